This design comes from an exercise in tuning for small area on the open sky130 flow, not from production work. RTL that was checked went through simulation tests only; none was proved equivalent to the original. Runs are listed by start time; runs that overlapped did not see each other's results, and the first one shown may already differ from the original design. Not every run is shown, and edits may drop behaviour that the tests do not exercise. No functional check of the RTL was part of runs 2, 3 and 8. Power figures rest on the tool's default switching activity, not on a simulated workload.

===== design/flow/design.v =====
module fa3(input a, input b, input c, output s, output co);
  assign s = a ^ b ^ c;
  assign co = (a & b) | (a & c) | (b & c);
endmodule
module ha2(input a, input b, output s, output co);
  assign s = a ^ b;
  assign co = a & b;
endmodule
module conv1_layer (
  input clk,
  input rst_n,
  input [7:0] data_in,
  output [11:0] conv_out_1, conv_out_2, conv_out_3,
  output valid_out_conv
);
  reg [8*141-1:0] sr;
  always @(posedge clk) sr <= {sr[8*140-1:0], data_in};
  reg [4:0] col, row;
  always @(posedge clk) begin
    if (!rst_n) begin col <= 5'd26; row <= 5'd0; end
    else if (col == 5'd27) begin col <= 5'd0; row <= row + 5'd1; end
    else col <= col + 5'd1;
  end
  wire [7:0] t00 = sr[1127:1120];
  wire [7:0] t01 = sr[1119:1112];
  wire [7:0] t02 = sr[1111:1104];
  wire [7:0] t03 = sr[1103:1096];
  wire [7:0] t04 = sr[1095:1088];
  wire [7:0] t10 = sr[903:896];
  wire [7:0] t11 = sr[895:888];
  wire [7:0] t12 = sr[887:880];
  wire [7:0] t13 = sr[879:872];
  wire [7:0] t14 = sr[871:864];
  wire [7:0] t20 = sr[679:672];
  wire [7:0] t21 = sr[671:664];
  wire [7:0] t22 = sr[663:656];
  wire [7:0] t23 = sr[655:648];
  wire [7:0] t24 = sr[647:640];
  wire [7:0] t30 = sr[455:448];
  wire [7:0] t31 = sr[447:440];
  wire [7:0] t32 = sr[439:432];
  wire [7:0] t33 = sr[431:424];
  wire [7:0] t34 = sr[423:416];
  wire [7:0] t40 = sr[231:224];
  wire [7:0] t41 = sr[223:216];
  wire [7:0] t42 = sr[215:208];
  wire [7:0] t43 = sr[207:200];
  wire [7:0] t44 = sr[199:192];
  wire f1 = (16'haaaa >> t00[3:0]) & 1'b1;
  wire f2 = (16'h6666 >> t00[3:0]) & 1'b1;
  wire f3 = (16'hb4b4 >> t00[3:0]) & 1'b1;
  wire f4 = (16'hc738 >> t00[3:0]) & 1'b1;
  wire f5 = (16'h07c0 >> t00[3:0]) & 1'b1;
  wire f6 = (16'hf800 >> t00[3:0]) & 1'b1;
  wire f7 = (16'h1e1e >> t00[3:0]) & 1'b1;
  wire f8 = (16'hab54 >> t00[3:0]) & 1'b1;
  wire f9 = (16'h3398 >> t00[3:0]) & 1'b1;
  wire f10 = (16'hc3e0 >> t00[3:0]) & 1'b1;
  wire f11 = (16'hfc00 >> t00[3:0]) & 1'b1;
  wire f12 = (16'haaaa >> t00[7:4]) & 1'b1;
  wire f13 = (16'h6666 >> t00[7:4]) & 1'b1;
  wire f14 = (16'hb4b4 >> t00[7:4]) & 1'b1;
  wire f15 = (16'hc738 >> t00[7:4]) & 1'b1;
  wire f16 = (16'h07c0 >> t00[7:4]) & 1'b1;
  wire f17 = (16'hf800 >> t00[7:4]) & 1'b1;
  wire f18 = (16'h1e1e >> t00[7:4]) & 1'b1;
  wire f19 = (16'hab54 >> t00[7:4]) & 1'b1;
  wire f20 = (16'h3398 >> t00[7:4]) & 1'b1;
  wire f21 = (16'hc3e0 >> t00[7:4]) & 1'b1;
  wire f22 = (16'hfc00 >> t00[7:4]) & 1'b1;
  wire f23 = (16'h01fe >> t00[7:4]) & 1'b1;
  wire f24 = (16'h0001 >> t00[7:4]) & 1'b1;
  wire f25 = (16'haaaa >> t01[3:0]) & 1'b1;
  wire f26 = (16'hcccc >> t01[3:0]) & 1'b1;
  wire f27 = (16'hf0f0 >> t01[3:0]) & 1'b1;
  wire f28 = (16'hff00 >> t01[3:0]) & 1'b1;
  wire f29 = (16'h6666 >> t01[3:0]) & 1'b1;
  wire f30 = (16'h9e9e >> t01[3:0]) & 1'b1;
  wire f31 = (16'h817e >> t01[3:0]) & 1'b1;
  wire f32 = (16'hd554 >> t01[3:0]) & 1'b1;
  wire f33 = (16'h1998 >> t01[3:0]) & 1'b1;
  wire f34 = (16'he1e0 >> t01[3:0]) & 1'b1;
  wire f35 = (16'hfe00 >> t01[3:0]) & 1'b1;
  wire f36 = (16'haaaa >> t01[7:4]) & 1'b1;
  wire f37 = (16'hcccc >> t01[7:4]) & 1'b1;
  wire f38 = (16'hf0f0 >> t01[7:4]) & 1'b1;
  wire f39 = (16'hff00 >> t01[7:4]) & 1'b1;
  wire f40 = (16'h6666 >> t01[7:4]) & 1'b1;
  wire f41 = (16'h9e9e >> t01[7:4]) & 1'b1;
  wire f42 = (16'h817e >> t01[7:4]) & 1'b1;
  wire f43 = (16'hd554 >> t01[7:4]) & 1'b1;
  wire f44 = (16'h1998 >> t01[7:4]) & 1'b1;
  wire f45 = (16'he1e0 >> t01[7:4]) & 1'b1;
  wire f46 = (16'hfe00 >> t01[7:4]) & 1'b1;
  wire f47 = (16'h7ffe >> t01[7:4]) & 1'b1;
  wire f48 = (16'h0001 >> t01[7:4]) & 1'b1;
  wire f49 = (16'haaaa >> t02[3:0]) & 1'b1;
  wire f50 = (16'hcccc >> t02[3:0]) & 1'b1;
  wire f51 = (16'hf0f0 >> t02[3:0]) & 1'b1;
  wire f52 = (16'hff00 >> t02[3:0]) & 1'b1;
  wire f53 = (16'h6666 >> t02[3:0]) & 1'b1;
  wire f54 = (16'hb4b4 >> t02[3:0]) & 1'b1;
  wire f55 = (16'hc738 >> t02[3:0]) & 1'b1;
  wire f56 = (16'h07c0 >> t02[3:0]) & 1'b1;
  wire f57 = (16'hf800 >> t02[3:0]) & 1'b1;
  wire f58 = (16'haaaa >> t02[7:4]) & 1'b1;
  wire f59 = (16'hcccc >> t02[7:4]) & 1'b1;
  wire f60 = (16'hf0f0 >> t02[7:4]) & 1'b1;
  wire f61 = (16'hff00 >> t02[7:4]) & 1'b1;
  wire f62 = (16'h6666 >> t02[7:4]) & 1'b1;
  wire f63 = (16'hb4b4 >> t02[7:4]) & 1'b1;
  wire f64 = (16'hc738 >> t02[7:4]) & 1'b1;
  wire f65 = (16'h07c0 >> t02[7:4]) & 1'b1;
  wire f66 = (16'hf800 >> t02[7:4]) & 1'b1;
  wire f67 = (16'haaaa >> t03[3:0]) & 1'b1;
  wire f68 = (16'hcccc >> t03[3:0]) & 1'b1;
  wire f69 = (16'hf0f0 >> t03[3:0]) & 1'b1;
  wire f70 = (16'hff00 >> t03[3:0]) & 1'b1;
  wire f71 = (16'haaaa >> t03[7:4]) & 1'b1;
  wire f72 = (16'hcccc >> t03[7:4]) & 1'b1;
  wire f73 = (16'hf0f0 >> t03[7:4]) & 1'b1;
  wire f74 = (16'hff00 >> t03[7:4]) & 1'b1;
  wire f75 = (16'haaaa >> t04[3:0]) & 1'b1;
  wire f76 = (16'hcccc >> t04[3:0]) & 1'b1;
  wire f77 = (16'hf0f0 >> t04[3:0]) & 1'b1;
  wire f78 = (16'hff00 >> t04[3:0]) & 1'b1;
  wire f79 = (16'haaaa >> t04[7:4]) & 1'b1;
  wire f80 = (16'hcccc >> t04[7:4]) & 1'b1;
  wire f81 = (16'hf0f0 >> t04[7:4]) & 1'b1;
  wire f82 = (16'hff00 >> t04[7:4]) & 1'b1;
  wire f83 = (16'haaaa >> t10[3:0]) & 1'b1;
  wire f84 = (16'h6666 >> t10[3:0]) & 1'b1;
  wire f85 = (16'h9e9e >> t10[3:0]) & 1'b1;
  wire f86 = (16'h2bd4 >> t10[3:0]) & 1'b1;
  wire f87 = (16'h3318 >> t10[3:0]) & 1'b1;
  wire f88 = (16'hc3e0 >> t10[3:0]) & 1'b1;
  wire f89 = (16'hfc00 >> t10[3:0]) & 1'b1;
  wire f90 = (16'h817e >> t10[3:0]) & 1'b1;
  wire f91 = (16'hd554 >> t10[3:0]) & 1'b1;
  wire f92 = (16'h1998 >> t10[3:0]) & 1'b1;
  wire f93 = (16'he1e0 >> t10[3:0]) & 1'b1;
  wire f94 = (16'hfe00 >> t10[3:0]) & 1'b1;
  wire f95 = (16'haaaa >> t10[7:4]) & 1'b1;
  wire f96 = (16'h6666 >> t10[7:4]) & 1'b1;
  wire f97 = (16'h9e9e >> t10[7:4]) & 1'b1;
  wire f98 = (16'h2bd4 >> t10[7:4]) & 1'b1;
  wire f99 = (16'h3318 >> t10[7:4]) & 1'b1;
  wire f100 = (16'hc3e0 >> t10[7:4]) & 1'b1;
  wire f101 = (16'hfc00 >> t10[7:4]) & 1'b1;
  wire f102 = (16'h817e >> t10[7:4]) & 1'b1;
  wire f103 = (16'hd554 >> t10[7:4]) & 1'b1;
  wire f104 = (16'h1998 >> t10[7:4]) & 1'b1;
  wire f105 = (16'he1e0 >> t10[7:4]) & 1'b1;
  wire f106 = (16'hfe00 >> t10[7:4]) & 1'b1;
  wire f107 = (16'h7ffe >> t10[7:4]) & 1'b1;
  wire f108 = (16'h0001 >> t10[7:4]) & 1'b1;
  wire f109 = (16'haaaa >> t11[3:0]) & 1'b1;
  wire f110 = (16'h6666 >> t11[3:0]) & 1'b1;
  wire f111 = (16'hb4b4 >> t11[3:0]) & 1'b1;
  wire f112 = (16'hc738 >> t11[3:0]) & 1'b1;
  wire f113 = (16'h07c0 >> t11[3:0]) & 1'b1;
  wire f114 = (16'hf800 >> t11[3:0]) & 1'b1;
  wire f115 = (16'hcccc >> t11[3:0]) & 1'b1;
  wire f116 = (16'hf0f0 >> t11[3:0]) & 1'b1;
  wire f117 = (16'hff00 >> t11[3:0]) & 1'b1;
  wire f118 = (16'haaaa >> t11[7:4]) & 1'b1;
  wire f119 = (16'h6666 >> t11[7:4]) & 1'b1;
  wire f120 = (16'hb4b4 >> t11[7:4]) & 1'b1;
  wire f121 = (16'hc738 >> t11[7:4]) & 1'b1;
  wire f122 = (16'h07c0 >> t11[7:4]) & 1'b1;
  wire f123 = (16'hf800 >> t11[7:4]) & 1'b1;
  wire f124 = (16'hcccc >> t11[7:4]) & 1'b1;
  wire f125 = (16'hf0f0 >> t11[7:4]) & 1'b1;
  wire f126 = (16'hff00 >> t11[7:4]) & 1'b1;
  wire f127 = (16'haaaa >> t12[3:0]) & 1'b1;
  wire f128 = (16'h6666 >> t12[3:0]) & 1'b1;
  wire f129 = (16'hb4b4 >> t12[3:0]) & 1'b1;
  wire f130 = (16'hc738 >> t12[3:0]) & 1'b1;
  wire f131 = (16'h07c0 >> t12[3:0]) & 1'b1;
  wire f132 = (16'hf800 >> t12[3:0]) & 1'b1;
  wire f133 = (16'haaaa >> t12[7:4]) & 1'b1;
  wire f134 = (16'h6666 >> t12[7:4]) & 1'b1;
  wire f135 = (16'hb4b4 >> t12[7:4]) & 1'b1;
  wire f136 = (16'hc738 >> t12[7:4]) & 1'b1;
  wire f137 = (16'h07c0 >> t12[7:4]) & 1'b1;
  wire f138 = (16'hf800 >> t12[7:4]) & 1'b1;
  wire f139 = (16'haaaa >> t13[3:0]) & 1'b1;
  wire f140 = (16'hcccc >> t13[3:0]) & 1'b1;
  wire f141 = (16'hf0f0 >> t13[3:0]) & 1'b1;
  wire f142 = (16'h55aa >> t13[3:0]) & 1'b1;
  wire f143 = (16'h66cc >> t13[3:0]) & 1'b1;
  wire f144 = (16'h78f0 >> t13[3:0]) & 1'b1;
  wire f145 = (16'h7f00 >> t13[3:0]) & 1'b1;
  wire f146 = (16'h8000 >> t13[3:0]) & 1'b1;
  wire f147 = (16'h6666 >> t13[3:0]) & 1'b1;
  wire f148 = (16'hb4b4 >> t13[3:0]) & 1'b1;
  wire f149 = (16'hc738 >> t13[3:0]) & 1'b1;
  wire f150 = (16'h07c0 >> t13[3:0]) & 1'b1;
  wire f151 = (16'hf800 >> t13[3:0]) & 1'b1;
  wire f152 = (16'haaaa >> t13[7:4]) & 1'b1;
  wire f153 = (16'hcccc >> t13[7:4]) & 1'b1;
  wire f154 = (16'hf0f0 >> t13[7:4]) & 1'b1;
  wire f155 = (16'h55aa >> t13[7:4]) & 1'b1;
  wire f156 = (16'h66cc >> t13[7:4]) & 1'b1;
  wire f157 = (16'h78f0 >> t13[7:4]) & 1'b1;
  wire f158 = (16'h7f00 >> t13[7:4]) & 1'b1;
  wire f159 = (16'h8000 >> t13[7:4]) & 1'b1;
  wire f160 = (16'h6666 >> t13[7:4]) & 1'b1;
  wire f161 = (16'hb4b4 >> t13[7:4]) & 1'b1;
  wire f162 = (16'hc738 >> t13[7:4]) & 1'b1;
  wire f163 = (16'h07c0 >> t13[7:4]) & 1'b1;
  wire f164 = (16'hf800 >> t13[7:4]) & 1'b1;
  wire f165 = (16'haaaa >> t14[3:0]) & 1'b1;
  wire f166 = (16'hcccc >> t14[3:0]) & 1'b1;
  wire f167 = (16'hf0f0 >> t14[3:0]) & 1'b1;
  wire f168 = (16'hff00 >> t14[3:0]) & 1'b1;
  wire f169 = (16'haaaa >> t14[7:4]) & 1'b1;
  wire f170 = (16'hcccc >> t14[7:4]) & 1'b1;
  wire f171 = (16'hf0f0 >> t14[7:4]) & 1'b1;
  wire f172 = (16'hff00 >> t14[7:4]) & 1'b1;
  wire f173 = (16'haaaa >> t20[3:0]) & 1'b1;
  wire f174 = (16'hcccc >> t20[3:0]) & 1'b1;
  wire f175 = (16'hf0f0 >> t20[3:0]) & 1'b1;
  wire f176 = (16'h55aa >> t20[3:0]) & 1'b1;
  wire f177 = (16'h66cc >> t20[3:0]) & 1'b1;
  wire f178 = (16'h78f0 >> t20[3:0]) & 1'b1;
  wire f179 = (16'h7f00 >> t20[3:0]) & 1'b1;
  wire f180 = (16'h8000 >> t20[3:0]) & 1'b1;
  wire f181 = (16'h6666 >> t20[3:0]) & 1'b1;
  wire f182 = (16'h9e9e >> t20[3:0]) & 1'b1;
  wire f183 = (16'h817e >> t20[3:0]) & 1'b1;
  wire f184 = (16'hd554 >> t20[3:0]) & 1'b1;
  wire f185 = (16'h1998 >> t20[3:0]) & 1'b1;
  wire f186 = (16'he1e0 >> t20[3:0]) & 1'b1;
  wire f187 = (16'hfe00 >> t20[3:0]) & 1'b1;
  wire f188 = (16'haaaa >> t20[7:4]) & 1'b1;
  wire f189 = (16'hcccc >> t20[7:4]) & 1'b1;
  wire f190 = (16'hf0f0 >> t20[7:4]) & 1'b1;
  wire f191 = (16'h55aa >> t20[7:4]) & 1'b1;
  wire f192 = (16'h66cc >> t20[7:4]) & 1'b1;
  wire f193 = (16'h78f0 >> t20[7:4]) & 1'b1;
  wire f194 = (16'h7f00 >> t20[7:4]) & 1'b1;
  wire f195 = (16'h8000 >> t20[7:4]) & 1'b1;
  wire f196 = (16'h6666 >> t20[7:4]) & 1'b1;
  wire f197 = (16'h9e9e >> t20[7:4]) & 1'b1;
  wire f198 = (16'h817e >> t20[7:4]) & 1'b1;
  wire f199 = (16'hd554 >> t20[7:4]) & 1'b1;
  wire f200 = (16'h1998 >> t20[7:4]) & 1'b1;
  wire f201 = (16'he1e0 >> t20[7:4]) & 1'b1;
  wire f202 = (16'hfe00 >> t20[7:4]) & 1'b1;
  wire f203 = (16'h7ffe >> t20[7:4]) & 1'b1;
  wire f204 = (16'h0001 >> t20[7:4]) & 1'b1;
  wire f205 = (16'haaaa >> t21[3:0]) & 1'b1;
  wire f206 = (16'h6666 >> t21[3:0]) & 1'b1;
  wire f207 = (16'hb4b4 >> t21[3:0]) & 1'b1;
  wire f208 = (16'h6d92 >> t21[3:0]) & 1'b1;
  wire f209 = (16'h4924 >> t21[3:0]) & 1'b1;
  wire f210 = (16'h8e38 >> t21[3:0]) & 1'b1;
  wire f211 = (16'h0fc0 >> t21[3:0]) & 1'b1;
  wire f212 = (16'hf000 >> t21[3:0]) & 1'b1;
  wire f213 = (16'h1e1e >> t21[3:0]) & 1'b1;
  wire f214 = (16'hab54 >> t21[3:0]) & 1'b1;
  wire f215 = (16'h3398 >> t21[3:0]) & 1'b1;
  wire f216 = (16'hc3e0 >> t21[3:0]) & 1'b1;
  wire f217 = (16'hfc00 >> t21[3:0]) & 1'b1;
  wire f218 = (16'haaaa >> t21[7:4]) & 1'b1;
  wire f219 = (16'h6666 >> t21[7:4]) & 1'b1;
  wire f220 = (16'hb4b4 >> t21[7:4]) & 1'b1;
  wire f221 = (16'h6d92 >> t21[7:4]) & 1'b1;
  wire f222 = (16'h4924 >> t21[7:4]) & 1'b1;
  wire f223 = (16'h8e38 >> t21[7:4]) & 1'b1;
  wire f224 = (16'h0fc0 >> t21[7:4]) & 1'b1;
  wire f225 = (16'hf000 >> t21[7:4]) & 1'b1;
  wire f226 = (16'h1e1e >> t21[7:4]) & 1'b1;
  wire f227 = (16'hab54 >> t21[7:4]) & 1'b1;
  wire f228 = (16'h3398 >> t21[7:4]) & 1'b1;
  wire f229 = (16'hc3e0 >> t21[7:4]) & 1'b1;
  wire f230 = (16'hfc00 >> t21[7:4]) & 1'b1;
  wire f231 = (16'h01fe >> t21[7:4]) & 1'b1;
  wire f232 = (16'h0001 >> t21[7:4]) & 1'b1;
  wire f233 = (16'haaaa >> t22[3:0]) & 1'b1;
  wire f234 = (16'hcccc >> t22[3:0]) & 1'b1;
  wire f235 = (16'h5a5a >> t22[3:0]) & 1'b1;
  wire f236 = (16'h39c6 >> t22[3:0]) & 1'b1;
  wire f237 = (16'h5294 >> t22[3:0]) & 1'b1;
  wire f238 = (16'h6318 >> t22[3:0]) & 1'b1;
  wire f239 = (16'h83e0 >> t22[3:0]) & 1'b1;
  wire f240 = (16'hfc00 >> t22[3:0]) & 1'b1;
  wire f241 = (16'haaaa >> t22[7:4]) & 1'b1;
  wire f242 = (16'hcccc >> t22[7:4]) & 1'b1;
  wire f243 = (16'h5a5a >> t22[7:4]) & 1'b1;
  wire f244 = (16'h39c6 >> t22[7:4]) & 1'b1;
  wire f245 = (16'h5294 >> t22[7:4]) & 1'b1;
  wire f246 = (16'h6318 >> t22[7:4]) & 1'b1;
  wire f247 = (16'h83e0 >> t22[7:4]) & 1'b1;
  wire f248 = (16'hfc00 >> t22[7:4]) & 1'b1;
  wire f249 = (16'haaaa >> t23[3:0]) & 1'b1;
  wire f250 = (16'hcccc >> t23[3:0]) & 1'b1;
  wire f251 = (16'hf0f0 >> t23[3:0]) & 1'b1;
  wire f252 = (16'hff00 >> t23[3:0]) & 1'b1;
  wire f253 = (16'h6666 >> t23[3:0]) & 1'b1;
  wire f254 = (16'h9e9e >> t23[3:0]) & 1'b1;
  wire f255 = (16'h817e >> t23[3:0]) & 1'b1;
  wire f256 = (16'hd554 >> t23[3:0]) & 1'b1;
  wire f257 = (16'h1998 >> t23[3:0]) & 1'b1;
  wire f258 = (16'he1e0 >> t23[3:0]) & 1'b1;
  wire f259 = (16'hfe00 >> t23[3:0]) & 1'b1;
  wire f260 = (16'haaaa >> t23[7:4]) & 1'b1;
  wire f261 = (16'hcccc >> t23[7:4]) & 1'b1;
  wire f262 = (16'hf0f0 >> t23[7:4]) & 1'b1;
  wire f263 = (16'hff00 >> t23[7:4]) & 1'b1;
  wire f264 = (16'h6666 >> t23[7:4]) & 1'b1;
  wire f265 = (16'h9e9e >> t23[7:4]) & 1'b1;
  wire f266 = (16'h817e >> t23[7:4]) & 1'b1;
  wire f267 = (16'hd554 >> t23[7:4]) & 1'b1;
  wire f268 = (16'h1998 >> t23[7:4]) & 1'b1;
  wire f269 = (16'he1e0 >> t23[7:4]) & 1'b1;
  wire f270 = (16'hfe00 >> t23[7:4]) & 1'b1;
  wire f271 = (16'h7ffe >> t23[7:4]) & 1'b1;
  wire f272 = (16'h0001 >> t23[7:4]) & 1'b1;
  wire f273 = (16'haaaa >> t24[3:0]) & 1'b1;
  wire f274 = (16'hcccc >> t24[3:0]) & 1'b1;
  wire f275 = (16'hf0f0 >> t24[3:0]) & 1'b1;
  wire f276 = (16'h55aa >> t24[3:0]) & 1'b1;
  wire f277 = (16'h66cc >> t24[3:0]) & 1'b1;
  wire f278 = (16'h78f0 >> t24[3:0]) & 1'b1;
  wire f279 = (16'h7f00 >> t24[3:0]) & 1'b1;
  wire f280 = (16'h8000 >> t24[3:0]) & 1'b1;
  wire f281 = (16'haaaa >> t24[7:4]) & 1'b1;
  wire f282 = (16'hcccc >> t24[7:4]) & 1'b1;
  wire f283 = (16'hf0f0 >> t24[7:4]) & 1'b1;
  wire f284 = (16'h55aa >> t24[7:4]) & 1'b1;
  wire f285 = (16'h66cc >> t24[7:4]) & 1'b1;
  wire f286 = (16'h78f0 >> t24[7:4]) & 1'b1;
  wire f287 = (16'h7f00 >> t24[7:4]) & 1'b1;
  wire f288 = (16'h8000 >> t24[7:4]) & 1'b1;
  wire f289 = (16'haaaa >> t30[3:0]) & 1'b1;
  wire f290 = (16'h6666 >> t30[3:0]) & 1'b1;
  wire f291 = (16'h9e9e >> t30[3:0]) & 1'b1;
  wire f292 = (16'h817e >> t30[3:0]) & 1'b1;
  wire f293 = (16'hd554 >> t30[3:0]) & 1'b1;
  wire f294 = (16'h1998 >> t30[3:0]) & 1'b1;
  wire f295 = (16'he1e0 >> t30[3:0]) & 1'b1;
  wire f296 = (16'hfe00 >> t30[3:0]) & 1'b1;
  wire f297 = (16'hb4b4 >> t30[3:0]) & 1'b1;
  wire f298 = (16'hc738 >> t30[3:0]) & 1'b1;
  wire f299 = (16'h07c0 >> t30[3:0]) & 1'b1;
  wire f300 = (16'hf800 >> t30[3:0]) & 1'b1;
  wire f301 = (16'haaaa >> t30[7:4]) & 1'b1;
  wire f302 = (16'h6666 >> t30[7:4]) & 1'b1;
  wire f303 = (16'h9e9e >> t30[7:4]) & 1'b1;
  wire f304 = (16'h817e >> t30[7:4]) & 1'b1;
  wire f305 = (16'hd554 >> t30[7:4]) & 1'b1;
  wire f306 = (16'h1998 >> t30[7:4]) & 1'b1;
  wire f307 = (16'he1e0 >> t30[7:4]) & 1'b1;
  wire f308 = (16'hfe00 >> t30[7:4]) & 1'b1;
  wire f309 = (16'hb4b4 >> t30[7:4]) & 1'b1;
  wire f310 = (16'hc738 >> t30[7:4]) & 1'b1;
  wire f311 = (16'h07c0 >> t30[7:4]) & 1'b1;
  wire f312 = (16'hf800 >> t30[7:4]) & 1'b1;
  wire f313 = (16'h1e1e >> t30[7:4]) & 1'b1;
  wire f314 = (16'h01fe >> t30[7:4]) & 1'b1;
  wire f315 = (16'h0001 >> t30[7:4]) & 1'b1;
  wire f316 = (16'haaaa >> t31[3:0]) & 1'b1;
  wire f317 = (16'hcccc >> t31[3:0]) & 1'b1;
  wire f318 = (16'h5a5a >> t31[3:0]) & 1'b1;
  wire f319 = (16'h39c6 >> t31[3:0]) & 1'b1;
  wire f320 = (16'h5294 >> t31[3:0]) & 1'b1;
  wire f321 = (16'h6318 >> t31[3:0]) & 1'b1;
  wire f322 = (16'h83e0 >> t31[3:0]) & 1'b1;
  wire f323 = (16'hfc00 >> t31[3:0]) & 1'b1;
  wire f324 = (16'h6666 >> t31[3:0]) & 1'b1;
  wire f325 = (16'hb4b4 >> t31[3:0]) & 1'b1;
  wire f326 = (16'hc738 >> t31[3:0]) & 1'b1;
  wire f327 = (16'h07c0 >> t31[3:0]) & 1'b1;
  wire f328 = (16'hf800 >> t31[3:0]) & 1'b1;
  wire f329 = (16'haaaa >> t31[7:4]) & 1'b1;
  wire f330 = (16'hcccc >> t31[7:4]) & 1'b1;
  wire f331 = (16'h5a5a >> t31[7:4]) & 1'b1;
  wire f332 = (16'h39c6 >> t31[7:4]) & 1'b1;
  wire f333 = (16'h5294 >> t31[7:4]) & 1'b1;
  wire f334 = (16'h6318 >> t31[7:4]) & 1'b1;
  wire f335 = (16'h83e0 >> t31[7:4]) & 1'b1;
  wire f336 = (16'hfc00 >> t31[7:4]) & 1'b1;
  wire f337 = (16'h6666 >> t31[7:4]) & 1'b1;
  wire f338 = (16'hb4b4 >> t31[7:4]) & 1'b1;
  wire f339 = (16'hc738 >> t31[7:4]) & 1'b1;
  wire f340 = (16'h07c0 >> t31[7:4]) & 1'b1;
  wire f341 = (16'hf800 >> t31[7:4]) & 1'b1;
  wire f342 = (16'h1e1e >> t31[7:4]) & 1'b1;
  wire f343 = (16'h01fe >> t31[7:4]) & 1'b1;
  wire f344 = (16'h0001 >> t31[7:4]) & 1'b1;
  wire f345 = (16'haaaa >> t32[3:0]) & 1'b1;
  wire f346 = (16'h6666 >> t32[3:0]) & 1'b1;
  wire f347 = (16'hb4b4 >> t32[3:0]) & 1'b1;
  wire f348 = (16'hc738 >> t32[3:0]) & 1'b1;
  wire f349 = (16'h07c0 >> t32[3:0]) & 1'b1;
  wire f350 = (16'hf800 >> t32[3:0]) & 1'b1;
  wire f351 = (16'h9e9e >> t32[3:0]) & 1'b1;
  wire f352 = (16'h817e >> t32[3:0]) & 1'b1;
  wire f353 = (16'hd554 >> t32[3:0]) & 1'b1;
  wire f354 = (16'h1998 >> t32[3:0]) & 1'b1;
  wire f355 = (16'he1e0 >> t32[3:0]) & 1'b1;
  wire f356 = (16'hfe00 >> t32[3:0]) & 1'b1;
  wire f357 = (16'haaaa >> t32[7:4]) & 1'b1;
  wire f358 = (16'h6666 >> t32[7:4]) & 1'b1;
  wire f359 = (16'hb4b4 >> t32[7:4]) & 1'b1;
  wire f360 = (16'hc738 >> t32[7:4]) & 1'b1;
  wire f361 = (16'h07c0 >> t32[7:4]) & 1'b1;
  wire f362 = (16'hf800 >> t32[7:4]) & 1'b1;
  wire f363 = (16'h9e9e >> t32[7:4]) & 1'b1;
  wire f364 = (16'h817e >> t32[7:4]) & 1'b1;
  wire f365 = (16'hd554 >> t32[7:4]) & 1'b1;
  wire f366 = (16'h1998 >> t32[7:4]) & 1'b1;
  wire f367 = (16'he1e0 >> t32[7:4]) & 1'b1;
  wire f368 = (16'hfe00 >> t32[7:4]) & 1'b1;
  wire f369 = (16'h7ffe >> t32[7:4]) & 1'b1;
  wire f370 = (16'h0001 >> t32[7:4]) & 1'b1;
  wire f371 = (16'haaaa >> t33[3:0]) & 1'b1;
  wire f372 = (16'h6666 >> t33[3:0]) & 1'b1;
  wire f373 = (16'hb4b4 >> t33[3:0]) & 1'b1;
  wire f374 = (16'hc738 >> t33[3:0]) & 1'b1;
  wire f375 = (16'h07c0 >> t33[3:0]) & 1'b1;
  wire f376 = (16'hf800 >> t33[3:0]) & 1'b1;
  wire f377 = (16'h1e1e >> t33[3:0]) & 1'b1;
  wire f378 = (16'hab54 >> t33[3:0]) & 1'b1;
  wire f379 = (16'h3398 >> t33[3:0]) & 1'b1;
  wire f380 = (16'hc3e0 >> t33[3:0]) & 1'b1;
  wire f381 = (16'hfc00 >> t33[3:0]) & 1'b1;
  wire f382 = (16'haaaa >> t33[7:4]) & 1'b1;
  wire f383 = (16'h6666 >> t33[7:4]) & 1'b1;
  wire f384 = (16'hb4b4 >> t33[7:4]) & 1'b1;
  wire f385 = (16'hc738 >> t33[7:4]) & 1'b1;
  wire f386 = (16'h07c0 >> t33[7:4]) & 1'b1;
  wire f387 = (16'hf800 >> t33[7:4]) & 1'b1;
  wire f388 = (16'h1e1e >> t33[7:4]) & 1'b1;
  wire f389 = (16'hab54 >> t33[7:4]) & 1'b1;
  wire f390 = (16'h3398 >> t33[7:4]) & 1'b1;
  wire f391 = (16'hc3e0 >> t33[7:4]) & 1'b1;
  wire f392 = (16'hfc00 >> t33[7:4]) & 1'b1;
  wire f393 = (16'h01fe >> t33[7:4]) & 1'b1;
  wire f394 = (16'h0001 >> t33[7:4]) & 1'b1;
  wire f395 = (16'haaaa >> t34[3:0]) & 1'b1;
  wire f396 = (16'h6666 >> t34[3:0]) & 1'b1;
  wire f397 = (16'h9e9e >> t34[3:0]) & 1'b1;
  wire f398 = (16'h817e >> t34[3:0]) & 1'b1;
  wire f399 = (16'hd554 >> t34[3:0]) & 1'b1;
  wire f400 = (16'h1998 >> t34[3:0]) & 1'b1;
  wire f401 = (16'he1e0 >> t34[3:0]) & 1'b1;
  wire f402 = (16'hfe00 >> t34[3:0]) & 1'b1;
  wire f403 = (16'hcccc >> t34[3:0]) & 1'b1;
  wire f404 = (16'h5a5a >> t34[3:0]) & 1'b1;
  wire f405 = (16'h39c6 >> t34[3:0]) & 1'b1;
  wire f406 = (16'h5294 >> t34[3:0]) & 1'b1;
  wire f407 = (16'h6318 >> t34[3:0]) & 1'b1;
  wire f408 = (16'h83e0 >> t34[3:0]) & 1'b1;
  wire f409 = (16'hfc00 >> t34[3:0]) & 1'b1;
  wire f410 = (16'haaaa >> t34[7:4]) & 1'b1;
  wire f411 = (16'h6666 >> t34[7:4]) & 1'b1;
  wire f412 = (16'h9e9e >> t34[7:4]) & 1'b1;
  wire f413 = (16'h817e >> t34[7:4]) & 1'b1;
  wire f414 = (16'hd554 >> t34[7:4]) & 1'b1;
  wire f415 = (16'h1998 >> t34[7:4]) & 1'b1;
  wire f416 = (16'he1e0 >> t34[7:4]) & 1'b1;
  wire f417 = (16'hfe00 >> t34[7:4]) & 1'b1;
  wire f418 = (16'hcccc >> t34[7:4]) & 1'b1;
  wire f419 = (16'h5a5a >> t34[7:4]) & 1'b1;
  wire f420 = (16'h39c6 >> t34[7:4]) & 1'b1;
  wire f421 = (16'h5294 >> t34[7:4]) & 1'b1;
  wire f422 = (16'h6318 >> t34[7:4]) & 1'b1;
  wire f423 = (16'h83e0 >> t34[7:4]) & 1'b1;
  wire f424 = (16'hfc00 >> t34[7:4]) & 1'b1;
  wire f425 = (16'h07c1 >> t34[7:4]) & 1'b1;
  wire f426 = (16'h003f >> t34[7:4]) & 1'b1;
  wire f427 = (16'haaaa >> t40[3:0]) & 1'b1;
  wire f428 = (16'hcccc >> t40[3:0]) & 1'b1;
  wire f429 = (16'hf0f0 >> t40[3:0]) & 1'b1;
  wire f430 = (16'h55aa >> t40[3:0]) & 1'b1;
  wire f431 = (16'h66cc >> t40[3:0]) & 1'b1;
  wire f432 = (16'h78f0 >> t40[3:0]) & 1'b1;
  wire f433 = (16'h7f00 >> t40[3:0]) & 1'b1;
  wire f434 = (16'h8000 >> t40[3:0]) & 1'b1;
  wire f435 = (16'h5a5a >> t40[3:0]) & 1'b1;
  wire f436 = (16'h39c6 >> t40[3:0]) & 1'b1;
  wire f437 = (16'h5294 >> t40[3:0]) & 1'b1;
  wire f438 = (16'h6318 >> t40[3:0]) & 1'b1;
  wire f439 = (16'h83e0 >> t40[3:0]) & 1'b1;
  wire f440 = (16'hfc00 >> t40[3:0]) & 1'b1;
  wire f441 = (16'haaaa >> t40[7:4]) & 1'b1;
  wire f442 = (16'hcccc >> t40[7:4]) & 1'b1;
  wire f443 = (16'hf0f0 >> t40[7:4]) & 1'b1;
  wire f444 = (16'h55aa >> t40[7:4]) & 1'b1;
  wire f445 = (16'h66cc >> t40[7:4]) & 1'b1;
  wire f446 = (16'h78f0 >> t40[7:4]) & 1'b1;
  wire f447 = (16'h7f00 >> t40[7:4]) & 1'b1;
  wire f448 = (16'h8000 >> t40[7:4]) & 1'b1;
  wire f449 = (16'h5a5a >> t40[7:4]) & 1'b1;
  wire f450 = (16'h39c6 >> t40[7:4]) & 1'b1;
  wire f451 = (16'h5294 >> t40[7:4]) & 1'b1;
  wire f452 = (16'h6318 >> t40[7:4]) & 1'b1;
  wire f453 = (16'h83e0 >> t40[7:4]) & 1'b1;
  wire f454 = (16'hfc00 >> t40[7:4]) & 1'b1;
  wire f455 = (16'h07c1 >> t40[7:4]) & 1'b1;
  wire f456 = (16'h003f >> t40[7:4]) & 1'b1;
  wire f457 = (16'haaaa >> t41[3:0]) & 1'b1;
  wire f458 = (16'hcccc >> t41[3:0]) & 1'b1;
  wire f459 = (16'h5a5a >> t41[3:0]) & 1'b1;
  wire f460 = (16'h936c >> t41[3:0]) & 1'b1;
  wire f461 = (16'h1c70 >> t41[3:0]) & 1'b1;
  wire f462 = (16'h1f80 >> t41[3:0]) & 1'b1;
  wire f463 = (16'he000 >> t41[3:0]) & 1'b1;
  wire f464 = (16'h39c6 >> t41[3:0]) & 1'b1;
  wire f465 = (16'h5294 >> t41[3:0]) & 1'b1;
  wire f466 = (16'h6318 >> t41[3:0]) & 1'b1;
  wire f467 = (16'h83e0 >> t41[3:0]) & 1'b1;
  wire f468 = (16'hfc00 >> t41[3:0]) & 1'b1;
  wire f469 = (16'haaaa >> t41[7:4]) & 1'b1;
  wire f470 = (16'hcccc >> t41[7:4]) & 1'b1;
  wire f471 = (16'h5a5a >> t41[7:4]) & 1'b1;
  wire f472 = (16'h936c >> t41[7:4]) & 1'b1;
  wire f473 = (16'h1c70 >> t41[7:4]) & 1'b1;
  wire f474 = (16'h1f80 >> t41[7:4]) & 1'b1;
  wire f475 = (16'he000 >> t41[7:4]) & 1'b1;
  wire f476 = (16'h39c6 >> t41[7:4]) & 1'b1;
  wire f477 = (16'h5294 >> t41[7:4]) & 1'b1;
  wire f478 = (16'h6318 >> t41[7:4]) & 1'b1;
  wire f479 = (16'h83e0 >> t41[7:4]) & 1'b1;
  wire f480 = (16'hfc00 >> t41[7:4]) & 1'b1;
  wire f481 = (16'h07c1 >> t41[7:4]) & 1'b1;
  wire f482 = (16'h003f >> t41[7:4]) & 1'b1;
  wire f483 = (16'haaaa >> t42[3:0]) & 1'b1;
  wire f484 = (16'h6666 >> t42[3:0]) & 1'b1;
  wire f485 = (16'h1e1e >> t42[3:0]) & 1'b1;
  wire f486 = (16'hab54 >> t42[3:0]) & 1'b1;
  wire f487 = (16'h3398 >> t42[3:0]) & 1'b1;
  wire f488 = (16'hc3e0 >> t42[3:0]) & 1'b1;
  wire f489 = (16'hfc00 >> t42[3:0]) & 1'b1;
  wire f490 = (16'haaaa >> t42[7:4]) & 1'b1;
  wire f491 = (16'h6666 >> t42[7:4]) & 1'b1;
  wire f492 = (16'h1e1e >> t42[7:4]) & 1'b1;
  wire f493 = (16'hab54 >> t42[7:4]) & 1'b1;
  wire f494 = (16'h3398 >> t42[7:4]) & 1'b1;
  wire f495 = (16'hc3e0 >> t42[7:4]) & 1'b1;
  wire f496 = (16'hfc00 >> t42[7:4]) & 1'b1;
  wire f497 = (16'h01fe >> t42[7:4]) & 1'b1;
  wire f498 = (16'h0001 >> t42[7:4]) & 1'b1;
  wire f499 = (16'haaaa >> t43[3:0]) & 1'b1;
  wire f500 = (16'h6666 >> t43[3:0]) & 1'b1;
  wire f501 = (16'h1e1e >> t43[3:0]) & 1'b1;
  wire f502 = (16'hab54 >> t43[3:0]) & 1'b1;
  wire f503 = (16'h3398 >> t43[3:0]) & 1'b1;
  wire f504 = (16'hc3e0 >> t43[3:0]) & 1'b1;
  wire f505 = (16'hfc00 >> t43[3:0]) & 1'b1;
  wire f506 = (16'h9e9e >> t43[3:0]) & 1'b1;
  wire f507 = (16'h817e >> t43[3:0]) & 1'b1;
  wire f508 = (16'hd554 >> t43[3:0]) & 1'b1;
  wire f509 = (16'h1998 >> t43[3:0]) & 1'b1;
  wire f510 = (16'he1e0 >> t43[3:0]) & 1'b1;
  wire f511 = (16'hfe00 >> t43[3:0]) & 1'b1;
  wire f512 = (16'haaaa >> t43[7:4]) & 1'b1;
  wire f513 = (16'h6666 >> t43[7:4]) & 1'b1;
  wire f514 = (16'h1e1e >> t43[7:4]) & 1'b1;
  wire f515 = (16'hab54 >> t43[7:4]) & 1'b1;
  wire f516 = (16'h3398 >> t43[7:4]) & 1'b1;
  wire f517 = (16'hc3e0 >> t43[7:4]) & 1'b1;
  wire f518 = (16'hfc00 >> t43[7:4]) & 1'b1;
  wire f519 = (16'h9e9e >> t43[7:4]) & 1'b1;
  wire f520 = (16'h817e >> t43[7:4]) & 1'b1;
  wire f521 = (16'hd554 >> t43[7:4]) & 1'b1;
  wire f522 = (16'h1998 >> t43[7:4]) & 1'b1;
  wire f523 = (16'he1e0 >> t43[7:4]) & 1'b1;
  wire f524 = (16'hfe00 >> t43[7:4]) & 1'b1;
  wire f525 = (16'h7ffe >> t43[7:4]) & 1'b1;
  wire f526 = (16'h0001 >> t43[7:4]) & 1'b1;
  wire f527 = (16'haaaa >> t44[3:0]) & 1'b1;
  wire f528 = (16'hcccc >> t44[3:0]) & 1'b1;
  wire f529 = (16'h5a5a >> t44[3:0]) & 1'b1;
  wire f530 = (16'h936c >> t44[3:0]) & 1'b1;
  wire f531 = (16'h1c70 >> t44[3:0]) & 1'b1;
  wire f532 = (16'h1f80 >> t44[3:0]) & 1'b1;
  wire f533 = (16'he000 >> t44[3:0]) & 1'b1;
  wire f534 = (16'hf0f0 >> t44[3:0]) & 1'b1;
  wire f535 = (16'hff00 >> t44[3:0]) & 1'b1;
  wire f536 = (16'haaaa >> t44[7:4]) & 1'b1;
  wire f537 = (16'hcccc >> t44[7:4]) & 1'b1;
  wire f538 = (16'h5a5a >> t44[7:4]) & 1'b1;
  wire f539 = (16'h936c >> t44[7:4]) & 1'b1;
  wire f540 = (16'h1c70 >> t44[7:4]) & 1'b1;
  wire f541 = (16'h1f80 >> t44[7:4]) & 1'b1;
  wire f542 = (16'he000 >> t44[7:4]) & 1'b1;
  wire f543 = (16'hf0f0 >> t44[7:4]) & 1'b1;
  wire f544 = (16'hff00 >> t44[7:4]) & 1'b1;
  wire s545, c546;
  fa3 us545(t00[0], t01[0], t10[0], s545, c546);
  wire s547, c548;
  fa3 us547(t20[0], t21[0], t23[0], s547, c548);
  wire s549, c550;
  fa3 us549(t30[0], t31[0], t32[0], s549, c550);
  wire s551, c552;
  fa3 us551(t33[0], t34[0], t40[0], s551, c552);
  wire s553, c554;
  fa3 us553(t41[0], t42[0], t43[0], s553, c554);
  wire s555, c556;
  fa3 us555((f8 | f15 | (f7 & f14)), (f32 | f39 | f36 | (f31 & f38)), (f56 | f58 | (f55 & f61)), s555, c556);
  wire s557, c558;
  ha2 us557(f71, (f79 | (f78 & f82)), s557, c558);
  wire s559, c560;
  fa3 us559(t00[1], t01[1], t10[1], s559, c560);
  wire s561, c562;
  fa3 us561(t20[1], t21[1], t23[1], s561, c562);
  wire s563, c564;
  fa3 us563(t30[1], t31[1], t32[1], s563, c564);
  wire s565, c566;
  fa3 us565(t33[1], t34[1], t40[1], s565, c566);
  wire s567, c568;
  fa3 us567(t41[1], t42[1], t43[1], s567, c568);
  wire s569, c570;
  fa3 us569((f9 | f16 | f12 | (f8 & f15)), (f33 | f40 | ((f32 & f39) | (f32 & f36) | (f39 & f36))), (f57 | f62 | (f56 & f58)), s569, c570);
  wire s571, c572;
  fa3 us571(f72, f80, (f92 | f100 | f96 | ((f91 & f99) | (f91 & f95) | (f99 & f95))), s571, c572);
  wire s573, c574;
  fa3 us573((f123 | f124 | (f122 & f118)), (f132 | f138 | f134 | ((f131 & f137) | (f131 & f133) | (f137 & f133))), (f151 | f157 | f160 | ((f150 & f156) | (f150 & f152) | (f156 & f152))), s573, c574);
  wire s575, c576;
  fa3 us575((f169 | (f168 & f172)), (f185 | f193 | f196 | ((f184 & f192) | (f184 & f188) | (f192 & f188))), (f215 | f223 | f218 | (f214 & f222)), s575, c576);
  wire s577, c578;
  fa3 us577(f246, (f257 | f262 | f264 | ((f256 & f261) | (f256 & f260) | (f261 & f260))), f286, s577, c578);
  wire s579, c580;
  fa3 us579(t00[2], t01[2], t10[2], s579, c580);
  wire s581, c582;
  fa3 us581(t20[2], t21[2], t23[2], s581, c582);
  wire s583, c584;
  fa3 us583(t30[2], t31[2], t32[2], s583, c584);
  wire s585, c586;
  fa3 us585(t33[2], t34[2], t40[2], s585, c586);
  wire s587, c588;
  fa3 us587(t41[2], t42[2], t43[2], s587, c588);
  wire s589, c590;
  fa3 us589((f10 | f17 | f13 | ((f9 & f16) | (f9 & f12) | (f16 & f12))), (f34 | f41 | (f33 & f40)), (f63 | (f57 & f62)), s589, c590);
  wire s591, c592;
  fa3 us591(f73, f81, (f93 | f101 | f97 | ((f92 & f100) | (f92 & f96) | (f100 & f96))), s591, c592);
  wire s593, c594;
  fa3 us593((f125 | (f123 & f124)), (f135 | ((f132 & f138) | (f132 & f134) | (f138 & f134))), (f158 | f161 | ((f151 & f157) | (f151 & f160) | (f157 & f160))), s593, c594);
  wire s595, c596;
  fa3 us595(f170, (f186 | f194 | f197 | ((f185 & f193) | (f185 & f196) | (f193 & f196))), (f216 | f224 | f219 | ((f215 & f223) | (f215 & f218) | (f223 & f218))), s595, c596);
  wire s597, c598;
  fa3 us597(f247, (f258 | f263 | f265 | ((f257 & f262) | (f257 & f264) | (f262 & f264))), f287, s597, c598);
  wire s599, c600;
  fa3 us599((f299 | f307 | f301 | (f298 & f306)), (f327 | f335 | f329 | (f326 & f334)), (f355 | f361 | f363 | ((f354 & f360) | (f354 & f358) | (f360 & f358))), s599, c600);
  wire s601, c602;
  fa3 us601(t00[3], t01[3], t10[3], s601, c602);
  wire s603, c604;
  fa3 us603(t20[3], t21[3], t23[3], s603, c604);
  wire s605, c606;
  fa3 us605(t30[3], t31[3], t32[3], s605, c606);
  wire s607, c608;
  fa3 us607(t33[3], t34[3], t40[3], s607, c608);
  wire s609, c610;
  fa3 us609(t41[3], t42[3], t43[3], s609, c610);
  wire s611, c612;
  fa3 us611((f11 | f18 | ((f10 & f17) | (f10 & f13) | (f17 & f13))), (f35 | f42 | (f34 & f41)), f64, s611, c612);
  wire s613, c614;
  fa3 us613(f74, f82, (f94 | f102 | ((f93 & f101) | (f93 & f97) | (f101 & f97))), s613, c614);
  wire s615, c616;
  fa3 us615(f126, f136, (f159 | f162 | (f158 & f161)), s615, c616);
  wire s617, c618;
  fa3 us617(f171, (f187 | f195 | f198 | ((f186 & f194) | (f186 & f197) | (f194 & f197))), (f217 | f225 | f226 | ((f216 & f224) | (f216 & f219) | (f224 & f219))), s617, c618);
  wire s619, c620;
  fa3 us619(f248, (f259 | f266 | ((f258 & f263) | (f258 & f265) | (f263 & f265))), f288, s619, c620);
  wire s621, c622;
  fa3 us621((f300 | f308 | f302 | ((f299 & f307) | (f299 & f301) | (f307 & f301))), (f328 | f336 | f337 | ((f327 & f335) | (f327 & f329) | (f335 & f329))), (f356 | f362 | f364 | ((f355 & f361) | (f355 & f363) | (f361 & f363))), s621, c622);
  wire s623, c624;
  ha2 us623((f381 | f387 | f388 | ((f380 & f386) | (f380 & f383) | (f386 & f383))), (f409 | f417 | f420 | ((f408 & f416) | (f408 & f419) | (f416 & f419))), s623, c624);
  wire s625, c626;
  fa3 us625(f23, f47, f65, s625, c626);
  wire s627, c628;
  fa3 us627(f107, f137, f163, s627, c628);
  wire s629, c630;
  ha2 us629(f1, f25, s629, c630);
  wire s631, c632;
  fa3 us631(f2, f26, f51, s631, c632);
  wire s633, c634;
  fa3 us633(f77, f85, f111, s633, c634);
  wire s635, c636;
  fa3 us635(f3, f27, f52, s635, c636);
  wire s637, c638;
  fa3 us637(f78, f86, f112, s637, c638);
  wire s639, c640;
  fa3 us639(f130, f142, f167, s639, c640);
  wire s641, c642;
  fa3 us641(f4, (f28 | f25), (f49 | f58), s641, c642);
  wire s643, c644;
  fa3 us643(f67, (f75 | f79), (f87 | f83 | f95), s643, c644);
  wire s645, c646;
  fa3 us645((f113 | f109 | f118), (f131 | f127 | f133), (f143 | f139 | f152), s645, c646);
  wire s647, c648;
  fa3 us647(f168, (f177 | f173 | f188), (f209 | f218), s647, c648);
  wire s649, c650;
  fa3 us649((f5 | f1 | f12), (f29 | f36), (f53 | f59), s649, c650);
  wire s651, c652;
  fa3 us651(f68, (f76 | f80), (f88 | f84 | f96), s651, c652);
  wire s653, c654;
  fa3 us653((f114 | f115 | f119), (f132 | f128 | f134), (f144 | f147 | f153), s653, c654);
  wire s655, c656;
  fa3 us655((f165 | f169), (f178 | f181 | f189), (f210 | f205 | f219), s655, c656);
  wire s657, c658;
  fa3 us657((f238 | f242), (f251 | f253), (f278 | f282), s657, c658);
  wire s659, c660;
  fa3 us659((f6 | f2 | f13), (f30 | f37), (f54 | f60), s659, c660);
  wire s661, c662;
  fa3 us661(f69, (f77 | f81), (f89 | f85 | f97), s661, c662);
  wire s663, c664;
  fa3 us663((f116 | f120), (f129 | f135), (f145 | f148 | f154), s663, c664);
  wire s665, c666;
  fa3 us665((f166 | f170), (f179 | f182 | f190), (f211 | f206 | f220), s665, c666);
  wire s667, c668;
  fa3 us667((f239 | f243), (f252 | f254), (f279 | f283), s667, c668);
  wire s669, c670;
  ha2 us669((f295 | f289 | f303), (f322 | f316 | f331), s669, c670);
  wire s671, c672;
  fa3 us671((f7 | f14 | ((f6 & f2) | (f6 & f13) | (f2 & f13))), (f31 | f38 | (f30 & f37)), (f55 | f61 | (f54 & f60)), s671, c672);
  wire s673, c674;
  fa3 us673(f70, (f78 | f82 | (f77 & f81)), (f90 | f98 | ((f89 & f85) | (f89 & f97) | (f85 & f97))), s673, c674);
  wire s675, c676;
  fa3 us675((f117 | f121 | (f116 & f120)), (f130 | f136 | (f129 & f135)), (f146 | f149 | f155 | ((f145 & f148) | (f145 & f154) | (f148 & f154))), s675, c676);
  wire s677, c678;
  fa3 us677((f167 | f171 | (f166 & f170)), (f180 | f183 | f191 | ((f179 & f182) | (f179 & f190) | (f182 & f190))), (f212 | f213 | f221 | ((f211 & f206) | (f211 & f220) | (f206 & f220))), s677, c678);
  wire s679, c680;
  fa3 us679((f240 | f244 | (f239 & f243)), (f255 | f260 | (f252 & f254)), (f280 | f284 | (f279 & f283)), s679, c680);
  wire s681, c682;
  fa3 us681((f296 | f290 | f304 | ((f295 & f289) | (f295 & f303) | (f289 & f303))), (f323 | f324 | f332 | ((f322 & f316) | (f322 & f331) | (f316 & f331))), (f350 | f352 | f358 | ((f349 & f351) | (f349 & f357) | (f351 & f357))), s681, c682);
  wire s683, c684;
  fa3 us683(s545, s547, s549, s683, c684);
  wire s685, c686;
  fa3 us685(s555, s557, (f91 | f99 | f95 | (f90 & f98)), s685, c686);
  wire s687, c688;
  fa3 us687((f122 | f118 | (f117 & f121)), (f131 | f137 | f133 | (f130 & f136)), (f150 | f156 | f152 | ((f146 & f149) | (f146 & f155) | (f149 & f155))), s687, c688);
  wire s689, c690;
  fa3 us689((f168 | f172 | (f167 & f171)), (f184 | f192 | f188 | ((f180 & f183) | (f180 & f191) | (f183 & f191))), (f214 | f222 | ((f212 & f213) | (f212 & f221) | (f213 & f221))), s689, c690);
  wire s691, c692;
  fa3 us691((f245 | (f240 & f244)), (f256 | f261 | f260 | (f255 & f260)), (f285 | (f280 & f284)), s691, c692);
  wire s693, c694;
  fa3 us693((f297 | f305 | ((f296 & f290) | (f296 & f304) | (f290 & f304))), (f325 | f333 | ((f323 & f324) | (f323 & f332) | (f324 & f332))), (f353 | f359 | f357 | ((f350 & f352) | (f350 & f358) | (f352 & f358))), s693, c694);
  wire s695, c696;
  fa3 us695((f378 | f384 | ((f376 & f377) | (f376 & f383) | (f377 & f383))), (f406 | f414 | f410 | ((f402 & f405) | (f402 & f413) | (f405 & f413))), (f437 | f445 | f441 | ((f434 & f436) | (f434 & f444) | (f436 & f444))), s695, c696);
  wire s697 = s551 ^ s553;
  wire c698 = s551 | s553;
  wire s699, c700;
  fa3 us699(c546, c548, c550, s699, c700);
  wire s701, c702;
  fa3 us701(c552, c554, s559, s701, c702);
  wire s703, c704;
  fa3 us703(s561, s563, s565, s703, c704);
  wire s705, c706;
  fa3 us705(c556, c558, s569, s705, c706);
  wire s707, c708;
  fa3 us707(s571, s573, s575, s707, c708);
  wire s709, c710;
  fa3 us709(s577, (f298 | f306 | (f297 & f305)), (f326 | f334 | (f325 & f333)), s709, c710);
  wire s711, c712;
  fa3 us711((f354 | f360 | f358 | ((f353 & f359) | (f353 & f357) | (f359 & f357))), (f379 | f385 | f382 | (f378 & f384)), (f407 | f415 | f418 | ((f406 & f414) | (f406 & f410) | (f414 & f410))), s711, c712);
  wire s713, c714;
  fa3 us713((f438 | f446 | f442 | ((f437 & f445) | (f437 & f441) | (f445 & f441))), (f466 | f474 | f470 | ((f465 & f473) | (f465 & f469) | (f473 & f469))), (f487 | f490), s713, c714);
  wire s715, c716;
  ha2 us715((f509 | f516 | f513 | ((f508 & f515) | (f508 & f512) | (f515 & f512))), (f540 | f537 | (f539 & f536)), s715, c716);
  wire s717, c718;
  fa3 us717(c560, c562, c564, s717, c718);
  wire s719, c720;
  fa3 us719(c566, c568, s579, s719, c720);
  wire s721, c722;
  fa3 us721(s581, s583, s585, s721, c722);
  wire s723, c724;
  fa3 us723(c570, c572, c574, s723, c724);
  wire s725, c726;
  fa3 us725(c576, c578, s589, s725, c726);
  wire s727, c728;
  fa3 us727(s591, s593, s595, s727, c728);
  wire s729, c730;
  fa3 us729(s597, s599, (f380 | f386 | f383 | ((f379 & f385) | (f379 & f382) | (f385 & f382))), s729, c730);
  wire s731, c732;
  fa3 us731((f408 | f416 | f419 | ((f407 & f415) | (f407 & f418) | (f415 & f418))), (f439 | f447 | f449 | ((f438 & f446) | (f438 & f442) | (f446 & f442))), (f467 | f475 | f471 | ((f466 & f474) | (f466 & f470) | (f474 & f470))), s731, c732);
  wire s733, c734;
  fa3 us733((f488 | f491 | (f487 & f490)), (f510 | f517 | f519 | ((f509 & f516) | (f509 & f513) | (f516 & f513))), (f541 | f543 | (f540 & f537)), s733, c734);
  wire s735, c736;
  fa3 us735(c580, c582, c584, s735, c736);
  wire s737, c738;
  fa3 us737(c586, c588, s601, s737, c738);
  wire s739, c740;
  fa3 us739(s603, s605, s607, s739, c740);
  wire s741, c742;
  fa3 us741(c590, c592, c594, s741, c742);
  wire s743, c744;
  fa3 us743(c596, c598, c600, s743, c744);
  wire s745, c746;
  fa3 us745(s611, s613, s615, s745, c746);
  wire s747, c748;
  fa3 us747(s617, s619, s621, s747, c748);
  wire s749, c750;
  fa3 us749(s623, (f440 | f448 | f450 | ((f439 & f447) | (f439 & f449) | (f447 & f449))), (f468 | f476 | ((f467 & f475) | (f467 & f471) | (f475 & f471))), s749, c750);
  wire s751, c752;
  fa3 us751((f489 | f492 | (f488 & f491)), (f511 | f518 | f520 | ((f510 & f517) | (f510 & f519) | (f517 & f519))), (f542 | f544 | (f541 & f543)), s751, c752);
  wire s753, c754;
  fa3 us753(c602, c604, c606, s753, c754);
  wire s755, c756;
  fa3 us755(c612, c614, c616, s755, c756);
  wire s757, c758;
  fa3 us757(c618, c620, c622, s757, c758);
  wire s759, c760;
  fa3 us759(c624, s625, s627, s759, c760);
  wire s761, c762;
  fa3 us761(f172, f203, f231, s761, c762);
  wire s763, c764;
  fa3 us763(f271, f313, f342, s763, c764);
  wire s765, c766;
  fa3 us765(f369, f393, f425, s765, c766);
  wire s767, c768;
  fa3 us767(f455, f481, f497, s767, c768);
  wire s769, c770;
  fa3 us769(c608, c610, ~f525, s769, c770);
  wire s771, c772;
  fa3 us771(c626, c628, f24, s771, c772);
  wire s773, c774;
  fa3 us773(f48, f66, f108, s773, c774);
  wire s775, c776;
  fa3 us775(f138, f164, f204, s775, c776);
  wire s777, c778;
  fa3 us777(f232, f272, f314, s777, c778);
  wire s779, c780;
  fa3 us779(f343, f370, f394, s779, c780);
  wire s781, c782;
  fa3 us781(f49, f75, f83, s781, c782);
  wire s783, c784;
  fa3 us783(s629, f50, f76, s783, c784);
  wire s785, c786;
  fa3 us785(f84, f110, f128, s785, c786);
  wire s787, c788;
  fa3 us787(f140, f165, f174, s787, c788);
  wire s789, c790;
  ha2 us789(f206, f234, s789, c790);
  wire s791, c792;
  fa3 us791(c630, s631, s633, s791, c792);
  wire s793, c794;
  fa3 us793(f129, f141, f166, s793, c794);
  wire s795, c796;
  fa3 us795(f175, f207, f235, s795, c796);
  wire s797, c798;
  fa3 us797(f275, f291, f318, s797, c798);
  wire s799, c800;
  fa3 us799(f345, f371, f397, s799, c800);
  wire s801, c802;
  fa3 us801(c632, c634, s635, s801, c802);
  wire s803, c804;
  fa3 us803(s637, s639, f176, s803, c804);
  wire s805, c806;
  fa3 us805(f208, f236, f249, s805, c806);
  wire s807, c808;
  fa3 us807(f276, f292, f319, s807, c808);
  wire s809, c810;
  fa3 us809(f346, f372, f398, s809, c810);
  wire s811, c812;
  ha2 us811(f430, f460, s811, c812);
  wire s813, c814;
  fa3 us813(c636, c638, c640, s813, c814);
  wire s815, c816;
  fa3 us815(s641, s643, s645, s815, c816);
  wire s817, c818;
  fa3 us817(s647, (f237 | f241), (f250 | f249), s817, c818);
  wire s819, c820;
  fa3 us819((f277 | f281), (f293 | f301), (f320 | f329), s819, c820);
  wire s821, c822;
  fa3 us821((f347 | f345), f373, (f399 | f395 | f410), s821, c822);
  wire s823, c824;
  fa3 us823((f431 | f427 | f441), (f461 | f457 | f469), (f502 | f499), s823, c824);
  wire s825, c826;
  fa3 us825(c642, c644, c646, s825, c826);
  wire s827, c828;
  fa3 us827(c648, s649, s651, s827, c828);
  wire s829, c830;
  fa3 us829(s653, s655, s657, s829, c830);
  wire s831, c832;
  fa3 us831((f294 | f302), (f321 | f330), (f348 | f346), s831, c832);
  wire s833, c834;
  fa3 us833((f374 | f371), (f400 | f403 | f411), (f432 | f428 | f442), s833, c834);
  wire s835, c836;
  fa3 us835((f462 | f458 | f470), f483, (f503 | f500 | f512), s835, c836);
  wire s837, c838;
  fa3 us837(c650, c652, c654, s837, c838);
  wire s839, c840;
  fa3 us839(c656, c658, s659, s839, c840);
  wire s841, c842;
  fa3 us841(s661, s663, s665, s841, c842);
  wire s843, c844;
  fa3 us843(s667, s669, (f349 | f351 | f357), s843, c844);
  wire s845, c846;
  fa3 us845((f375 | f372 | f382), (f401 | f404 | f412), (f433 | f435 | f443), s845, c846);
  wire s847, c848;
  fa3 us847((f463 | f459 | f471), f484, (f504 | f506 | f513), s847, c848);
  wire s849, c850;
  fa3 us849(c660, c662, c664, s849, c850);
  wire s851, c852;
  fa3 us851(c666, c668, c670, s851, c852);
  wire s853, c854;
  fa3 us853(s671, s673, s675, s853, c854);
  wire s855, c856;
  fa3 us855(s677, s679, s681, s855, c856);
  wire s857, c858;
  fa3 us857((f376 | f377 | f383 | ((f375 & f372) | (f375 & f382) | (f372 & f382))), (f402 | f405 | f413 | ((f401 & f404) | (f401 & f412) | (f404 & f412))), (f434 | f436 | f444 | ((f433 & f435) | (f433 & f443) | (f435 & f443))), s857, c858);
  wire s859, c860;
  fa3 us859((f464 | f472 | ((f463 & f459) | (f463 & f471) | (f459 & f471))), f485, (f505 | f507 | f514 | ((f504 & f506) | (f504 & f513) | (f506 & f513))), s859, c860);
  wire s861, c862;
  fa3 us861(c672, c674, c676, s861, c862);
  wire s863, c864;
  fa3 us863(c678, c680, c682, s863, c864);
  wire s865, c866;
  fa3 us865(s685, s687, s689, s865, c866);
  wire s867, c868;
  fa3 us867(s691, s693, s695, s867, c868);
  wire s869, c870;
  fa3 us869(s697, (f465 | f473 | f469 | (f464 & f472)), f486, s869, c870);
  wire s871, c872;
  fa3 us871((f508 | f515 | f512 | ((f505 & f507) | (f505 & f514) | (f507 & f514))), (f539 | f536 | ((f533 & f535) | (f533 & f538) | (f535 & f538))), 1'b1, s871, c872);
  wire s873, c874;
  fa3 us873(c684, c698, s699, s873, c874);
  wire s875, c876;
  fa3 us875(s701, s703, s567, s875, c876);
  wire s877, c878;
  fa3 us877(c686, c688, c690, s877, c878);
  wire s879, c880;
  fa3 us879(c692, c694, c696, s879, c880);
  wire s881, c882;
  fa3 us881(s705, s707, s709, s881, c882);
  wire s883, c884;
  fa3 us883(s711, s713, s715, s883, c884);
  wire s885, c886;
  fa3 us885(c700, c702, c704, s885, c886);
  wire s887, c888;
  fa3 us887(s717, s719, s721, s887, c888);
  wire s889, c890;
  fa3 us889(c706, c708, c710, s889, c890);
  wire s891, c892;
  fa3 us891(c712, c714, c716, s891, c892);
  wire s893, c894;
  fa3 us893(s723, s725, s727, s893, c894);
  wire s895, c896;
  fa3 us895(s729, s731, s733, s895, c896);
  wire s897, c898;
  fa3 us897(c718, c720, c722, s897, c898);
  wire s899, c900;
  fa3 us899(s735, s737, s739, s899, c900);
  wire s901, c902;
  fa3 us901(c724, c726, c728, s901, c902);
  wire s903, c904;
  fa3 us903(c730, c732, c734, s903, c904);
  wire s905, c906;
  fa3 us905(s741, s743, s745, s905, c906);
  wire s907, c908;
  fa3 us907(s747, s749, s751, s907, c908);
  wire s909, c910;
  fa3 us909(c736, c738, c740, s909, c910);
  wire s911, c912;
  fa3 us911(c742, c744, c746, s911, c912);
  wire s913, c914;
  fa3 us913(c748, c750, c752, s913, c914);
  wire s915, c916;
  fa3 us915(s755, s757, s759, s915, c916);
  wire s917, c918;
  fa3 us917(s761, s763, s765, s917, c918);
  wire s919, c920;
  fa3 us919(s753, ~s767, s769, s919, c920);
  wire s921, c922;
  fa3 us921(c756, c758, c760, s921, c922);
  wire s923, c924;
  fa3 us923(c762, c764, c766, s923, c924);
  wire s925, c926;
  fa3 us925(c768, s771, s773, s925, c926);
  wire s927, c928;
  fa3 us927(s775, s777, s779, s927, c928);
  wire s929, c930;
  fa3 us929(f426, f456, f482, s929, c930);
  wire s931, c932;
  fa3 us931(c754, c770, ~f498, s931, c932);
  wire s933, c934;
  ha2 us933(c772, c774, s933, c934);
  wire s935, c936;
  fa3 us935(s781, f109, f127, s935, c936);
  wire s937, c938;
  fa3 us937(f139, f173, f205, s937, c938);
  wire s939, c940;
  fa3 us939(c782, s783, s785, s939, c940);
  wire s941, c942;
  fa3 us941(s787, s789, f274, s941, c942);
  wire s943, c944;
  fa3 us943(f290, f317, f396, s943, c944);
  wire s945, c946;
  fa3 us945(c784, c786, c788, s945, c946);
  wire s947, c948;
  fa3 us947(c790, s791, s793, s947, c948);
  wire s949, c950;
  fa3 us949(s795, s797, s799, s949, c950);
  wire s951, c952;
  ha2 us951(f429, f459, s951, c952);
  wire s953, c954;
  fa3 us953(c792, c794, c796, s953, c954);
  wire s955, c956;
  fa3 us955(c798, c800, s801, s955, c956);
  wire s957, c958;
  fa3 us957(s803, s805, s807, s957, c958);
  wire s959, c960;
  fa3 us959(s809, s811, f501, s959, c960);
  wire s961, c962;
  fa3 us961(c802, c804, c806, s961, c962);
  wire s963, c964;
  fa3 us963(c808, c810, c812, s963, c964);
  wire s965, c966;
  fa3 us965(s813, s815, s817, s965, c966);
  wire s967, c968;
  fa3 us967(s819, s821, s823, s967, c968);
  wire s969, c970;
  fa3 us969(c814, c816, c818, s969, c970);
  wire s971, c972;
  fa3 us971(c820, c822, c824, s971, c972);
  wire s973, c974;
  fa3 us973(s825, s827, s829, s973, c974);
  wire s975, c976;
  fa3 us975(s831, s833, s835, s975, c976);
  wire s977, c978;
  fa3 us977(c826, c828, c830, s977, c978);
  wire s979, c980;
  fa3 us979(c832, c834, c836, s979, c980);
  wire s981, c982;
  fa3 us981(s837, s839, s841, s981, c982);
  wire s983, c984;
  fa3 us983(s843, s845, s847, s983, c984);
  wire s985, c986;
  fa3 us985(c838, c840, c842, s985, c986);
  wire s987, c988;
  fa3 us987(c844, c846, c848, s987, c988);
  wire s989, c990;
  fa3 us989(s849, s851, s853, s989, c990);
  wire s991, c992;
  fa3 us991(s855, s857, s859, s991, c992);
  wire s993, c994;
  fa3 us993(c850, c852, c854, s993, c994);
  wire s995, c996;
  fa3 us995(c856, c858, c860, s995, c996);
  wire s997, c998;
  fa3 us997(s861, s863, s865, s997, c998);
  wire s999, c1000;
  fa3 us999(s867, s869, s871, s999, c1000);
  wire s1001, c1002;
  fa3 us1001(c862, c864, c866, s1001, c1002);
  wire s1003, c1004;
  fa3 us1003(c868, c870, c872, s1003, c1004);
  wire s1005, c1006;
  fa3 us1005(s877, s879, s881, s1005, c1006);
  wire s1007, c1008;
  fa3 us1007(s873, s875, ~s883, s1007, c1008);
  wire s1009, c1010;
  fa3 us1009(c874, c876, s885, s1009, c1010);
  wire s1011, c1012;
  fa3 us1011(c878, c880, c882, s1011, c1012);
  wire s1013, c1014;
  fa3 us1013(c884, s889, s891, s1013, c1014);
  wire s1015, c1016;
  fa3 us1015(~s887, s893, s895, s1015, c1016);
  wire s1017, c1018;
  fa3 us1017(c886, c888, s897, s1017, c1018);
  wire s1019, c1020;
  fa3 us1019(c890, c892, c894, s1019, c1020);
  wire s1021, c1022;
  fa3 us1021(c896, s901, s903, s1021, c1022);
  wire s1023, c1024;
  fa3 us1023(~s899, s905, s907, s1023, c1024);
  wire s1025, c1026;
  fa3 us1025(c898, c900, s909, s1025, c1026);
  wire s1027, c1028;
  fa3 us1027(c902, c904, c906, s1027, c1028);
  wire s1029, c1030;
  fa3 us1029(c908, s911, s913, s1029, c1030);
  wire s1031, c1032;
  fa3 us1031(s915, s917, 1'b1, s1031, c1032);
  wire s1033, c1034;
  fa3 us1033(c910, c920, s931, s1033, c1034);
  wire s1035, c1036;
  fa3 us1035(c912, c914, c916, s1035, c1036);
  wire s1037, c1038;
  fa3 us1037(c918, s921, s923, s1037, c1038);
  wire s1039, c1040;
  fa3 us1039(s925, s927, s929, s1039, c1040);
  wire s1041, c1042;
  fa3 us1041(c922, c924, c926, s1041, c1042);
  wire s1043, c1044;
  fa3 us1043(c928, c930, s933, s1043, c1044);
  wire s1045, c1046;
  fa3 us1045(c776, c778, c780, s1045, c1046);
  wire s1047, c1048;
  fa3 us1047(f315, f344, 1'b1, s1047, c1048);
  wire s1049, c1050;
  fa3 us1049(s935, s937, f233, s1049, c1050);
  wire s1051, c1052;
  ha2 us1051(f273, f289, s1051, c1052);
  wire s1053, c1054;
  fa3 us1053(c936, c938, s939, s1053, c1054);
  wire s1055, c1056;
  fa3 us1055(s941, s943, f428, s1055, c1056);
  wire s1057, c1058;
  ha2 us1057(f458, f499, s1057, c1058);
  wire s1059, c1060;
  fa3 us1059(c940, c942, c944, s1059, c1060);
  wire s1061, c1062;
  fa3 us1061(s945, s947, s949, s1061, c1062);
  wire s1063, c1064;
  fa3 us1063(s951, f500, f528, s1063, c1064);
  wire s1065, c1066;
  fa3 us1065(c946, c948, c950, s1065, c1066);
  wire s1067, c1068;
  fa3 us1067(c952, s953, s955, s1067, c1068);
  wire s1069, c1070;
  fa3 us1069(s957, s959, f529, s1069, c1070);
  wire s1071, c1072;
  fa3 us1071(c954, c956, c958, s1071, c1072);
  wire s1073, c1074;
  fa3 us1073(c960, s961, s963, s1073, c1074);
  wire s1075, c1076;
  fa3 us1075(s965, s967, (f530 | f527), s1075, c1076);
  wire s1077, c1078;
  fa3 us1077(c962, c964, c966, s1077, c1078);
  wire s1079, c1080;
  fa3 us1079(c968, s969, s971, s1079, c1080);
  wire s1081, c1082;
  fa3 us1081(s973, s975, (f531 | f528 | f536), s1081, c1082);
  wire s1083, c1084;
  fa3 us1083(c970, c972, c974, s1083, c1084);
  wire s1085, c1086;
  fa3 us1085(c976, s977, s979, s1085, c1086);
  wire s1087, c1088;
  fa3 us1087(s981, s983, (f532 | f534 | f537), s1087, c1088);
  wire s1089, c1090;
  fa3 us1089(c978, c980, c982, s1089, c1090);
  wire s1091, c1092;
  fa3 us1091(c984, s985, s987, s1091, c1092);
  wire s1093, c1094;
  fa3 us1093(s989, s991, (f533 | f535 | f538 | ((f532 & f534) | (f532 & f537) | (f534 & f537))), s1093, c1094);
  wire s1095, c1096;
  fa3 us1095(c986, c988, c990, s1095, c1096);
  wire s1097, c1098;
  fa3 us1097(c992, s993, s995, s1097, c1098);
  wire s1099, c1100;
  fa3 us1099(s997, s999, ~s683, s1099, c1100);
  wire s1101, c1102;
  fa3 us1101(c994, c996, c998, s1101, c1102);
  wire s1103, c1104;
  fa3 us1103(c1000, s1001, s1003, s1103, c1104);
  wire s1105, c1106;
  fa3 us1105(s1005, ~s1007, 1'b1, s1105, c1106);
  wire s1107, c1108;
  fa3 us1107(c1008, s1009, s587, s1107, c1108);
  wire s1109, c1110;
  fa3 us1109(c1002, c1004, c1006, s1109, c1110);
  wire s1111, c1112;
  fa3 us1111(s1011, s1013, s1015, s1111, c1112);
  wire s1113, c1114;
  fa3 us1113(c1010, s1017, s609, s1113, c1114);
  wire s1115, c1116;
  fa3 us1115(c1012, c1014, c1016, s1115, c1116);
  wire s1117, c1118;
  fa3 us1117(s1019, s1021, s1023, s1117, c1118);
  wire s1119, c1120;
  fa3 us1119(c1018, s1025, s919, s1119, c1120);
  wire s1121, c1122;
  fa3 us1121(c1020, c1022, c1024, s1121, c1122);
  wire s1123, c1124;
  fa3 us1123(s1027, s1029, s1031, s1123, c1124);
  wire s1125, c1126;
  fa3 us1125(c1028, c1030, c1032, s1125, c1126);
  wire s1127, c1128;
  fa3 us1127(s1035, s1037, s1039, s1127, c1128);
  wire s1129, c1130;
  fa3 us1129(c1026, s1033, ~f526, s1129, c1130);
  wire s1131, c1132;
  fa3 us1131(c1036, c1038, c1040, s1131, c1132);
  wire s1133, c1134;
  fa3 us1133(s1041, s1043, s1045, s1133, c1134);
  wire s1135, c1136;
  fa3 us1135(c1034, ~s1047, c932, s1135, c1136);
  wire s1137, c1138;
  fa3 us1137(c1042, c1044, c1046, s1137, c1138);
  wire s1139, c1140;
  ha2 us1139(c1048, c934, s1139, c1140);
  wire s1141, c1142;
  fa3 us1141(s1049, s1051, f316, s1141, c1142);
  wire s1143, c1144;
  fa3 us1143(c1050, c1052, s1053, s1143, c1144);
  wire s1145, c1146;
  ha2 us1145(s1055, s1057, s1145, c1146);
  wire s1147, c1148;
  fa3 us1147(c1054, c1056, c1058, s1147, c1148);
  wire s1149, c1150;
  fa3 us1149(s1059, s1061, s1063, s1149, c1150);
  wire s1151, c1152;
  fa3 us1151(c1060, c1062, c1064, s1151, c1152);
  wire s1153, c1154;
  fa3 us1153(s1065, s1067, s1069, s1153, c1154);
  wire s1155, c1156;
  fa3 us1155(c1066, c1068, c1070, s1155, c1156);
  wire s1157, c1158;
  fa3 us1157(s1071, s1073, s1075, s1157, c1158);
  wire s1159, c1160;
  fa3 us1159(c1072, c1074, c1076, s1159, c1160);
  wire s1161, c1162;
  fa3 us1161(s1077, s1079, s1081, s1161, c1162);
  wire s1163, c1164;
  fa3 us1163(c1078, c1080, c1082, s1163, c1164);
  wire s1165, c1166;
  fa3 us1165(s1083, s1085, s1087, s1165, c1166);
  wire s1167, c1168;
  fa3 us1167(c1084, c1086, c1088, s1167, c1168);
  wire s1169, c1170;
  fa3 us1169(s1089, s1091, s1093, s1169, c1170);
  wire s1171, c1172;
  fa3 us1171(c1090, c1092, c1094, s1171, c1172);
  wire s1173, c1174;
  fa3 us1173(s1095, s1097, s1099, s1173, c1174);
  wire s1175, c1176;
  fa3 us1175(c1096, c1098, c1100, s1175, c1176);
  wire s1177, c1178;
  fa3 us1177(s1101, s1103, s1105, s1177, c1178);
  wire s1179, c1180;
  fa3 us1179(c1102, c1104, c1106, s1179, c1180);
  wire s1181, c1182;
  fa3 us1181(~s1107, s1109, s1111, s1181, c1182);
  wire s1183, c1184;
  fa3 us1183(c1110, c1112, s1115, s1183, c1184);
  wire s1185, c1186;
  fa3 us1185(c1108, s1113, ~s1117, s1185, c1186);
  wire s1187, c1188;
  fa3 us1187(c1116, c1118, s1121, s1187, c1188);
  wire s1189, c1190;
  fa3 us1189(c1114, s1119, ~s1123, s1189, c1190);
  wire s1191, c1192;
  fa3 us1191(c1122, c1124, s1125, s1191, c1192);
  wire s1193, c1194;
  fa3 us1193(c1120, ~s1127, s1129, s1193, c1194);
  wire s1195, c1196;
  fa3 us1195(c1126, c1128, s1131, s1195, c1196);
  wire s1197, c1198;
  fa3 us1197(c1130, ~s1133, s1135, s1197, c1198);
  wire s1199, c1200;
  fa3 us1199(c1132, c1134, s1137, s1199, c1200);
  wire s1201, c1202;
  fa3 us1201(~c1136, s1139, 1'b1, s1201, c1202);
  wire s1203, c1204;
  ha2 us1203(s1141, f395, s1203, c1204);
  wire s1205, c1206;
  fa3 us1205(c1142, s1143, s1145, s1205, c1206);
  wire s1207, c1208;
  fa3 us1207(c1144, c1146, s1147, s1207, c1208);
  wire s1209, c1210;
  fa3 us1209(c1148, c1150, s1151, s1209, c1210);
  wire s1211, c1212;
  fa3 us1211(c1152, c1154, s1155, s1211, c1212);
  wire s1213, c1214;
  fa3 us1213(c1156, c1158, s1159, s1213, c1214);
  wire s1215, c1216;
  fa3 us1215(c1160, c1162, s1163, s1215, c1216);
  wire s1217, c1218;
  fa3 us1217(c1164, c1166, s1167, s1217, c1218);
  wire s1219, c1220;
  fa3 us1219(c1168, c1170, s1171, s1219, c1220);
  wire s1221, c1222;
  fa3 us1221(c1172, c1174, s1175, s1221, c1222);
  wire s1223, c1224;
  fa3 us1223(c1176, c1178, s1179, s1223, c1224);
  wire s1225, c1226;
  fa3 us1225(c1180, c1182, s1183, s1225, c1226);
  wire s1227, c1228;
  fa3 us1227(c1184, ~c1186, s1187, s1227, c1228);
  wire s1229, c1230;
  fa3 us1229(c1188, ~c1190, s1191, s1229, c1230);
  wire s1231, c1232;
  fa3 us1231(c1192, ~c1194, s1195, s1231, c1232);
  wire s1233, c1234;
  fa3 us1233(c1196, s1199, s1201, s1233, c1234);
  wire s1235, c1236;
  fa3 us1235(c1200, c1202, c1138, s1235, c1236);
  wire s1237, c1238;
  ha2 us1237(s1203, f427, s1237, c1238);
  wire s1239, c1240;
  fa3 us1239(c1204, s1205, f527, s1239, c1240);
  wire s1241, c1242;
  fa3 us1241(c1206, s1207, s1149, s1241, c1242);
  wire s1243, c1244;
  fa3 us1243(c1208, s1209, s1153, s1243, c1244);
  wire s1245, c1246;
  fa3 us1245(c1210, s1211, s1157, s1245, c1246);
  wire s1247, c1248;
  fa3 us1247(c1212, s1213, s1161, s1247, c1248);
  wire s1249, c1250;
  fa3 us1249(c1214, s1215, s1165, s1249, c1250);
  wire s1251, c1252;
  fa3 us1251(c1216, s1217, s1169, s1251, c1252);
  wire s1253, c1254;
  fa3 us1253(c1218, s1219, s1173, s1253, c1254);
  wire s1255, c1256;
  fa3 us1255(c1220, s1221, s1177, s1255, c1256);
  wire s1257, c1258;
  fa3 us1257(c1222, s1223, s1181, s1257, c1258);
  wire s1259, c1260;
  fa3 us1259(c1224, s1225, ~s1185, s1259, c1260);
  wire s1261, c1262;
  fa3 us1261(c1226, s1227, ~s1189, s1261, c1262);
  wire s1263, c1264;
  fa3 us1263(c1228, s1229, ~s1193, s1263, c1264);
  wire s1265, c1266;
  fa3 us1265(c1230, s1231, ~s1197, s1265, c1266);
  wire s1267, c1268;
  fa3 us1267(c1232, s1233, ~c1198, s1267, c1268);
  wire s1269, c1270;
  fa3 us1269(c1234, s1235, c1140, s1269, c1270);
  wire k1271 = (s1237 & f457) | (1'b0 & (s1237 | f457));
  wire k1272 = (c1238 & s1239) | (k1271 & (c1238 | s1239));
  wire k1273 = (c1240 & s1241) | (k1272 & (c1240 | s1241));
  wire k1274 = (c1242 & s1243) | (k1273 & (c1242 | s1243));
  wire k1275 = (c1244 & s1245) | (k1274 & (c1244 | s1245));
  wire k1276 = (c1246 & s1247) | (k1275 & (c1246 | s1247));
  wire k1277 = (c1248 & s1249) | (k1276 & (c1248 | s1249));
  wire k1278 = (c1250 & s1251) | (k1277 & (c1250 | s1251));
  wire s1279, c1280;
  fa3 us1279(c1252, s1253, k1278, s1279, c1280);
  wire s1281, c1282;
  fa3 us1281(c1254, s1255, c1280, s1281, c1282);
  wire s1283, c1284;
  fa3 us1283(c1256, s1257, c1282, s1283, c1284);
  wire s1285, c1286;
  fa3 us1285(c1258, s1259, c1284, s1285, c1286);
  wire s1287, c1288;
  fa3 us1287(c1260, s1261, c1286, s1287, c1288);
  wire s1289, c1290;
  fa3 us1289(c1262, s1263, c1288, s1289, c1290);
  wire s1291, c1292;
  fa3 us1291(c1264, s1265, c1290, s1291, c1292);
  wire s1293, c1294;
  fa3 us1293(c1266, s1267, c1292, s1293, c1294);
  wire s1295, c1296;
  fa3 us1295(c1268, s1269, c1294, s1295, c1296);
  wire s1297, c1298;
  fa3 us1297(c1270, c1236, c1296, s1297, c1298);
  wire s1299, c1300;
  fa3 us1299(1'b1, 1'b0, c1298, s1299, c1300);
  wire s1301, c1302;
  fa3 us1301(1'b1, 1'b0, c1300, s1301, c1302);
  wire [11:0] res0 = {s1301, s1299, s1297, s1295, s1293, s1291, s1289, s1287, s1285, s1283, s1281, s1279};
  wire f1303 = (16'h9e9e >> t00[3:0]) & 1'b1;
  wire f1304 = (16'h817e >> t00[3:0]) & 1'b1;
  wire f1305 = (16'hd554 >> t00[3:0]) & 1'b1;
  wire f1306 = (16'h1998 >> t00[3:0]) & 1'b1;
  wire f1307 = (16'he1e0 >> t00[3:0]) & 1'b1;
  wire f1308 = (16'hfe00 >> t00[3:0]) & 1'b1;
  wire f1309 = (16'h9e9e >> t00[7:4]) & 1'b1;
  wire f1310 = (16'h817e >> t00[7:4]) & 1'b1;
  wire f1311 = (16'hd554 >> t00[7:4]) & 1'b1;
  wire f1312 = (16'h1998 >> t00[7:4]) & 1'b1;
  wire f1313 = (16'he1e0 >> t00[7:4]) & 1'b1;
  wire f1314 = (16'hfe00 >> t00[7:4]) & 1'b1;
  wire f1315 = (16'h7ffe >> t00[7:4]) & 1'b1;
  wire f1316 = (16'h6666 >> t03[3:0]) & 1'b1;
  wire f1317 = (16'hb4b4 >> t03[3:0]) & 1'b1;
  wire f1318 = (16'hc738 >> t03[3:0]) & 1'b1;
  wire f1319 = (16'h07c0 >> t03[3:0]) & 1'b1;
  wire f1320 = (16'hf800 >> t03[3:0]) & 1'b1;
  wire f1321 = (16'h9e9e >> t03[3:0]) & 1'b1;
  wire f1322 = (16'h817e >> t03[3:0]) & 1'b1;
  wire f1323 = (16'hd554 >> t03[3:0]) & 1'b1;
  wire f1324 = (16'h1998 >> t03[3:0]) & 1'b1;
  wire f1325 = (16'he1e0 >> t03[3:0]) & 1'b1;
  wire f1326 = (16'hfe00 >> t03[3:0]) & 1'b1;
  wire f1327 = (16'h6666 >> t03[7:4]) & 1'b1;
  wire f1328 = (16'hb4b4 >> t03[7:4]) & 1'b1;
  wire f1329 = (16'hc738 >> t03[7:4]) & 1'b1;
  wire f1330 = (16'h07c0 >> t03[7:4]) & 1'b1;
  wire f1331 = (16'hf800 >> t03[7:4]) & 1'b1;
  wire f1332 = (16'h9e9e >> t03[7:4]) & 1'b1;
  wire f1333 = (16'h817e >> t03[7:4]) & 1'b1;
  wire f1334 = (16'hd554 >> t03[7:4]) & 1'b1;
  wire f1335 = (16'h1998 >> t03[7:4]) & 1'b1;
  wire f1336 = (16'he1e0 >> t03[7:4]) & 1'b1;
  wire f1337 = (16'hfe00 >> t03[7:4]) & 1'b1;
  wire f1338 = (16'h7ffe >> t03[7:4]) & 1'b1;
  wire f1339 = (16'h0001 >> t03[7:4]) & 1'b1;
  wire f1340 = (16'h5a5a >> t04[3:0]) & 1'b1;
  wire f1341 = (16'h39c6 >> t04[3:0]) & 1'b1;
  wire f1342 = (16'h5294 >> t04[3:0]) & 1'b1;
  wire f1343 = (16'h6318 >> t04[3:0]) & 1'b1;
  wire f1344 = (16'h83e0 >> t04[3:0]) & 1'b1;
  wire f1345 = (16'hfc00 >> t04[3:0]) & 1'b1;
  wire f1346 = (16'h6666 >> t04[3:0]) & 1'b1;
  wire f1347 = (16'h9e9e >> t04[3:0]) & 1'b1;
  wire f1348 = (16'h817e >> t04[3:0]) & 1'b1;
  wire f1349 = (16'hd554 >> t04[3:0]) & 1'b1;
  wire f1350 = (16'h1998 >> t04[3:0]) & 1'b1;
  wire f1351 = (16'he1e0 >> t04[3:0]) & 1'b1;
  wire f1352 = (16'hfe00 >> t04[3:0]) & 1'b1;
  wire f1353 = (16'h5a5a >> t04[7:4]) & 1'b1;
  wire f1354 = (16'h39c6 >> t04[7:4]) & 1'b1;
  wire f1355 = (16'h5294 >> t04[7:4]) & 1'b1;
  wire f1356 = (16'h6318 >> t04[7:4]) & 1'b1;
  wire f1357 = (16'h83e0 >> t04[7:4]) & 1'b1;
  wire f1358 = (16'hfc00 >> t04[7:4]) & 1'b1;
  wire f1359 = (16'h6666 >> t04[7:4]) & 1'b1;
  wire f1360 = (16'h9e9e >> t04[7:4]) & 1'b1;
  wire f1361 = (16'h817e >> t04[7:4]) & 1'b1;
  wire f1362 = (16'hd554 >> t04[7:4]) & 1'b1;
  wire f1363 = (16'h1998 >> t04[7:4]) & 1'b1;
  wire f1364 = (16'he1e0 >> t04[7:4]) & 1'b1;
  wire f1365 = (16'hfe00 >> t04[7:4]) & 1'b1;
  wire f1366 = (16'h7ffe >> t04[7:4]) & 1'b1;
  wire f1367 = (16'h0001 >> t04[7:4]) & 1'b1;
  wire f1368 = (16'h1e1e >> t10[3:0]) & 1'b1;
  wire f1369 = (16'hab54 >> t10[3:0]) & 1'b1;
  wire f1370 = (16'h3398 >> t10[3:0]) & 1'b1;
  wire f1371 = (16'h1e1e >> t10[7:4]) & 1'b1;
  wire f1372 = (16'hab54 >> t10[7:4]) & 1'b1;
  wire f1373 = (16'h3398 >> t10[7:4]) & 1'b1;
  wire f1374 = (16'h01fe >> t10[7:4]) & 1'b1;
  wire f1375 = (16'h55aa >> t11[3:0]) & 1'b1;
  wire f1376 = (16'h66cc >> t11[3:0]) & 1'b1;
  wire f1377 = (16'h78f0 >> t11[3:0]) & 1'b1;
  wire f1378 = (16'h7f00 >> t11[3:0]) & 1'b1;
  wire f1379 = (16'h8000 >> t11[3:0]) & 1'b1;
  wire f1380 = (16'h1e1e >> t11[3:0]) & 1'b1;
  wire f1381 = (16'hab54 >> t11[3:0]) & 1'b1;
  wire f1382 = (16'h3398 >> t11[3:0]) & 1'b1;
  wire f1383 = (16'hc3e0 >> t11[3:0]) & 1'b1;
  wire f1384 = (16'hfc00 >> t11[3:0]) & 1'b1;
  wire f1385 = (16'h55aa >> t11[7:4]) & 1'b1;
  wire f1386 = (16'h66cc >> t11[7:4]) & 1'b1;
  wire f1387 = (16'h78f0 >> t11[7:4]) & 1'b1;
  wire f1388 = (16'h7f00 >> t11[7:4]) & 1'b1;
  wire f1389 = (16'h8000 >> t11[7:4]) & 1'b1;
  wire f1390 = (16'h1e1e >> t11[7:4]) & 1'b1;
  wire f1391 = (16'hab54 >> t11[7:4]) & 1'b1;
  wire f1392 = (16'h3398 >> t11[7:4]) & 1'b1;
  wire f1393 = (16'hc3e0 >> t11[7:4]) & 1'b1;
  wire f1394 = (16'hfc00 >> t11[7:4]) & 1'b1;
  wire f1395 = (16'h01fe >> t11[7:4]) & 1'b1;
  wire f1396 = (16'h0001 >> t11[7:4]) & 1'b1;
  wire f1397 = (16'h9e9e >> t13[3:0]) & 1'b1;
  wire f1398 = (16'h817e >> t13[3:0]) & 1'b1;
  wire f1399 = (16'hd554 >> t13[3:0]) & 1'b1;
  wire f1400 = (16'h1998 >> t13[3:0]) & 1'b1;
  wire f1401 = (16'he1e0 >> t13[3:0]) & 1'b1;
  wire f1402 = (16'hfe00 >> t13[3:0]) & 1'b1;
  wire f1403 = (16'h9e9e >> t13[7:4]) & 1'b1;
  wire f1404 = (16'h817e >> t13[7:4]) & 1'b1;
  wire f1405 = (16'hd554 >> t13[7:4]) & 1'b1;
  wire f1406 = (16'h1998 >> t13[7:4]) & 1'b1;
  wire f1407 = (16'he1e0 >> t13[7:4]) & 1'b1;
  wire f1408 = (16'hfe00 >> t13[7:4]) & 1'b1;
  wire f1409 = (16'h7ffe >> t13[7:4]) & 1'b1;
  wire f1410 = (16'h0001 >> t13[7:4]) & 1'b1;
  wire f1411 = (16'h5a5a >> t14[3:0]) & 1'b1;
  wire f1412 = (16'h936c >> t14[3:0]) & 1'b1;
  wire f1413 = (16'h1c70 >> t14[3:0]) & 1'b1;
  wire f1414 = (16'h1f80 >> t14[3:0]) & 1'b1;
  wire f1415 = (16'he000 >> t14[3:0]) & 1'b1;
  wire f1416 = (16'h6666 >> t14[3:0]) & 1'b1;
  wire f1417 = (16'h1e1e >> t14[3:0]) & 1'b1;
  wire f1418 = (16'hab54 >> t14[3:0]) & 1'b1;
  wire f1419 = (16'h3398 >> t14[3:0]) & 1'b1;
  wire f1420 = (16'hc3e0 >> t14[3:0]) & 1'b1;
  wire f1421 = (16'hfc00 >> t14[3:0]) & 1'b1;
  wire f1422 = (16'h5a5a >> t14[7:4]) & 1'b1;
  wire f1423 = (16'h936c >> t14[7:4]) & 1'b1;
  wire f1424 = (16'h1c70 >> t14[7:4]) & 1'b1;
  wire f1425 = (16'h1f80 >> t14[7:4]) & 1'b1;
  wire f1426 = (16'he000 >> t14[7:4]) & 1'b1;
  wire f1427 = (16'h6666 >> t14[7:4]) & 1'b1;
  wire f1428 = (16'h1e1e >> t14[7:4]) & 1'b1;
  wire f1429 = (16'hab54 >> t14[7:4]) & 1'b1;
  wire f1430 = (16'h3398 >> t14[7:4]) & 1'b1;
  wire f1431 = (16'hc3e0 >> t14[7:4]) & 1'b1;
  wire f1432 = (16'hfc00 >> t14[7:4]) & 1'b1;
  wire f1433 = (16'h01fe >> t14[7:4]) & 1'b1;
  wire f1434 = (16'h0001 >> t14[7:4]) & 1'b1;
  wire f1435 = (16'hb4b4 >> t20[3:0]) & 1'b1;
  wire f1436 = (16'hc738 >> t20[3:0]) & 1'b1;
  wire f1437 = (16'h07c0 >> t20[3:0]) & 1'b1;
  wire f1438 = (16'hf800 >> t20[3:0]) & 1'b1;
  wire f1439 = (16'h1e1e >> t20[3:0]) & 1'b1;
  wire f1440 = (16'hab54 >> t20[3:0]) & 1'b1;
  wire f1441 = (16'h3398 >> t20[3:0]) & 1'b1;
  wire f1442 = (16'hc3e0 >> t20[3:0]) & 1'b1;
  wire f1443 = (16'hfc00 >> t20[3:0]) & 1'b1;
  wire f1444 = (16'hb4b4 >> t20[7:4]) & 1'b1;
  wire f1445 = (16'hc738 >> t20[7:4]) & 1'b1;
  wire f1446 = (16'h07c0 >> t20[7:4]) & 1'b1;
  wire f1447 = (16'hf800 >> t20[7:4]) & 1'b1;
  wire f1448 = (16'h1e1e >> t20[7:4]) & 1'b1;
  wire f1449 = (16'hab54 >> t20[7:4]) & 1'b1;
  wire f1450 = (16'h3398 >> t20[7:4]) & 1'b1;
  wire f1451 = (16'hc3e0 >> t20[7:4]) & 1'b1;
  wire f1452 = (16'hfc00 >> t20[7:4]) & 1'b1;
  wire f1453 = (16'h01fe >> t20[7:4]) & 1'b1;
  wire f1454 = (16'h6666 >> t22[3:0]) & 1'b1;
  wire f1455 = (16'h9e9e >> t22[3:0]) & 1'b1;
  wire f1456 = (16'h2bd4 >> t22[3:0]) & 1'b1;
  wire f1457 = (16'h3318 >> t22[3:0]) & 1'b1;
  wire f1458 = (16'hc3e0 >> t22[3:0]) & 1'b1;
  wire f1459 = (16'h1e1e >> t22[3:0]) & 1'b1;
  wire f1460 = (16'hab54 >> t22[3:0]) & 1'b1;
  wire f1461 = (16'h3398 >> t22[3:0]) & 1'b1;
  wire f1462 = (16'h6666 >> t22[7:4]) & 1'b1;
  wire f1463 = (16'h9e9e >> t22[7:4]) & 1'b1;
  wire f1464 = (16'h2bd4 >> t22[7:4]) & 1'b1;
  wire f1465 = (16'h3318 >> t22[7:4]) & 1'b1;
  wire f1466 = (16'hc3e0 >> t22[7:4]) & 1'b1;
  wire f1467 = (16'h1e1e >> t22[7:4]) & 1'b1;
  wire f1468 = (16'hab54 >> t22[7:4]) & 1'b1;
  wire f1469 = (16'h3398 >> t22[7:4]) & 1'b1;
  wire f1470 = (16'h01fe >> t22[7:4]) & 1'b1;
  wire f1471 = (16'h0001 >> t22[7:4]) & 1'b1;
  wire f1472 = (16'hb4b4 >> t23[3:0]) & 1'b1;
  wire f1473 = (16'hc738 >> t23[3:0]) & 1'b1;
  wire f1474 = (16'h07c0 >> t23[3:0]) & 1'b1;
  wire f1475 = (16'hf800 >> t23[3:0]) & 1'b1;
  wire f1476 = (16'hb4b4 >> t23[7:4]) & 1'b1;
  wire f1477 = (16'hc738 >> t23[7:4]) & 1'b1;
  wire f1478 = (16'h07c0 >> t23[7:4]) & 1'b1;
  wire f1479 = (16'hf800 >> t23[7:4]) & 1'b1;
  wire f1480 = (16'hff00 >> t24[3:0]) & 1'b1;
  wire f1481 = (16'h6666 >> t24[3:0]) & 1'b1;
  wire f1482 = (16'h9e9e >> t24[3:0]) & 1'b1;
  wire f1483 = (16'h817e >> t24[3:0]) & 1'b1;
  wire f1484 = (16'hd554 >> t24[3:0]) & 1'b1;
  wire f1485 = (16'h1998 >> t24[3:0]) & 1'b1;
  wire f1486 = (16'he1e0 >> t24[3:0]) & 1'b1;
  wire f1487 = (16'hfe00 >> t24[3:0]) & 1'b1;
  wire f1488 = (16'hff00 >> t24[7:4]) & 1'b1;
  wire f1489 = (16'h6666 >> t24[7:4]) & 1'b1;
  wire f1490 = (16'h9e9e >> t24[7:4]) & 1'b1;
  wire f1491 = (16'h817e >> t24[7:4]) & 1'b1;
  wire f1492 = (16'hd554 >> t24[7:4]) & 1'b1;
  wire f1493 = (16'h1998 >> t24[7:4]) & 1'b1;
  wire f1494 = (16'he1e0 >> t24[7:4]) & 1'b1;
  wire f1495 = (16'hfe00 >> t24[7:4]) & 1'b1;
  wire f1496 = (16'h7ffe >> t24[7:4]) & 1'b1;
  wire f1497 = (16'h0001 >> t24[7:4]) & 1'b1;
  wire f1498 = (16'h1e1e >> t30[3:0]) & 1'b1;
  wire f1499 = (16'hab54 >> t30[3:0]) & 1'b1;
  wire f1500 = (16'h3398 >> t30[3:0]) & 1'b1;
  wire f1501 = (16'hc3e0 >> t30[3:0]) & 1'b1;
  wire f1502 = (16'hfc00 >> t30[3:0]) & 1'b1;
  wire f1503 = (16'hab54 >> t30[7:4]) & 1'b1;
  wire f1504 = (16'h3398 >> t30[7:4]) & 1'b1;
  wire f1505 = (16'hc3e0 >> t30[7:4]) & 1'b1;
  wire f1506 = (16'hfc00 >> t30[7:4]) & 1'b1;
  wire f1507 = (16'hcccc >> t33[3:0]) & 1'b1;
  wire f1508 = (16'h5a5a >> t33[3:0]) & 1'b1;
  wire f1509 = (16'h936c >> t33[3:0]) & 1'b1;
  wire f1510 = (16'h1c70 >> t33[3:0]) & 1'b1;
  wire f1511 = (16'h1f80 >> t33[3:0]) & 1'b1;
  wire f1512 = (16'he000 >> t33[3:0]) & 1'b1;
  wire f1513 = (16'hcccc >> t33[7:4]) & 1'b1;
  wire f1514 = (16'h5a5a >> t33[7:4]) & 1'b1;
  wire f1515 = (16'h936c >> t33[7:4]) & 1'b1;
  wire f1516 = (16'h1c70 >> t33[7:4]) & 1'b1;
  wire f1517 = (16'h1f80 >> t33[7:4]) & 1'b1;
  wire f1518 = (16'he000 >> t33[7:4]) & 1'b1;
  wire f1519 = (16'hb4b4 >> t34[3:0]) & 1'b1;
  wire f1520 = (16'h6d92 >> t34[3:0]) & 1'b1;
  wire f1521 = (16'h4924 >> t34[3:0]) & 1'b1;
  wire f1522 = (16'h8e38 >> t34[3:0]) & 1'b1;
  wire f1523 = (16'h0fc0 >> t34[3:0]) & 1'b1;
  wire f1524 = (16'hf000 >> t34[3:0]) & 1'b1;
  wire f1525 = (16'hb4b4 >> t34[7:4]) & 1'b1;
  wire f1526 = (16'h6d92 >> t34[7:4]) & 1'b1;
  wire f1527 = (16'h4924 >> t34[7:4]) & 1'b1;
  wire f1528 = (16'h8e38 >> t34[7:4]) & 1'b1;
  wire f1529 = (16'h0fc0 >> t34[7:4]) & 1'b1;
  wire f1530 = (16'hf000 >> t34[7:4]) & 1'b1;
  wire f1531 = (16'h6666 >> t40[3:0]) & 1'b1;
  wire f1532 = (16'h1e1e >> t40[3:0]) & 1'b1;
  wire f1533 = (16'hab54 >> t40[3:0]) & 1'b1;
  wire f1534 = (16'h3398 >> t40[3:0]) & 1'b1;
  wire f1535 = (16'hc3e0 >> t40[3:0]) & 1'b1;
  wire f1536 = (16'h9e9e >> t40[3:0]) & 1'b1;
  wire f1537 = (16'h817e >> t40[3:0]) & 1'b1;
  wire f1538 = (16'hd554 >> t40[3:0]) & 1'b1;
  wire f1539 = (16'h1998 >> t40[3:0]) & 1'b1;
  wire f1540 = (16'he1e0 >> t40[3:0]) & 1'b1;
  wire f1541 = (16'hfe00 >> t40[3:0]) & 1'b1;
  wire f1542 = (16'h6666 >> t40[7:4]) & 1'b1;
  wire f1543 = (16'h1e1e >> t40[7:4]) & 1'b1;
  wire f1544 = (16'hab54 >> t40[7:4]) & 1'b1;
  wire f1545 = (16'h3398 >> t40[7:4]) & 1'b1;
  wire f1546 = (16'hc3e0 >> t40[7:4]) & 1'b1;
  wire f1547 = (16'h9e9e >> t40[7:4]) & 1'b1;
  wire f1548 = (16'h817e >> t40[7:4]) & 1'b1;
  wire f1549 = (16'hd554 >> t40[7:4]) & 1'b1;
  wire f1550 = (16'h1998 >> t40[7:4]) & 1'b1;
  wire f1551 = (16'he1e0 >> t40[7:4]) & 1'b1;
  wire f1552 = (16'hfe00 >> t40[7:4]) & 1'b1;
  wire f1553 = (16'h7ffe >> t40[7:4]) & 1'b1;
  wire f1554 = (16'h0001 >> t40[7:4]) & 1'b1;
  wire f1555 = (16'h6666 >> t41[3:0]) & 1'b1;
  wire f1556 = (16'h1e1e >> t41[3:0]) & 1'b1;
  wire f1557 = (16'hab54 >> t41[3:0]) & 1'b1;
  wire f1558 = (16'h3398 >> t41[3:0]) & 1'b1;
  wire f1559 = (16'hc3e0 >> t41[3:0]) & 1'b1;
  wire f1560 = (16'h9e9e >> t41[3:0]) & 1'b1;
  wire f1561 = (16'h817e >> t41[3:0]) & 1'b1;
  wire f1562 = (16'hd554 >> t41[3:0]) & 1'b1;
  wire f1563 = (16'h1998 >> t41[3:0]) & 1'b1;
  wire f1564 = (16'he1e0 >> t41[3:0]) & 1'b1;
  wire f1565 = (16'hfe00 >> t41[3:0]) & 1'b1;
  wire f1566 = (16'h6666 >> t41[7:4]) & 1'b1;
  wire f1567 = (16'h1e1e >> t41[7:4]) & 1'b1;
  wire f1568 = (16'hab54 >> t41[7:4]) & 1'b1;
  wire f1569 = (16'h3398 >> t41[7:4]) & 1'b1;
  wire f1570 = (16'hc3e0 >> t41[7:4]) & 1'b1;
  wire f1571 = (16'h9e9e >> t41[7:4]) & 1'b1;
  wire f1572 = (16'h817e >> t41[7:4]) & 1'b1;
  wire f1573 = (16'hd554 >> t41[7:4]) & 1'b1;
  wire f1574 = (16'h1998 >> t41[7:4]) & 1'b1;
  wire f1575 = (16'he1e0 >> t41[7:4]) & 1'b1;
  wire f1576 = (16'hfe00 >> t41[7:4]) & 1'b1;
  wire f1577 = (16'h7ffe >> t41[7:4]) & 1'b1;
  wire f1578 = (16'h0001 >> t41[7:4]) & 1'b1;
  wire f1579 = (16'hcccc >> t42[3:0]) & 1'b1;
  wire f1580 = (16'hf0f0 >> t42[3:0]) & 1'b1;
  wire f1581 = (16'hff00 >> t42[3:0]) & 1'b1;
  wire f1582 = (16'hcccc >> t42[7:4]) & 1'b1;
  wire f1583 = (16'hf0f0 >> t42[7:4]) & 1'b1;
  wire f1584 = (16'hff00 >> t42[7:4]) & 1'b1;
  wire f1585 = (16'hcccc >> t43[3:0]) & 1'b1;
  wire f1586 = (16'hf0f0 >> t43[3:0]) & 1'b1;
  wire f1587 = (16'hff00 >> t43[3:0]) & 1'b1;
  wire f1588 = (16'hcccc >> t43[7:4]) & 1'b1;
  wire f1589 = (16'hf0f0 >> t43[7:4]) & 1'b1;
  wire f1590 = (16'hff00 >> t43[7:4]) & 1'b1;
  wire f1591 = (16'h6666 >> t44[3:0]) & 1'b1;
  wire f1592 = (16'h9e9e >> t44[3:0]) & 1'b1;
  wire f1593 = (16'h817e >> t44[3:0]) & 1'b1;
  wire f1594 = (16'hd554 >> t44[3:0]) & 1'b1;
  wire f1595 = (16'h1998 >> t44[3:0]) & 1'b1;
  wire f1596 = (16'he1e0 >> t44[3:0]) & 1'b1;
  wire f1597 = (16'hfe00 >> t44[3:0]) & 1'b1;
  wire f1598 = (16'h6666 >> t44[7:4]) & 1'b1;
  wire f1599 = (16'h9e9e >> t44[7:4]) & 1'b1;
  wire f1600 = (16'h817e >> t44[7:4]) & 1'b1;
  wire f1601 = (16'hd554 >> t44[7:4]) & 1'b1;
  wire f1602 = (16'h1998 >> t44[7:4]) & 1'b1;
  wire f1603 = (16'he1e0 >> t44[7:4]) & 1'b1;
  wire f1604 = (16'hfe00 >> t44[7:4]) & 1'b1;
  wire f1605 = (16'h7ffe >> t44[7:4]) & 1'b1;
  wire f1606 = (16'h0001 >> t44[7:4]) & 1'b1;
  wire s1607, c1608;
  fa3 us1607(t00[0], t03[0], t04[0], s1607, c1608);
  wire s1609, c1610;
  fa3 us1609(t10[0], t11[0], t13[0], s1609, c1610);
  wire s1611, c1612;
  fa3 us1611(t14[0], t20[0], t22[0], s1611, c1612);
  wire s1613, c1614;
  fa3 us1613(t24[0], t30[0], t32[0], s1613, c1614);
  wire s1615, c1616;
  fa3 us1615(t33[0], t40[0], t41[0], s1615, c1616);
  wire s1617, c1618;
  fa3 us1617((f1305 | f1311 | f12 | ((f1308 & f1304) | (f1308 & f1310) | (f1304 & f1310))), (f28 | f39 | (f27 & f38)), f65, s1617, c1618);
  wire s1619, c1620;
  fa3 us1619(t00[1], t03[1], t04[1], s1619, c1620);
  wire s1621, c1622;
  fa3 us1621(t10[1], t11[1], t13[1], s1621, c1622);
  wire s1623, c1624;
  fa3 us1623(t14[1], t20[1], t22[1], s1623, c1624);
  wire s1625, c1626;
  fa3 us1625(t24[1], t30[1], t32[1], s1625, c1626);
  wire s1627, c1628;
  fa3 us1627(t33[1], t40[1], t41[1], s1627, c1628);
  wire s1629, c1630;
  fa3 us1629((f1306 | f1312 | f13 | ((f1305 & f1311) | (f1305 & f12) | (f1311 & f12))), (f36 | (f28 & f39)), f66, s1629, c1630);
  wire s1631, c1632;
  fa3 us1631((f1324 | f1331 | f1327 | ((f1323 & f1330) | (f1323 & f71) | (f1330 & f71))), (f1350 | f1356 | f1359 | ((f1349 & f1355) | (f1349 & f79) | (f1355 & f79))), (f1370 | f1373 | f95 | (f1369 & f1372)), s1631, c1632);
  wire s1633, c1634;
  fa3 us1633((f1382 | f1387 | f118 | (f1381 & f1386)), (f1400 | f162 | f160 | ((f1399 & f161) | (f1399 & f152) | (f161 & f152))), (f1419 | f1425 | f169 | (f1418 & f1424)), s1633, c1634);
  wire s1635, c1636;
  ha2 us1635((f1441 | f1445 | f188 | (f1440 & f1444)), (f1461 | f1466 | f241 | (f1460 & f1465)), s1635, c1636);
  wire s1637, c1638;
  fa3 us1637(t00[2], t03[2], t04[2], s1637, c1638);
  wire s1639, c1640;
  fa3 us1639(t10[2], t11[2], t13[2], s1639, c1640);
  wire s1641, c1642;
  fa3 us1641(t14[2], t20[2], t22[2], s1641, c1642);
  wire s1643, c1644;
  fa3 us1643(t24[2], t30[2], t32[2], s1643, c1644);
  wire s1645, c1646;
  fa3 us1645(t33[2], t40[2], t41[2], s1645, c1646);
  wire s1647, c1648;
  fa3 us1647((f1307 | f1313 | f1309 | ((f1306 & f1312) | (f1306 & f13) | (f1312 & f13))), f37, (f1325 | f1332 | ((f1324 & f1331) | (f1324 & f1327) | (f1331 & f1327))), s1647, c1648);
  wire s1649, c1650;
  fa3 us1649((f1351 | f1357 | f1360 | ((f1350 & f1356) | (f1350 & f1359) | (f1356 & f1359))), (f88 | f100 | f96 | ((f1370 & f1373) | (f1370 & f95) | (f1373 & f95))), (f1383 | f1388 | f119 | ((f1382 & f1387) | (f1382 & f118) | (f1387 & f118))), s1649, c1650);
  wire s1651, c1652;
  fa3 us1651((f1401 | f163 | f1403 | ((f1400 & f162) | (f1400 & f160) | (f162 & f160))), (f1420 | f1426 | f1427 | ((f1419 & f1425) | (f1419 & f169) | (f1425 & f169))), (f1442 | f1446 | f196 | ((f1441 & f1445) | (f1441 & f188) | (f1445 & f188))), s1651, c1652);
  wire s1653, c1654;
  ha2 us1653((f1458 | f248 | f1462 | ((f1461 & f1466) | (f1461 & f241) | (f1466 & f241))), (f262 | (f1479 & f261)), s1653, c1654);
  wire s1655, c1656;
  fa3 us1655(t00[3], t03[3], t04[3], s1655, c1656);
  wire s1657, c1658;
  fa3 us1657(t10[3], t11[3], t13[3], s1657, c1658);
  wire s1659, c1660;
  fa3 us1659(t14[3], t20[3], t22[3], s1659, c1660);
  wire s1661, c1662;
  fa3 us1661(t24[3], t30[3], t32[3], s1661, c1662);
  wire s1663, c1664;
  fa3 us1663(t33[3], t40[3], t41[3], s1663, c1664);
  wire s1665, c1666;
  fa3 us1665((f1308 | f1314 | f1310 | ((f1307 & f1313) | (f1307 & f1309) | (f1313 & f1309))), f38, (f1326 | f1333 | (f1325 & f1332)), s1665, c1666);
  wire s1667, c1668;
  fa3 us1667((f1352 | f1358 | f1361 | ((f1351 & f1357) | (f1351 & f1360) | (f1357 & f1360))), (f89 | f101 | f1371 | ((f88 & f100) | (f88 & f96) | (f100 & f96))), (f1384 | f1389 | f1390 | ((f1383 & f1388) | (f1383 & f119) | (f1388 & f119))), s1667, c1668);
  wire s1669, c1670;
  fa3 us1669((f1402 | f164 | f1404 | ((f1401 & f163) | (f1401 & f1403) | (f163 & f1403))), (f1421 | f1428 | ((f1420 & f1426) | (f1420 & f1427) | (f1426 & f1427))), (f1443 | f1447 | f1448 | ((f1442 & f1446) | (f1442 & f196) | (f1446 & f196))), s1669, c1670);
  wire s1671, c1672;
  ha2 us1671((f240 | f1467 | ((f1458 & f248) | (f1458 & f1462) | (f248 & f1462))), f263, s1671, c1672);
  wire s1673, c1674;
  fa3 us1673(f1303, f26, f54, s1673, c1674);
  wire s1675, c1676;
  fa3 us1675(f1304, f27, f55, s1675, c1676);
  wire s1677, c1678;
  fa3 us1677(f1318, f1341, f1368, s1677, c1678);
  wire s1679, c1680;
  fa3 us1679((f1305 | f1 | f12), f28, (f56 | f58), s1679, c1680);
  wire s1681, c1682;
  fa3 us1681((f1319 | f67 | f71), (f1342 | f75 | f79), f1369, s1681, c1682);
  wire s1683, c1684;
  fa3 us1683((f1376 | f118), (f148 | f139), (f1413 | f169), s1683, c1684);
  wire s1685, c1686;
  fa3 us1685((f1306 | f2 | f13), (f25 | f36), (f57 | f62), s1685, c1686);
  wire s1687, c1688;
  fa3 us1687((f1320 | f1316 | f1327), (f1343 | f1346 | f80), (f1370 | f83 | f95), s1687, c1688);
  wire s1689, c1690;
  fa3 us1689((f1377 | f109 | f124), (f149 | f147), (f1414 | f165 | f170), s1689, c1690);
  wire s1691, c1692;
  ha2 us1691((f1436 | f173), (f1458 | f233 | f1462), s1691, c1692);
  wire s1693, c1694;
  fa3 us1693((f1307 | f1303 | f1309), (f26 | f37), f63, s1693, c1694);
  wire s1695, c1696;
  fa3 us1695((f1321 | f1328), (f1344 | f1347 | f1353), (f88 | f84 | f96), s1695, c1696);
  wire s1697, c1698;
  fa3 us1697((f1378 | f110 | f125), (f150 | f1397 | f152), (f1415 | f1416 | f1422), s1697, c1698);
  wire s1699, c1700;
  fa3 us1699((f1437 | f181 | f188), (f240 | f1454 | f1463), (f251 | f1476), s1699, c1700);
  wire s1701, c1702;
  fa3 us1701((f1308 | f1304 | f1310 | ((f1307 & f1303) | (f1307 & f1309) | (f1303 & f1309))), (f27 | f38 | (f26 & f37)), f64, s1701, c1702);
  wire s1703, c1704;
  fa3 us1703((f1322 | f1329 | (f1321 & f1328)), (f1345 | f1348 | f1354 | ((f1344 & f1347) | (f1344 & f1353) | (f1347 & f1353))), (f89 | f1368 | f1371 | ((f88 & f84) | (f88 & f96) | (f84 & f96))), s1703, c1704);
  wire s1705, c1706;
  fa3 us1705((f1379 | f1380 | f1385 | ((f1378 & f110) | (f1378 & f125) | (f110 & f125))), (f151 | f1398 | f160 | ((f150 & f1397) | (f150 & f152) | (f1397 & f152))), (f1417 | f1423 | ((f1415 & f1416) | (f1415 & f1422) | (f1416 & f1422))), s1705, c1706);
  wire s1707, c1708;
  fa3 us1707((f1438 | f1439 | f196 | ((f1437 & f181) | (f1437 & f188) | (f181 & f188))), (f1459 | f1464 | ((f240 & f1454) | (f240 & f1463) | (f1454 & f1463))), (f252 | f1477 | (f251 & f1476)), s1707, c1708);
  wire s1709, c1710;
  fa3 us1709(s1607, s1609, s1611, s1709, c1710);
  wire s1711, c1712;
  fa3 us1711(s1613, s1615, t44[0], s1711, c1712);
  wire s1713, c1714;
  fa3 us1713(s1617, (f1323 | f1330 | f71 | (f1322 & f1329)), (f1349 | f1355 | f79 | ((f1345 & f1348) | (f1345 & f1354) | (f1348 & f1354))), s1713, c1714);
  wire s1715, c1716;
  fa3 us1715((f1369 | f1372 | ((f89 & f1368) | (f89 & f1371) | (f1368 & f1371))), (f1381 | f1386 | ((f1379 & f1380) | (f1379 & f1385) | (f1380 & f1385))), (f1399 | f161 | f152 | ((f151 & f1398) | (f151 & f160) | (f1398 & f160))), s1715, c1716);
  wire s1717, c1718;
  fa3 us1717((f1418 | f1424 | (f1417 & f1423)), (f1440 | f1444 | ((f1438 & f1439) | (f1438 & f196) | (f1439 & f196))), (f1460 | f1465 | (f1459 & f1464)), s1717, c1718);
  wire s1719, c1720;
  fa3 us1719((f1478 | f260 | (f252 & f1477)), (f1484 | f282 | f281 | (f1483 & f281)), (f1499 | f1503 | ((f1502 & f1498) | (f1502 & f313) | (f1498 & f313))), s1719, c1720);
  wire s1721, c1722;
  ha2 us1721(f339, (f353 | f357), s1721, c1722);
  wire s1723, c1724;
  fa3 us1723(c1608, c1610, c1612, s1723, c1724);
  wire s1725, c1726;
  fa3 us1725(c1614, c1616, s1619, s1725, c1726);
  wire s1727, c1728;
  fa3 us1727(s1621, s1623, s1625, s1727, c1728);
  wire s1729, c1730;
  fa3 us1729(c1618, s1629, s1631, s1729, c1730);
  wire s1731, c1732;
  fa3 us1731(s1633, s1635, (f1479 | f261 | (f1478 & f260)), s1731, c1732);
  wire s1733, c1734;
  fa3 us1733((f1485 | f283 | f1489 | ((f1484 & f282) | (f1484 & f281) | (f282 & f281))), (f1500 | f1504 | f301 | (f1499 & f1503)), f340, s1733, c1734);
  wire s1735, c1736;
  fa3 us1735((f354 | f358 | (f353 & f357)), (f379 | f1516 | f382 | (f378 & f1515)), f1528, s1735, c1736);
  wire s1737, c1738;
  fa3 us1737((f1539 | f1545 | f1542 | ((f1538 & f1544) | (f1538 & f441) | (f1544 & f441))), (f1563 | f1569 | f1566 | ((f1562 & f1568) | (f1562 & f469) | (f1568 & f469))), f1590, s1737, c1738);
  wire s1739, c1740;
  fa3 us1739(c1620, c1622, c1624, s1739, c1740);
  wire s1741, c1742;
  fa3 us1741(c1626, c1628, s1637, s1741, c1742);
  wire s1743, c1744;
  fa3 us1743(s1639, s1641, s1643, s1743, c1744);
  wire s1745, c1746;
  fa3 us1745(c1630, c1632, c1634, s1745, c1746);
  wire s1747, c1748;
  fa3 us1747(c1636, s1647, s1649, s1747, c1748);
  wire s1749, c1750;
  fa3 us1749(s1651, s1653, (f1486 | f1488 | f1490 | ((f1485 & f283) | (f1485 & f1489) | (f283 & f1489))), s1749, c1750);
  wire s1751, c1752;
  fa3 us1751((f1501 | f1505 | f302 | ((f1500 & f1504) | (f1500 & f301) | (f1504 & f301))), f341, (f355 | f363 | (f354 & f358)), s1751, c1752);
  wire s1753, c1754;
  fa3 us1753((f380 | f1517 | f383 | ((f379 & f1516) | (f379 & f382) | (f1516 & f382))), f1529, (f1540 | f1546 | f1547 | ((f1539 & f1545) | (f1539 & f1542) | (f1545 & f1542))), s1753, c1754);
  wire s1755 = s1645 ^ t44[2];
  wire c1756 = s1645 | t44[2];
  wire s1757, c1758;
  fa3 us1757(c1638, c1640, c1642, s1757, c1758);
  wire s1759, c1760;
  fa3 us1759(c1644, c1646, s1655, s1759, c1760);
  wire s1761, c1762;
  fa3 us1761(s1657, s1659, s1661, s1761, c1762);
  wire s1763, c1764;
  fa3 us1763(c1648, c1650, c1652, s1763, c1764);
  wire s1765, c1766;
  fa3 us1765(c1654, s1665, s1667, s1765, c1766);
  wire s1767, c1768;
  fa3 us1767(s1669, s1671, (f1487 | f1491 | ((f1486 & f1488) | (f1486 & f1490) | (f1488 & f1490))), s1767, c1768);
  wire s1769, c1770;
  fa3 us1769((f1502 | f1506 | f313 | ((f1501 & f1505) | (f1501 & f302) | (f1505 & f302))), (f356 | f364 | (f355 & f363)), (f381 | f1518 | f388 | ((f380 & f1517) | (f380 & f383) | (f1517 & f383))), s1769, c1770);
  wire s1771, c1772;
  fa3 us1771(f1530, (f1541 | f454 | f1548 | ((f1540 & f1546) | (f1540 & f1547) | (f1546 & f1547))), (f1565 | f480 | f1572 | ((f1564 & f1570) | (f1564 & f1571) | (f1570 & f1571))), s1771, c1772);
  wire s1773, c1774;
  fa3 us1773(s1663, t44[3], ~(f1597 | f1600 | (f1596 & f1599)), s1773, c1774);
  wire s1775, c1776;
  fa3 us1775(c1656, c1658, c1660, s1775, c1776);
  wire s1777, c1778;
  fa3 us1777(c1666, c1668, c1670, s1777, c1778);
  wire s1779, c1780;
  fa3 us1779(c1672, f1315, f39, s1779, c1780);
  wire s1781, c1782;
  fa3 us1781(f1338, f1366, f1374, s1781, c1782);
  wire s1783, c1784;
  fa3 us1783(f1395, f1409, f1433, s1783, c1784);
  wire s1785, c1786;
  fa3 us1785(f1453, f1470, f1496, s1785, c1786);
  wire s1787, c1788;
  fa3 us1787(f314, f369, f393, s1787, c1788);
  wire s1789, c1790;
  fa3 us1789(f1553, f1577, f1605, s1789, c1790);
  wire s1791, c1792;
  fa3 us1791(f24, f1339, f1367, s1791, c1792);
  wire s1793, c1794;
  fa3 us1793(f108, f1396, f1410, s1793, c1794);
  wire s1795, c1796;
  fa3 us1795(f1434, f204, f1471, s1795, c1796);
  wire s1797, c1798;
  fa3 us1797(f2, f25, f53, s1797, c1798);
  wire s1799, c1800;
  fa3 us1799(f1316, f76, f83, s1799, c1800);
  wire s1801, c1802;
  fa3 us1801(s1673, f1317, f1340, s1801, c1802);
  wire s1803, c1804;
  fa3 us1803(f84, f116, f139, s1803, c1804);
  wire s1805, c1806;
  fa3 us1805(f1411, f173, f1455, s1805, c1806);
  wire s1807, c1808;
  fa3 us1807(f1472, f290, f324, s1807, c1808);
  wire s1809, c1810;
  fa3 us1809(c1674, s1675, s1677, s1809, c1810);
  wire s1811, c1812;
  fa3 us1811(f1375, f147, f1412, s1811, c1812);
  wire s1813, c1814;
  fa3 us1813(f181, f1456, f1473, s1813, c1814);
  wire s1815, c1816;
  fa3 us1815(f273, f1498, f325, s1815, c1816);
  wire s1817, c1818;
  fa3 us1817(f1508, f1520, f1532, s1817, c1818);
  wire s1819, c1820;
  fa3 us1819(c1676, c1678, s1679, s1819, c1820);
  wire s1821, c1822;
  fa3 us1821(s1681, s1683, f1435, s1821, c1822);
  wire s1823, c1824;
  fa3 us1823((f1457 | f241), (f1474 | f249 | f260), (f274 | f273), s1823, c1824);
  wire s1825, c1826;
  fa3 us1825(f1499, f326, f345, s1825, c1826);
  wire s1827, c1828;
  fa3 us1827(f1509, (f1521 | f410), (f1533 | f427), s1827, c1828);
  wire s1829, c1830;
  ha2 us1829((f1557 | f457), f1581, s1829, c1830);
  wire s1831, c1832;
  fa3 us1831(c1680, c1682, c1684, s1831, c1832);
  wire s1833, c1834;
  fa3 us1833(s1685, s1687, s1689, s1833, c1834);
  wire s1835, c1836;
  fa3 us1835(s1691, (f1475 | f250 | f264), (f275 | f1481), s1835, c1836);
  wire s1837, c1838;
  fa3 us1837((f1500 | f289 | f301), (f327 | f329), f346, s1837, c1838);
  wire s1839, c1840;
  fa3 us1839((f1510 | f371 | f382), (f1522 | f411), (f1534 | f1531 | f441), s1839, c1840);
  wire s1841, c1842;
  fa3 us1841((f1558 | f1555 | f469), f490, f1587, s1841, c1842);
  wire s1843, c1844;
  fa3 us1843(c1686, c1688, c1690, s1843, c1844);
  wire s1845, c1846;
  fa3 us1845(c1692, s1693, s1695, s1845, c1846);
  wire s1847, c1848;
  fa3 us1847(s1697, s1699, (f1480 | f1482), s1847, c1848);
  wire s1849, c1850;
  fa3 us1849((f1501 | f290 | f302), (f328 | f337), f351, s1849, c1850);
  wire s1851, c1852;
  fa3 us1851((f1511 | f372 | f1513), (f1523 | f1525), (f1535 | f1536 | f1542), s1851, c1852);
  wire s1853, c1854;
  fa3 us1853((f1559 | f1560 | f1566), f1582, f512, s1853, c1854);
  wire s1855, c1856;
  fa3 us1855(c1694, c1696, c1698, s1855, c1856);
  wire s1857, c1858;
  fa3 us1857(c1700, s1701, s1703, s1857, c1858);
  wire s1859, c1860;
  fa3 us1859(s1705, s1707, (f1483 | f281 | (f1480 & f1482)), s1859, c1860);
  wire s1861, c1862;
  fa3 us1861((f1502 | f1498 | f313 | ((f1501 & f290) | (f1501 & f302) | (f290 & f302))), (f338 | (f328 & f337)), f352, s1861, c1862);
  wire s1863, c1864;
  fa3 us1863((f1512 | f377 | f1514 | ((f1511 & f372) | (f1511 & f1513) | (f372 & f1513))), (f1524 | f1526 | (f1523 & f1525)), (f440 | f1537 | f1543 | ((f1535 & f1536) | (f1535 & f1542) | (f1536 & f1542))), s1863, c1864);
  wire s1865, c1866;
  fa3 us1865((f468 | f1561 | f1567 | ((f1559 & f1560) | (f1559 & f1566) | (f1560 & f1566))), f1583, f1588, s1865, c1866);
  wire s1867, c1868;
  fa3 us1867(c1702, c1704, c1706, s1867, c1868);
  wire s1869, c1870;
  fa3 us1869(c1708, s1713, s1715, s1869, c1870);
  wire s1871, c1872;
  fa3 us1871(s1717, s1719, s1721, s1871, c1872);
  wire s1873, c1874;
  fa3 us1873((f378 | f1515 | ((f1512 & f377) | (f1512 & f1514) | (f377 & f1514))), (f1527 | (f1524 & f1526)), (f1538 | f1544 | f441 | ((f440 & f1537) | (f440 & f1543) | (f1537 & f1543))), s1873, c1874);
  wire s1875, c1876;
  fa3 us1875((f1562 | f1568 | f469 | ((f468 & f1561) | (f468 & f1567) | (f1561 & f1567))), f1584, f1589, s1875, c1876);
  wire s1877, c1878;
  fa3 us1877(s1709, s1711, ~(f1594 | f543 | f536 | (f1593 & f537)), s1877, c1878);
  wire s1879, c1880;
  fa3 us1879(c1710, c1712, s1723, s1879, c1880);
  wire s1881, c1882;
  fa3 us1881(s1725, s1727, s1627, s1881, c1882);
  wire s1883, c1884;
  fa3 us1883(c1714, c1716, c1718, s1883, c1884);
  wire s1885, c1886;
  fa3 us1885(c1720, c1722, s1729, s1885, c1886);
  wire s1887, c1888;
  fa3 us1887(s1731, s1733, s1735, s1887, c1888);
  wire s1889, c1890;
  fa3 us1889(s1737, (f1595 | f544 | f1598 | ((f1594 & f543) | (f1594 & f536) | (f543 & f536))), 1'b1, s1889, c1890);
  wire s1891, c1892;
  fa3 us1891(c1724, c1726, c1728, s1891, c1892);
  wire s1893, c1894;
  fa3 us1893(s1739, s1741, s1743, s1893, c1894);
  wire s1895, c1896;
  fa3 us1895(c1730, c1732, c1734, s1895, c1896);
  wire s1897, c1898;
  fa3 us1897(c1736, c1738, s1745, s1897, c1898);
  wire s1899, c1900;
  fa3 us1899(s1747, s1749, s1751, s1899, c1900);
  wire s1901, c1902;
  fa3 us1901(s1753, s1755, (f1564 | f1570 | f1571 | ((f1563 & f1569) | (f1563 & f1566) | (f1569 & f1566))), s1901, c1902);
  wire s1903, c1904;
  fa3 us1903(c1740, c1742, c1744, s1903, c1904);
  wire s1905, c1906;
  fa3 us1905(c1756, s1757, s1759, s1905, c1906);
  wire s1907, c1908;
  fa3 us1907(c1746, c1748, c1750, s1907, c1908);
  wire s1909, c1910;
  fa3 us1909(c1752, c1754, s1763, s1909, c1910);
  wire s1911, c1912;
  fa3 us1911(s1765, s1767, s1769, s1911, c1912);
  wire s1913, c1914;
  fa3 us1913(s1761, ~s1771, s1773, s1913, c1914);
  wire s1915, c1916;
  fa3 us1915(c1758, c1760, c1762, s1915, c1916);
  wire s1917, c1918;
  fa3 us1917(c1774, s1775, c1662, s1917, c1918);
  wire s1919, c1920;
  fa3 us1919(c1764, c1766, c1768, s1919, c1920);
  wire s1921, c1922;
  fa3 us1921(c1770, c1772, s1777, s1921, c1922);
  wire s1923, c1924;
  fa3 us1923(s1779, s1781, s1783, s1923, c1924);
  wire s1925, c1926;
  fa3 us1925(s1785, s1787, s1789, s1925, c1926);
  wire s1927, c1928;
  fa3 us1927(c1778, c1780, c1782, s1927, c1928);
  wire s1929, c1930;
  fa3 us1929(c1784, c1786, c1788, s1929, c1930);
  wire s1931, c1932;
  fa3 us1931(c1790, s1791, s1793, s1931, c1932);
  wire s1933, c1934;
  fa3 us1933(s1795, f1497, f315, s1933, c1934);
  wire s1935, c1936;
  fa3 us1935(f370, f394, f1554, s1935, c1936);
  wire s1937, c1938;
  fa3 us1937(f1578, f1606, 1'b1, s1937, c1938);
  wire s1939, c1940;
  fa3 us1939(s1797, s1799, f115, s1939, c1940);
  wire s1941, c1942;
  fa3 us1941(f166, f1454, f253, s1941, c1942);
  wire s1943, c1944;
  fa3 us1943(c1798, c1800, s1801, s1943, c1944);
  wire s1945, c1946;
  fa3 us1945(s1803, s1805, s1807, s1945, c1946);
  wire s1947, c1948;
  fa3 us1947(f1507, f1519, f1531, s1947, c1948);
  wire s1949, c1950;
  fa3 us1949(c1802, c1804, c1806, s1949, c1950);
  wire s1951, c1952;
  fa3 us1951(c1808, s1809, s1811, s1951, c1952);
  wire s1953, c1954;
  fa3 us1953(s1813, s1815, s1817, s1953, c1954);
  wire s1955, c1956;
  ha2 us1955(f1556, f1580, s1955, c1956);
  wire s1957, c1958;
  fa3 us1957(c1810, c1812, c1814, s1957, c1958);
  wire s1959, c1960;
  fa3 us1959(c1816, c1818, s1819, s1959, c1960);
  wire s1961, c1962;
  fa3 us1961(s1821, s1823, s1825, s1961, c1962);
  wire s1963, c1964;
  fa3 us1963(s1827, s1829, f1586, s1963, c1964);
  wire s1965, c1966;
  fa3 us1965(c1820, c1822, c1824, s1965, c1966);
  wire s1967, c1968;
  fa3 us1967(c1826, c1828, c1830, s1967, c1968);
  wire s1969, c1970;
  fa3 us1969(s1831, s1833, s1835, s1969, c1970);
  wire s1971, c1972;
  fa3 us1971(s1837, s1839, s1841, s1971, c1972);
  wire s1973, c1974;
  fa3 us1973(c1832, c1834, c1836, s1973, c1974);
  wire s1975, c1976;
  fa3 us1975(c1838, c1840, c1842, s1975, c1976);
  wire s1977, c1978;
  fa3 us1977(s1843, s1845, s1847, s1977, c1978);
  wire s1979, c1980;
  fa3 us1979(s1849, s1851, s1853, s1979, c1980);
  wire s1981, c1982;
  fa3 us1981(c1844, c1846, c1848, s1981, c1982);
  wire s1983, c1984;
  fa3 us1983(c1850, c1852, c1854, s1983, c1984);
  wire s1985, c1986;
  fa3 us1985(s1855, s1857, s1859, s1985, c1986);
  wire s1987, c1988;
  fa3 us1987(s1861, s1863, s1865, s1987, c1988);
  wire s1989, c1990;
  fa3 us1989(c1856, c1858, c1860, s1989, c1990);
  wire s1991, c1992;
  fa3 us1991(c1862, c1864, c1866, s1991, c1992);
  wire s1993, c1994;
  fa3 us1993(s1867, s1869, s1871, s1993, c1994);
  wire s1995, c1996;
  fa3 us1995(s1873, s1875, 1'b1, s1995, c1996);
  wire s1997, c1998;
  fa3 us1997(c1878, s1879, s1881, s1997, c1998);
  wire s1999, c2000;
  fa3 us1999(c1868, c1870, c1872, s1999, c2000);
  wire s2001, c2002;
  fa3 us2001(c1874, c1876, s1883, s2001, c2002);
  wire s2003, c2004;
  fa3 us2003(s1885, s1887, s1889, s2003, c2004);
  wire s2005, c2006;
  fa3 us2005(c1880, c1882, s1891, s2005, c2006);
  wire s2007, c2008;
  fa3 us2007(c1884, c1886, c1888, s2007, c2008);
  wire s2009, c2010;
  fa3 us2009(c1890, s1895, s1897, s2009, c2010);
  wire s2011, c2012;
  fa3 us2011(s1899, s1901, (f1596 | f1599 | ((f1595 & f544) | (f1595 & f1598) | (f544 & f1598))), s2011, c2012);
  wire s2013, c2014;
  fa3 us2013(c1892, c1894, s1903, s2013, c2014);
  wire s2015, c2016;
  fa3 us2015(c1896, c1898, c1900, s2015, c2016);
  wire s2017, c2018;
  fa3 us2017(c1902, s1907, s1909, s2017, c2018);
  wire s2019, c2020;
  fa3 us2019(s1905, ~s1911, s1913, s2019, c2020);
  wire s2021, c2022;
  fa3 us2021(c1904, c1906, c1914, s2021, c2022);
  wire s2023, c2024;
  fa3 us2023(s1915, s1917, c1664, s2023, c2024);
  wire s2025, c2026;
  fa3 us2025(c1908, c1910, c1912, s2025, c2026);
  wire s2027, c2028;
  fa3 us2027(s1919, s1921, s1923, s2027, c2028);
  wire s2029, c2030;
  fa3 us2029(c1916, c1918, c1776, s2029, c2030);
  wire s2031, c2032;
  fa3 us2031(c1920, c1922, c1924, s2031, c2032);
  wire s2033, c2034;
  fa3 us2033(c1926, s1927, s1929, s2033, c2034);
  wire s2035, c2036;
  fa3 us2035(s1931, s1933, s1935, s2035, c2036);
  wire s2037, c2038;
  fa3 us2037(c1928, c1930, c1932, s2037, c2038);
  wire s2039, c2040;
  fa3 us2039(c1934, c1936, c1938, s2039, c2040);
  wire s2041, c2042;
  fa3 us2041(f1, f49, f67, s2041, c2042);
  wire s2043, c2044;
  ha2 us2043(f75, f109, s2043, c2044);
  wire s2045, c2046;
  fa3 us2045(s1939, s1941, f289, s2045, c2046);
  wire s2047, c2048;
  fa3 us2047(f316, f371, f396, s2047, c2048);
  wire s2049, c2050;
  ha2 us2049(f427, f457, s2049, c2050);
  wire s2051, c2052;
  fa3 us2051(c1940, c1942, s1943, s2051, c2052);
  wire s2053, c2054;
  fa3 us2053(s1945, s1947, f1555, s2053, c2054);
  wire s2055, c2056;
  fa3 us2055(f1579, f499, f527, s2055, c2056);
  wire s2057, c2058;
  fa3 us2057(c1944, c1946, c1948, s2057, c2058);
  wire s2059, c2060;
  fa3 us2059(s1949, s1951, s1953, s2059, c2060);
  wire s2061, c2062;
  fa3 us2061(s1955, f1585, f528, s2061, c2062);
  wire s2063, c2064;
  fa3 us2063(c1950, c1952, c1954, s2063, c2064);
  wire s2065, c2066;
  fa3 us2065(c1956, s1957, s1959, s2065, c2066);
  wire s2067, c2068;
  fa3 us2067(s1961, s1963, (f534 | f527), s2067, c2068);
  wire s2069, c2070;
  fa3 us2069(c1958, c1960, c1962, s2069, c2070);
  wire s2071, c2072;
  fa3 us2071(c1964, s1965, s1967, s2071, c2072);
  wire s2073, c2074;
  fa3 us2073(s1969, s1971, (f535 | f1591), s2073, c2074);
  wire s2075, c2076;
  fa3 us2075(c1966, c1968, c1970, s2075, c2076);
  wire s2077, c2078;
  fa3 us2077(c1972, s1973, s1975, s2077, c2078);
  wire s2079, c2080;
  fa3 us2079(s1977, s1979, (f1592 | f536), s2079, c2080);
  wire s2081, c2082;
  fa3 us2081(c1974, c1976, c1978, s2081, c2082);
  wire s2083, c2084;
  fa3 us2083(c1980, s1981, s1983, s2083, c2084);
  wire s2085, c2086;
  fa3 us2085(s1985, s1987, (f1593 | f537 | (f1592 & f536)), s2085, c2086);
  wire s2087, c2088;
  fa3 us2087(c1982, c1984, c1986, s2087, c2088);
  wire s2089, c2090;
  fa3 us2089(c1988, s1989, s1991, s2089, c2090);
  wire s2091, c2092;
  fa3 us2091(s1993, s1995, ~s1877, s2091, c2092);
  wire s2093, c2094;
  fa3 us2093(c1990, c1992, c1994, s2093, c2094);
  wire s2095, c2096;
  fa3 us2095(c1996, s1999, s2001, s2095, c2096);
  wire s2097, c2098;
  fa3 us2097(s1997, ~s2003, t44[1], s2097, c2098);
  wire s2099, c2100;
  fa3 us2099(c1998, s2005, s1893, s2099, c2100);
  wire s2101, c2102;
  fa3 us2101(c2000, c2002, c2004, s2101, c2102);
  wire s2103, c2104;
  fa3 us2103(s2007, s2009, s2011, s2103, c2104);
  wire s2105, c2106;
  fa3 us2105(c2006, s2013, s2019, s2105, c2106);
  wire s2107, c2108;
  fa3 us2107(c2008, c2010, c2012, s2107, c2108);
  wire s2109, c2110;
  fa3 us2109(s2015, s2017, 1'b1, s2109, c2110);
  wire s2111, c2112;
  fa3 us2111(c2014, c2020, s2021, s2111, c2112);
  wire s2113, c2114;
  fa3 us2113(c2016, c2018, s2025, s2113, c2114);
  wire s2115, c2116;
  fa3 us2115(~s2023, s2027, s1925, s2115, c2116);
  wire s2117, c2118;
  fa3 us2117(c2022, c2024, s2029, s2117, c2118);
  wire s2119, c2120;
  fa3 us2119(c2026, c2028, s2031, s2119, c2120);
  wire s2121, c2122;
  fa3 us2121(s2033, s2035, s1937, s2121, c2122);
  wire s2123, c2124;
  fa3 us2123(c2032, c2034, c2036, s2123, c2124);
  wire s2125, c2126;
  fa3 us2125(s2037, s2039, c1792, s2125, c2126);
  wire s2127, c2128;
  fa3 us2127(~c2030, c1794, c1796, s2127, c2128);
  wire s2129, c2130;
  fa3 us2129(s2041, s2043, f165, s2129, c2130);
  wire s2131, c2132;
  fa3 us2131(c2042, c2044, s2045, s2131, c2132);
  wire s2133, c2134;
  ha2 us2133(s2047, s2049, s2133, c2134);
  wire s2135, c2136;
  fa3 us2135(c2046, c2048, c2050, s2135, c2136);
  wire s2137, c2138;
  fa3 us2137(s2051, s2053, s2055, s2137, c2138);
  wire s2139, c2140;
  fa3 us2139(c2052, c2054, c2056, s2139, c2140);
  wire s2141, c2142;
  fa3 us2141(s2057, s2059, s2061, s2141, c2142);
  wire s2143, c2144;
  fa3 us2143(c2058, c2060, c2062, s2143, c2144);
  wire s2145, c2146;
  fa3 us2145(s2063, s2065, s2067, s2145, c2146);
  wire s2147, c2148;
  fa3 us2147(c2064, c2066, c2068, s2147, c2148);
  wire s2149, c2150;
  fa3 us2149(s2069, s2071, s2073, s2149, c2150);
  wire s2151, c2152;
  fa3 us2151(c2070, c2072, c2074, s2151, c2152);
  wire s2153, c2154;
  fa3 us2153(s2075, s2077, s2079, s2153, c2154);
  wire s2155, c2156;
  fa3 us2155(c2076, c2078, c2080, s2155, c2156);
  wire s2157, c2158;
  fa3 us2157(s2081, s2083, s2085, s2157, c2158);
  wire s2159, c2160;
  fa3 us2159(c2082, c2084, c2086, s2159, c2160);
  wire s2161, c2162;
  fa3 us2161(s2087, s2089, s2091, s2161, c2162);
  wire s2163, c2164;
  fa3 us2163(c2088, c2090, c2092, s2163, c2164);
  wire s2165, c2166;
  fa3 us2165(s2093, s2095, ~s2097, s2165, c2166);
  wire s2167, c2168;
  fa3 us2167(c2094, c2096, s2101, s2167, c2168);
  wire s2169, c2170;
  fa3 us2169(c2098, s2099, ~s2103, s2169, c2170);
  wire s2171, c2172;
  fa3 us2171(c2102, c2104, s2107, s2171, c2172);
  wire s2173, c2174;
  fa3 us2173(c2100, s2105, ~s2109, s2173, c2174);
  wire s2175, c2176;
  fa3 us2175(c2108, c2110, s2113, s2175, c2176);
  wire s2177, c2178;
  fa3 us2177(c2106, s2111, ~s2115, s2177, c2178);
  wire s2179, c2180;
  fa3 us2179(c2114, c2116, s2119, s2179, c2180);
  wire s2181, c2182;
  fa3 us2181(c2112, s2117, ~s2121, s2181, c2182);
  wire s2183, c2184;
  fa3 us2183(c2120, c2122, s2123, s2183, c2184);
  wire s2185, c2186;
  fa3 us2185(~c2118, s2125, s2127, s2185, c2186);
  wire s2187, c2188;
  fa3 us2187(c2124, c2126, c2128, s2187, c2188);
  wire s2189, c2190;
  ha2 us2189(c2038, c2040, s2189, c2190);
  wire s2191, c2192;
  ha2 us2191(s2129, f233, s2191, c2192);
  wire s2193, c2194;
  fa3 us2193(c2130, s2131, s2133, s2193, c2194);
  wire s2195, c2196;
  fa3 us2195(c2132, c2134, s2135, s2195, c2196);
  wire s2197, c2198;
  fa3 us2197(c2136, c2138, s2139, s2197, c2198);
  wire s2199, c2200;
  fa3 us2199(c2140, c2142, s2143, s2199, c2200);
  wire s2201, c2202;
  fa3 us2201(c2144, c2146, s2147, s2201, c2202);
  wire s2203, c2204;
  fa3 us2203(c2148, c2150, s2151, s2203, c2204);
  wire s2205, c2206;
  fa3 us2205(c2152, c2154, s2155, s2205, c2206);
  wire s2207, c2208;
  fa3 us2207(c2156, c2158, s2159, s2207, c2208);
  wire s2209, c2210;
  fa3 us2209(c2160, c2162, s2163, s2209, c2210);
  wire s2211, c2212;
  fa3 us2211(c2164, c2166, s2167, s2211, c2212);
  wire s2213, c2214;
  fa3 us2213(c2168, ~c2170, s2171, s2213, c2214);
  wire s2215, c2216;
  fa3 us2215(c2172, ~c2174, s2175, s2215, c2216);
  wire s2217, c2218;
  fa3 us2217(c2176, ~c2178, s2179, s2217, c2218);
  wire s2219, c2220;
  fa3 us2219(c2180, s2183, s2185, s2219, c2220);
  wire s2221, c2222;
  fa3 us2221(c2184, c2186, s2187, s2221, c2222);
  wire s2223, c2224;
  ha2 us2223(c2188, c2190, s2223, c2224);
  wire s2225, c2226;
  ha2 us2225(s2191, f249, s2225, c2226);
  wire s2227, c2228;
  fa3 us2227(c2192, s2193, f483, s2227, c2228);
  wire s2229, c2230;
  fa3 us2229(c2194, s2195, s2137, s2229, c2230);
  wire s2231, c2232;
  fa3 us2231(c2196, s2197, s2141, s2231, c2232);
  wire s2233, c2234;
  fa3 us2233(c2198, s2199, s2145, s2233, c2234);
  wire s2235, c2236;
  fa3 us2235(c2200, s2201, s2149, s2235, c2236);
  wire s2237, c2238;
  fa3 us2237(c2202, s2203, s2153, s2237, c2238);
  wire s2239, c2240;
  fa3 us2239(c2204, s2205, s2157, s2239, c2240);
  wire s2241, c2242;
  fa3 us2241(c2206, s2207, s2161, s2241, c2242);
  wire s2243, c2244;
  fa3 us2243(c2208, s2209, s2165, s2243, c2244);
  wire s2245, c2246;
  fa3 us2245(c2210, s2211, ~s2169, s2245, c2246);
  wire s2247, c2248;
  fa3 us2247(c2212, s2213, ~s2173, s2247, c2248);
  wire s2249, c2250;
  fa3 us2249(c2214, s2215, ~s2177, s2249, c2250);
  wire s2251, c2252;
  fa3 us2251(c2216, s2217, ~s2181, s2251, c2252);
  wire s2253, c2254;
  fa3 us2253(c2218, s2219, ~c2182, s2253, c2254);
  wire s2255, c2256;
  fa3 us2255(c2220, s2221, s2189, s2255, c2256);
  wire s2257, c2258;
  fa3 us2257(c2222, s2223, 1'b1, s2257, c2258);
  wire k2259 = (s2225 & f395) | (1'b0 & (s2225 | f395));
  wire k2260 = (c2226 & s2227) | (k2259 & (c2226 | s2227));
  wire k2261 = (c2228 & s2229) | (k2260 & (c2228 | s2229));
  wire k2262 = (c2230 & s2231) | (k2261 & (c2230 | s2231));
  wire k2263 = (c2232 & s2233) | (k2262 & (c2232 | s2233));
  wire k2264 = (c2234 & s2235) | (k2263 & (c2234 | s2235));
  wire k2265 = (c2236 & s2237) | (k2264 & (c2236 | s2237));
  wire k2266 = (c2238 & s2239) | (k2265 & (c2238 | s2239));
  wire s2267, c2268;
  fa3 us2267(c2240, s2241, k2266, s2267, c2268);
  wire s2269, c2270;
  fa3 us2269(c2242, s2243, c2268, s2269, c2270);
  wire s2271, c2272;
  fa3 us2271(c2244, s2245, c2270, s2271, c2272);
  wire s2273, c2274;
  fa3 us2273(c2246, s2247, c2272, s2273, c2274);
  wire s2275, c2276;
  fa3 us2275(c2248, s2249, c2274, s2275, c2276);
  wire s2277, c2278;
  fa3 us2277(c2250, s2251, c2276, s2277, c2278);
  wire s2279, c2280;
  fa3 us2279(c2252, s2253, c2278, s2279, c2280);
  wire s2281, c2282;
  fa3 us2281(c2254, s2255, c2280, s2281, c2282);
  wire s2283, c2284;
  fa3 us2283(c2256, s2257, c2282, s2283, c2284);
  wire s2285, c2286;
  fa3 us2285(c2258, c2224, c2284, s2285, c2286);
  wire s2287, c2288;
  fa3 us2287(1'b1, 1'b0, c2286, s2287, c2288);
  wire s2289, c2290;
  fa3 us2289(1'b1, 1'b0, c2288, s2289, c2290);
  wire [11:0] res1 = {s2289, s2287, s2285, s2283, s2281, s2279, s2277, s2275, s2273, s2271, s2269, s2267};
  wire f2291 = (16'hcccc >> t00[3:0]) & 1'b1;
  wire f2292 = (16'hf0f0 >> t00[3:0]) & 1'b1;
  wire f2293 = (16'h55aa >> t00[3:0]) & 1'b1;
  wire f2294 = (16'h66cc >> t00[3:0]) & 1'b1;
  wire f2295 = (16'h78f0 >> t00[3:0]) & 1'b1;
  wire f2296 = (16'h7f00 >> t00[3:0]) & 1'b1;
  wire f2297 = (16'h8000 >> t00[3:0]) & 1'b1;
  wire f2298 = (16'hcccc >> t00[7:4]) & 1'b1;
  wire f2299 = (16'hf0f0 >> t00[7:4]) & 1'b1;
  wire f2300 = (16'h55aa >> t00[7:4]) & 1'b1;
  wire f2301 = (16'h66cc >> t00[7:4]) & 1'b1;
  wire f2302 = (16'h78f0 >> t00[7:4]) & 1'b1;
  wire f2303 = (16'h7f00 >> t00[7:4]) & 1'b1;
  wire f2304 = (16'h8000 >> t00[7:4]) & 1'b1;
  wire f2305 = (16'hb4b4 >> t01[3:0]) & 1'b1;
  wire f2306 = (16'hc738 >> t01[3:0]) & 1'b1;
  wire f2307 = (16'h07c0 >> t01[3:0]) & 1'b1;
  wire f2308 = (16'hf800 >> t01[3:0]) & 1'b1;
  wire f2309 = (16'hb4b4 >> t01[7:4]) & 1'b1;
  wire f2310 = (16'hc738 >> t01[7:4]) & 1'b1;
  wire f2311 = (16'h07c0 >> t01[7:4]) & 1'b1;
  wire f2312 = (16'hf800 >> t01[7:4]) & 1'b1;
  wire f2313 = (16'h1e1e >> t02[3:0]) & 1'b1;
  wire f2314 = (16'hab54 >> t02[3:0]) & 1'b1;
  wire f2315 = (16'h3398 >> t02[3:0]) & 1'b1;
  wire f2316 = (16'hc3e0 >> t02[3:0]) & 1'b1;
  wire f2317 = (16'hfc00 >> t02[3:0]) & 1'b1;
  wire f2318 = (16'h1e1e >> t02[7:4]) & 1'b1;
  wire f2319 = (16'hab54 >> t02[7:4]) & 1'b1;
  wire f2320 = (16'h3398 >> t02[7:4]) & 1'b1;
  wire f2321 = (16'hc3e0 >> t02[7:4]) & 1'b1;
  wire f2322 = (16'hfc00 >> t02[7:4]) & 1'b1;
  wire f2323 = (16'hb4b4 >> t04[3:0]) & 1'b1;
  wire f2324 = (16'hc738 >> t04[3:0]) & 1'b1;
  wire f2325 = (16'h07c0 >> t04[3:0]) & 1'b1;
  wire f2326 = (16'hf800 >> t04[3:0]) & 1'b1;
  wire f2327 = (16'hb4b4 >> t04[7:4]) & 1'b1;
  wire f2328 = (16'hc738 >> t04[7:4]) & 1'b1;
  wire f2329 = (16'h07c0 >> t04[7:4]) & 1'b1;
  wire f2330 = (16'hf800 >> t04[7:4]) & 1'b1;
  wire f2331 = (16'hcccc >> t10[3:0]) & 1'b1;
  wire f2332 = (16'hf0f0 >> t10[3:0]) & 1'b1;
  wire f2333 = (16'hff00 >> t10[3:0]) & 1'b1;
  wire f2334 = (16'hcccc >> t10[7:4]) & 1'b1;
  wire f2335 = (16'hf0f0 >> t10[7:4]) & 1'b1;
  wire f2336 = (16'hff00 >> t10[7:4]) & 1'b1;
  wire f2337 = (16'h6d92 >> t12[3:0]) & 1'b1;
  wire f2338 = (16'h4924 >> t12[3:0]) & 1'b1;
  wire f2339 = (16'h8e38 >> t12[3:0]) & 1'b1;
  wire f2340 = (16'h0fc0 >> t12[3:0]) & 1'b1;
  wire f2341 = (16'hf000 >> t12[3:0]) & 1'b1;
  wire f2342 = (16'h6d92 >> t12[7:4]) & 1'b1;
  wire f2343 = (16'h4924 >> t12[7:4]) & 1'b1;
  wire f2344 = (16'h8e38 >> t12[7:4]) & 1'b1;
  wire f2345 = (16'h0fc0 >> t12[7:4]) & 1'b1;
  wire f2346 = (16'hf000 >> t12[7:4]) & 1'b1;
  wire f2347 = (16'hff00 >> t13[3:0]) & 1'b1;
  wire f2348 = (16'h5a5a >> t13[3:0]) & 1'b1;
  wire f2349 = (16'h936c >> t13[3:0]) & 1'b1;
  wire f2350 = (16'h1c70 >> t13[3:0]) & 1'b1;
  wire f2351 = (16'h1f80 >> t13[3:0]) & 1'b1;
  wire f2352 = (16'he000 >> t13[3:0]) & 1'b1;
  wire f2353 = (16'hff00 >> t13[7:4]) & 1'b1;
  wire f2354 = (16'h5a5a >> t13[7:4]) & 1'b1;
  wire f2355 = (16'h936c >> t13[7:4]) & 1'b1;
  wire f2356 = (16'h1c70 >> t13[7:4]) & 1'b1;
  wire f2357 = (16'h1f80 >> t13[7:4]) & 1'b1;
  wire f2358 = (16'he000 >> t13[7:4]) & 1'b1;
  wire f2359 = (16'h39c6 >> t14[3:0]) & 1'b1;
  wire f2360 = (16'h5294 >> t14[3:0]) & 1'b1;
  wire f2361 = (16'h6318 >> t14[3:0]) & 1'b1;
  wire f2362 = (16'h83e0 >> t14[3:0]) & 1'b1;
  wire f2363 = (16'h39c6 >> t14[7:4]) & 1'b1;
  wire f2364 = (16'h5294 >> t14[7:4]) & 1'b1;
  wire f2365 = (16'h6318 >> t14[7:4]) & 1'b1;
  wire f2366 = (16'h83e0 >> t14[7:4]) & 1'b1;
  wire f2367 = (16'hff00 >> t20[3:0]) & 1'b1;
  wire f2368 = (16'hff00 >> t20[7:4]) & 1'b1;
  wire f2369 = (16'hcccc >> t21[3:0]) & 1'b1;
  wire f2370 = (16'h5a5a >> t21[3:0]) & 1'b1;
  wire f2371 = (16'h936c >> t21[3:0]) & 1'b1;
  wire f2372 = (16'h1c70 >> t21[3:0]) & 1'b1;
  wire f2373 = (16'h1f80 >> t21[3:0]) & 1'b1;
  wire f2374 = (16'he000 >> t21[3:0]) & 1'b1;
  wire f2375 = (16'hcccc >> t21[7:4]) & 1'b1;
  wire f2376 = (16'h5a5a >> t21[7:4]) & 1'b1;
  wire f2377 = (16'h936c >> t21[7:4]) & 1'b1;
  wire f2378 = (16'h1c70 >> t21[7:4]) & 1'b1;
  wire f2379 = (16'h1f80 >> t21[7:4]) & 1'b1;
  wire f2380 = (16'he000 >> t21[7:4]) & 1'b1;
  wire f2381 = (16'hf0f0 >> t22[3:0]) & 1'b1;
  wire f2382 = (16'hff00 >> t22[3:0]) & 1'b1;
  wire f2383 = (16'h55aa >> t22[3:0]) & 1'b1;
  wire f2384 = (16'h66cc >> t22[3:0]) & 1'b1;
  wire f2385 = (16'h78f0 >> t22[3:0]) & 1'b1;
  wire f2386 = (16'h7f00 >> t22[3:0]) & 1'b1;
  wire f2387 = (16'h8000 >> t22[3:0]) & 1'b1;
  wire f2388 = (16'hf0f0 >> t22[7:4]) & 1'b1;
  wire f2389 = (16'hff00 >> t22[7:4]) & 1'b1;
  wire f2390 = (16'h55aa >> t22[7:4]) & 1'b1;
  wire f2391 = (16'h66cc >> t22[7:4]) & 1'b1;
  wire f2392 = (16'h78f0 >> t22[7:4]) & 1'b1;
  wire f2393 = (16'h7f00 >> t22[7:4]) & 1'b1;
  wire f2394 = (16'h8000 >> t22[7:4]) & 1'b1;
  wire f2395 = (16'h3399 >> t22[7:4]) & 1'b1;
  wire f2396 = (16'h0f87 >> t22[7:4]) & 1'b1;
  wire f2397 = (16'h007f >> t22[7:4]) & 1'b1;
  wire f2398 = (16'h5a5a >> t23[3:0]) & 1'b1;
  wire f2399 = (16'h936c >> t23[3:0]) & 1'b1;
  wire f2400 = (16'h1c70 >> t23[3:0]) & 1'b1;
  wire f2401 = (16'h1f80 >> t23[3:0]) & 1'b1;
  wire f2402 = (16'he000 >> t23[3:0]) & 1'b1;
  wire f2403 = (16'h5a5a >> t23[7:4]) & 1'b1;
  wire f2404 = (16'h936c >> t23[7:4]) & 1'b1;
  wire f2405 = (16'h1c70 >> t23[7:4]) & 1'b1;
  wire f2406 = (16'h1f80 >> t23[7:4]) & 1'b1;
  wire f2407 = (16'he000 >> t23[7:4]) & 1'b1;
  wire f2408 = (16'hb4b4 >> t24[3:0]) & 1'b1;
  wire f2409 = (16'hc738 >> t24[3:0]) & 1'b1;
  wire f2410 = (16'h07c0 >> t24[3:0]) & 1'b1;
  wire f2411 = (16'hf800 >> t24[3:0]) & 1'b1;
  wire f2412 = (16'hb4b4 >> t24[7:4]) & 1'b1;
  wire f2413 = (16'hc738 >> t24[7:4]) & 1'b1;
  wire f2414 = (16'h07c0 >> t24[7:4]) & 1'b1;
  wire f2415 = (16'hf800 >> t24[7:4]) & 1'b1;
  wire f2416 = (16'hcccc >> t30[3:0]) & 1'b1;
  wire f2417 = (16'hf0f0 >> t30[3:0]) & 1'b1;
  wire f2418 = (16'hff00 >> t30[3:0]) & 1'b1;
  wire f2419 = (16'hcccc >> t30[7:4]) & 1'b1;
  wire f2420 = (16'hf0f0 >> t30[7:4]) & 1'b1;
  wire f2421 = (16'hff00 >> t30[7:4]) & 1'b1;
  wire f2422 = (16'hf0f0 >> t31[3:0]) & 1'b1;
  wire f2423 = (16'hff00 >> t31[3:0]) & 1'b1;
  wire f2424 = (16'hf0f0 >> t31[7:4]) & 1'b1;
  wire f2425 = (16'hff00 >> t31[7:4]) & 1'b1;
  wire f2426 = (16'hcccc >> t32[3:0]) & 1'b1;
  wire f2427 = (16'h5a5a >> t32[3:0]) & 1'b1;
  wire f2428 = (16'h936c >> t32[3:0]) & 1'b1;
  wire f2429 = (16'h1c70 >> t32[3:0]) & 1'b1;
  wire f2430 = (16'h1f80 >> t32[3:0]) & 1'b1;
  wire f2431 = (16'he000 >> t32[3:0]) & 1'b1;
  wire f2432 = (16'hcccc >> t32[7:4]) & 1'b1;
  wire f2433 = (16'h5a5a >> t32[7:4]) & 1'b1;
  wire f2434 = (16'h936c >> t32[7:4]) & 1'b1;
  wire f2435 = (16'h1c70 >> t32[7:4]) & 1'b1;
  wire f2436 = (16'h1f80 >> t32[7:4]) & 1'b1;
  wire f2437 = (16'he000 >> t32[7:4]) & 1'b1;
  wire f2438 = (16'hf0f0 >> t33[3:0]) & 1'b1;
  wire f2439 = (16'hff00 >> t33[3:0]) & 1'b1;
  wire f2440 = (16'hf0f0 >> t33[7:4]) & 1'b1;
  wire f2441 = (16'hff00 >> t33[7:4]) & 1'b1;
  wire f2442 = (16'hf0f0 >> t34[3:0]) & 1'b1;
  wire f2443 = (16'hff00 >> t34[3:0]) & 1'b1;
  wire f2444 = (16'hf0f0 >> t34[7:4]) & 1'b1;
  wire f2445 = (16'hff00 >> t34[7:4]) & 1'b1;
  wire f2446 = (16'hb4b4 >> t40[3:0]) & 1'b1;
  wire f2447 = (16'hc738 >> t40[3:0]) & 1'b1;
  wire f2448 = (16'h07c0 >> t40[3:0]) & 1'b1;
  wire f2449 = (16'hf800 >> t40[3:0]) & 1'b1;
  wire f2450 = (16'hb4b4 >> t40[7:4]) & 1'b1;
  wire f2451 = (16'hc738 >> t40[7:4]) & 1'b1;
  wire f2452 = (16'h07c0 >> t40[7:4]) & 1'b1;
  wire f2453 = (16'hf800 >> t40[7:4]) & 1'b1;
  wire f2454 = (16'h01fe >> t40[7:4]) & 1'b1;
  wire f2455 = (16'hb4b4 >> t41[3:0]) & 1'b1;
  wire f2456 = (16'h6d92 >> t41[3:0]) & 1'b1;
  wire f2457 = (16'h4924 >> t41[3:0]) & 1'b1;
  wire f2458 = (16'h8e38 >> t41[3:0]) & 1'b1;
  wire f2459 = (16'h0fc0 >> t41[3:0]) & 1'b1;
  wire f2460 = (16'hf000 >> t41[3:0]) & 1'b1;
  wire f2461 = (16'hb4b4 >> t41[7:4]) & 1'b1;
  wire f2462 = (16'h6d92 >> t41[7:4]) & 1'b1;
  wire f2463 = (16'h4924 >> t41[7:4]) & 1'b1;
  wire f2464 = (16'h8e38 >> t41[7:4]) & 1'b1;
  wire f2465 = (16'h0fc0 >> t41[7:4]) & 1'b1;
  wire f2466 = (16'hf000 >> t41[7:4]) & 1'b1;
  wire f2467 = (16'hb4b4 >> t42[3:0]) & 1'b1;
  wire f2468 = (16'hc738 >> t42[3:0]) & 1'b1;
  wire f2469 = (16'h07c0 >> t42[3:0]) & 1'b1;
  wire f2470 = (16'hf800 >> t42[3:0]) & 1'b1;
  wire f2471 = (16'hb4b4 >> t42[7:4]) & 1'b1;
  wire f2472 = (16'hc738 >> t42[7:4]) & 1'b1;
  wire f2473 = (16'h07c0 >> t42[7:4]) & 1'b1;
  wire f2474 = (16'hf800 >> t42[7:4]) & 1'b1;
  wire f2475 = (16'hb4b4 >> t43[3:0]) & 1'b1;
  wire f2476 = (16'hc738 >> t43[3:0]) & 1'b1;
  wire f2477 = (16'h07c0 >> t43[3:0]) & 1'b1;
  wire f2478 = (16'hf800 >> t43[3:0]) & 1'b1;
  wire f2479 = (16'hb4b4 >> t43[7:4]) & 1'b1;
  wire f2480 = (16'hc738 >> t43[7:4]) & 1'b1;
  wire f2481 = (16'h07c0 >> t43[7:4]) & 1'b1;
  wire f2482 = (16'hf800 >> t43[7:4]) & 1'b1;
  wire f2483 = (16'hb4b4 >> t44[3:0]) & 1'b1;
  wire f2484 = (16'hc738 >> t44[3:0]) & 1'b1;
  wire f2485 = (16'h07c0 >> t44[3:0]) & 1'b1;
  wire f2486 = (16'hf800 >> t44[3:0]) & 1'b1;
  wire f2487 = (16'hb4b4 >> t44[7:4]) & 1'b1;
  wire f2488 = (16'hc738 >> t44[7:4]) & 1'b1;
  wire f2489 = (16'h07c0 >> t44[7:4]) & 1'b1;
  wire f2490 = (16'hf800 >> t44[7:4]) & 1'b1;
  wire s2491 = t04[0] ^ t22[0];
  wire c2492 = t04[0] | t22[0];
  wire s2493, c2494;
  fa3 us2493(t04[1], t22[1], t24[1], s2493, c2494);
  wire s2495, c2496;
  fa3 us2495(t04[2], t22[2], t24[2], s2495, c2496);
  wire s2497, c2498;
  ha2 us2497(f2303, (f37 | (f2312 & f36)), s2497, c2498);
  wire s2499, c2500;
  fa3 us2499(t04[3], t22[3], t24[3], s2499, c2500);
  wire s2501, c2502;
  ha2 us2501(f2304, f38, s2501, c2502);
  wire s2503, c2504;
  fa3 us2503(f2292, f2305, f53, s2503, c2504);
  wire s2505, c2506;
  ha2 us2505(f1317, f75, s2505, c2506);
  wire s2507, c2508;
  fa3 us2507(f2293, f2306, f2313, s2507, c2508);
  wire s2509, c2510;
  fa3 us2509(f1318, f1346, f86, s2509, c2510);
  wire s2511, c2512;
  fa3 us2511(f2337, f140, f2359, s2511, c2512);
  wire s2513, c2514;
  fa3 us2513((f2294 | f12), (f2307 | f36), f2314, s2513, c2514);
  wire s2515, c2516;
  fa3 us2515((f1319 | f67 | f71), (f2323 | f75), (f87 | f83 | f95), s2515, c2516);
  wire s2517, c2518;
  fa3 us2517(f109, (f2338 | f127 | f133), (f141 | f139), s2517, c2518);
  wire s2519, c2520;
  fa3 us2519((f2360 | f169), (f184 | f188), (f214 | f205), s2519, c2520);
  wire s2521, c2522;
  fa3 us2521((f2295 | f2298), (f2308 | f25 | f40), (f2315 | f49 | f58), s2521, c2522);
  wire s2523, c2524;
  fa3 us2523((f1320 | f68 | f1327), (f2324 | f1346), (f88 | f2331 | f96), s2523, c2524);
  wire s2525, c2526;
  fa3 us2525(f110, (f2339 | f128 | f134), (f2347 | f140), s2525, c2526);
  wire s2527, c2528;
  fa3 us2527((f2361 | f170), (f185 | f173 | f196), (f215 | f2369 | f218), s2527, c2528);
  wire s2529, c2530;
  ha2 us2529((f2381 | f234), (f2400 | f249 | f260), s2529, c2530);
  wire s2531, c2532;
  fa3 us2531((f2296 | f2299), (f26 | f2309), (f2316 | f50 | f62), s2531, c2532);
  wire s2533, c2534;
  fa3 us2533((f69 | f1328), (f2325 | f1347 | f79), (f89 | f2332 | f97), s2533, c2534);
  wire s2535, c2536;
  fa3 us2535(f111, (f2340 | f129 | f135), (f2348 | f152), s2535, c2536);
  wire s2537, c2538;
  fa3 us2537((f2362 | f1422), (f186 | f174 | f197), (f216 | f2370 | f219), s2537, c2538);
  wire s2539, c2540;
  fa3 us2539((f2382 | f2381), (f2401 | f253 | f261), (f2410 | f1482 | f281), s2539, c2540);
  wire s2541, c2542;
  ha2 us2541((f2416 | f2419), (f316 | f329), s2541, c2542);
  wire s2543, c2544;
  fa3 us2543((f2297 | f2300 | (f2296 & f2299)), (f27 | f2310 | (f26 & f2309)), (f2317 | f51 | f2318 | ((f2316 & f50) | (f2316 & f62) | (f50 & f62))), s2543, c2544);
  wire s2545, c2546;
  fa3 us2545((f70 | f1329 | (f69 & f1328)), (f2326 | f1348 | f1359 | ((f2325 & f1347) | (f2325 & f79) | (f1347 & f79))), (f2333 | f98 | ((f89 & f2332) | (f89 & f97) | (f2332 & f97))), s2545, c2546);
  wire s2547, c2548;
  fa3 us2547(f112, (f2341 | f130 | f2342 | ((f2340 & f129) | (f2340 & f135) | (f129 & f135))), (f2349 | f153 | (f2348 & f152)), s2547, c2548);
  wire s2549, c2550;
  fa3 us2549((f1421 | f2363 | (f2362 & f1422)), (f187 | f175 | f198 | ((f186 & f174) | (f186 & f197) | (f174 & f197))), (f217 | f2371 | f226 | ((f216 & f2370) | (f216 & f219) | (f2370 & f219))), s2549, c2550);
  wire s2551, c2552;
  fa3 us2551((f2383 | f241 | (f2382 & f2381)), (f2402 | f1472 | f2403 | ((f2401 & f253) | (f2401 & f261) | (f253 & f261))), (f2411 | f1483 | f1489 | ((f2410 & f1482) | (f2410 & f281) | (f1482 & f281))), s2551, c2552);
  wire s2553, c2554;
  fa3 us2553((f2417 | f2420 | (f2416 & f2419)), (f317 | f330 | (f316 & f329)), (f2428 | f360 | (f2427 & f359)), s2553, c2554);
  wire s2555, c2556;
  fa3 us2555(s2491, (f2301 | (f2297 & f2300)), (f28 | f2311 | (f27 & f2310)), s2555, c2556);
  wire s2557, c2558;
  fa3 us2557((f52 | f2319 | ((f2317 & f51) | (f2317 & f2318) | (f51 & f2318))), (f1330 | f71 | (f70 & f1329)), (f1349 | f2327 | f79 | ((f2326 & f1348) | (f2326 & f1359) | (f1348 & f1359))), s2557, c2558);
  wire s2559, c2560;
  fa3 us2559((f99 | f95 | (f2333 & f98)), (f113 | f118), (f131 | f2343 | f133 | ((f2341 & f130) | (f2341 & f2342) | (f130 & f2342))), s2559, c2560);
  wire s2561, c2562;
  fa3 us2561((f2350 | f154 | f152 | (f2349 & f153)), (f2364 | (f1421 & f2363)), (f2367 | f199 | ((f187 & f175) | (f187 & f198) | (f175 & f198))), s2561, c2562);
  wire s2563, c2564;
  fa3 us2563((f2372 | f227 | f218 | ((f217 & f2371) | (f217 & f226) | (f2371 & f226))), (f2384 | f242 | f241 | (f2383 & f241)), (f1473 | f2404 | ((f2402 & f1472) | (f2402 & f2403) | (f1472 & f2403))), s2563, c2564);
  wire s2565, c2566;
  fa3 us2565((f1484 | f2412 | f281 | ((f2411 & f1483) | (f2411 & f1489) | (f1483 & f1489))), (f2418 | f2421 | (f2417 & f2420)), (f2422 | f2424 | (f317 & f330)), s2565, c2566);
  wire s2567, c2568;
  fa3 us2567((f2429 | f361 | f357 | (f2428 & f360)), f2438, (f2443 | f2444 | (f2442 & f418)), s2567, c2568);
  wire s2569 = t24[0] ^ t40[0];
  wire c2570 = t24[0] | t40[0];
  wire s2571, c2572;
  fa3 us2571(c2492, s2493, t40[1], s2571, c2572);
  wire s2573, c2574;
  fa3 us2573(f2302, (f2312 | f36 | (f28 & f2311)), (f2320 | f58 | (f52 & f2319)), s2573, c2574);
  wire s2575, c2576;
  fa3 us2575((f1331 | f72 | (f1330 & f71)), (f1350 | f2328 | f1359 | ((f1349 & f2327) | (f1349 & f79) | (f2327 & f79))), (f100 | f2334 | (f99 & f95)), s2575, c2576);
  wire s2577, c2578;
  fa3 us2577((f114 | f119 | (f113 & f118)), (f132 | f2344 | f134 | ((f131 & f2343) | (f131 & f133) | (f2343 & f133))), (f2351 | f2353 | f153 | ((f2350 & f154) | (f2350 & f152) | (f154 & f152))), s2577, c2578);
  wire s2579, c2580;
  fa3 us2579(f2365, (f200 | f188 | (f2367 & f199)), (f2373 | f228 | f2375 | ((f2372 & f227) | (f2372 & f218) | (f227 & f218))), s2579, c2580);
  wire s2581, c2582;
  fa3 us2581((f2385 | f2388 | f242 | ((f2384 & f242) | (f2384 & f241) | (f242 & f241))), (f1474 | f2405 | f260 | (f1473 & f2404)), (f1485 | f2413 | f1489 | ((f1484 & f2412) | (f1484 & f281) | (f2412 & f281))), s2581, c2582);
  wire s2583, c2584;
  fa3 us2583((f301 | (f2418 & f2421)), (f2423 | f2425 | (f2422 & f2424)), (f2430 | f362 | f2432 | ((f2429 & f361) | (f2429 & f357) | (f361 & f357))), s2583, c2584);
  wire s2585, c2586;
  fa3 us2585(f2439, (f2445 | f410 | (f2443 & f2444)), (f1534 | f2452 | f441 | (f1533 & f2451)), s2585, c2586);
  wire s2587, c2588;
  ha2 us2587(f2464, (f2470 | f491 | (f2469 & f490)), s2587, c2588);
  wire s2589, c2590;
  fa3 us2589(c2494, s2495, t40[2], s2589, c2590);
  wire s2591, c2592;
  fa3 us2591(s2497, (f2321 | f59 | (f2320 & f58)), (f73 | (f1331 & f72)), s2591, c2592);
  wire s2593, c2594;
  fa3 us2593((f1351 | f2329 | f1360 | ((f1350 & f2328) | (f1350 & f1359) | (f2328 & f1359))), (f101 | f2335 | (f100 & f2334)), (f120 | (f114 & f119)), s2593, c2594);
  wire s2595, c2596;
  fa3 us2595((f2345 | f135 | ((f132 & f2344) | (f132 & f134) | (f2344 & f134))), (f2352 | f2354 | ((f2351 & f2353) | (f2351 & f153) | (f2353 & f153))), f2366, s2595, c2596);
  wire s2597, c2598;
  fa3 us2597((f201 | f189 | (f200 & f188)), (f2374 | f229 | f2376 | ((f2373 & f228) | (f2373 & f2375) | (f228 & f2375))), (f2386 | f2389 | f2388 | ((f2385 & f2388) | (f2385 & f242) | (f2388 & f242))), s2597, c2598);
  wire s2599, c2600;
  fa3 us2599((f1475 | f2406 | f264 | ((f1474 & f2405) | (f1474 & f260) | (f2405 & f260))), (f1486 | f2414 | f1490 | ((f1485 & f2413) | (f1485 & f1489) | (f2413 & f1489))), f2419, s2599, c2600);
  wire s2601, c2602;
  fa3 us2601((f329 | (f2423 & f2425)), (f2431 | f2433 | ((f2430 & f362) | (f2430 & f2432) | (f362 & f2432))), f382, s2601, c2602);
  wire s2603, c2604;
  fa3 us2603((f418 | (f2445 & f410)), (f1535 | f2453 | f1542 | ((f1534 & f2452) | (f1534 & f441) | (f2452 & f441))), f2465, s2603, c2604);
  wire s2605, c2606;
  fa3 us2605((f2471 | (f2470 & f491)), (f2482 | f1588 | (f2481 & f512)), (f2487 | (f2486 & f1598)), s2605, c2606);
  wire s2607, c2608;
  fa3 us2607(c2496, s2499, t40[3], s2607, c2608);
  wire s2609, c2610;
  fa3 us2609(c2498, s2501, (f2322 | f60 | (f2321 & f59)), s2609, c2610);
  wire s2611, c2612;
  fa3 us2611(f74, (f1352 | f2330 | f1361 | ((f1351 & f2329) | (f1351 & f1360) | (f2329 & f1360))), (f2336 | (f101 & f2335)), s2611, c2612);
  wire s2613, c2614;
  fa3 us2613(f121, (f2346 | f136 | (f2345 & f135)), (f2355 | (f2352 & f2354)), s2613, c2614);
  wire s2615, c2616;
  fa3 us2615(f1432, (f202 | f190 | (f201 & f189)), (f230 | f2377 | ((f2374 & f229) | (f2374 & f2376) | (f229 & f2376))), s2615, c2616);
  wire s2617, c2618;
  fa3 us2617((f2387 | f2390 | ((f2386 & f2389) | (f2386 & f2388) | (f2389 & f2388))), (f2407 | f1476 | ((f1475 & f2406) | (f1475 & f264) | (f2406 & f264))), (f1487 | f2415 | f1491 | ((f1486 & f2414) | (f1486 & f1490) | (f2414 & f1490))), s2617, c2618);
  wire s2619, c2620;
  fa3 us2619(f2420, f330, (f2434 | (f2431 & f2433)), s2619, c2620);
  wire s2621, c2622;
  fa3 us2621(f1513, f2444, (f440 | f1543 | ((f1535 & f2453) | (f1535 & f1542) | (f2453 & f1542))), s2621, c2622);
  wire s2623, c2624;
  fa3 us2623(f2466, f2472, (f1589 | (f2482 & f1588)), s2623, c2624);
  wire s2625, c2626;
  fa3 us2625(c2502, f39, f61, s2625, c2626);
  wire s2627, c2628;
  fa3 us2627(f1366, f122, f137, s2627, c2628);
  wire s2629, c2630;
  fa3 us2629(f2356, f2368, f2378, s2629, c2630);
  wire s2631, c2632;
  fa3 us2631(f2395, f1477, f1496, s2631, c2632);
  wire s2633, c2634;
  fa3 us2633(f2421, f2424, f2435, s2633, c2634);
  wire s2635, c2636;
  fa3 us2635(f2440, f2445, f2454, s2635, c2636);
  wire s2637, c2638;
  ha2 us2637(f2473, f1590, s2637, c2638);
  wire s2639, c2640;
  fa3 us2639(f1367, f123, f138, s2639, c2640);
  wire s2641, c2642;
  ha2 us2641(f2357, f2379, s2641, c2642);
  wire s2643, c2644;
  fa3 us2643(f2291, f29, f49, s2643, c2644);
  wire s2645, c2646;
  fa3 us2645(f1316, f84, f128, s2645, c2646);
  wire s2647, c2648;
  fa3 us2647(s2503, s2505, f85, s2647, c2648);
  wire s2649, c2650;
  fa3 us2649(f129, f139, f1411, s2649, c2650);
  wire s2651, c2652;
  fa3 us2651(f182, f206, f250, s2651, c2652);
  wire s2653, c2654;
  fa3 us2653(f273, f2416, f316, s2653, c2654);
  wire s2655, c2656;
  fa3 us2655(c2504, c2506, s2507, s2655, c2656);
  wire s2657, c2658;
  fa3 us2657(s2509, s2511, f183, s2657, c2658);
  wire s2659, c2660;
  fa3 us2659(f213, f233, f2398, s2659, c2660);
  wire s2661, c2662;
  fa3 us2661(f1481, f2417, f317, s2661, c2662);
  wire s2663, c2664;
  fa3 us2663(f348, f403, f2446, s2663, c2664);
  wire s2665, c2666;
  fa3 us2665(c2508, c2510, c2512, s2665, c2666);
  wire s2667, c2668;
  fa3 us2667(s2513, s2515, s2517, s2667, c2668);
  wire s2669, c2670;
  fa3 us2669(s2519, (f234 | f233), f2399, s2669, c2670);
  wire s2671, c2672;
  fa3 us2671((f2408 | f273), f2418, f2422, s2671, c2672);
  wire s2673, c2674;
  fa3 us2673((f349 | f345 | f357), f2442, f2447, s2673, c2674);
  wire s2675, c2676;
  ha2 us2675((f2457 | f469), (f483 | f490), s2675, c2676);
  wire s2677, c2678;
  fa3 us2677(c2514, c2516, c2518, s2677, c2678);
  wire s2679, c2680;
  fa3 us2679(c2520, s2521, s2523, s2679, c2680);
  wire s2681, c2682;
  fa3 us2681(s2525, s2527, s2529, s2681, c2682);
  wire s2683, c2684;
  fa3 us2683((f2409 | f1481), (f289 | f301), f2423, s2683, c2684);
  wire s2685, c2686;
  fa3 us2685((f350 | f2426 | f358), (f2443 | f395), (f2448 | f427 | f441), s2685, c2686);
  wire s2687, c2688;
  fa3 us2687((f2458 | f1566), (f484 | f1582), (f2477 | f499 | f512), s2687, c2688);
  wire s2689, c2690;
  fa3 us2689(c2522, c2524, c2526, s2689, c2690);
  wire s2691, c2692;
  fa3 us2691(c2528, c2530, s2531, s2691, c2692);
  wire s2693, c2694;
  fa3 us2693(s2533, s2535, s2537, s2693, c2694);
  wire s2695, c2696;
  fa3 us2695(s2539, s2541, (f2427 | f359), s2695, c2696);
  wire s2697, c2698;
  fa3 us2697(f371, (f403 | f410), (f2449 | f1531 | f1542), s2697, c2698);
  wire s2699, c2700;
  fa3 us2699((f2459 | f2461), (f2467 | f1583), (f2478 | f1585 | f513), s2699, c2700);
  wire s2701, c2702;
  fa3 us2701(c2532, c2534, c2536, s2701, c2702);
  wire s2703, c2704;
  fa3 us2703(c2538, c2540, c2542, s2703, c2704);
  wire s2705, c2706;
  fa3 us2705(s2543, s2545, s2547, s2705, c2706);
  wire s2707, c2708;
  fa3 us2707(s2549, s2551, s2553, s2707, c2708);
  wire s2709, c2710;
  fa3 us2709(f1507, (f2442 | f418 | (f403 & f410)), (f1532 | f2450 | ((f2449 & f1531) | (f2449 & f1542) | (f1531 & f1542))), s2709, c2710);
  wire s2711, c2712;
  fa3 us2711((f2460 | f2462 | (f2459 & f2461)), (f2468 | f1584 | (f2467 & f1583)), (f1586 | f2479 | ((f2478 & f1585) | (f2478 & f513) | (f1585 & f513))), s2711, c2712);
  wire s2713, c2714;
  fa3 us2713(c2544, c2546, c2548, s2713, c2714);
  wire s2715, c2716;
  fa3 us2715(c2550, c2552, c2554, s2715, c2716);
  wire s2717, c2718;
  fa3 us2717(s2555, s2557, s2559, s2717, c2718);
  wire s2719, c2720;
  fa3 us2719(s2561, s2563, s2565, s2719, c2720);
  wire s2721, c2722;
  fa3 us2721(s2567, s2569, (f1533 | f2451 | (f1532 & f2450)), s2721, c2722);
  wire s2723, c2724;
  fa3 us2723((f2463 | (f2460 & f2462)), (f2469 | f490 | (f2468 & f1584)), (f1587 | f2480 | (f1586 & f2479)), s2723, c2724);
  wire s2725, c2726;
  fa3 us2725(c2556, c2558, c2560, s2725, c2726);
  wire s2727, c2728;
  fa3 us2727(c2562, c2564, c2566, s2727, c2728);
  wire s2729, c2730;
  fa3 us2729(c2568, s2573, s2575, s2729, c2730);
  wire s2731, c2732;
  fa3 us2731(s2577, s2579, s2581, s2731, c2732);
  wire s2733, c2734;
  fa3 us2733(s2583, s2585, s2587, s2733, c2734);
  wire s2735, c2736;
  fa3 us2735(c2570, s2571, ~(f2481 | f512 | (f1587 & f2480)), s2735, c2736);
  wire s2737, c2738;
  fa3 us2737(c2574, c2576, c2578, s2737, c2738);
  wire s2739, c2740;
  fa3 us2739(c2580, c2582, c2584, s2739, c2740);
  wire s2741, c2742;
  fa3 us2741(c2586, c2588, s2591, s2741, c2742);
  wire s2743, c2744;
  fa3 us2743(s2593, s2595, s2597, s2743, c2744);
  wire s2745, c2746;
  fa3 us2745(s2599, s2601, s2603, s2745, c2746);
  wire s2747, c2748;
  fa3 us2747(c2572, s2589, ~s2605, s2747, c2748);
  wire s2749, c2750;
  fa3 us2749(c2592, c2594, c2596, s2749, c2750);
  wire s2751, c2752;
  fa3 us2751(c2598, c2600, c2602, s2751, c2752);
  wire s2753, c2754;
  fa3 us2753(c2604, c2606, s2609, s2753, c2754);
  wire s2755, c2756;
  fa3 us2755(s2611, s2613, s2615, s2755, c2756);
  wire s2757, c2758;
  fa3 us2757(s2617, s2619, s2621, s2757, c2758);
  wire s2759, c2760;
  fa3 us2759(c2590, s2607, ~s2623, s2759, c2760);
  wire s2761, c2762;
  fa3 us2761(c2610, c2612, c2614, s2761, c2762);
  wire s2763, c2764;
  fa3 us2763(c2616, c2618, c2620, s2763, c2764);
  wire s2765, c2766;
  fa3 us2765(c2622, c2624, s2625, s2765, c2766);
  wire s2767, c2768;
  fa3 us2767(s2627, s2629, s2631, s2767, c2768);
  wire s2769, c2770;
  fa3 us2769(s2633, s2635, s2637, s2769, c2770);
  wire s2771, c2772;
  fa3 us2771(c2608, c2500, ~f2489, s2771, c2772);
  wire s2773, c2774;
  fa3 us2773(c2626, c2628, c2630, s2773, c2774);
  wire s2775, c2776;
  fa3 us2775(c2632, c2634, c2636, s2775, c2776);
  wire s2777, c2778;
  fa3 us2777(c2638, s2639, s2641, s2777, c2778);
  wire s2779, c2780;
  fa3 us2779(f2396, f1478, f1497, s2779, c2780);
  wire s2781, c2782;
  fa3 us2781(f2425, f2436, f2441, s2781, c2782);
  wire s2783, c2784;
  fa3 us2783(f1554, f2474, f2490, s2783, c2784);
  wire s2785, c2786;
  ha2 us2785(c2640, c2642, s2785, c2786);
  wire s2787, c2788;
  ha2 us2787(f1, f25, s2787, c2788);
  wire s2789, c2790;
  fa3 us2789(s2643, s2645, f166, s2789, c2790);
  wire s2791, c2792;
  fa3 us2791(f181, f205, f249, s2791, c2792);
  wire s2793, c2794;
  ha2 us2793(f289, f346, s2793, c2794);
  wire s2795, c2796;
  fa3 us2795(c2644, c2646, s2647, s2795, c2796);
  wire s2797, c2798;
  fa3 us2797(s2649, s2651, s2653, s2797, c2798);
  wire s2799, c2800;
  fa3 us2799(f347, f395, f1531, s2799, c2800);
  wire s2801, c2802;
  ha2 us2801(f2455, f1580, s2801, c2802);
  wire s2803, c2804;
  fa3 us2803(c2648, c2650, c2652, s2803, c2804);
  wire s2805, c2806;
  fa3 us2805(c2654, s2655, s2657, s2805, c2806);
  wire s2807, c2808;
  fa3 us2807(s2659, s2661, s2663, s2807, c2808);
  wire s2809, c2810;
  fa3 us2809(f2456, f1581, f2475, s2809, c2810);
  wire s2811, c2812;
  fa3 us2811(c2656, c2658, c2660, s2811, c2812);
  wire s2813, c2814;
  fa3 us2813(c2662, c2664, s2665, s2813, c2814);
  wire s2815, c2816;
  fa3 us2815(s2667, s2669, s2671, s2815, c2816);
  wire s2817, c2818;
  fa3 us2817(s2673, s2675, f2476, s2817, c2818);
  wire s2819, c2820;
  fa3 us2819(c2666, c2668, c2670, s2819, c2820);
  wire s2821, c2822;
  fa3 us2821(c2672, c2674, c2676, s2821, c2822);
  wire s2823, c2824;
  fa3 us2823(s2677, s2679, s2681, s2823, c2824);
  wire s2825, c2826;
  fa3 us2825(s2683, s2685, s2687, s2825, c2826);
  wire s2827, c2828;
  fa3 us2827(c2678, c2680, c2682, s2827, c2828);
  wire s2829, c2830;
  fa3 us2829(c2684, c2686, c2688, s2829, c2830);
  wire s2831, c2832;
  fa3 us2831(s2689, s2691, s2693, s2831, c2832);
  wire s2833, c2834;
  fa3 us2833(s2695, s2697, s2699, s2833, c2834);
  wire s2835, c2836;
  fa3 us2835(c2690, c2692, c2694, s2835, c2836);
  wire s2837, c2838;
  fa3 us2837(c2696, c2698, c2700, s2837, c2838);
  wire s2839, c2840;
  fa3 us2839(s2701, s2703, s2705, s2839, c2840);
  wire s2841, c2842;
  fa3 us2841(s2707, s2709, s2711, s2841, c2842);
  wire s2843, c2844;
  fa3 us2843(c2702, c2704, c2706, s2843, c2844);
  wire s2845, c2846;
  fa3 us2845(c2708, c2710, c2712, s2845, c2846);
  wire s2847, c2848;
  fa3 us2847(s2713, s2715, s2717, s2847, c2848);
  wire s2849, c2850;
  fa3 us2849(s2719, s2721, s2723, s2849, c2850);
  wire s2851, c2852;
  fa3 us2851(c2714, c2716, c2718, s2851, c2852);
  wire s2853, c2854;
  fa3 us2853(c2720, c2722, c2724, s2853, c2854);
  wire s2855, c2856;
  fa3 us2855(s2725, s2727, s2729, s2855, c2856);
  wire s2857, c2858;
  fa3 us2857(s2731, s2733, (f2486 | f1598 | ((f2485 & f544) | (f2485 & f536) | (f544 & f536))), s2857, c2858);
  wire s2859, c2860;
  fa3 us2859(c2726, c2728, c2730, s2859, c2860);
  wire s2861, c2862;
  fa3 us2861(c2732, c2734, s2737, s2861, c2862);
  wire s2863, c2864;
  fa3 us2863(s2739, s2741, s2743, s2863, c2864);
  wire s2865, c2866;
  fa3 us2865(c2736, ~s2745, s2747, s2865, c2866);
  wire s2867, c2868;
  fa3 us2867(c2738, c2740, c2742, s2867, c2868);
  wire s2869, c2870;
  fa3 us2869(c2744, c2746, s2749, s2869, c2870);
  wire s2871, c2872;
  fa3 us2871(s2751, s2753, s2755, s2871, c2872);
  wire s2873, c2874;
  fa3 us2873(c2748, ~s2757, s2759, s2873, c2874);
  wire s2875, c2876;
  fa3 us2875(c2750, c2752, c2754, s2875, c2876);
  wire s2877, c2878;
  fa3 us2877(c2756, c2758, s2761, s2877, c2878);
  wire s2879, c2880;
  fa3 us2879(s2763, s2765, s2767, s2879, c2880);
  wire s2881, c2882;
  fa3 us2881(c2760, ~s2769, s2771, s2881, c2882);
  wire s2883, c2884;
  fa3 us2883(c2762, c2764, c2766, s2883, c2884);
  wire s2885, c2886;
  fa3 us2885(c2768, c2770, s2773, s2885, c2886);
  wire s2887, c2888;
  fa3 us2887(s2775, s2777, s2779, s2887, c2888);
  wire s2889, c2890;
  fa3 us2889(s2781, s2783, 1'b1, s2889, c2890);
  wire s2891, c2892;
  fa3 us2891(c2774, c2776, c2778, s2891, c2892);
  wire s2893, c2894;
  fa3 us2893(c2780, c2782, c2784, s2893, c2894);
  wire s2895, c2896;
  fa3 us2895(s2785, f2358, f2380, s2895, c2896);
  wire s2897, c2898;
  fa3 us2897(f2397, f1479, f2437, s2897, c2898);
  wire s2899, c2900;
  fa3 us2899(s2787, f67, f83, s2899, c2900);
  wire s2901, c2902;
  ha2 us2901(f127, f165, s2901, c2902);
  wire s2903, c2904;
  fa3 us2903(c2788, s2789, s2791, s2903, c2904);
  wire s2905, c2906;
  fa3 us2905(s2793, f427, f1555, s2905, c2906);
  wire s2907, c2908;
  ha2 us2907(f1579, f499, s2907, c2908);
  wire s2909, c2910;
  fa3 us2909(c2790, c2792, c2794, s2909, c2910);
  wire s2911, c2912;
  fa3 us2911(s2795, s2797, s2799, s2911, c2912);
  wire s2913, c2914;
  fa3 us2913(s2801, f500, f528, s2913, c2914);
  wire s2915, c2916;
  fa3 us2915(c2796, c2798, c2800, s2915, c2916);
  wire s2917, c2918;
  fa3 us2917(c2802, s2803, s2805, s2917, c2918);
  wire s2919, c2920;
  fa3 us2919(s2807, s2809, f534, s2919, c2920);
  wire s2921, c2922;
  fa3 us2921(c2804, c2806, c2808, s2921, c2922);
  wire s2923, c2924;
  fa3 us2923(c2810, s2811, s2813, s2923, c2924);
  wire s2925, c2926;
  fa3 us2925(s2815, s2817, (f535 | f527), s2925, c2926);
  wire s2927, c2928;
  fa3 us2927(c2812, c2814, c2816, s2927, c2928);
  wire s2929, c2930;
  fa3 us2929(c2818, s2819, s2821, s2929, c2930);
  wire s2931, c2932;
  fa3 us2931(s2823, s2825, (f1591 | f536), s2931, c2932);
  wire s2933, c2934;
  fa3 us2933(c2820, c2822, c2824, s2933, c2934);
  wire s2935, c2936;
  fa3 us2935(c2826, s2827, s2829, s2935, c2936);
  wire s2937, c2938;
  fa3 us2937(s2831, s2833, (f2483 | f537), s2937, c2938);
  wire s2939, c2940;
  fa3 us2939(c2828, c2830, c2832, s2939, c2940);
  wire s2941, c2942;
  fa3 us2941(c2834, s2835, s2837, s2941, c2942);
  wire s2943, c2944;
  fa3 us2943(s2839, s2841, (f2484 | f543 | (f2483 & f537)), s2943, c2944);
  wire s2945, c2946;
  fa3 us2945(c2836, c2838, c2840, s2945, c2946);
  wire s2947, c2948;
  fa3 us2947(c2842, s2843, s2845, s2947, c2948);
  wire s2949, c2950;
  fa3 us2949(s2847, s2849, (f2485 | f544 | f536 | (f2484 & f543)), s2949, c2950);
  wire s2951, c2952;
  fa3 us2951(c2844, c2846, c2848, s2951, c2952);
  wire s2953, c2954;
  fa3 us2953(c2850, s2851, s2853, s2953, c2954);
  wire s2955, c2956;
  fa3 us2955(s2855, s2857, ~s2735, s2955, c2956);
  wire s2957, c2958;
  fa3 us2957(c2852, c2854, c2856, s2957, c2958);
  wire s2959, c2960;
  fa3 us2959(c2858, s2859, s2861, s2959, c2960);
  wire s2961, c2962;
  fa3 us2961(s2863, ~s2865, 1'b1, s2961, c2962);
  wire s2963, c2964;
  fa3 us2963(c2860, c2862, c2864, s2963, c2964);
  wire s2965, c2966;
  fa3 us2965(s2867, s2869, s2871, s2965, c2966);
  wire s2967, c2968;
  fa3 us2967(c2866, s2873, ~f2488, s2967, c2968);
  wire s2969, c2970;
  fa3 us2969(c2868, c2870, c2872, s2969, c2970);
  wire s2971, c2972;
  fa3 us2971(s2875, s2877, s2879, s2971, c2972);
  wire s2973, c2974;
  fa3 us2973(c2874, s2881, ~1'b1, s2973, c2974);
  wire s2975, c2976;
  fa3 us2975(c2876, c2878, c2880, s2975, c2976);
  wire s2977, c2978;
  fa3 us2977(s2883, s2885, s2887, s2977, c2978);
  wire s2979, c2980;
  fa3 us2979(c2882, ~s2889, c2772, s2979, c2980);
  wire s2981, c2982;
  fa3 us2981(c2884, c2886, c2888, s2981, c2982);
  wire s2983, c2984;
  fa3 us2983(c2890, s2891, s2893, s2983, c2984);
  wire s2985, c2986;
  fa3 us2985(s2895, s2897, 1'b1, s2985, c2986);
  wire s2987, c2988;
  fa3 us2987(c2892, c2894, c2896, s2987, c2988);
  wire s2989, c2990;
  ha2 us2989(c2898, c2786, s2989, c2990);
  wire s2991, c2992;
  fa3 us2991(s2899, s2901, f173, s2991, c2992);
  wire s2993, c2994;
  fa3 us2993(c2900, c2902, s2903, s2993, c2994);
  wire s2995, c2996;
  ha2 us2995(s2905, s2907, s2995, c2996);
  wire s2997, c2998;
  fa3 us2997(c2904, c2906, c2908, s2997, c2998);
  wire s2999, c3000;
  fa3 us2999(s2909, s2911, s2913, s2999, c3000);
  wire s3001, c3002;
  fa3 us3001(c2910, c2912, c2914, s3001, c3002);
  wire s3003, c3004;
  fa3 us3003(s2915, s2917, s2919, s3003, c3004);
  wire s3005, c3006;
  fa3 us3005(c2916, c2918, c2920, s3005, c3006);
  wire s3007, c3008;
  fa3 us3007(s2921, s2923, s2925, s3007, c3008);
  wire s3009, c3010;
  fa3 us3009(c2922, c2924, c2926, s3009, c3010);
  wire s3011, c3012;
  fa3 us3011(s2927, s2929, s2931, s3011, c3012);
  wire s3013, c3014;
  fa3 us3013(c2928, c2930, c2932, s3013, c3014);
  wire s3015, c3016;
  fa3 us3015(s2933, s2935, s2937, s3015, c3016);
  wire s3017, c3018;
  fa3 us3017(c2934, c2936, c2938, s3017, c3018);
  wire s3019, c3020;
  fa3 us3019(s2939, s2941, s2943, s3019, c3020);
  wire s3021, c3022;
  fa3 us3021(c2940, c2942, c2944, s3021, c3022);
  wire s3023, c3024;
  fa3 us3023(s2945, s2947, s2949, s3023, c3024);
  wire s3025, c3026;
  fa3 us3025(c2946, c2948, c2950, s3025, c3026);
  wire s3027, c3028;
  fa3 us3027(s2951, s2953, s2955, s3027, c3028);
  wire s3029, c3030;
  fa3 us3029(c2952, c2954, c2956, s3029, c3030);
  wire s3031, c3032;
  fa3 us3031(s2957, s2959, s2961, s3031, c3032);
  wire s3033, c3034;
  fa3 us3033(c2958, c2960, c2962, s3033, c3034);
  wire s3035, c3036;
  fa3 us3035(s2963, s2965, ~s2967, s3035, c3036);
  wire s3037, c3038;
  fa3 us3037(c2964, c2966, s2969, s3037, c3038);
  wire s3039, c3040;
  fa3 us3039(c2968, ~s2971, s2973, s3039, c3040);
  wire s3041, c3042;
  fa3 us3041(c2970, c2972, s2975, s3041, c3042);
  wire s3043, c3044;
  fa3 us3043(c2974, ~s2977, s2979, s3043, c3044);
  wire s3045, c3046;
  fa3 us3045(c2976, c2978, s2981, s3045, c3046);
  wire s3047, c3048;
  fa3 us3047(~c2980, s2983, s2985, s3047, c3048);
  wire s3049, c3050;
  fa3 us3049(c2982, c2984, c2986, s3049, c3050);
  wire s3051, c3052;
  fa3 us3051(s2987, s2989, 1'b1, s3051, c3052);
  wire s3053, c3054;
  ha2 us3053(s2991, f345, s3053, c3054);
  wire s3055, c3056;
  fa3 us3055(c2992, s2993, s2995, s3055, c3056);
  wire s3057, c3058;
  fa3 us3057(c2994, c2996, s2997, s3057, c3058);
  wire s3059, c3060;
  fa3 us3059(c2998, c3000, s3001, s3059, c3060);
  wire s3061, c3062;
  fa3 us3061(c3002, c3004, s3005, s3061, c3062);
  wire s3063, c3064;
  fa3 us3063(c3006, c3008, s3009, s3063, c3064);
  wire s3065, c3066;
  fa3 us3065(c3010, c3012, s3013, s3065, c3066);
  wire s3067, c3068;
  fa3 us3067(c3014, c3016, s3017, s3067, c3068);
  wire s3069, c3070;
  fa3 us3069(c3018, c3020, s3021, s3069, c3070);
  wire s3071, c3072;
  fa3 us3071(c3022, c3024, s3025, s3071, c3072);
  wire s3073, c3074;
  fa3 us3073(c3026, c3028, s3029, s3073, c3074);
  wire s3075, c3076;
  fa3 us3075(c3030, c3032, s3033, s3075, c3076);
  wire s3077, c3078;
  fa3 us3077(c3034, c3036, s3037, s3077, c3078);
  wire s3079, c3080;
  fa3 us3079(c3038, ~c3040, s3041, s3079, c3080);
  wire s3081, c3082;
  fa3 us3081(c3042, s3045, s3047, s3081, c3082);
  wire s3083, c3084;
  fa3 us3083(c3046, c3048, s3049, s3083, c3084);
  wire s3085, c3086;
  fa3 us3085(c3050, c3052, c2988, s3085, c3086);
  wire s3087, c3088;
  ha2 us3087(s3053, f457, s3087, c3088);
  wire s3089, c3090;
  fa3 us3089(c3054, s3055, f527, s3089, c3090);
  wire s3091, c3092;
  fa3 us3091(c3056, s3057, s2999, s3091, c3092);
  wire s3093, c3094;
  fa3 us3093(c3058, s3059, s3003, s3093, c3094);
  wire s3095, c3096;
  fa3 us3095(c3060, s3061, s3007, s3095, c3096);
  wire s3097, c3098;
  fa3 us3097(c3062, s3063, s3011, s3097, c3098);
  wire s3099, c3100;
  fa3 us3099(c3064, s3065, s3015, s3099, c3100);
  wire s3101, c3102;
  fa3 us3101(c3066, s3067, s3019, s3101, c3102);
  wire s3103, c3104;
  fa3 us3103(c3068, s3069, s3023, s3103, c3104);
  wire s3105, c3106;
  fa3 us3105(c3070, s3071, s3027, s3105, c3106);
  wire s3107, c3108;
  fa3 us3107(c3072, s3073, s3031, s3107, c3108);
  wire s3109, c3110;
  fa3 us3109(c3074, s3075, s3035, s3109, c3110);
  wire s3111, c3112;
  fa3 us3111(c3076, s3077, ~s3039, s3111, c3112);
  wire s3113, c3114;
  fa3 us3113(c3078, s3079, ~s3043, s3113, c3114);
  wire s3115, c3116;
  fa3 us3115(c3080, s3081, ~c3044, s3115, c3116);
  wire s3117, c3118;
  fa3 us3117(c3082, s3083, s3051, s3117, c3118);
  wire s3119, c3120;
  fa3 us3119(c3084, s3085, c2990, s3119, c3120);
  wire s3121, c3122;
  ha2 us3121(c3086, 1'b1, s3121, c3122);
  wire k3123 = (s3087 & f483) | (1'b0 & (s3087 | f483));
  wire k3124 = (c3088 & s3089) | (k3123 & (c3088 | s3089));
  wire k3125 = (c3090 & s3091) | (k3124 & (c3090 | s3091));
  wire k3126 = (c3092 & s3093) | (k3125 & (c3092 | s3093));
  wire k3127 = (c3094 & s3095) | (k3126 & (c3094 | s3095));
  wire k3128 = (c3096 & s3097) | (k3127 & (c3096 | s3097));
  wire k3129 = (c3098 & s3099) | (k3128 & (c3098 | s3099));
  wire k3130 = (c3100 & s3101) | (k3129 & (c3100 | s3101));
  wire s3131, c3132;
  fa3 us3131(c3102, s3103, k3130, s3131, c3132);
  wire s3133, c3134;
  fa3 us3133(c3104, s3105, c3132, s3133, c3134);
  wire s3135, c3136;
  fa3 us3135(c3106, s3107, c3134, s3135, c3136);
  wire s3137, c3138;
  fa3 us3137(c3108, s3109, c3136, s3137, c3138);
  wire s3139, c3140;
  fa3 us3139(c3110, s3111, c3138, s3139, c3140);
  wire s3141, c3142;
  fa3 us3141(c3112, s3113, c3140, s3141, c3142);
  wire s3143, c3144;
  fa3 us3143(c3114, s3115, c3142, s3143, c3144);
  wire s3145, c3146;
  fa3 us3145(c3116, s3117, c3144, s3145, c3146);
  wire s3147, c3148;
  fa3 us3147(c3118, s3119, c3146, s3147, c3148);
  wire s3149, c3150;
  fa3 us3149(c3120, s3121, c3148, s3149, c3150);
  wire s3151, c3152;
  fa3 us3151(c3122, 1'b1, c3150, s3151, c3152);
  wire s3153, c3154;
  fa3 us3153(1'b1, 1'b0, c3152, s3153, c3154);
  wire [11:0] res2 = {s3153, s3151, s3149, s3147, s3145, s3143, s3141, s3139, s3137, s3135, s3133, s3131};
  wire valid_c = (col < 5'd24) && (row >= 5'd6) && (row <= 5'd29);
  assign conv_out_1=res0; assign conv_out_2=res1; assign conv_out_3=res2;
  assign valid_out_conv = valid_c;
endmodule

===== design/flow/run.sh =====
#!/bin/bash
# synth_recipe.tcl (not shown) runs the flow's synth.tcl, then flattens the netlist and writes it again
# the make line also repeats each setting of config.mk as NAME=value (left out here)
make -C /OpenROAD-flow-scripts/flow DESIGN_CONFIG=/design/flow/config.mk WORK_HOME=/design/flow/orfs CLKGATE_MAP_FILE= SYNTH_SCRIPT=/design/flow/synth_recipe.tcl finish

===== design/flow/config.mk =====
export PLATFORM = sky130hd
export DESIGN_NAME = conv1_layer
export DESIGN_NICKNAME = conv1_layer
export VERILOG_FILES = /design/flow/design.v
export SDC_FILE = /design/flow/constraint.sdc
export NUM_CORES = 4
export LEC_CHECK = 0
export ABC_AREA = 1
export CAP_MARGIN = 20
export CORE_MARGIN = 2
export CORE_UTILIZATION = 40
export SLEW_MARGIN = 20
export SYNTH_HIERARCHICAL = 1

===== design/flow/constraint.sdc =====
create_clock -name core_clock -period 15.0 [get_ports {clk}]
set_input_delay 3.0000 -clock core_clock [delete_from_list [all_inputs] [get_ports {clk}]]
set_output_delay 3.0000 -clock core_clock [all_outputs]
set_load 0.01 [all_outputs]

==> flow_metrics.tcl, run 1 <==
set metrics [dict create \
    synthDistinctLibCells 62 \
    initial_antenna_violation_count 11 \
    die_h_um 399 \
    synth-main-ff-cell "dfxtp_1" \
    dp_hpwl_um 198000 \
    route.antenna.remaining_nets 0 \
    clockBufferDepth 3 \
    clock_tree_from_tritoncts "done" \
    part_of_the_yosys_area_used_for_sequential_elements_pct 36.4 \
    crit_arrival_ps 11800 \
    result_of_the_run "timing/DRC/antenna clean" \
    cts_sinks 1138 \
    grt_use_total_pct 29.2 \
    post_drt_via_cell_ratio 5.31 \
    p_sw_w 0.00362 \
    worst_setup_path_end_kind "output port" \
    totalWireLength_um 230000 \
    final.setup.tns_ps 0 \
    number_of_flip_flops_and_latches_in_the_synthesized_netlist 1138 \
    post_cts_hold_buffer_count 0 \
    clock_insertion_delay_worst_skew_ps 790 \
    worst_slew_pin_slew_ps 1110 \
    power.combinational.fraction_pct 40.6 \
    post-place-ws_ps 421 \
    finalCoreUtilization_pct 45.1 \
    clock_tree.htree_level_count 3 \
    cts.reportedPaths.clkPinSlew_ps 70 \
    power.share.switching_pct 35.4 \
    buffer_ports.inserted 46 \
    synthesis.area_per_instance_sq_um 10.7 \
    drc_errors 0 \
    pd_cells_mw_per_mm2 145 \
    cts-buffers-inserted 113 \
    grt_setup_unrepaired "yes" \
    timing.slew.headroom_pct 25.3 \
    num_rows 145 \
    post_synth_instance_area_sq_mm 0.0626 \
    via_count 43340 \
    p_leak_nw 29.9 \
    global_route_wire_length_before_repair_um 322000 \
    finalWeightedCongestion 1.09 \
    hold_path_class "reg -> reg" \
    synthToLayoutAreaGrowth_pct 12.4 \
    chipWidth_um 399 \
    synth-edff-count 0 \
    fin_cells 8165 \
    timing.critical_path.required_ps 12000 \
    clock-root-buffer "clkbuf_16" \
    starting_density_of_the_core_pct 40.1 \
    grt_pass1_vias 42534 \
    peakVddDrop_mv 0.370 \
    dp_cells 7956 \
    synthesis.instances 5829 \
    pin_count_of_the_biggest_net_entering_global_routing 21 \
    power_report.internal_total_w 0.00659 \
    critical_path_peak_fanout 9 \
    clock_skew_ps 62.3 \
    synth-async-reset-ratio_pct 0 \
    start_kind "register" \
    final_net_count 7350 \
    final.min_clock_period_ps 14800 \
    clkPwrFrac_pct 28.8 \
    final.setup.worst_slack_ps 197 \
    first_iter_violations 5326 \
    globalRouteOverflowTotal 0 \
    avgRoutedWirePerCell_um 28.2 \
    finalMaxSlewViolations 0 \
    fmaxAchievable_ghz 0.0676 \
    synth.yosys.warnings 7 \
    worstSetupPathType "reg -> out" \
    firstDrtPassIters 6 \
    core_area_sq_mm 0.156 \
    ioPinCount 47 \
    seq_power_share_pct 30.6 \
    finalHoldViolations 0 \
    fp.dieArea_sq_mm 0.160 \
    max_cap_viol_count 0 \
    setup_violations 0 \
    final.period_utilization_pct 98.7 \
    drive_above_1_share_pct 8.62 \
]
[final cells by class]
type	count	area, sq um
inverter	589	2230
multi-input combinational	3974	37000
clock inverter	54	771
tap	2058	2570
timing repair buffer	199	1660
antenna	2	5.00
fill	14471	85500
sequential	1138	22800
clock buffer	151	3170
[synth_stat cells (4+ instances only)]
master	number	area share, %
o2111ai_1	30	0.42
fa_1	988	32
nor3_1	55	0.44
o221ai_1	12	0.17
a21boi_0	4	0.048
a211oi_1	6	0.072
nand4_1	30	0.30
dfxtp_1	1138	36
o211ai_1	103	1.2
a21oi_1	198	1.6
xnor2_1	4	0.056
or2_1	11	0.11
nand3b_1	4	0.048
nand3_1	146	1.2
o21ai_0	382	3.1
o22ai_1	17	0.17
buf_6	4	0.072
clkinv_1	17	0.10
nor2_2	5	0.050
o31ai_1	12	0.14
o21ai_1	15	0.12
buf_4	56	0.67
inv_2	26	0.16
o21a_1	6	0.072
inv_1	544	3.3
clkbuf_1	33	0.20
nor4_1	10	0.10
nor2_1	430	2.6
and2_1	7	0.070
a22oi_1	11	0.13
xor2_1	99	1.4
or2_2	26	0.26
o21bai_1	11	0.13
maj3_1	4	0.064
ha_1	337	6.7
buf_2	58	0.46
nand2_2	4	0.040
nand2_1	933	5.6
a31oi_1	9	0.090
[what timing repair did]
item                                    4_1_cts  5_1_grt
setup buffers                                 0        2
pin swaps                                     1       17
gates resized for setup                      40      109
endpoints found under the setup margin        4        4
[metrics by stage]
step                cell area (sq um)  power, W  hold slack, ps
global route                    70300    0.0106             276
detailed placement              66000   0.00723             312
global placement                66000   0.00724             310
CTS                             70000    0.0102             281
finish                          70300    0.0102             296
floorplan                       62700   0.00536             310
[registers in the layout, indices dropped and copies added (netlist names)]
signal  flops
row         5
col         5
sr       1128
[modules after synthesis (local to each module, per instance)]
module	flops+latches	cells
ha2	0	1
fa3	0	1
conv1_layer	1138	4792
[layout by cell type, fill, tap and decap left out, drive strengths merged, types with 11 or more instances in the layout]
master	n
o211ai	103
a21oi	201
nor2	436
a22oi	11
ha	337
xor2	99
o22ai	17
conb	27
nand2	937
clkbuf	151
inv	591
o31ai	12
o221ai	12
o21ai	399
o2111ai	30
clkdlybuf4s50	46
nand3	146
fa	988
nor3	55
o21bai	11
clkinv	37
buf	153
dfxtp	1138
or2	42
nand4	30
[routing by layer]
layer  vias up  global-route usage [%]  wire (um)
met4         4                    18.5      17700
met5         -                       0         26
met1     21809                    40.8      97200
li1      18918                       -          -
met3       472                    5.83      21200
met2      2137                    41.4      94100
[worst max-delay path, cell delays in order (launching register included)]
cell and delay (ps):
dfxtp_1 510, inv_1 140, ha_1 280, nor2_1 180, inv_1 120, maj3_1 380, nand2_1 110, fa_1 500
fa_1 720, fa_1 530, fa_1 520, fa_1 400, fa_1 540, fa_1 440, fa_1 410, fa_1 400
fa_1 400, fa_1 420, fa_1 400, fa_1 390, fa_2 380, fa_1 430, fa_1 410, fa_1 370
buf_4 180, fa_1 380, fa_1 500, clkdlybuf4s50_1 530
[worst paths after layout]
| path | start | to | slack [ps] | depth (start not counted) |
|---|---|---|---|---|
| worst min-delay path | sr[50]$_DFF_P_ | sr[58]$_DFF_P_ | 300 | 0 |
| worst max register to register | col[0]$_SDFF_PP0_ | row[4]$_SDFFE_PN0N_ | 13530 | 8 |
| worst min register to register | sr[50]$_DFF_P_ | sr[58]$_DFF_P_ | 300 | 0 |
| worst max-delay path | sr[658]$_DFF_P_ | conv_out_2[11] | 200 | 27 |
[kinds of logic after synthesis]
logic type	count (synthesis)	share of synthesized area, %
adders and majority gates	1331	38.5
and+or+nand+nor	1670	10.9
DFF	1138	36.4
other	2	0.0120
buffers and inverters	742	4.96
xor gates and xnor gates	103	1.44
AOI/OAI and AO/OA	843	7.83
[power groups by stage]
stage / Sequential, W / Combinational, W / Clock [W]
floorplan: 0.00317 / 0.00218 / 0
global placement: 0.00319 / 0.00405 / 0
detailed placement: 0.00319 / 0.00404 / 0
CTS: 0.00313 / 0.00407 / 0.00303
global route: 0.00313 / 0.00432 / 0.00314
finish: 0.00312 / 0.00415 / 0.00294
==> run 2: too many edits to list; what changed since run 1 <==
design/flow/design.v: 3209 -> 3655 lines; modules unchanged: 2
  ha2n: new, 4 lines
  conv1_layer: edited, 3201 -> 3643 lines, shown in part
==> module ha2n as of run 2 <==
module ha2n(input a, input b, output s, output co);
  assign s = a ^ b;
  assign co = a | b;
endmodule
==> module conv1_layer as of run 2, first 53 of 3643 lines <==
module conv1_layer (
  input clk,
  input rst_n,
  input [7:0] data_in,
  output [11:0] conv_out_1, conv_out_2, conv_out_3,
  output valid_out_conv
);
  reg [8*140-1:0] sr;
  always @(posedge clk) sr <= {sr[8*139-1:0], data_in};
  reg [4:0] col, row;
  always @(posedge clk) begin
    if (!rst_n) begin col <= 5'd26; row <= 5'd0; end
    else if (col == 5'd27) begin col <= 5'd0; row <= row + 5'd1; end
    else col <= col + 5'd1;
  end
  wire [7:0] t00 = sr[1119:1112];
  wire [7:0] t01 = sr[1111:1104];
  wire [7:0] t02 = sr[1103:1096];
  wire [7:0] t03 = sr[1095:1088];
  wire [7:0] t04 = sr[1087:1080];
  wire [7:0] t10 = sr[895:888];
  wire [7:0] t11 = sr[887:880];
  wire [7:0] t12 = sr[879:872];
  wire [7:0] t13 = sr[871:864];
  wire [7:0] t14 = sr[863:856];
  wire [7:0] t20 = sr[671:664];
  wire [7:0] t21 = sr[663:656];
  wire [7:0] t22 = sr[655:648];
  wire [7:0] t23 = sr[647:640];
  wire [7:0] t24 = sr[639:632];
  wire [7:0] t30 = sr[447:440];
  wire [7:0] t31 = sr[439:432];
  wire [7:0] t32 = sr[431:424];
  wire [7:0] t33 = sr[423:416];
  wire [7:0] t34 = sr[415:408];
  wire [7:0] t40 = sr[223:216];
  wire [7:0] t41 = sr[215:208];
  wire [7:0] t42 = sr[207:200];
  wire [7:0] t43 = sr[199:192];
  wire [7:0] t44 = sr[191:184];
  wire f1 = (16'h01fe >> t00[7:4]) & 1'b1;
  wire f2 = (16'h0001 >> t00[7:4]) & 1'b1;
  wire f3 = (16'haaaa >> t00[3:0]) & 1'b1;
  wire f4 = (16'h6666 >> t00[3:0]) & 1'b1;
  wire f5 = (16'hb4b4 >> t00[3:0]) & 1'b1;
  wire f6 = (16'hc738 >> t00[3:0]) & 1'b1;
  wire f7 = (16'hafea >> t00[3:0]) & 1'b1;
  wire f8 = (16'haaaa >> t00[7:4]) & 1'b1;
  wire d9 = ~(f7 | f8);
  wire f10 = (16'hfe66 >> t00[3:0]) & 1'b1;
  wire f11 = (16'h6666 >> t00[7:4]) & 1'b1;
  wire d12 = ~(f10 | f11);
  wire f13 = (16'h7e1e >> t00[3:0]) & 1'b1;
removed: design/flow/run.sh
==> design/flow/flow/run.sh (new file) <==
#!/bin/bash
# Standard ORFS layout, with one extra step after synthesis: the combinational
# logic of the standard netlist is re-mapped by ABC for area (registers and
# adder cells are kept as synthesized), then the standard flow continues.
set -euo pipefail
R=orfs/results/$FLOW_PLATFORM/conv1_layer/base
LOGD=orfs/logs/$FLOW_PLATFORM/conv1_layer/base
bash standard.sh synth > 1_standard_synth.log 2>&1
python3 flow/clean.py $R/1_2_yosys.v pre.v > 2_clean.log 2>&1
LIB=$FLOW_HOME/platforms/sky130hd/lib/sky130_fd_sc_hd__tt_025C_1v80.lib
DU=$(grep "^abc -script" $LOGD/1_2_yosys.log | grep -o "\-dont_use [^ ]*" | tr '\n' ' ')
KEEP=$(grep -o "sky130_fd_sc_hd__\(df\|fa_\|ha_\|conb\|dl\|sdf\|edf\)[a-z0-9_]*" $R/1_2_yosys.v | sort -u | tr '\n' ' ')
sed -e "s|@LIB@|$LIB|g" -e "s|@DU@|$DU|g" -e "s|@KEEP@|$KEEP|g" -e "s|@ABCSCRIPT@|$FLOW_HOME/scripts/abc_area.script|g" flow/post.ys.in > post.ys
yosys -s post.ys > 3_post_yosys.log 2>&1
cp $R/1_2_yosys.v 1_2_yosys.standard.v
cp post.v $R/1_2_yosys.v
rm -f $R/1_synth.odb $R/1_synth.sdc
bash standard.sh finish > 4_standard_finish.log 2>&1
==> design/flow/flow/clean.py (new file) <==
import re,sys
# Replace half adders whose SUM output is unused by plain AND gates.
src=open(sys.argv[1]).read()
cells=list(re.finditer(r'(sky130_fd_sc_hd__ha_1)\s+(\S+)\s*\((.*?)\);',src,re.S))
# count net references
refs={}
for m in re.finditer(r'\.(\w+)\(([^()]*)\)',src):
    n=m.group(2).strip(); refs[n]=refs.get(n,0)+1
out=[];last=0;nrep=0
for m in cells:
    pins=dict((p,n.strip()+' ') for p,n in re.findall(r'\.(\w+)\(([^()]*)\)',m.group(3)))
    s=pins.get('SUM','').strip()
    if s=='' or refs.get(s,0)<=1:
        out.append(src[last:m.start()])
        out.append(f"sky130_fd_sc_hd__and2_1 {m.group(2)} (\n    .A({pins['A']}),\n    .B({pins['B']}),\n    .X({pins['COUT']})\n  );")
        last=m.end(); nrep+=1
out.append(src[last:])
open(sys.argv[2],'w').write(''.join(out))
print('replaced',nrep,'half adders',file=sys.stderr)
==> design/flow/flow/post.ys.in (new file) <==
# Re-map the combinational logic of the standard synthesis netlist with ABC's
# area script. Registers, full adders and half adders stay as they are.
read_liberty -ignore_miss_func @LIB@
read_verilog pre.v
hierarchy -top conv1_layer
setattr -mod -set keep_hierarchy 1 @KEEP@
flatten
select conv1_layer
opt_clean -purge
abc -script @ABCSCRIPT@ -liberty @LIB@ @DU@ -D 10000
opt_clean -purge
splitnets
opt_clean -purge
hilomap -singleton -hicell sky130_fd_sc_hd__conb_1 HI -locell sky130_fd_sc_hd__conb_1 LO
insbuf -buf sky130_fd_sc_hd__buf_4 A X
opt_clean -purge
select -clear
select conv1_layer
stat -liberty @LIB@
check
write_verilog -noattr -nohex -nodec -selected post.v
==> design/flow/standard.sh (new file) <==
#!/bin/bash
# synth_recipe.tcl (not shown) runs the flow's synth.tcl, then flattens the netlist and writes it again
# the make line also repeats each setting of config.mk as NAME=value (left out here)
make -C /OpenROAD-flow-scripts/flow DESIGN_CONFIG=/design/flow/config.mk WORK_HOME=/design/flow/orfs CLKGATE_MAP_FILE= SYNTH_SCRIPT=/design/flow/synth_recipe.tcl "${@:-finish}"
--- a/design/flow/config.mk
+++ b/design/flow/config.mk
@@ -9,5 +9,6 @@
 export CAP_MARGIN = 20
 export CORE_MARGIN = 2
 export CORE_UTILIZATION = 40
+export CTS_BUF_LIST = sky130_fd_sc_hd__clkbuf_8
 export SLEW_MARGIN = 20
 export SYNTH_HIERARCHICAL = 1
==> run 2 against run 1 <==
Still clean; cell count fell by 3.5%; worst setup slack improved by 3700 ps; clock power fell by 3%; register-to-register slack got worse by 9600 ps; combinational power fell by 41%; highest routed layer unchanged; critical path type is now reg -> reg; sequential cell count rose by 26; power fell by 16%; hold slack got worse by 9.6 ps.
==> flow_metrics.tcl, run 2 <==
set metrics [dict create \
    firstDrtPassIters 6 \
    final.min_clock_period_ps 11090 \
    clock_skew_ps 41.9 \
    grt_pass1_vias 42114 \
    initial_antenna_violation_count 12 \
    clock_tree_from_tritoncts "done" \
    post_drt_via_cell_ratio 5.32 \
    die_h_um 389 \
    totalWireLength_um 246000 \
    num-fill-cells 14046 \
    chipWidth_um 389 \
    cts-buffers-inserted 185 \
    core_area_sq_mm 0.147 \
    synthesis.instances 5551 \
    worst_setup_path_end_kind "register" \
    most_frequent_cells_in_the_layout "1164 x dfxtp_1, 983 x fa_1, 919 x nand2_1, 517 x inv_1, 445 x nor2_1" \
    synthToLayoutAreaGrowth_pct 12.0 \
    drive_above_1_share_pct 9.83 \
    pin_count_of_the_biggest_net_entering_global_routing 20 \
    post_cts.repair.setup_buffers 0 \
    post_cts_hold_buffer_count 0 \
    clock-root-buffer "clkbuf_8" \
    ioPinCount 47 \
    drc_errors 0 \
    fp.dieArea_sq_mm 0.151 \
    largest_register_ff_count 1120 \
    worst_slew_pin_slew_ps 1270 \
    hold_path_class "reg -> reg" \
    final.setup.tns_ps 0 \
    route.antenna.remaining_nets 0 \
    layout_commonest_cell "dfxtp_1" \
    timing.critical_path.required_ps 15800 \
    finalWeightedCongestion 1.08 \
    fmaxAchievable_ghz 0.0902 \
    peakVddDrop_mv 0.194 \
    synth.yosys.warnings 7 \
    cts_sinks 1164 \
    clock_insertion_delay_worst_skew_ps 930 \
    globalRouteOverflowTotal 0 \
    largest-register "sr" \
    setup_violations 0 \
    largestRegisters "sr: 1120 flops, o3: 12 flops" \
    post_synth_instance_area_sq_mm 0.0593 \
    dp_hpwl_um 211000 \
    pd_cells_mw_per_mm2 129 \
    finalMaxSlewViolations 0 \
    crit_arrival_ps 11890 \
    buffer_ports.inserted 46 \
    timing.slew.headroom_pct 15.3 \
    cts-resized-gates 0 \
    result_of_the_run "timing/DRC/antenna clean" \
    synthesis.area_per_instance_sq_um 10.7 \
    cts.reportedPaths.clkPinSlew_ps 70 \
    p_leak_nw 27.5 \
    critical_path_peak_fanout 12 \
    starting_density_of_the_core_pct 40.2 \
    setup.reg_to_reg.worst_slack_ps 3910 \
    max_cap_viol_count 0 \
    grt_setup_unrepaired "no" \
    grt_use_total_pct 33.0 \
    first_iter_violations 4532 \
    final.period_utilization_pct 73.9 \
    global_route_wire_length_before_repair_um 338000 \
    clockBufferDepth 3 \
    num_rows 141 \
    avgRoutedWirePerCell_um 31.3 \
    finalCoreUtilization_pct 45.0 \
    worstSetupPathType "reg -> reg" \
    via_count 41961 \
    clock_tree.htree_level_count 4 \
    finalHoldViolations 0 \
    final_net_count 6923 \
    start_kind "register" \
]
## run 2: final cells by class
type	count	area, sq um	share of cell area (%)
multi-input combinational	3679	33300	50.1
sequential	1164	23300	35.1
clock inverter	102	930	1.40
inverter	702	2680	4.04
tap	1930	2410	3.64
timing repair buffer	77	693	1.04
antenna	3	7.51	0.0113
clock buffer	225	3100	4.67
## run 2: worst max-delay path, cell delays in order, from the launching register on
cell and delay (ps):
dfxtp_1 850, inv_2 110, ha_1 570, nand2_1 160, nand2_1 130, xor2_1 80
nor3_1 930, fa_1 600, fa_1 420, fa_1 510, fa_1 510, inv_1 50
fa_1 460, fa_1 540, fa_1 440, fa_1 430, fa_1 410, fa_1 420
fa_1 400, fa_1 480, fa_1 460, fa_1 400, fa_1 390, fa_1 380
fa_1 380, fa_1 440
## run 2: final timing paths
path | to | cells past startpoint | start
setup reg to reg | o3[10]$_DFF_P_ | 25 | sr[424]$_DFF_P_
hold reg to reg | sr[152]$_DFF_P_ | 0 | sr[144]$_DFF_P_
setup / recovery | o3[10]$_DFF_P_ | 25 | sr[424]$_DFF_P_
hold / removal | sr[152]$_DFF_P_ | 0 | sr[144]$_DFF_P_
## run 2: stage by stage
step                      cell area (sq um)  std cells  hold WS [ps]  power [W]  worst slack [ps]
after detailed placement              62300       7552           312    0.00576              3890
final                                 66400       7882           286    0.00858              3910
after CTS                             66400       7879           272    0.00866              3900
after floorplan                       59300       5565           310    0.00448              5570
after global routing                  66400       7881           281    0.00899              3730
after global placement                62300       7552           309    0.00578              3990
## run 2: routing by layer
metal | up-vias | track usage, % | share of wire [%]
met1 | 21178 | 44.9 | 42
met2 | 2135 | 48.0 | 42
met3 | 483 | 9.08 | 9.6
met4 | 10 | 17.5 | 6.3
met5 | - | 0 | 0.030
li1 | 18155 | - | -
## run 2: power breakdown
| part | total (W) | internal [W] | switching (W) |
|---|---|---|---|
| sequential | 0.00330 | 0.00324 | 0.0000600 |
| combinational | 0.00243 | 0.000955 | 0.00148 |
| clock | 0.00285 | 0.00154 | 0.00130 |
| total | 0.00858 | 0.00574 | 0.00284 |
==> run 3, diff against run 2 <==
--- a/design/flow/config.mk
+++ b/design/flow/config.mk
@@ -9,6 +9,6 @@
 export CAP_MARGIN = 20
 export CORE_MARGIN = 2
 export CORE_UTILIZATION = 40
-export CTS_BUF_LIST = sky130_fd_sc_hd__clkbuf_8
+export CTS_BUF_LIST = sky130_fd_sc_hd__clkbuf_4
 export SLEW_MARGIN = 20
 export SYNTH_HIERARCHICAL = 1
==> run 3 against run 2 <==
Combinational power hardly changed; critical path type unchanged; maximum frequency shrank 0.59%; die area unchanged; clock power is 6% lower; area after synthesis stayed put; power is 1.8% lower.
==> flow_metrics.tcl, run 3 <==
set metrics [dict create \
    finalWeightedCongestion 1.08 \
    starting_density_of_the_core_pct 40.2 \
    crit_arrival_ps 12330 \
    clock_tree_from_tritoncts "done" \
    p_leak_nw 27.5 \
    synthToLayoutAreaGrowth_pct 11.6 \
    worst_case_reg_to_reg_path_depth 25 \
    clockBufferDepth 4 \
    crit_slowest_cell "nor3_1" \
    synthesis.area_per_instance_sq_um 10.7 \
    pin_count_of_the_biggest_net_entering_global_routing 20 \
    cts-resized-gates 0 \
    fp.dieArea_sq_mm 0.151 \
    r2r_start "sr[424]$_DFF_P_" \
    dp_hpwl_um 211000 \
    final.setup.tns_ps 0 \
    area_of_all_placed_cells_without_fillers_sq_mm 0.0662 \
    grt_pass1_vias 43371 \
    cts-buffers-inserted 317 \
    grt_setup_unrepaired "no" \
    worst_hold_path.num_cells 0 \
    cts.reportedPaths.clkPinSlew_ps 70 \
    cp_slowest_stage_delay_ps 960 \
    post_cts_hold_buffer_count 0 \
    largestRegisters "sr: 1120 flops, o3: 12 flops" \
    synthesis.instances 5551 \
    largest_register_ff_count 1120 \
    rr_endpoint "o3[10]$_DFF_P_" \
    synth.yosys.warnings 7 \
    hold_path_class "reg -> reg" \
    layout_commonest_cell "dfxtp_1" \
    final.period_utilization_pct 74.4 \
    finalMaxSlewViolations 0 \
    totalWireLength_um 248000 \
    timing.critical_path.required_ps 16170 \
    max_cap_viol_count 0 \
    avgRoutedWirePerCell_um 30.6 \
    critical_path.top_delay_family "adder cells" \
    via_count 42859 \
    core_area_sq_mm 0.147 \
    global_route_wire_length_before_repair_um 341000 \
    drive_above_1_share_pct 12.7 \
    final_net_count 7055 \
    cts_sinks 1164 \
    grt_use_total_pct 33.2 \
    worst_slew_pin_slew_ps 1300 \
    worst_setup_path_end_kind "register" \
    worstSetupPathType "reg -> reg" \
    result_of_the_run "timing/DRC/antenna clean" \
    post_cts.repair.setup_buffers 0 \
    num-fill-cells 14208 \
    timing.critical_path.buf_inv 2 \
    clock-root-buffer "clkbuf_4" \
    final.min_clock_period_ps 11150 \
    route.antenna.remaining_nets 0 \
    num_rows 141 \
    critical_path_peak_fanout 12 \
    first_iter_violations 4455 \
    die_h_um 389 \
    clock_tree.htree_level_count 5 \
    start_kind "register" \
    setup.reg_to_reg.worst_slack_ps 3850 \
    setup_violations 0 \
    worst_path_most_repeated_cell "fa_1" \
    placed_area_sq_mm 0.0623 \
    post_synth_instance_area_sq_mm 0.0593 \
    largest-register "sr" \
    post_drt_via_cell_ratio 5.29 \
    min_delay_src "sr[174]$_DFF_P_" \
    globalRouteOverflowTotal 0 \
    timing.slew.headroom_pct 13.2 \
    buffer_ports.inserted 46 \
    clock_skew_ps 165 \
    ioPinCount 47 \
    clock_insertion_delay_worst_skew_ps 1360 \
    finalHoldViolations 0 \
    worstHoldEndpoint "sr[182]$_DFF_P_" \
    fmaxAchievable_ghz 0.0896 \
    pd_cells_mw_per_mm2 127 \
    firstDrtPassIters 7 \
    drc_errors 0 \
    peakVddDrop_mv 0.189 \
    chipWidth_um 389 \
    initial_antenna_violation_count 9 \
    most_frequent_cells_in_the_layout "1164 x dfxtp_1, 983 x fa_1, 919 x nand2_1, 463 x inv_1, 445 x nor2_1" \
]
run 3: cell count changes in the layout (fill, tap and decap cells not counted), moves of 4 or more:
cell,delta
inv_12,-4
clkbuf_4,+441
clkinv_16,-5
inv_1,-54
inv_16,-4
bufinv_16,-5
clkinv_1,+63
diode_2,+10
clkbuf_8,-225
run 3: layer usage:
layer  vias to the layer above  wire length, um  global-route usage [%]
met3                       487            23100                    8.81
met5                         -                8                       0
met2                      2097           104000                    47.9
met4                         2            16600                    19.2
li1                      18572                -                       -
met1                     21701           104000                    45.1
run 3: worst max-delay path by stage:
stage                               start        endpoint  slack [ps]  cells past startpoint
after floorplan           sr[424]$_DFF_P_  o3[10]$_DFF_P_        5570                     25
after global placement    sr[424]$_DFF_P_  o3[10]$_DFF_P_        3990                     25
after detailed placement  sr[424]$_DFF_P_  o3[10]$_DFF_P_        3890                     25
after CTS                 sr[424]$_DFF_P_  o3[10]$_DFF_P_        3880                     25
after global routing      sr[424]$_DFF_P_  o3[10]$_DFF_P_        3710                     25
final                     sr[424]$_DFF_P_  o3[10]$_DFF_P_        3850                     25
run 3: report_power, final:
group	switching (W)	total [W]	internal, W
logic	0.00148	0.00243	0.000957
registers	0.0000604	0.00330	0.00324
clock network	0.00127	0.00269	0.00142
total	0.00281	0.00843	0.00562
run 3: per-stage QoR:
stage | instances | hold WS (ps) | setup WS (ps) | util [%] | total power [W]
6_report | 8097 | 245 | 3850 | 44.9 | 0.00843
5_1_grt | 8091 | 221 | 3710 | 44.9 | 0.00887
4_1_cts | 8084 | 238 | 3880 | 44.8 | 0.00852
3_5_place_dp | 7552 | 312 | 3890 | 42.3 | 0.00576
3_3_place_gp | 7552 | 309 | 3990 | 42.3 | 0.00578
2_1_floorplan | 5565 | 310 | 5570 | - | 0.00448
run 3: area by class of cell:
class	instances	area, sq um	share of cell area (%)
antenna	13	32.5	0.0492
clock buffer	441	3310	5.00
clock inverter	91	478	0.722
inverter	702	2680	4.05
multi-input combinational	3679	33300	50.3
sequential	1164	23300	35.2
tap	1930	2410	3.65
timing repair buffer	77	693	1.05
## Run 4: large edit since run 3, in outline
design/flow/design.v: 3655 -> 3585 lines; modules unchanged: 3
  conv1_layer: edited, 3643 -> 3573 lines, shown in part
==> module conv1_layer as of run 4, first 59 of 3573 lines <==
module conv1_layer (
  input clk,
  input rst_n,
  input [7:0] data_in,
  output [11:0] conv_out_1, conv_out_2, conv_out_3,
  output valid_out_conv
);
  reg [8*140-1:0] sr;
  always @(posedge clk) sr <= {sr[8*139-1:0], data_in};
  reg [4:0] col, row;
  always @(posedge clk) begin
    if (!rst_n) begin col <= 5'd26; row <= 5'd0; end
    else if (col == 5'd27) begin col <= 5'd0; row <= row + 5'd1; end
    else col <= col + 5'd1;
  end
  wire [7:0] t00 = sr[1119:1112];
  wire [7:0] t01 = sr[1111:1104];
  wire [7:0] t02 = sr[1103:1096];
  wire [7:0] t03 = sr[1095:1088];
  wire [7:0] t04 = sr[1087:1080];
  wire [7:0] t10 = sr[895:888];
  wire [7:0] t11 = sr[887:880];
  wire [7:0] t12 = sr[879:872];
  wire [7:0] t13 = sr[871:864];
  wire [7:0] t14 = sr[863:856];
  wire [7:0] t20 = sr[671:664];
  wire [7:0] t21 = sr[663:656];
  wire [7:0] t22 = sr[655:648];
  wire [7:0] t23 = sr[647:640];
  wire [7:0] t24 = sr[639:632];
  wire [7:0] t30 = sr[447:440];
  wire [7:0] t31 = sr[439:432];
  wire [7:0] t32 = sr[431:424];
  wire [7:0] t33 = sr[423:416];
  wire [7:0] t34 = sr[415:408];
  wire [7:0] t40 = sr[223:216];
  wire [7:0] t41 = sr[215:208];
  wire [7:0] t42 = sr[207:200];
  wire [7:0] t43 = sr[199:192];
  wire [7:0] t44 = sr[191:184];
  wire s1, c2;
  fa3 us1(t00[0], t10[0], t20[0], s1, c2);
  wire s3, c4;
  fa3 us3(t00[1], t10[1], t20[1], s3, c4);
  wire s5, c6;
  ha2 us5(t30[1], t32[1], s5, c6);
  wire s7, c8;
  fa3 us7(t00[2], t10[2], t20[2], s7, c8);
  wire s9, c10;
  fa3 us9(t30[2], t32[2], t33[2], s9, c10);
  wire s11, c12;
  fa3 us11(t00[3], t10[3], t20[3], s11, c12);
  wire s13, c14;
  fa3 us13(t30[3], t32[3], t33[3], s13, c14);
  wire s15, c16;
  fa3 us15(s1, t30[0], t32[0], s15, c16);
  wire s17, c18;
  fa3 us17(c2, s3, s5, s17, c18);
  wire s19, c20;
--- a/design/flow/flow/run.sh
+++ b/design/flow/flow/run.sh
@@ -10,9 +10,10 @@
 LIB=$FLOW_HOME/platforms/sky130hd/lib/sky130_fd_sc_hd__tt_025C_1v80.lib
 DU=$(grep "^abc -script" $LOGD/1_2_yosys.log | grep -o "\-dont_use [^ ]*" | tr '\n' ' ')
 KEEP=$(grep -o "sky130_fd_sc_hd__\(df\|fa_\|ha_\|conb\|dl\|sdf\|edf\)[a-z0-9_]*" $R/1_2_yosys.v | sort -u | tr '\n' ' ')
-sed -e "s|@LIB@|$LIB|g" -e "s|@DU@|$DU|g" -e "s|@KEEP@|$KEEP|g" -e "s|@ABCSCRIPT@|$FLOW_HOME/scripts/abc_area.script|g" flow/post.ys.in > post.ys
+sed -e "s|@LIB@|$LIB|g" -e "s|@DU@|$DU|g" -e "s|@KEEP@|$KEEP|g" -e "s|@ABCSCRIPT@|flow/abc_min.script|g" flow/post.ys.in > post.ys
 yosys -s post.ys > 3_post_yosys.log 2>&1
 cp $R/1_2_yosys.v 1_2_yosys.standard.v
 cp post.v $R/1_2_yosys.v
 rm -f $R/1_synth.odb $R/1_synth.sdc
+if [[ -f flow/cts_args.txt ]]; then export CTS_ARGS="$(cat flow/cts_args.txt)"; fi
 bash standard.sh finish > 4_standard_finish.log 2>&1
==> design/flow/flow/abc_min.script (new file) <==
strash
dch -f
map -a
topo
dnsize -c
==> design/flow/flow/cts_args.txt (new file) <==
-sink_clustering_enable -repair_clock_nets -dont_use_dummy_load
--- a/design/flow/config.mk
+++ b/design/flow/config.mk
@@ -9,6 +9,5 @@
 export CAP_MARGIN = 20
 export CORE_MARGIN = 2
 export CORE_UTILIZATION = 40
-export CTS_BUF_LIST = sky130_fd_sc_hd__clkbuf_4
 export SLEW_MARGIN = 20
 export SYNTH_HIERARCHICAL = 1
==> run 4 against run 3 <==
Still clean on timing, DRC and antenna; clock-buffer cell count fell by 328; core utilization is 0.17 points lower; critical path depth shrank 2; non-clock buffer count up 28; cell count down 11%; sequential power about the same; synthesized cell count decreased by 7.8%; via count shrank 6.7%; die area shrank 3.3%; clock power fell by 11%; final area shrank 4.1%; largest power group unchanged.
==> flow_metrics.tcl, run 4 <==
set metrics [dict create \
    fp.dieArea_sq_mm 0.146 \
    setup_violations 0 \
    finalMaxSlewViolations 0 \
    power_report.internal_total_w 0.00544 \
    dp_hpwl_um 205000 \
    avgRoutedWirePerCell_um 32.9 \
    path_cells "fa_1 > fa_1 > fa_1 > fa_1 > fa_1 > fa_1 > fa_1 > fa_1 > fa_1 > fa_1 > clkinv_1 > fa_1 > fa_1 > fa_1 > fa_1 > fa_1 > fa_1 > fa_1 > fa_1 > fa_1 > fa_1 > fa_1 > fa_1" \
    crit_arrival_ps 12350 \
    p_sw_w 0.00244 \
    clock_skew_ps 80.6 \
    initial_antenna_violation_count 11 \
    buffer_ports.inserted 46 \
    grt_setup_unrepaired "no" \
    fmaxAchievable_ghz 0.0853 \
    finalWeightedCongestion 1.13 \
    setup.reg_to_reg.worst_slack_ps 3280 \
    largestRegisters "sr: 1120 flops, o3: 12 flops" \
    power.share.switching_pct 31.0 \
    final_net_count 6420 \
    cts_sinks 1164 \
    synth.yosys.warnings 7 \
    largest-register "sr" \
    timing.critical_path.buf_inv 1 \
    synthToLayoutAreaGrowth_pct 10.7 \
    grt_pass1_vias 39176 \
    worst_hold_path.num_cells 0 \
    globalRouteOverflowTotal 0 \
    global_route_wire_length_before_repair_um 324000 \
    drc_errors 0 \
    timing.critical_path.required_ps 15630 \
    grt_use_total_pct 32.9 \
    worst_slew_pin_slew_ps 1250 \
    start_kind "register" \
    rr_endpoint "o2[9]$_DFF_P_" \
    min_delay_src "sr[739]$_DFF_P_" \
    synthesis.instances 5120 \
    worst_path_most_repeated_cell "fa_1" \
    final.setup.worst_slack_ps 3280 \
    p_leak_nw 25.4 \
    max_cap_viol_count 0 \
    most_frequent_cells_in_the_layout "1164 x dfxtp_1, 948 x fa_1, 707 x nor2_1, 660 x clkinv_1, 334 x a21oi_1" \
    clockBufferDepth 3 \
    clock-root-buffer "clkbuf_16" \
    critical_path_peak_fanout 12 \
    worstSetupPathType "reg -> reg" \
    post-place-ws_ps 3160 \
    timing.slew.headroom_pct 16.2 \
    post_cts.repair.setup_buffers 0 \
    num_rows 138 \
    cts-resized-gates 0 \
    finalHoldViolations 0 \
    crit_slowest_cell "fa_1" \
    hold_path_class "reg -> reg" \
    power.combinational.fraction_pct 27.8 \
    largest_register_ff_count 1120 \
    chipWidth_um 382 \
    peakVddDrop_mv 0.183 \
    final.setup.tns_ps 0 \
    cp_slowest_stage_delay_ps 890 \
    totalWireLength_um 238000 \
    finalCoreUtilization_pct 44.7 \
    ioPinCount 47 \
    clock_tree_from_tritoncts "done" \
    starting_density_of_the_core_pct 40.4 \
    cts-buffers-inserted 113 \
    seq_power_share_pct 41.8 \
    pin_count_of_the_biggest_net_entering_global_routing 19 \
    first_iter_violations 4785 \
    post_synth_instance_area_sq_mm 0.0573 \
    drive_above_1_share_pct 3.45 \
    route.antenna.remaining_nets 0 \
    die_h_um 382 \
    post_cts_hold_buffer_count 0 \
    pd_cells_mw_per_mm2 124 \
    final.min_clock_period_ps 11720 \
    firstDrtPassIters 6 \
    synthesis.area_per_instance_sq_um 11.2 \
    worst_case_reg_to_reg_path_depth 23 \
    result_of_the_run "timing/DRC/antenna clean" \
    worst_setup_path_end_kind "register" \
    clkPwrFrac_pct 30.4 \
    final.period_utilization_pct 78.1 \
    via_count 40000 \
    cts.reportedPaths.clkPinSlew_ps 60 \
    critical_path.top_delay_family "adder cells" \
    worstHoldEndpoint "sr[747]$_DFF_P_" \
    clock_tree.htree_level_count 3 \
    clock_insertion_delay_worst_skew_ps 760 \
    post_drt_via_cell_ratio 5.53 \
    core_area_sq_mm 0.142 \
    r2r_start "sr[888]$_DFF_P_" \
    layout_commonest_cell "dfxtp_1" \
    finalHoldWorstSlack_ps 275 \
]
## run 4: changes by cell type in the layout (fill, tap and decap cells not counted), moves of 35 or more
| cell | change |
|---|---|
| a211oi_1 | +75 |
| a21oi_1 | +77 |
| clkbuf_16 | +113 |
| clkbuf_4 | -441 |
| clkinv_1 | +593 |
| fa_1 | -35 |
| inv_1 | -463 |
| inv_2 | -218 |
| nand2_1 | -601 |
| nand3_1 | -124 |
| nor2_1 | +262 |
| nor3_1 | +56 |
| o21ai_0 | +62 |
| o21ai_1 | -163 |
## run 4: metrics by stage
step	power (W)	std cells	instance area [sq um]
after floorplan	0.00442	5130	57300
after global placement	0.00555	7115	60600
after detailed placement	0.00552	7115	60600
after CTS	0.00796	7228	63400
after global routing	0.00828	7229	63400
final	0.00787	7237	63400
## run 4: final cells by class
class,count,area (sq um)
Inverter,660,2480
Antenna cell,8,20.0
Fill cell,13415,78500
Multi-Input combinational cell,3297,31500
Sequential cell,1164,23300
Tap cell,1890,2360
Clock buffer,113,2830
Timing Repair Buffer,105,908
## run 4: worst max-delay path by stage
stage	startpoint	endpoint	slack (ps)	cells past startpoint
global placement	sr[888]$_DFF_P_	o2[9]$_DFF_P_	3180	23
floorplan	sr[888]$_DFF_P_	o1[9]$_DFF_P_	4380	23
CTS	sr[888]$_DFF_P_	o2[9]$_DFF_P_	3260	23
finish	sr[888]$_DFF_P_	o2[9]$_DFF_P_	3280	23
global route	sr[888]$_DFF_P_	o2[9]$_DFF_P_	2940	23
detailed placement	sr[888]$_DFF_P_	o2[9]$_DFF_P_	3160	23
## run 4: power groups by stage
stage          registers [W]  logic [W]  clock network [W]
6_report             0.00329    0.00219            0.00239
3_5_place_dp         0.00336    0.00216                  0
4_1_cts              0.00329    0.00218            0.00248
3_3_place_gp         0.00336    0.00219                  0
2_1_floorplan        0.00336    0.00106                  0
5_1_grt              0.00330    0.00239            0.00258
## run 4: metal layers
layer,part of all wire (%),global-route usage (%)
met1,43,46.8
met2,42,47.0
met3,9.1,7.26
met4,6.1,16.5
met5,0.018,0
## run 4: worst register-to-register path, delay by kind of cell, from the launching register on
| family | cells | cell delay, ps |
|---|---|---|
| adder cells (fa/ha/maj) | 22 | 10820 |
| buffers and inverters | 1 | 80 |
| flip-flops | 1 | 780 |
==> run 5, diff against run 4 <==
==> design/flow/flow/cts_args.txt (replaced) <==
-sink_clustering_enable -repair_clock_nets -dont_use_dummy_load -buf_list sky130_fd_sc_hd__clkbuf_8 -sink_clustering_size 20 -sink_clustering_max_diameter 60
==> run 5 against run 4 <==
Still clean on timing, DRC and antenna; register-to-register slack lost 50 ps; final area shrank 2.3%; cell count shrank 0.19%; power shrank 11%; die area is the same; first-iteration DRC count grew 1.3%; non-clock buffer count is the same; wire length shrank 0.36%; synthesized cell count is the same; combinational power is essentially flat; via count shrank 0.44%; area after synthesis is the same; critical path type unchanged.
==> flow_metrics.tcl, run 5 <==
set metrics [dict create \
    timing.critical_path.required_ps 15730 \
    critical_path_peak_fanout 12 \
    clock_tree_from_tritoncts "done" \
    most_frequent_cells_in_the_layout "1164 x dfxtp_1, 948 x fa_1, 707 x nor2_1, 660 x clkinv_1, 334 x a21oi_1" \
    clock_skew_ps 98.6 \
    synthesis.area_per_instance_sq_um 11.2 \
    worst_slew_pin_slew_ps 1360 \
    clock_tree.htree_level_count 3 \
    chipWidth_um 382 \
    buffer_ports.inserted 46 \
    die_h_um 382 \
    first_iter_violations 4847 \
    route.antenna.remaining_nets 0 \
    hold_path_class "reg -> reg" \
    p_leak_nw 24.7 \
    finalHoldViolations 0 \
    cts-resized-gates 0 \
    grt_pass1_vias 39007 \
    peakVddDrop_mv 0.196 \
    clock-root-buffer "clkbuf_8" \
    cts_sinks 1164 \
    worst_case_reg_to_reg_path_depth 23 \
    largest_register_ff_count 1120 \
    fp.dieArea_sq_mm 0.146 \
    clockBufferDepth 3 \
    result_of_the_run "timing/DRC/antenna clean" \
    initial_antenna_violation_count 14 \
    fmaxAchievable_ghz 0.0850 \
    via_count 39823 \
    starting_density_of_the_core_pct 40.4 \
    cts.reportedPaths.clkPinSlew_ps 110 \
    global_route_wire_length_before_repair_um 322000 \
    synthesis.instances 5120 \
    global_route.usage.met1_pct 46.5 \
    max_cap_viol_count 0 \
    cts-buffers-inserted 98 \
    finalHoldWorstSlack_ps 259 \
    global_route.usage.met3_pct 7.81 \
    final.period_utilization_pct 78.4 \
    largestRegisters "sr: 1120 flops, o3: 12 flops" \
    finalWeightedCongestion 1.13 \
    setup_violations 0 \
    globalRouteMet2Util_pct 47.1 \
    placed_area_sq_mm 0.0606 \
    totalWireLength_um 237000 \
    drive_above_1_share_pct 3.17 \
    area_of_all_placed_cells_without_fillers_sq_mm 0.0620 \
    drc_errors 0 \
    avgRoutedWirePerCell_um 32.8 \
    start_kind "register" \
    pd_cells_mw_per_mm2 113 \
    largest-register "sr" \
    post_synth_instance_area_sq_mm 0.0573 \
    num_rows 138 \
    worst_hold_path.num_cells 0 \
    post_drt_via_cell_ratio 5.51 \
    globalRouteOverflowTotal 0 \
    finalMaxSlewViolations 0 \
    final.setup.tns_ps 0 \
    synth.yosys.warnings 7 \
    firstDrtPassIters 6 \
    layout_commonest_cell "dfxtp_1" \
    ioPinCount 47 \
    grt_busiest_layer "met2" \
    post_cts.repair.setup_buffers 0 \
    timing.slew.headroom_pct 8.53 \
    clock_insertion_delay_worst_skew_ps 870 \
    dp_hpwl_um 205000 \
    crit_arrival_ps 12490 \
    worst_setup_path_end_kind "register" \
    grt_setup_unrepaired "no" \
    core_area_sq_mm 0.142 \
    pin_count_of_the_biggest_net_entering_global_routing 21 \
    final_net_count 6405 \
    worstSetupPathType "reg -> reg" \
    grt_use_total_pct 32.7 \
    post_cts_hold_buffer_count 0 \
    synthToLayoutAreaGrowth_pct 8.13 \
    final.min_clock_period_ps 11770 \
]
[run 5: worst max-delay path, cell delays in order (launching register included)]
cell,delay (ps)
dfxtp_1,770
fa_1,580
fa_1,470
fa_1,590
fa_1,460
fa_1,880
fa_1,530
fa_1,550
fa_1,460
fa_1,500
fa_1,500
clkinv_1,80
fa_1,460
fa_1,540
fa_1,440
fa_1,420
fa_1,390
fa_1,390
fa_1,530
fa_1,500
fa_1,410
fa_1,400
fa_1,390
fa_1,430
[run 5: routing by layer]
| layer | up-vias | routed length (um) |
|---|---|---|
| li1 | 17013 | - |
| met5 | - | 46 |
| met1 | 20352 | 102000 |
| met4 | 8 | 13500 |
| met2 | 2031 | 99100 |
| met3 | 419 | 22800 |
[run 5: final timing paths]
path / start / endpoint / slack (ps)
setup / recovery: sr[888]$_DFF_P_ / o2[9]$_DFF_P_ / 3230
hold / removal: sr[689]$_DFF_P_ / sr[697]$_DFF_P_ / 260
setup reg to reg: sr[888]$_DFF_P_ / o2[9]$_DFF_P_ / 3230
hold reg to reg: sr[689]$_DFF_P_ / sr[697]$_DFF_P_ / 260
[run 5: layout make-up]
class | count | area [sq um]
inverters | 660 | 2480
fillers | 13570 | 80000
clock buffers | 98 | 1350
repair buffers | 105 | 908
diodes | 9 | 22.5
flip-flops and latches | 1164 | 23300
well taps | 1890 | 2360
multi-input cells | 3297 | 31500
[run 5: stage by stage]
step	total power, W	worst slack [ps]	utilization [%]	cells
detailed placement	0.00552	3160	42.7	7115
finish	0.00702	3230	43.7	7223
floorplan	0.00442	4380	-	5130
global placement	0.00555	3180	42.7	7115
global route	0.00741	2930	43.6	7217
CTS	0.00710	3180	43.6	7213
[run 5: power by group]
part	internal [W]	total [W]	switching (W)
registers	0.00324	0.00329	0.0000512
logic	0.000888	0.00220	0.00131
clock network	0.000578	0.00154	0.000960
total	0.00470	0.00702	0.00232
==> run 6, diff against run 5 <==
==> design/flow/flow/cts_args.txt (replaced) <==
-sink_clustering_enable -repair_clock_nets -dont_use_dummy_load -buf_list sky130_fd_sc_hd__clkbuf_16 -sink_clustering_size 32 -sink_clustering_max_diameter 90
==> run 6 against run 5 <==
Still clean on timing, DRC and antenna; worst setup slack better by 14 ps; area after synthesis unchanged; critical path type unchanged; wire length down 0.22%; combinational power about the same; critical path depth unchanged; synthesized cell count unchanged; sequential cell count unchanged; clock skew down 9.7 ps; highest routed layer unchanged.
==> flow_metrics.tcl, run 6 <==
set metrics [dict create \
    result_of_the_run "timing/DRC/antenna clean" \
    synthesis.instances 5120 \
    setup_violations 0 \
    worstSetupPathType "reg -> reg" \
    critical_path_peak_fanout 12 \
    post_synth_instance_area_sq_mm 0.0573 \
    startpoint_of_the_worst_setup_timing_path "sr[888]$_DFF_P_" \
    totalPowerFinal_w 0.00714 \
    largestRegisters "sr: 1120 flops, o3: 12 flops" \
    clock_skew_ps 88.9 \
    firstDrtPassIters 8 \
    max_cap_viol_count 0 \
    clock_tree.htree_level_count 2 \
    pin_count_of_the_biggest_net_entering_global_routing 33 \
    post_drt_via_cell_ratio 5.51 \
    clock-root-buffer "clkbuf_16" \
    layout_commonest_cell "dfxtp_1" \
    grt_pass1_vias 38613 \
    finalCoreUtilization_pct 43.7 \
    fmaxAchievable_ghz 0.0851 \
    cts-buffers-inserted 59 \
    globalRouteOverflowTotal 0 \
    ioPinCount 47 \
    timing.slew.headroom_pct 12.6 \
    route.antenna.remaining_nets 0 \
    chipWidth_um 382 \
    p_leak_nw 24.7 \
    critical_path_depth 23 \
    rr_endpoint "o2[9]$_DFF_P_" \
    synthToLayoutAreaGrowth_pct 8.34 \
    starting_density_of_the_core_pct 40.4 \
    crit_arrival_ps 12340 \
    finalMaxSlewViolations 0 \
    pd_cells_mw_per_mm2 115 \
    fin_cells 7181 \
    num_rows 138 \
    core_area_sq_mm 0.142 \
    peakVddDrop_mv 0.193 \
    cts-resized-gates 0 \
    final.min_clock_period_ps 11750 \
    buffer_ports.inserted 46 \
    clock_tree_from_tritoncts "done" \
    min_delay_src "sr[242]$_DFF_P_" \
    timing.critical_path.buf_inv 1 \
    largest-register "sr" \
    final_net_count 6366 \
    drive_above_1_share_pct 2.46 \
    first_iter_violations 4737 \
    crit_slowest_cell "fa_1" \
    path_cells "fa_1 > fa_1 > fa_1 > fa_1 > fa_1 > fa_1 > fa_1 > fa_1 > fa_1 > fa_1 > clkinv_1 > fa_1 > fa_1 > fa_1 > fa_1 > fa_1 > fa_1 > fa_1 > fa_1 > fa_1 > fa_1 > fa_1 > fa_1" \
    avgRoutedWirePerCell_um 33.0 \
    worst_setup_path_end_kind "register" \
    worst_case_reg_to_reg_path_depth 23 \
    start_kind "register" \
    finalHoldViolations 0 \
    die_h_um 382 \
    post_cts.repair.setup_buffers 0 \
    via_count 39539 \
    post_cts_hold_buffer_count 0 \
    setup.worst_path.end "o2[9]$_DFF_P_" \
    r2r_start "sr[888]$_DFF_P_" \
    most_frequent_cells_in_the_layout "1164 x dfxtp_1, 948 x fa_1, 707 x nor2_1, 660 x clkinv_1, 334 x a21oi_1" \
    drc_errors 0 \
    dp_cells 7115 \
    cts.reportedPaths.clkPinSlew_ps 110 \
    fp.dieArea_sq_mm 0.146 \
    finalWeightedCongestion 1.13 \
    synth.yosys.warnings 7 \
    synthesis.area_per_instance_sq_um 11.2 \
    grt_use_total_pct 32.6 \
    setup.reg_to_reg.worst_slack_ps 3250 \
    worst_slew_pin_slew_ps 1300 \
    dp_hpwl_um 205000 \
    worst_path_most_repeated_cell "fa_1" \
    grt_setup_unrepaired "no" \
    num-fill-cells 13534 \
    hold_path_class "reg -> reg" \
    multi_input_gate_area_in_the_final_layout_sq_mm 0.0315 \
    cp_slowest_stage_delay_ps 900 \
    critical_path.top_delay_family "adder cells" \
    cts_sinks 1164 \
    global_route_wire_length_before_repair_um 321000 \
    timing.critical_path.required_ps 15590 \
    largest_register_ff_count 1120 \
    clock_insertion_delay_worst_skew_ps 730 \
    final.setup.tns_ps 0 \
    clockBufferDepth 3 \
    initial_antenna_violation_count 12 \
    totalWireLength_um 237000 \
    register_area_sq_mm 0.0233 \
    final.period_utilization_pct 78.4 \
]
==> run 6: changes by cell type in the layout (fill, tap and decap cells not counted) <==
cell       change
clkbuf_8      -98
clkbuf_16     +59
diode_2        -3
==> run 6: worst register-to-register path, delay by kind of cell (launching register included) <==
kind	cells	cell delay, ps
adders and majority gates	22	10820
buffers and inverters	1	80
DFF	1	770
==> run 6: metal layers <==
layer | GRT usage, % | vias to the layer above | share of wire, %
met3 | 7.32 | 332 | 9.5
met1 | 46.5 | 20332 | 43
met4 | 14.0 | 12 | 5.3
li1 | - | 16959 | -
met5 | 0 | - | 0.032
met2 | 47.4 | 1904 | 42
==> run 6: final cells by class <==
cell class | count | area share [%]
Antenna cell | 6 | 0.0242
Clock buffer | 59 | 2.38
Inverter | 660 | 3.99
Multi-Input combinational cell | 3297 | 50.8
Sequential cell | 1164 | 37.5
Tap cell | 1890 | 3.81
Timing Repair Buffer | 105 | 1.46
==> run 6: where the power goes <==
part	internal, W	total, W	switching (W)	leakage [nW]
clock network	0.000695	0.00165	0.000960	0.727
registers	0.00324	0.00329	0.0000513	9.54
logic	0.000889	0.00219	0.00131	14.4
==> run 6: how the worst min path moves through the flow <==
stage / slack, ps / end / depth (start not counted)
global route: 280 / sr[170]$_DFF_P_ / 0
detailed placement: 310 / sr[495]$_DFF_P_ / 0
global placement: 310 / sr[697]$_DFF_P_ / 0
finish: 290 / sr[250]$_DFF_P_ / 0
CTS: 280 / sr[85]$_DFF_P_ / 0
floorplan: 310 / sr[1000]$_DFF_P_ / 0
==> run 6: per-stage QoR <==
step | setup slack, ps | area (sq um) | hold WS [ps]
after detailed placement | 3160 | 60600 | 312
after CTS | 3200 | 62000 | 283
after global placement | 3180 | 60600 | 310
final | 3250 | 62100 | 288
after floorplan | 4380 | 57300 | 310
after global routing | 2900 | 62100 | 281
==> run 7, diff against run 6 <==
==> design/flow/flow/cts_args.txt (replaced) <==
-sink_clustering_enable -repair_clock_nets -dont_use_dummy_load -buf_list sky130_fd_sc_hd__clkbuf_8 -sink_clustering_size 20 -sink_clustering_max_diameter 60
--- a/design/flow/config.mk
+++ b/design/flow/config.mk
@@ -8,6 +8,7 @@
 export ABC_AREA = 1
 export CAP_MARGIN = 20
 export CORE_MARGIN = 2
-export CORE_UTILIZATION = 40
+export CORE_UTILIZATION = 55
+export GPL_TIMING_DRIVEN = 0
 export SLEW_MARGIN = 20
 export SYNTH_HIERARCHICAL = 1
==> run 7 against run 6 <==
Via count unchanged; still clean on timing, DRC and antenna; largest power group unchanged; sequential share of layout area rose by 0.83 points; core utilization up 15 points; area after synthesis unchanged; combinational power rose by 7%; maximum frequency shrank 4.2%; worst setup slack worse by 520 ps; hold slack worse by 26 ps; critical endpoint is now o1[9]$_DFF_P_.
==> flow_metrics.tcl, run 7 <==
set metrics [dict create \
    peakVddDrop_mv 0.143 \
    clock_tree.htree_level_count 3 \
    crit_slowest_cell "dfxtp_1" \
    route.antenna.remaining_nets 0 \
    clock_skew_ps 115 \
    worst_slew_pin_slew_ps 1280 \
    post_synth_instance_area_sq_mm 0.0573 \
    pd_cells_mw_per_mm2 116 \
    layout_commonest_cell "dfxtp_1" \
    post_cts_hold_buffer_count 0 \
    worst_setup_path_end_kind "register" \
    largest-register "sr" \
    post_cts.repair.setup_buffers 0 \
    chipWidth_um 327 \
    clock_insertion_delay_worst_skew_ps 780 \
    critical_path_peak_fanout 10 \
    finalHoldViolations 0 \
    finalCoreUtilization_pct 58.7 \
    initial_antenna_violation_count 8 \
    post_drt_via_cell_ratio 5.95 \
    dp_cells 6560 \
    grt_setup_unrepaired "no" \
    final.min_clock_period_ps 12270 \
    dp_hpwl_um 177000 \
    hold_path_class "reg -> reg" \
    first_iter_violations 4589 \
    synthesis.instances 5120 \
    core_area_sq_mm 0.103 \
    firstDrtPassIters 8 \
    clock-root-buffer "clkbuf_8" \
    worstSetupPathType "reg -> reg" \
    fp.dieArea_sq_mm 0.107 \
    synth.yosys.warnings 7 \
    starting_density_of_the_core_pct 55.4 \
    final_net_count 6343 \
    setup.reg_to_reg.worst_slack_ps 2730 \
    crit_arrival_ps 12850 \
    setup_violations 0 \
    global_route_wire_length_before_repair_um 290000 \
    via_count 39539 \
    pin_count_of_the_biggest_net_entering_global_routing 21 \
    cts-resized-gates 0 \
    start_kind "register" \
    grt_pass1_vias 39050 \
    buffer_ports.inserted 46 \
    drc_errors 0 \
    synthToLayoutAreaGrowth_pct 6.00 \
    worst_path_most_repeated_cell "fa_1" \
    drive_above_1_share_pct 2.03 \
    path_cells "fa_1 > fa_1 > fa_1 > fa_1 > fa_1 > fa_1 > fa_1 > fa_1 > fa_1 > fa_1 > fa_1 > clkinv_1 > fa_1 > fa_1 > fa_1 > fa_1 > fa_1 > fa_1 > fa_1 > fa_1 > fa_1 > fa_1 > fa_1" \
    largest_register_ff_count 1120 \
    finalWeightedCongestion 1.13 \
    largestRegisters "sr: 1120 flops, o3: 12 flops" \
    most_frequent_cells_in_the_layout "1162 x dfxtp_1, 948 x fa_1, 707 x nor2_1, 660 x clkinv_1, 334 x a21oi_1" \
    finalMaxSlewViolations 0 \
    synthesis.area_per_instance_sq_um 11.2 \
    timing.critical_path.required_ps 15580 \
    clock_tree_from_tritoncts "done" \
    ioPinCount 47 \
    cp_slowest_stage_delay_ps 1080 \
    fin_cells 6646 \
    grt_use_total_pct 39.5 \
    globalRouteOverflowTotal 0 \
    avgRoutedWirePerCell_um 31.2 \
    finalHoldWorstSlack_ps 261 \
    timing.slew.headroom_pct 14.2 \
    final.period_utilization_pct 81.8 \
    post-place-ws_ps 2950 \
    die_h_um 327 \
    p_leak_nw 24.3 \
    max_cap_viol_count 0 \
    num_rows 118 \
    final.setup.tns_ps 0 \
    final.setup.worst_slack_ps 2730 \
    num-fill-cells 8603 \
    fmaxAchievable_ghz 0.0815 \
    totalWireLength_um 207000 \
    result_of_the_run "timing/DRC/antenna clean" \
    clockBufferDepth 3 \
    cts.reportedPaths.clkPinSlew_ps 110 \
    cts-buffers-inserted 82 \
    cts_sinks 1164 \
]
## run 7: per-layer routing
metal	vias to the layer above	wire, um	global-route usage [%]	share of wire, %
li1	16887	-	-	-
met1	19648	80400	52.8	39
met2	2415	84300	54.8	41
met3	589	25600	13.8	12
met4	0	16900	25.4	8.2
met5	-	0	0	0
## run 7: power by group
group / switching (W) / internal (W) / total [W]
Clock: 0.000894 / 0.000490 / 0.00138
Sequential: 0.0000576 / 0.00324 / 0.00329
Combinational: 0.00139 / 0.000953 / 0.00234
Total: 0.00234 / 0.00468 / 0.00702
## run 7: final timing paths
path	startpoint	endpoint	cells past startpoint
worst max-delay path	sr[664]$_DFF_P_	o1[9]$_DFF_P_	23
worst min-delay path	sr[908]$_DFF_P_	sr[916]$_DFF_P_	0
worst max register to register	sr[664]$_DFF_P_	o1[9]$_DFF_P_	23
worst min register to register	sr[908]$_DFF_P_	sr[916]$_DFF_P_	0
## run 7: worst max-delay path, delay by kind of cell, from the launching register on
family | cells | cell delay (ps)
fa+ha+maj | 22 | 10930
buf+inv | 1 | 70
flops | 1 | 1080
## run 7: area by class of cell
class                   instances  area [sq um]  area share (%)
clock buffers                  82          1130            1.86
flip-flops and latches       1164         23300            38.4
well taps                    1380          1730            2.84
plain buffers                   9          48.8          0.0803
multi-input cells            3297         31500            51.9
diodes                          4          10.0          0.0165
repair buffers                 50           493           0.812
inverters                     660          2480            4.08
## run 7: metrics by stage
| stage | power [W] | instance area (sq um) |
|---|---|---|
| 2_1_floorplan | 0.00442 | 57300 |
| 3_3_place_gp | 0.00560 | 59500 |
| 3_5_place_dp | 0.00561 | 59600 |
| 4_1_cts | 0.00699 | 60700 |
| 5_1_grt | 0.00726 | 60700 |
| 6_report | 0.00702 | 60700 |
==> run 8, diff against run 7 <==
--- a/design/flow/design.v
+++ b/design/flow/design.v
@@ -17,39 +17,39 @@
   output [11:0] conv_out_1, conv_out_2, conv_out_3,
   output valid_out_conv
 );
-  reg [8*140-1:0] sr;
-  always @(posedge clk) sr <= {sr[8*139-1:0], data_in};
+  reg [8*141-1:0] sr;
+  always @(posedge clk) sr <= {sr[8*140-1:0], data_in};
   reg [4:0] col, row;
   always @(posedge clk) begin
     if (!rst_n) begin col <= 5'd26; row <= 5'd0; end
     else if (col == 5'd27) begin col <= 5'd0; row <= row + 5'd1; end
     else col <= col + 5'd1;
   end
-  wire [7:0] t00 = sr[1119:1112];
-  wire [7:0] t01 = sr[1111:1104];
-  wire [7:0] t02 = sr[1103:1096];
-  wire [7:0] t03 = sr[1095:1088];
-  wire [7:0] t04 = sr[1087:1080];
-  wire [7:0] t10 = sr[895:888];
-  wire [7:0] t11 = sr[887:880];
-  wire [7:0] t12 = sr[879:872];
-  wire [7:0] t13 = sr[871:864];
-  wire [7:0] t14 = sr[863:856];
-  wire [7:0] t20 = sr[671:664];
-  wire [7:0] t21 = sr[663:656];
-  wire [7:0] t22 = sr[655:648];
-  wire [7:0] t23 = sr[647:640];
-  wire [7:0] t24 = sr[639:632];
-  wire [7:0] t30 = sr[447:440];
-  wire [7:0] t31 = sr[439:432];
-  wire [7:0] t32 = sr[431:424];
-  wire [7:0] t33 = sr[423:416];
-  wire [7:0] t34 = sr[415:408];
-  wire [7:0] t40 = sr[223:216];
-  wire [7:0] t41 = sr[215:208];
-  wire [7:0] t42 = sr[207:200];
-  wire [7:0] t43 = sr[199:192];
-  wire [7:0] t44 = sr[191:184];
+  wire [7:0] t00 = sr[1127:1120];
+  wire [7:0] t01 = sr[1119:1112];
+  wire [7:0] t02 = sr[1111:1104];
+  wire [7:0] t03 = sr[1103:1096];
+  wire [7:0] t04 = sr[1095:1088];
+  wire [7:0] t10 = sr[903:896];
+  wire [7:0] t11 = sr[895:888];
+  wire [7:0] t12 = sr[887:880];
+  wire [7:0] t13 = sr[879:872];
+  wire [7:0] t14 = sr[871:864];
+  wire [7:0] t20 = sr[679:672];
+  wire [7:0] t21 = sr[671:664];
+  wire [7:0] t22 = sr[663:656];
+  wire [7:0] t23 = sr[655:648];
+  wire [7:0] t24 = sr[647:640];
+  wire [7:0] t30 = sr[455:448];
+  wire [7:0] t31 = sr[447:440];
+  wire [7:0] t32 = sr[439:432];
+  wire [7:0] t33 = sr[431:424];
+  wire [7:0] t34 = sr[423:416];
+  wire [7:0] t40 = sr[231:224];
+  wire [7:0] t41 = sr[223:216];
+  wire [7:0] t42 = sr[215:208];
+  wire [7:0] t43 = sr[207:200];
+  wire [7:0] t44 = sr[199:192];
   wire s1, c2;
   fa3 us1(t00[0], t10[0], t20[0], s1, c2);
   wire s3, c4;
@@ -3578,8 +3578,6 @@
   fa3 us3523(c3459, 1'b1, c3522, s3523, c3524);
   wire [11:0] res2 = {~c3524, s3523, s3521, s3519, s3517, s3515, s3513, s3511, s3509, s3507, s3505, s3503};
   wire valid_c = (col < 5'd24) && (row >= 5'd6) && (row <= 5'd29);
-  reg [11:0] o1,o2,o3;
-  always @(posedge clk) begin o1<=res0; o2<=res1; o3<=res2; end
-  assign conv_out_1=o1; assign conv_out_2=o2; assign conv_out_3=o3;
+  assign conv_out_1=res0; assign conv_out_2=res1; assign conv_out_3=res2;
   assign valid_out_conv = valid_c;
 endmodule
--- a/design/flow/config.mk
+++ b/design/flow/config.mk
@@ -8,7 +8,7 @@
 export ABC_AREA = 1
 export CAP_MARGIN = 20
 export CORE_MARGIN = 2
-export CORE_UTILIZATION = 55
+export CORE_UTILIZATION = 40
 export GPL_TIMING_DRIVEN = 0
 export SLEW_MARGIN = 20
 export SYNTH_HIERARCHICAL = 1
==> run 8 against run 7 <==
The layout now fails its checks (setup timing); register-to-register slack improved by 10000 ps; clock power is 3% higher; non-clock buffer count rose by 58; largest power group is now combinational cells.
==> flow_metrics.tcl, run 8 <==
set metrics [dict create \
    p_sw_w 0.00282 \
    finalMaxSlewViolations 0 \
    fmaxAchievable_ghz 0.0665 \
    avgRoutedWirePerCell_um 30.0 \
    worstSetupPathType "reg -> out" \
    pin_count_of_the_biggest_net_entering_global_routing 21 \
    initial_antenna_violation_count 11 \
    drive_above_1_share_pct 6.44 \
    largest_register_ff_count 1128 \
    fp.dieArea_sq_mm 0.145 \
    via_count 39248 \
    synthesis.instances 5087 \
    most_frequent_cells_in_the_layout "1063 x dfxtp_1, 917 x fa_1, 687 x nor2_1, 609 x clkinv_1, 335 x a21oi_1" \
    finalCoreUtilization_pct 43.8 \
    power.combinational.fraction_pct 46.1 \
    crit_arrival_ps 12040 \
    grt_pass1_vias 38258 \
    fin_cells 7161 \
    post_synth_instance_area_sq_mm 0.0569 \
    critical_path_peak_fanout 11 \
    crit_slowest_cell "a2111oi_4" \
    chipWidth_um 381 \
    drc_errors 0 \
    global_route.usage.met3_pct 7.74 \
    die_h_um 381 \
    cts-buffers-inserted 89 \
    pd_cells_mw_per_mm2 136 \
    min_delay_src "sr[280]$_DFF_P_" \
    cts.reportedPaths.clkPinSlew_ps 110 \
    clock_skew_ps 123 \
    totalPowerFinal_w 0.00844 \
    first_iter_violations 4956 \
    worstHoldEndpoint "sr[288]$_DFF_P_" \
    synthToLayoutAreaGrowth_pct 8.69 \
    layout_commonest_cell "dfxtp_1" \
    dp_hpwl_um 182000 \
    clock_tree.htree_level_count 3 \
    setup.reg_to_reg.worst_slack_ps 13050 \
    r2r_start "col[0]$_SDFF_PP0_" \
    timing.critical_path.buf_inv 4 \
    final.setup.tns_ps -35.6 \
    dp_cells 7040 \
    cp_slowest_stage_delay_ps 700 \
    result_of_the_run "failed layout checks" \
    synthesis.area_per_instance_sq_um 11.2 \
    num_rows 138 \
    clkPwrFrac_pct 16.9 \
    start_kind "register" \
    core_area_sq_mm 0.141 \
    starting_density_of_the_core_pct 40.3 \
    worst_slew_pin_slew_ps 1310 \
    globalRouteMet2Util_pct 41.7 \
    checkFailReasons "setup timing" \
    critical_path_depth 27 \
    power.share.switching_pct 33.4 \
    clock-root-buffer "clkbuf_8" \
    finalWeightedCongestion 1.11 \
    clock_tree_from_tritoncts "done" \
    seq_power_share_pct 37.0 \
    clock_insertion_delay_worst_skew_ps 850 \
    globalRouteOverflowTotal 0 \
    max_cap_viol_count 0 \
    worst_hold_path.num_cells 0 \
    ioPinCount 47 \
    grt_use_total_pct 29.6 \
    setup_violations 1 \
    cts_sinks 1138 \
    final_net_count 6348 \
    rr_endpoint "row[4]$_SDFFE_PN0N_" \
    worst_setup_path_end_kind "output port" \
    post_drt_via_cell_ratio 5.48 \
    timing.critical_path.required_ps 12000 \
    hold_path_class "reg -> reg" \
    finalHoldViolations 0 \
    buffer_ports.inserted 46 \
    firstDrtPassIters 5 \
    critical_path.top_delay_family "adder cells" \
    final.period_utilization_pct 100 \
    largest-register "sr" \
    grt_busiest_layer "met2" \
    peakVddDrop_mv 0.348 \
    route.antenna.remaining_nets 0 \
    synth.yosys.warnings 7 \
    worst_case_reg_to_reg_path_depth 8 \
    largestRegisters "sr: 1128 flops, col: 5 flops, row: 5 flops" \
    worst_path_most_repeated_cell "fa_1" \
    clockBufferDepth 3 \
    power_report.internal_total_w 0.00562 \
    timing.slew.headroom_pct 12.5 \
    final.min_clock_period_ps 15040 \
    grt_setup_unrepaired "yes" \
    totalWireLength_um 215000 \
    p_leak_nw 24.5 \
    final.setup.worst_slack_ps -35.6 \
    global_route_wire_length_before_repair_um 296000 \
    global_route.usage.met1_pct 40.9 \
]
run 8: cell count changes in the layout (fill, tap and decap cells not counted), moves of 16 or more:
| cell | change |
|---|---|
| buf_4 | +58 |
| clkinv_1 | -51 |
| dfxtp_1 | -99 |
| dfxtp_2 | +49 |
| dfxtp_4 | +24 |
| fa_1 | -31 |
| fa_2 | +31 |
| nor2_1 | -20 |
| o21ai_0 | -16 |
run 8: through the flow:
step           setup slack (ps)  hold WS (ps)  area (sq um)
2_1_floorplan              1330           310         57000
3_3_place_gp              -1260           310         59800
3_5_place_dp               -879           312         59900
4_1_cts                    -157           264         61600
5_1_grt                    -187           253         61900
6_report                  -35.6           262         61900
run 8: power groups by stage:
stage                     logic (W)  clock network [W]  registers, W
after global routing        0.00407            0.00160       0.00313
after global placement      0.00373                  0       0.00319
after floorplan             0.00183                  0       0.00318
final                       0.00389            0.00142       0.00312
after CTS                   0.00385            0.00150       0.00313
after detailed placement    0.00374                  0       0.00320
run 8: area by class of cell:
class / instances / area (sq um)
Fill cell: 13373 / 79500
Multi-Input combinational cell: 3296 / 32000
Sequential cell: 1138 / 22900
Inverter: 626 / 2390
Tap cell: 1890 / 2360
Clock buffer: 89 / 1220
Timing Repair Buffer: 80 / 722
Buffer: 37 / 267
Antenna cell: 5 / 12.5
run 8: timing repair:
action	in CTS	in global routing
setup endpoints to repair	18	9
gates resized for setup	144	78
pin swaps	27	18
setup buffers	16	10
hold buffers	0	0
run 8: metal layers:
metal / part of all wire (%) / up-vias / wire, um
met4: 7.2 / 6 / 15600
li1: - / 16855 / -
met5: 0.019 / - / 41
met1: 41 / 19880 / 88600
met2: 41 / 2025 / 88200
met3: 11 / 482 / 22600
run 8: worst reg2reg max path, delay by kind of cell (launching register included):
kind / cells / cell delay (ps)
DFF: 1 / 360
and+or+nand+nor: 4 / 870
buffers and inverters: 1 / 180
adders and majority gates: 1 / 210
AOI/OAI and AO/OA: 2 / 220
run 8: worst max path at each step:
| stage | from | endpoint | slack (ps) |
|---|---|---|---|
| final | sr[867]$_DFF_P_ | conv_out_3[10] | -40 |
| after global routing | sr[432]$_DFF_P_ | conv_out_3[10] | -190 |
| after CTS | sr[432]$_DFF_P_ | conv_out_3[10] | -160 |
| after detailed placement | sr[432]$_DFF_P_ | conv_out_3[10] | -880 |
| after global placement | sr[865]$_DFF_P_ | conv_out_3[10] | -1260 |
| after floorplan | sr[672]$_DFF_P_ | conv_out_1[9] | 1330 |
==> run 9, diff against run 8 <==
==> design/flow/design.v: back to that of run 4 <==
==> run 9 against run 8 <==
The run now finishes clean; die area rose by 0.61%; register-to-register slack got worse by 11000 ps; synthesized cell count grew 0.65%; power fell by 15%; global-route usage fell by 0.49 points; sequential cell count is 26 higher; critical path type is now reg -> reg.
==> flow_metrics.tcl, run 9 <==
set metrics [dict create \
    result_of_the_run "timing/DRC/antenna clean" \
    first_iter_violations 4934 \
    drc_errors 0 \
    pd_cells_mw_per_mm2 116 \
    crit_arrival_ps 13240 \
    grt_busiest_layer "met2" \
    final.period_utilization_pct 83.7 \
    avgRoutedWirePerCell_um 29.5 \
    via_count 39267 \
    global_route.usage.met1_pct 39.7 \
    final_net_count 6354 \
    fmaxAchievable_ghz 0.0796 \
    buffer_ports.inserted 46 \
    worst_hold_path.num_cells 0 \
    cp_slowest_stage_delay_ps 1070 \
    final.setup.tns_ps 0 \
    largest_register_ff_count 1120 \
    route.antenna.remaining_nets 0 \
    globalRouteOverflowTotal 0 \
    finalWeightedCongestion 1.11 \
    largestRegisters "sr: 1120 flops, o3: 12 flops" \
    synthesis.instances 5120 \
    post_cts_hold_buffer_count 0 \
    starting_density_of_the_core_pct 40.4 \
    clock-root-buffer "clkbuf_8" \
    setup_violations 0 \
    num-fill-cells 13491 \
    worst_path_most_repeated_cell "fa_1" \
    cts-resized-gates 0 \
    chipWidth_um 382 \
    critical_path_peak_fanout 10 \
    cts.reportedPaths.clkPinSlew_ps 110 \
    fin_cells 7170 \
    worst_slew_pin_slew_ps 1170 \
    clock_skew_ps 118 \
    timing.critical_path.buf_inv 4 \
    cts_sinks 1164 \
    global_route_wire_length_before_repair_um 294000 \
    most_frequent_cells_in_the_layout "1162 x dfxtp_1, 948 x fa_1, 707 x nor2_1, 660 x clkinv_1, 334 x a21oi_1" \
    totalWireLength_um 211000 \
    largest-register "sr" \
    grt_setup_unrepaired "no" \
    firstDrtPassIters 6 \
    post_cts.repair.setup_buffers 0 \
    worst_setup_path_end_kind "register" \
    setup.reg_to_reg.worst_slack_ps 2440 \
    drive_above_1_share_pct 2.31 \
    dp_hpwl_um 181000 \
    post_synth_instance_area_sq_mm 0.0573 \
    clock_tree_from_tritoncts "done" \
    post_drt_via_cell_ratio 5.48 \
    hold_path_class "reg -> reg" \
    worstSetupPathType "reg -> reg" \
    area_of_all_placed_cells_without_fillers_sq_mm 0.0616 \
    grt_use_total_pct 29.1 \
    min_delay_src "sr[142]$_DFF_P_" \
    finalHoldViolations 0 \
    p_leak_nw 24.4 \
    final.min_clock_period_ps 12560 \
    worst_case_reg_to_reg_path_depth 27 \
    totalPowerFinal_w 0.00713 \
    start_kind "register" \
    layout_commonest_cell "dfxtp_1" \
    core_area_sq_mm 0.142 \
    num_rows 138 \
    worstHoldEndpoint "sr[150]$_DFF_P_" \
    ioPinCount 47 \
    fp.dieArea_sq_mm 0.146 \
    crit_slowest_cell "dfxtp_1" \
    max_cap_viol_count 0 \
    initial_antenna_violation_count 13 \
    critical_path.top_delay_family "adder cells" \
    timing.critical_path.required_ps 15680 \
    cts-buffers-inserted 94 \
    clockBufferDepth 3 \
    rr_endpoint "o3[10]$_DFF_P_" \
    dp_cells 7069 \
    pin_count_of_the_biggest_net_entering_global_routing 21 \
    placed_area_sq_mm 0.0602 \
    global_route.usage.met3_pct 8.26 \
    synthesis.area_per_instance_sq_um 11.2 \
    clock_insertion_delay_worst_skew_ps 860 \
    synth.yosys.warnings 7 \
    r2r_start "sr[424]$_DFF_P_" \
    synthToLayoutAreaGrowth_pct 7.42 \
    globalRouteMet2Util_pct 40.6 \
    finalHoldWorstSlack_ps 245 \
    timing.slew.headroom_pct 21.7 \
    peakVddDrop_mv 0.133 \
    finalMaxSlewViolations 0 \
    die_h_um 382 \
    clock_tree.htree_level_count 3 \
    grt_pass1_vias 38435 \
]
run 9: report_power, final:
group	switching, W	internal (W)	total [W]
sequential	0.0000531	0.00324	0.00329
combinational	0.00141	0.000950	0.00236
clock	0.000924	0.000555	0.00148
run 9: worst max-delay path by stage:
stage	cells after the start	to	slack, ps	from
after floorplan	23	o1[9]$_DFF_P_	4380	sr[888]$_DFF_P_
after global placement	27	o3[10]$_DFF_P_	2650	sr[424]$_DFF_P_
after detailed placement	27	o3[10]$_DFF_P_	2570	sr[424]$_DFF_P_
after CTS	27	o3[10]$_DFF_P_	2500	sr[424]$_DFF_P_
after global routing	27	o3[10]$_DFF_P_	2020	sr[424]$_DFF_P_
final	27	o3[10]$_DFF_P_	2440	sr[424]$_DFF_P_
run 9: routing by layer:
layer / up-vias / part of all wire [%]
met5: - / 0.010
met4: 4 / 7.7
met3: 485 / 11
met2: 2175 / 41
met1: 19682 / 41
li1: 16921 / -
run 9: worst register-to-register path: stages, from the launching register on:
cell      delay (ps)
dfxtp_1         1070
clkinv_1         470
ha_1             850
clkinv_1         190
nor2_1           260
a21oi_1           90
xor2_1           160
clkinv_1         110
a211oi_1         720
fa_1             570
fa_1             600
clkinv_1          90
fa_1             470
fa_1             500
fa_1             560
fa_1             440
fa_1             510
fa_1             440
fa_1             410
fa_1             410
fa_1             470
fa_1             440
fa_1             420
fa_1             490
fa_1             420
fa_1             390
fa_1             390
fa_1             430
run 9: cell type report:
type	count	area, sq um	share of cell area, %
Timing Repair Buffer	49	480	0.781
Sequential cell	1164	23300	37.9
Buffer	9	48.8	0.0793
Clock buffer	94	1290	2.10
Multi-Input combinational cell	3297	31600	51.3
Inverter	660	2480	4.02
Tap cell	1890	2360	3.84
Antenna cell	7	17.5	0.0285
run 9: through the flow:
step | utilization, % | setup slack, ps
after floorplan | - | 4380
after global placement | 42.4 | 2650
after detailed placement | 42.4 | 2570
after CTS | 43.3 | 2500
after global routing | 43.4 | 2020
final | 43.4 | 2440
==> run 10, diff against run 9 <==
==> design/flow/flow/cts_args.txt (replaced) <==
-sink_clustering_enable -repair_clock_nets -dont_use_dummy_load -buf_list sky130_fd_sc_hd__clkbuf_4 -sink_clustering_size 10 -sink_clustering_max_diameter 45
==> run 10 against run 9 <==
Global-route usage grew 0.21 points; critical endpoint unchanged; first-iteration DRC count up 0.24%; maximum frequency is 0.11% higher; cell count is 0.99% higher; sequential power about the same; clock-buffer cell count increased by 66.
==> flow_metrics.tcl, run 10 <==
set metrics [dict create \
    clock_tree_from_tritoncts "done" \
    layout_commonest_cell "dfxtp_1" \
    post_cts_hold_buffer_count 0 \
    largestRegisters "sr: 1120 flops, o3: 12 flops" \
    die_h_um 382 \
    timing.slew.headroom_pct 14.3 \
    cts-resized-gates 0 \
    worst_slew_pin_slew_ps 1270 \
    fp.dieArea_sq_mm 0.146 \
    critical_path_peak_fanout 10 \
    power.combinational.fraction_pct 33.5 \
    largest_register_ff_count 1120 \
    cts_sinks 1164 \
    cp_slowest_stage_delay_ps 1070 \
    pin_count_of_the_biggest_net_entering_global_routing 17 \
    final.min_clock_period_ps 12550 \
    register_area_sq_mm 0.0233 \
    fmaxAchievable_ghz 0.0797 \
    multi_input_gate_area_in_the_final_layout_sq_mm 0.0316 \
    buffer_ports.inserted 46 \
    result_of_the_run "timing/DRC/antenna clean" \
    chipWidth_um 382 \
    via_count 39841 \
    worstSetupPathType "reg -> reg" \
    ioPinCount 47 \
    route.antenna.remaining_nets 0 \
    worstHoldEndpoint "sr[775]$_DFF_P_" \
    r2r_start "sr[424]$_DFF_P_" \
    clkPwrFrac_pct 20.1 \
    post_cts.repair.setup_buffers 0 \
    p_leak_nw 24.4 \
    synth.yosys.warnings 7 \
    p_sw_w 0.00242 \
    placed_area_sq_mm 0.0602 \
    totalWireLength_um 212000 \
    worst_case_reg_to_reg_path_depth 27 \
    worst_path_most_repeated_cell "fa_1" \
    cts-buffers-inserted 160 \
    global_route_wire_length_before_repair_um 295000 \
    grt_setup_unrepaired "no" \
    dp_hpwl_um 181000 \
    timing.critical_path.required_ps 16050 \
    power.share.switching_pct 34.1 \
    worst_hold_path.num_cells 0 \
    crit_arrival_ps 13590 \
    drc_errors 0 \
    grt_use_total_pct 29.4 \
    clock-root-buffer "clkbuf_4" \
    seq_power_share_pct 46.4 \
    final.setup.tns_ps 0 \
    drive_above_1_share_pct 3.48 \
    grt_pass1_vias 39058 \
    setup.reg_to_reg.worst_slack_ps 2450 \
    hold_path_class "reg -> reg" \
    clock_skew_ps 154 \
    power_report.internal_total_w 0.00468 \
    area_of_all_placed_cells_without_fillers_sq_mm 0.0615 \
    final.period_utilization_pct 83.6 \
    clockBufferDepth 3 \
    globalRouteOverflowTotal 0 \
    starting_density_of_the_core_pct 40.4 \
    synthesis.area_per_instance_sq_um 11.2 \
    worst_setup_path_end_kind "register" \
    first_iter_violations 4946 \
    largest-register "sr" \
    clock_insertion_delay_worst_skew_ps 1240 \
    synthesis.instances 5120 \
    finalMaxSlewViolations 0 \
    final_net_count 6420 \
    rr_endpoint "o3[10]$_DFF_P_" \
    cts.reportedPaths.clkPinSlew_ps 110 \
    avgRoutedWirePerCell_um 29.3 \
    post_synth_instance_area_sq_mm 0.0573 \
    synthToLayoutAreaGrowth_pct 7.27 \
    start_kind "register" \
    core_area_sq_mm 0.142 \
    clock_tree.htree_level_count 4 \
    min_delay_src "sr[767]$_DFF_P_" \
    finalWeightedCongestion 1.11 \
    num_rows 138 \
    pd_cells_mw_per_mm2 115 \
    setup_violations 0 \
    most_frequent_cells_in_the_layout "1162 x dfxtp_1, 948 x fa_1, 707 x nor2_1, 660 x clkinv_1, 334 x a21oi_1" \
    max_cap_viol_count 0 \
    peakVddDrop_mv 0.132 \
    post_drt_via_cell_ratio 5.50 \
    firstDrtPassIters 6 \
    crit_slowest_cell "dfxtp_1" \
    initial_antenna_violation_count 14 \
    num-fill-cells 13528 \
    finalHoldViolations 0 \
]
==> run 10: routing by layer <==
layer  GRT usage, %  wire (um)
met1           39.8      87100
met2           40.8      86900
met3           8.87      22500
met4           18.5      15600
met5              0         27
==> run 10: critical path, delay by kind of cell (launching register included) <==
kind / cells / cell delay, ps
fa+ha+maj: 19 / 9210
flops: 1 / 1070
compound gates: 2 / 870
buf+inv: 4 / 810
simple gates: 1 / 250
xor+xnor: 1 / 160
==> run 10: worst max path at each step <==
| stage | slack, ps | end | cells past startpoint | start |
|---|---|---|---|---|
| floorplan | 4380 | o1[9]$_DFF_P_ | 23 | sr[888]$_DFF_P_ |
| global placement | 2650 | o3[10]$_DFF_P_ | 27 | sr[424]$_DFF_P_ |
| detailed placement | 2570 | o3[10]$_DFF_P_ | 27 | sr[424]$_DFF_P_ |
| CTS | 2590 | o3[10]$_DFF_P_ | 27 | sr[424]$_DFF_P_ |
| global route | 2140 | o3[10]$_DFF_P_ | 27 | sr[424]$_DFF_P_ |
| finish | 2450 | o3[10]$_DFF_P_ | 27 | sr[424]$_DFF_P_ |
==> run 10: per-stage QoR <==
step | cells | total power (W) | setup slack [ps] | hold slack (ps) | util, %
floorplan | 5130 | 0.00442 | 4380 | 310 | -
CTS | 7229 | 0.00715 | 2590 | 242 | 43.3
finish | 7241 | 0.00709 | 2450 | 248 | 43.3
global route | 7236 | 0.00747 | 2140 | 241 | 43.3
detailed placement | 7069 | 0.00568 | 2570 | 312 | 42.4
global placement | 7066 | 0.00568 | 2650 | 309 | 42.4
==> run 10: area by class of cell <==
cell class              count  share of cell area (%)
multi-input cells        3297                    51.3
flip-flops and latches   1164                    37.9
inverters                 660                    4.03
well taps                1890                    3.85
clock buffers             160                    1.95
repair buffers             49                   0.782
plain buffers               9                  0.0794
diodes                     12                  0.0489
==> run 10: power by group through the flow <==
stage | Combinational [W] | Sequential [W] | Clock, W
after global placement | 0.00232 | 0.00336 | 0
after floorplan | 0.00106 | 0.00336 | 0
after CTS | 0.00234 | 0.00329 | 0.00153
after global routing | 0.00252 | 0.00330 | 0.00165
after detailed placement | 0.00232 | 0.00336 | 0
final | 0.00238 | 0.00329 | 0.00143
==> run 11, diff against run 10 <==
--- a/design/flow/config.mk
+++ b/design/flow/config.mk
@@ -8,7 +8,7 @@
 export ABC_AREA = 1
 export CAP_MARGIN = 20
 export CORE_MARGIN = 2
-export CORE_UTILIZATION = 40
+export CORE_UTILIZATION = 55
 export GPL_TIMING_DRIVEN = 0
 export SLEW_MARGIN = 20
 export SYNTH_HIERARCHICAL = 1
==> run 11 against run 10 <==
Still clean; synthesized cell count unchanged; core utilization up 15 points; register-to-register slack better by 400 ps; highest routed layer unchanged; largest power group unchanged; largest cell class unchanged.
==> flow_metrics.tcl, run 11 <==
set metrics [dict create \
    result_of_the_run "timing/DRC/antenna clean" \
    clock-root-buffer "clkbuf_4" \
    clock_skew_ps 117 \
    worst_hold_path.num_cells 0 \
    drc_errors 0 \
    avgRoutedWirePerCell_um 30.9 \
    fmaxAchievable_ghz 0.0823 \
    chipWidth_um 327 \
    route.antenna.remaining_nets 0 \
    critical_path_depth 23 \
    ioPinCount 47 \
    cts-buffers-inserted 149 \
    most_frequent_cells_in_the_layout "1162 x dfxtp_1, 948 x fa_1, 707 x nor2_1, 660 x clkinv_1, 334 x a21oi_1" \
    synthesis.instances 5120 \
    hold_path_class "reg -> reg" \
    critical_path.top_delay_family "adder cells" \
    rr_endpoint "o1[9]$_DFF_P_" \
    via_count 39797 \
    num-fill-cells 8641 \
    pin_count_of_the_biggest_net_entering_global_routing 17 \
    worst_slew_pin_slew_ps 1200 \
    synthesis.area_per_instance_sq_um 11.2 \
    post_cts.repair.setup_buffers 0 \
    totalWireLength_um 208000 \
    post_synth_instance_area_sq_mm 0.0573 \
    cts_sinks 1164 \
    setup_violations 0 \
    core_area_sq_mm 0.103 \
    final.period_utilization_pct 81.0 \
    start_kind "register" \
    largest_register_ff_count 1120 \
    initial_antenna_violation_count 10 \
    cp_slowest_stage_delay_ps 1030 \
    finalCoreUtilization_pct 58.7 \
    synth.yosys.warnings 7 \
    dp_hpwl_um 177000 \
    cts-resized-gates 0 \
    worstSetupPathType "reg -> reg" \
    grt_pass1_vias 39717 \
    finalHoldWorstSlack_ps 256 \
    timing.critical_path.buf_inv 1 \
    worst_case_reg_to_reg_path_depth 23 \
    layout_commonest_cell "dfxtp_1" \
    drive_above_1_share_pct 3.27 \
    clockBufferDepth 3 \
    finalHoldViolations 0 \
    setup.reg_to_reg.worst_slack_ps 2850 \
    fp.dieArea_sq_mm 0.107 \
    globalRouteOverflowTotal 0 \
    firstDrtPassIters 9 \
    largest-register "sr" \
    min_delay_src "sr[764]$_DFF_P_" \
    r2r_start "sr[664]$_DFF_P_" \
    p_leak_nw 24.4 \
    finalWeightedCongestion 1.13 \
    num_rows 118 \
    first_iter_violations 4490 \
    final.setup.tns_ps 0 \
    largestRegisters "sr: 1120 flops, o3: 12 flops" \
    final_net_count 6410 \
    synthToLayoutAreaGrowth_pct 5.99 \
    timing.slew.headroom_pct 19.1 \
    clock_tree_from_tritoncts "done" \
    critical_path_peak_fanout 10 \
    worst_setup_path_end_kind "register" \
    global_route_wire_length_before_repair_um 292000 \
    pd_cells_mw_per_mm2 115 \
    crit_slowest_cell "dfxtp_1" \
    timing.critical_path.required_ps 15920 \
    die_h_um 327 \
    max_cap_viol_count 0 \
    worst_path_most_repeated_cell "fa_1" \
    grt_use_total_pct 39.8 \
    crit_arrival_ps 13070 \
    path_cells "fa_1 > fa_1 > fa_1 > fa_1 > fa_1 > fa_1 > fa_1 > fa_1 > fa_1 > fa_1 > fa_1 > clkinv_1 > fa_1 > fa_1 > fa_1 > fa_1 > fa_1 > fa_1 > fa_1 > fa_1 > fa_1 > fa_1 > fa_1" \
    clock_tree.htree_level_count 4 \
    cts.reportedPaths.clkPinSlew_ps 90 \
    grt_setup_unrepaired "no" \
    buffer_ports.inserted 46 \
    finalMaxSlewViolations 0 \
    starting_density_of_the_core_pct 55.4 \
    worstHoldEndpoint "sr[772]$_DFF_P_" \
    peakVddDrop_mv 0.150 \
    post_drt_via_cell_ratio 5.93 \
    clock_insertion_delay_worst_skew_ps 1110 \
    startpoint_of_the_worst_setup_timing_path "sr[664]$_DFF_P_" \
    final.min_clock_period_ps 12150 \
    post_cts_hold_buffer_count 0 \
]
run 11: area by class of cell:
type | count | area [sq um] | area share (%)
antenna | 7 | 17.5 | 0.0288
buffer | 9 | 48.8 | 0.0803
clock buffer | 149 | 1120 | 1.84
inverter | 660 | 2480 | 4.08
multi-input combinational | 3297 | 31500 | 51.9
sequential | 1164 | 23300 | 38.4
tap | 1380 | 1730 | 2.84
timing repair buffer | 50 | 493 | 0.812
run 11: how the worst max path moves through the flow:
stage                     slack, ps              to
after floorplan                4380   o1[9]$_DFF_P_
after global placement         2660  o3[10]$_DFF_P_
after detailed placement       2950   o1[9]$_DFF_P_
after CTS                      2970   o1[9]$_DFF_P_
after global routing           2730  o3[10]$_DFF_P_
final                          2850   o1[9]$_DFF_P_
run 11: routing by layer:
| layer | share of wire (%) | vias up | GRT usage, % |
|---|---|---|---|
| met5 | 0.0063 | - | 0 |
| met4 | 8.2 | 2 | 26.5 |
| met2 | 41 | 2401 | 54.7 |
| met3 | 13 | 594 | 14.6 |
| met1 | 39 | 19733 | 52.8 |
| li1 | - | 17067 | - |
run 11: power by group:
part	switching, W	internal (W)	leakage (nW)
Sequential	0.0000577	0.00324	9.54
Clock	0.000913	0.000456	0.686
Combinational	0.00138	0.000953	14.1
run 11: through the flow:
step	area, sq um	cells	total power, W	setup slack (ps)
final	60700	6716	0.00700	2850
after global routing	60700	6715	0.00727	2730
after CTS	60700	6709	0.00699	2970
after detailed placement	59600	6560	0.00561	2950
after global placement	59500	6556	0.00560	2660
after floorplan	57300	5130	0.00442	4380
run 11: worst reg2reg max path, stage by stage, from the launching register on:
cell,delay (ps)
dfxtp_1,1030
fa_1,630
fa_1,470
fa_1,570
fa_1,450
fa_1,440
fa_1,740
fa_1,550
fa_1,710
fa_1,490
fa_1,500
fa_1,500
clkinv_1,70
fa_1,480
fa_1,560
fa_1,450
fa_1,430
fa_1,420
fa_1,430
fa_1,420
fa_1,400
fa_1,400
fa_1,390
fa_1,500
==> run 12, diff against run 11 <==
==> design/flow/flow/cts_args.txt (replaced) <==
-sink_clustering_enable -repair_clock_nets -dont_use_dummy_load -buf_list sky130_fd_sc_hd__clkbuf_8 -sink_clustering_size 20 -sink_clustering_max_diameter 90
--- a/design/flow/config.mk
+++ b/design/flow/config.mk
@@ -8,7 +8,7 @@
 export ABC_AREA = 1
 export CAP_MARGIN = 20
 export CORE_MARGIN = 2
-export CORE_UTILIZATION = 55
+export CORE_UTILIZATION = 40
 export GPL_TIMING_DRIVEN = 0
 export SLEW_MARGIN = 20
 export SYNTH_HIERARCHICAL = 1
==> run 12 against run 11 <==
Cell count increased by 6.5%; critical endpoint is now o3[10]$_DFF_P_; largest power group unchanged; die area is 37% higher; first-iteration DRC count rose by 12%; largest cell class unchanged; non-clock buffer count is 1 lower.
==> flow_metrics.tcl, run 12 <==
set metrics [dict create \
    global_route_wire_length_before_repair_um 294000 \
    grt_setup_unrepaired "no" \
    fmaxAchievable_ghz 0.0806 \
    starting_density_of_the_core_pct 40.4 \
    synth.yosys.warnings 7 \
    final.setup.tns_ps 0 \
    buffer_ports.inserted 46 \
    cts_sinks 1164 \
    pin_count_of_the_biggest_net_entering_global_routing 21 \
    totalWireLength_um 212000 \
    max_cap_viol_count 0 \
    startpoint_of_the_worst_setup_timing_path "sr[424]$_DFF_P_" \
    post_cts.repair.setup_buffers 0 \
    finalWeightedCongestion 1.11 \
    cts.reportedPaths.clkPinSlew_ps 110 \
    via_count 39273 \
    final.min_clock_period_ps 12410 \
    post_drt_via_cell_ratio 5.49 \
    result_of_the_run "timing/DRC/antenna clean" \
    final.setup.worst_slack_ps 2590 \
    num-fill-cells 13525 \
    post-place-ws_ps 2570 \
    ioPinCount 47 \
    clockBufferDepth 3 \
    peakVddDrop_mv 0.135 \
    crit_arrival_ps 13120 \
    area_of_all_placed_cells_without_fillers_sq_mm 0.0613 \
    start_kind "register" \
    setup.reg_to_reg.worst_slack_ps 2590 \
    rr_endpoint "o3[10]$_DFF_P_" \
    largestRegisters "sr: 1120 flops, o3: 12 flops" \
    post_cts_hold_buffer_count 0 \
    synthToLayoutAreaGrowth_pct 6.97 \
    clock-root-buffer "clkbuf_8" \
    drive_above_1_share_pct 1.92 \
    post_synth_instance_area_sq_mm 0.0573 \
    timing.critical_path.required_ps 15710 \
    initial_antenna_violation_count 11 \
    setup_violations 0 \
    first_iter_violations 5043 \
    clock_skew_ps 97.9 \
    grt_pass1_vias 38297 \
    clock_tree_from_tritoncts "done" \
    layout_commonest_cell "dfxtp_1" \
    synthesis.instances 5120 \
    hold_path_class "reg -> reg" \
    globalRouteOverflowTotal 0 \
    dp_hpwl_um 181000 \
    final.period_utilization_pct 82.7 \
    grt_use_total_pct 29.2 \
    largest_register_ff_count 1120 \
    synthesis.area_per_instance_sq_um 11.2 \
    firstDrtPassIters 6 \
    avgRoutedWirePerCell_um 29.6 \
    final_net_count 6336 \
    r2r_start "sr[424]$_DFF_P_" \
    core_area_sq_mm 0.142 \
    cts-buffers-inserted 76 \
    most_frequent_cells_in_the_layout "1162 x dfxtp_1, 948 x fa_1, 707 x nor2_1, 660 x clkinv_1, 334 x a21oi_1" \
    critical_path_peak_fanout 10 \
    timing.slew.headroom_pct 6.48 \
    largest-register "sr" \
    cp_slowest_stage_delay_ps 1080 \
    finalHoldViolations 0 \
    placed_area_sq_mm 0.0602 \
    worst_setup_path_end_kind "register" \
    min_delay_src "sr[796]$_DFF_P_" \
    chipWidth_um 382 \
    finalCoreUtilization_pct 43.2 \
    die_h_um 382 \
    pd_cells_mw_per_mm2 115 \
    fp.dieArea_sq_mm 0.146 \
    p_leak_nw 24.2 \
    route.antenna.remaining_nets 0 \
    worst_path_most_repeated_cell "fa_1" \
    crit_slowest_cell "dfxtp_1" \
    cts-resized-gates 0 \
    worst_slew_pin_slew_ps 1390 \
    setup.worst_path.end "o3[10]$_DFF_P_" \
    finalMaxSlewViolations 0 \
    clock_tree.htree_level_count 3 \
    worst_case_reg_to_reg_path_depth 27 \
    worstSetupPathType "reg -> reg" \
    drc_errors 0 \
    num_rows 138 \
    multi_input_gate_area_in_the_final_layout_sq_mm 0.0315 \
    register_area_sq_mm 0.0233 \
    clock_insertion_delay_worst_skew_ps 870 \
]
==> run 12: cell count changes in the layout (fill, tap and decap cells not counted), moves of 2 or more <==
| cell | previous run | this run |
|---|---|---|
| a2111oi_0 | 7 | 9 |
| a2111oi_1 | 7 | 4 |
| clkbuf_4 | 149 | 0 |
| clkbuf_8 | 0 | 76 |
| clkdlybuf4s18_2 | 2 | 0 |
| nor4_1 | 12 | 10 |
| nor4_2 | 1 | 3 |
==> run 12: power by group <==
group	total (W)	internal, W	leakage [nW]	switching (W)
registers	0.00329	0.00324	9.54	0.0000529
logic	0.00237	0.000949	14.1	0.00142
clock network	0.00137	0.000457	0.546	0.000914
total	0.00703	0.00464	24.2	0.00239
==> run 12: worst min path at each step <==
stage                                  end  cells past startpoint  slack [ps]
after floorplan           sr[1000]$_DFF_P_                      0         310
after global placement     sr[124]$_DFF_P_                      0         310
after detailed placement   sr[834]$_DFF_P_                      0         310
after CTS                  sr[804]$_DFF_P_                      0         260
after global routing       sr[804]$_DFF_P_                      0         260
final                      sr[804]$_DFF_P_                      0         270
==> run 12: metal layers <==
layer	vias to the layer above	wire [um]	global-route usage, %
li1	16879	-	-
met1	19734	86200	39.9
met2	2164	85400	40.4
met3	494	23300	7.98
met4	2	16700	19.2
met5	-	13	0
==> run 12: critical path: cells and delay by family (launching register included) <==
family	cells	cell delay, ps
AO/OA/AOI/OAI	2	810
flip-flops	1	1080
buffers and inverters	4	810
adder cells (fa/ha/maj)	19	9140
XOR/XNOR	1	160
AND/OR/NAND/NOR	1	260
==> run 12: area by class of cell <==
type	instances	share of cell area, %
timing repair buffer	49	0.784
clock buffer	76	1.71
antenna	8	0.0327
multi-input combinational	3297	51.5
inverter	660	4.04
buffer	9	0.0796
tap	1890	3.86
sequential	1164	38.0
==> run 12: per-stage QoR <==
step / hold slack, ps / cells / power (W)
6_report: 268 / 7153 / 0.00703
5_1_grt: 265 / 7146 / 0.00737
4_1_cts: 255 / 7145 / 0.00708
3_5_place_dp: 312 / 7069 / 0.00568
3_3_place_gp: 309 / 7066 / 0.00568
2_1_floorplan: 310 / 5130 / 0.00442
==> run 13: too many edits to list; what changed since run 12 <==
design/flow/design.v: 3585 -> 3585 lines; modules unchanged: 3
  conv1_layer: edited, 3573 -> 3573 lines, shown in part
==> module conv1_layer, changes in run 13, first 48 of 2278 lines <==
@@ -758,41 +758,41 @@
   wire f718 = (16'hdcfc >> t44[7:4]) & 1'b1;
   wire f719 = (16'hff80 >> t44[7:4]) & 1'b1;
   wire s720, c721;
-  fa3 us720(s49, d97, t01[0], s720, c721);
+  fa3 us720(s49, t01[0], t21[0], s720, c721);
   wire s722, c723;
-  fa3 us722(d125, d152, d181, s722, c723);
+  fa3 us722(t23[0], t31[0], t34[0], s722, c723);
   wire s724, c725;
-  ha2n us724(d203, d232, s724, c725);
+  ha2n us724(t42[0], t43[0], s724, c725);
   wire s726, c727;
-  fa3 us726(s51, d100, t01[1], s726, c727);
+  fa3 us726(s51, t01[1], t21[1], s726, c727);
   wire s728, c729;
-  fa3 us728(d128, d155, d206, s728, c729);
+  fa3 us728(t23[1], t31[1], t34[1], s728, c729);
   wire s730, c731;
-  fa3 us730(d257, d286, d306, s730, c731);
+  fa3 us730(t42[1], t43[1], d100, s730, c731);
   wire s732, c733;
-  fa3 us732(d331, t21[1], d365, s732, c733);
+  fa3 us732(~d128, ~d155, f166, s732, c733);
   wire s734, c735;
-  fa3 us734(s53, d103, t01[2], s734, c735);
+  fa3 us734(s53, t01[2], t21[2], s734, c735);
   wire s736, c737;
-  fa3 us736(d132, d157, d210, s736, c737);
+  fa3 us736(t23[2], t31[2], t34[2], s736, c737);
   wire s738, c739;
-  fa3 us738(d260, d289, d335, s738, c739);
+  fa3 us738(t42[2], t43[2], d103, s738, c739);
   wire s740, c741;
-  fa3 us740(t21[2], d368, t23[2], s740, c741);
+  fa3 us740(~d132, ~d157, f167, s740, c741);
   wire s742, c743;
-  fa3 us742(d413, d468, t31[2], s742, c743);
+  fa3 us742(f177, ~d210, f234, s742, c743);
   wire s744, c745;
-  fa3 us744(s55, d107, t01[3], s744, c745);
+  fa3 us744(s55, t01[3], t21[3], s744, c745);
   wire s746, c747;
-  fa3 us746(d135, d214, d339, s746, c747);
+  fa3 us746(t23[3], t31[3], t34[3], s746, c747);
   wire s748, c749;
-  fa3 us748(t21[3], d372, t23[3], s748, c749);
+  fa3 us748(t42[3], t43[3], d107, s748, c749);
==> design/flow/flow/clean.py (replaced) <==
import re,sys
# Turn half adders that are not between adder cells into plain gates, so that
# the ABC run that follows can merge them into the logic around them.
src=open(sys.argv[1]).read()
refs={}; drv={}
for typ,name,body in re.findall(r'(sky130_fd_sc_hd__\w+)\s+(\S+)\s*\((.*?)\);',src,re.S):
    for p,v in re.findall(r'\.(\w+)\(([^()]*)\)',body):
        v=v.strip(); refs[v]=refs.get(v,0)+1
        if p in ('X','Y','SUM','COUT','Q','HI','LO'): drv[v]=typ
out=[];last=0;na=0;nx=0;kept=0
for m in re.finditer(r'(sky130_fd_sc_hd__ha_1)\s+(\S+)\s*\((.*?)\);',src,re.S):
    pins=dict((p,v.strip()+' ') for p,v in re.findall(r'\.(\w+)\(([^()]*)\)',m.group(3)))
    s=pins.get('SUM','').strip()
    ins=[drv.get(pins[p].strip(),'') for p in 'AB']
    nm=m.group(2).rstrip()
    if s=='' or refs.get(s,0)<=1:
        rep=f"sky130_fd_sc_hd__and2_1 {nm} (.A({pins['A']}), .B({pins['B']}), .X({pins['COUT']}));"; na+=1
    elif all(d.endswith(('fa_1','ha_1')) for d in ins):
        kept+=1; continue
    else:
        rep=(f"sky130_fd_sc_hd__xor2_1 {nm}_x (.A({pins['A']}), .B({pins['B']}), .X({pins['SUM']}));\n"
             f"  sky130_fd_sc_hd__and2_1 {nm}_a (.A({pins['A']}), .B({pins['B']}), .X({pins['COUT']}));"); nx+=1
    out.append(src[last:m.start()]); out.append(rep); last=m.end()
out.append(src[last:])
open(sys.argv[2],'w').write(''.join(out))
print('half adders: %d to and2, %d to xor2+and2, %d kept'%(na,nx,kept),file=sys.stderr)
==> design/flow/flow/cts_args.txt (replaced) <==
-sink_clustering_enable -repair_clock_nets -dont_use_dummy_load -buf_list sky130_fd_sc_hd__clkbuf_4 -sink_clustering_size 10 -sink_clustering_max_diameter 45
--- a/design/flow/config.mk
+++ b/design/flow/config.mk
@@ -8,7 +8,7 @@
 export ABC_AREA = 1
 export CAP_MARGIN = 20
 export CORE_MARGIN = 2
-export CORE_UTILIZATION = 40
+export CORE_UTILIZATION = 55
 export GPL_TIMING_DRIVEN = 0
 export SLEW_MARGIN = 20
 export SYNTH_HIERARCHICAL = 1
==> run 13 against run 12 <==
Wire length decreased by 7.2%; global-route usage increased by 9.3 points; maximum frequency increased by 4.6%; worst setup slack improved by 550 ps; synthesized cell count decreased by 0.68%; sequential share of layout area increased by 1.1 points; highest routed layer unchanged; hold slack got worse by 4.2 ps; critical path type unchanged; core utilization increased by 15 points; combinational power increased by 23%; first-iteration DRC count decreased by 9.6%.
==> flow_metrics.tcl, run 13 <==
set metrics [dict create \
    firstDrtPassIters 12 \
    grt_pass1_vias 38203 \
    max_cap_viol_count 0 \
    setup_violations 0 \
    finalHoldViolations 0 \
    most_frequent_cells_in_the_layout "1164 x dfxtp_1, 948 x fa_1, 820 x nor2_1, 617 x clkinv_1, 412 x nand2_1" \
    grt_setup_unrepaired "no" \
    largest-register "sr" \
    avgRoutedWirePerCell_um 29.4 \
    post_synth_instance_area_sq_mm 0.0562 \
    register_area_sq_mm 0.0233 \
    crit_slowest_cell "dfxtp_1" \
    chipWidth_um 324 \
    clockBufferDepth 3 \
    post-place-ws_ps 3380 \
    cts_sinks 1164 \
    worst_setup_path_end_kind "register" \
    route.antenna.remaining_nets 0 \
    grt_use_total_pct 38.5 \
    totalWireLength_um 196000 \
    timing.critical_path.required_ps 15910 \
    final.period_utilization_pct 79.1 \
    critical_path_peak_fanout 8 \
    initial_antenna_violation_count 9 \
    clock-root-buffer "clkbuf_4" \
    post_drt_via_cell_ratio 5.88 \
    via_count 39209 \
    totalPowerFinal_w 0.00759 \
    synthesis.area_per_instance_sq_um 11.0 \
    finalMaxSlewViolations 0 \
    drive_above_1_share_pct 3.21 \
    fp.dieArea_sq_mm 0.105 \
    start_kind "register" \
    final.setup.worst_slack_ps 3130 \
    synthToLayoutAreaGrowth_pct 6.05 \
    synth.yosys.warnings 7 \
    largest_register_ff_count 1120 \
    cts-buffers-inserted 153 \
    pd_cells_mw_per_mm2 127 \
    hold_path_class "reg -> reg" \
    cp_slowest_stage_delay_ps 800 \
    result_of_the_run "timing/DRC/antenna clean" \
    cts.reportedPaths.clkPinSlew_ps 100 \
    layout_commonest_cell "dfxtp_1" \
    finalWeightedCongestion 1.17 \
    setup.reg_to_reg.worst_slack_ps 3130 \
    die_h_um 324 \
    critical_path.top_delay_family "adder cells" \
    final_net_count 6260 \
    crit_arrival_ps 12780 \
    first_iter_violations 4561 \
    global_route_wire_length_before_repair_um 275000 \
    synthesis.instances 5085 \
    timing.slew.headroom_pct 15.5 \
    starting_density_of_the_core_pct 55.3 \
    timing.critical_path.buf_inv 6 \
    num_rows 117 \
    clock_tree.htree_level_count 4 \
    final.min_clock_period_ps 11870 \
    worstSetupPathType "reg -> reg" \
    finalCoreUtilization_pct 58.6 \
    dp_hpwl_um 166000 \
    buffer_ports.inserted 46 \
    p_leak_nw 23.2 \
    clock_insertion_delay_worst_skew_ps 1100 \
    peakVddDrop_mv 0.174 \
    post_cts_hold_buffer_count 0 \
    worst_path_most_repeated_cell "fa_1" \
    largestRegisters "sr: 1120 flops, o3: 12 flops" \
    post_cts.repair.setup_buffers 0 \
    ioPinCount 47 \
    globalRouteOverflowTotal 0 \
    num-fill-cells 8673 \
    core_area_sq_mm 0.102 \
    clock_tree_from_tritoncts "done" \
    pin_count_of_the_biggest_net_entering_global_routing 20 \
    cts-resized-gates 0 \
    final.setup.tns_ps 0 \
    worst_slew_pin_slew_ps 1260 \
    fmaxAchievable_ghz 0.0843 \
    multi_input_gate_area_in_the_final_layout_sq_mm 0.0306 \
    drc_errors 0 \
    clock_skew_ps 109 \
]
run 13: power by group:
| part | switching (W) | internal, W |
|---|---|---|
| clock | 0.000914 | 0.000468 |
| combinational | 0.00173 | 0.00118 |
| sequential | 0.0000493 | 0.00325 |
run 13: path summary, 6_finish.rpt:
kind	cells after the start	from	to
max	28	sr[441]$_DFF_P_	o1[9]$_DFF_P_
min	0	sr[614]$_DFF_P_	sr[622]$_DFF_P_
max reg2reg	28	sr[441]$_DFF_P_	o1[9]$_DFF_P_
min reg2reg	0	sr[614]$_DFF_P_	sr[622]$_DFF_P_
run 13: per-stage QoR:
stage	hold slack [ps]	instance area [sq um]	instances
after floorplan	310	56200	5095
after global placement	310	58400	6509
after detailed placement	312	58400	6510
after CTS	240	59500	6663
after global routing	249	59600	6667
final	264	59600	6671
run 13: metal layers:
metal  vias to the layer above  part of all wire [%]  track usage, %
met2                      2409                    41            53.5
li1                      16789                     -               -
met1                     19445                    38            50.2
met3                       560                    13            15.5
met4                         6                   7.7            24.1
met5                         -                 0.016               0
run 13: cell type report:
cell class,count,area share (%)
Multi-Input combinational cell,3307,51.3
Sequential cell,1164,39.1
Inverter,617,3.89
Tap cell,1368,2.87
Clock buffer,153,1.93
Timing Repair Buffer,47,0.781
Buffer,7,0.0693
Antenna cell,8,0.0336
==> run 14, diff against run 13 <==
--- a/design/flow/config.mk
+++ b/design/flow/config.mk
@@ -8,7 +8,7 @@
 export ABC_AREA = 1
 export CAP_MARGIN = 20
 export CORE_MARGIN = 2
-export CORE_UTILIZATION = 55
+export CORE_UTILIZATION = 65
 export GPL_TIMING_DRIVEN = 0
 export SLEW_MARGIN = 20
 export SYNTH_HIERARCHICAL = 1
==> run 14 against run 13 <==
Via count rose by 4.0%; combinational power rose by 2%; register-to-register slack got worse by 80 ps; sequential cell count did not move; critical path depth did not move; cell count fell by 3.4%.
==> flow_metrics.tcl, run 14 <==
set metrics [dict create \
    result_of_the_run "timing/DRC/antenna clean" \
    final.min_clock_period_ps 11950 \
    clockBufferDepth 3 \
    post_cts_hold_buffer_count 0 \
    ioPinCount 47 \
    critical_path_peak_fanout 8 \
    cts-buffers-inserted 148 \
    dp_hpwl_um 167000 \
    die_h_um 298 \
    avgRoutedWirePerCell_um 30.9 \
    final_net_count 6256 \
    totalWireLength_um 199000 \
    largestRegisters "sr: 1120 flops, o3: 12 flops" \
    synth.yosys.warnings 7 \
    num-fill-cells 6225 \
    grt_setup_unrepaired "no" \
    fp.dieArea_sq_mm 0.0888 \
    setup_violations 0 \
    timing.critical_path.required_ps 16040 \
    grt_pass1_vias 40848 \
    layout_commonest_cell "dfxtp_1" \
    clock_tree_from_tritoncts "done" \
    finalCoreUtilization_pct 69.4 \
    crit_slowest_cell "dfxtp_1" \
    route.antenna.remaining_nets 0 \
    start_kind "register" \
    initial_antenna_violation_count 9 \
    most_frequent_cells_in_the_layout "1164 x dfxtp_1, 948 x fa_1, 820 x nor2_1, 617 x clkinv_1, 412 x nand2_1" \
    worst_path_most_repeated_cell "fa_1" \
    buffer_ports.inserted 46 \
    global_route_wire_length_before_repair_um 282000 \
    clock_insertion_delay_worst_skew_ps 1190 \
    final.setup.tns_ps 0 \
    finalHoldViolations 0 \
    worst_slew_pin_slew_ps 1310 \
    clock-root-buffer "clkbuf_4" \
    max_cap_viol_count 0 \
    drive_above_1_share_pct 3.14 \
    clock_tree.htree_level_count 4 \
    final.period_utilization_pct 79.7 \
    pin_count_of_the_biggest_net_entering_global_routing 20 \
    post_synth_instance_area_sq_mm 0.0562 \
    firstDrtPassIters 7 \
    drc_errors 0 \
    via_count 40769 \
    clock_skew_ps 83.1 \
    post_drt_via_cell_ratio 6.33 \
    worstSetupPathType "reg -> reg" \
    cts.reportedPaths.clkPinSlew_ps 120 \
    synthesis.instances 5085 \
    post_cts.repair.setup_buffers 0 \
    starting_density_of_the_core_pct 65.8 \
    cts_sinks 1164 \
    hold_path_class "reg -> reg" \
    timing.slew.headroom_pct 11.6 \
    finalMaxSlewViolations 0 \
    worst_setup_path_end_kind "register" \
    pd_cells_mw_per_mm2 129 \
    peakVddDrop_mv 0.272 \
    crit_arrival_ps 12990 \
    p_leak_nw 23.1 \
    globalRouteOverflowTotal 0 \
    chipWidth_um 298 \
    largest_register_ff_count 1120 \
    synthToLayoutAreaGrowth_pct 5.49 \
    core_area_sq_mm 0.0854 \
    cts-resized-gates 0 \
    first_iter_violations 5973 \
    fmaxAchievable_ghz 0.0837 \
    num_rows 107 \
    largest-register "sr" \
    grt_use_total_pct 45.9 \
    synthesis.area_per_instance_sq_um 11.0 \
    finalWeightedCongestion 1.20 \
    cp_slowest_stage_delay_ps 950 \
]
## run 14: critical path: cells and delay by family, from the launching register on
family	cells	cell delay (ps)
flip-flops	1	950
adder cells (fa/ha/maj)	20	9120
AND/OR/NAND/NOR	2	820
buffers and inverters	6	880
## run 14: metrics by stage
| step | hold WS (ps) | setup WS [ps] | cell area (sq um) | power, W | instances |
|---|---|---|---|---|---|
| after floorplan | 310 | 4930 | 56200 | 0.00477 | 5095 |
| after global placement | 309 | 3360 | 58100 | 0.00616 | 6285 |
| after detailed placement | 312 | 3280 | 58100 | 0.00621 | 6287 |
| after CTS | 254 | 3290 | 59200 | 0.00759 | 6435 |
| after global routing | 251 | 3000 | 59300 | 0.00792 | 6442 |
| final | 261 | 3050 | 59300 | 0.00767 | 6443 |
## run 14: power breakdown
| part | total, W | leakage [nW] | switching (W) | internal, W |
|---|---|---|---|---|
| clock network | 0.00140 | 0.681 | 0.000949 | 0.000454 |
| registers | 0.00330 | 9.54 | 0.0000537 | 0.00325 |
| logic | 0.00297 | 12.9 | 0.00177 | 0.00120 |
## run 14: area by class of cell
cell class | instances | area, sq um | share of cell area, %
multi-input cells | 3307 | 30600 | 51.6
plain buffers | 7 | 41.3 | 0.0697
diodes | 8 | 20.0 | 0.0338
inverters | 617 | 2320 | 3.91
well taps | 1144 | 1430 | 2.42
clock buffers | 148 | 1110 | 1.87
flip-flops and latches | 1164 | 23300 | 39.3
repair buffers | 48 | 473 | 0.798
## run 14: final timing paths
check             startpoint              end  slack, ps  cells past startpoint
max          sr[441]$_DFF_P_    o1[9]$_DFF_P_       3050                     28
min          sr[157]$_DFF_P_  sr[165]$_DFF_P_        260                      0
max reg2reg  sr[441]$_DFF_P_    o1[9]$_DFF_P_       3050                     28
min reg2reg  sr[157]$_DFF_P_  sr[165]$_DFF_P_        260                      0
## run 14: routing by layer
metal | vias up | global-route usage [%] | share of wire, %
met4 | 2 | 31.8 | 9.3
met1 | 19772 | 57.1 | 34
met5 | - | 0 | 0.0065
met3 | 891 | 21.1 | 16
met2 | 3343 | 63.7 | 41
li1 | 16761 | - | -
==> run 15, diff against run 14 <==
--- a/design/flow/flow/run.sh
+++ b/design/flow/flow/run.sh
@@ -15,5 +15,6 @@
 cp $R/1_2_yosys.v 1_2_yosys.standard.v
 cp post.v $R/1_2_yosys.v
 rm -f $R/1_synth.odb $R/1_synth.sdc
+if [[ -f flow/buffer_ports_args.txt ]]; then export BUFFER_PORTS_ARGS="$(cat flow/buffer_ports_args.txt)"; fi
 if [[ -f flow/cts_args.txt ]]; then export CTS_ARGS="$(cat flow/cts_args.txt)"; fi
 bash standard.sh finish > 4_standard_finish.log 2>&1
==> design/flow/flow/buffer_ports_args.txt (new file) <==
-buffer_cell sky130_fd_sc_hd__buf_1
==> run 15 against run 14 <==
Still clean on timing, DRC and antenna; critical path depth did not move; sequential share of layout area rose by 0.19 points; clock-buffer cell count rose by 1; clock power barely moved; largest cell class unchanged.
==> flow_metrics.tcl, run 15 <==
set metrics [dict create \
    startpoint_of_the_worst_setup_timing_path "sr[441]$_DFF_P_" \
    setup.worst_path.end "o1[9]$_DFF_P_" \
    worst_path_most_repeated_cell "fa_1" \
    rr_endpoint "o1[9]$_DFF_P_" \
    starting_density_of_the_core_pct 65.8 \
    finalHoldWorstSlack_ps 245 \
    cp_slowest_stage_delay_ps 1000 \
    clock_tree.htree_level_count 4 \
    synthesis.instances 5085 \
    critical_path_peak_fanout 8 \
    timing.slew.headroom_pct 8.42 \
    core_area_sq_mm 0.0854 \
    largestRegisters "sr: 1120 flops, o3: 12 flops" \
    pd_cells_mw_per_mm2 128 \
    result_of_the_run "timing/DRC/antenna clean" \
    setup.reg_to_reg.worst_slack_ps 2860 \
    post-place-ws_ps 3170 \
    synth.yosys.warnings 7 \
    buffer_ports.inserted 46 \
    cts_sinks 1164 \
    worst_case_reg_to_reg_path_depth 28 \
    worst_setup_path_end_kind "register" \
    area_of_all_placed_cells_without_fillers_sq_mm 0.0590 \
    hold_path_class "reg -> reg" \
    initial_antenna_violation_count 6 \
    drive_above_1_share_pct 3.19 \
    synthesis.area_per_instance_sq_um 11.0 \
    grt_setup_unrepaired "no" \
    post_cts_hold_buffer_count 0 \
    dp_hpwl_um 167000 \
    largest-register "sr" \
    setup_violations 0 \
    chipWidth_um 298 \
    route.antenna.remaining_nets 0 \
    layout_commonest_cell "dfxtp_1" \
    num-fill-cells 6419 \
    ioPinCount 47 \
    firstDrtPassIters 7 \
    finalHoldViolations 0 \
    start_kind "register" \
    clockBufferDepth 3 \
    min_delay_src "sr[570]$_DFF_P_" \
    globalRouteOverflowTotal 0 \
    worstSetupPathType "reg -> reg" \
    post_drt_via_cell_ratio 6.34 \
    final.min_clock_period_ps 12140 \
    grt_use_total_pct 46.1 \
    p_leak_nw 23.0 \
    final.setup.tns_ps 0 \
    clock_tree_from_tritoncts "done" \
    num_rows 107 \
    worst_slew_pin_slew_ps 1360 \
    cts.reportedPaths.clkPinSlew_ps 100 \
    synthToLayoutAreaGrowth_pct 5.00 \
    timing.critical_path.required_ps 15990 \
    clock_insertion_delay_worst_skew_ps 1200 \
    cts-resized-gates 0 \
    most_frequent_cells_in_the_layout "1163 x dfxtp_1, 948 x fa_1, 819 x nor2_1, 617 x clkinv_1, 412 x nand2_1" \
    die_h_um 298 \
    largest_register_ff_count 1120 \
    crit_arrival_ps 13140 \
    final.period_utilization_pct 81.0 \
    max_cap_viol_count 0 \
    pin_count_of_the_biggest_net_entering_global_routing 20 \
    via_count 40848 \
    grt_pass1_vias 40805 \
    r2r_start "sr[441]$_DFF_P_" \
    cts-buffers-inserted 149 \
    clock-root-buffer "clkbuf_4" \
    post_cts.repair.setup_buffers 0 \
    totalWireLength_um 199000 \
    post_synth_instance_area_sq_mm 0.0562 \
    fmaxAchievable_ghz 0.0823 \
    finalWeightedCongestion 1.19 \
    final_net_count 6258 \
    crit_slowest_cell "dfxtp_1" \
    placed_area_sq_mm 0.0578 \
    final.setup.worst_slack_ps 2860 \
    peakVddDrop_mv 0.183 \
    avgRoutedWirePerCell_um 30.9 \
    drc_errors 0 \
    totalPowerFinal_w 0.00755 \
    fp.dieArea_sq_mm 0.0888 \
    global_route_wire_length_before_repair_um 283000 \
    clock_skew_ps 115 \
    finalMaxSlewViolations 0 \
    first_iter_violations 5529 \
]
## run 15: worst min-delay path by stage
stage / endpoint / slack [ps] / depth (start not counted)
finish: sr[578]$_DFF_P_ / 250 / 0
global placement: sr[13]$_DFF_P_ / 310 / 0
global route: sr[578]$_DFF_P_ / 230 / 0
CTS: sr[578]$_DFF_P_ / 240 / 0
floorplan: sr[1000]$_DFF_P_ / 310 / 0
detailed placement: sr[917]$_DFF_P_ / 310 / 0
## run 15: layout make-up
class / instances / area, sq um / area share, %
multi-input cells: 3307 / 30600 / 51.8
flip-flops and latches: 1164 / 23300 / 39.5
inverters: 617 / 2320 / 3.93
well taps: 1144 / 1430 / 2.43
clock buffers: 149 / 1120 / 1.90
repair buffers: 49 / 193 / 0.327
plain buffers: 7 / 41.3 / 0.0700
diodes: 6 / 15.0 / 0.0255
## run 15: worst max-delay path: cells and delay by family (launching register included)
kind          cells  cell delay (ps)
fa+ha+maj        20             9170
buf+inv           6             1040
flops             1             1000
simple gates      2              750
## run 15: layer usage
metal / vias up / share of wire [%] / track usage, %
met3: 904 / 16 / 22.5
met1: 19716 / 34 / 57.1
met2: 3425 / 40 / 62.5
met5: - / 0.038 / 0
met4: 6 / 9.4 / 33.5
li1: 16797 / - / -
## run 15: metrics by stage
step                      utilization, %  std cells
after floorplan                        -       5095
after global routing                69.0       6442
after detailed placement            67.7       6287
after global placement              67.7       6285
after CTS                           69.0       6436
final                               69.1       6443
## run 15: where the power goes
group	internal (W)	leakage [nW]	switching, W	total, W
Combinational	0.00114	12.8	0.00172	0.00286
Sequential	0.00325	9.54	0.0000529	0.00330
Clock	0.000457	0.686	0.000935	0.00139

## what the ideal ports hide
In the flow no input, the clock included, has a driving cell. The finished layouts below were timed again as built, in two steps.
Step 1: set_driving_cell puts a clkbuf_16 on clk and a buf_2 on each other input, an assumption about the parent block.
Step 2 adds t to the input delays and takes it off the output delays; t is the mean of the earliest and latest rising clock arrival at the registers after step 1. Input paths then give back, and output paths get back, about the clock's delay inside the block.
Slacks: ideal ports / drivers / drivers and shift; pairs: ideal ports / drivers.
run | shift t [ns] | setup slack, ns | worst setup path after step 2
run 1 | 0.838 | 0.197 / 0.116 / 0.954 | register to output
run 2 | 0.990 | 3.911 / 3.911 / 3.911 | register to register
run 3 | 1.352 | 3.845 / 3.845 / 3.845 | register to register
run 4 | 0.794 | 3.282 / 3.282 / 3.282 | register to register
run 5 | 0.896 | 3.233 / 3.233 / 3.233 | register to register
run 6 | 0.762 | 3.247 / 3.247 / 3.247 | register to register
run 7 | 0.799 | 2.732 / 2.732 / 2.732 | register to register
run 8 | 0.866 | -0.036 / -0.110 / 0.756 | register to output
run 9 | 0.871 | 2.440 / 2.440 / 2.440 | register to register
run 10 | 1.214 | 2.454 / 2.454 / 2.454 | register to register
run 11 | 1.131 | 2.849 / 2.849 / 2.849 | register to register
run 12 | 0.892 | 2.590 / 2.590 / 2.590 | register to register
run 13 | 1.119 | 3.135 / 3.135 / 3.135 | register to register
run 14 | 1.225 | 3.050 / 3.050 / 3.050 | register to register
run 15 | 1.220 | 2.856 / 2.856 / 2.856 | register to register
